Background: an optimization exercise with open tools, aiming at small area and a short achievable clock period. Do not read the settings as production practice.
At most, simulation tests tie the RTL to the original design; equivalence was not proved.
The runs stand in the order in which they began. Some may have run side by side, so a run need not build on the results above it, and the first need not be the original design.
The series may have gaps, and a smaller design here may also do less where the tests do not look.
Only the layout flow was run in runs 1 to 7, 14, 28, 30 and 31; the RTL was not checked for function there.
Power and IR drop assume default switching activity.

## flow/design.v

```verilog
module Decoder (
input  wire [1:0] IN ,
output reg  [3:0] OUT
);
always @(*)
  begin
  OUT = 4'b0000 ;
    case (IN)
     2'b00 : OUT = 4'b0001 ;
     2'b01 : OUT = 4'b0010 ;          
     2'b10 : OUT = 4'b0100 ;     
     2'b11 : OUT = 4'b1000 ;     
   endcase
 end 
 endmodule
module ARITHMETIC_UNIT 
#( parameter IN_DATA_WIDTH = 16,
             OUT_DATA_WIDTH = 16
)
(
input  wire [IN_DATA_WIDTH-1:0]   A   ,
input  wire [IN_DATA_WIDTH-1:0]   B   ,
input  wire [1:0]                 ALU_FUNC ,
input  wire                       CLK ,
input  wire                       Arith_enable ,
output reg                        Carry_OUT,
output reg [OUT_DATA_WIDTH-1:0]   Arith_OUT,
output reg                        Arith_Flag
);
reg [OUT_DATA_WIDTH-1:0]  Arith_OUT_comb  ;
reg                       Arith_Flag_comb ;
wire                      Carry_OUT_comb  ;
always @ (posedge CLK)
 begin 
   Arith_OUT <= Arith_OUT_comb ;
   Carry_OUT <= Carry_OUT_comb ;
   Arith_Flag <= Arith_Flag_comb ;
	end
always @ (*)
 begin 
    Arith_OUT_comb = 1'b0 ;
    Arith_Flag_comb = 1'b0 ;
	if(Arith_enable)
      case (ALU_FUNC)
      2'b00 : begin
              Arith_OUT_comb = A + B ;
              Arith_Flag_comb = 1'b1 ;              
		      end
      2'b01 : begin
              Arith_OUT_comb = A - B ;
              Arith_Flag_comb = 1'b1 ;           
		      end
      2'b10 : begin
              Arith_OUT_comb = A * B ;
              Arith_Flag_comb = 1'b1 ;           
		      end
      2'b11 : begin
              Arith_OUT_comb = (B == 0) ? {IN_DATA_WIDTH{1'b1}} : A / B ;   
              Arith_Flag_comb = 1'b1 ;           
		      end
      endcase
	else
	 begin
      Arith_OUT_comb = 'b0 ;
      Arith_Flag_comb = 1'b0 ;
     end
 end
assign Carry_OUT_comb = Arith_OUT_comb [IN_DATA_WIDTH] ;
 endmodule
module LOGIC_UNIT 
#( parameter IN_DATA_WIDTH = 16 ,
             OUT_DATA_WIDTH = 16
)
(
input  wire [IN_DATA_WIDTH-1:0]  A   ,
input  wire [IN_DATA_WIDTH-1:0]  B   ,
input  wire [1:0]                ALU_FUNC ,
input  wire                      CLK ,
input  wire                      Logic_enable ,
output reg [OUT_DATA_WIDTH-1:0]  Logic_OUT,
output reg                       Logic_Flag
);
reg [OUT_DATA_WIDTH-1:0]  Logic_OUT_comb  ;
reg                       Logic_Flag_comb ;
always @ (posedge CLK)
 begin 
   Logic_OUT  <= Logic_OUT_comb ;
   Logic_Flag <= Logic_Flag_comb ;
	end
always @ (*)
 begin 
    Logic_OUT_comb = 1'b0 ;
    Logic_Flag_comb = 1'b0 ;
	if(Logic_enable)
      case (ALU_FUNC)
      2'b00 : begin
              Logic_OUT_comb = A & B ;
              Logic_Flag_comb = 1'b1 ;              
		      end
      2'b01 : begin
              Logic_OUT_comb = A | B ;
              Logic_Flag_comb = 1'b1 ;           
		      end
      2'b10 : begin
              Logic_OUT_comb = ~(A & B) ;
              Logic_Flag_comb = 1'b1 ;           
		      end
      2'b11 : begin
              Logic_OUT_comb = ~(A | B) ;
              Logic_Flag_comb = 1'b1 ;           
		      end
      endcase
	else
	 begin
      Logic_OUT_comb = 1'b0 ;
      Logic_Flag_comb = 1'b0 ;
     end
 end
 endmodule
module SHIFT_UNIT 
#( parameter IN_DATA_WIDTH = 16 ,
             OUT_DATA_WIDTH = 16
)
(
input  wire [IN_DATA_WIDTH-1:0]  A   ,
input  wire [IN_DATA_WIDTH-1:0]  B   ,
input  wire [1:0]                ALU_FUNC ,
input  wire                      CLK ,
input  wire                      Shift_enable ,
output reg  [OUT_DATA_WIDTH-1:0] Shift_OUT,
output reg                       Shift_Flag
);
reg [OUT_DATA_WIDTH-1:0]  Shift_OUT_comb  ;
reg                       Shift_Flag_comb ;
always @ (posedge CLK)
 begin 
   Shift_OUT  <= Shift_OUT_comb ;
   Shift_Flag <= Shift_Flag_comb ;
	end
always @ (*)
 begin 
    Shift_OUT_comb = 1'b0 ;
    Shift_Flag_comb = 1'b0 ;
	if(Shift_enable)
      case (ALU_FUNC)
      2'b00 : begin
              Shift_OUT_comb = A >> 1  ;
              Shift_Flag_comb = 1'b1 ;              
		      end
      2'b01 : begin
              Shift_OUT_comb = A << 1 ;
              Shift_Flag_comb = 1'b1 ;           
		      end
      2'b10 : begin
              Shift_OUT_comb = B >> 1 ;
              Shift_Flag_comb = 1'b1 ;           
		      end
      2'b11 : begin
              Shift_OUT_comb = B << 1 ;
              Shift_Flag_comb = 1'b1 ;           
		      end
      endcase
	else
	 begin
      Shift_OUT_comb = 1'b0 ;
      Shift_Flag_comb = 1'b0 ;
     end
 end
 endmodule
module CMP_UNIT 
#( parameter IN_DATA_WIDTH  = 16,
             OUT_DATA_WIDTH = 16
)
(
input  wire [IN_DATA_WIDTH-1:0]   A   ,
input  wire [IN_DATA_WIDTH-1:0]   B   ,
input  wire [1:0]                 ALU_FUNC ,
input  wire                       CLK ,
input  wire                       CMP_enable ,
output reg  [OUT_DATA_WIDTH-1:0]  CMP_OUT ,
output reg                        CMP_Flag
);
reg [OUT_DATA_WIDTH-1:0]  CMP_OUT_comb  ;
reg                       CMP_Flag_comb ;
always @ (posedge CLK)
 begin 
   CMP_OUT  <= CMP_OUT_comb ;
   CMP_Flag <= CMP_Flag_comb ;
	end
always @ (*)
 begin 
    CMP_OUT_comb = 1'b0 ;
    CMP_Flag_comb = 1'b0 ;
	if(CMP_enable)
      case (ALU_FUNC)
      2'b00 : begin
              CMP_OUT_comb = 'b0  ;
              CMP_Flag_comb = 1'b1 ;              
		      end
      2'b01 : begin
              CMP_Flag_comb = 1'b1 ;  
              if (A==B)
                CMP_OUT_comb = 'b1;
              else
                CMP_OUT_comb = 'b0;			  
		      end
      2'b10 : begin
              CMP_Flag_comb = 1'b1 ;  
              if (A>B)
                CMP_OUT_comb = 'b10;
              else
                CMP_OUT_comb = 'b0;			  
		      end
      2'b11 : begin
              CMP_Flag_comb = 1'b1 ; 
              if (A<B)
                CMP_OUT_comb = 'b11;
              else
                CMP_OUT_comb = 'b0;			  
		      end
      endcase
	else
	 begin
      CMP_OUT_comb = 'b0 ;
      CMP_Flag_comb = 1'b0 ;
     end
 end
 endmodule
module ALU_TOP 
#( parameter OP_DATA_WIDTH = 16 ,
             Arith_OUT_WIDTH = OP_DATA_WIDTH + OP_DATA_WIDTH ,            
             Logic_OUT_WIDTH = OP_DATA_WIDTH ,
             Shift_OUT_WIDTH = OP_DATA_WIDTH ,
             CMP_OUT_WIDTH = 3 
)
(
input  wire [OP_DATA_WIDTH-1:0]    A   ,
input  wire [OP_DATA_WIDTH-1:0]    B   ,
input  wire [3:0]                  ALU_FUNC ,
input  wire                        CLK ,
output wire [Arith_OUT_WIDTH-1:0]  Arith_OUT,
output wire                        Carry_OUT,
output wire                        Arith_Flag,
output wire [Logic_OUT_WIDTH-1:0]  Logic_OUT,
output wire                        Logic_Flag,
output wire [Shift_OUT_WIDTH-1:0]  Shift_OUT,
output wire                        Shift_Flag,
output wire [CMP_OUT_WIDTH-1:0]    CMP_OUT,
output wire                        CMP_Flag
);
wire                  CMP_enable ;
wire                  Shift_enable ;
wire                  Logic_enable ;
wire                  Arith_enable ;
Decoder U0 (
.IN(ALU_FUNC[3:2]),
.OUT({Shift_enable,CMP_enable,Logic_enable,Arith_enable})
);
ARITHMETIC_UNIT # ( .IN_DATA_WIDTH(OP_DATA_WIDTH), .OUT_DATA_WIDTH(Arith_OUT_WIDTH)) U0_ARITHMETIC_UNIT (
.A(A),
.B(B),
.ALU_FUNC(ALU_FUNC[1:0]),
.CLK(CLK),
.Arith_enable(Arith_enable),
.Arith_OUT(Arith_OUT),
.Carry_OUT(Carry_OUT),
.Arith_Flag(Arith_Flag)
);
LOGIC_UNIT # ( .IN_DATA_WIDTH(OP_DATA_WIDTH), .OUT_DATA_WIDTH(Logic_OUT_WIDTH)) U0_LOGIC_UNIT (
.A(A),
.B(B),
.ALU_FUNC(ALU_FUNC[1:0]),
.CLK(CLK),
.Logic_enable(Logic_enable),
.Logic_OUT(Logic_OUT),
.Logic_Flag(Logic_Flag)
);
SHIFT_UNIT # ( .IN_DATA_WIDTH(OP_DATA_WIDTH), .OUT_DATA_WIDTH(Shift_OUT_WIDTH)) U0_SHIFT_UNIT (
.A(A),
.B(B),
.ALU_FUNC(ALU_FUNC[1:0]),
.CLK(CLK),
.Shift_enable(Shift_enable),
.Shift_OUT(Shift_OUT),
.Shift_Flag(Shift_Flag)
);
CMP_UNIT # ( .IN_DATA_WIDTH(OP_DATA_WIDTH), .OUT_DATA_WIDTH(CMP_OUT_WIDTH)) U0_CMP_UNIT (
.A(A),
.B(B),
.ALU_FUNC(ALU_FUNC[1:0]),
.CLK(CLK),
.CMP_enable(CMP_enable),
.CMP_OUT(CMP_OUT),
.CMP_Flag(CMP_Flag)
);
endmodule
```

## flow/config.mk

```make
export PLATFORM = sky130hd
export DESIGN_NAME = ALU_TOP
export DESIGN_NICKNAME = ALU_TOP
export VERILOG_FILES = /design/flow/design.v
export SDC_FILE = /design/flow/constraint.sdc
export NUM_CORES = 4
export LEC_CHECK = 0
export CAP_MARGIN = 20
export CORE_MARGIN = 2
export CORE_UTILIZATION = 40
export SLEW_MARGIN = 20
```

## flow/constraint.sdc

```tcl
create_clock -name core_clock -period 105.0 [get_ports {CLK}]
set_input_delay 21.0000 -clock core_clock [delete_from_list [all_inputs] [get_ports {CLK}]]
set_output_delay 21.0000 -clock core_clock [all_outputs]
set_load 0.01 [all_outputs]
```

## flow/run.sh

```bash
#!/bin/bash
# synth_recipe.tcl (not shown) runs the flow's synth.tcl, then flattens the netlist and writes it again
# the make line also repeats each setting of config.mk as NAME=value (left out here)
make -C /OpenROAD-flow-scripts/flow DESIGN_CONFIG=/design/flow/config.mk WORK_HOME=/design/flow/orfs CLKGATE_MAP_FILE= SYNTH_SCRIPT=/design/flow/synth_recipe.tcl finish
```

==> implementation parameters, run 1 <==
Parameter                              Value

Synth
  Number of enable-type register cells in the synthesized netlist ... 0
  Share of the synthesized area in the top cell type ... 0.2014
  Cell area after synthesis ... 33910 sq um
  Warnings, synthesis ... 5
  Most used DFF post-synth ... sky130_fd_sc_hd__dfxtp_1
  Main area contributors after synthesis ... sky130_fd_sc_hd__ha_1 20%, sky130_fd_sc_hd__fa_1 12%, sky130_fd_sc_hd__nor2_1 5.8%
  Number of instances in the synthesized netlist ... 4529
  Mean instance size in the synthesized netlist ... 7.488 sq um
  Post-synthesis sequential area ratio ... 0.04132
  Flop and latch count out of synthesis ... 70
  Asr flop ratio synth ... 0
  Unique masters post-synth ... 129
  Biggest area consumer among synthesized cells ... sky130_fd_sc_hd__ha_1

STA
  Worst Max-Slew Pin Slew ... 1.129 ns
  Fmax ... 9.917 MHz
  Tcrit/Tclk final ... 0.9604
  Setup Viol. Count Final ... 0
  Post-layout min period ... 100.84 ns
  Tightest slew margin relative to the limit ... 0.2471
  Final Hold Violating Endpoints ... 0
  Final-report max-slew violation count ... 0

CTS
  TritonCTS Sinks ... 70
  Deepest level of the CTS H-tree ... 3
  Hold-fix buffer count after cts ... 0
  Buffers from clock root to sink, at most ... 2
  Clock transition at the registers of the reported paths ... 0.08 ns
  CTS tree ... built
  Number of buffers added by the clock tree synthesis step ... 9
  Cell chosen for the clock root ... sky130_fd_sc_hd__clkbuf_16

Critical path
  Endpoint arrival time on the critical path ... 101.11 ns
  Crit path depth ... 422
  Kind of cell adding the most delay to the critical path ... compound AO/OA/AOI/OAI gates
  Delay of the slowest cell on the worst path ... 0.59 ns
  Crit path from ... B[12]
  Critical Path Source Type ... input port
  Most common cell on crit path ... sky130_fd_sc_hd__o21a_1
  Critical path endpoint ... U0_ARITHMETIC_UNIT.Arith_OUT[0]$_SDFF_PP0_
  Buffers & Inverters on Critical Path ... 31
  Class of the most critical setup path ... input port to flip-flop
  CP Capture Type ... flip-flop
  Standard cell with the maximum stage delay on the critical path ... sky130_fd_sc_hd__or4_4
  WP data required ... 105.28 ns
  Peak fanout along the critical path ... 32

Cells and area
  Proportion of layout cells with a drive suffix above 1 ... 0.1588
  Core Util, Final ... 0.4762
  Most common cell after layout, fill and taps aside ... sky130_fd_sc_hd__ha_1
  Post-layout nets ... 5600
  Commonest non-fill, non-tap cells in the layout ... 522 x sky130_fd_sc_hd__ha_1, 497 x sky130_fd_sc_hd__nor2_1, 414 x sky130_fd_sc_hd__nand2_1, 339 x sky130_fd_sc_hd__inv_1, 302 x sky130_fd_sc_hd__buf_4
  Synth-to-Final Area Change ... 17.70%
  Antenna cells ... 0
  Number of fill cells in the layout ... 8359

Worst hold path
  Hold path startpoint ... ALU_FUNC[1]
  Path class of the lowest-slack min-delay path ... input port to flip-flop

Detailed routing
  Vias after detailed routing ... 34925
  Final ANT Viol Nets ... 0
  Number of vias per cell after detailed routing ... 5.861
  Number of optimization iterations in the first detailed-route pass ... 6
  Iteration-0 DRC count of the detailed router ... 3035
  Routed Wire Length ... 119.7 mm
  Post-detailed-route DRC marker count ... 0
  Detail-routed net length per standard cell ... 20.08 microns

Placed design
  HPWL after detailed placement ... 92.18 mm
  Final weighted congestion in routability-driven placement ... 0.9530
  IO buf count ... 107

Die
  Horizontal die dimension ... 295.2 microns
  Area of the die ... 87130 sq um
  Die height ... 295.2 microns
  I/O Pins ... 109
  Placement row count ... 106
  Initial core utilization ... 0.4046
  Area of the core region ... 83820 sq um

Run status
  Outcome ... no timing/DRC/antenna violations

GRT
  GRT Util Overall ... 0.2655
  Total global routing overflow ... 0
  Wire length of the first global-routing pass ... 183.3 mm
  Number of antenna violations at the first check in global routing ... 3
  Largest net degree at the start of global routing ... 54
  Number of global-route vias before repair ... 32595

Job
  Max-cap violations ... 0
[Yosys cell counts, types with 41 or more instances]
| cell | count |
|---|---|
| sky130_fd_sc_hd__nor3_1 | 235 |
| sky130_fd_sc_hd__mux2i_1 | 41 |
| sky130_fd_sc_hd__o31ai_1 | 113 |
| sky130_fd_sc_hd__o21ai_0 | 166 |
| sky130_fd_sc_hd__o21a_1 | 193 |
| sky130_fd_sc_hd__nor2_1 | 525 |
| sky130_fd_sc_hd__ha_1 | 546 |
| sky130_fd_sc_hd__inv_1 | 343 |
| sky130_fd_sc_hd__mux2_2 | 73 |
| sky130_fd_sc_hd__a211oi_1 | 43 |
| sky130_fd_sc_hd__a21oi_1 | 277 |
| sky130_fd_sc_hd__xnor2_1 | 157 |
| sky130_fd_sc_hd__and2_1 | 41 |
| sky130_fd_sc_hd__nand2_1 | 422 |
| sky130_fd_sc_hd__dfxtp_1 | 70 |
| sky130_fd_sc_hd__xor2_1 | 72 |
| sky130_fd_sc_hd__fa_1 | 196 |
| sky130_fd_sc_hd__a21o_1 | 101 |
| sky130_fd_sc_hd__nand3_1 | 64 |
| sky130_fd_sc_hd__clkbuf_1 | 97 |
| sky130_fd_sc_hd__nor2b_1 | 55 |
| sky130_fd_sc_hd__or2_2 | 50 |
[routing by layer]
metal | wire, microns | GRT usage | up-vias
met3 | 8322 | 0.03684 | 235
met5 | 0 | 0 | -
li1 | - | - | 16831
met2 | 51300 | 0.4115 | 1188
met4 | 4087 | 0.08481 | 0
met1 | 55970 | 0.3782 | 16671
[through the flow]
stage	setup TNS (ns)	worst slack (ns)	std cells	hold WS, ns	area (sq um)
after CTS	0	0.03420	5865	20.94	38030
after global routing	-0.5451	-0.5451	5959	20.97	39920
after floorplan	0	0.02913	4545	21.09	34220
after global placement	-0.07520	-0.07520	5843	21.38	37630
after detailed placement	-1.755	-1.755	5843	21.37	37630
final	0	4.161	5959	20.96	39920
[final cells by class]
type	count	area, sq um	area share
sequential	70	1401	0.03511
clock buffer	9	225.2	0.005642
multi-input combinational	3956	31910	0.7995
timing repair buffer	425	3566	0.08934
clock inverter	6	38.79	0.0009717
tap	1134	1419	0.03555
inverter	359	1351	0.03385
[worst min-delay path by stage]
stage | end | slack [ns] | cells past startpoint
6_report | U0_ARITHMETIC_UNIT.Arith_OUT[14]$_SDFF_PP0_ | 20.96 | 2
5_1_grt | U0_ARITHMETIC_UNIT.Arith_OUT[14]$_SDFF_PP0_ | 20.97 | 2
4_1_cts | U0_ARITHMETIC_UNIT.Arith_OUT[14]$_SDFF_PP0_ | 20.94 | 2
3_5_place_dp | U0_ARITHMETIC_UNIT.Arith_OUT[14]$_SDFF_PP0_ | 21.37 | 2
3_3_place_gp | U0_ARITHMETIC_UNIT.Arith_OUT[14]$_SDFF_PP0_ | 21.38 | 2
2_1_floorplan | U0_CMP_UNIT.CMP_Flag$_SDFF_PN0_ | 21.09 | 1
[cells by family after synthesis]
family                     Yosys count  share of synthesized area
buffers and inverters              520                    0.05980
and+or+nand+nor                   1613                     0.2243
muxes                              131                    0.04674
adders and majority gates          743                     0.3174
xor gates and xnor gates           231                    0.06010
DFF                                 70                    0.04132
other                                1                  0.0001106
AOI/OAI and AO/OA                 1220                     0.2502
[timing repair]
action	in CTS	in global routing
buffers inserted	7	91
endpoints found under the setup margin	1	2
gates cloned	0	3
resized for setup	23	242
pin swaps	4	92
[state kept, by name, summed over array words and instances (netlist names)]
| signal | flops |
|---|---|
| U0_ARITHMETIC_UNIT.Arith_OUT | 32 |
| U0_LOGIC_UNIT.Logic_OUT | 16 |
| U0_SHIFT_UNIT.Shift_OUT | 16 |
| U0_CMP_UNIT.CMP_OUT | 2 |
| U0_ARITHMETIC_UNIT.Arith_Flag | 1 |
| U0_CMP_UNIT.CMP_Flag | 1 |
| U0_LOGIC_UNIT.Logic_Flag | 1 |
| U0_SHIFT_UNIT.Shift_Flag | 1 |
Power of run 1 is not shown: default switching activity piles up to over one toggle a cycle in this logic, so the estimate is an artifact.
==> run 2, diff against run 1 <==
==> flow/design.v (replaced) <==
module Decoder (
input  wire [1:0] IN ,
output wire [3:0] OUT
);
assign OUT = {IN == 2'b11, IN == 2'b10, IN == 2'b01, IN == 2'b00};
endmodule
module DIV_UNIT (
input  wire [15:0] A ,
input  wire [15:0] B ,
output wire [15:0] Q
);
wire [15:0] r [0:16];
assign r[16] = A;
genvar i;
generate
  for (i = 15; i >= 0; i = i - 1) begin : row
    wire [16-i:0] d = {1'b0, r[i+1][15:i]} - {1'b0, B[15-i:0]};
    wire          fit;
    if (i == 0) begin : f0
      assign fit = 1'b1;
    end else begin : fn
      assign fit = ~|B[15:16-i];
    end
    assign Q[i] = fit & ~d[16-i];
    assign r[i][15:i] = Q[i] ? d[15-i:0] : r[i+1][15:i];
    if (i > 0) begin : low
      assign r[i][i-1:0] = r[i+1][i-1:0];
    end
  end
endgenerate
endmodule
module MUL_UNIT (
input  wire [15:0] A ,
input  wire [15:0] B ,
output wire [31:0] P
);
assign P = A * B;
endmodule
module LOGIC_UNIT (
input  wire [15:0] A ,
input  wire [15:0] B ,
input  wire [1:0]  F ,
output wire [15:0] Y
);
assign Y = (F[0] ? (A | B) : (A & B)) ^ {16{F[1]}};
endmodule
module SHIFT_UNIT (
input  wire [15:0] A ,
input  wire [15:0] B ,
input  wire [1:0]  F ,
output wire [15:0] Y
);
wire [15:0] x = F[1] ? B : A;
assign Y = F[0] ? {x[14:0], 1'b0} : {1'b0, x[15:1]};
endmodule
module CMP_UNIT (
input  wire       eq ,
input  wire       lt ,
input  wire [1:0] F ,
output wire [2:0] Y
);
assign Y = (F == 2'b01) ? {2'b00, eq} :
           (F == 2'b10) ? {1'b0, ~lt & ~eq, 1'b0} :
           (F == 2'b11) ? {1'b0, lt, lt} : 3'b000;
endmodule
module ALU_TOP (
input  wire [15:0] A ,
input  wire [15:0] B ,
input  wire [3:0]  ALU_FUNC ,
input  wire        CLK ,
output reg  [31:0] Arith_OUT ,
output reg         Carry_OUT ,
output reg         Arith_Flag ,
output reg  [15:0] Logic_OUT ,
output reg         Logic_Flag ,
output reg  [15:0] Shift_OUT ,
output reg         Shift_Flag ,
output reg  [2:0]  CMP_OUT ,
output reg         CMP_Flag
);
wire [3:0] en;
Decoder U0 (.IN(ALU_FUNC[3:2]), .OUT(en));
wire        sub = (en[0] & (ALU_FUNC[1:0] == 2'b01)) | en[2];
wire [16:0] s   = {1'b0, A} + {1'b0, B ^ {16{sub}}} + {16'b0, sub};
wire        lt  = ~s[16];
wire        eq  = (A == B);
wire [31:0] prod;
wire [15:0] quot;
MUL_UNIT U_MUL (.A(A), .B(B), .P(prod));
DIV_UNIT U_DIV (.A(A), .B(B), .Q(quot));
reg [31:0] arith;
always @(*) begin
  case (ALU_FUNC[1:0])
    2'b00: arith = {15'b0, s};
    2'b01: arith = {{16{lt}}, s[15:0]};
    2'b10: arith = prod;
    default: arith = {16'b0, quot};
  endcase
end
wire [15:0] logic_y, shift_y;
wire [2:0]  cmp_y;
LOGIC_UNIT U_LOGIC (.A(A), .B(B), .F(ALU_FUNC[1:0]), .Y(logic_y));
SHIFT_UNIT U_SHIFT (.A(A), .B(B), .F(ALU_FUNC[1:0]), .Y(shift_y));
CMP_UNIT   U_CMP   (.eq(eq), .lt(lt), .F(ALU_FUNC[1:0]), .Y(cmp_y));
always @(posedge CLK) begin
  Arith_OUT  <= en[0] ? arith : 32'b0;
  Carry_OUT  <= en[0] & arith[16];
  Arith_Flag <= en[0];
  Logic_OUT  <= en[1] ? logic_y : 16'b0;
  Logic_Flag <= en[1];
  CMP_OUT    <= en[2] ? cmp_y : 3'b0;
  CMP_Flag   <= en[2];
  Shift_OUT  <= en[3] ? shift_y : 16'b0;
  Shift_Flag <= en[3];
end
endmodule
==> implementation parameters, run 2 <==
Parameter                              Value

Detailed routing
  Iteration-0 DRC count of the detailed router ... 1400 (-54%)
  Detail-routed net length per standard cell ... 22.03 microns (+9.7%)
  Number of vias per cell after detailed routing ... 5.808 (-0.90%)
  Final ANT Viol Nets ... 0 (unchanged)
  Routed Wire Length ... 68.76 mm (-43%)
  Post-detailed-route DRC marker count ... 0 (unchanged)
  Vias after detailed routing ... 18128 (-48%)
  Number of optimization iterations in the first detailed-route pass ... 6 (unchanged)

Synth
  Flop and latch count out of synthesis ... 71 (+1.4%)
  Biggest area consumer among synthesized cells ... sky130_fd_sc_hd__fa_1
  Mean instance size in the synthesized netlist ... 8.126 sq um (+8.5%)
  Warnings, synthesis ... 2 (-3)
  Cell area after synthesis ... 19620 sq um (-42%)
  Most used DFF post-synth ... sky130_fd_sc_hd__dfxtp_1
  Post-synthesis sequential area ratio ... 0.07246 (+0.03114)
  Asr flop ratio synth ... 0 (unchanged)
  Library cell with the highest instance count after synthesis ... sky130_fd_sc_hd__inv_1
  Number of enable-type register cells in the synthesized netlist ... 0 (unchanged)
  Share of the synthesized area in the top cell type ... 0.2133 (+0.01185)
  Main area contributors after synthesis ... sky130_fd_sc_hd__fa_1 21%, sky130_fd_sc_hd__ha_1 19%, sky130_fd_sc_hd__dfxtp_1 7.2%
  Number of instances in the synthesized netlist ... 2414 (-47%)
  Unique masters post-synth ... 91 (-29%)
  Synth cell count leaders ... 303 x sky130_fd_sc_hd__inv_1, 301 x sky130_fd_sc_hd__ha_1, 277 x sky130_fd_sc_hd__nand2_1, 220 x sky130_fd_sc_hd__nor2_1, 209 x sky130_fd_sc_hd__fa_1

CTS
  Deepest level of the CTS H-tree ... 3 (unchanged)
  Clock transition at the registers of the reported paths ... 0.07 ns (about the same)
  Hold-fix buffer count after cts ... 0 (unchanged)
  Number of buffers added by the clock tree synthesis step ... 9 (unchanged)
  PostCTS Resize Cnt ... 0 (-100%)
  CTS tree ... built
  TritonCTS Sinks ... 71 (+1.4%)
  Cell chosen for the clock root ... sky130_fd_sc_hd__clkbuf_16
  Post-CTS setup buffer count ... 0 (-7)
  Buffers from clock root to sink, at most ... 2 (unchanged)

Critical path
  WP data required ... 105.29 ns (about the same)
  Kind of cell adding the most delay to the critical path ... compound AO/OA/AOI/OAI gates
  Endpoint arrival time on the critical path ... 52.06 ns (-49.05 ns)
  CP Capture Type ... flip-flop
  Peak fanout along the critical path ... 20 (-38%)
  Class of the most critical setup path ... input port to flip-flop
  Critical Path Source Type ... input port
  Standard cell with the maximum stage delay on the critical path ... sky130_fd_sc_hd__o22a_1
  Delay of the slowest cell on the worst path ... 0.75 ns (+0.16 ns)
  Buffers & Inverters on Critical Path ... 6 (-81%)

STA
  Tcrit/Tclk final ... 0.4931 (-0.4673)
  Setup Viol. Count Final ... 0 (unchanged)
  Final Hold Violating Endpoints ... 0 (unchanged)
  Post-layout min period ... 51.78 ns (-49.06 ns)
  Final-report max-slew violation count ... 0 (unchanged)
  Worst Max-Slew Pin Slew ... 1.070 ns (-0.05974 ns)
  Hold Worst Slack ... 21.25 ns (+0.2887 ns)
  Post-Route Setup TNS ... 0 ns (unchanged)
  Post-route setup slack ... 53.22 ns (+49.06 ns)
  Unrepaired setup endpoints after global routing ... no
  Fmax ... 19.31 MHz (+95%)
  Tightest slew margin relative to the limit ... 0.2869 (+0.03983)

Run status
  Outcome ... no timing/DRC/antenna violations

GRT
  Total global routing overflow ... 0 (unchanged)
  Largest net degree at the start of global routing ... 64 (+19%)
  Number of antenna violations at the first check in global routing ... 1 (-2)
  Number of global-route vias before repair ... 17687 (-46%)
  GRT Util Overall ... 0.2733 (+0.007792)
  Wire length of the first global-routing pass ... 105.0 mm (-43%)

Worst hold path
  Path class of the lowest-slack min-delay path ... input port to flip-flop
  Hold path startpoint ... ALU_FUNC[0]
  Hold Crit Endpoint ... Logic_OUT[12]$_SDFF_PN0_
  Depth of the worst hold-timing path ... 4 (+2)

Power
  Internal power ... 0.2205 mW
  Net Switching ... 0.2511 mW
  Overall power consumption ... 0.4716 mW
  Proportion of power drawn by flip-flops and latches ... 0.068
  Power per cell area ... 21.67 nW/um^2
  Clock network fraction of design power ... 0.073
  Sw Share ... 0.5324
  Part of the power in combinational logic ... 0.859
  Static leakage ... 10.27 nW
  Peak supply drop ... 0.00003383 V

Cells and area
  Number of fill cells in the layout ... 4860 (-42%)
  Post-layout nets ... 3040 (-46%)
  Post-route insts no fill ... 3121 (-48%)
  Most common cell after layout, fill and taps aside ... sky130_fd_sc_hd__inv_1
  Largest registers ranked by flip-flop count ... Arith_OUT x32, Logic_OUT x16, Shift_OUT x16
  Most flop-heavy register ... Arith_OUT
  Proportion of layout cells with a drive suffix above 1 ... 0.06245 (-0.09631)
  Synth-to-Final Area Change ... 10.96%
  Flip-flop count of the largest register after layout ... 32 (unchanged)
  Finished layout cell area ... 21770 sq um (-45%)
  Core Util, Final ... 0.4474 (-0.02878)
  Commonest non-fill, non-tap cells in the layout ... 303 x sky130_fd_sc_hd__inv_1, 301 x sky130_fd_sc_hd__ha_1, 277 x sky130_fd_sc_hd__nand2_1, 220 x sky130_fd_sc_hd__nor2_1, 209 x sky130_fd_sc_hd__fa_1

Placed design
  Final weighted congestion in routability-driven placement ... 0.9398 (-1.4%)
  IO buf count ... 107 (unchanged)
  Worst setup slack before clock tree synthesis ... 53.23 ns (+54.98 ns)
  HPWL after detailed placement ... 52.13 mm (-43%)
  Area after detailed placement ... 21450 sq um (-43%)
  Number of instances in the placed design ... 3104 (-47%)

Die
  I/O Pins ... 109 (unchanged)
  Area of the core region ... 48650 sq um (-42%)
  Placement row count ... 81 (-24%)
  Initial core utilization ... 0.4032 (-0.001360)
  Die height ... 225.5 microns (-24%)
  Area of the die ... 50830 sq um (-42%)
  Horizontal die dimension ... 225.5 microns (-24%)

Job
  Max-cap violations ... 0 (unchanged)
[run 2: cell count changes in the layout (fill, tap and decap cells not counted), sizes merged, moves of 48 or more]
cell	change
a21o	-67
a21oi	-158
buf	-270
ha	-245
mux2	-48
nand2	-145
nor2	-305
nor3	-194
o21a	-154
o21ai	-68
o31ai	-108
xnor2	-68
[run 2: cell type report]
| type | count | area, sq um | area share |
|---|---|---|---|
| Multi-Input combinational cell | 1947 | 16690 | 0.7666 |
| Sequential cell | 71 | 1421 | 0.06530 |
| Timing Repair Buffer | 153 | 1404 | 0.06450 |
| Inverter | 311 | 1167 | 0.05363 |
| Tap cell | 622 | 778.2 | 0.03576 |
| Clock buffer | 9 | 225.2 | 0.01035 |
| Clock inverter | 7 | 81.33 | 0.003736 |
| Antenna cell | 1 | 2.502 | 0.0001150 |
[run 2: cells by family after synthesis]
logic type	share of synthesized area
buffers and inverters	0.07756
DFF	0.07246
xor gates and xnor gates	0.05760
AOI/OAI and AO/OA	0.1668
adders and majority gates	0.4053
muxes	0.04682
other	0.0001912
and+or+nand+nor	0.1733
[run 2: how the worst max path moves through the flow]
stage,startpoint,to,cells past startpoint
finish,B[11],Arith_OUT[0]$_SDFF_PN0_,115
CTS,B[10],Arith_OUT[0]$_SDFF_PN0_,113
detailed placement,B[10],Arith_OUT[0]$_SDFF_PN0_,113
global placement,B[15],Arith_OUT[0]$_SDFF_PN0_,114
floorplan,B[6],Arith_OUT[0]$_SDFF_PN0_,127
global route,B[10],Arith_OUT[0]$_SDFF_PN0_,118
[run 2: power groups by stage]
stage	Clock, mW	Combinational (mW)	Sequential, mW
2_1_floorplan	0	0.294	0.0345
3_3_place_gp	0	0.396	0.0326
3_5_place_dp	0	0.398	0.0327
4_1_cts	0.0355	0.403	0.0322
5_1_grt	0.0363	0.453	0.0324
6_report	0.0344	0.405	0.0320
[run 2: per-layer routing]
layer / track usage / vias up / part of all wire
li1: - / 8307 / -
met2: 0.4180 / 804 / 0.43
met4: 0.09229 / 2 / 0.030
met1: 0.3842 / 8885 / 0.45
met3: 0.05372 / 130 / 0.089
met5: 0 / - / 0.00016
==> run 3, diff against run 2 <==
--- a/flow/config.mk
+++ b/flow/config.mk
@@ -5,6 +5,7 @@
 export SDC_FILE = /design/flow/constraint.sdc
 export NUM_CORES = 4
 export LEC_CHECK = 0
+export ABC_AREA = 1
 export CAP_MARGIN = 20
 export CORE_MARGIN = 2
 export CORE_UTILIZATION = 40
==> implementation parameters, run 3 <==
Parameter                              Value

Worst hold path
  Path class of the lowest-slack min-delay path ... input port to flip-flop
  Depth of the worst hold-timing path ... 3 (-1)
  Hold path startpoint ... ALU_FUNC[1]
  Hold Crit Endpoint ... Logic_OUT[5]$_SDFF_PN0_

Cells and area
  Most common cell after layout, fill and taps aside ... sky130_fd_sc_hd__nand2_1
  Finished layout cell area ... 21200 sq um (-2.6%)
  Most flop-heavy register ... Arith_OUT
  Flip-flop count of the largest register after layout ... 32 (unchanged)
  Proportion of layout cells with a drive suffix above 1 ... 0.06642 (+0.003972)
  Synth-to-Final Area Change ... 10.67%
  Antenna cells ... 0 (-1)
  Largest registers ranked by flip-flop count ... Arith_OUT x32, Logic_OUT x16, Shift_OUT x16
  Post-layout nets ... 3267 (+7.5%)
  Commonest non-fill, non-tap cells in the layout ... 594 x sky130_fd_sc_hd__nand2_1, 530 x sky130_fd_sc_hd__inv_1, 301 x sky130_fd_sc_hd__ha_1, 209 x sky130_fd_sc_hd__fa_1, 183 x sky130_fd_sc_hd__a21oi_1

Run status
  Outcome ... no timing/DRC/antenna violations

Power
  Overall power consumption ... 0.4529 mW (-4.0%)
  Static leakage ... 11.53 nW (+12%)
  Power per cell area ... 21.36 nW/um^2 (-1.4%)
  Peak supply drop ... 0.00002509 V (-26%)

Synth
  Synth cell count leaders ... 594 x sky130_fd_sc_hd__nand2_1, 530 x sky130_fd_sc_hd__inv_1, 301 x sky130_fd_sc_hd__ha_1, 209 x sky130_fd_sc_hd__fa_1, 183 x sky130_fd_sc_hd__a21oi_1
  Asr flop ratio synth ... 0 (unchanged)
  Share of the synthesized area in the top cell type ... 0.2184 (+0.005084)
  Flop and latch count out of synthesis ... 71 (unchanged)
  Library cell with the highest instance count after synthesis ... sky130_fd_sc_hd__nand2_1
  Number of enable-type register cells in the synthesized netlist ... 0 (unchanged)
  Post-synthesis sequential area ratio ... 0.07419 (+0.001727)
  Unique masters post-synth ... 60 (-34%)
  Warnings, synthesis ... 2 (unchanged)
  Cell area after synthesis ... 19160 sq um (-2.3%)
  Main area contributors after synthesis ... sky130_fd_sc_hd__fa_1 22%, sky130_fd_sc_hd__ha_1 20%, sky130_fd_sc_hd__nand2_1 12%
  Most used DFF post-synth ... sky130_fd_sc_hd__dfxtp_1
  Number of instances in the synthesized netlist ... 2654 (+9.9%)
  Biggest area consumer among synthesized cells ... sky130_fd_sc_hd__fa_1
  Mean instance size in the synthesized netlist ... 7.219 sq um (-11%)

GRT
  Number of global-route vias before repair ... 17104 (-3.3%)
  Largest net degree at the start of global routing ... 65 (+1.6%)
  Wire length of the first global-routing pass ... 97.00 mm (-7.6%)
  Total global routing overflow ... 0 (unchanged)
  Number of antenna violations at the first check in global routing ... 4 (+3)
  GRT Util Overall ... 0.2534 (-0.01993)

Critical path
  Class of the most critical setup path ... input port to flip-flop
  CP Capture Type ... flip-flop
  WP data required ... 105.31 ns (+0.02 ns)
  Peak fanout along the critical path ... 28 (+40%)
  Endpoint arrival time on the critical path ... 50.40 ns (-1.66 ns)
  Most common cell on crit path ... sky130_fd_sc_hd__nand2_1
  Delay of the slowest cell on the worst path ... 0.96 ns (+0.21 ns)
  Critical Path Source Type ... input port
  Standard cell with the maximum stage delay on the critical path ... sky130_fd_sc_hd__clkdlybuf4s50_1

STA
  Unrepaired setup endpoints after global routing ... no
  Tightest slew margin relative to the limit ... 0.2921 (+0.005188)
  Final-report max-slew violation count ... 0 (unchanged)
  Setup Viol. Count Final ... 0 (unchanged)
  Fmax ... 19.96 MHz (+3.4%)
  Post-Route Setup TNS ... 0 ns (unchanged)
  Final Hold Violating Endpoints ... 0 (unchanged)
  Worst Max-Slew Pin Slew ... 1.059 ns (-0.01110 ns)
  Tcrit/Tclk final ... 0.4771 (-0.01606)
  Post-layout min period ... 50.09 ns (-1.686 ns)

Placed design
  HPWL after detailed placement ... 48.53 mm (-6.9%)
  Area after detailed placement ... 20880 sq um (-2.7%)
  IO buf count ... 107 (unchanged)
  Final weighted congestion in routability-driven placement ... 0.9258 (-1.5%)

Detailed routing
  Post-detailed-route DRC marker count ... 0 (unchanged)
  Final ANT Viol Nets ... 0 (unchanged)
  Iteration-0 DRC count of the detailed router ... 1272 (-9.1%)
  Detail-routed net length per standard cell ... 18.45 microns (-16%)
  Number of optimization iterations in the first detailed-route pass ... 6 (unchanged)
  Routed Wire Length ... 61.62 mm (-10%)
  Number of vias per cell after detailed routing ... 5.202 (-10%)
  Vias after detailed routing ... 17374 (-4.2%)

Die
  Initial core utilization ... 0.4030 (about the same)
  Placement row count ... 80 (-1.2%)
  Area of the core region ... 47550 sq um (-2.3%)
  I/O Pins ... 109 (unchanged)
  Horizontal die dimension ... 222.9 microns (-1.1%)
  Area of the die ... 49670 sq um (-2.3%)
  Die height ... 222.9 microns (-1.1%)

CTS
  CTS tree ... built
  Post-CTS setup buffer count ... 0 (unchanged)
  TritonCTS Sinks ... 71 (unchanged)
  PostCTS Resize Cnt ... 0 (unchanged)
  Buffers from clock root to sink, at most ... 2 (unchanged)
  Number of buffers added by the clock tree synthesis step ... 9 (unchanged)
  Hold-fix buffer count after cts ... 0 (unchanged)
  Deepest level of the CTS H-tree ... 3 (unchanged)
  Clock transition at the registers of the reported paths ... 0.08 ns (about the same)
  Cell chosen for the clock root ... sky130_fd_sc_hd__clkbuf_16

Job
  Max-cap violations ... 0 (unchanged)
run 3: critical path, delay by kind of cell:
| family | cells | cell delay, ns |
|---|---|---|
| buf+inv | 17 | 3.26 |
| fa+ha+maj | 15 | 5.49 |
| simple gates | 72 | 9.64 |
| compound gates | 72 | 10.91 |
run 3: final cells by class:
class	instances	area (sq um)
sequential	71	1421
timing repair buffer	150	1384
inverter	543	2041
multi-input combinational	1945	15260
clock buffer	9	225.2
tap	615	769.5
clock inverter	7	100.1
fill	4811	26340
run 3: where the power goes:
group          internal (mW)  total, mW  switching (mW)  leakage (nW)
registers             0.0308     0.0321         0.00134         0.582
logic                  0.141      0.384           0.243          10.8
clock network         0.0211     0.0369          0.0159         0.161
total                  0.193      0.453           0.260          11.5
run 3: per-stage QoR:
| stage | instances | hold slack (ns) | util | worst slack (ns) |
|---|---|---|---|---|
| global route | 3340 | 21.28 | 0.4460 | 51.59 |
| finish | 3340 | 21.23 | 0.4460 | 54.91 |
| floorplan | 2654 | 21.08 | - | 60.71 |
| global placement | 3324 | 21.67 | 0.4391 | 55.80 |
| CTS | 3340 | 21.24 | 0.4460 | 55.10 |
| detailed placement | 3324 | 21.65 | 0.4391 | 54.76 |
run 3: worst max-delay path by stage:
stage	from	end	slack [ns]
2_1_floorplan	B[1]	Arith_OUT[0]$_SDFF_PN0_	60.71
3_3_place_gp	B[4]	Arith_OUT[0]$_SDFF_PN0_	55.80
3_5_place_dp	B[4]	Arith_OUT[0]$_SDFF_PN0_	54.76
4_1_cts	B[4]	Arith_OUT[0]$_SDFF_PN0_	55.10
5_1_grt	B[4]	Arith_OUT[0]$_SDFF_PN0_	51.59
6_report	B[4]	Arith_OUT[0]$_SDFF_PN0_	54.91
run 3: logic make-up after synthesis:
kind of cell / after synthesis / share of synthesized area
AND/OR/NAND/NOR: 886 / 0.2037
other: 1 / 0.0001957
flip-flops: 71 / 0.07419
adder cells (fa/ha/maj): 510 / 0.4149
buffers and inverters: 638 / 0.1292
AO/OA/AOI/OAI: 464 / 0.1393
multiplexers: 1 / 0.0005225
XOR/XNOR: 83 / 0.03794
run 3: metal layers:
metal	global-route usage	part of all wire
met4	0.08833	0.030
met5	0	0.00047
met3	0.03345	0.066
met1	0.3453	0.45
met2	0.4130	0.46
==> run 4, diff against run 3 <==
--- a/flow/design.v
+++ b/flow/design.v
@@ -9,22 +9,31 @@
 input  wire [15:0] B ,
 output wire [15:0] Q
 );
-wire [15:0] r [0:16];
-assign r[16] = A;
-genvar i;
+wire [17:0] b1 = {2'b00, B};
+wire [17:0] b2 = {1'b0, B, 1'b0};
+wire [17:0] b3 = b1 + b2;
+wire [15:0] r [0:8];
+assign r[8] = A;
+genvar k;
 generate
-  for (i = 15; i >= 0; i = i - 1) begin : row
-    wire [16-i:0] d = {1'b0, r[i+1][15:i]} - {1'b0, B[15-i:0]};
-    wire          fit;
-    if (i == 0) begin : f0
-      assign fit = 1'b1;
-    end else begin : fn
-      assign fit = ~|B[15:16-i];
-    end
-    assign Q[i] = fit & ~d[16-i];
-    assign r[i][15:i] = Q[i] ? d[15-i:0] : r[i+1][15:i];
-    if (i > 0) begin : low
-      assign r[i][i-1:0] = r[i+1][i-1:0];
+  for (k = 7; k >= 0; k = k - 1) begin : row
+    localparam integer I = 2 * k;
+    localparam integer W = 16 - I;
+    wire [W-1:0] p = r[k+1][15:I];
+    wire fit1 = (B <= ((1 << W) - 1));
+    wire fit2 = (B <= ((1 << W) - 1) / 2);
+    wire fit3 = (B <= ((1 << W) - 1) / 3);
+    wire [W:0] d1 = {1'b0, p} - {1'b0, b1[W-1:0]};
+    wire [W:0] d2 = {1'b0, p} - {1'b0, b2[W-1:0]};
+    wire [W:0] d3 = {1'b0, p} - {1'b0, b3[W-1:0]};
+    wire ge1 = fit1 & ~d1[W];
+    wire ge2 = fit2 & ~d2[W];
+    wire ge3 = fit3 & ~d3[W];
+    assign Q[I+1] = ge2;
+    assign Q[I]   = ge3 | (ge1 & ~ge2);
+    assign r[k][15:I] = ge3 ? d3[W-1:0] : ge2 ? d2[W-1:0] : ge1 ? d1[W-1:0] : p;
+    if (I > 0) begin : low
+      assign r[k][I-1:0] = r[k+1][I-1:0];
     end
   end
 endgenerate
@@ -34,7 +43,1479 @@
 input  wire [15:0] B ,
 output wire [31:0] P
 );
-assign P = A * B;
+wire pp_0_0;
+wire pp_0_1;
+wire pp_0_2;
+wire pp_0_3;
+wire pp_0_4;
+wire pp_0_5;
+wire pp_0_6;
+wire pp_0_7;
+wire pp_0_8;
+wire pp_0_9;
+wire pp_0_10;
+wire pp_0_11;
+wire pp_0_12;
+wire pp_0_13;
+wire pp_0_14;
+wire pp_0_15;
+wire pp_1_0;
+wire pp_1_1;
+wire pp_1_2;
+wire pp_1_3;
+wire pp_1_4;
+wire pp_1_5;
+wire pp_1_6;
+wire pp_1_7;
+wire pp_1_8;
+wire pp_1_9;
+wire pp_1_10;
+wire pp_1_11;
+wire pp_1_12;
+wire pp_1_13;
+wire pp_1_14;
+wire pp_1_15;
+wire pp_2_0;
+wire pp_2_1;
+wire pp_2_2;
+wire pp_2_3;
+wire pp_2_4;
+wire pp_2_5;
+wire pp_2_6;
+wire pp_2_7;
+wire pp_2_8;
+wire pp_2_9;
+wire pp_2_10;
+wire pp_2_11;
+wire pp_2_12;
+wire pp_2_13;
+wire pp_2_14;
+wire pp_2_15;
+wire pp_3_0;
+wire pp_3_1;
+wire pp_3_2;
+wire pp_3_3;
+wire pp_3_4;
+wire pp_3_5;
+wire pp_3_6;
+wire pp_3_7;
+wire pp_3_8;
+wire pp_3_9;
+wire pp_3_10;
+wire pp_3_11;
+wire pp_3_12;
+wire pp_3_13;
+wire pp_3_14;
+wire pp_3_15;
+wire pp_4_0;
+wire pp_4_1;
+wire pp_4_2;
+wire pp_4_3;
+wire pp_4_4;
+wire pp_4_5;
+wire pp_4_6;
+wire pp_4_7;
+wire pp_4_8;
+wire pp_4_9;
+wire pp_4_10;
+wire pp_4_11;
+wire pp_4_12;
+wire pp_4_13;
+wire pp_4_14;
+wire pp_4_15;
+wire pp_5_0;
+wire pp_5_1;
+wire pp_5_2;
+wire pp_5_3;
+wire pp_5_4;
+wire pp_5_5;
+wire pp_5_6;
+wire pp_5_7;
+wire pp_5_8;
+wire pp_5_9;
+wire pp_5_10;
+wire pp_5_11;
+wire pp_5_12;
+wire pp_5_13;
+wire pp_5_14;
+wire pp_5_15;
+wire pp_6_0;
+wire pp_6_1;
+wire pp_6_2;
+wire pp_6_3;
+wire pp_6_4;
+wire pp_6_5;
+wire pp_6_6;
+wire pp_6_7;
+wire pp_6_8;
+wire pp_6_9;
+wire pp_6_10;
+wire pp_6_11;
+wire pp_6_12;
+wire pp_6_13;
+wire pp_6_14;
+wire pp_6_15;
+wire pp_7_0;
+wire pp_7_1;
+wire pp_7_2;
+wire pp_7_3;
+wire pp_7_4;
+wire pp_7_5;
+wire pp_7_6;
+wire pp_7_7;
+wire pp_7_8;
+wire pp_7_9;
+wire pp_7_10;
+wire pp_7_11;
+wire pp_7_12;
+wire pp_7_13;
+wire pp_7_14;
+wire pp_7_15;
+wire pp_8_0;
+wire pp_8_1;
+wire pp_8_2;
+wire pp_8_3;
+wire pp_8_4;
+wire pp_8_5;
+wire pp_8_6;
+wire pp_8_7;
+wire pp_8_8;
+wire pp_8_9;
+wire pp_8_10;
+wire pp_8_11;
+wire pp_8_12;
+wire pp_8_13;
+wire pp_8_14;
+wire pp_8_15;
+wire pp_9_0;
+wire pp_9_1;
+wire pp_9_2;
+wire pp_9_3;
+wire pp_9_4;
+wire pp_9_5;
+wire pp_9_6;
+wire pp_9_7;
+wire pp_9_8;
+wire pp_9_9;
+wire pp_9_10;
+wire pp_9_11;
+wire pp_9_12;
+wire pp_9_13;
+wire pp_9_14;
+wire pp_9_15;
+wire pp_10_0;
+wire pp_10_1;
+wire pp_10_2;
+wire pp_10_3;
+wire pp_10_4;
+wire pp_10_5;
+wire pp_10_6;
+wire pp_10_7;
+wire pp_10_8;
+wire pp_10_9;
+wire pp_10_10;
+wire pp_10_11;
+wire pp_10_12;
+wire pp_10_13;
+wire pp_10_14;
+wire pp_10_15;
+wire pp_11_0;
+wire pp_11_1;
+wire pp_11_2;
+wire pp_11_3;
+wire pp_11_4;
+wire pp_11_5;
+wire pp_11_6;
+wire pp_11_7;
+wire pp_11_8;
+wire pp_11_9;
+wire pp_11_10;
+wire pp_11_11;
+wire pp_11_12;
+wire pp_11_13;
+wire pp_11_14;
+wire pp_11_15;
+wire pp_12_0;
+wire pp_12_1;
+wire pp_12_2;
+wire pp_12_3;
+wire pp_12_4;
+wire pp_12_5;
+wire pp_12_6;
+wire pp_12_7;
+wire pp_12_8;
+wire pp_12_9;
+wire pp_12_10;
+wire pp_12_11;
+wire pp_12_12;
+wire pp_12_13;
+wire pp_12_14;
+wire pp_12_15;
+wire pp_13_0;
+wire pp_13_1;
+wire pp_13_2;
+wire pp_13_3;
+wire pp_13_4;
+wire pp_13_5;
+wire pp_13_6;
+wire pp_13_7;
+wire pp_13_8;
+wire pp_13_9;
+wire pp_13_10;
+wire pp_13_11;
+wire pp_13_12;
+wire pp_13_13;
+wire pp_13_14;
+wire pp_13_15;
+wire pp_14_0;
+wire pp_14_1;
+wire pp_14_2;
+wire pp_14_3;
+wire pp_14_4;
+wire pp_14_5;
+wire pp_14_6;
+wire pp_14_7;
+wire pp_14_8;
+wire pp_14_9;
+wire pp_14_10;
+wire pp_14_11;
+wire pp_14_12;
+wire pp_14_13;
+wire pp_14_14;
+wire pp_14_15;
+wire pp_15_0;
+wire pp_15_1;
+wire pp_15_2;
+wire pp_15_3;
+wire pp_15_4;
+wire pp_15_5;
+wire pp_15_6;
+wire pp_15_7;
+wire pp_15_8;
+wire pp_15_9;
+wire pp_15_10;
+wire pp_15_11;
+wire pp_15_12;
+wire pp_15_13;
+wire pp_15_14;
+wire pp_15_15;
+wire s1;
+wire c2;
+wire s3;
+wire c4;
+wire s5;
+wire c6;
+wire s7;
+wire c8;
+wire s9;
+wire c10;
+wire s11;
+wire c12;
+wire s13;
+wire c14;
+wire s15;
+wire c16;
+wire s17;
+wire c18;
+wire s19;
+wire c20;
+wire s21;
+wire c22;
+wire s23;
+wire c24;
+wire s25;
+wire c26;
+wire s27;
+wire c28;
+wire s29;
+wire c30;
+wire s31;
+wire c32;
+wire s33;
+wire c34;
+wire s35;
+wire c36;
+wire s37;
+wire c38;
+wire s39;
+wire c40;
+wire s41;
+wire c42;
+wire s43;
+wire c44;
+wire s45;
+wire c46;
+wire s47;
+wire c48;
+wire s49;
+wire c50;
+wire s51;
+wire c52;
+wire s53;
+wire c54;
+wire s55;
+wire c56;
+wire s57;
+wire c58;
+wire s59;
+wire c60;
+wire s61;
+wire c62;
+wire s63;
+wire c64;
+wire s65;
+wire c66;
+wire s67;
+wire c68;
+wire s69;
+wire c70;
+wire s71;
+wire c72;
+wire s73;
+wire c74;
+wire s75;
+wire c76;
+wire s77;
+wire c78;
+wire s79;
+wire c80;
+wire s81;
+wire c82;
+wire s83;
+wire c84;
+wire s85;
+wire c86;
+wire s87;
+wire c88;
+wire s89;
+wire c90;
+wire s91;
+wire c92;
+wire s93;
+wire c94;
+wire s95;
+wire c96;
+wire s97;
+wire c98;
+wire s99;
+wire c100;
+wire s101;
+wire c102;
+wire s103;
+wire c104;
+wire s105;
+wire c106;
+wire s107;
+wire c108;
+wire s109;
+wire c110;
+wire s111;
+wire c112;
+wire s113;
+wire c114;
+wire s115;
+wire c116;
+wire s117;
+wire c118;
+wire s119;
+wire c120;
+wire s121;
+wire c122;
+wire s123;
+wire c124;
+wire s125;
+wire c126;
+wire s127;
+wire c128;
+wire s129;
+wire c130;
+wire s131;
+wire c132;
+wire s133;
+wire c134;
+wire s135;
+wire c136;
+wire s137;
+wire c138;
+wire s139;
+wire c140;
+wire s141;
+wire c142;
+wire s143;
+wire c144;
+wire s145;
+wire c146;
+wire s147;
+wire c148;
+wire s149;
+wire c150;
+wire s151;
+wire c152;
+wire s153;
+wire c154;
+wire s155;
+wire c156;
+wire s157;
+wire c158;
+wire s159;
+wire c160;
+wire s161;
+wire c162;
+wire s163;
+wire c164;
+wire s165;
+wire c166;
+wire s167;
+wire c168;
+wire s169;
+wire c170;
+wire s171;
+wire c172;
+wire s173;
+wire c174;
+wire s175;
+wire c176;
+wire s177;
+wire c178;
+wire s179;
+wire c180;
+wire s181;
+wire c182;
+wire s183;
+wire c184;
+wire s185;
+wire c186;
+wire s187;
+wire c188;
+wire s189;
+wire c190;
+wire s191;
+wire c192;
+wire s193;
+wire c194;
+wire s195;
+wire c196;
+wire s197;
+wire c198;
+wire s199;
+wire c200;
+wire s201;
+wire c202;
+wire s203;
+wire c204;
+wire s205;
+wire c206;
+wire s207;
+wire c208;
+wire s209;
+wire c210;
+wire s211;
+wire c212;
+wire s213;
+wire c214;
+wire s215;
+wire c216;
+wire s217;
+wire c218;
+wire s219;
+wire c220;
+wire s221;
+wire c222;
+wire s223;
+wire c224;
+wire s225;
+wire c226;
+wire s227;
+wire c228;
+wire s229;
+wire c230;
+wire s231;
+wire c232;
+wire s233;
+wire c234;
+wire s235;
+wire c236;
+wire s237;
+wire c238;
+wire s239;
+wire c240;
+wire s241;
+wire c242;
+wire s243;
+wire c244;
+wire s245;
+wire c246;
+wire s247;
+wire c248;
+wire s249;
+wire c250;
+wire s251;
+wire c252;
+wire s253;
+wire c254;
+wire s255;
+wire c256;
+wire s257;
+wire c258;
+wire s259;
+wire c260;
+wire s261;
+wire c262;
+wire s263;
+wire c264;
+wire s265;
+wire c266;
+wire s267;
+wire c268;
+wire s269;
+wire c270;
+wire s271;
+wire c272;
+wire s273;
+wire c274;
+wire s275;
+wire c276;
+wire s277;
+wire c278;
+wire s279;
+wire c280;
+wire s281;
+wire c282;
+wire s283;
+wire c284;
+wire s285;
+wire c286;
+wire s287;
+wire c288;
+wire s289;
+wire c290;
+wire s291;
+wire c292;
+wire s293;
+wire c294;
+wire s295;
+wire c296;
+wire s297;
+wire c298;
+wire s299;
+wire c300;
+wire s301;
+wire c302;
+wire s303;
+wire c304;
+wire s305;
+wire c306;
+wire s307;
+wire c308;
+wire s309;
+wire c310;
+wire s311;
+wire c312;
+wire s313;
+wire c314;
+wire s315;
+wire c316;
+wire s317;
+wire c318;
+wire s319;
+wire c320;
+wire s321;
+wire c322;
+wire s323;
+wire c324;
+wire s325;
+wire c326;
+wire s327;
+wire c328;
+wire s329;
+wire c330;
+wire s331;
+wire c332;
+wire s333;
+wire c334;
+wire s335;
+wire c336;
+wire s337;
+wire c338;
+wire s339;
+wire c340;
+wire s341;
+wire c342;
+wire s343;
+wire c344;
+wire s345;
+wire c346;
+wire s347;
+wire c348;
+wire s349;
+wire c350;
+wire s351;
+wire c352;
+wire s353;
+wire c354;
+wire s355;
+wire c356;
+wire s357;
+wire c358;
+wire s359;
+wire c360;
+wire s361;
+wire c362;
+wire s363;
+wire c364;
+wire s365;
+wire c366;
+wire s367;
+wire c368;
+wire s369;
+wire c370;
+wire s371;
+wire c372;
+wire s373;
+wire c374;
+wire s375;
+wire c376;
+wire s377;
+wire c378;
+wire s379;
+wire c380;
+wire s381;
+wire c382;
+wire s383;
+wire c384;
+wire s385;
+wire c386;
+wire s387;
+wire c388;
+wire s389;
+wire c390;
+wire s391;
+wire c392;
+wire s393;
+wire c394;
+wire s395;
+wire c396;
+wire s397;
+wire c398;
+wire s399;
+wire c400;
+wire s401;
+wire c402;
+wire s403;
+wire c404;
+wire s405;
+wire c406;
+wire s407;
+wire c408;
+wire s409;
+wire c410;
+wire s411;
+wire c412;
+wire s413;
+wire c414;
+wire s415;
+wire c416;
+wire s417;
+wire c418;
+wire s419;
+wire c420;
+wire s421;
+wire c422;
+wire s423;
+wire c424;
+wire s425;
+wire c426;
+wire s427;
+wire c428;
+wire s429;
+wire c430;
+wire s431;
+wire c432;
+wire s433;
+wire c434;
+wire s435;
+wire c436;
+wire s437;
+wire c438;
+wire s439;
+wire c440;
+wire s441;
+wire c442;
+wire s443;
+wire c444;
+wire s445;
+wire c446;
+wire s447;
+wire c448;
+wire s449;
+wire c450;
+wire s451;
+wire c452;
+wire s453;
+wire c454;
+wire s455;
+wire c456;
+wire s457;
+wire c458;
+wire s459;
+wire c460;
+wire s461;
+wire c462;
+wire s463;
+wire c464;
+wire s465;
+wire c466;
+wire s467;
+wire c468;
+wire s469;
+wire c470;
+wire s471;
+wire c472;
+wire s473;
+wire c474;
+wire s475;
+wire c476;
+wire s477;
+wire c478;
+wire s479;
+wire c480;
+assign pp_0_0 = A[0] & B[0];
+assign pp_0_1 = A[1] & B[0];
+assign pp_0_2 = A[2] & B[0];
+assign pp_0_3 = A[3] & B[0];
+assign pp_0_4 = A[4] & B[0];
+assign pp_0_5 = A[5] & B[0];
+assign pp_0_6 = A[6] & B[0];
+assign pp_0_7 = A[7] & B[0];
+assign pp_0_8 = A[8] & B[0];
+assign pp_0_9 = A[9] & B[0];
+assign pp_0_10 = A[10] & B[0];
+assign pp_0_11 = A[11] & B[0];
+assign pp_0_12 = A[12] & B[0];
+assign pp_0_13 = A[13] & B[0];
+assign pp_0_14 = A[14] & B[0];
+assign pp_0_15 = A[15] & B[0];
+assign pp_1_0 = A[0] & B[1];
+assign pp_1_1 = A[1] & B[1];
+assign pp_1_2 = A[2] & B[1];
+assign pp_1_3 = A[3] & B[1];
+assign pp_1_4 = A[4] & B[1];
+assign pp_1_5 = A[5] & B[1];
+assign pp_1_6 = A[6] & B[1];
+assign pp_1_7 = A[7] & B[1];
+assign pp_1_8 = A[8] & B[1];
+assign pp_1_9 = A[9] & B[1];
+assign pp_1_10 = A[10] & B[1];
+assign pp_1_11 = A[11] & B[1];
+assign pp_1_12 = A[12] & B[1];
+assign pp_1_13 = A[13] & B[1];
+assign pp_1_14 = A[14] & B[1];
+assign pp_1_15 = A[15] & B[1];
+assign pp_2_0 = A[0] & B[2];
+assign pp_2_1 = A[1] & B[2];
+assign pp_2_2 = A[2] & B[2];
+assign pp_2_3 = A[3] & B[2];
+assign pp_2_4 = A[4] & B[2];
+assign pp_2_5 = A[5] & B[2];
+assign pp_2_6 = A[6] & B[2];
+assign pp_2_7 = A[7] & B[2];
+assign pp_2_8 = A[8] & B[2];
+assign pp_2_9 = A[9] & B[2];
+assign pp_2_10 = A[10] & B[2];
+assign pp_2_11 = A[11] & B[2];
+assign pp_2_12 = A[12] & B[2];
+assign pp_2_13 = A[13] & B[2];
+assign pp_2_14 = A[14] & B[2];
+assign pp_2_15 = A[15] & B[2];
+assign pp_3_0 = A[0] & B[3];
+assign pp_3_1 = A[1] & B[3];
+assign pp_3_2 = A[2] & B[3];
+assign pp_3_3 = A[3] & B[3];
+assign pp_3_4 = A[4] & B[3];
+assign pp_3_5 = A[5] & B[3];
+assign pp_3_6 = A[6] & B[3];
+assign pp_3_7 = A[7] & B[3];
+assign pp_3_8 = A[8] & B[3];
+assign pp_3_9 = A[9] & B[3];
+assign pp_3_10 = A[10] & B[3];
+assign pp_3_11 = A[11] & B[3];
+assign pp_3_12 = A[12] & B[3];
+assign pp_3_13 = A[13] & B[3];
+assign pp_3_14 = A[14] & B[3];
+assign pp_3_15 = A[15] & B[3];
+assign pp_4_0 = A[0] & B[4];
+assign pp_4_1 = A[1] & B[4];
+assign pp_4_2 = A[2] & B[4];
+assign pp_4_3 = A[3] & B[4];
+assign pp_4_4 = A[4] & B[4];
+assign pp_4_5 = A[5] & B[4];
+assign pp_4_6 = A[6] & B[4];
+assign pp_4_7 = A[7] & B[4];
+assign pp_4_8 = A[8] & B[4];
+assign pp_4_9 = A[9] & B[4];
+assign pp_4_10 = A[10] & B[4];
+assign pp_4_11 = A[11] & B[4];
+assign pp_4_12 = A[12] & B[4];
+assign pp_4_13 = A[13] & B[4];
+assign pp_4_14 = A[14] & B[4];
+assign pp_4_15 = A[15] & B[4];
+assign pp_5_0 = A[0] & B[5];
+assign pp_5_1 = A[1] & B[5];
+assign pp_5_2 = A[2] & B[5];
+assign pp_5_3 = A[3] & B[5];
+assign pp_5_4 = A[4] & B[5];
+assign pp_5_5 = A[5] & B[5];
+assign pp_5_6 = A[6] & B[5];
+assign pp_5_7 = A[7] & B[5];
+assign pp_5_8 = A[8] & B[5];
+assign pp_5_9 = A[9] & B[5];
+assign pp_5_10 = A[10] & B[5];
+assign pp_5_11 = A[11] & B[5];
+assign pp_5_12 = A[12] & B[5];
+assign pp_5_13 = A[13] & B[5];
+assign pp_5_14 = A[14] & B[5];
+assign pp_5_15 = A[15] & B[5];
+assign pp_6_0 = A[0] & B[6];
+assign pp_6_1 = A[1] & B[6];
+assign pp_6_2 = A[2] & B[6];
+assign pp_6_3 = A[3] & B[6];
+assign pp_6_4 = A[4] & B[6];
+assign pp_6_5 = A[5] & B[6];
+assign pp_6_6 = A[6] & B[6];
+assign pp_6_7 = A[7] & B[6];
+assign pp_6_8 = A[8] & B[6];
+assign pp_6_9 = A[9] & B[6];
+assign pp_6_10 = A[10] & B[6];
+assign pp_6_11 = A[11] & B[6];
+assign pp_6_12 = A[12] & B[6];
+assign pp_6_13 = A[13] & B[6];
+assign pp_6_14 = A[14] & B[6];
+assign pp_6_15 = A[15] & B[6];
+assign pp_7_0 = A[0] & B[7];
+assign pp_7_1 = A[1] & B[7];
+assign pp_7_2 = A[2] & B[7];
+assign pp_7_3 = A[3] & B[7];
+assign pp_7_4 = A[4] & B[7];
+assign pp_7_5 = A[5] & B[7];
+assign pp_7_6 = A[6] & B[7];
+assign pp_7_7 = A[7] & B[7];
+assign pp_7_8 = A[8] & B[7];
+assign pp_7_9 = A[9] & B[7];
+assign pp_7_10 = A[10] & B[7];
+assign pp_7_11 = A[11] & B[7];
+assign pp_7_12 = A[12] & B[7];
+assign pp_7_13 = A[13] & B[7];
+assign pp_7_14 = A[14] & B[7];
+assign pp_7_15 = A[15] & B[7];
+assign pp_8_0 = A[0] & B[8];
+assign pp_8_1 = A[1] & B[8];
+assign pp_8_2 = A[2] & B[8];
+assign pp_8_3 = A[3] & B[8];
+assign pp_8_4 = A[4] & B[8];
+assign pp_8_5 = A[5] & B[8];
+assign pp_8_6 = A[6] & B[8];
+assign pp_8_7 = A[7] & B[8];
+assign pp_8_8 = A[8] & B[8];
+assign pp_8_9 = A[9] & B[8];
+assign pp_8_10 = A[10] & B[8];
+assign pp_8_11 = A[11] & B[8];
+assign pp_8_12 = A[12] & B[8];
+assign pp_8_13 = A[13] & B[8];
+assign pp_8_14 = A[14] & B[8];
+assign pp_8_15 = A[15] & B[8];
+assign pp_9_0 = A[0] & B[9];
+assign pp_9_1 = A[1] & B[9];
+assign pp_9_2 = A[2] & B[9];
+assign pp_9_3 = A[3] & B[9];
+assign pp_9_4 = A[4] & B[9];
+assign pp_9_5 = A[5] & B[9];
+assign pp_9_6 = A[6] & B[9];
+assign pp_9_7 = A[7] & B[9];
+assign pp_9_8 = A[8] & B[9];
+assign pp_9_9 = A[9] & B[9];
+assign pp_9_10 = A[10] & B[9];
+assign pp_9_11 = A[11] & B[9];
+assign pp_9_12 = A[12] & B[9];
+assign pp_9_13 = A[13] & B[9];
+assign pp_9_14 = A[14] & B[9];
+assign pp_9_15 = A[15] & B[9];
+assign pp_10_0 = A[0] & B[10];
+assign pp_10_1 = A[1] & B[10];
+assign pp_10_2 = A[2] & B[10];
+assign pp_10_3 = A[3] & B[10];
+assign pp_10_4 = A[4] & B[10];
+assign pp_10_5 = A[5] & B[10];
+assign pp_10_6 = A[6] & B[10];
+assign pp_10_7 = A[7] & B[10];
+assign pp_10_8 = A[8] & B[10];
+assign pp_10_9 = A[9] & B[10];
+assign pp_10_10 = A[10] & B[10];
+assign pp_10_11 = A[11] & B[10];
+assign pp_10_12 = A[12] & B[10];
+assign pp_10_13 = A[13] & B[10];
+assign pp_10_14 = A[14] & B[10];
+assign pp_10_15 = A[15] & B[10];
+assign pp_11_0 = A[0] & B[11];
+assign pp_11_1 = A[1] & B[11];
+assign pp_11_2 = A[2] & B[11];
+assign pp_11_3 = A[3] & B[11];
+assign pp_11_4 = A[4] & B[11];
+assign pp_11_5 = A[5] & B[11];
+assign pp_11_6 = A[6] & B[11];
+assign pp_11_7 = A[7] & B[11];
+assign pp_11_8 = A[8] & B[11];
+assign pp_11_9 = A[9] & B[11];
+assign pp_11_10 = A[10] & B[11];
+assign pp_11_11 = A[11] & B[11];
+assign pp_11_12 = A[12] & B[11];
+assign pp_11_13 = A[13] & B[11];
+assign pp_11_14 = A[14] & B[11];
+assign pp_11_15 = A[15] & B[11];
+assign pp_12_0 = A[0] & B[12];
+assign pp_12_1 = A[1] & B[12];
+assign pp_12_2 = A[2] & B[12];
+assign pp_12_3 = A[3] & B[12];
+assign pp_12_4 = A[4] & B[12];
+assign pp_12_5 = A[5] & B[12];
+assign pp_12_6 = A[6] & B[12];
+assign pp_12_7 = A[7] & B[12];
+assign pp_12_8 = A[8] & B[12];
+assign pp_12_9 = A[9] & B[12];
+assign pp_12_10 = A[10] & B[12];
+assign pp_12_11 = A[11] & B[12];
+assign pp_12_12 = A[12] & B[12];
+assign pp_12_13 = A[13] & B[12];
+assign pp_12_14 = A[14] & B[12];
+assign pp_12_15 = A[15] & B[12];
+assign pp_13_0 = A[0] & B[13];
+assign pp_13_1 = A[1] & B[13];
+assign pp_13_2 = A[2] & B[13];
+assign pp_13_3 = A[3] & B[13];
+assign pp_13_4 = A[4] & B[13];
+assign pp_13_5 = A[5] & B[13];
+assign pp_13_6 = A[6] & B[13];
+assign pp_13_7 = A[7] & B[13];
+assign pp_13_8 = A[8] & B[13];
+assign pp_13_9 = A[9] & B[13];
+assign pp_13_10 = A[10] & B[13];
+assign pp_13_11 = A[11] & B[13];
+assign pp_13_12 = A[12] & B[13];
+assign pp_13_13 = A[13] & B[13];
+assign pp_13_14 = A[14] & B[13];
+assign pp_13_15 = A[15] & B[13];
+assign pp_14_0 = A[0] & B[14];
+assign pp_14_1 = A[1] & B[14];
+assign pp_14_2 = A[2] & B[14];
+assign pp_14_3 = A[3] & B[14];
+assign pp_14_4 = A[4] & B[14];
+assign pp_14_5 = A[5] & B[14];
+assign pp_14_6 = A[6] & B[14];
+assign pp_14_7 = A[7] & B[14];
+assign pp_14_8 = A[8] & B[14];
+assign pp_14_9 = A[9] & B[14];
+assign pp_14_10 = A[10] & B[14];
+assign pp_14_11 = A[11] & B[14];
+assign pp_14_12 = A[12] & B[14];
+assign pp_14_13 = A[13] & B[14];
+assign pp_14_14 = A[14] & B[14];
+assign pp_14_15 = A[15] & B[14];
+assign pp_15_0 = A[0] & B[15];
+assign pp_15_1 = A[1] & B[15];
+assign pp_15_2 = A[2] & B[15];
+assign pp_15_3 = A[3] & B[15];
+assign pp_15_4 = A[4] & B[15];
+assign pp_15_5 = A[5] & B[15];
+assign pp_15_6 = A[6] & B[15];
+assign pp_15_7 = A[7] & B[15];
+assign pp_15_8 = A[8] & B[15];
+assign pp_15_9 = A[9] & B[15];
+assign pp_15_10 = A[10] & B[15];
+assign pp_15_11 = A[11] & B[15];
+assign pp_15_12 = A[12] & B[15];
+assign pp_15_13 = A[13] & B[15];
+assign pp_15_14 = A[14] & B[15];
+assign pp_15_15 = A[15] & B[15];
+assign s1 = pp_0_13 ^ pp_1_12;
+assign c2 = pp_0_13 & pp_1_12;
+assign s3 = pp_0_14 ^ pp_1_13 ^ pp_2_12;
+assign c4 = (pp_0_14 & pp_1_13) | (pp_0_14 & pp_2_12) | (pp_1_13 & pp_2_12);
+assign s5 = pp_3_11 ^ pp_4_10;
+assign c6 = pp_3_11 & pp_4_10;
+assign s7 = pp_0_15 ^ pp_1_14 ^ pp_2_13;
+assign c8 = (pp_0_15 & pp_1_14) | (pp_0_15 & pp_2_13) | (pp_1_14 & pp_2_13);
+assign s9 = pp_3_12 ^ pp_4_11 ^ pp_5_10;
+assign c10 = (pp_3_12 & pp_4_11) | (pp_3_12 & pp_5_10) | (pp_4_11 & pp_5_10);
+assign s11 = pp_6_9 ^ pp_7_8;
+assign c12 = pp_6_9 & pp_7_8;
+assign s13 = pp_1_15 ^ pp_2_14 ^ pp_3_13;
+assign c14 = (pp_1_15 & pp_2_14) | (pp_1_15 & pp_3_13) | (pp_2_14 & pp_3_13);
+assign s15 = pp_4_12 ^ pp_5_11 ^ pp_6_10;
+assign c16 = (pp_4_12 & pp_5_11) | (pp_4_12 & pp_6_10) | (pp_5_11 & pp_6_10);
+assign s17 = pp_7_9 ^ pp_8_8;
+assign c18 = pp_7_9 & pp_8_8;
+assign s19 = pp_2_15 ^ pp_3_14 ^ pp_4_13;
+assign c20 = (pp_2_15 & pp_3_14) | (pp_2_15 & pp_4_13) | (pp_3_14 & pp_4_13);
+assign s21 = pp_5_12 ^ pp_6_11 ^ pp_7_10;
+assign c22 = (pp_5_12 & pp_6_11) | (pp_5_12 & pp_7_10) | (pp_6_11 & pp_7_10);
+assign s23 = pp_3_15 ^ pp_4_14 ^ pp_5_13;
+assign c24 = (pp_3_15 & pp_4_14) | (pp_3_15 & pp_5_13) | (pp_4_14 & pp_5_13);
+assign s25 = pp_0_9 ^ pp_1_8;
+assign c26 = pp_0_9 & pp_1_8;
+assign s27 = pp_0_10 ^ pp_1_9 ^ pp_2_8;
+assign c28 = (pp_0_10 & pp_1_9) | (pp_0_10 & pp_2_8) | (pp_1_9 & pp_2_8);
+assign s29 = pp_3_7 ^ pp_4_6;
+assign c30 = pp_3_7 & pp_4_6;
+assign s31 = pp_0_11 ^ pp_1_10 ^ pp_2_9;
+assign c32 = (pp_0_11 & pp_1_10) | (pp_0_11 & pp_2_9) | (pp_1_10 & pp_2_9);
+assign s33 = pp_3_8 ^ pp_4_7 ^ pp_5_6;
+assign c34 = (pp_3_8 & pp_4_7) | (pp_3_8 & pp_5_6) | (pp_4_7 & pp_5_6);
+assign s35 = pp_6_5 ^ pp_7_4;
+assign c36 = pp_6_5 & pp_7_4;
+assign s37 = pp_0_12 ^ pp_1_11 ^ pp_2_10;
+assign c38 = (pp_0_12 & pp_1_11) | (pp_0_12 & pp_2_10) | (pp_1_11 & pp_2_10);
+assign s39 = pp_3_9 ^ pp_4_8 ^ pp_5_7;
+assign c40 = (pp_3_9 & pp_4_8) | (pp_3_9 & pp_5_7) | (pp_4_8 & pp_5_7);
+assign s41 = pp_6_6 ^ pp_7_5 ^ pp_8_4;
+assign c42 = (pp_6_6 & pp_7_5) | (pp_6_6 & pp_8_4) | (pp_7_5 & pp_8_4);
+assign s43 = pp_9_3 ^ pp_10_2;
+assign c44 = pp_9_3 & pp_10_2;
+assign s45 = s1 ^ pp_2_11 ^ pp_3_10;
+assign c46 = (s1 & pp_2_11) | (s1 & pp_3_10) | (pp_2_11 & pp_3_10);
+assign s47 = pp_4_9 ^ pp_5_8 ^ pp_6_7;
+assign c48 = (pp_4_9 & pp_5_8) | (pp_4_9 & pp_6_7) | (pp_5_8 & pp_6_7);
+assign s49 = pp_7_6 ^ pp_8_5 ^ pp_9_4;
+assign c50 = (pp_7_6 & pp_8_5) | (pp_7_6 & pp_9_4) | (pp_8_5 & pp_9_4);
+assign s51 = pp_10_3 ^ pp_11_2 ^ pp_12_1;
+assign c52 = (pp_10_3 & pp_11_2) | (pp_10_3 & pp_12_1) | (pp_11_2 & pp_12_1);
+assign s53 = c2 ^ s3 ^ s5;
+assign c54 = (c2 & s3) | (c2 & s5) | (s3 & s5);
+assign s55 = pp_5_9 ^ pp_6_8 ^ pp_7_7;
+assign c56 = (pp_5_9 & pp_6_8) | (pp_5_9 & pp_7_7) | (pp_6_8 & pp_7_7);
+assign s57 = pp_8_6 ^ pp_9_5 ^ pp_10_4;
+assign c58 = (pp_8_6 & pp_9_5) | (pp_8_6 & pp_10_4) | (pp_9_5 & pp_10_4);
+assign s59 = pp_11_3 ^ pp_12_2 ^ pp_13_1;
+assign c60 = (pp_11_3 & pp_12_2) | (pp_11_3 & pp_13_1) | (pp_12_2 & pp_13_1);
+assign s61 = c4 ^ c6 ^ s7;
+assign c62 = (c4 & c6) | (c4 & s7) | (c6 & s7);
+assign s63 = s9 ^ s11 ^ pp_8_7;
+assign c64 = (s9 & s11) | (s9 & pp_8_7) | (s11 & pp_8_7);
+assign s65 = pp_9_6 ^ pp_10_5 ^ pp_11_4;
+assign c66 = (pp_9_6 & pp_10_5) | (pp_9_6 & pp_11_4) | (pp_10_5 & pp_11_4);
+assign s67 = pp_12_3 ^ pp_13_2 ^ pp_14_1;
+assign c68 = (pp_12_3 & pp_13_2) | (pp_12_3 & pp_14_1) | (pp_13_2 & pp_14_1);
+assign s69 = c8 ^ c10 ^ c12;
+assign c70 = (c8 & c10) | (c8 & c12) | (c10 & c12);
+assign s71 = s13 ^ s15 ^ s17;
+assign c72 = (s13 & s15) | (s13 & s17) | (s15 & s17);
+assign s73 = pp_9_7 ^ pp_10_6 ^ pp_11_5;
+assign c74 = (pp_9_7 & pp_10_6) | (pp_9_7 & pp_11_5) | (pp_10_6 & pp_11_5);
+assign s75 = pp_12_4 ^ pp_13_3 ^ pp_14_2;
+assign c76 = (pp_12_4 & pp_13_3) | (pp_12_4 & pp_14_2) | (pp_13_3 & pp_14_2);
+assign s77 = c14 ^ c16 ^ c18;
+assign c78 = (c14 & c16) | (c14 & c18) | (c16 & c18);
+assign s79 = s19 ^ s21 ^ pp_8_9;
+assign c80 = (s19 & s21) | (s19 & pp_8_9) | (s21 & pp_8_9);
+assign s81 = pp_9_8 ^ pp_10_7 ^ pp_11_6;
+assign c82 = (pp_9_8 & pp_10_7) | (pp_9_8 & pp_11_6) | (pp_10_7 & pp_11_6);
+assign s83 = pp_12_5 ^ pp_13_4 ^ pp_14_3;
+assign c84 = (pp_12_5 & pp_13_4) | (pp_12_5 & pp_14_3) | (pp_13_4 & pp_14_3);
+assign s85 = c20 ^ c22 ^ s23;
+assign c86 = (c20 & c22) | (c20 & s23) | (c22 & s23);
+assign s87 = pp_6_12 ^ pp_7_11 ^ pp_8_10;
+assign c88 = (pp_6_12 & pp_7_11) | (pp_6_12 & pp_8_10) | (pp_7_11 & pp_8_10);
+assign s89 = pp_9_9 ^ pp_10_8 ^ pp_11_7;
+assign c90 = (pp_9_9 & pp_10_8) | (pp_9_9 & pp_11_7) | (pp_10_8 & pp_11_7);
+assign s91 = pp_12_6 ^ pp_13_5 ^ pp_14_4;
+assign c92 = (pp_12_6 & pp_13_5) | (pp_12_6 & pp_14_4) | (pp_13_5 & pp_14_4);
+assign s93 = c24 ^ pp_4_15 ^ pp_5_14;
+assign c94 = (c24 & pp_4_15) | (c24 & pp_5_14) | (pp_4_15 & pp_5_14);
+assign s95 = pp_6_13 ^ pp_7_12 ^ pp_8_11;
+assign c96 = (pp_6_13 & pp_7_12) | (pp_6_13 & pp_8_11) | (pp_7_12 & pp_8_11);
+assign s97 = pp_9_10 ^ pp_10_9 ^ pp_11_8;
+assign c98 = (pp_9_10 & pp_10_9) | (pp_9_10 & pp_11_8) | (pp_10_9 & pp_11_8);
+assign s99 = pp_12_7 ^ pp_13_6 ^ pp_14_5;
+assign c100 = (pp_12_7 & pp_13_6) | (pp_12_7 & pp_14_5) | (pp_13_6 & pp_14_5);
+assign s101 = pp_5_15 ^ pp_6_14 ^ pp_7_13;
+assign c102 = (pp_5_15 & pp_6_14) | (pp_5_15 & pp_7_13) | (pp_6_14 & pp_7_13);
+assign s103 = pp_8_12 ^ pp_9_11 ^ pp_10_10;
+assign c104 = (pp_8_12 & pp_9_11) | (pp_8_12 & pp_10_10) | (pp_9_11 & pp_10_10);
+assign s105 = pp_11_9 ^ pp_12_8 ^ pp_13_7;
+assign c106 = (pp_11_9 & pp_12_8) | (pp_11_9 & pp_13_7) | (pp_12_8 & pp_13_7);
+assign s107 = pp_6_15 ^ pp_7_14 ^ pp_8_13;
+assign c108 = (pp_6_15 & pp_7_14) | (pp_6_15 & pp_8_13) | (pp_7_14 & pp_8_13);
+assign s109 = pp_9_12 ^ pp_10_11 ^ pp_11_10;
+assign c110 = (pp_9_12 & pp_10_11) | (pp_9_12 & pp_11_10) | (pp_10_11 & pp_11_10);
+assign s111 = pp_7_15 ^ pp_8_14 ^ pp_9_13;
+assign c112 = (pp_7_15 & pp_8_14) | (pp_7_15 & pp_9_13) | (pp_8_14 & pp_9_13);
+assign s113 = pp_0_6 ^ pp_1_5;
+assign c114 = pp_0_6 & pp_1_5;
+assign s115 = pp_0_7 ^ pp_1_6 ^ pp_2_5;
+assign c116 = (pp_0_7 & pp_1_6) | (pp_0_7 & pp_2_5) | (pp_1_6 & pp_2_5);
+assign s117 = pp_3_4 ^ pp_4_3;
+assign c118 = pp_3_4 & pp_4_3;
+assign s119 = pp_0_8 ^ pp_1_7 ^ pp_2_6;
+assign c120 = (pp_0_8 & pp_1_7) | (pp_0_8 & pp_2_6) | (pp_1_7 & pp_2_6);
+assign s121 = pp_3_5 ^ pp_4_4 ^ pp_5_3;
+assign c122 = (pp_3_5 & pp_4_4) | (pp_3_5 & pp_5_3) | (pp_4_4 & pp_5_3);
+assign s123 = pp_6_2 ^ pp_7_1;
+assign c124 = pp_6_2 & pp_7_1;
+assign s125 = s25 ^ pp_2_7 ^ pp_3_6;
+assign c126 = (s25 & pp_2_7) | (s25 & pp_3_6) | (pp_2_7 & pp_3_6);
+assign s127 = pp_4_5 ^ pp_5_4 ^ pp_6_3;
+assign c128 = (pp_4_5 & pp_5_4) | (pp_4_5 & pp_6_3) | (pp_5_4 & pp_6_3);
+assign s129 = pp_7_2 ^ pp_8_1 ^ pp_9_0;
+assign c130 = (pp_7_2 & pp_8_1) | (pp_7_2 & pp_9_0) | (pp_8_1 & pp_9_0);
+assign s131 = c26 ^ s27 ^ s29;
+assign c132 = (c26 & s27) | (c26 & s29) | (s27 & s29);
+assign s133 = pp_5_5 ^ pp_6_4 ^ pp_7_3;
+assign c134 = (pp_5_5 & pp_6_4) | (pp_5_5 & pp_7_3) | (pp_6_4 & pp_7_3);
+assign s135 = pp_8_2 ^ pp_9_1 ^ pp_10_0;
+assign c136 = (pp_8_2 & pp_9_1) | (pp_8_2 & pp_10_0) | (pp_9_1 & pp_10_0);
+assign s137 = c28 ^ c30 ^ s31;
+assign c138 = (c28 & c30) | (c28 & s31) | (c30 & s31);
+assign s139 = s33 ^ s35 ^ pp_8_3;
+assign c140 = (s33 & s35) | (s33 & pp_8_3) | (s35 & pp_8_3);
+assign s141 = pp_9_2 ^ pp_10_1 ^ pp_11_0;
+assign c142 = (pp_9_2 & pp_10_1) | (pp_9_2 & pp_11_0) | (pp_10_1 & pp_11_0);
+assign s143 = c32 ^ c34 ^ c36;
+assign c144 = (c32 & c34) | (c32 & c36) | (c34 & c36);
+assign s145 = s37 ^ s39 ^ s41;
+assign c146 = (s37 & s39) | (s37 & s41) | (s39 & s41);
+assign s147 = s43 ^ pp_11_1 ^ pp_12_0;
+assign c148 = (s43 & pp_11_1) | (s43 & pp_12_0) | (pp_11_1 & pp_12_0);
+assign s149 = c38 ^ c40 ^ c42;
+assign c150 = (c38 & c40) | (c38 & c42) | (c40 & c42);
+assign s151 = c44 ^ s45 ^ s47;
+assign c152 = (c44 & s45) | (c44 & s47) | (s45 & s47);
+assign s153 = s49 ^ s51 ^ pp_13_0;
+assign c154 = (s49 & s51) | (s49 & pp_13_0) | (s51 & pp_13_0);
+assign s155 = c46 ^ c48 ^ c50;
+assign c156 = (c46 & c48) | (c46 & c50) | (c48 & c50);
+assign s157 = c52 ^ s53 ^ s55;
+assign c158 = (c52 & s53) | (c52 & s55) | (s53 & s55);
+assign s159 = s57 ^ s59 ^ pp_14_0;
+assign c160 = (s57 & s59) | (s57 & pp_14_0) | (s59 & pp_14_0);
+assign s161 = c54 ^ c56 ^ c58;
+assign c162 = (c54 & c56) | (c54 & c58) | (c56 & c58);
+assign s163 = c60 ^ s61 ^ s63;
+assign c164 = (c60 & s61) | (c60 & s63) | (s61 & s63);
+assign s165 = s65 ^ s67 ^ pp_15_0;
+assign c166 = (s65 & s67) | (s65 & pp_15_0) | (s67 & pp_15_0);
+assign s167 = c62 ^ c64 ^ c66;
+assign c168 = (c62 & c64) | (c62 & c66) | (c64 & c66);
+assign s169 = c68 ^ s69 ^ s71;
+assign c170 = (c68 & s69) | (c68 & s71) | (s69 & s71);
+assign s171 = s73 ^ s75 ^ pp_15_1;
+assign c172 = (s73 & s75) | (s73 & pp_15_1) | (s75 & pp_15_1);
+assign s173 = c70 ^ c72 ^ c74;
+assign c174 = (c70 & c72) | (c70 & c74) | (c72 & c74);
+assign s175 = c76 ^ s77 ^ s79;
+assign c176 = (c76 & s77) | (c76 & s79) | (s77 & s79);
+assign s177 = s81 ^ s83 ^ pp_15_2;
+assign c178 = (s81 & s83) | (s81 & pp_15_2) | (s83 & pp_15_2);
+assign s179 = c78 ^ c80 ^ c82;
+assign c180 = (c78 & c80) | (c78 & c82) | (c80 & c82);
+assign s181 = c84 ^ s85 ^ s87;
+assign c182 = (c84 & s85) | (c84 & s87) | (s85 & s87);
+assign s183 = s89 ^ s91 ^ pp_15_3;
+assign c184 = (s89 & s91) | (s89 & pp_15_3) | (s91 & pp_15_3);
+assign s185 = c86 ^ c88 ^ c90;
+assign c186 = (c86 & c88) | (c86 & c90) | (c88 & c90);
+assign s187 = c92 ^ s93 ^ s95;
+assign c188 = (c92 & s93) | (c92 & s95) | (s93 & s95);
+assign s189 = s97 ^ s99 ^ pp_15_4;
+assign c190 = (s97 & s99) | (s97 & pp_15_4) | (s99 & pp_15_4);
+assign s191 = c94 ^ c96 ^ c98;
+assign c192 = (c94 & c96) | (c94 & c98) | (c96 & c98);
+assign s193 = c100 ^ s101 ^ s103;
+assign c194 = (c100 & s101) | (c100 & s103) | (s101 & s103);
+assign s195 = s105 ^ pp_14_6 ^ pp_15_5;
+assign c196 = (s105 & pp_14_6) | (s105 & pp_15_5) | (pp_14_6 & pp_15_5);
+assign s197 = c102 ^ c104 ^ c106;
+assign c198 = (c102 & c104) | (c102 & c106) | (c104 & c106);
+assign s199 = s107 ^ s109 ^ pp_12_9;
+assign c200 = (s107 & s109) | (s107 & pp_12_9) | (s109 & pp_12_9);
+assign s201 = pp_13_8 ^ pp_14_7 ^ pp_15_6;
+assign c202 = (pp_13_8 & pp_14_7) | (pp_13_8 & pp_15_6) | (pp_14_7 & pp_15_6);
+assign s203 = c108 ^ c110 ^ s111;
+assign c204 = (c108 & c110) | (c108 & s111) | (c110 & s111);
+assign s205 = pp_10_12 ^ pp_11_11 ^ pp_12_10;
+assign c206 = (pp_10_12 & pp_11_11) | (pp_10_12 & pp_12_10) | (pp_11_11 & pp_12_10);
+assign s207 = pp_13_9 ^ pp_14_8 ^ pp_15_7;
+assign c208 = (pp_13_9 & pp_14_8) | (pp_13_9 & pp_15_7) | (pp_14_8 & pp_15_7);
+assign s209 = c112 ^ pp_8_15 ^ pp_9_14;
+assign c210 = (c112 & pp_8_15) | (c112 & pp_9_14) | (pp_8_15 & pp_9_14);
+assign s211 = pp_10_13 ^ pp_11_12 ^ pp_12_11;
+assign c212 = (pp_10_13 & pp_11_12) | (pp_10_13 & pp_12_11) | (pp_11_12 & pp_12_11);
+assign s213 = pp_13_10 ^ pp_14_9 ^ pp_15_8;
+assign c214 = (pp_13_10 & pp_14_9) | (pp_13_10 & pp_15_8) | (pp_14_9 & pp_15_8);
+assign s215 = pp_9_15 ^ pp_10_14 ^ pp_11_13;
+assign c216 = (pp_9_15 & pp_10_14) | (pp_9_15 & pp_11_13) | (pp_10_14 & pp_11_13);
+assign s217 = pp_12_12 ^ pp_13_11 ^ pp_14_10;
+assign c218 = (pp_12_12 & pp_13_11) | (pp_12_12 & pp_14_10) | (pp_13_11 & pp_14_10);
+assign s219 = pp_10_15 ^ pp_11_14 ^ pp_12_13;
+assign c220 = (pp_10_15 & pp_11_14) | (pp_10_15 & pp_12_13) | (pp_11_14 & pp_12_13);
+assign s221 = pp_0_4 ^ pp_1_3;
+assign c222 = pp_0_4 & pp_1_3;
+assign s223 = pp_0_5 ^ pp_1_4 ^ pp_2_3;
+assign c224 = (pp_0_5 & pp_1_4) | (pp_0_5 & pp_2_3) | (pp_1_4 & pp_2_3);
+assign s225 = pp_3_2 ^ pp_4_1;
+assign c226 = pp_3_2 & pp_4_1;
+assign s227 = s113 ^ pp_2_4 ^ pp_3_3;
+assign c228 = (s113 & pp_2_4) | (s113 & pp_3_3) | (pp_2_4 & pp_3_3);
+assign s229 = pp_4_2 ^ pp_5_1 ^ pp_6_0;
+assign c230 = (pp_4_2 & pp_5_1) | (pp_4_2 & pp_6_0) | (pp_5_1 & pp_6_0);
+assign s231 = c114 ^ s115 ^ s117;
+assign c232 = (c114 & s115) | (c114 & s117) | (s115 & s117);
+assign s233 = pp_5_2 ^ pp_6_1 ^ pp_7_0;
+assign c234 = (pp_5_2 & pp_6_1) | (pp_5_2 & pp_7_0) | (pp_6_1 & pp_7_0);
+assign s235 = c116 ^ c118 ^ s119;
+assign c236 = (c116 & c118) | (c116 & s119) | (c118 & s119);
+assign s237 = s121 ^ s123 ^ pp_8_0;
+assign c238 = (s121 & s123) | (s121 & pp_8_0) | (s123 & pp_8_0);
+assign s239 = c120 ^ c122 ^ c124;
+assign c240 = (c120 & c122) | (c120 & c124) | (c122 & c124);
+assign s241 = s125 ^ s127 ^ s129;
+assign c242 = (s125 & s127) | (s125 & s129) | (s127 & s129);
+assign s243 = c126 ^ c128 ^ c130;
+assign c244 = (c126 & c128) | (c126 & c130) | (c128 & c130);
+assign s245 = s131 ^ s133 ^ s135;
+assign c246 = (s131 & s133) | (s131 & s135) | (s133 & s135);
+assign s247 = c132 ^ c134 ^ c136;
+assign c248 = (c132 & c134) | (c132 & c136) | (c134 & c136);
+assign s249 = s137 ^ s139 ^ s141;
+assign c250 = (s137 & s139) | (s137 & s141) | (s139 & s141);
+assign s251 = c138 ^ c140 ^ c142;
+assign c252 = (c138 & c140) | (c138 & c142) | (c140 & c142);
+assign s253 = s143 ^ s145 ^ s147;
+assign c254 = (s143 & s145) | (s143 & s147) | (s145 & s147);
+assign s255 = c144 ^ c146 ^ c148;
+assign c256 = (c144 & c146) | (c144 & c148) | (c146 & c148);
+assign s257 = s149 ^ s151 ^ s153;
+assign c258 = (s149 & s151) | (s149 & s153) | (s151 & s153);
+assign s259 = c150 ^ c152 ^ c154;
+assign c260 = (c150 & c152) | (c150 & c154) | (c152 & c154);
+assign s261 = s155 ^ s157 ^ s159;
+assign c262 = (s155 & s157) | (s155 & s159) | (s157 & s159);
+assign s263 = c156 ^ c158 ^ c160;
+assign c264 = (c156 & c158) | (c156 & c160) | (c158 & c160);
+assign s265 = s161 ^ s163 ^ s165;
+assign c266 = (s161 & s163) | (s161 & s165) | (s163 & s165);
+assign s267 = c162 ^ c164 ^ c166;
+assign c268 = (c162 & c164) | (c162 & c166) | (c164 & c166);
+assign s269 = s167 ^ s169 ^ s171;
+assign c270 = (s167 & s169) | (s167 & s171) | (s169 & s171);
+assign s271 = c168 ^ c170 ^ c172;
+assign c272 = (c168 & c170) | (c168 & c172) | (c170 & c172);
+assign s273 = s173 ^ s175 ^ s177;
+assign c274 = (s173 & s175) | (s173 & s177) | (s175 & s177);
+assign s275 = c174 ^ c176 ^ c178;
+assign c276 = (c174 & c176) | (c174 & c178) | (c176 & c178);
+assign s277 = s179 ^ s181 ^ s183;
+assign c278 = (s179 & s181) | (s179 & s183) | (s181 & s183);
+assign s279 = c180 ^ c182 ^ c184;
+assign c280 = (c180 & c182) | (c180 & c184) | (c182 & c184);
+assign s281 = s185 ^ s187 ^ s189;
+assign c282 = (s185 & s187) | (s185 & s189) | (s187 & s189);
+assign s283 = c186 ^ c188 ^ c190;
+assign c284 = (c186 & c188) | (c186 & c190) | (c188 & c190);
+assign s285 = s191 ^ s193 ^ s195;
+assign c286 = (s191 & s193) | (s191 & s195) | (s193 & s195);
+assign s287 = c192 ^ c194 ^ c196;
+assign c288 = (c192 & c194) | (c192 & c196) | (c194 & c196);
+assign s289 = s197 ^ s199 ^ s201;
+assign c290 = (s197 & s199) | (s197 & s201) | (s199 & s201);
+assign s291 = c198 ^ c200 ^ c202;
+assign c292 = (c198 & c200) | (c198 & c202) | (c200 & c202);
+assign s293 = s203 ^ s205 ^ s207;
+assign c294 = (s203 & s205) | (s203 & s207) | (s205 & s207);
+assign s295 = c204 ^ c206 ^ c208;
+assign c296 = (c204 & c206) | (c204 & c208) | (c206 & c208);
+assign s297 = s209 ^ s211 ^ s213;
+assign c298 = (s209 & s211) | (s209 & s213) | (s211 & s213);
+assign s299 = c210 ^ c212 ^ c214;
+assign c300 = (c210 & c212) | (c210 & c214) | (c212 & c214);
+assign s301 = s215 ^ s217 ^ pp_15_9;
+assign c302 = (s215 & s217) | (s215 & pp_15_9) | (s217 & pp_15_9);
+assign s303 = c216 ^ c218 ^ s219;
+assign c304 = (c216 & c218) | (c216 & s219) | (c218 & s219);
+assign s305 = pp_13_12 ^ pp_14_11 ^ pp_15_10;
+assign c306 = (pp_13_12 & pp_14_11) | (pp_13_12 & pp_15_10) | (pp_14_11 & pp_15_10);
+assign s307 = c220 ^ pp_11_15 ^ pp_12_14;
+assign c308 = (c220 & pp_11_15) | (c220 & pp_12_14) | (pp_11_15 & pp_12_14);
+assign s309 = pp_13_13 ^ pp_14_12 ^ pp_15_11;
+assign c310 = (pp_13_13 & pp_14_12) | (pp_13_13 & pp_15_11) | (pp_14_12 & pp_15_11);
+assign s311 = pp_12_15 ^ pp_13_14 ^ pp_14_13;
+assign c312 = (pp_12_15 & pp_13_14) | (pp_12_15 & pp_14_13) | (pp_13_14 & pp_14_13);
+assign s313 = pp_0_3 ^ pp_1_2;
+assign c314 = pp_0_3 & pp_1_2;
+assign s315 = s221 ^ pp_2_2 ^ pp_3_1;
+assign c316 = (s221 & pp_2_2) | (s221 & pp_3_1) | (pp_2_2 & pp_3_1);
+assign s317 = c222 ^ s223 ^ s225;
+assign c318 = (c222 & s223) | (c222 & s225) | (s223 & s225);
+assign s319 = c224 ^ c226 ^ s227;
+assign c320 = (c224 & c226) | (c224 & s227) | (c226 & s227);
+assign s321 = c228 ^ c230 ^ s231;
+assign c322 = (c228 & c230) | (c228 & s231) | (c230 & s231);
+assign s323 = c232 ^ c234 ^ s235;
+assign c324 = (c232 & c234) | (c232 & s235) | (c234 & s235);
+assign s325 = c236 ^ c238 ^ s239;
+assign c326 = (c236 & c238) | (c236 & s239) | (c238 & s239);
+assign s327 = c240 ^ c242 ^ s243;
+assign c328 = (c240 & c242) | (c240 & s243) | (c242 & s243);
+assign s329 = c244 ^ c246 ^ s247;
+assign c330 = (c244 & c246) | (c244 & s247) | (c246 & s247);
+assign s331 = c248 ^ c250 ^ s251;
+assign c332 = (c248 & c250) | (c248 & s251) | (c250 & s251);
+assign s333 = c252 ^ c254 ^ s255;
+assign c334 = (c252 & c254) | (c252 & s255) | (c254 & s255);
+assign s335 = c256 ^ c258 ^ s259;
+assign c336 = (c256 & c258) | (c256 & s259) | (c258 & s259);
+assign s337 = c260 ^ c262 ^ s263;
+assign c338 = (c260 & c262) | (c260 & s263) | (c262 & s263);
+assign s339 = c264 ^ c266 ^ s267;
+assign c340 = (c264 & c266) | (c264 & s267) | (c266 & s267);
+assign s341 = c268 ^ c270 ^ s271;
+assign c342 = (c268 & c270) | (c268 & s271) | (c270 & s271);
+assign s343 = c272 ^ c274 ^ s275;
+assign c344 = (c272 & c274) | (c272 & s275) | (c274 & s275);
+assign s345 = c276 ^ c278 ^ s279;
+assign c346 = (c276 & c278) | (c276 & s279) | (c278 & s279);
+assign s347 = c280 ^ c282 ^ s283;
+assign c348 = (c280 & c282) | (c280 & s283) | (c282 & s283);
+assign s349 = c284 ^ c286 ^ s287;
+assign c350 = (c284 & c286) | (c284 & s287) | (c286 & s287);
+assign s351 = c288 ^ c290 ^ s291;
+assign c352 = (c288 & c290) | (c288 & s291) | (c290 & s291);
+assign s353 = c292 ^ c294 ^ s295;
+assign c354 = (c292 & c294) | (c292 & s295) | (c294 & s295);
+assign s355 = c296 ^ c298 ^ s299;
+assign c356 = (c296 & c298) | (c296 & s299) | (c298 & s299);
+assign s357 = c300 ^ c302 ^ s303;
+assign c358 = (c300 & c302) | (c300 & s303) | (c302 & s303);
+assign s359 = c304 ^ c306 ^ s307;
+assign c360 = (c304 & c306) | (c304 & s307) | (c306 & s307);
+assign s361 = c308 ^ c310 ^ s311;
+assign c362 = (c308 & c310) | (c308 & s311) | (c310 & s311);
+assign s363 = c312 ^ pp_13_15 ^ pp_14_14;
+assign c364 = (c312 & pp_13_15) | (c312 & pp_14_14) | (pp_13_15 & pp_14_14);
+assign s365 = pp_0_2 ^ pp_1_1;
+assign c366 = pp_0_2 & pp_1_1;
+assign s367 = s313 ^ pp_2_1 ^ pp_3_0;
+assign c368 = (s313 & pp_2_1) | (s313 & pp_3_0) | (pp_2_1 & pp_3_0);
+assign s369 = c314 ^ s315 ^ pp_4_0;
+assign c370 = (c314 & s315) | (c314 & pp_4_0) | (s315 & pp_4_0);
+assign s371 = c316 ^ s317 ^ pp_5_0;
+assign c372 = (c316 & s317) | (c316 & pp_5_0) | (s317 & pp_5_0);
+assign s373 = c318 ^ s319 ^ s229;
+assign c374 = (c318 & s319) | (c318 & s229) | (s319 & s229);
+assign s375 = c320 ^ s321 ^ s233;
+assign c376 = (c320 & s321) | (c320 & s233) | (s321 & s233);
+assign s377 = c322 ^ s323 ^ s237;
+assign c378 = (c322 & s323) | (c322 & s237) | (s323 & s237);
+assign s379 = c324 ^ s325 ^ s241;
+assign c380 = (c324 & s325) | (c324 & s241) | (s325 & s241);
+assign s381 = c326 ^ s327 ^ s245;
+assign c382 = (c326 & s327) | (c326 & s245) | (s327 & s245);
+assign s383 = c328 ^ s329 ^ s249;
+assign c384 = (c328 & s329) | (c328 & s249) | (s329 & s249);
+assign s385 = c330 ^ s331 ^ s253;
+assign c386 = (c330 & s331) | (c330 & s253) | (s331 & s253);
+assign s387 = c332 ^ s333 ^ s257;
+assign c388 = (c332 & s333) | (c332 & s257) | (s333 & s257);
+assign s389 = c334 ^ s335 ^ s261;
+assign c390 = (c334 & s335) | (c334 & s261) | (s335 & s261);
+assign s391 = c336 ^ s337 ^ s265;
+assign c392 = (c336 & s337) | (c336 & s265) | (s337 & s265);
+assign s393 = c338 ^ s339 ^ s269;
+assign c394 = (c338 & s339) | (c338 & s269) | (s339 & s269);
+assign s395 = c340 ^ s341 ^ s273;
+assign c396 = (c340 & s341) | (c340 & s273) | (s341 & s273);
+assign s397 = c342 ^ s343 ^ s277;
+assign c398 = (c342 & s343) | (c342 & s277) | (s343 & s277);
+assign s399 = c344 ^ s345 ^ s281;
+assign c400 = (c344 & s345) | (c344 & s281) | (s345 & s281);
+assign s401 = c346 ^ s347 ^ s285;
+assign c402 = (c346 & s347) | (c346 & s285) | (s347 & s285);
+assign s403 = c348 ^ s349 ^ s289;
+assign c404 = (c348 & s349) | (c348 & s289) | (s349 & s289);
+assign s405 = c350 ^ s351 ^ s293;
+assign c406 = (c350 & s351) | (c350 & s293) | (s351 & s293);
+assign s407 = c352 ^ s353 ^ s297;
+assign c408 = (c352 & s353) | (c352 & s297) | (s353 & s297);
+assign s409 = c354 ^ s355 ^ s301;
+assign c410 = (c354 & s355) | (c354 & s301) | (s355 & s301);
+assign s411 = c356 ^ s357 ^ s305;
+assign c412 = (c356 & s357) | (c356 & s305) | (s357 & s305);
+assign s413 = c358 ^ s359 ^ s309;
+assign c414 = (c358 & s359) | (c358 & s309) | (s359 & s309);
+assign s415 = c360 ^ s361 ^ pp_15_12;
+assign c416 = (c360 & s361) | (c360 & pp_15_12) | (s361 & pp_15_12);
+assign s417 = c362 ^ s363 ^ pp_15_13;
+assign c418 = (c362 & s363) | (c362 & pp_15_13) | (s363 & pp_15_13);
+assign s419 = c364 ^ pp_14_15 ^ pp_15_14;
+assign c420 = (c364 & pp_14_15) | (c364 & pp_15_14) | (pp_14_15 & pp_15_14);
+assign s421 = pp_0_1 ^ pp_1_0;
+assign c422 = pp_0_1 & pp_1_0;
+assign s423 = s365 ^ pp_2_0 ^ c422;
+assign c424 = (s365 & pp_2_0) | (s365 & c422) | (pp_2_0 & c422);
+assign s425 = c366 ^ s367 ^ c424;
+assign c426 = (c366 & s367) | (c366 & c424) | (s367 & c424);
+assign s427 = c368 ^ s369 ^ c426;
+assign c428 = (c368 & s369) | (c368 & c426) | (s369 & c426);
+assign s429 = c370 ^ s371 ^ c428;
+assign c430 = (c370 & s371) | (c370 & c428) | (s371 & c428);
+assign s431 = c372 ^ s373 ^ c430;
+assign c432 = (c372 & s373) | (c372 & c430) | (s373 & c430);
+assign s433 = c374 ^ s375 ^ c432;
+assign c434 = (c374 & s375) | (c374 & c432) | (s375 & c432);
+assign s435 = c376 ^ s377 ^ c434;
+assign c436 = (c376 & s377) | (c376 & c434) | (s377 & c434);
+assign s437 = c378 ^ s379 ^ c436;
+assign c438 = (c378 & s379) | (c378 & c436) | (s379 & c436);
+assign s439 = c380 ^ s381 ^ c438;
+assign c440 = (c380 & s381) | (c380 & c438) | (s381 & c438);
+assign s441 = c382 ^ s383 ^ c440;
+assign c442 = (c382 & s383) | (c382 & c440) | (s383 & c440);
+assign s443 = c384 ^ s385 ^ c442;
+assign c444 = (c384 & s385) | (c384 & c442) | (s385 & c442);
+assign s445 = c386 ^ s387 ^ c444;
+assign c446 = (c386 & s387) | (c386 & c444) | (s387 & c444);
+assign s447 = c388 ^ s389 ^ c446;
+assign c448 = (c388 & s389) | (c388 & c446) | (s389 & c446);
+assign s449 = c390 ^ s391 ^ c448;
+assign c450 = (c390 & s391) | (c390 & c448) | (s391 & c448);
+assign s451 = c392 ^ s393 ^ c450;
+assign c452 = (c392 & s393) | (c392 & c450) | (s393 & c450);
+assign s453 = c394 ^ s395 ^ c452;
+assign c454 = (c394 & s395) | (c394 & c452) | (s395 & c452);
+assign s455 = c396 ^ s397 ^ c454;
+assign c456 = (c396 & s397) | (c396 & c454) | (s397 & c454);
+assign s457 = c398 ^ s399 ^ c456;
+assign c458 = (c398 & s399) | (c398 & c456) | (s399 & c456);
+assign s459 = c400 ^ s401 ^ c458;
+assign c460 = (c400 & s401) | (c400 & c458) | (s401 & c458);
+assign s461 = c402 ^ s403 ^ c460;
+assign c462 = (c402 & s403) | (c402 & c460) | (s403 & c460);
+assign s463 = c404 ^ s405 ^ c462;
+assign c464 = (c404 & s405) | (c404 & c462) | (s405 & c462);
+assign s465 = c406 ^ s407 ^ c464;
+assign c466 = (c406 & s407) | (c406 & c464) | (s407 & c464);
+assign s467 = c408 ^ s409 ^ c466;
+assign c468 = (c408 & s409) | (c408 & c466) | (s409 & c466);
+assign s469 = c410 ^ s411 ^ c468;
+assign c470 = (c410 & s411) | (c410 & c468) | (s411 & c468);
+assign s471 = c412 ^ s413 ^ c470;
+assign c472 = (c412 & s413) | (c412 & c470) | (s413 & c470);
+assign s473 = c414 ^ s415 ^ c472;
+assign c474 = (c414 & s415) | (c414 & c472) | (s415 & c472);
+assign s475 = c416 ^ s417 ^ c474;
+assign c476 = (c416 & s417) | (c416 & c474) | (s417 & c474);
+assign s477 = c418 ^ s419 ^ c476;
+assign c478 = (c418 & s419) | (c418 & c476) | (s419 & c476);
+assign s479 = c420 ^ pp_15_15 ^ c478;
+assign c480 = (c420 & pp_15_15) | (c420 & c478) | (pp_15_15 & c478);
+assign P = {c480, s479, s477, s475, s473, s471, s469, s467, s465, s463, s461, s459, s457, s455, s453, s451, s449, s447, s445, s443, s441, s439, s437, s435, s433, s431, s429, s427, s425, s423, s421, pp_0_0};
 endmodule
 module LOGIC_UNIT (
 input  wire [15:0] A ,
--- a/flow/config.mk
+++ b/flow/config.mk
@@ -5,7 +5,6 @@
 export SDC_FILE = /design/flow/constraint.sdc
 export NUM_CORES = 4
 export LEC_CHECK = 0
-export ABC_AREA = 1
 export CAP_MARGIN = 20
 export CORE_MARGIN = 2
 export CORE_UTILIZATION = 40
==> implementation parameters, run 4 <==
Parameter                              Value

Run status
  Outcome ... no timing/DRC/antenna violations

Power
  Net Switching ... 0.2022 mW (-22%)
  Power per cell area ... 16.14 nW/um^2 (-24%)
  Peak supply drop ... 0.00001084 V (-57%)
  Static leakage ... 10.70 nW (-7.2%)
  Overall power consumption ... 0.3824 mW (-16%)
  Proportion of power drawn by flip-flops and latches ... 0.083 (+0.012)
  Clock network fraction of design power ... 0.083 (about the same)
  Part of the power in combinational logic ... 0.834 (-0.014)
  Internal power ... 0.1801 mW (-6.6%)
  Sw Share ... 0.5289 (-0.04544)

Cells and area
  Number of fill cells in the layout ... 5162 (+7.3%)
  Proportion of layout cells with a drive suffix above 1 ... 0.04985 (-0.01657)
  Most common cell after layout, fill and taps aside ... sky130_fd_sc_hd__inv_1
  Commonest non-fill, non-tap cells in the layout ... 332 x sky130_fd_sc_hd__inv_1, 316 x sky130_fd_sc_hd__nor2_1, 313 x sky130_fd_sc_hd__ha_1, 246 x sky130_fd_sc_hd__fa_1, 166 x sky130_fd_sc_hd__nand2_1
  Most flop-heavy register ... Arith_OUT
  Post-route insts no fill ... 3396 (+1.7%)
  Flip-flop count of the largest register after layout ... 32 (unchanged)
  Core Util, Final ... 0.4490 (+0.002992)
  Largest registers ranked by flip-flop count ... Arith_OUT x32, Logic_OUT x16, Shift_OUT x16
  Antenna cells ... 0 (unchanged)
  Post-layout nets ... 3299 (+0.98%)
  Synth-to-Final Area Change ... 10.71% (about the same)

GRT
  GRT Util Overall ... 0.2955 (+0.04213)
  Total global routing overflow ... 0 (unchanged)
  Number of global-route vias before repair ... 20431 (+19%)
  Largest net degree at the start of global routing ... 53 (-18%)
  Number of antenna violations at the first check in global routing ... 6 (+2)
  Wire length of the first global-routing pass ... 124.9 mm (+29%)

Die
  Placement row count ... 84 (+5.0%)
  Die height ... 235.3 microns (+5.6%)
  Initial core utilization ... 0.4055 (+0.002571)
  I/O Pins ... 109 (unchanged)
  Horizontal die dimension ... 235.3 microns (+5.6%)
  Area of the die ... 55360 sq um (+11%)
  Area of the core region ... 52760 sq um (+11%)

STA
  Worst Max-Slew Pin Slew ... 1.075 ns (+0.01692 ns)
  Tcrit/Tclk final ... 0.3999 (-0.07714)
  Tightest slew margin relative to the limit ... 0.2808 (-0.01132)
  Setup Viol. Count Final ... 0 (unchanged)
  Fmax ... 23.81 MHz (+19%)
  Post-layout min period ... 41.99 ns (-8.100 ns)
  Unrepaired setup endpoints after global routing ... no
  Post-Route Setup TNS ... 0 ns (unchanged)
  Final Hold Violating Endpoints ... 0 (unchanged)
  Final-report max-slew violation count ... 0 (unchanged)

Job
  Max-cap violations ... 0 (unchanged)

Worst hold path
  Path class of the lowest-slack min-delay path ... input port to flip-flop
  Depth of the worst hold-timing path ... 3 (unchanged)

Synth
  Most used DFF post-synth ... sky130_fd_sc_hd__dfxtp_1
  Share of the synthesized area in the top cell type ... 0.2302 (+0.01179)
  Unique masters post-synth ... 96 (+60%)
  Post-synthesis sequential area ratio ... 0.06643 (-0.007756)
  Library cell with the highest instance count after synthesis ... sky130_fd_sc_hd__inv_1
  Number of enable-type register cells in the synthesized netlist ... 0 (unchanged)
  Main area contributors after synthesis ... sky130_fd_sc_hd__fa_1 23%, sky130_fd_sc_hd__ha_1 18%, sky130_fd_sc_hd__dfxtp_1 6.6%
  Synth cell count leaders ... 332 x sky130_fd_sc_hd__inv_1, 316 x sky130_fd_sc_hd__nor2_1, 313 x sky130_fd_sc_hd__ha_1, 246 x sky130_fd_sc_hd__fa_1, 166 x sky130_fd_sc_hd__nand2_1
  Asr flop ratio synth ... 0 (unchanged)
  Biggest area consumer among synthesized cells ... sky130_fd_sc_hd__fa_1
  Mean instance size in the synthesized netlist ... 8.179 sq um (+13%)
  Cell area after synthesis ... 21400 sq um (+12%)
  Number of instances in the synthesized netlist ... 2616 (-1.4%)
  Flop and latch count out of synthesis ... 71 (unchanged)
  Warnings, synthesis ... 2 (unchanged)

CTS
  Cell chosen for the clock root ... sky130_fd_sc_hd__clkbuf_16
  CTS tree ... built
  Post-CTS setup buffer count ... 0 (unchanged)
  Clock transition at the registers of the reported paths ... 0.09 ns (about the same)
  Deepest level of the CTS H-tree ... 3 (unchanged)
  PostCTS Resize Cnt ... 0 (unchanged)
  Buffers from clock root to sink, at most ... 2 (unchanged)
  TritonCTS Sinks ... 71 (unchanged)
  Hold-fix buffer count after cts ... 0 (unchanged)
  Number of buffers added by the clock tree synthesis step ... 9 (unchanged)

Detailed routing
  Vias after detailed routing ... 20249 (+17%)
  Post-detailed-route DRC marker count ... 0 (unchanged)
  Routed Wire Length ... 82.32 mm (+34%)
  Final ANT Viol Nets ... 0 (unchanged)
  Iteration-0 DRC count of the detailed router ... 1713 (+35%)
  Wire length on met1 ... 34.14 mm (+24%)
  Met3 wire length ... 7.540 mm (+85%)
  Detail-routed net length per standard cell ... 24.24 microns (+31%)
  Routed met2 length ... 36.41 mm (+29%)
  Number of optimization iterations in the first detailed-route pass ... 6 (unchanged)
  Number of vias per cell after detailed routing ... 5.963 (+15%)
  Top routing layer in use ... met5

Critical path
  Most common cell on crit path ... sky130_fd_sc_hd__o21ai_0
  Class of the most critical setup path ... input port to flip-flop
  Endpoint arrival time on the critical path ... 42.31 ns (-8.09 ns)
  Delay of the slowest cell on the worst path ... 1.01 ns (+0.05 ns)
  Standard cell with the maximum stage delay on the critical path ... sky130_fd_sc_hd__clkdlybuf4s50_1
  Critical Path Source Type ... input port
  Peak fanout along the critical path ... 18 (-36%)
  WP data required ... 105.32 ns (about the same)
  CP Capture Type ... flip-flop

Placed design
  HPWL after detailed placement ... 62.37 mm (+29%)
  Final weighted congestion in routability-driven placement ... 0.9674 (+4.5%)
  IO buf count ... 107 (unchanged)
  Number of instances in the placed design ... 3380 (+1.7%)
==> run 4: changes by cell type after synthesis, moves of 37 or more <==
cell,delta
sky130_fd_sc_hd__nor2_1,+236
sky130_fd_sc_hd__nand3_1,-42
sky130_fd_sc_hd__a21oi_1,-44
sky130_fd_sc_hd__nand2_1,-428
sky130_fd_sc_hd__nor3_1,+46
sky130_fd_sc_hd__o21a_1,+46
sky130_fd_sc_hd__a21o_1,+39
sky130_fd_sc_hd__nor2b_1,+55
sky130_fd_sc_hd__fa_1,+37
sky130_fd_sc_hd__inv_1,-198
sky130_fd_sc_hd__xnor2_1,+74
==> run 4: path summary, 6_finish.rpt <==
| check | from | slack (ns) | end |
|---|---|---|---|
| worst max-delay path | B[12] | 63.01 | Arith_OUT[0]$_SDFF_PN0_ |
| worst min-delay path | ALU_FUNC[1] | 21.20 | Logic_OUT[9]$_SDFF_PN0_ |
==> run 4: through the flow <==
| stage | setup slack [ns] | cell area [sq um] | hold slack, ns |
|---|---|---|---|
| finish | 63.01 | 23690 | 21.20 |
| global route | 61.53 | 23690 | 21.23 |
| CTS | 63.35 | 23690 | 21.19 |
| detailed placement | 62.95 | 23400 | 21.58 |
| global placement | 63.64 | 23400 | 21.59 |
| floorplan | 68.42 | 21400 | 21.11 |
==> run 4: cell type report <==
class	instances	area (sq um)	share of cell area
inverters	336	1261	0.05324
well taps	688	860.8	0.03634
repair buffers	164	1484	0.06265
multi-input cells	2121	18380	0.7757
clock buffers	9	225.2	0.009508
flip-flops and latches	71	1421	0.06000
clock inverters	7	60.06	0.002535
==> run 4: routing by layer <==
layer | GRT usage | vias to the layer above
li1 | - | 9095
met1 | 0.3887 | 9891
met2 | 0.4770 | 1025
met3 | 0.05042 | 232
met4 | 0.1312 | 6
met5 | 0 | -
==> run 4: logic make-up (layout without fill, tap and decap cells) <==
kind of cell             after synthesis  in the layout  synth area share
other                                  1              1         0.0001753
flip-flops                            71             71           0.06643
AO/OA/AOI/OAI                        596            596            0.1862
multiplexers                          53             53           0.03339
buffers and inverters                424            516           0.07578
XOR/XNOR                             142            142           0.05813
adder cells (fa/ha/maj)              559            559            0.4132
AND/OR/NAND/NOR                      770            770            0.1667
==> run 4: critical path: cells and delay by family <==
| kind | cells | cell delay [ns] |
|---|---|---|
| buffers and inverters | 5 | 2.16 |
| and+or+nand+nor | 12 | 2.95 |
| muxes | 4 | 1.75 |
| AOI/OAI and AO/OA | 37 | 11.33 |
| adders and majority gates | 8 | 3.04 |
==> run 4: power groups by stage <==
| stage | logic (mW) | clock network, mW | registers (mW) |
|---|---|---|---|
| after global placement | 0.313 | 0 | 0.0324 |
| after detailed placement | 0.312 | 0 | 0.0324 |
| final | 0.319 | 0.0319 | 0.0318 |
| after floorplan | 0.217 | 0 | 0.0341 |
| after CTS | 0.315 | 0.0322 | 0.0318 |
| after global routing | 0.360 | 0.0328 | 0.0321 |
==> run 5, diff against run 4 <==
--- a/flow/config.mk
+++ b/flow/config.mk
@@ -5,6 +5,7 @@
 export SDC_FILE = /design/flow/constraint.sdc
 export NUM_CORES = 4
 export LEC_CHECK = 0
+export ABC_AREA = 1
 export CAP_MARGIN = 20
 export CORE_MARGIN = 2
 export CORE_UTILIZATION = 40
==> implementation parameters, run 5 <==
Parameter                              Value

Run status
  Outcome ... no timing/DRC/antenna violations

Synth
  Cell area after synthesis ... 21150 sq um (-1.2%)
  Post-synthesis sequential area ratio ... 0.06722 (+0.0007901)
  Unique masters post-synth ... 55 (-43%)
  Share of the synthesized area in the top cell type ... 0.2329 (+0.002737)
  Synth cell count leaders ... 682 x sky130_fd_sc_hd__inv_1, 672 x sky130_fd_sc_hd__nand2_1, 313 x sky130_fd_sc_hd__ha_1, 246 x sky130_fd_sc_hd__fa_1, 205 x sky130_fd_sc_hd__a21oi_1
  Biggest area consumer among synthesized cells ... sky130_fd_sc_hd__fa_1
  Main area contributors after synthesis ... sky130_fd_sc_hd__fa_1 23%, sky130_fd_sc_hd__ha_1 19%, sky130_fd_sc_hd__inv_1 12%
  Library cell with the highest instance count after synthesis ... sky130_fd_sc_hd__inv_1
  Number of instances in the synthesized netlist ... 2990 (+14%)
  Number of enable-type register cells in the synthesized netlist ... 0 (unchanged)
  Flop and latch count out of synthesis ... 71 (unchanged)
  Asr flop ratio synth ... 0 (unchanged)
  Warnings, synthesis ... 2 (unchanged)
  Most used DFF post-synth ... sky130_fd_sc_hd__dfxtp_1
  Mean instance size in the synthesized netlist ... 7.072 sq um (-14%)

STA
  Setup Viol. Count Final ... 0 (unchanged)
  Final-report max-slew violation count ... 0 (unchanged)
  Post-layout min period ... 38.32 ns (-3.674 ns)
  Tightest slew margin relative to the limit ... 0.3339 (+0.05307)
  Worst Max-Slew Pin Slew ... 0.9958 ns (-0.07961 ns)
  Fmax ... 26.10 MHz (+9.6%)
  Post-route setup slack ... 66.68 ns (+3.674 ns)
  Final Hold Violating Endpoints ... 0 (unchanged)
  Post-Route Setup TNS ... 0 ns (unchanged)
  Tcrit/Tclk final ... 0.3649 (-0.03499)
  Unrepaired setup endpoints after global routing ... no
  Hold Worst Slack ... 21.25 ns (+0.05430 ns)

Placed design
  Number of instances in the placed design ... 3753 (+11%)
  Final weighted congestion in routability-driven placement ... 1.003 (+3.7%)
  IO buf count ... 107 (unchanged)
  HPWL after detailed placement ... 59.14 mm (-5.2%)
  Area after detailed placement ... 23120 sq um (-1.2%)
  Worst setup slack before clock tree synthesis ... 66.70 ns (+3.750 ns)

Cells and area
  Most flop-heavy register ... Arith_OUT
  Proportion of layout cells with a drive suffix above 1 ... 0.04479 (-0.005062)
  Commonest non-fill, non-tap cells in the layout ... 682 x sky130_fd_sc_hd__inv_1, 672 x sky130_fd_sc_hd__nand2_1, 313 x sky130_fd_sc_hd__ha_1, 246 x sky130_fd_sc_hd__fa_1, 205 x sky130_fd_sc_hd__a21oi_1
  Number of fill cells in the layout ... 5309 (+2.8%)
  Most common cell after layout, fill and taps aside ... sky130_fd_sc_hd__inv_1
  Post-layout nets ... 3672 (+11%)
  Largest registers ranked by flip-flop count ... Arith_OUT x32, Logic_OUT x16, Shift_OUT x16
  Finished layout cell area ... 23430 sq um (-1.1%)
  Synth-to-Final Area Change ... 10.82%
  Flip-flop count of the largest register after layout ... 32 (unchanged)
  Antenna cells ... 0 (unchanged)
  Post-route insts no fill ... 3769 (+11%)

Critical path
  WP data required ... 105.30 ns (-0.02 ns)
  Standard cell with the maximum stage delay on the critical path ... sky130_fd_sc_hd__inv_1
  Peak fanout along the critical path ... 20 (+2)
  Critical Path Source Type ... input port
  Delay of the slowest cell on the worst path ... 0.66 ns (-0.35 ns)
  Endpoint arrival time on the critical path ... 38.62 ns (-3.69 ns)
  CP Capture Type ... flip-flop
  Most common cell on crit path ... sky130_fd_sc_hd__nand2_1
  Class of the most critical setup path ... input port to flip-flop

CTS
  Deepest level of the CTS H-tree ... 3 (unchanged)
  Post-CTS setup buffer count ... 0 (unchanged)
  TritonCTS Sinks ... 71 (unchanged)
  Number of buffers added by the clock tree synthesis step ... 9 (unchanged)
  PostCTS Resize Cnt ... 0 (unchanged)
  Clock transition at the registers of the reported paths ... 0.08 ns (about the same)
  Cell chosen for the clock root ... sky130_fd_sc_hd__clkbuf_16
  Buffers from clock root to sink, at most ... 2 (unchanged)
  Hold-fix buffer count after cts ... 0 (unchanged)
  CTS tree ... built

Die
  Placement row count ... 84 (unchanged)
  Area of the core region ... 52450 sq um (-0.60%)
  I/O Pins ... 109 (unchanged)
  Initial core utilization ... 0.4032 (-0.002357)
  Area of the die ... 54720 sq um (-1.2%)
  Horizontal die dimension ... 233.9 microns (-0.58%)
  Die height ... 233.9 microns (-0.58%)

Power
  Power per cell area ... 15.99 nW/um^2 (-0.97%)
  Peak supply drop ... 0.00001897 V (+75%)
  Static leakage ... 12.75 nW (+19%)

Detailed routing
  Routed Wire Length ... 76.71 mm (-6.8%)
  Final ANT Viol Nets ... 0 (unchanged)
  Vias after detailed routing ... 20174 (-0.37%)
  Detail-routed net length per standard cell ... 20.35 microns (-16%)
  Number of vias per cell after detailed routing ... 5.353 (-10%)
  Post-detailed-route DRC marker count ... 0 (unchanged)
  Iteration-0 DRC count of the detailed router ... 1922 (+12%)
  Number of optimization iterations in the first detailed-route pass ... 8 (+2)

Worst hold path
  Path class of the lowest-slack min-delay path ... input port to flip-flop

GRT
  Wire length of the first global-routing pass ... 117.4 mm (-6.0%)
  Total global routing overflow ... 0 (unchanged)
  Largest net degree at the start of global routing ... 60 (+13%)
  Number of global-route vias before repair ... 20152 (-1.4%)
  GRT Util Overall ... 0.2839 (-0.01160)
  Number of antenna violations at the first check in global routing ... 1 (-5)

Job
  Max-cap violations ... 0 (unchanged)
run 5: path summary, 6_finish.rpt:
path                     from                       to  cells past startpoint
setup / recovery        B[11]  Arith_OUT[0]$_SDFF_PN0_                     94
hold / removal    ALU_FUNC[1]  Logic_OUT[4]$_SDFF_PN0_                      3
run 5: layer usage:
layer	wire length (microns)	global-route usage
met5	0	0
met4	3045	0.09810
met3	5771	0.04134
met2	34340	0.4608
met1	33560	0.3859
run 5: area by class of cell:
type | count | area, sq um | share of cell area
clock buffer | 9 | 225.2 | 0.009611
clock inverter | 7 | 85.08 | 0.003631
sequential | 71 | 1421 | 0.06065
inverter | 690 | 2590 | 0.1105
tap | 688 | 860.8 | 0.03673
multi-input combinational | 2146 | 16810 | 0.7172
timing repair buffer | 158 | 1444 | 0.06162
run 5: logic make-up after synthesis:
logic type / count (synthesis) / share of synthesized area
AO/OA/AOI/OAI: 519 / 0.1428
AND/OR/NAND/NOR: 957 / 0.1881
adder cells (fa/ha/maj): 559 / 0.4181
other: 1 / 0.0001773
flip-flops: 71 / 0.06722
XOR/XNOR: 110 / 0.04556
buffers and inverters: 773 / 0.1380
run 5: critical path: cells and delay by family:
kind | cells | cell delay, ns
AO/OA/AOI/OAI | 43 | 8.23
adder cells (fa/ha/maj) | 8 | 2.74
buffers and inverters | 11 | 2.67
AND/OR/NAND/NOR | 32 | 3.96
run 5: stage by stage:
| stage | utilization | power (mW) |
|---|---|---|
| floorplan | - | 0.2437 |
| global placement | 0.4409 | 0.3368 |
| global route | 0.4468 | 0.4196 |
| CTS | 0.4468 | 0.3771 |
| detailed placement | 0.4409 | 0.3393 |
| finish | 0.4468 | 0.3746 |
run 5: power breakdown:
part	leakage [nW]	internal (mW)	switching, mW	total, mW
combinational	12.0	0.122	0.186	0.308
sequential	0.582	0.0307	0.00137	0.0321
clock	0.146	0.0189	0.0158	0.0347
total	12.7	0.172	0.203	0.375
==> run 6, diff against run 5 <==
--- a/flow/config.mk
+++ b/flow/config.mk
@@ -5,7 +5,7 @@
 export SDC_FILE = /design/flow/constraint.sdc
 export NUM_CORES = 4
 export LEC_CHECK = 0
-export ABC_AREA = 1
+export ABC_CLOCK_PERIOD_IN_PS = 12000
 export CAP_MARGIN = 20
 export CORE_MARGIN = 2
 export CORE_UTILIZATION = 40
==> implementation parameters, run 6 <==
Parameter                              Value

Run status
  Outcome ... no timing/DRC/antenna violations

Die
  Placement row count ... 84 (unchanged)
  Area of the die ... 55360 sq um (+1.2%)
  Initial core utilization ... 0.4055 (+0.002357)
  I/O Pins ... 109 (unchanged)
  Area of the core region ... 52760 sq um (+0.60%)
  Horizontal die dimension ... 235.3 microns (+0.58%)
  Die height ... 235.3 microns (+0.58%)

Detailed routing
  Final ANT Viol Nets ... 0 (unchanged)
  Number of vias per cell after detailed routing ... 5.963 (+11%)
  Iteration-0 DRC count of the detailed router ... 1713 (-11%)
  Post-detailed-route DRC marker count ... 0 (unchanged)
  Number of optimization iterations in the first detailed-route pass ... 6 (-2)
  Vias after detailed routing ... 20249 (+0.37%)
  Detail-routed net length per standard cell ... 24.24 microns (+19%)
  Routed Wire Length ... 82.32 mm (+7.3%)

Cells and area
  Post-route insts no fill ... 3396 (-9.9%)
  Finished layout cell area ... 23690 sq um (+1.1%)
  Antenna cells ... 0 (unchanged)
  Most flop-heavy register ... Arith_OUT
  Proportion of layout cells with a drive suffix above 1 ... 0.04985 (+0.005062)
  Post-layout nets ... 3299 (-10%)
  Synth-to-Final Area Change ... 10.71%
  Flip-flop count of the largest register after layout ... 32 (unchanged)
  Most common cell after layout, fill and taps aside ... sky130_fd_sc_hd__inv_1
  Largest registers ranked by flip-flop count ... Arith_OUT x32, Logic_OUT x16, Shift_OUT x16
  Core Util, Final ... 0.4490 (+0.002144)
  Commonest non-fill, non-tap cells in the layout ... 332 x sky130_fd_sc_hd__inv_1, 316 x sky130_fd_sc_hd__nor2_1, 313 x sky130_fd_sc_hd__ha_1, 246 x sky130_fd_sc_hd__fa_1, 166 x sky130_fd_sc_hd__nand2_1

Power
  Clock network fraction of design power ... 0.083 (-0.010)
  Static leakage ... 10.70 nW (-16%)
  Proportion of power drawn by flip-flops and latches ... 0.083 (-0.003)
  Net Switching ... 0.2022 mW (-0.25%)
  Part of the power in combinational logic ... 0.834 (+0.012)
  Overall power consumption ... 0.3824 mW (+2.1%)
  Peak supply drop ... 0.00001084 V (-43%)
  Power per cell area ... 16.14 nW/um^2 (+0.98%)
  Sw Share ... 0.5289 (-0.01231)
  Internal power ... 0.1801 mW (+4.8%)

CTS
  Cell chosen for the clock root ... sky130_fd_sc_hd__clkbuf_16
  CTS tree ... built
  Hold-fix buffer count after cts ... 0 (unchanged)
  TritonCTS Sinks ... 71 (unchanged)
  Clock transition at the registers of the reported paths ... 0.09 ns (about the same)
  Buffers from clock root to sink, at most ... 2 (unchanged)
  Number of buffers added by the clock tree synthesis step ... 9 (unchanged)
  Deepest level of the CTS H-tree ... 3 (unchanged)
  Post-CTS setup buffer count ... 0 (unchanged)
  PostCTS Resize Cnt ... 0 (unchanged)

Synth
  Most used DFF post-synth ... sky130_fd_sc_hd__dfxtp_1
  Biggest area consumer among synthesized cells ... sky130_fd_sc_hd__fa_1
  Asr flop ratio synth ... 0 (unchanged)
  Main area contributors after synthesis ... sky130_fd_sc_hd__fa_1 23%, sky130_fd_sc_hd__ha_1 18%, sky130_fd_sc_hd__dfxtp_1 6.6%
  Number of instances in the synthesized netlist ... 2616 (-13%)
  Share of the synthesized area in the top cell type ... 0.2302 (-0.002737)
  Flop and latch count out of synthesis ... 71 (unchanged)
  Synth cell count leaders ... 332 x sky130_fd_sc_hd__inv_1, 316 x sky130_fd_sc_hd__nor2_1, 313 x sky130_fd_sc_hd__ha_1, 246 x sky130_fd_sc_hd__fa_1, 166 x sky130_fd_sc_hd__nand2_1
  Number of enable-type register cells in the synthesized netlist ... 0 (unchanged)
  Library cell with the highest instance count after synthesis ... sky130_fd_sc_hd__inv_1
  Warnings, synthesis ... 2 (unchanged)
  Post-synthesis sequential area ratio ... 0.06643 (-0.0007901)
  Mean instance size in the synthesized netlist ... 8.179 sq um (+16%)
  Cell area after synthesis ... 21400 sq um (+1.2%)
  Unique masters post-synth ... 96 (+75%)

Critical path
  Delay of the slowest cell on the worst path ... 1.01 ns (+0.35 ns)
  Most common cell on crit path ... sky130_fd_sc_hd__o21ai_0
  Peak fanout along the critical path ... 18 (-10%)
  Standard cell with the maximum stage delay on the critical path ... sky130_fd_sc_hd__clkdlybuf4s50_1
  Critical Path Source Type ... input port
  WP data required ... 105.32 ns (+0.02 ns)
  Class of the most critical setup path ... input port to flip-flop
  Endpoint arrival time on the critical path ... 42.31 ns (+3.69 ns)
  CP Capture Type ... flip-flop

Placed design
  HPWL after detailed placement ... 62.37 mm (+5.5%)
  IO buf count ... 107 (unchanged)
  Number of instances in the placed design ... 3380 (-9.9%)
  Area after detailed placement ... 23400 sq um (+1.2%)
  Worst setup slack before clock tree synthesis ... 62.95 ns (-3.750 ns)
  Final weighted congestion in routability-driven placement ... 0.9674 (-3.6%)

GRT
  Wire length of the first global-routing pass ... 124.9 mm (+6.4%)
  Total global routing overflow ... 0 (unchanged)
  Number of antenna violations at the first check in global routing ... 6 (+5)
  Number of global-route vias before repair ... 20431 (+1.4%)
  Largest net degree at the start of global routing ... 53 (-12%)
  GRT Util Overall ... 0.2955 (+0.01160)

STA
  Post-route setup slack ... 63.01 ns (-3.674 ns)
  Final Hold Violating Endpoints ... 0 (unchanged)
  Final-report max-slew violation count ... 0 (unchanged)
  Hold Worst Slack ... 21.20 ns (-0.05430 ns)
  Worst Max-Slew Pin Slew ... 1.075 ns (+0.07961 ns)
  Unrepaired setup endpoints after global routing ... no
  Tcrit/Tclk final ... 0.3999 (+0.03499)
  Tightest slew margin relative to the limit ... 0.2808 (-0.05307)
  Fmax ... 23.81 MHz (-8.8%)
  Setup Viol. Count Final ... 0 (unchanged)
  Post-Route Setup TNS ... 0 ns (unchanged)
  Post-layout min period ... 41.99 ns (+3.674 ns)

Worst hold path
  Path class of the lowest-slack min-delay path ... input port to flip-flop

Job
  Max-cap violations ... 0 (unchanged)
-- run 6: changes by cell type after synthesis, moves of 34 or more --
cell                      delta
sky130_fd_sc_hd__nor3_1     +37
sky130_fd_sc_hd__inv_1     -350
sky130_fd_sc_hd__nand2_1   -506
sky130_fd_sc_hd__a21o_1     +34
sky130_fd_sc_hd__nor2b_1    +55
sky130_fd_sc_hd__xnor2_1    +55
sky130_fd_sc_hd__mux2i_1    +35
sky130_fd_sc_hd__o21a_1     +45
sky130_fd_sc_hd__nor2_1    +227
sky130_fd_sc_hd__nand3_1    -60
sky130_fd_sc_hd__a21oi_1    -66
-- run 6: area by class of cell --
cell class / instances / area [sq um]
Clock buffer: 9 / 225.2
Clock inverter: 7 / 60.06
Fill cell: 5162 / 29070
Inverter: 336 / 1261
Multi-Input combinational cell: 2121 / 18380
Sequential cell: 71 / 1421
Tap cell: 688 / 860.8
Timing Repair Buffer: 164 / 1484
-- run 6: kinds of logic (layout without fill, tap and decap cells) --
group / after synthesis / in the layout / share of synthesized area
other: 1 / 1 / 0.0001753
AO/OA/AOI/OAI: 596 / 596 / 0.1862
flip-flops: 71 / 71 / 0.06643
adder cells (fa/ha/maj): 559 / 559 / 0.4132
AND/OR/NAND/NOR: 770 / 770 / 0.1667
multiplexers: 53 / 53 / 0.03339
buffers and inverters: 424 / 516 / 0.07578
XOR/XNOR: 142 / 142 / 0.05813
-- run 6: worst paths after layout --
path / startpoint / end / slack (ns) / depth (start not counted)
setup / recovery: B[12] / Arith_OUT[0]$_SDFF_PN0_ / 63.01 / 66
hold / removal: ALU_FUNC[1] / Logic_OUT[9]$_SDFF_PN0_ / 21.20 / 3
-- run 6: critical path, delay by kind of cell --
family	cells	cell delay, ns
muxes	4	1.75
and+or+nand+nor	12	2.95
AOI/OAI and AO/OA	37	11.33
adders and majority gates	8	3.04
buffers and inverters	5	2.16
-- run 6: metal layers --
layer  share of wire  GRT usage  routed length [microns]  up-vias
met5         0.00039          0                       32        -
met2            0.44     0.4770                    36410     1025
met4           0.051     0.1312                     4190        6
met1            0.41     0.3887                    34140     9891
met3           0.092    0.05042                     7540      232
li1                -          -                        -     9095
-- run 6: power by group through the flow --
stage               sequential, mW  combinational, mW  clock (mW)
floorplan                   0.0341              0.217           0
global placement            0.0324              0.313           0
detailed placement          0.0324              0.312           0
CTS                         0.0318              0.315      0.0322
global route                0.0321              0.360      0.0328
finish                      0.0318              0.319      0.0319
==> run 7, diff against run 6 <==
--- a/flow/config.mk
+++ b/flow/config.mk
@@ -5,7 +5,7 @@
 export SDC_FILE = /design/flow/constraint.sdc
 export NUM_CORES = 4
 export LEC_CHECK = 0
-export ABC_CLOCK_PERIOD_IN_PS = 12000
+export ABC_CLOCK_PERIOD_IN_PS = 18000
 export CAP_MARGIN = 20
 export CORE_MARGIN = 2
 export CORE_UTILIZATION = 40
==> implementation parameters, run 7 <==
Parameter                              Value

Run status
  Outcome ... no timing/DRC/antenna violations

Synth
  Library cell with the highest instance count after synthesis ... sky130_fd_sc_hd__inv_1
  Number of instances in the synthesized netlist ... 2616 (unchanged)
  Warnings, synthesis ... 2 (unchanged)
  Flop and latch count out of synthesis ... 71 (unchanged)
  Asr flop ratio synth ... 0 (unchanged)
  Number of enable-type register cells in the synthesized netlist ... 0 (unchanged)
  Unique masters post-synth ... 96 (unchanged)
  Cell area after synthesis ... 21400 sq um (unchanged)
  Biggest area consumer among synthesized cells ... sky130_fd_sc_hd__fa_1
  Mean instance size in the synthesized netlist ... 8.179 sq um (unchanged)
  Post-synthesis sequential area ratio ... 0.06643 (unchanged)
  Main area contributors after synthesis ... sky130_fd_sc_hd__fa_1 23%, sky130_fd_sc_hd__ha_1 18%, sky130_fd_sc_hd__dfxtp_1 6.6%
  Synth cell count leaders ... 332 x sky130_fd_sc_hd__inv_1, 316 x sky130_fd_sc_hd__nor2_1, 313 x sky130_fd_sc_hd__ha_1, 246 x sky130_fd_sc_hd__fa_1, 166 x sky130_fd_sc_hd__nand2_1
  Share of the synthesized area in the top cell type ... 0.2302 (unchanged)
  Most used DFF post-synth ... sky130_fd_sc_hd__dfxtp_1

Worst hold path
  Path class of the lowest-slack min-delay path ... input port to flip-flop
  Depth of the worst hold-timing path ... 3 (unchanged)

Die
  Die height ... 235.3 microns (unchanged)
  I/O Pins ... 109 (unchanged)
  Horizontal die dimension ... 235.3 microns (unchanged)
  Area of the die ... 55360 sq um (unchanged)
  Initial core utilization ... 0.4055 (unchanged)
  Placement row count ... 84 (unchanged)
  Area of the core region ... 52760 sq um (unchanged)

Power
  Sw Share ... 0.5289 (unchanged)
  Overall power consumption ... 0.3824 mW (unchanged)
  Net Switching ... 0.2022 mW (unchanged)
  Clock network fraction of design power ... 0.083 (about the same)
  Proportion of power drawn by flip-flops and latches ... 0.083 (about the same)
  Static leakage ... 10.70 nW (unchanged)
  Power per cell area ... 16.14 nW/um^2 (unchanged)
  Part of the power in combinational logic ... 0.834 (about the same)
  Internal power ... 0.1801 mW (unchanged)
  Peak supply drop ... 0.00001084 V (unchanged)

Cells and area
  Number of fill cells in the layout ... 5162 (unchanged)
  Flip-flop count of the largest register after layout ... 32 (unchanged)
  Sequential cell area ... 1421 sq um (unchanged)
  Proportion of layout cells with a drive suffix above 1 ... 0.04985 (unchanged)
  Most flop-heavy register ... Arith_OUT
  Commonest non-fill, non-tap cells in the layout ... 332 x sky130_fd_sc_hd__inv_1, 316 x sky130_fd_sc_hd__nor2_1, 313 x sky130_fd_sc_hd__ha_1, 246 x sky130_fd_sc_hd__fa_1, 166 x sky130_fd_sc_hd__nand2_1
  Most common cell after layout, fill and taps aside ... sky130_fd_sc_hd__inv_1
  Synth-to-Final Area Change ... 10.71% (unchanged)
  Area used by multi-input combinational logic ... 18380 sq um (unchanged)
  Post-layout nets ... 3299 (unchanged)
  Largest registers ranked by flip-flop count ... Arith_OUT x32, Logic_OUT x16, Shift_OUT x16
  Antenna cells ... 0 (unchanged)

CTS
  Cell chosen for the clock root ... sky130_fd_sc_hd__clkbuf_16
  Hold-fix buffer count after cts ... 0 (unchanged)
  Number of buffers added by the clock tree synthesis step ... 9 (unchanged)
  Deepest level of the CTS H-tree ... 3 (unchanged)
  Clock transition at the registers of the reported paths ... 0.09 ns (about the same)
  Buffers from clock root to sink, at most ... 2 (unchanged)
  TritonCTS Sinks ... 71 (unchanged)
  PostCTS Resize Cnt ... 0 (unchanged)
  CTS tree ... built
  Post-CTS setup buffer count ... 0 (unchanged)

STA
  Tcrit/Tclk final ... 0.3999 (unchanged)
  Tightest slew margin relative to the limit ... 0.2808 (unchanged)
  Post-Route Setup TNS ... 0 ns (unchanged)
  Final Hold Violating Endpoints ... 0 (unchanged)
  Final-report max-slew violation count ... 0 (unchanged)
  Setup Viol. Count Final ... 0 (unchanged)
  Unrepaired setup endpoints after global routing ... no
  Post-layout min period ... 41.99 ns (unchanged)
  Worst Max-Slew Pin Slew ... 1.075 ns (unchanged)
  Fmax ... 23.81 MHz (unchanged)

Placed design
  IO buf count ... 107 (unchanged)
  Final weighted congestion in routability-driven placement ... 0.9674 (unchanged)
  HPWL after detailed placement ... 62.37 mm (unchanged)

Job
  Max-cap violations ... 0 (unchanged)

Detailed routing
  Routed Wire Length ... 82.32 mm (unchanged)
  Top routing layer in use ... met5
  Post-detailed-route DRC marker count ... 0 (unchanged)
  Routed met2 length ... 36.41 mm (unchanged)
  Met3 wire length ... 7.540 mm (unchanged)
  Number of optimization iterations in the first detailed-route pass ... 6 (unchanged)
  Number of vias per cell after detailed routing ... 5.963 (unchanged)
  Wire length on met1 ... 34.14 mm (unchanged)
  Detail-routed net length per standard cell ... 24.24 microns (unchanged)
  Iteration-0 DRC count of the detailed router ... 1713 (unchanged)
  Final ANT Viol Nets ... 0 (unchanged)
  Vias after detailed routing ... 20249 (unchanged)

GRT
  GRT Util Overall ... 0.2955 (unchanged)
  Largest net degree at the start of global routing ... 53 (unchanged)
  Number of antenna violations at the first check in global routing ... 6 (unchanged)
  Total global routing overflow ... 0 (unchanged)
  Wire length of the first global-routing pass ... 124.9 mm (unchanged)
  Number of global-route vias before repair ... 20431 (unchanged)

Critical path
  Class of the most critical setup path ... input port to flip-flop
  WP data required ... 105.32 ns (about the same)
  Critical Path Source Type ... input port
  Standard cell with the maximum stage delay on the critical path ... sky130_fd_sc_hd__clkdlybuf4s50_1
  Peak fanout along the critical path ... 18 (unchanged)
  Most common cell on crit path ... sky130_fd_sc_hd__o21ai_0
  Delay of the slowest cell on the worst path ... 1.01 ns (about the same)
  CP Capture Type ... flip-flop
  Endpoint arrival time on the critical path ... 42.31 ns (about the same)
-- run 7: cell counts in the layout (fill, tap and decap cells not counted) --
Identical to the previous run, type by type.
-- run 7: area by class of cell --
type,count,area share
clock buffers,9,0.009508
clock inverters,7,0.002535
inverters,336,0.05324
multi-input cells,2121,0.7757
flip-flops and latches,71,0.06000
well taps,688,0.03634
repair buffers,164,0.06265
-- run 7: logic make-up (layout without fill, tap and decap cells) --
logic type                 count (synthesis)  count (layout)  synth area share
AOI/OAI and AO/OA                        596             596            0.1862
xor gates and xnor gates                 142             142           0.05813
adders and majority gates                559             559            0.4132
buffers and inverters                    424             516           0.07578
DFF                                       71              71           0.06643
muxes                                     53              53           0.03339
other                                      1               1         0.0001753
and+or+nand+nor                          770             770            0.1667
-- run 7: metrics by stage --
stage                     cell area [sq um]  cells  utilization  worst slack (ns)  hold slack (ns)
after global routing                  23690   3396       0.4490             61.53            21.23
final                                 23690   3396       0.4490             63.01            21.20
after detailed placement              23400   3380       0.4436             62.95            21.58
after floorplan                       21400   2616            -             68.42            21.11
after global placement                23400   3380       0.4434             63.64            21.59
after CTS                             23690   3396       0.4490             63.35            21.19
-- run 7: layer usage --
| metal | GRT usage | up-vias |
|---|---|---|
| li1 | - | 9095 |
| met1 | 0.3887 | 9891 |
| met2 | 0.4770 | 1025 |
| met3 | 0.05042 | 232 |
| met4 | 0.1312 | 6 |
| met5 | 0 | - |
-- run 7: power by group through the flow --
stage	Clock (mW)	Combinational, mW	Sequential [mW]
final	0.0319	0.319	0.0318
after global routing	0.0328	0.360	0.0321
after CTS	0.0322	0.315	0.0318
after detailed placement	0	0.312	0.0324
after global placement	0	0.313	0.0324
after floorplan	0	0.217	0.0341
-- run 7: worst paths after layout --
check / from / end / slack, ns
min: ALU_FUNC[1] / Logic_OUT[9]$_SDFF_PN0_ / 21.20
max: B[12] / Arith_OUT[0]$_SDFF_PN0_ / 63.01
-- run 7: worst max-delay path: cells and delay by family --
| family | cells | cell delay (ns) |
|---|---|---|
| fa+ha+maj | 8 | 3.04 |
| buf+inv | 5 | 2.16 |
| compound gates | 37 | 11.33 |
| simple gates | 12 | 2.95 |
| mux | 4 | 1.75 |
==> run 8, diff against run 7 <==
==> flow/design.v (replaced) <==
module Decoder (
input  wire [1:0] IN ,
output wire [3:0] OUT
);
assign OUT = {IN == 2'b11, IN == 2'b10, IN == 2'b01, IN == 2'b00};
endmodule
module DIV_UNIT (
input  wire [15:0] A ,
input  wire [15:0] B ,
output wire [15:0] Q
);
wire [17:0] b1 = {2'b00, B};
wire [17:0] b2 = {1'b0, B, 1'b0};
wire [17:0] b3 = b1 + b2;
wire [15:0] r [0:8];
assign r[8] = A;
genvar k;
generate
  for (k = 7; k >= 0; k = k - 1) begin : row
    localparam integer I = 2 * k;
    localparam integer W = 16 - I;
    wire [W-1:0] p = r[k+1][15:I];
    wire fit1 = (B <= ((1 << W) - 1));
    wire fit2 = (B <= ((1 << W) - 1) / 2);
    wire fit3 = (B <= ((1 << W) - 1) / 3);
    wire [W:0] d1 = {1'b0, p} - {1'b0, b1[W-1:0]};
    wire [W:0] d2 = {1'b0, p} - {1'b0, b2[W-1:0]};
    wire [W:0] d3 = {1'b0, p} - {1'b0, b3[W-1:0]};
    wire ge1 = fit1 & ~d1[W];
    wire ge2 = fit2 & ~d2[W];
    wire ge3 = fit3 & ~d3[W];
    assign Q[I+1] = ge2;
    assign Q[I]   = ge3 | (ge1 & ~ge2);
    assign r[k][15:I] = ge3 ? d3[W-1:0] : ge2 ? d2[W-1:0] : ge1 ? d1[W-1:0] : p;
    if (I > 0) begin : low
      assign r[k][I-1:0] = r[k+1][I-1:0];
    end
  end
endgenerate
endmodule
module MUL_UNIT (
input  wire [15:0] A ,
input  wire [15:0] B ,
output wire [31:0] P
);
wire one0;
wire two0;
wire neg0;
wire pp0_0;
wire pp0_1;
wire pp0_2;
wire pp0_3;
wire pp0_4;
wire pp0_5;
wire pp0_6;
wire pp0_7;
wire pp0_8;
wire pp0_9;
wire pp0_10;
wire pp0_11;
wire pp0_12;
wire pp0_13;
wire pp0_14;
wire pp0_15;
wire pp0_16;
wire ns0;
wire one1;
wire two1;
wire neg1;
wire pp1_0;
wire pp1_1;
wire pp1_2;
wire pp1_3;
wire pp1_4;
wire pp1_5;
wire pp1_6;
wire pp1_7;
wire pp1_8;
wire pp1_9;
wire pp1_10;
wire pp1_11;
wire pp1_12;
wire pp1_13;
wire pp1_14;
wire pp1_15;
wire pp1_16;
wire ns1;
wire one2;
wire two2;
wire neg2;
wire pp2_0;
wire pp2_1;
wire pp2_2;
wire pp2_3;
wire pp2_4;
wire pp2_5;
wire pp2_6;
wire pp2_7;
wire pp2_8;
wire pp2_9;
wire pp2_10;
wire pp2_11;
wire pp2_12;
wire pp2_13;
wire pp2_14;
wire pp2_15;
wire pp2_16;
wire ns2;
wire one3;
wire two3;
wire neg3;
wire pp3_0;
wire pp3_1;
wire pp3_2;
wire pp3_3;
wire pp3_4;
wire pp3_5;
wire pp3_6;
wire pp3_7;
wire pp3_8;
wire pp3_9;
wire pp3_10;
wire pp3_11;
wire pp3_12;
wire pp3_13;
wire pp3_14;
wire pp3_15;
wire pp3_16;
wire ns3;
wire one4;
wire two4;
wire neg4;
wire pp4_0;
wire pp4_1;
wire pp4_2;
wire pp4_3;
wire pp4_4;
wire pp4_5;
wire pp4_6;
wire pp4_7;
wire pp4_8;
wire pp4_9;
wire pp4_10;
wire pp4_11;
wire pp4_12;
wire pp4_13;
wire pp4_14;
wire pp4_15;
wire pp4_16;
wire ns4;
wire one5;
wire two5;
wire neg5;
wire pp5_0;
wire pp5_1;
wire pp5_2;
wire pp5_3;
wire pp5_4;
wire pp5_5;
wire pp5_6;
wire pp5_7;
wire pp5_8;
wire pp5_9;
wire pp5_10;
wire pp5_11;
wire pp5_12;
wire pp5_13;
wire pp5_14;
wire pp5_15;
wire pp5_16;
wire ns5;
wire one6;
wire two6;
wire neg6;
wire pp6_0;
wire pp6_1;
wire pp6_2;
wire pp6_3;
wire pp6_4;
wire pp6_5;
wire pp6_6;
wire pp6_7;
wire pp6_8;
wire pp6_9;
wire pp6_10;
wire pp6_11;
wire pp6_12;
wire pp6_13;
wire pp6_14;
wire pp6_15;
wire pp6_16;
wire ns6;
wire one7;
wire two7;
wire neg7;
wire pp7_0;
wire pp7_1;
wire pp7_2;
wire pp7_3;
wire pp7_4;
wire pp7_5;
wire pp7_6;
wire pp7_7;
wire pp7_8;
wire pp7_9;
wire pp7_10;
wire pp7_11;
wire pp7_12;
wire pp7_13;
wire pp7_14;
wire pp7_15;
wire pp7_16;
wire ns7;
wire pl_0;
wire pl_1;
wire pl_2;
wire pl_3;
wire pl_4;
wire pl_5;
wire pl_6;
wire pl_7;
wire pl_8;
wire pl_9;
wire pl_10;
wire pl_11;
wire pl_12;
wire pl_13;
wire pl_14;
wire pl_15;
wire s1;
wire s2;
wire s3;
wire s4;
wire s5;
wire s6;
wire s7;
wire s8;
wire s9;
wire c10;
wire s11;
wire c12;
wire s13;
wire c14;
wire s15;
wire c16;
wire s17;
wire c18;
wire s19;
wire c20;
wire s21;
wire c22;
wire s23;
wire c24;
wire s25;
wire c26;
wire s27;
wire c28;
wire s29;
wire c30;
wire s31;
wire c32;
wire s33;
wire c34;
wire s35;
wire c36;
wire s37;
wire c38;
wire s39;
wire c40;
wire s41;
wire c42;
wire s43;
wire c44;
wire s45;
wire c46;
wire s47;
wire c48;
wire s49;
wire c50;
wire s51;
wire c52;
wire s53;
wire c54;
wire s55;
wire c56;
wire s57;
wire c58;
wire s59;
wire c60;
wire s61;
wire c62;
wire s63;
wire c64;
wire s65;
wire c66;
wire s67;
wire c68;
wire s69;
wire c70;
wire s71;
wire c72;
wire s73;
wire c74;
wire s75;
wire c76;
wire s77;
wire c78;
wire s79;
wire c80;
wire s81;
wire c82;
wire s83;
wire c84;
wire s85;
wire c86;
wire s87;
wire c88;
wire s89;
wire c90;
wire s91;
wire c92;
wire s93;
wire c94;
wire s95;
wire c96;
wire s97;
wire c98;
wire s99;
wire c100;
wire s101;
wire c102;
wire s103;
wire c104;
wire s105;
wire c106;
wire s107;
wire c108;
wire s109;
wire c110;
wire s111;
wire c112;
wire s113;
wire c114;
wire s115;
wire c116;
wire s117;
wire c118;
wire s119;
wire c120;
wire s121;
wire c122;
wire s123;
wire c124;
wire s125;
wire c126;
wire s127;
wire c128;
wire s129;
wire c130;
wire s131;
wire c132;
wire s133;
wire c134;
wire s135;
wire c136;
wire s137;
wire c138;
wire s139;
wire c140;
wire s141;
wire c142;
wire s143;
wire c144;
wire s145;
wire c146;
wire s147;
wire c148;
wire s149;
wire c150;
wire s151;
wire c152;
wire s153;
wire c154;
wire s155;
wire c156;
wire s157;
wire c158;
wire s159;
wire c160;
wire s161;
wire c162;
wire s163;
wire c164;
wire s165;
wire c166;
wire s167;
wire c168;
wire s169;
wire c170;
wire s171;
wire c172;
wire s173;
wire c174;
wire s175;
wire c176;
wire s177;
wire c178;
wire s179;
wire c180;
wire s181;
wire c182;
wire s183;
wire c184;
wire s185;
wire c186;
wire s187;
wire c188;
wire s189;
wire c190;
wire s191;
wire c192;
wire s193;
wire c194;
wire s195;
wire c196;
wire s197;
wire c198;
wire s199;
wire c200;
wire s201;
wire c202;
wire s203;
wire c204;
wire s205;
wire c206;
wire s207;
wire c208;
wire s209;
wire c210;
wire s211;
wire c212;
wire s213;
wire c214;
wire s215;
wire c216;
wire s217;
wire c218;
wire s219;
wire c220;
wire s221;
wire c222;
wire s223;
wire c224;
wire s225;
wire c226;
wire s227;
wire c228;
wire s229;
wire c230;
wire s231;
wire c232;
wire s233;
wire c234;
wire s235;
wire c236;
wire s237;
wire c238;
wire s239;
wire c240;
wire s241;
wire c242;
wire s243;
wire c244;
wire s245;
wire c246;
wire s247;
wire c248;
wire s249;
wire c250;
wire s251;
wire c252;
wire s253;
wire c254;
wire s255;
wire c256;
wire s257;
wire c258;
wire s259;
wire c260;
wire s261;
wire c262;
wire s263;
wire c264;
wire s265;
wire c266;
wire s267;
wire c268;
wire s269;
wire c270;
wire s271;
wire c272;
wire s273;
wire c274;
wire s275;
wire c276;
wire s277;
wire c278;
wire s279;
wire c280;
wire s281;
wire c282;
wire s283;
wire c284;
wire s285;
wire c286;
wire s287;
wire c288;
wire s289;
wire c290;
wire s291;
wire c292;
wire s293;
wire c294;
wire s295;
wire c296;
wire s297;
wire c298;
wire s299;
wire c300;
wire s301;
wire c302;
wire s303;
wire c304;
wire s305;
wire c306;
wire s307;
wire c308;
wire s309;
wire c310;
wire s311;
wire c312;
wire s313;
wire c314;
wire s315;
wire c316;
wire s317;
wire c318;
wire s319;
wire c320;
wire s321;
wire c322;
wire s323;
wire c324;
assign one0 = B[0] ^ 1'b0;
assign two0 = (B[1] & ~B[0] & ~1'b0) | (~B[1] & B[0] & 1'b0);
assign neg0 = B[1];
assign pp0_0 = ((one0 & A[0])) ^ neg0;
assign pp0_1 = ((one0 & A[1]) | (two0 & A[0])) ^ neg0;
assign pp0_2 = ((one0 & A[2]) | (two0 & A[1])) ^ neg0;
assign pp0_3 = ((one0 & A[3]) | (two0 & A[2])) ^ neg0;
assign pp0_4 = ((one0 & A[4]) | (two0 & A[3])) ^ neg0;
assign pp0_5 = ((one0 & A[5]) | (two0 & A[4])) ^ neg0;
assign pp0_6 = ((one0 & A[6]) | (two0 & A[5])) ^ neg0;
assign pp0_7 = ((one0 & A[7]) | (two0 & A[6])) ^ neg0;
assign pp0_8 = ((one0 & A[8]) | (two0 & A[7])) ^ neg0;
assign pp0_9 = ((one0 & A[9]) | (two0 & A[8])) ^ neg0;
assign pp0_10 = ((one0 & A[10]) | (two0 & A[9])) ^ neg0;
assign pp0_11 = ((one0 & A[11]) | (two0 & A[10])) ^ neg0;
assign pp0_12 = ((one0 & A[12]) | (two0 & A[11])) ^ neg0;
assign pp0_13 = ((one0 & A[13]) | (two0 & A[12])) ^ neg0;
assign pp0_14 = ((one0 & A[14]) | (two0 & A[13])) ^ neg0;
assign pp0_15 = ((one0 & A[15]) | (two0 & A[14])) ^ neg0;
assign pp0_16 = ((two0 & A[15])) ^ neg0;
assign ns0 = ~neg0;
assign one1 = B[2] ^ B[1];
assign two1 = (B[3] & ~B[2] & ~B[1]) | (~B[3] & B[2] & B[1]);
assign neg1 = B[3];
assign pp1_0 = ((one1 & A[0])) ^ neg1;
assign pp1_1 = ((one1 & A[1]) | (two1 & A[0])) ^ neg1;
assign pp1_2 = ((one1 & A[2]) | (two1 & A[1])) ^ neg1;
assign pp1_3 = ((one1 & A[3]) | (two1 & A[2])) ^ neg1;
assign pp1_4 = ((one1 & A[4]) | (two1 & A[3])) ^ neg1;
assign pp1_5 = ((one1 & A[5]) | (two1 & A[4])) ^ neg1;
assign pp1_6 = ((one1 & A[6]) | (two1 & A[5])) ^ neg1;
assign pp1_7 = ((one1 & A[7]) | (two1 & A[6])) ^ neg1;
assign pp1_8 = ((one1 & A[8]) | (two1 & A[7])) ^ neg1;
assign pp1_9 = ((one1 & A[9]) | (two1 & A[8])) ^ neg1;
assign pp1_10 = ((one1 & A[10]) | (two1 & A[9])) ^ neg1;
assign pp1_11 = ((one1 & A[11]) | (two1 & A[10])) ^ neg1;
assign pp1_12 = ((one1 & A[12]) | (two1 & A[11])) ^ neg1;
assign pp1_13 = ((one1 & A[13]) | (two1 & A[12])) ^ neg1;
assign pp1_14 = ((one1 & A[14]) | (two1 & A[13])) ^ neg1;
assign pp1_15 = ((one1 & A[15]) | (two1 & A[14])) ^ neg1;
assign pp1_16 = ((two1 & A[15])) ^ neg1;
assign ns1 = ~neg1;
assign one2 = B[4] ^ B[3];
assign two2 = (B[5] & ~B[4] & ~B[3]) | (~B[5] & B[4] & B[3]);
assign neg2 = B[5];
assign pp2_0 = ((one2 & A[0])) ^ neg2;
assign pp2_1 = ((one2 & A[1]) | (two2 & A[0])) ^ neg2;
assign pp2_2 = ((one2 & A[2]) | (two2 & A[1])) ^ neg2;
assign pp2_3 = ((one2 & A[3]) | (two2 & A[2])) ^ neg2;
assign pp2_4 = ((one2 & A[4]) | (two2 & A[3])) ^ neg2;
assign pp2_5 = ((one2 & A[5]) | (two2 & A[4])) ^ neg2;
assign pp2_6 = ((one2 & A[6]) | (two2 & A[5])) ^ neg2;
assign pp2_7 = ((one2 & A[7]) | (two2 & A[6])) ^ neg2;
assign pp2_8 = ((one2 & A[8]) | (two2 & A[7])) ^ neg2;
assign pp2_9 = ((one2 & A[9]) | (two2 & A[8])) ^ neg2;
assign pp2_10 = ((one2 & A[10]) | (two2 & A[9])) ^ neg2;
assign pp2_11 = ((one2 & A[11]) | (two2 & A[10])) ^ neg2;
assign pp2_12 = ((one2 & A[12]) | (two2 & A[11])) ^ neg2;
assign pp2_13 = ((one2 & A[13]) | (two2 & A[12])) ^ neg2;
assign pp2_14 = ((one2 & A[14]) | (two2 & A[13])) ^ neg2;
assign pp2_15 = ((one2 & A[15]) | (two2 & A[14])) ^ neg2;
assign pp2_16 = ((two2 & A[15])) ^ neg2;
assign ns2 = ~neg2;
assign one3 = B[6] ^ B[5];
assign two3 = (B[7] & ~B[6] & ~B[5]) | (~B[7] & B[6] & B[5]);
assign neg3 = B[7];
assign pp3_0 = ((one3 & A[0])) ^ neg3;
assign pp3_1 = ((one3 & A[1]) | (two3 & A[0])) ^ neg3;
assign pp3_2 = ((one3 & A[2]) | (two3 & A[1])) ^ neg3;
assign pp3_3 = ((one3 & A[3]) | (two3 & A[2])) ^ neg3;
assign pp3_4 = ((one3 & A[4]) | (two3 & A[3])) ^ neg3;
assign pp3_5 = ((one3 & A[5]) | (two3 & A[4])) ^ neg3;
assign pp3_6 = ((one3 & A[6]) | (two3 & A[5])) ^ neg3;
assign pp3_7 = ((one3 & A[7]) | (two3 & A[6])) ^ neg3;
assign pp3_8 = ((one3 & A[8]) | (two3 & A[7])) ^ neg3;
assign pp3_9 = ((one3 & A[9]) | (two3 & A[8])) ^ neg3;
assign pp3_10 = ((one3 & A[10]) | (two3 & A[9])) ^ neg3;
assign pp3_11 = ((one3 & A[11]) | (two3 & A[10])) ^ neg3;
assign pp3_12 = ((one3 & A[12]) | (two3 & A[11])) ^ neg3;
assign pp3_13 = ((one3 & A[13]) | (two3 & A[12])) ^ neg3;
assign pp3_14 = ((one3 & A[14]) | (two3 & A[13])) ^ neg3;
assign pp3_15 = ((one3 & A[15]) | (two3 & A[14])) ^ neg3;
assign pp3_16 = ((two3 & A[15])) ^ neg3;
assign ns3 = ~neg3;
assign one4 = B[8] ^ B[7];
assign two4 = (B[9] & ~B[8] & ~B[7]) | (~B[9] & B[8] & B[7]);
assign neg4 = B[9];
assign pp4_0 = ((one4 & A[0])) ^ neg4;
assign pp4_1 = ((one4 & A[1]) | (two4 & A[0])) ^ neg4;
assign pp4_2 = ((one4 & A[2]) | (two4 & A[1])) ^ neg4;
assign pp4_3 = ((one4 & A[3]) | (two4 & A[2])) ^ neg4;
assign pp4_4 = ((one4 & A[4]) | (two4 & A[3])) ^ neg4;
assign pp4_5 = ((one4 & A[5]) | (two4 & A[4])) ^ neg4;
assign pp4_6 = ((one4 & A[6]) | (two4 & A[5])) ^ neg4;
assign pp4_7 = ((one4 & A[7]) | (two4 & A[6])) ^ neg4;
assign pp4_8 = ((one4 & A[8]) | (two4 & A[7])) ^ neg4;
assign pp4_9 = ((one4 & A[9]) | (two4 & A[8])) ^ neg4;
assign pp4_10 = ((one4 & A[10]) | (two4 & A[9])) ^ neg4;
assign pp4_11 = ((one4 & A[11]) | (two4 & A[10])) ^ neg4;
assign pp4_12 = ((one4 & A[12]) | (two4 & A[11])) ^ neg4;
assign pp4_13 = ((one4 & A[13]) | (two4 & A[12])) ^ neg4;
assign pp4_14 = ((one4 & A[14]) | (two4 & A[13])) ^ neg4;
assign pp4_15 = ((one4 & A[15]) | (two4 & A[14])) ^ neg4;
assign pp4_16 = ((two4 & A[15])) ^ neg4;
assign ns4 = ~neg4;
assign one5 = B[10] ^ B[9];
assign two5 = (B[11] & ~B[10] & ~B[9]) | (~B[11] & B[10] & B[9]);
assign neg5 = B[11];
assign pp5_0 = ((one5 & A[0])) ^ neg5;
assign pp5_1 = ((one5 & A[1]) | (two5 & A[0])) ^ neg5;
assign pp5_2 = ((one5 & A[2]) | (two5 & A[1])) ^ neg5;
assign pp5_3 = ((one5 & A[3]) | (two5 & A[2])) ^ neg5;
assign pp5_4 = ((one5 & A[4]) | (two5 & A[3])) ^ neg5;
assign pp5_5 = ((one5 & A[5]) | (two5 & A[4])) ^ neg5;
assign pp5_6 = ((one5 & A[6]) | (two5 & A[5])) ^ neg5;
assign pp5_7 = ((one5 & A[7]) | (two5 & A[6])) ^ neg5;
assign pp5_8 = ((one5 & A[8]) | (two5 & A[7])) ^ neg5;
assign pp5_9 = ((one5 & A[9]) | (two5 & A[8])) ^ neg5;
assign pp5_10 = ((one5 & A[10]) | (two5 & A[9])) ^ neg5;
assign pp5_11 = ((one5 & A[11]) | (two5 & A[10])) ^ neg5;
assign pp5_12 = ((one5 & A[12]) | (two5 & A[11])) ^ neg5;
assign pp5_13 = ((one5 & A[13]) | (two5 & A[12])) ^ neg5;
assign pp5_14 = ((one5 & A[14]) | (two5 & A[13])) ^ neg5;
assign pp5_15 = ((one5 & A[15]) | (two5 & A[14])) ^ neg5;
assign pp5_16 = ((two5 & A[15])) ^ neg5;
assign ns5 = ~neg5;
assign one6 = B[12] ^ B[11];
assign two6 = (B[13] & ~B[12] & ~B[11]) | (~B[13] & B[12] & B[11]);
assign neg6 = B[13];
assign pp6_0 = ((one6 & A[0])) ^ neg6;
assign pp6_1 = ((one6 & A[1]) | (two6 & A[0])) ^ neg6;
assign pp6_2 = ((one6 & A[2]) | (two6 & A[1])) ^ neg6;
assign pp6_3 = ((one6 & A[3]) | (two6 & A[2])) ^ neg6;
assign pp6_4 = ((one6 & A[4]) | (two6 & A[3])) ^ neg6;
assign pp6_5 = ((one6 & A[5]) | (two6 & A[4])) ^ neg6;
assign pp6_6 = ((one6 & A[6]) | (two6 & A[5])) ^ neg6;
assign pp6_7 = ((one6 & A[7]) | (two6 & A[6])) ^ neg6;
assign pp6_8 = ((one6 & A[8]) | (two6 & A[7])) ^ neg6;
assign pp6_9 = ((one6 & A[9]) | (two6 & A[8])) ^ neg6;
assign pp6_10 = ((one6 & A[10]) | (two6 & A[9])) ^ neg6;
assign pp6_11 = ((one6 & A[11]) | (two6 & A[10])) ^ neg6;
assign pp6_12 = ((one6 & A[12]) | (two6 & A[11])) ^ neg6;
assign pp6_13 = ((one6 & A[13]) | (two6 & A[12])) ^ neg6;
assign pp6_14 = ((one6 & A[14]) | (two6 & A[13])) ^ neg6;
assign pp6_15 = ((one6 & A[15]) | (two6 & A[14])) ^ neg6;
assign pp6_16 = ((two6 & A[15])) ^ neg6;
assign ns6 = ~neg6;
assign one7 = B[14] ^ B[13];
assign two7 = (B[15] & ~B[14] & ~B[13]) | (~B[15] & B[14] & B[13]);
assign neg7 = B[15];
assign pp7_0 = ((one7 & A[0])) ^ neg7;
assign pp7_1 = ((one7 & A[1]) | (two7 & A[0])) ^ neg7;
assign pp7_2 = ((one7 & A[2]) | (two7 & A[1])) ^ neg7;
assign pp7_3 = ((one7 & A[3]) | (two7 & A[2])) ^ neg7;
assign pp7_4 = ((one7 & A[4]) | (two7 & A[3])) ^ neg7;
assign pp7_5 = ((one7 & A[5]) | (two7 & A[4])) ^ neg7;
assign pp7_6 = ((one7 & A[6]) | (two7 & A[5])) ^ neg7;
assign pp7_7 = ((one7 & A[7]) | (two7 & A[6])) ^ neg7;
assign pp7_8 = ((one7 & A[8]) | (two7 & A[7])) ^ neg7;
assign pp7_9 = ((one7 & A[9]) | (two7 & A[8])) ^ neg7;
assign pp7_10 = ((one7 & A[10]) | (two7 & A[9])) ^ neg7;
assign pp7_11 = ((one7 & A[11]) | (two7 & A[10])) ^ neg7;
assign pp7_12 = ((one7 & A[12]) | (two7 & A[11])) ^ neg7;
assign pp7_13 = ((one7 & A[13]) | (two7 & A[12])) ^ neg7;
assign pp7_14 = ((one7 & A[14]) | (two7 & A[13])) ^ neg7;
assign pp7_15 = ((one7 & A[15]) | (two7 & A[14])) ^ neg7;
assign pp7_16 = ((two7 & A[15])) ^ neg7;
assign ns7 = ~neg7;
assign pl_0 = A[0] & B[15];
assign pl_1 = A[1] & B[15];
assign pl_2 = A[2] & B[15];
assign pl_3 = A[3] & B[15];
assign pl_4 = A[4] & B[15];
assign pl_5 = A[5] & B[15];
assign pl_6 = A[6] & B[15];
assign pl_7 = A[7] & B[15];
assign pl_8 = A[8] & B[15];
assign pl_9 = A[9] & B[15];
assign pl_10 = A[10] & B[15];
assign pl_11 = A[11] & B[15];
assign pl_12 = A[12] & B[15];
assign pl_13 = A[13] & B[15];
assign pl_14 = A[14] & B[15];
assign pl_15 = A[15] & B[15];
assign s1 = ~ns0;
assign s2 = ~pp1_16;
assign s3 = ~pp2_16;
assign s4 = ~pp3_16;
assign s5 = ~pp4_16;
assign s6 = ~pp5_16;
assign s7 = ~pp6_16;
assign s8 = ~pp7_16;
assign s9 = pp0_10 ^ pp1_8;
assign c10 = pp0_10 & pp1_8;
assign s11 = pp0_11 ^ pp1_9;
assign c12 = pp0_11 & pp1_9;
assign s13 = pp0_12 ^ pp1_10 ^ pp2_8;
assign c14 = (pp0_12 & pp1_10) | (pp0_12 & pp2_8) | (pp1_10 & pp2_8);
assign s15 = pp3_6 ^ pp4_4;
assign c16 = pp3_6 & pp4_4;
assign s17 = pp0_13 ^ pp1_11 ^ pp2_9;
assign c18 = (pp0_13 & pp1_11) | (pp0_13 & pp2_9) | (pp1_11 & pp2_9);
assign s19 = pp3_7 ^ pp4_5;
assign c20 = pp3_7 & pp4_5;
assign s21 = pp0_14 ^ pp1_12 ^ pp2_10;
assign c22 = (pp0_14 & pp1_12) | (pp0_14 & pp2_10) | (pp1_12 & pp2_10);
assign s23 = pp3_8 ^ pp4_6 ^ pp5_4;
assign c24 = (pp3_8 & pp4_6) | (pp3_8 & pp5_4) | (pp4_6 & pp5_4);
assign s25 = pp6_2 ^ pp7_0;
assign c26 = pp6_2 & pp7_0;
assign s27 = pp0_15 ^ pp1_13 ^ pp2_11;
assign c28 = (pp0_15 & pp1_13) | (pp0_15 & pp2_11) | (pp1_13 & pp2_11);
assign s29 = pp3_9 ^ pp4_7 ^ pp5_5;
assign c30 = (pp3_9 & pp4_7) | (pp3_9 & pp5_5) | (pp4_7 & pp5_5);
assign s31 = pp6_3 ^ pp7_1;
assign c32 = pp6_3 & pp7_1;
assign s33 = pp0_16 ^ pp1_14 ^ pp2_12;
assign c34 = (pp0_16 & pp1_14) | (pp0_16 & pp2_12) | (pp1_14 & pp2_12);
assign s35 = pp3_10 ^ pp4_8 ^ pp5_6;
assign c36 = (pp3_10 & pp4_8) | (pp3_10 & pp5_6) | (pp4_8 & pp5_6);
assign s37 = pp6_4 ^ pp7_2 ^ pl_0;
assign c38 = (pp6_4 & pp7_2) | (pp6_4 & pl_0) | (pp7_2 & pl_0);
assign s39 = pp1_15 ^ pp2_13 ^ pp3_11;
assign c40 = (pp1_15 & pp2_13) | (pp1_15 & pp3_11) | (pp2_13 & pp3_11);
assign s41 = pp4_9 ^ pp5_7 ^ pp6_5;
assign c42 = (pp4_9 & pp5_7) | (pp4_9 & pp6_5) | (pp5_7 & pp6_5);
assign s43 = pp7_3 ^ pl_1 ^ s1;
assign c44 = (pp7_3 & pl_1) | (pp7_3 & s1) | (pl_1 & s1);
assign s45 = pp2_14 ^ pp3_12 ^ pp4_10;
assign c46 = (pp2_14 & pp3_12) | (pp2_14 & pp4_10) | (pp3_12 & pp4_10);
assign s47 = pp5_8 ^ pp6_6 ^ pp7_4;
assign c48 = (pp5_8 & pp6_6) | (pp5_8 & pp7_4) | (pp6_6 & pp7_4);
assign s49 = pl_2 ^ ns0 ^ s2;
assign c50 = (pl_2 & ns0) | (pl_2 & s2) | (ns0 & s2);
assign s51 = ns1 ^ pp2_15 ^ pp3_13;
assign c52 = (ns1 & pp2_15) | (ns1 & pp3_13) | (pp2_15 & pp3_13);
assign s53 = pp4_11 ^ pp5_9 ^ pp6_7;
assign c54 = (pp4_11 & pp5_9) | (pp4_11 & pp6_7) | (pp5_9 & pp6_7);
assign s55 = pp7_5 ^ pl_3 ^ pp1_16;
assign c56 = (pp7_5 & pl_3) | (pp7_5 & pp1_16) | (pl_3 & pp1_16);
assign s57 = pp3_14 ^ pp4_12 ^ pp5_10;
assign c58 = (pp3_14 & pp4_12) | (pp3_14 & pp5_10) | (pp4_12 & pp5_10);
assign s59 = pp6_8 ^ pp7_6 ^ pl_4;
assign c60 = (pp6_8 & pp7_6) | (pp6_8 & pl_4) | (pp7_6 & pl_4);
assign s61 = ns2 ^ pp3_15 ^ pp4_13;
assign c62 = (ns2 & pp3_15) | (ns2 & pp4_13) | (pp3_15 & pp4_13);
assign s63 = pp5_11 ^ pp6_9 ^ pp7_7;
assign c64 = (pp5_11 & pp6_9) | (pp5_11 & pp7_7) | (pp6_9 & pp7_7);
assign s65 = pp4_14 ^ pp5_12 ^ pp6_10;
assign c66 = (pp4_14 & pp5_12) | (pp4_14 & pp6_10) | (pp5_12 & pp6_10);
assign s67 = ns3 ^ pp4_15 ^ pp5_13;
assign c68 = (ns3 & pp4_15) | (ns3 & pp5_13) | (pp4_15 & pp5_13);
assign s69 = pp0_6 ^ pp1_4;
assign c70 = pp0_6 & pp1_4;
assign s71 = pp0_7 ^ pp1_5;
assign c72 = pp0_7 & pp1_5;
assign s73 = pp0_8 ^ pp1_6 ^ pp2_4;
assign c74 = (pp0_8 & pp1_6) | (pp0_8 & pp2_4) | (pp1_6 & pp2_4);
assign s75 = pp3_2 ^ pp4_0;
assign c76 = pp3_2 & pp4_0;
assign s77 = pp0_9 ^ pp1_7 ^ pp2_5;
assign c78 = (pp0_9 & pp1_7) | (pp0_9 & pp2_5) | (pp1_7 & pp2_5);
assign s79 = pp3_3 ^ pp4_1;
assign c80 = pp3_3 & pp4_1;
assign s81 = s9 ^ pp2_6 ^ pp3_4;
assign c82 = (s9 & pp2_6) | (s9 & pp3_4) | (pp2_6 & pp3_4);
assign s83 = pp4_2 ^ pp5_0 ^ neg5;
assign c84 = (pp4_2 & pp5_0) | (pp4_2 & neg5) | (pp5_0 & neg5);
assign s85 = c10 ^ s11 ^ pp2_7;
assign c86 = (c10 & s11) | (c10 & pp2_7) | (s11 & pp2_7);
assign s87 = pp3_5 ^ pp4_3 ^ pp5_1;
assign c88 = (pp3_5 & pp4_3) | (pp3_5 & pp5_1) | (pp4_3 & pp5_1);
assign s89 = c12 ^ s13 ^ s15;
assign c90 = (c12 & s13) | (c12 & s15) | (s13 & s15);
assign s91 = pp5_2 ^ pp6_0 ^ neg6;
assign c92 = (pp5_2 & pp6_0) | (pp5_2 & neg6) | (pp6_0 & neg6);
assign s93 = c14 ^ c16 ^ s17;
assign c94 = (c14 & c16) | (c14 & s17) | (c16 & s17);
assign s95 = s19 ^ pp5_3 ^ pp6_1;
assign c96 = (s19 & pp5_3) | (s19 & pp6_1) | (pp5_3 & pp6_1);
assign s97 = c18 ^ c20 ^ s21;
assign c98 = (c18 & c20) | (c18 & s21) | (c20 & s21);
assign s99 = s23 ^ s25 ^ neg7;
assign c100 = (s23 & s25) | (s23 & neg7) | (s25 & neg7);
assign s101 = c22 ^ c24 ^ c26;
assign c102 = (c22 & c24) | (c22 & c26) | (c24 & c26);
assign s103 = s27 ^ s29 ^ s31;
assign c104 = (s27 & s29) | (s27 & s31) | (s29 & s31);
assign s105 = c28 ^ c30 ^ c32;
assign c106 = (c28 & c30) | (c28 & c32) | (c30 & c32);
assign s107 = s33 ^ s35 ^ s37;
assign c108 = (s33 & s35) | (s33 & s37) | (s35 & s37);
assign s109 = c34 ^ c36 ^ c38;
assign c110 = (c34 & c36) | (c34 & c38) | (c36 & c38);
assign s111 = s39 ^ s41 ^ s43;
assign c112 = (s39 & s41) | (s39 & s43) | (s41 & s43);
assign s113 = c40 ^ c42 ^ c44;
assign c114 = (c40 & c42) | (c40 & c44) | (c42 & c44);
assign s115 = s45 ^ s47 ^ s49;
assign c116 = (s45 & s47) | (s45 & s49) | (s47 & s49);
assign s117 = c46 ^ c48 ^ c50;
assign c118 = (c46 & c48) | (c46 & c50) | (c48 & c50);
assign s119 = s51 ^ s53 ^ s55;
assign c120 = (s51 & s53) | (s51 & s55) | (s53 & s55);
assign s121 = c52 ^ c54 ^ c56;
assign c122 = (c52 & c54) | (c52 & c56) | (c54 & c56);
assign s123 = s57 ^ s59 ^ s3;
assign c124 = (s57 & s59) | (s57 & s3) | (s59 & s3);
assign s125 = c58 ^ c60 ^ s61;
assign c126 = (c58 & c60) | (c58 & s61) | (c60 & s61);
assign s127 = s63 ^ pl_5 ^ pp2_16;
assign c128 = (s63 & pl_5) | (s63 & pp2_16) | (pl_5 & pp2_16);
assign s129 = c62 ^ c64 ^ s65;
assign c130 = (c62 & c64) | (c62 & s65) | (c64 & s65);
assign s131 = pp7_8 ^ pl_6 ^ s4;
assign c132 = (pp7_8 & pl_6) | (pp7_8 & s4) | (pl_6 & s4);
assign s133 = c66 ^ s67 ^ pp6_11;
assign c134 = (c66 & s67) | (c66 & pp6_11) | (s67 & pp6_11);
assign s135 = pp7_9 ^ pl_7 ^ pp3_16;
assign c136 = (pp7_9 & pl_7) | (pp7_9 & pp3_16) | (pl_7 & pp3_16);
assign s137 = c68 ^ pp5_14 ^ pp6_12;
assign c138 = (c68 & pp5_14) | (c68 & pp6_12) | (pp5_14 & pp6_12);
assign s139 = pp7_10 ^ pl_8 ^ s5;
assign c140 = (pp7_10 & pl_8) | (pp7_10 & s5) | (pl_8 & s5);
assign s141 = ns4 ^ pp5_15 ^ pp6_13;
assign c142 = (ns4 & pp5_15) | (ns4 & pp6_13) | (pp5_15 & pp6_13);
assign s143 = pp7_11 ^ pl_9 ^ pp4_16;
assign c144 = (pp7_11 & pl_9) | (pp7_11 & pp4_16) | (pl_9 & pp4_16);
assign s145 = pp6_14 ^ pp7_12 ^ pl_10;
assign c146 = (pp6_14 & pp7_12) | (pp6_14 & pl_10) | (pp7_12 & pl_10);
assign s147 = ns5 ^ pp6_15 ^ pp7_13;
assign c148 = (ns5 & pp6_15) | (ns5 & pp7_13) | (pp6_15 & pp7_13);
assign s149 = pp0_4 ^ pp1_2;
assign c150 = pp0_4 & pp1_2;
assign s151 = pp0_5 ^ pp1_3;
assign c152 = pp0_5 & pp1_3;
assign s153 = s69 ^ pp2_2 ^ pp3_0;
assign c154 = (s69 & pp2_2) | (s69 & pp3_0) | (pp2_2 & pp3_0);
assign s155 = c70 ^ s71 ^ pp2_3;
assign c156 = (c70 & s71) | (c70 & pp2_3) | (s71 & pp2_3);
assign s157 = c72 ^ s73 ^ s75;
assign c158 = (c72 & s73) | (c72 & s75) | (s73 & s75);
assign s159 = c74 ^ c76 ^ s77;
assign c160 = (c74 & c76) | (c74 & s77) | (c76 & s77);
assign s161 = c78 ^ c80 ^ s81;
assign c162 = (c78 & c80) | (c78 & s81) | (c80 & s81);
assign s163 = c82 ^ c84 ^ s85;
assign c164 = (c82 & c84) | (c82 & s85) | (c84 & s85);
assign s165 = c86 ^ c88 ^ s89;
assign c166 = (c86 & c88) | (c86 & s89) | (c88 & s89);
assign s167 = c90 ^ c92 ^ s93;
assign c168 = (c90 & c92) | (c90 & s93) | (c92 & s93);
assign s169 = c94 ^ c96 ^ s97;
assign c170 = (c94 & c96) | (c94 & s97) | (c96 & s97);
assign s171 = c98 ^ c100 ^ s101;
assign c172 = (c98 & c100) | (c98 & s101) | (c100 & s101);
assign s173 = c102 ^ c104 ^ s105;
assign c174 = (c102 & c104) | (c102 & s105) | (c104 & s105);
assign s175 = c106 ^ c108 ^ s109;
assign c176 = (c106 & c108) | (c106 & s109) | (c108 & s109);
assign s177 = c110 ^ c112 ^ s113;
assign c178 = (c110 & c112) | (c110 & s113) | (c112 & s113);
assign s179 = c114 ^ c116 ^ s117;
assign c180 = (c114 & c116) | (c114 & s117) | (c116 & s117);
assign s181 = c118 ^ c120 ^ s121;
assign c182 = (c118 & c120) | (c118 & s121) | (c120 & s121);
assign s183 = c122 ^ c124 ^ s125;
assign c184 = (c122 & c124) | (c122 & s125) | (c124 & s125);
assign s185 = c126 ^ c128 ^ s129;
assign c186 = (c126 & c128) | (c126 & s129) | (c128 & s129);
assign s187 = c130 ^ c132 ^ s133;
assign c188 = (c130 & c132) | (c130 & s133) | (c132 & s133);
assign s189 = c134 ^ c136 ^ s137;
assign c190 = (c134 & c136) | (c134 & s137) | (c136 & s137);
assign s191 = c138 ^ c140 ^ s141;
assign c192 = (c138 & c140) | (c138 & s141) | (c140 & s141);
assign s193 = c142 ^ c144 ^ s145;
assign c194 = (c142 & c144) | (c142 & s145) | (c144 & s145);
assign s195 = c146 ^ s147 ^ pl_11;
assign c196 = (c146 & s147) | (c146 & pl_11) | (s147 & pl_11);
assign s197 = c148 ^ pp7_14 ^ pl_12;
assign c198 = (c148 & pp7_14) | (c148 & pl_12) | (pp7_14 & pl_12);
assign s199 = ns6 ^ pp7_15 ^ pl_13;
assign c200 = (ns6 & pp7_15) | (ns6 & pl_13) | (pp7_15 & pl_13);
assign s201 = pp0_2 ^ pp1_0;
assign c202 = pp0_2 & pp1_0;
assign s203 = pp0_3 ^ pp1_1;
assign c204 = pp0_3 & pp1_1;
assign s205 = s149 ^ pp2_0 ^ neg2;
assign c206 = (s149 & pp2_0) | (s149 & neg2) | (pp2_0 & neg2);
assign s207 = c150 ^ s151 ^ pp2_1;
assign c208 = (c150 & s151) | (c150 & pp2_1) | (s151 & pp2_1);
assign s209 = c152 ^ s153 ^ neg3;
assign c210 = (c152 & s153) | (c152 & neg3) | (s153 & neg3);
assign s211 = c154 ^ s155 ^ pp3_1;
assign c212 = (c154 & s155) | (c154 & pp3_1) | (s155 & pp3_1);
assign s213 = c156 ^ s157 ^ neg4;
assign c214 = (c156 & s157) | (c156 & neg4) | (s157 & neg4);
assign s215 = c158 ^ s159 ^ s79;
assign c216 = (c158 & s159) | (c158 & s79) | (s159 & s79);
assign s217 = c160 ^ s161 ^ s83;
assign c218 = (c160 & s161) | (c160 & s83) | (s161 & s83);
assign s219 = c162 ^ s163 ^ s87;
assign c220 = (c162 & s163) | (c162 & s87) | (s163 & s87);
assign s221 = c164 ^ s165 ^ s91;
assign c222 = (c164 & s165) | (c164 & s91) | (s165 & s91);
assign s223 = c166 ^ s167 ^ s95;
assign c224 = (c166 & s167) | (c166 & s95) | (s167 & s95);
assign s225 = c168 ^ s169 ^ s99;
assign c226 = (c168 & s169) | (c168 & s99) | (s169 & s99);
assign s227 = c170 ^ s171 ^ s103;
assign c228 = (c170 & s171) | (c170 & s103) | (s171 & s103);
assign s229 = c172 ^ s173 ^ s107;
assign c230 = (c172 & s173) | (c172 & s107) | (s173 & s107);
assign s231 = c174 ^ s175 ^ s111;
assign c232 = (c174 & s175) | (c174 & s111) | (s175 & s111);
assign s233 = c176 ^ s177 ^ s115;
assign c234 = (c176 & s177) | (c176 & s115) | (s177 & s115);
assign s235 = c178 ^ s179 ^ s119;
assign c236 = (c178 & s179) | (c178 & s119) | (s179 & s119);
assign s237 = c180 ^ s181 ^ s123;
assign c238 = (c180 & s181) | (c180 & s123) | (s181 & s123);
assign s239 = c182 ^ s183 ^ s127;
assign c240 = (c182 & s183) | (c182 & s127) | (s183 & s127);
assign s241 = c184 ^ s185 ^ s131;
assign c242 = (c184 & s185) | (c184 & s131) | (s185 & s131);
assign s243 = c186 ^ s187 ^ s135;
assign c244 = (c186 & s187) | (c186 & s135) | (s187 & s135);
assign s245 = c188 ^ s189 ^ s139;
assign c246 = (c188 & s189) | (c188 & s139) | (s189 & s139);
assign s247 = c190 ^ s191 ^ s143;
assign c248 = (c190 & s191) | (c190 & s143) | (s191 & s143);
assign s249 = c192 ^ s193 ^ s6;
assign c250 = (c192 & s193) | (c192 & s6) | (s193 & s6);
assign s251 = c194 ^ s195 ^ pp5_16;
assign c252 = (c194 & s195) | (c194 & pp5_16) | (s195 & pp5_16);
assign s253 = c196 ^ s197 ^ s7;
assign c254 = (c196 & s197) | (c196 & s7) | (s197 & s7);
assign s255 = c198 ^ s199 ^ pp6_16;
assign c256 = (c198 & s199) | (c198 & pp6_16) | (s199 & pp6_16);
assign s257 = c200 ^ pl_14 ^ s8;
assign c258 = (c200 & pl_14) | (c200 & s8) | (pl_14 & s8);
assign s259 = ns7 ^ pl_15 ^ pp7_16;
assign c260 = (ns7 & pl_15) | (ns7 & pp7_16) | (pl_15 & pp7_16);
assign s261 = pp0_0 ^ neg0;
assign c262 = pp0_0 & neg0;
assign s263 = pp0_1 ^ c262;
assign c264 = pp0_1 & c262;
assign s265 = s201 ^ neg1 ^ c264;
assign c266 = (s201 & neg1) | (s201 & c264) | (neg1 & c264);
assign s267 = c202 ^ s203 ^ c266;
assign c268 = (c202 & s203) | (c202 & c266) | (s203 & c266);
assign s269 = c204 ^ s205 ^ c268;
assign c270 = (c204 & s205) | (c204 & c268) | (s205 & c268);
assign s271 = c206 ^ s207 ^ c270;
assign c272 = (c206 & s207) | (c206 & c270) | (s207 & c270);
assign s273 = c208 ^ s209 ^ c272;
assign c274 = (c208 & s209) | (c208 & c272) | (s209 & c272);
assign s275 = c210 ^ s211 ^ c274;
assign c276 = (c210 & s211) | (c210 & c274) | (s211 & c274);
assign s277 = c212 ^ s213 ^ c276;
assign c278 = (c212 & s213) | (c212 & c276) | (s213 & c276);
assign s279 = c214 ^ s215 ^ c278;
assign c280 = (c214 & s215) | (c214 & c278) | (s215 & c278);
assign s281 = c216 ^ s217 ^ c280;
assign c282 = (c216 & s217) | (c216 & c280) | (s217 & c280);
assign s283 = c218 ^ s219 ^ c282;
assign c284 = (c218 & s219) | (c218 & c282) | (s219 & c282);
assign s285 = c220 ^ s221 ^ c284;
assign c286 = (c220 & s221) | (c220 & c284) | (s221 & c284);
assign s287 = c222 ^ s223 ^ c286;
assign c288 = (c222 & s223) | (c222 & c286) | (s223 & c286);
assign s289 = c224 ^ s225 ^ c288;
assign c290 = (c224 & s225) | (c224 & c288) | (s225 & c288);
assign s291 = c226 ^ s227 ^ c290;
assign c292 = (c226 & s227) | (c226 & c290) | (s227 & c290);
assign s293 = c228 ^ s229 ^ c292;
assign c294 = (c228 & s229) | (c228 & c292) | (s229 & c292);
assign s295 = c230 ^ s231 ^ c294;
assign c296 = (c230 & s231) | (c230 & c294) | (s231 & c294);
assign s297 = c232 ^ s233 ^ c296;
assign c298 = (c232 & s233) | (c232 & c296) | (s233 & c296);
assign s299 = c234 ^ s235 ^ c298;
assign c300 = (c234 & s235) | (c234 & c298) | (s235 & c298);
assign s301 = c236 ^ s237 ^ c300;
assign c302 = (c236 & s237) | (c236 & c300) | (s237 & c300);
assign s303 = c238 ^ s239 ^ c302;
assign c304 = (c238 & s239) | (c238 & c302) | (s239 & c302);
assign s305 = c240 ^ s241 ^ c304;
assign c306 = (c240 & s241) | (c240 & c304) | (s241 & c304);
assign s307 = c242 ^ s243 ^ c306;
assign c308 = (c242 & s243) | (c242 & c306) | (s243 & c306);
assign s309 = c244 ^ s245 ^ c308;
assign c310 = (c244 & s245) | (c244 & c308) | (s245 & c308);
assign s311 = c246 ^ s247 ^ c310;
assign c312 = (c246 & s247) | (c246 & c310) | (s247 & c310);
assign s313 = c248 ^ s249 ^ c312;
assign c314 = (c248 & s249) | (c248 & c312) | (s249 & c312);
assign s315 = c250 ^ s251 ^ c314;
assign c316 = (c250 & s251) | (c250 & c314) | (s251 & c314);
assign s317 = c252 ^ s253 ^ c316;
assign c318 = (c252 & s253) | (c252 & c316) | (s253 & c316);
assign s319 = c254 ^ s255 ^ c318;
assign c320 = (c254 & s255) | (c254 & c318) | (s255 & c318);
assign s321 = c256 ^ s257 ^ c320;
assign c322 = (c256 & s257) | (c256 & c320) | (s257 & c320);
assign s323 = c258 ^ s259 ^ c322;
assign c324 = (c258 & s259) | (c258 & c322) | (s259 & c322);
assign P = {s323, s321, s319, s317, s315, s313, s311, s309, s307, s305, s303, s301, s299, s297, s295, s293, s291, s289, s287, s285, s283, s281, s279, s277, s275, s273, s271, s269, s267, s265, s263, s261};
endmodule
module LOGIC_UNIT (
input  wire [15:0] A ,
input  wire [15:0] B ,
input  wire [1:0]  F ,
output wire [15:0] Y
);
assign Y = (F[0] ? (A | B) : (A & B)) ^ {16{F[1]}};
endmodule
module SHIFT_UNIT (
input  wire [15:0] A ,
input  wire [15:0] B ,
input  wire [1:0]  F ,
output wire [15:0] Y
);
wire [15:0] x = F[1] ? B : A;
assign Y = F[0] ? {x[14:0], 1'b0} : {1'b0, x[15:1]};
endmodule
module CMP_UNIT (
input  wire       eq ,
input  wire       lt ,
input  wire [1:0] F ,
output wire [2:0] Y
);
assign Y = (F == 2'b01) ? {2'b00, eq} :
           (F == 2'b10) ? {1'b0, ~lt & ~eq, 1'b0} :
           (F == 2'b11) ? {1'b0, lt, lt} : 3'b000;
endmodule
module ALU_TOP (
input  wire [15:0] A ,
input  wire [15:0] B ,
input  wire [3:0]  ALU_FUNC ,
input  wire        CLK ,
output reg  [31:0] Arith_OUT ,
output reg         Carry_OUT ,
output reg         Arith_Flag ,
output reg  [15:0] Logic_OUT ,
output reg         Logic_Flag ,
output reg  [15:0] Shift_OUT ,
output reg         Shift_Flag ,
output reg  [2:0]  CMP_OUT ,
output reg         CMP_Flag
);
wire [3:0] en;
Decoder U0 (.IN(ALU_FUNC[3:2]), .OUT(en));
wire        sub = (en[0] & (ALU_FUNC[1:0] == 2'b01)) | en[2];
wire [16:0] s   = {1'b0, A} + {1'b0, B ^ {16{sub}}} + {16'b0, sub};
wire        lt  = ~s[16];
wire        eq  = (A == B);
wire [31:0] prod;
wire [15:0] quot;
MUL_UNIT U_MUL (.A(A), .B(B), .P(prod));
DIV_UNIT U_DIV (.A(A), .B(B), .Q(quot));
reg [31:0] arith;
always @(*) begin
  case (ALU_FUNC[1:0])
    2'b00: arith = {15'b0, s};
    2'b01: arith = {{16{lt}}, s[15:0]};
    2'b10: arith = prod;
    default: arith = {16'b0, quot};
  endcase
end
wire [15:0] logic_y, shift_y;
wire [2:0]  cmp_y;
LOGIC_UNIT U_LOGIC (.A(A), .B(B), .F(ALU_FUNC[1:0]), .Y(logic_y));
SHIFT_UNIT U_SHIFT (.A(A), .B(B), .F(ALU_FUNC[1:0]), .Y(shift_y));
CMP_UNIT   U_CMP   (.eq(eq), .lt(lt), .F(ALU_FUNC[1:0]), .Y(cmp_y));
always @(posedge CLK) begin
  Arith_OUT  <= en[0] ? arith : 32'b0;
  Carry_OUT  <= en[0] & arith[16];
  Arith_Flag <= en[0];
  Logic_OUT  <= en[1] ? logic_y : 16'b0;
  Logic_Flag <= en[1];
  CMP_OUT    <= en[2] ? cmp_y : 3'b0;
  CMP_Flag   <= en[2];
  Shift_OUT  <= en[3] ? shift_y : 16'b0;
  Shift_Flag <= en[3];
end
endmodule
--- a/flow/config.mk
+++ b/flow/config.mk
@@ -5,7 +5,7 @@
 export SDC_FILE = /design/flow/constraint.sdc
 export NUM_CORES = 4
 export LEC_CHECK = 0
-export ABC_CLOCK_PERIOD_IN_PS = 18000
+export ABC_AREA = 1
 export CAP_MARGIN = 20
 export CORE_MARGIN = 2
 export CORE_UTILIZATION = 40
==> implementation parameters, run 8 <==
Parameter                              Value

Critical path
  Delay of the slowest cell on the worst path ... 1.16 ns (+0.15 ns)
  Critical Path Source Type ... input port
  Standard cell with the maximum stage delay on the critical path ... sky130_fd_sc_hd__clkdlybuf4s50_1
  Peak fanout along the critical path ... 20 (+2)
  CP Capture Type ... flip-flop
  Class of the most critical setup path ... input port to flip-flop
  WP data required ... 105.20 ns (-0.12 ns)
  Kind of cell adding the most delay to the critical path ... compound AO/OA/AOI/OAI gates
  Endpoint arrival time on the critical path ... 40.29 ns (-2.02 ns)
  Buffers & Inverters on Critical Path ... 9 (+4)
  Most common cell on crit path ... sky130_fd_sc_hd__nand2_1

GRT
  Largest net degree at the start of global routing ... 54 (+1.9%)
  Number of global-route vias before repair ... 18915 (-7.4%)
  GRT Util Overall ... 0.2924 (-0.003103)
  Number of antenna violations at the first check in global routing ... 0 (-6)
  Wire length of the first global-routing pass ... 112.3 mm (-10%)
  Total global routing overflow ... 0 (unchanged)

STA
  Fmax ... 24.95 MHz (+4.8%)
  Final-report max-slew violation count ... 0 (unchanged)
  Tightest slew margin relative to the limit ... 0.2676 (-0.01324)
  Post-layout min period ... 40.08 ns (-1.908 ns)
  Worst Max-Slew Pin Slew ... 1.095 ns (+0.01951 ns)
  Post-Route Setup TNS ... 0 ns (unchanged)
  Final Hold Violating Endpoints ... 0 (unchanged)
  Tcrit/Tclk final ... 0.3817 (-0.01817)
  Setup Viol. Count Final ... 0 (unchanged)
  Unrepaired setup endpoints after global routing ... no

Synth
  Unique masters post-synth ... 55 (-43%)
  Share of the synthesized area in the top cell type ... 0.2028 (-0.02735)
  Warnings, synthesis ... 2 (unchanged)
  Post-synthesis sequential area ratio ... 0.07314 (+0.006710)
  Cell area after synthesis ... 19430 sq um (-9.2%)
  Main area contributors after synthesis ... sky130_fd_sc_hd__ha_1 20%, sky130_fd_sc_hd__fa_1 16%, sky130_fd_sc_hd__xor2_1 9.6%
  Flop and latch count out of synthesis ... 71 (unchanged)
  Number of enable-type register cells in the synthesized netlist ... 0 (unchanged)
  Mean instance size in the synthesized netlist ... 7.279 sq um (-11%)
  Biggest area consumer among synthesized cells ... sky130_fd_sc_hd__ha_1
  Library cell with the highest instance count after synthesis ... sky130_fd_sc_hd__nand2_1
  Number of instances in the synthesized netlist ... 2670 (+2.1%)
  Synth cell count leaders ... 444 x sky130_fd_sc_hd__nand2_1, 405 x sky130_fd_sc_hd__inv_1, 315 x sky130_fd_sc_hd__ha_1, 223 x sky130_fd_sc_hd__a21oi_1, 214 x sky130_fd_sc_hd__xor2_1
  Asr flop ratio synth ... 0 (unchanged)
  Most used DFF post-synth ... sky130_fd_sc_hd__dfxtp_1

Cells and area
  Antenna cells ... 0 (unchanged)
  Post-layout nets ... 3282 (-0.52%)
  Flip-flop count of the largest register after layout ... 32 (unchanged)
  Core Util, Final ... 0.4546 (+0.005610)
  Largest registers ranked by flip-flop count ... Arith_OUT x32, Logic_OUT x16, Shift_OUT x16
  Number of fill cells in the layout ... 4838 (-6.3%)
  Commonest non-fill, non-tap cells in the layout ... 444 x sky130_fd_sc_hd__nand2_1, 404 x sky130_fd_sc_hd__inv_1, 315 x sky130_fd_sc_hd__ha_1, 223 x sky130_fd_sc_hd__a21oi_1, 214 x sky130_fd_sc_hd__xor2_1
  Post-route insts no fill ... 3391 (-0.15%)
  Most common cell after layout, fill and taps aside ... sky130_fd_sc_hd__nand2_1
  Most flop-heavy register ... Arith_OUT
  Proportion of layout cells with a drive suffix above 1 ... 0.05115 (+0.001300)
  Synth-to-Final Area Change ... 11.92%

Job
  Max-cap violations ... 0 (unchanged)

Die
  Area of the die ... 50360 sq um (-9.0%)
  Placement row count ... 80 (-4.8%)
  Area of the core region ... 47850 sq um (-9.3%)
  I/O Pins ... 109 (unchanged)
  Die height ... 224.4 microns (-4.6%)
  Horizontal die dimension ... 224.4 microns (-4.6%)
  Initial core utilization ... 0.4062 (+0.0006271)

Run status
  Outcome ... no timing/DRC/antenna violations

Detailed routing
  Routed Wire Length ... 73.80 mm (-10%)
  Vias after detailed routing ... 19235 (-5.0%)
  Final ANT Viol Nets ... 0 (unchanged)
  Post-detailed-route DRC marker count ... 0 (unchanged)
  Number of optimization iterations in the first detailed-route pass ... 8 (+2)
  Number of vias per cell after detailed routing ... 5.672 (-4.9%)
  Detail-routed net length per standard cell ... 21.76 microns (-10%)
  Iteration-0 DRC count of the detailed router ... 1847 (+7.8%)

CTS
  Number of buffers added by the clock tree synthesis step ... 9 (unchanged)
  Cell chosen for the clock root ... sky130_fd_sc_hd__clkbuf_16
  Deepest level of the CTS H-tree ... 3 (unchanged)
  CTS tree ... built
  PostCTS Resize Cnt ... 0 (unchanged)
  TritonCTS Sinks ... 71 (unchanged)
  Clock transition at the registers of the reported paths ... 0.06 ns (-0.03 ns)
  Post-CTS setup buffer count ... 0 (unchanged)
  Buffers from clock root to sink, at most ... 2 (unchanged)
  Hold-fix buffer count after cts ... 0 (unchanged)

Placed design
  HPWL after detailed placement ... 55.94 mm (-10%)
  Number of instances in the placed design ... 3375 (-0.15%)
  IO buf count ... 107 (unchanged)
  Final weighted congestion in routability-driven placement ... 0.9512 (-1.7%)

Power
  Overall power consumption ... 0.4357 mW (+14%)
  Power per cell area ... 20.03 nW/um^2 (+24%)
  Static leakage ... 10.76 nW (+0.55%)
  Peak supply drop ... 0.00001504 V (+39%)

Worst hold path
  Path class of the lowest-slack min-delay path ... input port to flip-flop
-- run 8: report_power, final --
group / total [mW] / switching (mW) / leakage (nW) / internal [mW]
Combinational: 0.371 / 0.221 / 10.0 / 0.150
Clock: 0.0331 / 0.0140 / 0.145 / 0.0192
Sequential: 0.0321 / 0.00109 / 0.582 / 0.0310
-- run 8: cell type report --
class / instances / area (sq um) / area share
flip-flops and latches: 71 / 1421 / 0.06535
repair buffers: 169 / 1531 / 0.07041
multi-input cells: 2098 / 16140 / 0.7419
inverters: 422 / 1584 / 0.07283
clock buffers: 10 / 239.0 / 0.01099
well taps: 615 / 769.5 / 0.03538
clock inverters: 6 / 67.56 / 0.003106
-- run 8: layer usage --
layer / vias to the layer above / part of all wire / track usage
met5: - / 0 / 0
met4: 0 / 0.043 / 0.1205
met3: 187 / 0.079 / 0.04311
met2: 890 / 0.45 / 0.4782
met1: 9115 / 0.43 / 0.3863
li1: 9043 / - / -
-- run 8: per-stage QoR --
stage | hold WS, ns | area [sq um] | setup slack (ns)
CTS | 21.28 | 21750 | 65.17
detailed placement | 21.66 | 21440 | 64.88
global route | 21.36 | 21750 | 63.18
global placement | 21.68 | 21440 | 65.45
finish | 21.30 | 21750 | 64.92
floorplan | 21.08 | 19430 | 68.89
-- run 8: path summary, 6_finish.rpt --
check	to	from	slack [ns]	depth (start not counted)
max	Arith_OUT[1]$_SDFF_PN0_	B[13]	64.92	101
min	CMP_Flag$_DFF_P_	ALU_FUNC[3]	21.30	3
-- run 8: logic make-up after synthesis --
| kind of cell | synth area share |
|---|---|
| AND/OR/NAND/NOR | 0.1577 |
| multiplexers | 0.001094 |
| XOR/XNOR | 0.1127 |
| other | 0.0001930 |
| flip-flops | 0.07314 |
| adder cells (fa/ha/maj) | 0.3666 |
| AO/OA/AOI/OAI | 0.1912 |
| buffers and inverters | 0.09748 |
==> run 9, diff against run 8 <==
--- a/flow/config.mk
+++ b/flow/config.mk
@@ -8,5 +8,5 @@
 export ABC_AREA = 1
 export CAP_MARGIN = 20
 export CORE_MARGIN = 2
-export CORE_UTILIZATION = 40
+export CORE_UTILIZATION = 65
 export SLEW_MARGIN = 20
==> implementation parameters, run 9 <==
Parameter                              Value

Synth
  Main area contributors after synthesis ... sky130_fd_sc_hd__ha_1 20%, sky130_fd_sc_hd__fa_1 16%, sky130_fd_sc_hd__xor2_1 9.6%
  Number of instances in the synthesized netlist ... 2670 (unchanged)
  Library cell with the highest instance count after synthesis ... sky130_fd_sc_hd__nand2_1
  Mean instance size in the synthesized netlist ... 7.279 sq um (unchanged)
  Unique masters post-synth ... 55 (unchanged)
  Synth cell count leaders ... 444 x sky130_fd_sc_hd__nand2_1, 405 x sky130_fd_sc_hd__inv_1, 315 x sky130_fd_sc_hd__ha_1, 223 x sky130_fd_sc_hd__a21oi_1, 214 x sky130_fd_sc_hd__xor2_1
  Post-synthesis sequential area ratio ... 0.07314 (unchanged)
  Warnings, synthesis ... 2 (unchanged)
  Share of the synthesized area in the top cell type ... 0.2028 (unchanged)
  Number of enable-type register cells in the synthesized netlist ... 0 (unchanged)
  Flop and latch count out of synthesis ... 71 (unchanged)
  Most used DFF post-synth ... sky130_fd_sc_hd__dfxtp_1
  Asr flop ratio synth ... 0 (unchanged)
  Cell area after synthesis ... 19430 sq um (unchanged)
  Biggest area consumer among synthesized cells ... sky130_fd_sc_hd__ha_1

Placed design
  HPWL after detailed placement ... 52.47 mm (-6.2%)
  Final weighted congestion in routability-driven placement ... 1.033 (+8.6%)
  IO buf count ... 107 (unchanged)
  Number of instances in the placed design ... 3132 (-7.2%)

STA
  Tightest slew margin relative to the limit ... 0.1394 (-0.1281)
  Final-report max-slew violation count ... 0 (unchanged)
  Post-layout min period ... 39.50 ns (-0.5835 ns)
  Post-Route Setup TNS ... 0 ns (unchanged)
  Final Hold Violating Endpoints ... 0 (unchanged)
  Tcrit/Tclk final ... 0.3762 (-0.005557)
  Unrepaired setup endpoints after global routing ... no
  Setup Viol. Count Final ... 0 (unchanged)
  Worst Max-Slew Pin Slew ... 1.266 ns (+0.1709 ns)
  Fmax ... 25.32 MHz (+1.5%)

Detailed routing
  Routed Wire Length ... 70.87 mm (-4.0%)
  Vias after detailed routing ... 20077 (+4.4%)
  Detail-routed net length per standard cell ... 22.51 microns (+3.4%)
  Number of optimization iterations in the first detailed-route pass ... 10 (+2)
  Post-detailed-route DRC marker count ... 0 (unchanged)
  Number of vias per cell after detailed routing ... 6.378 (+12%)
  Final ANT Viol Nets ... 0 (unchanged)
  Iteration-0 DRC count of the detailed router ... 2519 (+36%)

Critical path
  Most common cell on crit path ... sky130_fd_sc_hd__nand2_1
  Endpoint arrival time on the critical path ... 39.78 ns (-0.51 ns)
  Peak fanout along the critical path ... 25 (+25%)
  Delay of the slowest cell on the worst path ... 0.71 ns (-0.45 ns)
  Class of the most critical setup path ... input port to flip-flop
  CP Capture Type ... flip-flop
  WP data required ... 105.28 ns (+0.08 ns)
  Critical Path Source Type ... input port
  Standard cell with the maximum stage delay on the critical path ... sky130_fd_sc_hd__clkdlybuf4s50_1
  Crit path from ... B[11]

GRT
  Total global routing overflow ... 0 (unchanged)
  Number of global-route vias before repair ... 19684 (+4.1%)
  GRT Util Overall ... 0.4494 (+0.1570)
  Largest net degree at the start of global routing ... 54 (unchanged)
  Number of antenna violations at the first check in global routing ... 2 (+2)
  Wire length of the first global-routing pass ... 107.8 mm (-4.0%)

Job
  Max-cap violations ... 0 (unchanged)

Die
  Area of the die ... 31300 sq um (-38%)
  Horizontal die dimension ... 176.9 microns (-21%)
  Die height ... 176.9 microns (-21%)
  I/O Pins ... 109 (unchanged)
  Initial core utilization ... 0.6574 (+0.2513)
  Area of the core region ... 29560 sq um (-38%)
  Placement row count ... 63 (-21%)

Worst hold path
  Hold path startpoint ... ALU_FUNC[1]
  Path class of the lowest-slack min-delay path ... input port to flip-flop

CTS
  Buffers from clock root to sink, at most ... 2 (unchanged)
  Number of buffers added by the clock tree synthesis step ... 9 (unchanged)
  PostCTS Resize Cnt ... 0 (unchanged)
  Cell chosen for the clock root ... sky130_fd_sc_hd__clkbuf_16
  TritonCTS Sinks ... 71 (unchanged)
  Clock transition at the registers of the reported paths ... 0.07 ns (about the same)
  Post-CTS setup buffer count ... 0 (unchanged)
  Deepest level of the CTS H-tree ... 3 (unchanged)
  CTS tree ... built
  Hold-fix buffer count after cts ... 0 (unchanged)

Cells and area
  Proportion of layout cells with a drive suffix above 1 ... 0.04460 (-0.006555)
  Commonest non-fill, non-tap cells in the layout ... 444 x sky130_fd_sc_hd__nand2_1, 404 x sky130_fd_sc_hd__inv_1, 315 x sky130_fd_sc_hd__ha_1, 223 x sky130_fd_sc_hd__a21oi_1, 214 x sky130_fd_sc_hd__xor2_1
  Antenna cells ... 0 (unchanged)
  Number of fill cells in the layout ... 2427 (-50%)
  Most common cell after layout, fill and taps aside ... sky130_fd_sc_hd__nand2_1
  Post-layout nets ... 3264 (-0.55%)
  Largest registers ranked by flip-flop count ... Arith_OUT x32, Logic_OUT x16, Shift_OUT x16
  Most flop-heavy register ... Arith_OUT
  Flip-flop count of the largest register after layout ... 32 (unchanged)
  Synth-to-Final Area Change ... 9.703%
  Post-route insts no fill ... 3148 (-7.2%)

Power
  Static leakage ... 10.67 nW (-0.83%)
  Power per cell area ... 19.88 nW/um^2 (-0.75%)
  Peak supply drop ... 0.00001832 V (+22%)

Run status
  Outcome ... no timing/DRC/antenna violations
run 9: cell counts after synthesis:
Identical to the previous run, type by type.
run 9: where the power goes:
part	internal (mW)	switching (mW)
Clock	0.0185	0.0132
Combinational	0.146	0.214
Sequential	0.0310	0.00111
Total	0.196	0.228
run 9: through the flow:
stage / power (mW) / worst slack [ns] / hold slack, ns / cell area (sq um) / util
2_1_floorplan: 0.2810 / 68.89 / 21.08 / 19430 / -
3_3_place_gp: 0.3735 / 66.36 / 21.62 / 21020 / 0.7112
3_5_place_dp: 0.3866 / 65.66 / 21.63 / 21020 / 0.7112
4_1_cts: 0.4210 / 65.95 / 21.28 / 21320 / 0.7212
5_1_grt: 0.4712 / 63.61 / 21.35 / 21320 / 0.7212
6_report: 0.4239 / 65.50 / 21.30 / 21320 / 0.7212
run 9: path summary, 6_finish.rpt:
kind | to | cells past startpoint
setup / recovery | Arith_OUT[0]$_SDFF_PN0_ | 101
hold / removal | Logic_OUT[1]$_SDFF_PN0_ | 2
run 9: final cells by class:
cell class	count	area, sq um	area share
Tap cell	390	488.0	0.02289
Sequential cell	71	1421	0.06667
Multi-Input combinational cell	2098	16130	0.7567
Clock inverter	6	68.82	0.003228
Clock buffer	10	229.0	0.01074
Inverter	422	1584	0.07430
Timing Repair Buffer	151	1396	0.06550
run 9: logic make-up (layout without fill, tap and decap cells):
| group | after synthesis | count (layout) | synth area share |
|---|---|---|---|
| compound gates | 641 | 641 | 0.1912 |
| xor+xnor | 250 | 250 | 0.1127 |
| fa+ha+maj | 474 | 474 | 0.3666 |
| buf+inv | 501 | 589 | 0.09748 |
| flops | 71 | 71 | 0.07314 |
| mux | 2 | 2 | 0.001094 |
| other cells | 1 | 1 | 0.0001930 |
| simple gates | 730 | 730 | 0.1577 |
run 9: layer usage:
layer | up-vias | share of wire | routed length [microns] | global-route usage
met1 | 9175 | 0.36 | 25380 | 0.5331
met2 | 1441 | 0.42 | 30080 | 0.6930
met3 | 459 | 0.13 | 9245 | 0.1336
li1 | 9000 | - | - | -
met5 | - | 0.00017 | 12 | 0
met4 | 2 | 0.087 | 6150 | 0.3233
run 9: worst max-delay path, delay by kind of cell:
kind | cells | cell delay [ns]
simple gates | 39 | 5.30
fa+ha+maj | 8 | 2.82
buf+inv | 10 | 2.17
compound gates | 44 | 8.41
==> run 10, diff against run 9 <==
==> flow/flow/run.sh (new file) <==
#!/bin/bash
# Standard layout, unchanged.
set -e
bash standard.sh > standard.log 2>&1
==> flow/standard.sh (new file) <==
#!/bin/bash
# synth_recipe.tcl (not shown) runs the flow's synth.tcl, then flattens the netlist and writes it again
# the make line also repeats each setting of config.mk as NAME=value (left out here)
make -C /OpenROAD-flow-scripts/flow DESIGN_CONFIG=/design/flow/config.mk WORK_HOME=/design/flow/orfs CLKGATE_MAP_FILE= SYNTH_SCRIPT=/design/flow/synth_recipe.tcl "${@:-finish}"
--- a/flow/config.mk
+++ b/flow/config.mk
@@ -8,5 +8,5 @@
 export ABC_AREA = 1
 export CAP_MARGIN = 20
 export CORE_MARGIN = 2
-export CORE_UTILIZATION = 65
+export CORE_UTILIZATION = 40
 export SLEW_MARGIN = 20
removed: flow/run.sh
==> implementation parameters, run 10 <==
Parameter                              Value

Detailed routing
  Iteration-0 DRC count of the detailed router ... 1847 (-27%)
  Final ANT Viol Nets ... 0 (unchanged)
  Detail-routed net length per standard cell ... 21.76 microns (-3.3%)
  Routed Wire Length ... 73.80 mm (+4.1%)
  Number of vias per cell after detailed routing ... 5.672 (-11%)
  Vias after detailed routing ... 19235 (-4.2%)
  Post-detailed-route DRC marker count ... 0 (unchanged)
  Number of optimization iterations in the first detailed-route pass ... 8 (-2)

Synth
  Flop and latch count out of synthesis ... 71 (unchanged)
  Number of instances in the synthesized netlist ... 2670 (unchanged)
  Post-synthesis sequential area ratio ... 0.07314 (unchanged)
  Share of the synthesized area in the top cell type ... 0.2028 (unchanged)
  Most used DFF post-synth ... sky130_fd_sc_hd__dfxtp_1
  Mean instance size in the synthesized netlist ... 7.279 sq um (unchanged)
  Main area contributors after synthesis ... sky130_fd_sc_hd__ha_1 20%, sky130_fd_sc_hd__fa_1 16%, sky130_fd_sc_hd__xor2_1 9.6%
  Warnings, synthesis ... 2 (unchanged)
  Asr flop ratio synth ... 0 (unchanged)
  Cell area after synthesis ... 19430 sq um (unchanged)
  Unique masters post-synth ... 55 (unchanged)
  Library cell with the highest instance count after synthesis ... sky130_fd_sc_hd__nand2_1
  Synth cell count leaders ... 444 x sky130_fd_sc_hd__nand2_1, 405 x sky130_fd_sc_hd__inv_1, 315 x sky130_fd_sc_hd__ha_1, 223 x sky130_fd_sc_hd__a21oi_1, 214 x sky130_fd_sc_hd__xor2_1
  Number of enable-type register cells in the synthesized netlist ... 0 (unchanged)
  Biggest area consumer among synthesized cells ... sky130_fd_sc_hd__ha_1

GRT
  Number of antenna violations at the first check in global routing ... 0 (-2)
  Number of global-route vias before repair ... 18915 (-3.9%)
  Wire length of the first global-routing pass ... 112.3 mm (+4.2%)
  GRT Util Overall ... 0.2924 (-0.1570)
  Total global routing overflow ... 0 (unchanged)
  Largest net degree at the start of global routing ... 54 (unchanged)

Cells and area
  Synth-to-Final Area Change ... 11.92%
  Flip-flop count of the largest register after layout ... 32 (unchanged)
  Proportion of layout cells with a drive suffix above 1 ... 0.05115 (+0.006555)
  Commonest non-fill, non-tap cells in the layout ... 444 x sky130_fd_sc_hd__nand2_1, 404 x sky130_fd_sc_hd__inv_1, 315 x sky130_fd_sc_hd__ha_1, 223 x sky130_fd_sc_hd__a21oi_1, 214 x sky130_fd_sc_hd__xor2_1
  Most common cell after layout, fill and taps aside ... sky130_fd_sc_hd__nand2_1
  Number of fill cells in the layout ... 4838 (+99%)
  Antenna cells ... 0 (unchanged)
  Largest registers ranked by flip-flop count ... Arith_OUT x32, Logic_OUT x16, Shift_OUT x16
  Most flop-heavy register ... Arith_OUT
  Post-layout nets ... 3282 (+0.55%)

CTS
  Hold-fix buffer count after cts ... 0 (unchanged)
  CTS tree ... built
  PostCTS Resize Cnt ... 0 (unchanged)
  Post-CTS setup buffer count ... 0 (unchanged)
  TritonCTS Sinks ... 71 (unchanged)
  Deepest level of the CTS H-tree ... 3 (unchanged)
  Buffers from clock root to sink, at most ... 2 (unchanged)
  Clock transition at the registers of the reported paths ... 0.06 ns (about the same)
  Cell chosen for the clock root ... sky130_fd_sc_hd__clkbuf_16
  Number of buffers added by the clock tree synthesis step ... 9 (unchanged)

Power
  Power per cell area ... 20.03 nW/um^2 (+0.75%)
  Static leakage ... 10.76 nW (+0.84%)
  Peak supply drop ... 0.00001504 V (-18%)

Critical path
  Endpoint arrival time on the critical path ... 40.29 ns (+0.51 ns)
  Standard cell with the maximum stage delay on the critical path ... sky130_fd_sc_hd__clkdlybuf4s50_1
  Buffers & Inverters on Critical Path ... 9 (-1)
  Crit path from ... B[13]
  Peak fanout along the critical path ... 20 (-20%)
  Kind of cell adding the most delay to the critical path ... compound AO/OA/AOI/OAI gates
  Delay of the slowest cell on the worst path ... 1.16 ns (+0.45 ns)
  WP data required ... 105.20 ns (-0.08 ns)
  Most common cell on crit path ... sky130_fd_sc_hd__nand2_1
  Class of the most critical setup path ... input port to flip-flop
  Critical Path Source Type ... input port
  CP Capture Type ... flip-flop

Die
  I/O Pins ... 109 (unchanged)
  Area of the die ... 50360 sq um (+61%)
  Horizontal die dimension ... 224.4 microns (+27%)
  Initial core utilization ... 0.4062 (-0.2513)
  Area of the core region ... 47850 sq um (+62%)
  Placement row count ... 80 (+27%)
  Die height ... 224.4 microns (+27%)

Job
  Max-cap violations ... 0 (unchanged)

Worst hold path
  Hold path startpoint ... ALU_FUNC[3]
  Path class of the lowest-slack min-delay path ... input port to flip-flop

STA
  Unrepaired setup endpoints after global routing ... no
  Setup Viol. Count Final ... 0 (unchanged)
  Tcrit/Tclk final ... 0.3817 (+0.005557)
  Fmax ... 24.95 MHz (-1.5%)
  Final Hold Violating Endpoints ... 0 (unchanged)
  Post-route setup slack ... 64.92 ns (-0.5835 ns)
  Post-layout min period ... 40.08 ns (+0.5835 ns)
  Post-Route Setup TNS ... 0 ns (unchanged)
  Hold Worst Slack ... 21.30 ns (+0.007200 ns)
  Tightest slew margin relative to the limit ... 0.2676 (+0.1281)
  Final-report max-slew violation count ... 0 (unchanged)
  Worst Max-Slew Pin Slew ... 1.095 ns (-0.1709 ns)

Placed design
  HPWL after detailed placement ... 55.94 mm (+6.6%)
  Final weighted congestion in routability-driven placement ... 0.9512 (-7.9%)
  IO buf count ... 107 (unchanged)
  Worst setup slack before clock tree synthesis ... 64.88 ns (-0.7812 ns)

Run status
  Outcome ... no timing/DRC/antenna violations
==> run 10: area by class of cell <==
class                   instances  area, sq um  share of cell area
multi-input cells            2098        16140              0.7419
well taps                     615        769.5             0.03538
clock inverters                 6        67.56            0.003106
flip-flops and latches         71         1421             0.06535
inverters                     422         1584             0.07283
repair buffers                169         1531             0.07041
clock buffers                  10        239.0             0.01099
==> run 10: metal layers <==
metal  GRT usage  wire [microns]  share of wire
met1      0.3863           31580           0.43
met2      0.4782           33210           0.45
met3     0.04311            5827          0.079
met4      0.1205            3190          0.043
met5           0               0              0
==> run 10: worst min-delay path, cell delays in order <==
cell and delay, ns:
sky130_fd_sc_hd__clkdlybuf4s50_1 0.47, sky130_fd_sc_hd__inv_1 0.10, sky130_fd_sc_hd__nor2_1 0.05
==> run 10: where the power goes <==
part | switching (mW) | internal (mW)
clock | 0.0140 | 0.0192
sequential | 0.00109 | 0.0310
combinational | 0.221 | 0.150
==> run 10: path summary, 6_finish.rpt <==
check	endpoint	slack (ns)	depth (start not counted)
worst min-delay path	CMP_Flag$_DFF_P_	21.30	3
worst max-delay path	Arith_OUT[1]$_SDFF_PN0_	64.92	101
==> run 10: stage by stage <==
step           std cells  utilization  area (sq um)  total power, mW
2_1_floorplan       2670            -         19430           0.2810
4_1_cts             3391       0.4546         21750           0.4413
5_1_grt             3391       0.4546         21750           0.4898
6_report            3391       0.4546         21750           0.4357
3_5_place_dp        3375       0.4482         21440           0.4049
3_3_place_gp        3375       0.4482         21440           0.4006
==> run 10: logic make-up after synthesis <==
logic type	synth area share
buffers and inverters	0.09748
AO/OA/AOI/OAI	0.1912
AND/OR/NAND/NOR	0.1577
other	0.0001930
adder cells (fa/ha/maj)	0.3666
multiplexers	0.001094
XOR/XNOR	0.1127
flip-flops	0.07314
==> run 11, diff against run 10 <==
==> flow/flow/run.sh (replaced) <==
#!/bin/bash
# Layout flow: the standard synthesis, then the combinational logic is
# re-mapped (full-adder polarity chosen to save inverters, other cells
# re-mapped by ABC; flip-flops untouched), proven equivalent to the standard
# netlist, and laid out by the standard flow with small port buffers.
set -euo pipefail
F=$PWD/flow
source $F/params.sh
R=$PWD/orfs/results/sky130hd/ALU_TOP/base
export LIB=$FLOW_HOME/platforms/sky130hd/lib/sky130_fd_sc_hd__tt_025C_1v80.lib
export YOSYS=$(command -v yosys || echo /OpenROAD-flow-scripts/tools/install/yosys/bin/yosys)
export YOSYS_ABC=$(command -v yosys-abc || echo $(dirname $YOSYS)/yosys-abc)

bash standard.sh synth > synth.log 2>&1
cp $R/1_2_yosys.v std_synth.v
python3 $F/fixinv.py std_synth.v fixinv1.v > fixinv1.log 2>&1
RS_IN=$PWD/fixinv1.v RS_OUT=$PWD/resynth.v RS_LIB=$LIB RS_SCRIPT=$F/$ABC_SCRIPT \
  RS_DONT_USE="$(cat $F/dont_use.txt)" RS_CONSTR=$F/abc.constr \
  $YOSYS -c $F/resynth.tcl > resynth.log 2>&1
python3 $F/fixinv.py resynth.v fixinv2.v > fixinv2.log 2>&1
if bash $F/equiv.sh std_synth.v fixinv2.v $PWD/equiv > equiv.log 2>&1; then
  echo "re-mapped netlist proven equivalent" >> equiv.log
  cp fixinv2.v $R/1_2_yosys.v
  rm -f $R/1_synth.odb $R/1_synth.sdc
else
  echo "equivalence not proven: keeping the standard netlist" >> equiv.log
fi
bash standard.sh "${EXTRA[@]}" finish > layout.log 2>&1
==> flow/flow/abc.constr (new file) <==
set_driving_cell sky130_fd_sc_hd__buf_1
set_load 5
==> flow/flow/cutff.py (new file) <==
#!/usr/bin/env python3
"""cutff.py IN.v OUT.v: turn every dfxtp flip-flop into a pair of ports
(Q as input ffq_N, D as output ffd_N, N from the sorted instance names)."""
import re, sys
src = open(sys.argv[1]).read()
inst_re = re.compile(r"^\s*(sky130_fd_sc_hd__dfxtp_\w+)\s+(\\\S+\s|\S+)\s*\((.*?)\);", re.S | re.M)
ffs = []
def repl(m):
    pins = dict((p, n.strip()) for p, n in re.findall(r"\.(\w+)\(\s*(.*?)\s*\)\s*(?:,|$)", m.group(3), re.S))
    ffs.append((m.group(2).strip(), pins))
    return ""
body = inst_re.sub(repl, src)
ffs.sort()
esc = lambda s: s + " " if s.startswith("\\") else s
hdr_end = body.index(");") 
ports = ", ".join(f"ffq_{i}, ffd_{i}" for i in range(len(ffs)))
body = body[:hdr_end] + ", " + ports + body[hdr_end:]
decl = "".join(f"  input ffq_{i};\n  output ffd_{i};\n  assign {esc(p['Q'])} = ffq_{i};\n  assign ffd_{i} = {esc(p['D'])};\n" for i, (n, p) in enumerate(ffs))
k = body.rindex("endmodule")
body = body[:k] + decl + body[k:]
open(sys.argv[2], "w").write(body)
sys.stderr.write(f"cutff: {len(ffs)} flip-flops\n")
==> flow/flow/dont_use.txt (new file) <==
sky130_fd_sc_hd__probe_p_8 sky130_fd_sc_hd__probec_p_8 sky130_fd_sc_hd__lpflow_bleeder_1 sky130_fd_sc_hd__lpflow_clkbufkapwr_1 sky130_fd_sc_hd__lpflow_clkbufkapwr_16 sky130_fd_sc_hd__lpflow_clkbufkapwr_2 sky130_fd_sc_hd__lpflow_clkbufkapwr_4 sky130_fd_sc_hd__lpflow_clkbufkapwr_8 sky130_fd_sc_hd__lpflow_clkinvkapwr_1 sky130_fd_sc_hd__lpflow_clkinvkapwr_16 sky130_fd_sc_hd__lpflow_clkinvkapwr_2 sky130_fd_sc_hd__lpflow_clkinvkapwr_4 sky130_fd_sc_hd__lpflow_clkinvkapwr_8 sky130_fd_sc_hd__lpflow_decapkapwr_12 sky130_fd_sc_hd__lpflow_decapkapwr_3 sky130_fd_sc_hd__lpflow_decapkapwr_4 sky130_fd_sc_hd__lpflow_decapkapwr_6 sky130_fd_sc_hd__lpflow_decapkapwr_8 sky130_fd_sc_hd__lpflow_inputiso0n_1 sky130_fd_sc_hd__lpflow_inputiso0p_1 sky130_fd_sc_hd__lpflow_inputiso1n_1 sky130_fd_sc_hd__lpflow_inputiso1p_1 sky130_fd_sc_hd__lpflow_inputisolatch_1 sky130_fd_sc_hd__lpflow_isobufsrc_1 sky130_fd_sc_hd__lpflow_isobufsrc_16 sky130_fd_sc_hd__lpflow_isobufsrc_2 sky130_fd_sc_hd__lpflow_isobufsrc_4 sky130_fd_sc_hd__lpflow_isobufsrc_8 sky130_fd_sc_hd__lpflow_isobufsrckapwr_16 sky130_fd_sc_hd__lpflow_lsbuf_lh_hl_isowell_tap_1 sky130_fd_sc_hd__lpflow_lsbuf_lh_hl_isowell_tap_2 sky130_fd_sc_hd__lpflow_lsbuf_lh_hl_isowell_tap_4 sky130_fd_sc_hd__lpflow_lsbuf_lh_isowell_4 sky130_fd_sc_hd__lpflow_lsbuf_lh_isowell_tap_1 sky130_fd_sc_hd__lpflow_lsbuf_lh_isowell_tap_2 sky130_fd_sc_hd__lpflow_lsbuf_lh_isowell_tap_4
==> flow/flow/equiv.sh (new file) <==
#!/bin/bash
# equiv.sh GOLD.v GATE.v DIR: prove two sky130 netlists with the same flip-flops equivalent
set -u
T=$3; mkdir -p $T
F=$(dirname "$0")
python3 $F/cutff.py $1 $T/gold.v && python3 $F/cutff.py $2 $T/gate.v || exit 1
cat > $T/eq.ys <<EOT
read_liberty -ignore_miss_func $LIB
read_verilog -noblackbox $T/gold.v
rename ALU_TOP gold
read_verilog -noblackbox $T/gate.v
rename ALU_TOP gate
flatten gold gate
miter -equiv -flatten gold gate miter
hierarchy -top miter
flatten
techmap
aigmap
opt_clean
write_aiger -zinit $T/miter.aig
EOT
$YOSYS $T/eq.ys > $T/eq_yosys.log 2>&1 || exit 1
$YOSYS_ABC -c "read $T/miter.aig; strash; print_stats; iprove" > $T/eq_abc.log 2>&1
grep -q "^UNSATISFIABLE" $T/eq_abc.log
==> flow/flow/fixinv.py (new file) <==
#!/usr/bin/env python3
"""Re-choose the polarity of sky130 full adders in a Yosys netlist to need
fewer inverters.

A full adder is self-dual: FA(~a,~b,~c) = (~sum, ~cout).  Each fa cell may be
used in either polarity; a local search picks the polarities that need the
fewest inverters, then every inv_1 (except ones driving ports) is rebuilt:
at most one inverter per signal.  The logic function is unchanged and
flip-flops are not touched.
Usage: fixinv.py IN.v OUT.v
"""
import re, sys, random

OUTPINS = {"X", "Y", "Q", "Q_N", "SUM", "COUT", "HI", "LO"}
INV = "sky130_fd_sc_hd__inv_1"
FA = "sky130_fd_sc_hd__fa_1"

src = open(sys.argv[1]).read()
m = re.search(r"^\s*sky130_fd_sc_hd__\w+\s", src, re.M)
head = src[:m.start()]
body = src[m.start():src.rindex("endmodule")]
if re.search(r"^\s*assign\s", body, re.M):
    sys.exit("fixinv: assign statements in the cell list are not handled")
inst_re = re.compile(r"(sky130_fd_sc_hd__\w+)\s+(\\\S+\s|\S+)\s*\((.*?)\);", re.S)
pin_re = re.compile(r"\.(\w+)\(\s*(.*?)\s*\)\s*(?:,|$)", re.S)
insts = {}
for t, n, pins in inst_re.findall(body):
    insts[n.strip()] = [t, {p: net.strip() for p, net in pin_re.findall(pins)}]
ports = set()
for d, rng, names in re.findall(r"^\s*(input|output|inout)\s+(\[[^\]]+\]\s+)?([^;]+);", head, re.M):
    for nm in names.split(","):
        nm = nm.strip()
        ports.add(nm)
        if rng:
            hi, lo = map(int, re.findall(r"-?\d+", rng))
            for i in range(min(hi, lo), max(hi, lo) + 1):
                ports.add(f"{nm}[{i}]")

drv = {}
for n, (t, pins) in insts.items():
    for p, net in pins.items():
        if p in OUTPINS:
            drv[net] = (n, p)
# inverters that may be rebuilt: inv_1 not driving a port
free_inv = {n for n, (t, pins) in insts.items() if t == INV and pins["Y"] not in ports}
def base_of(net):
    par = 0
    seen = 0
    while net in drv and drv[net][0] in free_inv and seen < 100:
        net = insts[drv[net][0]][1]["A"]
        par ^= 1
        seen += 1
    return net, par
fas = [n for n, (t, _) in insts.items() if t == FA]
fa_idx = {n: i for i, n in enumerate(fas)}
# source variable of each base signal
src_var = {}
for n in fas:
    for p in ("SUM", "COUT"):
        src_var[insts[n][1][p]] = fa_idx[n]
# fas whose outputs reach ports keep their polarity
fixed = set()
# consumers: list of (base, parity, fa index or None, inst, pin)
cons = {}
for n, (t, pins) in insts.items():
    if n in free_inv:
        continue
    for p, net in pins.items():
        if p in OUTPINS:
            continue
        b, par = base_of(net)
        v = fa_idx[n] if t == FA else None
        cons.setdefault(b, []).append((par, v, n, p))
for net in ports:
    if net in drv or net in src_var:
        b, par = base_of(net)
        if b in src_var:
            fixed.add(src_var[b])
x = [0] * len(fas)
def sig_cost(b):
    sp = x[src_var[b]] if b in src_var else 0
    for par, v, _, _ in cons.get(b, ()):
        w = par ^ (x[v] if v is not None else 0)
        if w != sp:
            return 1
    return 0
# signals touched by each fa
touch = [set() for _ in fas]
for b, cl in cons.items():
    for _, v, _, _ in cl:
        if v is not None:
            touch[v].add(b)
for b, v in src_var.items():
    touch[v].add(b)
def total():
    return sum(sig_cost(b) for b in cons)
start = total()
best_x, best = list(x), start
cur = start
rng = random.Random(1)
T = 1.0
for step in range(200000):
    i = rng.randrange(len(fas))
    if i in fixed:
        continue
    before = sum(sig_cost(b) for b in touch[i])
    x[i] ^= 1
    d = sum(sig_cost(b) for b in touch[i]) - before
    if d <= 0 or rng.random() < pow(2.718, -d / T):
        cur += d
        if cur < best:
            best, best_x = cur, list(x)
    else:
        x[i] ^= 1
    T = max(0.05, T * 0.99997)
x = best_x
sys.stderr.write(f"fixinv: signals needing an inverter {start} -> {total()} "
                 f"({sum(x)} of {len(fas)} full adders flipped; {len(free_inv)} inverters before)\n")
# rebuild
for n in free_inv:
    del insts[n]
cnt = [0]
inv_net = {}
new_wires = []
for b, cl in cons.items():
    sp = x[src_var[b]] if b in src_var else 0
    for par, v, n, p in cl:
        w = par ^ (x[v] if v is not None else 0)
        if w == sp:
            insts[n][1][p] = b
        else:
            if b not in inv_net:
                cnt[0] += 1
                y = f"_fixinv_n{cnt[0]}_"
                new_wires.append(y)
                insts[f"_fixinv_i{cnt[0]}_"] = [INV, {"A": b, "Y": y}]
                inv_net[b] = y
            insts[n][1][p] = inv_net[b]
sys.stderr.write(f"fixinv: inverters now {sum(1 for t, _ in insts.values() if t == INV)}\n")
out = [head.rstrip("\n") + "\n"]
for w in new_wires:
    out.append(f"  wire {w};\n")
for n, (t, pins) in insts.items():
    esc = lambda s: s + " " if s.startswith("\\") else s
    pl = ",\n".join(f"    .{p}({esc(net)})" for p, net in pins.items())
    out.append(f"  {t} {esc(n)} (\n{pl}\n  );\n")
out.append("endmodule\n")
open(sys.argv[2], "w").write("".join(out))
==> flow/flow/params.sh (new file) <==
ABC_SCRIPT=resynth.abc
EXTRA=("BUFFER_PORTS_ARGS=-buffer_cell sky130_fd_sc_hd__buf_1")
==> flow/flow/resynth.abc (new file) <==
strash
dc2
dch
map -B 0.9
topo
stime -c
buffer -c
upsize -c
dnsize -c
==> flow/flow/resynth.tcl (new file) <==
# Re-map the combinational logic of a synthesized sky130 netlist with ABC.
# Full adders, flip-flops and tie cells stay as they are; every other cell is
# dissolved into its logic function and mapped again.
# env: RS_IN, RS_OUT, RS_LIB, RS_SCRIPT, RS_DONT_USE, RS_CONSTR
yosys -import
set lib $::env(RS_LIB)
read_liberty -ignore_miss_func $lib
read_verilog -noblackbox $::env(RS_IN)
hierarchy -top ALU_TOP
set keep {sky130_fd_sc_hd__fa_1 sky130_fd_sc_hd__dfxtp_1 sky130_fd_sc_hd__conb_1}
foreach c $keep { catch { setattr -mod -set keep_hierarchy 1 $c } }
flatten
foreach c $keep { catch { blackbox $c } }
opt_clean -purge
set dont {}
foreach c $::env(RS_DONT_USE) { lappend dont -dont_use $c }
abc -liberty $lib {*}$dont -script $::env(RS_SCRIPT) -constr $::env(RS_CONSTR)
opt_clean -purge
hilomap -singleton -hicell sky130_fd_sc_hd__conb_1 HI -locell sky130_fd_sc_hd__conb_1 LO
splitnets
opt_clean -purge
insbuf -buf sky130_fd_sc_hd__buf_2 A X
opt_clean -purge
stat -liberty $lib
write_verilog -noattr -noexpr -nohex -nodec -selected $::env(RS_OUT)
==> implementation parameters, run 11 <==
Parameter                              Value

Run status
  Outcome ... no timing/DRC/antenna violations

STA
  Final Hold Violating Endpoints ... 0 (unchanged)
  Final-report max-slew violation count ... 0 (unchanged)
  Tightest slew margin relative to the limit ... 0.2847 (+0.01717)
  Post-Route Setup TNS ... 0 ns (unchanged)
  Unrepaired setup endpoints after global routing ... no
  Fmax ... 29.34 MHz (+18%)
  Worst Max-Slew Pin Slew ... 1.072 ns (-0.02323 ns)
  Setup Viol. Count Final ... 0 (unchanged)
  Tcrit/Tclk final ... 0.3246 (-0.05714)
  Post-layout min period ... 34.08 ns (-5.999 ns)

Power
  Peak supply drop ... 0.00004706 V (+210%)
  Power per cell area ... 16.63 nW/um^2 (-17%)
  Static leakage ... 9.866 nW (-8.3%)

Cells and area
  Flip-flop count of the largest register after layout ... 32 (unchanged)
  Proportion of layout cells with a drive suffix above 1 ... 0.1093 (+0.05812)
  Most flop-heavy register ... Arith_OUT
  Commonest non-fill, non-tap cells in the layout ... 954 x sky130_fd_sc_hd__nand2_1, 267 x sky130_fd_sc_hd__inv_1, 201 x sky130_fd_sc_hd__nand3_1, 175 x sky130_fd_sc_hd__xor2_1, 169 x sky130_fd_sc_hd__nor2_1
  Post-layout nets ... 3221 (-1.9%)
  Largest registers ranked by flip-flop count ... Arith_OUT x32, Logic_OUT x16, Shift_OUT x16
  Synth-to-Final Area Change ... 6.720%
  Finished layout cell area ... 19690 sq um (-9.5%)
  Most common cell after layout, fill and taps aside ... sky130_fd_sc_hd__nand2_1
  Core Util, Final ... 0.4330 (-0.02159)
  Antenna cells ... 0 (unchanged)

GRT
  Number of antenna violations at the first check in global routing ... 2 (+2)
  Total global routing overflow ... 0 (unchanged)
  Largest net degree at the start of global routing ... 63 (+17%)
  Number of global-route vias before repair ... 20273 (+7.2%)
  GRT Util Overall ... 0.3266 (+0.03418)
  Wire length of the first global-routing pass ... 118.8 mm (+5.9%)

CTS
  Clock transition at the registers of the reported paths ... 0.07 ns (about the same)
  CTS tree ... built
  PostCTS Resize Cnt ... 0 (unchanged)
  TritonCTS Sinks ... 71 (unchanged)
  Deepest level of the CTS H-tree ... 3 (unchanged)
  Hold-fix buffer count after cts ... 0 (unchanged)
  Cell chosen for the clock root ... sky130_fd_sc_hd__clkbuf_16
  Post-CTS setup buffer count ... 0 (unchanged)
  Number of buffers added by the clock tree synthesis step ... 9 (unchanged)
  Buffers from clock root to sink, at most ... 2 (unchanged)

Critical path
  Most common cell on crit path ... sky130_fd_sc_hd__nand2_1
  Standard cell with the maximum stage delay on the critical path ... sky130_fd_sc_hd__nor2_1
  Critical Path Source Type ... input port
  Class of the most critical setup path ... input port to flip-flop
  Endpoint arrival time on the critical path ... 34.36 ns (-5.93 ns)
  Peak fanout along the critical path ... 38 (+90%)
  Delay of the slowest cell on the worst path ... 0.74 ns (-0.42 ns)
  CP Capture Type ... flip-flop
  WP data required ... 105.28 ns (+0.08 ns)

Detailed routing
  Post-detailed-route DRC marker count ... 0 (unchanged)
  Detail-routed net length per standard cell ... 21.64 microns (-0.58%)
  Routed Wire Length ... 78.52 mm (+6.4%)
  Iteration-0 DRC count of the detailed router ... 2422 (+31%)
  Number of vias per cell after detailed routing ... 5.795 (+2.2%)
  Final ANT Viol Nets ... 0 (unchanged)
  Vias after detailed routing ... 21031 (+9.3%)
  Number of optimization iterations in the first detailed-route pass ... 6 (-2)

Synth
  Mean instance size in the synthesized netlist ... 6.181 sq um (-15%)
  Warnings, synthesis ... 2 (unchanged)
  Cell area after synthesis ... 18450 sq um (-5.1%)
  Number of instances in the synthesized netlist ... 2985 (+12%)

Job
  Max-cap violations ... 0 (unchanged)

Die
  Initial core utilization ... 0.4057 (-0.0004546)
  Horizontal die dimension ... 218.8 microns (-2.5%)
  Area of the core region ... 45480 sq um (-4.9%)
  Area of the die ... 47860 sq um (-5.0%)
  I/O Pins ... 109 (unchanged)
  Placement row count ... 78 (-2.5%)
  Die height ... 218.8 microns (-2.5%)

Placed design
  Area after detailed placement ... 19420 sq um (-9.4%)
  Final weighted congestion in routability-driven placement ... 0.9710 (+2.1%)
  IO buf count ... 107 (unchanged)
  HPWL after detailed placement ... 59.22 mm (+5.9%)

Worst hold path
  Path class of the lowest-slack min-delay path ... input port to flip-flop
==> run 11: changes by cell type in the layout (fill, tap and decap cells not counted), moves of 35 or more <==
cell / previous run / this run
sky130_fd_sc_hd__nand2_1: 444 / 954
sky130_fd_sc_hd__ha_1: 315 / 0
sky130_fd_sc_hd__inv_1: 404 / 267
sky130_fd_sc_hd__a21oi_1: 223 / 101
sky130_fd_sc_hd__nand3_1: 91 / 201
sky130_fd_sc_hd__clkdlybuf4s50_1: 106 / 0
sky130_fd_sc_hd__buf_1: 0 / 102
sky130_fd_sc_hd__nand2_2: 10 / 83
sky130_fd_sc_hd__nor2_1: 108 / 169
sky130_fd_sc_hd__inv_2: 8 / 67
sky130_fd_sc_hd__o21ai_0: 156 / 115
sky130_fd_sc_hd__xor2_1: 214 / 175
sky130_fd_sc_hd__o21bai_1: 37 / 2
==> run 11: cell type report <==
cell class,count,area [sq um]
Clock inverter,6,46.29
Timing Repair Buffer,170,880.8
Inverter,355,1341
Tap cell,600,750.7
Clock buffer,9,225.2
Sequential cell,71,1421
Fill cell,4981,25790
Multi-Input combinational cell,2418,15030
==> run 11: through the flow <==
| stage | setup WS [ns] | hold slack (ns) | instances | power (mW) |
|---|---|---|---|---|
| after floorplan | 72.69 | 21.10 | 2985 | 0.2144 |
| after global placement | 71.02 | 21.31 | 3614 | 0.2979 |
| after detailed placement | 70.86 | 21.31 | 3614 | 0.2977 |
| after CTS | 71.22 | 20.94 | 3629 | 0.3296 |
| after global routing | 69.66 | 20.98 | 3629 | 0.3619 |
| final | 70.92 | 20.94 | 3629 | 0.3275 |
==> run 11: critical path, delay by kind of cell <==
kind,cells,cell delay (ns)
and+or+nand+nor,94,9.99
AOI/OAI and AO/OA,8,1.01
buffers and inverters,9,1.50
adders and majority gates,2,0.75
==> run 11: power breakdown <==
group | switching [mW] | internal [mW]
clock | 0.0136 | 0.0160
sequential | 0.00107 | 0.0306
combinational | 0.160 | 0.106
total | 0.175 | 0.153
==> run 11: path summary, 6_finish.rpt <==
check / from / to / slack, ns / cells after the start
max: B[0] / Arith_OUT[0]$_SDFF_PN0_ / 70.92 / 113
min: ALU_FUNC[2] / CMP_Flag$_DFF_P_ / 20.94 / 2
==> run 11: layer usage <==
| layer | up-vias | wire length (microns) | track usage |
|---|---|---|---|
| met3 | 226 | 8240 | 0.07082 |
| met4 | 2 | 4375 | 0.1628 |
| met1 | 9963 | 31450 | 0.4249 |
| met2 | 1141 | 34450 | 0.5109 |
| met5 | - | 13 | 0 |
| li1 | 9699 | - | - |
==> run 12, diff against run 11 <==
==> flow/flow/area.abc (new file) <==
strash
dch
map -B 0.9
topo
stime -c
buffer -c
upsize -c
dnsize -c
==> flow/flow/params.sh (replaced) <==
ABC_SCRIPT=area.abc
EXTRA=("BUFFER_PORTS_ARGS=-buffer_cell sky130_fd_sc_hd__buf_1")
==> implementation parameters, run 12 <==
Parameter                              Value

Run status
  Outcome ... no timing/DRC/antenna violations

Cells and area
  Flip-flop count of the largest register after layout ... 32 (unchanged)
  Post-layout nets ... 3317 (+3.0%)
  Proportion of layout cells with a drive suffix above 1 ... 0.1068 (-0.002431)
  Largest registers ranked by flip-flop count ... Arith_OUT x32, Logic_OUT x16, Shift_OUT x16
  Synth-to-Final Area Change ... 5.271%
  Commonest non-fill, non-tap cells in the layout ... 832 x sky130_fd_sc_hd__nand2_1, 327 x sky130_fd_sc_hd__nor2_1, 297 x sky130_fd_sc_hd__inv_1, 203 x sky130_fd_sc_hd__xor2_1, 188 x sky130_fd_sc_hd__nand3_1
  Most common cell after layout, fill and taps aside ... sky130_fd_sc_hd__nand2_1
  Finished layout cell area ... 20270 sq um (+2.9%)
  Most flop-heavy register ... Arith_OUT

CTS
  PostCTS Resize Cnt ... 0 (unchanged)
  Number of buffers added by the clock tree synthesis step ... 9 (unchanged)
  Hold-fix buffer count after cts ... 0 (unchanged)
  Deepest level of the CTS H-tree ... 3 (unchanged)
  Post-CTS setup buffer count ... 0 (unchanged)
  Cell chosen for the clock root ... sky130_fd_sc_hd__clkbuf_16
  CTS tree ... built
  Buffers from clock root to sink, at most ... 2 (unchanged)
  Clock transition at the registers of the reported paths ... 0.10 ns (+0.03 ns)
  TritonCTS Sinks ... 71 (unchanged)

Synth
  Cell area after synthesis ... 19250 sq um (+4.3%)
  Mean instance size in the synthesized netlist ... 6.220 sq um (+0.62%)
  Number of instances in the synthesized netlist ... 3095 (+3.7%)
  Warnings, synthesis ... 2 (unchanged)

Placed design
  Final weighted congestion in routability-driven placement ... 0.9641 (-0.71%)
  HPWL after detailed placement ... 57.65 mm (-2.7%)
  Worst setup slack before clock tree synthesis ... 71.61 ns (+0.7496 ns)
  IO buf count ... 107 (unchanged)
  Area after detailed placement ... 19970 sq um (+2.9%)

Die
  Initial core utilization ... 0.4040 (-0.001673)
  Area of the die ... 49900 sq um (+4.3%)
  Area of the core region ... 47650 sq um (+4.8%)
  I/O Pins ... 109 (unchanged)
  Horizontal die dimension ... 223.4 microns (+2.1%)
  Placement row count ... 80 (+2.6%)
  Die height ... 223.4 microns (+2.1%)

Detailed routing
  Vias after detailed routing ... 21406 (+1.8%)
  Final ANT Viol Nets ... 0 (unchanged)
  Detail-routed net length per standard cell ... 20.24 microns (-6.4%)
  Post-detailed-route DRC marker count ... 0 (unchanged)
  Routed Wire Length ... 75.78 mm (-3.5%)
  Iteration-0 DRC count of the detailed router ... 2309 (-4.7%)
  Number of optimization iterations in the first detailed-route pass ... 6 (unchanged)
  Number of vias per cell after detailed routing ... 5.719 (-1.3%)

Critical path
  CP Capture Type ... flip-flop
  Buffers & Inverters on Critical Path ... 7 (-2)
  Endpoint arrival time on the critical path ... 33.39 ns (-0.97 ns)
  Kind of cell adding the most delay to the critical path ... adder cells
  Class of the most critical setup path ... input port to flip-flop
  Delay of the slowest cell on the worst path ... 0.69 ns (-0.05 ns)
  WP data required ... 105.22 ns (-0.06 ns)
  Most common cell on crit path ... sky130_fd_sc_hd__fa_1
  Critical Path Source Type ... input port
  Peak fanout along the critical path ... 21 (-45%)
  Standard cell with the maximum stage delay on the critical path ... sky130_fd_sc_hd__inv_1

Power
  Internal power ... 0.1537 mW (+0.46%)
  Proportion of power drawn by flip-flops and latches ... 0.094 (-0.003)
  Power per cell area ... 16.47 nW/um^2 (-0.99%)
  Overall power consumption ... 0.3338 mW (+1.9%)
  Static leakage ... 10.00 nW (+1.4%)
  Part of the power in combinational logic ... 0.806 (-0.007)
  Sw Share ... 0.5394 (+0.006559)
  Net Switching ... 0.1800 mW (+3.1%)
  Clock network fraction of design power ... 0.100 (+0.010)
  Peak supply drop ... 0.00002489 V (-47%)

GRT
  Largest net degree at the start of global routing ... 52 (-17%)
  Wire length of the first global-routing pass ... 116.8 mm (-1.7%)
  Number of global-route vias before repair ... 20676 (+2.0%)
  Total global routing overflow ... 0 (unchanged)
  Number of antenna violations at the first check in global routing ... 2 (unchanged)
  GRT Util Overall ... 0.3003 (-0.02632)

STA
  Post-Route Setup TNS ... 0 ns (unchanged)
  Setup Viol. Count Final ... 0 (unchanged)
  Final Hold Violating Endpoints ... 0 (unchanged)
  Tightest slew margin relative to the limit ... 0.3014 (+0.01669)
  Worst Max-Slew Pin Slew ... 1.048 ns (-0.02399 ns)
  Unrepaired setup endpoints after global routing ... no
  Post-route setup slack ... 71.83 ns (+0.9129 ns)
  Fmax ... 30.15 MHz (+2.8%)
  Post-layout min period ... 33.17 ns (-0.9129 ns)
  Final-report max-slew violation count ... 0 (unchanged)
  Tcrit/Tclk final ... 0.3159 (-0.008694)

Worst hold path
  Path class of the lowest-slack min-delay path ... input port to flip-flop
  Depth of the worst hold-timing path ... 2 (unchanged)
  Hold path startpoint ... ALU_FUNC[2]
  Hold Crit Endpoint ... CMP_Flag$_DFF_P_

Job
  Max-cap violations ... 0 (unchanged)
==> run 12: cell count changes in the layout (fill, tap and decap cells not counted), sizes merged, moves of 14 or more <==
cell and change:
nand3 -20, o21ai +31, nand2 -102, inv +17
buf -14, nor2 +171, xor2 +28
==> run 12: worst max-delay path by stage <==
stage	endpoint	cells past startpoint	startpoint
after floorplan	Arith_OUT[31]$_SDFF_PN0_	44	B[1]
after global placement	Arith_OUT[31]$_SDFF_PN0_	44	B[3]
after detailed placement	Arith_OUT[31]$_SDFF_PN0_	42	B[4]
after CTS	Arith_OUT[31]$_SDFF_PN0_	42	B[4]
after global routing	Arith_OUT[0]$_SDFF_PN0_	109	B[2]
final	Arith_OUT[31]$_SDFF_PN0_	42	B[4]
==> run 12: stage by stage <==
step	cells	utilization	hold WS [ns]
2_1_floorplan	3095	-	21.11
6_report	3743	0.4253	20.95
3_3_place_gp	3724	0.4190	21.36
5_1_grt	3742	0.4253	21.01
3_5_place_dp	3725	0.4192	21.35
4_1_cts	3741	0.4252	20.95
==> run 12: power groups by stage <==
stage	sequential, mW	combinational [mW]	clock, mW
3_3_place_gp	0.0319	0.259	0
6_report	0.0313	0.269	0.0334
5_1_grt	0.0316	0.303	0.0345
3_5_place_dp	0.0320	0.265	0
2_1_floorplan	0.0337	0.184	0
4_1_cts	0.0314	0.266	0.0332
==> run 12: area by class of cell <==
type,count,area (sq um)
tap,615,769.5
inverter,374,1424
sequential,71,1421
fill,5096,27380
timing repair buffer,159,805.8
clock buffer,9,225.2
antenna,2,5.005
multi-input combinational,2506,15550
clock inverter,7,61.31
==> run 12: layer usage <==
| metal | share of wire | track usage | vias up |
|---|---|---|---|
| li1 | - | - | 9973 |
| met2 | 0.42 | 0.4663 | 1199 |
| met3 | 0.11 | 0.05650 | 209 |
| met5 | 0 | 0 | - |
| met1 | 0.43 | 0.4099 | 10025 |
| met4 | 0.044 | 0.1226 | 0 |
==> run 13, diff against run 12 <==
==> flow/flow/params.sh (replaced) <==
ABC_SCRIPT=area.abc
EXTRA=("BUFFER_PORTS_ARGS=-buffer_cell sky130_fd_sc_hd__buf_1" "SETUP_SLACK_MARGIN=75")
==> implementation parameters, run 13 <==
Parameter                              Value

Synth
  Mean instance size in the synthesized netlist ... 6.220 sq um (unchanged)
  Cell area after synthesis ... 19250 sq um (unchanged)
  Number of instances in the synthesized netlist ... 3095 (unchanged)
  Warnings, synthesis ... 2 (unchanged)

Critical path
  Standard cell with the maximum stage delay on the critical path ... sky130_fd_sc_hd__fa_1
  Class of the most critical setup path ... input port to flip-flop
  Critical Path Source Type ... input port
  Delay of the slowest cell on the worst path ... 0.54 ns (-0.15 ns)
  Most common cell on crit path ... sky130_fd_sc_hd__fa_2
  CP Capture Type ... flip-flop
  Peak fanout along the critical path ... 16 (-24%)
  WP data required ... 105.21 ns (about the same)
  Endpoint arrival time on the critical path ... 31.52 ns (-1.87 ns)

CTS
  Clock transition at the registers of the reported paths ... 0.08 ns (-0.02 ns)
  Deepest level of the CTS H-tree ... 3 (unchanged)
  Cell chosen for the clock root ... sky130_fd_sc_hd__clkbuf_16
  Buffers from clock root to sink, at most ... 2 (unchanged)
  TritonCTS Sinks ... 71 (unchanged)
  CTS tree ... built
  Number of buffers added by the clock tree synthesis step ... 9 (unchanged)

GRT
  Number of antenna violations at the first check in global routing ... 2 (unchanged)
  GRT Util Overall ... 0.3342 (+0.03386)
  Largest net degree at the start of global routing ... 52 (unchanged)
  Total global routing overflow ... 0 (unchanged)
  Wire length of the first global-routing pass ... 128.7 mm (+10%)
  Number of global-route vias before repair ... 22168 (+7.2%)

Cells and area
  Most flop-heavy register ... Arith_OUT
  Post-route insts no fill ... 4011 (+7.2%)
  Number of fill cells in the layout ... 4691 (-7.9%)
  Commonest non-fill, non-tap cells in the layout ... 676 x sky130_fd_sc_hd__nand2_1, 284 x sky130_fd_sc_hd__nor2_1, 266 x sky130_fd_sc_hd__inv_1, 259 x sky130_fd_sc_hd__buf_4, 199 x sky130_fd_sc_hd__xor2_1
  Most common cell after layout, fill and taps aside ... sky130_fd_sc_hd__nand2_1
  Sequential cell area ... 1421 sq um (unchanged)
  Area used by multi-input combinational logic ... 17460 sq um (+12%)
  Synth-to-Final Area Change ... 30.62%
  Post-layout nets ... 3587 (+8.1%)
  Antenna cells ... 0 (-2)
  Core Util, Final ... 0.5278 (+0.1024)
  Flip-flop count of the largest register after layout ... 32 (unchanged)
  Largest registers ranked by flip-flop count ... Arith_OUT x32, Logic_OUT x16, Shift_OUT x16
  Proportion of layout cells with a drive suffix above 1 ... 0.2877 (+0.1808)

Detailed routing
  Vias after detailed routing ... 23138 (+8.1%)
  Routed Wire Length ... 86.44 mm (+14%)
  Number of optimization iterations in the first detailed-route pass ... 6 (unchanged)
  Number of vias per cell after detailed routing ... 5.769 (+0.87%)
  Post-detailed-route DRC marker count ... 0 (unchanged)
  Final ANT Viol Nets ... 0 (unchanged)
  Detail-routed net length per standard cell ... 21.55 microns (+6.5%)
  Iteration-0 DRC count of the detailed router ... 2438 (+5.6%)

STA
  Tcrit/Tclk final ... 0.2982 (-0.01775)
  Final-report max-slew violation count ... 0 (unchanged)
  Worst Max-Slew Pin Slew ... 1.085 ns (+0.03706 ns)
  Fmax ... 31.94 MHz (+6.0%)
  Post-layout min period ... 31.31 ns (-1.864 ns)
  Tightest slew margin relative to the limit ... 0.2768 (-0.02461)
  Unrepaired setup endpoints after global routing ... yes
  Final Hold Violating Endpoints ... 0 (unchanged)
  Setup Viol. Count Final ... 0 (unchanged)
  Post-Route Setup TNS ... 0 ns (unchanged)

Worst hold path
  Depth of the worst hold-timing path ... 3 (+1)
  Path class of the lowest-slack min-delay path ... input port to flip-flop
  Hold Crit Endpoint ... CMP_Flag$_DFF_P_
  Hold path startpoint ... ALU_FUNC[3]

Die
  Horizontal die dimension ... 223.4 microns (unchanged)
  Area of the core region ... 47650 sq um (unchanged)
  I/O Pins ... 109 (unchanged)
  Initial core utilization ... 0.4040 (unchanged)
  Area of the die ... 49900 sq um (unchanged)
  Placement row count ... 80 (unchanged)
  Die height ... 223.4 microns (unchanged)

Power
  Static leakage ... 12.06 nW (+21%)
  Power per cell area ... 15.04 nW/um^2 (-8.7%)
  Peak supply drop ... 0.00002944 V (+18%)

Placed design
  Number of instances in the placed design ... 3722 (-0.081%)
  IO buf count ... 107 (unchanged)
  Final weighted congestion in routability-driven placement ... 0.9489 (-1.6%)
  HPWL after detailed placement ... 59.23 mm (+2.7%)

Run status
  Outcome ... no timing/DRC/antenna violations

Job
  Max-cap violations ... 0 (unchanged)
run 13: power by group:
part | switching (mW) | leakage, nW | internal (mW) | total (mW)
clock network | 0.0151 | 0.147 | 0.0187 | 0.0338
logic | 0.179 | 11.3 | 0.134 | 0.313
registers | 0.00106 | 0.582 | 0.0305 | 0.0315
total | 0.195 | 12.1 | 0.183 | 0.378
run 13: worst max-delay path by stage:
stage	endpoint	slack [ns]	cells after the start	startpoint
floorplan	Arith_OUT[31]$_SDFF_PN0_	73.82	44	B[1]
global route	Arith_OUT[0]$_SDFF_PN0_	73.06	106	B[0]
CTS	Arith_OUT[31]$_SDFF_PN0_	73.82	43	B[4]
global placement	Arith_OUT[0]$_SDFF_PN0_	71.69	96	B[2]
detailed placement	Arith_OUT[0]$_SDFF_PN0_	71.44	105	B[2]
finish	Arith_OUT[31]$_SDFF_PN0_	73.69	40	B[8]
run 13: final cells by class:
class	count	area share
repair inverters	3	0.001194
flip-flops and latches	71	0.05653
multi-input cells	2512	0.6944
inverters	374	0.06603
well taps	615	0.03060
repair buffers	420	0.1392
clock buffers	9	0.008957
clock inverters	7	0.003085
run 13: critical path: cells and delay by family:
kind	cells	cell delay [ns]
buffers and inverters	7	1.04
AO/OA/AOI/OAI	3	0.50
XOR/XNOR	3	0.59
AND/OR/NAND/NOR	4	0.68
adder cells (fa/ha/maj)	23	7.69
run 13: metal layers:
| metal | track usage | share of wire |
|---|---|---|
| met2 | 0.5249 | 0.43 |
| met3 | 0.06927 | 0.11 |
| met5 | 0 | 0.00027 |
| met4 | 0.1490 | 0.052 |
| met1 | 0.4425 | 0.41 |
run 13: stage by stage:
step                hold slack, ns  setup WS [ns]  instance area, sq um  total power, mW
floorplan                    21.11          73.82                 19420           0.2280
global placement             21.36          71.69                 20050           0.3017
detailed placement           21.36          71.44                 20050           0.3078
CTS                          21.00          73.82                 23470           0.3619
global route                 21.01          73.06                 25150           0.4152
finish                       21.00          73.69                 25150           0.3783
run 13: repair_timing:
item | CTS | global route
buffers inserted | 162 | 90
gates cloned | 17 | 4
gates resized for setup | 376 | 252
pin swaps | 123 | 179
endpoints found under the setup margin | 17 | 13
hold buffers | 0 | 0
==> run 14, diff against run 13 <==
--- a/flow/design.v
+++ b/flow/design.v
@@ -551,6 +551,56 @@
 wire c322;
 wire s323;
 wire c324;
+wire k325;
+wire s326;
+wire c327;
+wire s328;
+wire c329;
+wire s330;
+wire c331;
+wire s332;
+wire c333;
+wire s334;
+wire c335;
+wire s336;
+wire c337;
+wire s338;
+wire c339;
+wire s340;
+wire c341;
+wire s342;
+wire c343;
+wire s344;
+wire c345;
+wire s346;
+wire c347;
+wire s348;
+wire c349;
+wire s350;
+wire c351;
+wire s352;
+wire c353;
+wire s354;
+wire c355;
+wire s356;
+wire c357;
+wire m358;
+wire m359;
+wire m360;
+wire m361;
+wire m362;
+wire m363;
+wire m364;
+wire m365;
+wire m366;
+wire m367;
+wire m368;
+wire m369;
+wire m370;
+wire m371;
+wire m372;
+wire m373;
+wire cs374;
 assign one0 = B[0] ^ 1'b0;
 assign two0 = (B[1] & ~B[0] & ~1'b0) | (~B[1] & B[0] & 1'b0);
 assign neg0 = B[1];
@@ -1027,8 +1077,8 @@
 assign c290 = (c224 & s225) | (c224 & c288) | (s225 & c288);
 assign s291 = c226 ^ s227 ^ c290;
 assign c292 = (c226 & s227) | (c226 & c290) | (s227 & c290);
-assign s293 = c228 ^ s229 ^ c292;
-assign c294 = (c228 & s229) | (c228 & c292) | (s229 & c292);
+assign s293 = c228 ^ s229;
+assign c294 = c228 & s229;
 assign s295 = c230 ^ s231 ^ c294;
 assign c296 = (c230 & s231) | (c230 & c294) | (s231 & c294);
 assign s297 = c232 ^ s233 ^ c296;
@@ -1059,7 +1109,57 @@
 assign c322 = (c256 & s257) | (c256 & c320) | (s257 & c320);
 assign s323 = c258 ^ s259 ^ c322;
 assign c324 = (c258 & s259) | (c258 & c322) | (s259 & c322);
-assign P = {s323, s321, s319, s317, s315, s313, s311, s309, s307, s305, s303, s301, s299, s297, s295, s293, s291, s289, s287, s285, s283, s281, s279, s277, s275, s273, s271, s269, s267, s265, s263, s261};
+assign k325 = 1'b1;
+assign s326 = c228 ^ s229 ^ k325;
+assign c327 = (c228 & s229) | (c228 & k325) | (s229 & k325);
+assign s328 = c230 ^ s231 ^ c327;
+assign c329 = (c230 & s231) | (c230 & c327) | (s231 & c327);
+assign s330 = c232 ^ s233 ^ c329;
+assign c331 = (c232 & s233) | (c232 & c329) | (s233 & c329);
+assign s332 = c234 ^ s235 ^ c331;
+assign c333 = (c234 & s235) | (c234 & c331) | (s235 & c331);
+assign s334 = c236 ^ s237 ^ c333;
+assign c335 = (c236 & s237) | (c236 & c333) | (s237 & c333);
+assign s336 = c238 ^ s239 ^ c335;
+assign c337 = (c238 & s239) | (c238 & c335) | (s239 & c335);
+assign s338 = c240 ^ s241 ^ c337;
+assign c339 = (c240 & s241) | (c240 & c337) | (s241 & c337);
+assign s340 = c242 ^ s243 ^ c339;
+assign c341 = (c242 & s243) | (c242 & c339) | (s243 & c339);
+assign s342 = c244 ^ s245 ^ c341;
+assign c343 = (c244 & s245) | (c244 & c341) | (s245 & c341);
+assign s344 = c246 ^ s247 ^ c343;
+assign c345 = (c246 & s247) | (c246 & c343) | (s247 & c343);
+assign s346 = c248 ^ s249 ^ c345;
+assign c347 = (c248 & s249) | (c248 & c345) | (s249 & c345);
+assign s348 = c250 ^ s251 ^ c347;
+assign c349 = (c250 & s251) | (c250 & c347) | (s251 & c347);
+assign s350 = c252 ^ s253 ^ c349;
+assign c351 = (c252 & s253) | (c252 & c349) | (s253 & c349);
+assign s352 = c254 ^ s255 ^ c351;
+assign c353 = (c254 & s255) | (c254 & c351) | (s255 & c351);
+assign s354 = c256 ^ s257 ^ c353;
+assign c355 = (c256 & s257) | (c256 & c353) | (s257 & c353);
+assign s356 = c258 ^ s259 ^ c355;
+assign c357 = (c258 & s259) | (c258 & c355) | (s259 & c355);
+assign m358 = c292 ? s326 : s293;
+assign m359 = c292 ? s328 : s295;
+assign m360 = c292 ? s330 : s297;
+assign m361 = c292 ? s332 : s299;
+assign m362 = c292 ? s334 : s301;
+assign m363 = c292 ? s336 : s303;
+assign m364 = c292 ? s338 : s305;
+assign m365 = c292 ? s340 : s307;
+assign m366 = c292 ? s342 : s309;
+assign m367 = c292 ? s344 : s311;
+assign m368 = c292 ? s346 : s313;
+assign m369 = c292 ? s348 : s315;
+assign m370 = c292 ? s350 : s317;
+assign m371 = c292 ? s352 : s319;
+assign m372 = c292 ? s354 : s321;
+assign m373 = c292 ? s356 : s323;
+assign cs374 = c292 ? c357 : c324;
+assign P = {m373, m372, m371, m370, m369, m368, m367, m366, m365, m364, m363, m362, m361, m360, m359, m358, s291, s289, s287, s285, s283, s281, s279, s277, s275, s273, s271, s269, s267, s265, s263, s261};
 endmodule
 module LOGIC_UNIT (
 input  wire [15:0] A ,
==> flow/flow/params.sh (replaced) <==
ABC_SCRIPT=resynth.abc
EXTRA=("BUFFER_PORTS_ARGS=-buffer_cell sky130_fd_sc_hd__buf_1")
==> flow/flow/resynth.abc (replaced) <==
strash
dc2
dch
map -B 0.9
topo
stime -c
upsize -c
dnsize -c
removed: flow/flow/area.abc
==> implementation parameters, run 14 <==
Parameter                              Value

Run status
  Outcome ... no timing/DRC/antenna violations

Cells and area
  Most flop-heavy register ... Arith_OUT
  Post-layout nets ... 3314 (-7.6%)
  Number of fill cells in the layout ... 4945 (+5.4%)
  Synth-to-Final Area Change ... 10.16%
  Flip-flop count of the largest register after layout ... 32 (unchanged)
  Area used by multi-input combinational logic ... 14860 sq um (-15%)
  Most common cell after layout, fill and taps aside ... sky130_fd_sc_hd__nand2_1
  Sequential cell area ... 1421 sq um (unchanged)
  Antenna cells ... 0 (unchanged)
  Largest registers ranked by flip-flop count ... Arith_OUT x32, Logic_OUT x16, Shift_OUT x16
  Proportion of layout cells with a drive suffix above 1 ... 0.09528 (-0.1924)
  Commonest non-fill, non-tap cells in the layout ... 1005 x sky130_fd_sc_hd__nand2_1, 295 x sky130_fd_sc_hd__clkinv_1, 228 x sky130_fd_sc_hd__nand3_1, 185 x sky130_fd_sc_hd__nor2_1, 160 x sky130_fd_sc_hd__xor2_1

GRT
  Total global routing overflow ... 0 (unchanged)
  GRT Util Overall ... 0.3415 (+0.007343)
  Wire length of the first global-routing pass ... 122.7 mm (-4.6%)
  Largest net degree at the start of global routing ... 65 (+25%)
  Number of antenna violations at the first check in global routing ... 0 (-2)
  Number of global-route vias before repair ... 20971 (-5.4%)

Power
  Peak supply drop ... 0.00003100 V (+5.3%)
  Static leakage ... 9.161 nW (-24%)
  Power per cell area ... 17.73 nW/um^2 (+18%)

Die
  I/O Pins ... 109 (unchanged)
  Horizontal die dimension ... 215.4 microns (-3.6%)
  Placement row count ... 77 (-3.8%)
  Area of the core region ... 44120 sq um (-7.4%)
  Die height ... 215.4 microns (-3.6%)
  Initial core utilization ... 0.4051 (+0.001077)
  Area of the die ... 46400 sq um (-7.0%)

Critical path
  Peak fanout along the critical path ... 32 (+16)
  Critical Path Source Type ... input port
  Delay of the slowest cell on the worst path ... 0.65 ns (+0.11 ns)
  CP Capture Type ... flip-flop
  Most common cell on crit path ... sky130_fd_sc_hd__nand2_1
  Class of the most critical setup path ... input port to flip-flop
  WP data required ... 105.27 ns (+0.06 ns)
  Endpoint arrival time on the critical path ... 34.53 ns (+3.01 ns)
  Standard cell with the maximum stage delay on the critical path ... sky130_fd_sc_hd__clkinv_1

CTS
  Number of buffers added by the clock tree synthesis step ... 9 (unchanged)
  Clock transition at the registers of the reported paths ... 0.07 ns (about the same)
  Cell chosen for the clock root ... sky130_fd_sc_hd__clkbuf_16
  Buffers from clock root to sink, at most ... 2 (unchanged)
  TritonCTS Sinks ... 71 (unchanged)
  PostCTS Resize Cnt ... 0 (-100%)
  Deepest level of the CTS H-tree ... 3 (unchanged)
  Hold-fix buffer count after cts ... 0 (unchanged)
  CTS tree ... built
  Post-CTS setup buffer count ... 0 (-100%)

Job
  Max-cap violations ... 0 (unchanged)

STA
  Final Hold Violating Endpoints ... 0 (unchanged)
  Post-layout min period ... 34.25 ns (+2.946 ns)
  Post-route setup slack ... 70.75 ns (-2.946 ns)
  Unrepaired setup endpoints after global routing ... no
  Tightest slew margin relative to the limit ... 0.2657 (-0.01110)
  Tcrit/Tclk final ... 0.3262 (+0.02806)
  Post-Route Setup TNS ... 0 ns (unchanged)
  Fmax ... 29.20 MHz (-8.6%)
  Final-report max-slew violation count ... 0 (unchanged)
  Worst Max-Slew Pin Slew ... 1.095 ns (+0.009886 ns)
  Setup Viol. Count Final ... 0 (unchanged)

Detailed routing
  Number of optimization iterations in the first detailed-route pass ... 8 (+2)
  Vias after detailed routing ... 21599 (-6.7%)
  Detail-routed net length per standard cell ... 21.49 microns (-0.30%)
  Final ANT Viol Nets ... 0 (unchanged)
  Routed Wire Length ... 80.14 mm (-7.3%)
  Number of vias per cell after detailed routing ... 5.791 (+0.38%)
  Post-detailed-route DRC marker count ... 0 (unchanged)
  Iteration-0 DRC count of the detailed router ... 2381 (-2.3%)

Synth
  Number of instances in the synthesized netlist ... 2968 (-4.1%)
  Cell area after synthesis ... 17880 sq um (-7.1%)
  Warnings, synthesis ... 2 (unchanged)
  Mean instance size in the synthesized netlist ... 6.023 sq um (-3.2%)

Placed design
  Worst setup slack before clock tree synthesis ... 70.72 ns (-0.7228 ns)
  Final weighted congestion in routability-driven placement ... 0.9662 (+1.8%)
  IO buf count ... 107 (unchanged)
  HPWL after detailed placement ... 59.33 mm (+0.17%)

Worst hold path
  Path class of the lowest-slack min-delay path ... input port to flip-flop
## run 14: cell types whose count changed in the layout (fill, tap and decap cells not counted), moves of 90 or more
cell and change:
sky130_fd_sc_hd__nand3_1 +90, sky130_fd_sc_hd__nand2_1 +329, sky130_fd_sc_hd__buf_4 -207, sky130_fd_sc_hd__nor2_1 -99, sky130_fd_sc_hd__inv_1 -245, sky130_fd_sc_hd__clkinv_1 +290
sky130_fd_sc_hd__nand2_2 -126
## run 14: metal layers
layer  routed length [microns]  GRT usage  up-vias
met1                     32340     0.4426     9989
met2                     35270     0.5461     1239
met4                      4770     0.1791        0
met3                      7765    0.05694      271
li1                          -          -    10100
met5                         0          0        -
## run 14: critical path: cells and delay by family
kind	cells	cell delay (ns)
buffers and inverters	13	2.59
XOR/XNOR	1	0.16
adder cells (fa/ha/maj)	2	0.92
AND/OR/NAND/NOR	73	8.19
AO/OA/AOI/OAI	10	1.58
## run 14: path summary, 6_finish.rpt
path / startpoint / slack [ns] / endpoint / depth (start not counted)
hold / removal: ALU_FUNC[2] / 20.98 / Arith_Flag$_DFF_P_ / 2
setup / recovery: B[1] / 70.75 / Arith_OUT[0]$_SDFF_PN0_ / 99
## run 14: cell type report
class	instances	share of cell area
Inverter	411	0.08032
Tap cell	592	0.03762
Timing Repair Buffer	159	0.04060
Multi-Input combinational cell	2481	0.7546
Clock inverter	7	0.003241
Clock buffer	9	0.01144
Sequential cell	71	0.07218
## run 14: where the power goes
group          internal, mW  switching (mW)  total (mW)
logic                 0.105           0.180       0.285
registers            0.0309         0.00138      0.0322
clock network        0.0166          0.0151      0.0317
## run 14: through the flow
| step | instance area, sq um | total power [mW] | util | instances | hold slack, ns |
|---|---|---|---|---|---|
| 4_1_cts | 19690 | 0.3475 | 0.4462 | 3730 | 20.97 |
| 5_1_grt | 19690 | 0.3900 | 0.4463 | 3730 | 21.03 |
| 2_1_floorplan | 17880 | 0.2372 | - | 2968 | 21.09 |
| 6_report | 19690 | 0.3492 | 0.4463 | 3730 | 20.98 |
| 3_5_place_dp | 19400 | 0.3128 | 0.4397 | 3714 | 21.34 |
| 3_3_place_gp | 19400 | 0.3097 | 0.4397 | 3714 | 21.34 |
--- run 15: outline of the changes from run 14 ---
flow/design.v: 1241 -> 2494 lines; modules unchanged: 5
  DIV_UNIT: edited, 34 -> 1276 lines, shown in part
  ALU_TOP: edited, 51 -> 62 lines
==> module DIV_UNIT, changes in run 15, first 49 of 1299 lines <==
@@ -5,30 +5,1272 @@
 );
 wire [17:0] b1 = {2'b00, B};
 wire [17:0] b2 = {1'b0, B, 1'b0};
-wire [17:0] b3 = b1 + b2;
-wire [15:0] r [0:8];
-assign r[8] = A;
-genvar k;
-generate
-  for (k = 7; k >= 0; k = k - 1) begin : row
-    localparam integer I = 2 * k;
-    localparam integer W = 16 - I;
-    wire [W-1:0] p = r[k+1][15:I];
-    wire fit1 = (B <= ((1 << W) - 1));
-    wire fit2 = (B <= ((1 << W) - 1) / 2);
-    wire fit3 = (B <= ((1 << W) - 1) / 3);
-    wire [W:0] d1 = {1'b0, p} - {1'b0, b1[W-1:0]};
-    wire [W:0] d2 = {1'b0, p} - {1'b0, b2[W-1:0]};
-    wire [W:0] d3 = {1'b0, p} - {1'b0, b3[W-1:0]};
-    wire ge1 = fit1 & ~d1[W];
-    wire ge2 = fit2 & ~d2[W];
-    wire ge3 = fit3 & ~d3[W];
-    assign Q[I+1] = ge2;
-    assign Q[I]   = ge3 | (ge1 & ~ge2);
-    assign r[k][15:I] = ge3 ? d3[W-1:0] : ge2 ? d2[W-1:0] : ge1 ? d1[W-1:0] : p;
-    if (I > 0) begin : low
-      assign r[k][I-1:0] = r[k+1][I-1:0];
-    end
-  end
-endgenerate
+wire [17:0] b3;
+assign b3[0] = B[0];
+assign b3[1] = B[1] ^ B[0];
+wire t3c1 = B[1] & B[0];
+assign b3[2] = B[2] ^ B[1] ^ t3c1;
+wire t3c2 = (B[2] & B[1]) | (B[2] & t3c1) | (B[1] & t3c1);
+assign b3[3] = B[3] ^ B[2] ^ t3c2;
+wire t3c3 = (B[3] & B[2]) | (B[3] & t3c2) | (B[2] & t3c2);
+assign b3[4] = B[4] ^ B[3] ^ t3c3;
+wire t3c4 = (B[4] & B[3]) | (B[4] & t3c3) | (B[3] & t3c3);
+assign b3[5] = B[5] ^ B[4] ^ t3c4;
+wire t3c5 = (B[5] & B[4]) | (B[5] & t3c4) | (B[4] & t3c4);
+assign b3[6] = B[6] ^ B[5] ^ t3c5;
+wire t3c6 = (B[6] & B[5]) | (B[6] & t3c5) | (B[5] & t3c5);
+assign b3[7] = B[7] ^ B[6] ^ t3c6;
+wire t3c7 = (B[7] & B[6]) | (B[7] & t3c6) | (B[6] & t3c6);
+assign b3[8] = B[8] ^ B[7] ^ t3c7;
+wire t3c8 = (B[8] & B[7]) | (B[8] & t3c7) | (B[7] & t3c7);
+assign b3[9] = B[9] ^ B[8] ^ t3c8;
==> module ALU_TOP, changes in run 15 <==
@@ -16,7 +16,18 @@
 wire [3:0] en;
 Decoder U0 (.IN(ALU_FUNC[3:2]), .OUT(en));
 wire        sub = (en[0] & (ALU_FUNC[1:0] == 2'b01)) | en[2];
-wire [16:0] s   = {1'b0, A} + {1'b0, B ^ {16{sub}}} + {16'b0, sub};
+wire [15:0] y   = B ^ {16{sub}};
+wire [16:0] c;
+wire [16:0] s;
+assign c[0] = sub;
+genvar i;
+generate
+  for (i = 0; i < 16; i = i + 1) begin : add
+    assign s[i]   = A[i] ^ y[i] ^ c[i];
+    assign c[i+1] = (A[i] & y[i]) | (A[i] & c[i]) | (y[i] & c[i]);
+  end
+endgenerate
+assign s[16] = c[16];
 wire        lt  = ~s[16];
 wire        eq  = (A == B);
 wire [31:0] prod;
==> flow/flow/resynth.abc (replaced) <==
strash
dch
map -B 0.9
topo
stime -c
buffer -c
upsize -c
dnsize -c
==> implementation parameters, run 15 <==
Parameter                              Value

STA
  Final Hold Violating Endpoints ... 0 (unchanged)
  Worst Max-Slew Pin Slew ... 1.034 ns (-0.06099 ns)
  Tightest slew margin relative to the limit ... 0.3101 (+0.04441)
  Hold Worst Slack ... 20.96 ns (-0.02330 ns)
  Unrepaired setup endpoints after global routing ... no
  Post-route setup slack ... 71.79 ns (+1.040 ns)
  Setup Viol. Count Final ... 0 (unchanged)
  Post-layout min period ... 33.21 ns (-1.040 ns)
  Final-report max-slew violation count ... 0 (unchanged)
  Fmax ... 30.11 MHz (+3.1%)
  Tcrit/Tclk final ... 0.3163 (-0.009910)
  Post-Route Setup TNS ... 0 ns (unchanged)

Critical path
  Peak fanout along the critical path ... 32 (unchanged)
  Class of the most critical setup path ... input port to flip-flop
  Standard cell with the maximum stage delay on the critical path ... sky130_fd_sc_hd__nor2_1
  Endpoint arrival time on the critical path ... 33.46 ns (-1.07 ns)
  Delay of the slowest cell on the worst path ... 0.68 ns (+0.03 ns)
  WP data required ... 105.25 ns (-0.02 ns)
  Most common cell on crit path ... sky130_fd_sc_hd__nand2_1
  Critical Path Source Type ... input port
  CP Capture Type ... flip-flop

Cells and area
  Antenna cells ... 0 (unchanged)
  Flip-flop count of the largest register after layout ... 32 (unchanged)
  Proportion of layout cells with a drive suffix above 1 ... 0.1093 (+0.01405)
  Post-layout nets ... 3292 (-0.66%)
  Synth-to-Final Area Change ... 6.226%
  Most flop-heavy register ... Arith_OUT
  Core Util, Final ... 0.4296 (-0.01663)
  Commonest non-fill, non-tap cells in the layout ... 901 x sky130_fd_sc_hd__nand2_1, 277 x sky130_fd_sc_hd__nand3_1, 252 x sky130_fd_sc_hd__inv_1, 228 x sky130_fd_sc_hd__nor2_1, 205 x sky130_fd_sc_hd__fa_1
  Most common cell after layout, fill and taps aside ... sky130_fd_sc_hd__nand2_1
  Largest registers ranked by flip-flop count ... Arith_OUT x32, Logic_OUT x16, Shift_OUT x16

Placed design
  IO buf count ... 107 (unchanged)
  HPWL after detailed placement ... 59.43 mm (+0.16%)
  Final weighted congestion in routability-driven placement ... 0.9904 (+2.5%)
  Worst setup slack before clock tree synthesis ... 71.60 ns (+0.8829 ns)

Synth
  Mean instance size in the synthesized netlist ... 6.403 sq um (+6.3%)
  Cell area after synthesis ... 19310 sq um (+8.0%)
  Warnings, synthesis ... 1 (-1)
  Number of instances in the synthesized netlist ... 3016 (+1.6%)

Die
  Area of the die ... 50050 sq um (+7.9%)
  Initial core utilization ... 0.4045 (-0.0006661)
  I/O Pins ... 109 (unchanged)
  Area of the core region ... 47750 sq um (+8.2%)
  Die height ... 223.7 microns (+3.9%)
  Placement row count ... 80 (+3.9%)
  Horizontal die dimension ... 223.7 microns (+3.9%)

CTS
  Number of buffers added by the clock tree synthesis step ... 9 (unchanged)
  TritonCTS Sinks ... 71 (unchanged)
  Deepest level of the CTS H-tree ... 3 (unchanged)
  PostCTS Resize Cnt ... 0 (unchanged)
  CTS tree ... built
  Post-CTS setup buffer count ... 0 (unchanged)
  Clock transition at the registers of the reported paths ... 0.07 ns (about the same)
  Buffers from clock root to sink, at most ... 2 (unchanged)
  Hold-fix buffer count after cts ... 0 (unchanged)
  Cell chosen for the clock root ... sky130_fd_sc_hd__clkbuf_16

Detailed routing
  Number of optimization iterations in the first detailed-route pass ... 6 (-2)
  Post-detailed-route DRC marker count ... 0 (unchanged)
  Final ANT Viol Nets ... 0 (unchanged)
  Vias after detailed routing ... 20920 (-3.1%)
  Routed Wire Length ... 78.04 mm (-2.6%)
  Number of vias per cell after detailed routing ... 5.700 (-1.6%)
  Detail-routed net length per standard cell ... 21.26 microns (-1.0%)
  Iteration-0 DRC count of the detailed router ... 2075 (-13%)

GRT
  GRT Util Overall ... 0.3129 (-0.02856)
  Number of antenna violations at the first check in global routing ... 1 (+1)
  Number of global-route vias before repair ... 20782 (-0.90%)
  Wire length of the first global-routing pass ... 120.7 mm (-1.7%)
  Largest net degree at the start of global routing ... 45 (-31%)
  Total global routing overflow ... 0 (unchanged)

Run status
  Outcome ... no timing/DRC/antenna violations

Worst hold path
  Depth of the worst hold-timing path ... 2 (unchanged)
  Path class of the lowest-slack min-delay path ... input port to flip-flop

Power
  Static leakage ... 10.17 nW (+11%)
  Peak supply drop ... 0.00004668 V (+51%)
  Power per cell area ... 17.91 nW/um^2 (+1.0%)
  Overall power consumption ... 0.3675 mW (+5.2%)

Job
  Max-cap violations ... 0 (unchanged)
==> run 15: final timing paths <==
check	endpoint	start	slack, ns
worst max-delay path	Arith_OUT[0]$_SDFF_PN0_	B[0]	71.79
worst min-delay path	CMP_Flag$_DFF_P_	ALU_FUNC[2]	20.96
==> run 15: layout make-up <==
cell class	instances	area, sq um
inverters	346	1301
clock inverters	7	76.32
repair buffers	161	819.5
well taps	615	769.5
multi-input cells	2461	15900
fillers	5094	27230
flip-flops and latches	71	1421
clock buffers	9	225.2
==> run 15: metrics by stage <==
| stage | std cells | instance area [sq um] |
|---|---|---|
| 2_1_floorplan | 3016 | 19310 |
| 3_3_place_gp | 3654 | 20210 |
| 3_5_place_dp | 3654 | 20210 |
| 4_1_cts | 3670 | 20510 |
| 5_1_grt | 3670 | 20510 |
| 6_report | 3670 | 20510 |
==> run 15: per-layer routing <==
metal,GRT usage,part of all wire,up-vias
met3,0.03843,0.079,243
li1,-,-,9701
met2,0.5171,0.46,1001
met4,0.1516,0.053,2
met5,0,0.00017,-
met1,0.4060,0.41,9973
==> run 15: worst max-delay path, delay by kind of cell <==
| kind | cells | cell delay, ns |
|---|---|---|
| adders and majority gates | 4 | 1.42 |
| AOI/OAI and AO/OA | 7 | 1.32 |
| buffers and inverters | 10 | 2.05 |
| and+or+nand+nor | 51 | 7.15 |
| xor gates and xnor gates | 3 | 0.49 |
==> run 15: power breakdown <==
part           total [mW]  switching, mW  internal, mW  leakage [nW]
clock network      0.0341         0.0171        0.0170         0.149
logic               0.301          0.188         0.113          9.44
registers          0.0326        0.00148        0.0311         0.582
==> run 16, diff against run 15 <==
==> flow/flow/resynth.abc (replaced) <==
strash
dc2
dch
map -B 0.9
topo
stime -c
upsize -c
dnsize -c
==> implementation parameters, run 16 <==
Parameter                              Value

Detailed routing
  Post-detailed-route DRC marker count ... 0 (unchanged)
  Iteration-0 DRC count of the detailed router ... 1965 (-5.3%)
  Number of optimization iterations in the first detailed-route pass ... 6 (unchanged)
  Detail-routed net length per standard cell ... 21.53 microns (+1.3%)
  Number of vias per cell after detailed routing ... 5.685 (-0.26%)
  Vias after detailed routing ... 19046 (-9.0%)
  Final ANT Viol Nets ... 0 (unchanged)
  Routed Wire Length ... 72.14 mm (-7.6%)

Critical path
  Delay of the slowest cell on the worst path ... 0.52 ns (-0.16 ns)
  Critical Path Source Type ... input port
  Standard cell with the maximum stage delay on the critical path ... sky130_fd_sc_hd__fa_1
  Endpoint arrival time on the critical path ... 33.53 ns (+0.07 ns)
  Class of the most critical setup path ... input port to flip-flop
  Peak fanout along the critical path ... 39 (+22%)
  WP data required ... 105.24 ns (about the same)
  Most common cell on crit path ... sky130_fd_sc_hd__nand2_1
  CP Capture Type ... flip-flop

Die
  Die height ... 213.0 microns (-4.8%)
  Area of the core region ... 43080 sq um (-9.8%)
  Initial core utilization ... 0.4054 (+0.0009709)
  Placement row count ... 76 (-5.0%)
  Area of the die ... 45350 sq um (-9.4%)
  I/O Pins ... 109 (unchanged)
  Horizontal die dimension ... 213.0 microns (-4.8%)

Cells and area
  Largest registers ranked by flip-flop count ... Arith_OUT x32, Logic_OUT x16, Shift_OUT x16
  Synth-to-Final Area Change ... 10.26%
  Sequential cell area ... 1421 sq um (unchanged)
  Number of fill cells in the layout ... 4579 (-10%)
  Area used by multi-input combinational logic ... 14610 sq um (-8.1%)
  Flip-flop count of the largest register after layout ... 32 (unchanged)
  Most common cell after layout, fill and taps aside ... sky130_fd_sc_hd__nand2_1
  Proportion of layout cells with a drive suffix above 1 ... 0.1136 (+0.004233)
  Post-layout nets ... 3002 (-8.8%)
  Most flop-heavy register ... Arith_OUT
  Antenna cells ... 0 (unchanged)
  Commonest non-fill, non-tap cells in the layout ... 738 x sky130_fd_sc_hd__nand2_1, 251 x sky130_fd_sc_hd__clkinv_1, 208 x sky130_fd_sc_hd__nor2_1, 205 x sky130_fd_sc_hd__fa_1, 163 x sky130_fd_sc_hd__xor2_1

GRT
  Number of global-route vias before repair ... 18259 (-12%)
  Total global routing overflow ... 0 (unchanged)
  Wire length of the first global-routing pass ... 109.8 mm (-9.0%)
  Number of antenna violations at the first check in global routing ... 0 (-1)
  GRT Util Overall ... 0.3226 (+0.009667)
  Largest net degree at the start of global routing ... 62 (+38%)

CTS
  Buffers from clock root to sink, at most ... 2 (unchanged)
  CTS tree ... built
  Deepest level of the CTS H-tree ... 3 (unchanged)
  Hold-fix buffer count after cts ... 0 (unchanged)
  PostCTS Resize Cnt ... 0 (unchanged)
  Post-CTS setup buffer count ... 0 (unchanged)
  TritonCTS Sinks ... 71 (unchanged)
  Cell chosen for the clock root ... sky130_fd_sc_hd__clkbuf_16
  Number of buffers added by the clock tree synthesis step ... 9 (unchanged)
  Clock transition at the registers of the reported paths ... 0.06 ns (about the same)

Placed design
  IO buf count ... 107 (unchanged)
  HPWL after detailed placement ... 55.10 mm (-7.3%)
  Final weighted congestion in routability-driven placement ... 0.9910 (about the same)
  Worst setup slack before clock tree synthesis ... 71.52 ns (-0.08070 ns)

STA
  Post-Route Setup TNS ... 0 ns (unchanged)
  Tcrit/Tclk final ... 0.3171 (+0.0008114)
  Setup Viol. Count Final ... 0 (unchanged)
  Unrepaired setup endpoints after global routing ... no
  Fmax ... 30.03 MHz (-0.26%)
  Final Hold Violating Endpoints ... 0 (unchanged)
  Post-route setup slack ... 71.70 ns (-0.08520 ns)
  Post-layout min period ... 33.30 ns (+0.08520 ns)
  Worst Max-Slew Pin Slew ... 1.116 ns (+0.08220 ns)
  Final-report max-slew violation count ... 0 (unchanged)
  Tightest slew margin relative to the limit ... 0.2561 (-0.05404)

Synth
  Cell area after synthesis ... 17460 sq um (-9.6%)
  Number of instances in the synthesized netlist ... 2599 (-14%)
  Mean instance size in the synthesized netlist ... 6.720 sq um (+4.9%)
  Warnings, synthesis ... 1 (unchanged)

Power
  Proportion of power drawn by flip-flops and latches ... 0.092 (+0.003)
  Power per cell area ... 18.12 nW/um^2 (+1.1%)
  Clock network fraction of design power ... 0.092 (about the same)
  Net Switching ... 0.1907 mW (-7.6%)
  Sw Share ... 0.5466 (-0.01525)
  Part of the power in combinational logic ... 0.816 (-0.003)
  Internal power ... 0.1582 mW (-1.8%)
  Peak supply drop ... 0.00001990 V (-57%)
  Static leakage ... 8.400 nW (-17%)
  Overall power consumption ... 0.3489 mW (-5.1%)

Run status
  Outcome ... no timing/DRC/antenna violations

Job
  Max-cap violations ... 0 (unchanged)

Worst hold path
  Path class of the lowest-slack min-delay path ... input port to flip-flop
## run 16: cell count changes in the layout (fill, tap and decap cells not counted), moves of 21 or more
cell	change
sky130_fd_sc_hd__inv_1	-220
sky130_fd_sc_hd__nand2_1	-163
sky130_fd_sc_hd__nand3_1	-119
sky130_fd_sc_hd__clkinv_1	+225
sky130_fd_sc_hd__nand3_2	-21
sky130_fd_sc_hd__xor2_1	-25
## run 16: final timing paths
path / from / endpoint / slack (ns) / depth (start not counted)
max: B[0] / Arith_OUT[0]$_SDFF_PN0_ / 71.70 / 90
min: ALU_FUNC[2] / CMP_Flag$_DFF_P_ / 20.95 / 2
## run 16: cell type report
class,instances,share of cell area
Inverter,358,0.07316
Timing Repair Buffer,157,0.04081
Clock inverter,6,0.003574
Sequential cell,71,0.07381
Multi-Input combinational cell,2163,0.7587
Tap cell,585,0.03801
Clock buffer,10,0.01189
## run 16: power by group through the flow
stage	combinational (mW)	clock (mW)	sequential, mW
after floorplan	0.203	0	0.0350
after global placement	0.275	0	0.0326
after detailed placement	0.280	0	0.0327
after CTS	0.282	0.0330	0.0321
after global routing	0.322	0.0336	0.0325
final	0.285	0.0320	0.0321
## run 16: critical path: cells and delay by family
| kind | cells | cell delay, ns |
|---|---|---|
| and+or+nand+nor | 63 | 7.28 |
| xor gates and xnor gates | 1 | 0.19 |
| buffers and inverters | 12 | 1.84 |
| adders and majority gates | 3 | 1.40 |
| AOI/OAI and AO/OA | 11 | 1.75 |
## run 16: through the flow
stage	instances	utilization	hold WS [ns]	instance area, sq um
floorplan	2599	-	21.09	17460
global placement	3334	0.4401	21.32	18960
detailed placement	3334	0.4401	21.31	18960
CTS	3350	0.4470	20.92	19260
global route	3350	0.4470	21.01	19260
finish	3350	0.4470	20.95	19260
## run 16: metal layers
metal | wire length [microns] | vias up | global-route usage
met3 | 5719 | 177 | 0.04133
met1 | 30140 | 9108 | 0.4252
met2 | 32590 | 944 | 0.5227
li1 | - | 8817 | -
met4 | 3686 | 0 | 0.1563
met5 | 0 | - | 0
==> run 17, diff against run 16 <==
--- a/flow/design.v
+++ b/flow/design.v
@@ -2436,7 +2436,7 @@
 input  wire [3:0]  ALU_FUNC ,
 input  wire        CLK ,
 output reg  [31:0] Arith_OUT ,
-output reg         Carry_OUT ,
+output wire        Carry_OUT ,
 output reg         Arith_Flag ,
 output reg  [15:0] Logic_OUT ,
 output reg         Logic_Flag ,
@@ -2482,7 +2482,6 @@
 CMP_UNIT   U_CMP   (.eq(eq), .lt(lt), .F(ALU_FUNC[1:0]), .Y(cmp_y));
 always @(posedge CLK) begin
   Arith_OUT  <= en[0] ? arith : 32'b0;
-  Carry_OUT  <= en[0] & arith[16];
   Arith_Flag <= en[0];
   Logic_OUT  <= en[1] ? logic_y : 16'b0;
   Logic_Flag <= en[1];
@@ -2491,4 +2490,5 @@
   Shift_OUT  <= en[3] ? shift_y : 16'b0;
   Shift_Flag <= en[3];
 end
+assign Carry_OUT = Arith_OUT[16];
 endmodule
--- a/flow/config.mk
+++ b/flow/config.mk
@@ -9,4 +9,5 @@
 export CAP_MARGIN = 20
 export CORE_MARGIN = 2
 export CORE_UTILIZATION = 40
+export CTS_BUF_LIST = sky130_fd_sc_hd__clkbuf_4 sky130_fd_sc_hd__clkbuf_8
 export SLEW_MARGIN = 20
==> implementation parameters, run 17 <==
Parameter                              Value

Run status
  Outcome ... no timing/DRC/antenna violations

GRT
  Wire length of the first global-routing pass ... 110.0 mm (+0.17%)
  Total global routing overflow ... 0 (unchanged)
  Number of antenna violations at the first check in global routing ... 0 (unchanged)
  Number of global-route vias before repair ... 18098 (-0.88%)
  GRT Util Overall ... 0.3232 (+0.0006057)
  Largest net degree at the start of global routing ... 57 (-8.1%)

Power
  Peak supply drop ... 0.00001771 V (-11%)
  Power per cell area ... 17.32 nW/um^2 (-4.4%)
  Overall power consumption ... 0.3311 mW (-5.1%)
  Static leakage ... 8.213 nW (-2.2%)

CTS
  Deepest level of the CTS H-tree ... 3 (unchanged)
  Buffers from clock root to sink, at most ... 2 (unchanged)
  Cell chosen for the clock root ... sky130_fd_sc_hd__clkbuf_8
  Clock transition at the registers of the reported paths ... 0.10 ns (+0.04 ns)
  PostCTS Resize Cnt ... 0 (unchanged)
  CTS tree ... built
  Number of buffers added by the clock tree synthesis step ... 9 (unchanged)
  TritonCTS Sinks ... 70 (-1.4%)
  Hold-fix buffer count after cts ... 0 (unchanged)
  Post-CTS setup buffer count ... 0 (unchanged)

STA
  Final Hold Violating Endpoints ... 0 (unchanged)
  Post-layout min period ... 33.11 ns (-0.1890 ns)
  Tightest slew margin relative to the limit ... 0.2816 (+0.02550)
  Fmax ... 30.20 MHz (+0.57%)
  Worst Max-Slew Pin Slew ... 1.074 ns (-0.04222 ns)
  Setup Viol. Count Final ... 0 (unchanged)
  Final-report max-slew violation count ... 0 (unchanged)
  Unrepaired setup endpoints after global routing ... no
  Tcrit/Tclk final ... 0.3153 (-0.001800)
  Post-Route Setup TNS ... 0 ns (unchanged)

Critical path
  Most common cell on crit path ... sky130_fd_sc_hd__nand2_1
  Peak fanout along the critical path ... 39 (unchanged)
  Delay of the slowest cell on the worst path ... 0.49 ns (-0.03 ns)
  Critical Path Source Type ... input port
  Endpoint arrival time on the critical path ... 33.41 ns (-0.12 ns)
  WP data required ... 105.30 ns (+0.06 ns)
  CP Capture Type ... flip-flop
  Standard cell with the maximum stage delay on the critical path ... sky130_fd_sc_hd__fa_1
  Kind of cell adding the most delay to the critical path ... simple AND/OR/NAND/NOR gates
  Class of the most critical setup path ... input port to flip-flop
  Buffers & Inverters on Critical Path ... 10 (-2)

Cells and area
  Commonest non-fill, non-tap cells in the layout ... 720 x sky130_fd_sc_hd__nand2_1, 279 x sky130_fd_sc_hd__clkinv_1, 205 x sky130_fd_sc_hd__fa_1, 200 x sky130_fd_sc_hd__nor2_1, 156 x sky130_fd_sc_hd__xor2_1
  Number of fill cells in the layout ... 4561 (-0.39%)
  Post-layout nets ... 3013 (+0.37%)
  Most flop-heavy register ... Arith_OUT
  Proportion of layout cells with a drive suffix above 1 ... 0.1178 (+0.004233)
  Most common cell after layout, fill and taps aside ... sky130_fd_sc_hd__nand2_1
  Antenna cells ... 0 (unchanged)
  Largest registers ranked by flip-flop count ... Arith_OUT x32, Logic_OUT x16, Shift_OUT x16
  Flip-flop count of the largest register after layout ... 32 (unchanged)
  Synth-to-Final Area Change ... 10.04%

Placed design
  Final weighted congestion in routability-driven placement ... 0.9850 (-0.61%)
  HPWL after detailed placement ... 55.56 mm (+0.82%)
  IO buf count ... 107 (unchanged)

Worst hold path
  Path class of the lowest-slack min-delay path ... input port to flip-flop

Detailed routing
  Routed Wire Length ... 72.34 mm (+0.28%)
  Detail-routed net length per standard cell ... 21.52 microns (about the same)
  Vias after detailed routing ... 19091 (+0.24%)
  Final ANT Viol Nets ... 0 (unchanged)
  Number of optimization iterations in the first detailed-route pass ... 7 (+1)
  Iteration-0 DRC count of the detailed router ... 2156 (+9.7%)
  Number of vias per cell after detailed routing ... 5.680 (about the same)
  Post-detailed-route DRC marker count ... 0 (unchanged)

Die
  Die height ... 212.4 microns (-0.26%)
  Horizontal die dimension ... 212.4 microns (-0.26%)
  Area of the die ... 45110 sq um (-0.53%)
  Initial core utilization ... 0.4041 (-0.001286)
  Area of the core region ... 42980 sq um (-0.22%)
  I/O Pins ... 109 (unchanged)
  Placement row count ... 76 (unchanged)

Synth
  Cell area after synthesis ... 17370 sq um (-0.54%)
  Mean instance size in the synthesized netlist ... 6.676 sq um (-0.65%)
  Number of instances in the synthesized netlist ... 2602 (+0.12%)
  Warnings, synthesis ... 1 (unchanged)

Job
  Max-cap violations ... 0 (unchanged)
==> run 17: cell count changes in the layout (fill, tap and decap cells not counted), sizes merged, moves of 5 or more <==
cell    previous run  this run
clkinv           253       281
nand2            829       806
o21ai            153       173
inv              107        89
nand3            184       198
buf              150       161
xor2             163       156
nand4             18        24
a21oi             82        87
a22oi              2         7
o21a               6         1
==> run 17: worst paths after layout <==
path | slack, ns | cells after the start | startpoint | to
hold / removal | 20.90 | 3 | ALU_FUNC[3] | CMP_Flag$_DFF_P_
setup / recovery | 71.89 | 91 | B[0] | Arith_OUT[0]$_SDFF_PN0_
==> run 17: layer usage <==
layer	up-vias	track usage	share of wire
li1	8842	-	-
met1	9142	0.4408	0.42
met2	947	0.5269	0.46
met3	160	0.04018	0.084
met4	0	0.1133	0.037
met5	-	0	0
==> run 17: layout make-up <==
| class | count | area (sq um) | area share |
|---|---|---|---|
| flip-flops and latches | 70 | 1401 | 0.07331 |
| inverters | 366 | 1408 | 0.07364 |
| multi-input cells | 2157 | 14530 | 0.7601 |
| clock inverters | 7 | 61.31 | 0.003207 |
| clock buffers | 9 | 123.9 | 0.006480 |
| repair buffers | 167 | 859.6 | 0.04497 |
| well taps | 585 | 732.0 | 0.03829 |
==> run 17: power breakdown <==
| part | switching (mW) | total, mW | leakage, nW | internal [mW] |
|---|---|---|---|---|
| clock | 0.0145 | 0.0235 | 0.0888 | 0.00901 |
| combinational | 0.174 | 0.276 | 7.55 | 0.102 |
| sequential | 0.000953 | 0.0315 | 0.574 | 0.0305 |
| total | 0.189 | 0.331 | 8.21 | 0.142 |
==> run 17: through the flow <==
step	instance area, sq um	setup slack, ns	util	cells	hold WS, ns
2_1_floorplan	17370	73.75	-	2602	21.09
6_report	19110	71.89	0.4447	3361	20.90
4_1_cts	19110	72.07	0.4447	3361	20.88
5_1_grt	19110	70.61	0.4447	3361	20.91
3_5_place_dp	18930	71.62	0.4404	3345	21.33
3_3_place_gp	18930	71.86	0.4404	3345	21.33
==> run 18, diff against run 17 <==
--- a/flow/flow/run.sh
+++ b/flow/flow/run.sh
@@ -13,7 +13,7 @@
 
 bash standard.sh synth > synth.log 2>&1
 cp $R/1_2_yosys.v std_synth.v
-python3 $F/fixinv.py std_synth.v fixinv1.v > fixinv1.log 2>&1
+python3 $F/fixinv.py std_synth.v fixinv1.v $SOFTEN > fixinv1.log 2>&1
 RS_IN=$PWD/fixinv1.v RS_OUT=$PWD/resynth.v RS_LIB=$LIB RS_SCRIPT=$F/$ABC_SCRIPT \
   RS_DONT_USE="$(cat $F/dont_use.txt)" RS_CONSTR=$F/abc.constr \
   $YOSYS -c $F/resynth.tcl > resynth.log 2>&1
--- a/flow/flow/fixinv.py
+++ b/flow/flow/fixinv.py
@@ -99,7 +99,7 @@
 cur = start
 rng = random.Random(1)
 T = 1.0
-for step in range(200000):
+for step in range(200000 if fas else 0):
     i = rng.randrange(len(fas))
     if i in fixed:
         continue
@@ -137,6 +137,36 @@
                 inv_net[b] = y
             insts[n][1][p] = inv_net[b]
 sys.stderr.write(f"fixinv: inverters now {sum(1 for t, _ in insts.values() if t == INV)}\n")
+SOFT = "--soften" in sys.argv
+soft_def = ""
+if SOFT:
+    # full adders whose carry feeds logic other than full adders are handed
+    # back to ABC (as plain logic) so it can restructure those paths
+    drv2, loads2 = {}, {}
+    for n, (t, pins) in insts.items():
+        for p, net in pins.items():
+            if p in OUTPINS: drv2[net] = n
+            else: loads2.setdefault(net, []).append(n)
+    def fa_only(net):
+        for ln in loads2.get(net, []):
+            t = insts[ln][0]
+            if t == FA: continue
+            if t == INV and all(insts[l2][0] == FA for l2 in loads2.get(insts[ln][1]["Y"], [])): continue
+            return False
+        return True
+    nsoft = 0
+    for n, (t, pins) in list(insts.items()):
+        if t == FA and ("--soften-all" in sys.argv or not fa_only(pins["COUT"])):
+            insts[n][0] = "fa_soft"; nsoft += 1
+    sys.stderr.write(f"fixinv: {nsoft} full adders handed back as logic\n")
+    soft_def = """
+module fa_soft (A, B, CIN, SUM, COUT);
+  input A, B, CIN;
+  output SUM, COUT;
+  assign SUM = A ^ B ^ CIN;
+  assign COUT = (A & B) | (A & CIN) | (B & CIN);
+endmodule
+"""
 out = [head.rstrip("\n") + "\n"]
 for w in new_wires:
     out.append(f"  wire {w};\n")
@@ -145,4 +175,5 @@
     pl = ",\n".join(f"    .{p}({esc(net)})" for p, net in pins.items())
     out.append(f"  {t} {esc(n)} (\n{pl}\n  );\n")
 out.append("endmodule\n")
+out.append(soft_def)
 open(sys.argv[2], "w").write("".join(out))
==> flow/flow/params.sh (replaced) <==
ABC_SCRIPT=resynth.abc
SOFTEN="--soften --soften-all"
EXTRA=("BUFFER_PORTS_ARGS=-buffer_cell sky130_fd_sc_hd__buf_1")
==> implementation parameters, run 18 <==
Parameter                              Value

Detailed routing
  Routed Wire Length ... 70.50 mm (-2.6%)
  Number of vias per cell after detailed routing ... 5.683 (about the same)
  Final ANT Viol Nets ... 0 (unchanged)
  Number of optimization iterations in the first detailed-route pass ... 5 (-2)
  Iteration-0 DRC count of the detailed router ... 1650 (-23%)
  Post-detailed-route DRC marker count ... 0 (unchanged)
  Detail-routed net length per standard cell ... 22.18 microns (+3.0%)
  Vias after detailed routing ... 18065 (-5.4%)

Critical path
  Delay of the slowest cell on the worst path ... 0.66 ns (+0.17 ns)
  Most common cell on crit path ... sky130_fd_sc_hd__nand2_1
  Standard cell with the maximum stage delay on the critical path ... sky130_fd_sc_hd__a22oi_1
  Peak fanout along the critical path ... 28 (-28%)
  WP data required ... 105.33 ns (+0.03 ns)
  Class of the most critical setup path ... input port to flip-flop
  Endpoint arrival time on the critical path ... 38.11 ns (+4.70 ns)
  CP Capture Type ... flip-flop
  Critical Path Source Type ... input port

Job
  Max-cap violations ... 0 (unchanged)

STA
  Tightest slew margin relative to the limit ... 0.3233 (+0.04175)
  Worst Max-Slew Pin Slew ... 1.015 ns (-0.05880 ns)
  Setup Viol. Count Final ... 0 (unchanged)
  Post-layout min period ... 37.78 ns (+4.669 ns)
  Final-report max-slew violation count ... 0 (unchanged)
  Fmax ... 26.47 MHz (-12%)
  Post-Route Setup TNS ... 0 ns (unchanged)
  Unrepaired setup endpoints after global routing ... no
  Final Hold Violating Endpoints ... 0 (unchanged)
  Tcrit/Tclk final ... 0.3598 (+0.04447)

Cells and area
  Post-layout nets ... 3100 (+2.9%)
  Most common cell after layout, fill and taps aside ... sky130_fd_sc_hd__nand2_1
  Flip-flop count of the largest register after layout ... 32 (unchanged)
  Commonest non-fill, non-tap cells in the layout ... 409 x sky130_fd_sc_hd__nand2_1, 358 x sky130_fd_sc_hd__inv_1, 300 x sky130_fd_sc_hd__ha_1, 205 x sky130_fd_sc_hd__fa_1, 178 x sky130_fd_sc_hd__xor2_1
  Proportion of layout cells with a drive suffix above 1 ... 0.06048 (-0.05732)
  Most flop-heavy register ... Arith_OUT
  Largest registers ranked by flip-flop count ... Arith_OUT x32, Logic_OUT x16, Shift_OUT x16
  Synth-to-Final Area Change ... 7.517%

Synth
  Flop and latch count out of synthesis ... 70
  Number of enable-type register cells in the synthesized netlist ... 0
  Unique masters post-synth ... 63
  Mean instance size in the synthesized netlist ... 7.740 sq um (+16%)
  Biggest area consumer among synthesized cells ... sky130_fd_sc_hd__fa_1
  Asr flop ratio synth ... 0
  Synth cell count leaders ... 409 x sky130_fd_sc_hd__nand2_1, 358 x sky130_fd_sc_hd__inv_1, 300 x sky130_fd_sc_hd__ha_1, 205 x sky130_fd_sc_hd__fa_1, 178 x sky130_fd_sc_hd__xor2_1
  Cell area after synthesis ... 19130 sq um (+10%)
  Warnings, synthesis ... 1 (unchanged)
  Main area contributors after synthesis ... sky130_fd_sc_hd__fa_1 21%, sky130_fd_sc_hd__ha_1 20%, sky130_fd_sc_hd__xor2_1 8.2%
  Post-synthesis sequential area ratio ... 0.07327
  Most used DFF post-synth ... sky130_fd_sc_hd__dfxtp_1
  Library cell with the highest instance count after synthesis ... sky130_fd_sc_hd__nand2_1
  Number of instances in the synthesized netlist ... 2471 (-5.0%)
  Share of the synthesized area in the top cell type ... 0.2146

CTS
  Deepest level of the CTS H-tree ... 3 (unchanged)
  Buffers from clock root to sink, at most ... 2 (unchanged)
  Hold-fix buffer count after cts ... 0 (unchanged)
  Cell chosen for the clock root ... sky130_fd_sc_hd__clkbuf_8
  TritonCTS Sinks ... 70 (unchanged)
  Post-CTS setup buffer count ... 0 (unchanged)
  PostCTS Resize Cnt ... 0 (unchanged)
  Clock transition at the registers of the reported paths ... 0.08 ns (-0.02 ns)
  CTS tree ... built
  Number of buffers added by the clock tree synthesis step ... 9 (unchanged)

GRT
  Met1 usage ... 0.3751 (-0.06576)
  Met3 usage in global routing ... 0.03742 (-0.002753)
  Number of global-route vias before repair ... 18091 (-0.039%)
  Wire length of the first global-routing pass ... 107.7 mm (-2.1%)
  Largest net degree at the start of global routing ... 45 (-21%)
  GR Layer Usage met2 ... 0.4672 (-0.05969)
  Most congested layer reported by global routing ... met2
  Total global routing overflow ... 0 (unchanged)
  Number of antenna violations at the first check in global routing ... 1 (+1)
  GRT Util Overall ... 0.2849 (-0.03834)

Die
  I/O Pins ... 109 (unchanged)
  Horizontal die dimension ... 222.7 microns (+4.8%)
  Placement row count ... 80 (+5.3%)
  Initial core utilization ... 0.4031 (-0.001028)
  Area of the die ... 49580 sq um (+9.9%)
  Die height ... 222.7 microns (+4.8%)
  Area of the core region ... 47450 sq um (+10%)

Placed design
  IO buf count ... 107 (unchanged)
  Final weighted congestion in routability-driven placement ... 0.9607 (-2.5%)
  HPWL after detailed placement ... 53.96 mm (-2.9%)

Run status
  Outcome ... no timing/DRC/antenna violations

Worst hold path
  Hold path startpoint ... ALU_FUNC[3]
  Hold Crit Endpoint ... CMP_Flag$_DFF_P_
  Path class of the lowest-slack min-delay path ... input port to flip-flop
  Depth of the worst hold-timing path ... 3 (unchanged)
[run 18: worst max path at each step]
stage,from,endpoint,depth (start not counted)
after CTS,B[7],Arith_OUT[0]$_SDFF_PN0_,86
after floorplan,B[13],Arith_OUT[0]$_SDFF_PN0_,86
after detailed placement,B[7],Arith_OUT[0]$_SDFF_PN0_,86
final,B[7],Arith_OUT[0]$_SDFF_PN0_,86
after global routing,B[7],Arith_OUT[0]$_SDFF_PN0_,84
after global placement,B[7],Arith_OUT[0]$_SDFF_PN0_,84
[run 18: logic make-up after synthesis]
family | Yosys count | synth area share
adder cells (fa/ha/maj) | 505 | 0.4108
AO/OA/AOI/OAI | 559 | 0.1755
XOR/XNOR | 218 | 0.09983
buffers and inverters | 456 | 0.09041
other | 1 | 0.0001961
AND/OR/NAND/NOR | 659 | 0.1484
multiplexers | 3 | 0.001635
flip-flops | 70 | 0.07327
[run 18: final cells by class]
class	instances	area [sq um]
timing repair buffer	156	777.0
clock inverter	6	68.82
clock buffer	10	131.4
multi-input combinational	1945	16000
tap	615	769.5
inverter	376	1414
sequential	70	1401
fill	4892	26880
antenna	1	2.502
[run 18: critical path: cells and delay by family]
kind | cells | cell delay (ns)
AO/OA/AOI/OAI | 26 | 6.20
adder cells (fa/ha/maj) | 8 | 2.70
buffers and inverters | 17 | 3.97
AND/OR/NAND/NOR | 35 | 4.21
[run 18: metal layers]
metal | wire [microns] | share of wire
met5 | 0 | 0
met1 | 29740 | 0.42
met3 | 5293 | 0.075
met2 | 32180 | 0.46
met4 | 3283 | 0.047
[run 18: through the flow]
step	hold WS [ns]	area [sq um]	setup slack, ns	std cells	util
after floorplan	21.08	19130	70.82	2471	-
after global placement	21.36	20360	67.41	3162	0.4291
after detailed placement	21.37	20360	67.15	3162	0.4291
after CTS	20.94	20560	67.50	3178	0.4334
after global routing	20.94	20560	65.64	3178	0.4334
final	20.96	20560	67.22	3179	0.4334
Power of run 18 is not shown: the default activity estimate is doubtful for this run.
==> run 19, diff against run 18 <==
==> flow/flow/params.sh (replaced) <==
ABC_SCRIPT=resynth.abc
SOFTEN="--soften"
EXTRA=("BUFFER_PORTS_ARGS=-buffer_cell sky130_fd_sc_hd__buf_1")
--- a/flow/flow/resynth.tcl
+++ b/flow/flow/resynth.tcl
@@ -11,6 +11,8 @@
 foreach c $keep { catch { setattr -mod -set keep_hierarchy 1 $c } }
 flatten
 foreach c $keep { catch { blackbox $c } }
+techmap
+opt -fast
 opt_clean -purge
 set dont {}
 foreach c $::env(RS_DONT_USE) { lappend dont -dont_use $c }
==> implementation parameters, run 19 <==
Parameter                              Value

Run status
  Outcome ... no timing/DRC/antenna violations

Cells and area
  Flip-flop count of the largest register after layout ... 32 (unchanged)
  Synth-to-Final Area Change ... 10.16%
  Most flop-heavy register ... Arith_OUT
  Antenna cells ... 0 (-1)
  Commonest non-fill, non-tap cells in the layout ... 792 x sky130_fd_sc_hd__nand2_1, 310 x sky130_fd_sc_hd__clkinv_1, 191 x sky130_fd_sc_hd__nor2_1, 186 x sky130_fd_sc_hd__xor2_1, 164 x sky130_fd_sc_hd__nand3_1
  Largest registers ranked by flip-flop count ... Arith_OUT x32, Logic_OUT x16, Shift_OUT x16
  Most common cell after layout, fill and taps aside ... sky130_fd_sc_hd__nand2_1
  Proportion of layout cells with a drive suffix above 1 ... 0.1393 (+0.07883)
  Number of fill cells in the layout ... 4648 (-5.0%)
  Post-layout nets ... 3098 (-0.065%)

Critical path
  Standard cell with the maximum stage delay on the critical path ... sky130_fd_sc_hd__nor2_2
  Buffers & Inverters on Critical Path ... 15 (-2)
  Endpoint arrival time on the critical path ... 32.82 ns (-5.29 ns)
  Critical Path Source Type ... input port
  WP data required ... 105.32 ns (about the same)
  Class of the most critical setup path ... input port to flip-flop
  Most common cell on crit path ... sky130_fd_sc_hd__nand2_1
  CP Capture Type ... flip-flop
  Kind of cell adding the most delay to the critical path ... simple AND/OR/NAND/NOR gates
  Crit path depth ... 107 (+24%)
  Peak fanout along the critical path ... 12 (-57%)
  Delay of the slowest cell on the worst path ... 0.40 ns (-0.26 ns)

Power
  Overall power consumption ... 0.3244 mW
  Power per cell area ... 16.92 nW/um^2
  Static leakage ... 8.482 nW
  Peak supply drop ... 0.00002690 V

Synth
  Number of instances in the synthesized netlist ... 2761 (+12%)
  Cell area after synthesis ... 17410 sq um (-9.0%)
  Mean instance size in the synthesized netlist ... 6.304 sq um (-19%)
  Warnings, synthesis ... 1 (unchanged)

CTS
  Cell chosen for the clock root ... sky130_fd_sc_hd__clkbuf_8
  Clock transition at the registers of the reported paths ... 0.09 ns (about the same)
  TritonCTS Sinks ... 70 (unchanged)
  Hold-fix buffer count after cts ... 0 (unchanged)
  Post-CTS setup buffer count ... 0 (unchanged)
  Number of buffers added by the clock tree synthesis step ... 9 (unchanged)
  PostCTS Resize Cnt ... 0 (unchanged)
  Buffers from clock root to sink, at most ... 2 (unchanged)
  Deepest level of the CTS H-tree ... 3 (unchanged)
  CTS tree ... built

GRT
  Number of antenna violations at the first check in global routing ... 0 (-1)
  Number of global-route vias before repair ... 19118 (+5.7%)
  Largest net degree at the start of global routing ... 57 (+27%)
  Wire length of the first global-routing pass ... 109.1 mm (+1.3%)
  Total global routing overflow ... 0 (unchanged)
  GRT Util Overall ... 0.3165 (+0.03164)

Job
  Max-cap violations ... 0 (unchanged)

Detailed routing
  Iteration-0 DRC count of the detailed router ... 2013 (+22%)
  Detail-routed net length per standard cell ... 20.13 microns (-9.2%)
  Post-detailed-route DRC marker count ... 0 (unchanged)
  Number of optimization iterations in the first detailed-route pass ... 7 (+2)
  Final ANT Viol Nets ... 0 (unchanged)
  Number of vias per cell after detailed routing ... 5.629 (-0.94%)
  Routed Wire Length ... 70.87 mm (+0.53%)
  Vias after detailed routing ... 19821 (+9.7%)

STA
  Worst Max-Slew Pin Slew ... 1.005 ns (-0.01009 ns)
  Post-Route Setup TNS ... 0 ns (unchanged)
  Fmax ... 30.77 MHz (+16%)
  Post-layout min period ... 32.50 ns (-5.277 ns)
  Setup Viol. Count Final ... 0 (unchanged)
  Unrepaired setup endpoints after global routing ... no
  Hold Worst Slack ... 21.03 ns (+0.07470 ns)
  Final Hold Violating Endpoints ... 0 (unchanged)
  Tcrit/Tclk final ... 0.3095 (-0.05026)
  Tightest slew margin relative to the limit ... 0.3217 (-0.001683)
  Final-report max-slew violation count ... 0 (unchanged)

Die
  Horizontal die dimension ... 212.6 microns (-4.5%)
  Area of the die ... 45200 sq um (-8.8%)
  Placement row count ... 76 (-5.0%)
  Area of the core region ... 42980 sq um (-9.4%)
  Initial core utilization ... 0.4050 (+0.001872)
  Die height ... 212.6 microns (-4.5%)
  I/O Pins ... 109 (unchanged)

Worst hold path
  Hold Crit Endpoint ... CMP_Flag$_DFF_P_
  Depth of the worst hold-timing path ... 3 (unchanged)
  Path class of the lowest-slack min-delay path ... input port to flip-flop
  Hold path startpoint ... ALU_FUNC[3]

Placed design
  HPWL after detailed placement ... 53.55 mm (-0.75%)
  Final weighted congestion in routability-driven placement ... 0.9756 (+1.6%)
  IO buf count ... 107 (unchanged)
[run 19: final cells by class]
class / count / area [sq um] / area share
Multi-Input combinational cell: 2280 / 14370 / 0.7496
Inverter: 409 / 1629 / 0.08495
Sequential cell: 70 / 1401 / 0.07308
Timing Repair Buffer: 161 / 812.0 / 0.04235
Tap cell: 585 / 732.0 / 0.03817
Clock buffer: 9 / 123.9 / 0.006460
Clock inverter: 7 / 103.9 / 0.005416
[run 19: metrics by stage]
| step | utilization | setup WS [ns] | cells | cell area (sq um) |
|---|---|---|---|---|
| finish | 0.4461 | 72.50 | 3521 | 19180 |
| global route | 0.4461 | 71.32 | 3521 | 19180 |
| CTS | 0.4461 | 72.70 | 3521 | 19180 |
| detailed placement | 0.4408 | 72.29 | 3505 | 18950 |
| global placement | 0.4408 | 72.42 | 3505 | 18950 |
| floorplan | - | 74.86 | 2761 | 17410 |
[run 19: metal layers]
metal / wire length, microns / track usage
met4: 4557 / 0.1857
met1: 28750 / 0.4039
met2: 31410 / 0.5057
met3: 6144 / 0.04978
met5: 0 / 0
[run 19: worst max-delay path by stage]
stage	startpoint	endpoint	slack (ns)
3_3_place_gp	B[12]	Arith_OUT[0]$_SDFF_PN0_	72.42
4_1_cts	B[12]	Arith_OUT[0]$_SDFF_PN0_	72.70
3_5_place_dp	B[12]	Arith_OUT[0]$_SDFF_PN0_	72.29
2_1_floorplan	B[3]	Arith_OUT[31]$_SDFF_PN0_	74.86
6_report	B[12]	Arith_OUT[0]$_SDFF_PN0_	72.50
5_1_grt	B[12]	Arith_OUT[0]$_SDFF_PN0_	71.32
[run 19: worst min-delay path, stage by stage]
cell	delay, ns
sky130_fd_sc_hd__buf_1	0.20
sky130_fd_sc_hd__clkinv_1	0.08
sky130_fd_sc_hd__nor2_1	0.08
[run 19: power breakdown]
| part | switching (mW) | internal (mW) |
|---|---|---|
| clock network | 0.0137 | 0.0137 |
| logic | 0.169 | 0.0969 |
| registers | 0.00126 | 0.0302 |
==> run 20, diff against run 19 <==
--- a/flow/config.mk
+++ b/flow/config.mk
@@ -8,6 +8,6 @@
 export ABC_AREA = 1
 export CAP_MARGIN = 20
 export CORE_MARGIN = 2
-export CORE_UTILIZATION = 40
+export CORE_UTILIZATION = 55
 export CTS_BUF_LIST = sky130_fd_sc_hd__clkbuf_4 sky130_fd_sc_hd__clkbuf_8
 export SLEW_MARGIN = 20
==> implementation parameters, run 20 <==
Parameter                              Value

Critical path
  Critical Path Source Type ... input port
  CP Capture Type ... flip-flop
  Endpoint arrival time on the critical path ... 32.99 ns (+0.17 ns)
  WP data required ... 105.31 ns (about the same)
  Delay of the slowest cell on the worst path ... 0.40 ns (about the same)
  Class of the most critical setup path ... input port to flip-flop
  Peak fanout along the critical path ... 17 (+5)
  Standard cell with the maximum stage delay on the critical path ... sky130_fd_sc_hd__nor2_2
  Most common cell on crit path ... sky130_fd_sc_hd__nand2_1

Placed design
  IO buf count ... 107 (unchanged)
  Final weighted congestion in routability-driven placement ... 0.9780 (+0.25%)
  HPWL after detailed placement ... 52.24 mm (-2.5%)

Detailed routing
  Final ANT Viol Nets ... 0 (unchanged)
  Wire length on met1 ... 26.49 mm (-7.9%)
  Met3 wire length ... 7.286 mm (+19%)
  Post-detailed-route DRC marker count ... 0 (unchanged)
  Iteration-0 DRC count of the detailed router ... 2087 (+3.7%)
  Vias after detailed routing ... 20149 (+1.7%)
  Top routing layer in use ... met4
  Number of vias per cell after detailed routing ... 6.045 (+7.4%)
  Number of optimization iterations in the first detailed-route pass ... 6 (-1)
  Detail-routed net length per standard cell ... 20.66 microns (+2.7%)
  Routed Wire Length ... 68.87 mm (-2.8%)
  Routed met2 length ... 30.51 mm (-2.9%)

STA
  Post-Route Setup TNS ... 0 ns (unchanged)
  Final-report max-slew violation count ... 0 (unchanged)
  Worst Max-Slew Pin Slew ... 1.070 ns (+0.06524 ns)
  Unrepaired setup endpoints after global routing ... no
  Tightest slew margin relative to the limit ... 0.2840 (-0.03763)
  Setup Viol. Count Final ... 0 (unchanged)
  Final Hold Violating Endpoints ... 0 (unchanged)
  Fmax ... 30.60 MHz (-0.56%)
  Post-layout min period ... 32.68 ns (+0.1825 ns)
  Tcrit/Tclk final ... 0.3113 (+0.001738)

Cells and area
  Largest registers ranked by flip-flop count ... Arith_OUT x32, Logic_OUT x16, Shift_OUT x16
  Post-layout nets ... 3093 (-0.16%)
  Proportion of layout cells with a drive suffix above 1 ... 0.1378 (-0.001468)
  Flip-flop count of the largest register after layout ... 32 (unchanged)
  Synth-to-Final Area Change ... 8.482%
  Commonest non-fill, non-tap cells in the layout ... 792 x sky130_fd_sc_hd__nand2_1, 310 x sky130_fd_sc_hd__clkinv_1, 191 x sky130_fd_sc_hd__nor2_1, 186 x sky130_fd_sc_hd__xor2_1, 164 x sky130_fd_sc_hd__nand3_1
  Most common cell after layout, fill and taps aside ... sky130_fd_sc_hd__nand2_1
  Antenna cells ... 0 (unchanged)
  Most flop-heavy register ... Arith_OUT

Die
  Area of the core region ... 31390 sq um (-27%)
  I/O Pins ... 109 (unchanged)
  Placement row count ... 65 (-14%)
  Area of the die ... 33090 sq um (-27%)
  Initial core utilization ... 0.5545 (+0.1495)
  Die height ... 181.9 microns (-14%)
  Horizontal die dimension ... 181.9 microns (-14%)

Power
  Overall power consumption ... 0.3238 mW (-0.18%)
  Power per cell area ... 17.15 nW/um^2 (+1.4%)
  Peak supply drop ... 0.00003069 V (+14%)
  Static leakage ... 8.449 nW (-0.39%)

CTS
  PostCTS Resize Cnt ... 0 (unchanged)
  Number of buffers added by the clock tree synthesis step ... 9 (unchanged)
  TritonCTS Sinks ... 70 (unchanged)
  Buffers from clock root to sink, at most ... 2 (unchanged)
  Clock transition at the registers of the reported paths ... 0.09 ns (about the same)
  Cell chosen for the clock root ... sky130_fd_sc_hd__clkbuf_8
  Post-CTS setup buffer count ... 0 (unchanged)
  Deepest level of the CTS H-tree ... 3 (unchanged)
  Hold-fix buffer count after cts ... 0 (unchanged)
  CTS tree ... built

Synth
  Cell area after synthesis ... 17410 sq um (unchanged)
  Mean instance size in the synthesized netlist ... 6.304 sq um (unchanged)
  Warnings, synthesis ... 1 (unchanged)
  Number of instances in the synthesized netlist ... 2761 (unchanged)

GRT
  Number of antenna violations at the first check in global routing ... 0 (unchanged)
  Largest net degree at the start of global routing ... 55 (-3.5%)
  Wire length of the first global-routing pass ... 107.0 mm (-1.9%)
  Number of global-route vias before repair ... 19265 (+0.77%)
  Total global routing overflow ... 0 (unchanged)
  GRT Util Overall ... 0.4193 (+0.1028)

Run status
  Outcome ... no timing/DRC/antenna violations

Worst hold path
  Path class of the lowest-slack min-delay path ... input port to flip-flop

Job
  Max-cap violations ... 0 (unchanged)
-- run 20: critical path, delay by kind of cell --
family          cells  cell delay (ns)
simple gates       80             8.95
compound gates      8             1.19
buf+inv            15             1.80
-- run 20: metrics by stage --
step	hold WS [ns]	util	worst slack (ns)	std cells	instance area, sq um
finish	20.94	0.6015	72.32	3333	18880
CTS	20.92	0.6015	72.60	3333	18880
global route	20.97	0.6015	71.21	3333	18880
floorplan	21.09	-	74.86	2761	17410
detailed placement	21.33	0.5950	72.23	3317	18680
global placement	21.34	0.5950	72.17	3317	18680
-- run 20: where the power goes --
part / internal, mW / switching [mW] / total [mW]
sequential: 0.0302 / 0.00123 / 0.0315
clock: 0.0114 / 0.0133 / 0.0247
combinational: 0.0975 / 0.170 / 0.268
total: 0.139 / 0.185 / 0.324
-- run 20: cell type report --
cell class                      count  area, sq um
Tap cell                          402        503.0
Inverter                          409         1629
Multi-Input combinational cell   2280        14370
Clock buffer                        9        123.9
Fill cell                        3104        12510
Sequential cell                    70         1401
Timing Repair Buffer              156        775.7
Clock inverter                      7        80.08
-- run 20: final timing paths --
path  slack (ns)        start                       to  cells past startpoint
min        20.94  ALU_FUNC[3]         CMP_Flag$_DFF_P_                      3
max        72.32        B[12]  Arith_OUT[0]$_SDFF_PN0_                    103
-- run 20: per-layer routing --
layer / track usage / up-vias
li1: - / 9389
met1: 0.5337 / 9253
met2: 0.6725 / 1196
met3: 0.06799 / 311
met4: 0.2494 / 0
met5: 0 / -
==> run 21, diff against run 20 <==
--- a/flow/flow/fixinv.py
+++ b/flow/flow/fixinv.py
@@ -156,7 +156,8 @@
         return True
     nsoft = 0
     for n, (t, pins) in list(insts.items()):
-        if t == FA and ("--soften-all" in sys.argv or not fa_only(pins["COUT"])):
+        if t == FA and ("--soften-all" in sys.argv or not fa_only(pins["COUT"])
+                        or ("--soften-sum" in sys.argv and not fa_only(pins["SUM"]))):
             insts[n][0] = "fa_soft"; nsoft += 1
     sys.stderr.write(f"fixinv: {nsoft} full adders handed back as logic\n")
     soft_def = """
--- a/flow/config.mk
+++ b/flow/config.mk
@@ -8,6 +8,5 @@
 export ABC_AREA = 1
 export CAP_MARGIN = 20
 export CORE_MARGIN = 2
-export CORE_UTILIZATION = 55
-export CTS_BUF_LIST = sky130_fd_sc_hd__clkbuf_4 sky130_fd_sc_hd__clkbuf_8
+export CORE_UTILIZATION = 40
 export SLEW_MARGIN = 20
==> implementation parameters, run 21 <==
Parameter                              Value

Run status
  Outcome ... no timing/DRC/antenna violations

Critical path
  Most common cell on crit path ... sky130_fd_sc_hd__nand2_1
  Kind of cell adding the most delay to the critical path ... simple AND/OR/NAND/NOR gates
  Delay of the slowest cell on the worst path ... 0.41 ns (about the same)
  Class of the most critical setup path ... input port to flip-flop
  Endpoint arrival time on the critical path ... 32.86 ns (-0.13 ns)
  Peak fanout along the critical path ... 12 (-5)
  WP data required ... 105.28 ns (-0.03 ns)
  Crit path depth ... 105 (+1.9%)
  Standard cell with the maximum stage delay on the critical path ... sky130_fd_sc_hd__nor2_2
  CP Capture Type ... flip-flop
  Buffers & Inverters on Critical Path ... 13 (-2)
  Critical Path Source Type ... input port

GRT
  Total global routing overflow ... 0 (unchanged)
  GRT Util Overall ... 0.3170 (-0.1023)
  Largest net degree at the start of global routing ... 57 (+3.6%)
  Number of global-route vias before repair ... 19119 (-0.76%)
  Number of antenna violations at the first check in global routing ... 0 (unchanged)
  Wire length of the first global-routing pass ... 109.1 mm (+2.0%)

STA
  Tcrit/Tclk final ... 0.3103 (-0.001001)
  Worst Max-Slew Pin Slew ... 1.022 ns (-0.04779 ns)
  Post-Route Setup TNS ... 0 ns (unchanged)
  Final-report max-slew violation count ... 0 (unchanged)
  Unrepaired setup endpoints after global routing ... no
  Final Hold Violating Endpoints ... 0 (unchanged)
  Post-route setup slack ... 72.42 ns (+0.1051 ns)
  Fmax ... 30.70 MHz (+0.32%)
  Tightest slew margin relative to the limit ... 0.3099 (+0.02585)
  Setup Viol. Count Final ... 0 (unchanged)
  Post-layout min period ... 32.58 ns (-0.1051 ns)
  Hold Worst Slack ... 21.06 ns (+0.1197 ns)

Die
  Area of the core region ... 42980 sq um (+37%)
  I/O Pins ... 109 (unchanged)
  Placement row count ... 76 (+17%)
  Die height ... 212.6 microns (+17%)
  Horizontal die dimension ... 212.6 microns (+17%)
  Area of the die ... 45200 sq um (+37%)
  Initial core utilization ... 0.4050 (-0.1495)

Cells and area
  Sequential cell area ... 1401 sq um (unchanged)
  Core Util, Final ... 0.4485 (-0.1530)
  Synth-to-Final Area Change ... 10.75%
  Largest registers ranked by flip-flop count ... Arith_OUT x32, Logic_OUT x16, Shift_OUT x16
  Flip-flop count of the largest register after layout ... 32 (unchanged)
  Area used by multi-input combinational logic ... 14370 sq um (about the same)
  Most flop-heavy register ... Arith_OUT
  Commonest non-fill, non-tap cells in the layout ... 792 x sky130_fd_sc_hd__nand2_1, 310 x sky130_fd_sc_hd__clkinv_1, 191 x sky130_fd_sc_hd__nor2_1, 186 x sky130_fd_sc_hd__xor2_1, 164 x sky130_fd_sc_hd__nand3_1
  Post-layout nets ... 3098 (+0.16%)
  Proportion of layout cells with a drive suffix above 1 ... 0.1393 (+0.001468)
  Number of fill cells in the layout ... 4644 (+50%)
  Antenna cells ... 0 (unchanged)
  Most common cell after layout, fill and taps aside ... sky130_fd_sc_hd__nand2_1

Detailed routing
  Number of vias per cell after detailed routing ... 5.629 (-6.9%)
  Vias after detailed routing ... 19820 (-1.6%)
  Routed Wire Length ... 70.97 mm (+3.0%)
  Final ANT Viol Nets ... 0 (unchanged)
  Iteration-0 DRC count of the detailed router ... 2120 (+1.6%)
  Detail-routed net length per standard cell ... 20.16 microns (-2.5%)
  Number of optimization iterations in the first detailed-route pass ... 5 (-1)
  Post-detailed-route DRC marker count ... 0 (unchanged)

Power
  Overall power consumption ... 0.3334 mW (+3.0%)
  Sw Share ... 0.5551 (-0.01531)
  Clock network fraction of design power ... 0.108 (+0.032)
  Net Switching ... 0.1851 mW (+0.21%)
  Part of the power in combinational logic ... 0.798 (-0.029)
  Static leakage ... 8.528 nW (+0.94%)
  Peak supply drop ... 0.00002685 V (-13%)
  Proportion of power drawn by flip-flops and latches ... 0.095 (-0.002)
  Internal power ... 0.1483 mW (+6.6%)
  Power per cell area ... 17.30 nW/um^2 (+0.86%)

CTS
  Cell chosen for the clock root ... sky130_fd_sc_hd__clkbuf_16
  Buffers from clock root to sink, at most ... 2 (unchanged)
  PostCTS Resize Cnt ... 0 (unchanged)
  Post-CTS setup buffer count ... 0 (unchanged)
  Number of buffers added by the clock tree synthesis step ... 9 (unchanged)
  Deepest level of the CTS H-tree ... 3 (unchanged)
  Hold-fix buffer count after cts ... 0 (unchanged)
  Clock transition at the registers of the reported paths ... 0.06 ns (-0.03 ns)
  CTS tree ... built
  TritonCTS Sinks ... 70 (unchanged)

Placed design
  IO buf count ... 107 (unchanged)
  Worst setup slack before clock tree synthesis ... 72.29 ns (+0.06710 ns)
  HPWL after detailed placement ... 53.55 mm (+2.5%)
  Final weighted congestion in routability-driven placement ... 0.9756 (-0.25%)

Synth
  Cell area after synthesis ... 17410 sq um (unchanged)
  Warnings, synthesis ... 1 (unchanged)
  Mean instance size in the synthesized netlist ... 6.304 sq um (unchanged)
  Number of instances in the synthesized netlist ... 2761 (unchanged)

Worst hold path
  Depth of the worst hold-timing path ... 3 (unchanged)
  Path class of the lowest-slack min-delay path ... input port to flip-flop

Job
  Max-cap violations ... 0 (unchanged)
## run 21: final timing paths
| check | start | endpoint |
|---|---|---|
| max | B[12] | Arith_OUT[0]$_SDFF_PN0_ |
| min | ALU_FUNC[3] | CMP_Flag$_DFF_P_ |
## run 21: power by group through the flow
stage                     clock network, mW  registers (mW)  logic, mW
after floorplan                           0          0.0337      0.195
after detailed placement                  0          0.0321      0.263
after global placement                    0          0.0320      0.259
after CTS                            0.0365          0.0315      0.265
after global routing                 0.0371          0.0318      0.302
final                                0.0359          0.0315      0.266
## run 21: metrics by stage
step	instance area, sq um	cells
finish	19280	3521
global route	19280	3521
CTS	19280	3521
detailed placement	18950	3505
global placement	18950	3505
floorplan	17410	2761
## run 21: final cells by class
| type | count | share of cell area |
|---|---|---|
| sequential | 70 | 0.07269 |
| clock inverter | 7 | 0.005387 |
| timing repair buffer | 161 | 0.04212 |
| multi-input combinational | 2280 | 0.7456 |
| clock buffer | 9 | 0.01168 |
| inverter | 409 | 0.08451 |
| tap | 585 | 0.03797 |
## run 21: metal layers
metal	part of all wire	up-vias	wire length (microns)	GRT usage
li1	-	9398	-	-
met1	0.41	9197	28960	0.4069
met2	0.44	971	31570	0.5078
met3	0.084	254	5969	0.04653
met4	0.063	0	4481	0.1825
met5	0	-	0	0
==> run 22, diff against run 21 <==
--- a/flow/design.v
+++ b/flow/design.v
@@ -2461,7 +2461,7 @@
 endgenerate
 assign s[16] = c[16];
 wire        lt  = ~s[16];
-wire        eq  = (A == B);
+wire        eq  = ~|s[15:0];    
 wire [31:0] prod;
 wire [15:0] quot;
 MUL_UNIT U_MUL (.A(A), .B(B), .P(prod));
--- a/flow/config.mk
+++ b/flow/config.mk
@@ -6,7 +6,7 @@
 export NUM_CORES = 4
 export LEC_CHECK = 0
 export ABC_AREA = 1
-export CAP_MARGIN = 20
+export CAP_MARGIN = 5
 export CORE_MARGIN = 2
 export CORE_UTILIZATION = 40
-export SLEW_MARGIN = 20
+export SLEW_MARGIN = 5
==> implementation parameters, run 22 <==
Parameter                              Value

Run status
  Outcome ... no timing/DRC/antenna violations

Detailed routing
  Post-detailed-route DRC marker count ... 0 (unchanged)
  Number of optimization iterations in the first detailed-route pass ... 5 (unchanged)
  Routed met2 length ... 30.22 mm (-4.3%)
  Met3 wire length ... 7.152 mm (+20%)
  Final ANT Viol Nets ... 0 (unchanged)
  Routed Wire Length ... 71.88 mm (+1.3%)
  Vias after detailed routing ... 19570 (-1.3%)
  Wire length on met1 ... 30.67 mm (+5.9%)
  Top routing layer in use ... met5
  Number of vias per cell after detailed routing ... 5.819 (+3.4%)
  Detail-routed net length per standard cell ... 21.37 microns (+6.0%)
  Iteration-0 DRC count of the detailed router ... 1941 (-8.4%)

CTS
  PostCTS Resize Cnt ... 0 (unchanged)
  Hold-fix buffer count after cts ... 0 (unchanged)
  Clock transition at the registers of the reported paths ... 0.07 ns (about the same)
  Number of buffers added by the clock tree synthesis step ... 9 (unchanged)
  CTS tree ... built
  Buffers from clock root to sink, at most ... 2 (unchanged)
  Cell chosen for the clock root ... sky130_fd_sc_hd__clkbuf_16
  TritonCTS Sinks ... 70 (unchanged)
  Deepest level of the CTS H-tree ... 3 (unchanged)
  Post-CTS setup buffer count ... 0 (unchanged)

Cells and area
  Post-route insts no fill ... 3363 (-4.5%)
  Post-layout nets ... 2993 (-3.4%)
  Largest registers ranked by flip-flop count ... Arith_OUT x32, Logic_OUT x16, Shift_OUT x16
  Finished layout cell area ... 18510 sq um (-4.0%)
  Most flop-heavy register ... Arith_OUT
  Proportion of layout cells with a drive suffix above 1 ... 0.1088 (-0.03051)
  Synth-to-Final Area Change ... 10.49%
  Flip-flop count of the largest register after layout ... 32 (unchanged)
  Commonest non-fill, non-tap cells in the layout ... 796 x sky130_fd_sc_hd__nand2_1, 291 x sky130_fd_sc_hd__clkinv_1, 191 x sky130_fd_sc_hd__nor2_1, 183 x sky130_fd_sc_hd__xor2_1, 151 x sky130_fd_sc_hd__o22ai_1
  Core Util, Final ... 0.4502 (+0.001673)
  Most common cell after layout, fill and taps aside ... sky130_fd_sc_hd__nand2_1
  Antenna cells ... 0 (unchanged)

Synth
  Number of instances in the synthesized netlist ... 2662 (-3.6%)
  Warnings, synthesis ... 1 (unchanged)
  Cell area after synthesis ... 16750 sq um (-3.8%)
  Mean instance size in the synthesized netlist ... 6.292 sq um (-0.20%)

STA
  Tightest slew margin relative to the limit ... 0.2726 (-0.03729)
  Post-Route Setup TNS ... 0 ns (unchanged)
  Hold Worst Slack ... 20.97 ns (-0.08290 ns)
  Fmax ... 29.63 MHz (-3.5%)
  Post-route setup slack ... 71.25 ns (-1.176 ns)
  Worst Max-Slew Pin Slew ... 1.091 ns (+0.06890 ns)
  Setup Viol. Count Final ... 0 (unchanged)
  Final Hold Violating Endpoints ... 0 (unchanged)
  Unrepaired setup endpoints after global routing ... no
  Tcrit/Tclk final ... 0.3215 (+0.01120)
  Final-report max-slew violation count ... 0 (unchanged)
  Post-layout min period ... 33.75 ns (+1.176 ns)

Placed design
  Area after detailed placement ... 18180 sq um (-4.1%)
  Number of instances in the placed design ... 3347 (-4.5%)
  IO buf count ... 107 (unchanged)
  HPWL after detailed placement ... 53.81 mm (+0.47%)
  Worst setup slack before clock tree synthesis ... 71.23 ns (-1.063 ns)
  Final weighted congestion in routability-driven placement ... 0.9605 (-1.5%)

Critical path
  Most common cell on crit path ... sky130_fd_sc_hd__nand2_1
  Delay of the slowest cell on the worst path ... 0.44 ns (+0.03 ns)
  Buffers & Inverters on Critical Path ... 10 (-3)
  Peak fanout along the critical path ... 21 (+9)
  Endpoint arrival time on the critical path ... 34.03 ns (+1.17 ns)
  Critical Path Source Type ... input port
  CP Capture Type ... flip-flop
  WP data required ... 105.28 ns (about the same)
  Standard cell with the maximum stage delay on the critical path ... sky130_fd_sc_hd__inv_2
  Crit path depth ... 109 (+3.8%)
  Kind of cell adding the most delay to the critical path ... simple AND/OR/NAND/NOR gates
  Class of the most critical setup path ... input port to flip-flop

Power
  Peak supply drop ... 0.00001679 V (-37%)
  Power per cell area ... 18.63 nW/um^2 (+7.7%)
  Static leakage ... 8.081 nW (-5.2%)
  Overall power consumption ... 0.3447 mW (+3.4%)

Die
  Horizontal die dimension ... 208.6 microns (-1.9%)
  Area of the core region ... 41110 sq um (-4.4%)
  Placement row count ... 74 (-2.6%)
  I/O Pins ... 109 (unchanged)
  Area of the die ... 43530 sq um (-3.7%)
  Die height ... 208.6 microns (-1.9%)
  Initial core utilization ... 0.4074 (+0.002461)

GRT
  Wire length of the first global-routing pass ... 109.3 mm (+0.17%)
  Number of antenna violations at the first check in global routing ... 1 (+1)
  GRT Util Overall ... 0.3257 (+0.008702)
  Largest net degree at the start of global routing ... 67 (+18%)
  Total global routing overflow ... 0 (unchanged)
  Number of global-route vias before repair ... 18554 (-3.0%)

Job
  Max-cap violations ... 0 (unchanged)

Worst hold path
  Path class of the lowest-slack min-delay path ... input port to flip-flop
  Depth of the worst hold-timing path ... 3 (unchanged)
## run 22: final timing paths
kind	from	slack, ns	to
max	B[13]	71.25	Arith_OUT[0]$_SDFF_PN0_
min	ALU_FUNC[2]	20.97	Shift_OUT[14]$_SDFF_PN0_
## run 22: final cells by class
| type | instances | area (sq um) |
|---|---|---|
| Timing Repair Buffer | 155 | 769.5 |
| Clock inverter | 7 | 102.6 |
| Multi-Input combinational cell | 2240 | 13970 |
| Clock buffer | 9 | 225.2 |
| Inverter | 350 | 1371 |
| Fill cell | 4443 | 22600 |
| Sequential cell | 70 | 1401 |
| Tap cell | 532 | 665.6 |
## run 22: power breakdown
part	leakage, nW	internal (mW)	switching (mW)
clock	0.157	0.0211	0.0140
sequential	0.574	0.0304	0.00130
combinational	7.35	0.102	0.176
total	8.08	0.154	0.191
## run 22: per-layer routing
layer | vias up | GRT usage
met5 | - | 0
met4 | 2 | 0.1539
met3 | 215 | 0.06327
met2 | 1046 | 0.4944
met1 | 9173 | 0.4451
li1 | 9134 | -
## run 22: tightest hold or removal path: stages
cell and delay [ns]:
sky130_fd_sc_hd__buf_1 0.12, sky130_fd_sc_hd__nand2_1 0.10, sky130_fd_sc_hd__nor2_1 0.05
==> run 23, diff against run 22 <==
==> flow/flow/params.sh (replaced) <==
ABC_SCRIPT=resynth.abc
SOFTEN="--soften"
EXTRA=("BUFFER_PORTS_ARGS=-buffer_cell sky130_fd_sc_hd__buf_1" "SETUP_SLACK_MARGIN=72.5" "TNS_END_PERCENT=10")
--- a/flow/config.mk
+++ b/flow/config.mk
@@ -6,7 +6,7 @@
 export NUM_CORES = 4
 export LEC_CHECK = 0
 export ABC_AREA = 1
-export CAP_MARGIN = 5
+export CAP_MARGIN = 20
 export CORE_MARGIN = 2
 export CORE_UTILIZATION = 40
-export SLEW_MARGIN = 5
+export SLEW_MARGIN = 20
==> implementation parameters, run 23 <==
Parameter                              Value

Critical path
  Most common cell on crit path ... sky130_fd_sc_hd__nand2_1
  Delay of the slowest cell on the worst path ... 0.83 ns (+0.39 ns)
  Standard cell with the maximum stage delay on the critical path ... sky130_fd_sc_hd__fa_1
  Critical Path Source Type ... input port
  Endpoint arrival time on the critical path ... 32.21 ns (-1.82 ns)
  CP Capture Type ... flip-flop
  Class of the most critical setup path ... input port to flip-flop
  Peak fanout along the critical path ... 35 (+67%)
  WP data required ... 105.28 ns (about the same)

Detailed routing
  Number of optimization iterations in the first detailed-route pass ... 7 (+2)
  Routed Wire Length ... 74.41 mm (+3.5%)
  Iteration-0 DRC count of the detailed router ... 2069 (+6.6%)
  Final ANT Viol Nets ... 0 (unchanged)
  Vias after detailed routing ... 20223 (+3.3%)
  Detail-routed net length per standard cell ... 21.37 microns (about the same)
  Post-detailed-route DRC marker count ... 0 (unchanged)
  Number of vias per cell after detailed routing ... 5.808 (-0.19%)

Power
  Part of the power in combinational logic ... 0.812 (+0.006)
  Internal power ... 0.1591 mW (+3.6%)
  Proportion of power drawn by flip-flops and latches ... 0.089 (-0.003)
  Peak supply drop ... 0.00001674 V (-0.24%)
  Static leakage ... 8.897 nW (+10%)
  Net Switching ... 0.1965 mW (+2.8%)
  Sw Share ... 0.5526 (-0.001903)
  Clock network fraction of design power ... 0.099 (-0.003)
  Overall power consumption ... 0.3556 mW (+3.2%)
  Power per cell area ... 17.34 nW/um^2 (-6.9%)

STA
  Hold Worst Slack ... 20.97 ns (-0.004300 ns)
  Fmax ... 31.31 MHz (+5.7%)
  Final-report max-slew violation count ... 0 (unchanged)
  Worst Max-Slew Pin Slew ... 1.142 ns (+0.05069 ns)
  Tightest slew margin relative to the limit ... 0.2388 (-0.03380)
  Tcrit/Tclk final ... 0.3041 (-0.01732)
  Unrepaired setup endpoints after global routing ... no
  Post-route setup slack ... 73.07 ns (+1.819 ns)
  Post-layout min period ... 31.93 ns (-1.819 ns)
  Setup Viol. Count Final ... 0 (unchanged)
  Final Hold Violating Endpoints ... 0 (unchanged)
  Post-Route Setup TNS ... 0 ns (unchanged)

Worst hold path
  Depth of the worst hold-timing path ... 3 (unchanged)
  Path class of the lowest-slack min-delay path ... input port to flip-flop
  Hold path startpoint ... ALU_FUNC[2]
  Hold Crit Endpoint ... Shift_OUT[14]$_SDFF_PN0_

Synth
  Mean instance size in the synthesized netlist ... 6.292 sq um (unchanged)
  Warnings, synthesis ... 1 (unchanged)
  Cell area after synthesis ... 16750 sq um (unchanged)
  Number of instances in the synthesized netlist ... 2662 (unchanged)

Cells and area
  Largest registers ranked by flip-flop count ... Arith_OUT x32, Logic_OUT x16, Shift_OUT x16
  Antenna cells ... 0 (unchanged)
  Core Util, Final ... 0.4988 (+0.04857)
  Synth-to-Final Area Change ... 22.41%
  Most flop-heavy register ... Arith_OUT
  Number of fill cells in the layout ... 4332 (-2.5%)
  Commonest non-fill, non-tap cells in the layout ... 708 x sky130_fd_sc_hd__nand2_1, 271 x sky130_fd_sc_hd__clkinv_1, 183 x sky130_fd_sc_hd__xor2_1, 180 x sky130_fd_sc_hd__nor2_1, 153 x sky130_fd_sc_hd__buf_4
  Finished layout cell area ... 20500 sq um (+11%)
  Proportion of layout cells with a drive suffix above 1 ... 0.2031 (+0.09426)
  Post-layout nets ... 3112 (+4.0%)
  Post-route insts no fill ... 3482 (+3.5%)
  Flip-flop count of the largest register after layout ... 32 (unchanged)
  Most common cell after layout, fill and taps aside ... sky130_fd_sc_hd__nand2_1
  Sequential cell area ... 1401 sq um (unchanged)
  Area used by multi-input combinational logic ... 14860 sq um (+6.4%)

CTS
  Number of buffers added by the clock tree synthesis step ... 9 (unchanged)
  Deepest level of the CTS H-tree ... 3 (unchanged)
  Clock transition at the registers of the reported paths ... 0.07 ns (about the same)
  Buffers from clock root to sink, at most ... 2 (unchanged)
  Cell chosen for the clock root ... sky130_fd_sc_hd__clkbuf_16
  CTS tree ... built
  Hold-fix buffer count after cts ... 0 (unchanged)
  TritonCTS Sinks ... 70 (unchanged)

GRT
  Number of global-route vias before repair ... 18578 (+0.13%)
  Total global routing overflow ... 0 (unchanged)
  GRT Util Overall ... 0.3260 (about the same)
  Largest net degree at the start of global routing ... 67 (unchanged)
  Number of antenna violations at the first check in global routing ... 1 (unchanged)
  Wire length of the first global-routing pass ... 109.5 mm (+0.13%)

Die
  Placement row count ... 74 (unchanged)
  Die height ... 208.6 microns (unchanged)
  Area of the die ... 43530 sq um (unchanged)
  Initial core utilization ... 0.4074 (unchanged)
  Area of the core region ... 41110 sq um (unchanged)
  Horizontal die dimension ... 208.6 microns (unchanged)
  I/O Pins ... 109 (unchanged)

Placed design
  Area after detailed placement ... 18180 sq um (unchanged)
  Final weighted congestion in routability-driven placement ... 0.9605 (unchanged)
  IO buf count ... 107 (unchanged)
  HPWL after detailed placement ... 53.81 mm (unchanged)
  Worst setup slack before clock tree synthesis ... 71.23 ns (unchanged)
  Number of instances in the placed design ... 3347 (unchanged)

Run status
  Outcome ... no timing/DRC/antenna violations

Job
  Max-cap violations ... 0 (unchanged)
==> run 23: area by class of cell <==
class                      instances  share of cell area
clock buffer                       9             0.01098
clock inverter                     7            0.005004
inverter                         350             0.07201
multi-input combinational       2242              0.7249
sequential                        70             0.06835
tap                              532             0.03246
timing repair buffer             272             0.08629
==> run 23: timing repair <==
action	4_1_cts	5_1_grt
gates cloned	0	5
gates resized for setup	16	278
setup buffers	8	106
pin swaps	5	111
endpoints found under the setup margin	2	3
==> run 23: worst max-delay path by stage <==
stage,start,endpoint,slack [ns],cells after the start
floorplan,B[11],Arith_OUT[0]$_SDFF_PN0_,74.73,105
global placement,B[13],Arith_OUT[0]$_SDFF_PN0_,71.11,99
detailed placement,B[13],Arith_OUT[0]$_SDFF_PN0_,71.23,105
CTS,B[11],Arith_OUT[0]$_SDFF_PN0_,72.50,104
global route,B[15],Arith_OUT[0]$_SDFF_PN0_,72.30,103
finish,B[0],Arith_OUT[0]$_SDFF_PN0_,73.07,81
==> run 23: power groups by stage <==
stage / sequential, mW / clock (mW) / combinational (mW)
2_1_floorplan: 0.0339 / 0 / 0.206
3_3_place_gp: 0.0322 / 0 / 0.270
3_5_place_dp: 0.0322 / 0 / 0.274
4_1_cts: 0.0317 / 0.0355 / 0.277
5_1_grt: 0.0320 / 0.0367 / 0.326
6_report: 0.0317 / 0.0352 / 0.289
==> run 23: critical path, delay by kind of cell <==
kind / cells / cell delay (ns)
adder cells (fa/ha/maj): 2 / 1.23
AND/OR/NAND/NOR: 55 / 6.13
buffers and inverters: 12 / 1.72
AO/OA/AOI/OAI: 12 / 2.06
==> run 23: per-layer routing <==
layer / vias up / track usage / routed length, microns
met4: 2 / 0.1512 / 3952
met3: 228 / 0.06507 / 8042
met2: 1133 / 0.4961 / 31620
met1: 9491 / 0.4445 / 30790
li1: 9369 / - / -
met5: - / 0 / 9
==> run 24, diff against run 23 <==
==> flow/flow/params.sh (replaced) <==
ABC_SCRIPT=resynth.abc
SOFTEN="--soften"
EXTRA=("BUFFER_PORTS_ARGS=-buffer_cell sky130_fd_sc_hd__buf_1" "SETUP_SLACK_MARGIN=74" "TNS_END_PERCENT=10")
==> implementation parameters, run 24 <==
Parameter                              Value

Power
  Peak supply drop ... 0.00001678 V (+0.18%)
  Sw Share ... 0.5535 (+0.0008778)
  Part of the power in combinational logic ... 0.810 (-0.002)
  Static leakage ... 8.659 nW (-2.7%)
  Clock network fraction of design power ... 0.100 (about the same)
  Proportion of power drawn by flip-flops and latches ... 0.090 (about the same)
  Overall power consumption ... 0.3517 mW (-1.1%)
  Net Switching ... 0.1947 mW (-0.93%)
  Power per cell area ... 17.76 nW/um^2 (+2.4%)
  Internal power ... 0.1571 mW (-1.3%)

Placed design
  Final weighted congestion in routability-driven placement ... 0.9605 (unchanged)
  IO buf count ... 107 (unchanged)
  HPWL after detailed placement ... 53.81 mm (unchanged)

Die
  Die height ... 208.6 microns (unchanged)
  Horizontal die dimension ... 208.6 microns (unchanged)
  I/O Pins ... 109 (unchanged)
  Initial core utilization ... 0.4074 (unchanged)
  Area of the die ... 43530 sq um (unchanged)
  Placement row count ... 74 (unchanged)
  Area of the core region ... 41110 sq um (unchanged)

Cells and area
  Most common cell after layout, fill and taps aside ... sky130_fd_sc_hd__nand2_1
  Area used by multi-input combinational logic ... 14440 sq um (-2.9%)
  Post-layout nets ... 3078 (-1.1%)
  Number of fill cells in the layout ... 4360 (+0.65%)
  Antenna cells ... 0 (unchanged)
  Sequential cell area ... 1401 sq um (unchanged)
  Flip-flop count of the largest register after layout ... 32 (unchanged)
  Commonest non-fill, non-tap cells in the layout ... 741 x sky130_fd_sc_hd__nand2_1, 279 x sky130_fd_sc_hd__clkinv_1, 183 x sky130_fd_sc_hd__nor2_1, 183 x sky130_fd_sc_hd__xor2_1, 149 x sky130_fd_sc_hd__o22ai_1
  Synth-to-Final Area Change ... 18.25%
  Most flop-heavy register ... Arith_OUT
  Proportion of layout cells with a drive suffix above 1 ... 0.1725 (-0.03055)
  Largest registers ranked by flip-flop count ... Arith_OUT x32, Logic_OUT x16, Shift_OUT x16

STA
  Unrepaired setup endpoints after global routing ... yes
  Final Hold Violating Endpoints ... 0 (unchanged)
  Setup Viol. Count Final ... 0 (unchanged)
  Final-report max-slew violation count ... 0 (unchanged)
  Tcrit/Tclk final ... 0.3024 (-0.001702)
  Post-layout min period ... 31.76 ns (-0.1787 ns)
  Post-Route Setup TNS ... 0 ns (unchanged)
  Worst Max-Slew Pin Slew ... 1.079 ns (-0.06240 ns)
  Tightest slew margin relative to the limit ... 0.2804 (+0.04160)
  Fmax ... 31.49 MHz (+0.56%)

Detailed routing
  Final ANT Viol Nets ... 0 (unchanged)
  Detail-routed net length per standard cell ... 21.41 microns (+0.17%)
  Vias after detailed routing ... 20055 (-0.83%)
  Number of vias per cell after detailed routing ... 5.816 (+0.15%)
  Number of optimization iterations in the first detailed-route pass ... 5 (-2)
  Post-detailed-route DRC marker count ... 0 (unchanged)
  Routed Wire Length ... 73.81 mm (-0.81%)
  Iteration-0 DRC count of the detailed router ... 2089 (+0.97%)

CTS
  Deepest level of the CTS H-tree ... 3 (unchanged)
  Cell chosen for the clock root ... sky130_fd_sc_hd__clkbuf_16
  Buffers from clock root to sink, at most ... 2 (unchanged)
  Number of buffers added by the clock tree synthesis step ... 9 (unchanged)
  CTS tree ... built
  Hold-fix buffer count after cts ... 0 (unchanged)
  TritonCTS Sinks ... 70 (unchanged)
  Clock transition at the registers of the reported paths ... 0.07 ns (about the same)

GRT
  GR Layer Usage met2 ... 0.5131 (+0.01695)
  Met3 usage in global routing ... 0.05786 (-0.007214)
  Met1 usage ... 0.4613 (+0.01682)
  GRT Util Overall ... 0.3348 (+0.008733)
  Most congested layer reported by global routing ... met2
  Largest net degree at the start of global routing ... 67 (unchanged)
  Number of global-route vias before repair ... 19100 (+2.8%)
  Number of antenna violations at the first check in global routing ... 0 (-1)
  Total global routing overflow ... 0 (unchanged)
  Wire length of the first global-routing pass ... 112.6 mm (+2.9%)

Critical path
  Standard cell with the maximum stage delay on the critical path ... sky130_fd_sc_hd__nor3_4
  Most common cell on crit path ... sky130_fd_sc_hd__nand2_1
  Delay of the slowest cell on the worst path ... 0.23 ns (-0.60 ns)
  WP data required ... 105.28 ns (about the same)
  Endpoint arrival time on the critical path ... 32.03 ns (-0.18 ns)
  Peak fanout along the critical path ... 17 (-51%)
  Class of the most critical setup path ... input port to flip-flop
  Critical Path Source Type ... input port
  CP Capture Type ... flip-flop

Synth
  Number of instances in the synthesized netlist ... 2662 (unchanged)
  Warnings, synthesis ... 1 (unchanged)
  Cell area after synthesis ... 16750 sq um (unchanged)
  Mean instance size in the synthesized netlist ... 6.292 sq um (unchanged)

Run status
  Outcome ... no timing/DRC/antenna violations

Worst hold path
  Path class of the lowest-slack min-delay path ... input port to flip-flop

Job
  Max-cap violations ... 0 (unchanged)
run 24: area by class of cell:
| cell class | count | share of cell area |
|---|---|---|
| clock buffer | 9 | 0.01137 |
| clock inverter | 7 | 0.005180 |
| inverter | 350 | 0.07246 |
| multi-input combinational | 2240 | 0.7289 |
| sequential | 70 | 0.07075 |
| tap | 532 | 0.03361 |
| timing repair buffer | 240 | 0.07770 |
run 24: layer usage:
metal,routed length (microns),vias to the layer above
li1,-,9311
met1,31170,9450
met2,31650,1096
met3,7454,198
met4,3535,0
met5,0,-
run 24: power by group through the flow:
stage | Sequential, mW | Clock, mW | Combinational (mW)
after global routing | 0.0320 | 0.0367 | 0.322
after floorplan | 0.0339 | 0 | 0.206
after CTS | 0.0317 | 0.0355 | 0.282
after detailed placement | 0.0322 | 0 | 0.274
final | 0.0317 | 0.0352 | 0.285
after global placement | 0.0322 | 0 | 0.270
run 24: stage by stage:
stage	hold WS [ns]	util	cells	area [sq um]	setup slack, ns
finish	20.97	0.4818	3448	19810	73.24
global route	20.97	0.4818	3448	19810	72.38
CTS	20.96	0.4771	3440	19610	73.63
detailed placement	21.31	0.4422	3347	18180	71.23
global placement	21.32	0.4422	3347	18180	71.11
floorplan	21.09	-	2662	16750	74.73
run 24: critical path, delay by kind of cell:
kind                   cells  cell delay [ns]
AO/OA/AOI/OAI             10             1.31
buffers and inverters     23             2.78
AND/OR/NAND/NOR           74             6.88
run 24: worst paths after layout:
kind / endpoint / start / cells past startpoint / slack (ns)
setup / recovery: Arith_OUT[0]$_SDFF_PN0_ / B[11] / 107 / 73.24
hold / removal: Shift_OUT[14]$_SDFF_PN0_ / ALU_FUNC[2] / 3 / 20.97
run 24: repair_timing:
item | CTS | global route
setup endpoints to repair | 4 | 9
buffers inserted | 75 | 8
pin swaps | 50 | 25
endpoints found under the hold margin | 0 | 0
gates resized for setup | 136 | 38
gates cloned | 2 | 0
==> run 25, diff against run 24 <==
==> flow/flow/params.sh (replaced) <==
ABC_SCRIPT=resynth.abc
SOFTEN="--soften"
EXTRA=("BUFFER_PORTS_ARGS=-buffer_cell sky130_fd_sc_hd__buf_1")
--- a/flow/config.mk
+++ b/flow/config.mk
@@ -9,4 +9,6 @@
 export CAP_MARGIN = 20
 export CORE_MARGIN = 2
 export CORE_UTILIZATION = 40
+export CTS_CLUSTER_DIAMETER = 300
+export CTS_CLUSTER_SIZE = 40
 export SLEW_MARGIN = 20
==> implementation parameters, run 25 <==
Parameter                              Value

Run status
  Outcome ... no timing/DRC/antenna violations

STA
  Tightest slew margin relative to the limit ... 0.2726 (-0.007801)
  Post-Route Setup TNS ... 0 ns (unchanged)
  Fmax ... 29.63 MHz (-5.9%)
  Setup Viol. Count Final ... 0 (unchanged)
  Final-report max-slew violation count ... 0 (unchanged)
  Post-layout min period ... 33.75 ns (+1.998 ns)
  Post-route setup slack ... 71.25 ns (-1.998 ns)
  Worst Max-Slew Pin Slew ... 1.091 ns (+0.01170 ns)
  Unrepaired setup endpoints after global routing ... no
  Tcrit/Tclk final ... 0.3215 (+0.01902)
  Final Hold Violating Endpoints ... 0 (unchanged)

Cells and area
  Most flop-heavy register ... Arith_OUT
  Commonest non-fill, non-tap cells in the layout ... 796 x sky130_fd_sc_hd__nand2_1, 291 x sky130_fd_sc_hd__clkinv_1, 191 x sky130_fd_sc_hd__nor2_1, 183 x sky130_fd_sc_hd__xor2_1, 151 x sky130_fd_sc_hd__o22ai_1
  Number of fill cells in the layout ... 4443 (+1.9%)
  Largest registers ranked by flip-flop count ... Arith_OUT x32, Logic_OUT x16, Shift_OUT x16
  Antenna cells ... 0 (unchanged)
  Synth-to-Final Area Change ... 10.49%
  Area used by multi-input combinational logic ... 13970 sq um (-3.2%)
  Sequential cell area ... 1401 sq um (unchanged)
  Most common cell after layout, fill and taps aside ... sky130_fd_sc_hd__nand2_1
  Proportion of layout cells with a drive suffix above 1 ... 0.1088 (-0.06370)
  Post-layout nets ... 2993 (-2.8%)
  Flip-flop count of the largest register after layout ... 32 (unchanged)

Synth
  Cell area after synthesis ... 16750 sq um (unchanged)
  Number of instances in the synthesized netlist ... 2662 (unchanged)
  Mean instance size in the synthesized netlist ... 6.292 sq um (unchanged)
  Warnings, synthesis ... 1 (unchanged)

Detailed routing
  Number of vias per cell after detailed routing ... 5.819 (about the same)
  Detail-routed net length per standard cell ... 21.37 microns (-0.16%)
  Final ANT Viol Nets ... 0 (unchanged)
  Number of optimization iterations in the first detailed-route pass ... 5 (unchanged)
  Routed Wire Length ... 71.88 mm (-2.6%)
  Iteration-0 DRC count of the detailed router ... 1941 (-7.1%)
  Post-detailed-route DRC marker count ... 0 (unchanged)
  Vias after detailed routing ... 19570 (-2.4%)

Power
  Static leakage ... 8.081 nW (-6.7%)
  Peak supply drop ... 0.00001679 V (about the same)
  Power per cell area ... 18.63 nW/um^2 (+4.9%)

CTS
  CTS tree ... built
  Deepest level of the CTS H-tree ... 3 (unchanged)
  PostCTS Resize Cnt ... 0 (-100%)
  Clock transition at the registers of the reported paths ... 0.07 ns (about the same)
  Cell chosen for the clock root ... sky130_fd_sc_hd__clkbuf_16
  Number of buffers added by the clock tree synthesis step ... 9 (unchanged)
  Hold-fix buffer count after cts ... 0 (unchanged)
  TritonCTS Sinks ... 70 (unchanged)
  Post-CTS setup buffer count ... 0 (-100%)
  Buffers from clock root to sink, at most ... 2 (unchanged)

Critical path
  WP data required ... 105.28 ns (about the same)
  Class of the most critical setup path ... input port to flip-flop
  CP Capture Type ... flip-flop
  Endpoint arrival time on the critical path ... 34.03 ns (+2.00 ns)
  Critical Path Source Type ... input port
  Delay of the slowest cell on the worst path ... 0.44 ns (+0.21 ns)
  Standard cell with the maximum stage delay on the critical path ... sky130_fd_sc_hd__inv_2
  Most common cell on crit path ... sky130_fd_sc_hd__nand2_1
  Peak fanout along the critical path ... 21 (+4)

GRT
  Wire length of the first global-routing pass ... 109.3 mm (-2.9%)
  Number of antenna violations at the first check in global routing ... 1 (+1)
  GRT Util Overall ... 0.3257 (-0.009034)
  Number of global-route vias before repair ... 18554 (-2.9%)
  Total global routing overflow ... 0 (unchanged)
  Largest net degree at the start of global routing ... 67 (unchanged)

Job
  Max-cap violations ... 0 (unchanged)

Placed design
  HPWL after detailed placement ... 53.81 mm (unchanged)
  IO buf count ... 107 (unchanged)
  Final weighted congestion in routability-driven placement ... 0.9605 (unchanged)
  Worst setup slack before clock tree synthesis ... 71.23 ns (unchanged)

Die
  Horizontal die dimension ... 208.6 microns (unchanged)
  Placement row count ... 74 (unchanged)
  Area of the die ... 43530 sq um (unchanged)
  I/O Pins ... 109 (unchanged)
  Area of the core region ... 41110 sq um (unchanged)
  Die height ... 208.6 microns (unchanged)
  Initial core utilization ... 0.4074 (unchanged)

Worst hold path
  Path class of the lowest-slack min-delay path ... input port to flip-flop
==> run 25: where the power goes <==
group	leakage [nW]	internal, mW	switching (mW)
sequential	0.574	0.0304	0.00130
clock	0.157	0.0211	0.0140
combinational	7.35	0.102	0.176
==> run 25: layout make-up <==
type / instances / area share
clock buffer: 9 / 0.01217
timing repair buffer: 155 / 0.04158
sequential: 70 / 0.07572
inverter: 350 / 0.07410
multi-input combinational: 2240 / 0.7549
clock inverter: 7 / 0.005544
tap: 532 / 0.03597
==> run 25: critical path, delay by kind of cell <==
family / cells / cell delay (ns)
buf+inv: 10 / 1.47
compound gates: 7 / 1.10
simple gates: 92 / 10.36
==> run 25: metrics by stage <==
step,util,total power [mW],std cells,hold slack [ns],cell area [sq um]
global placement,0.4422,0.3022,3347,21.32,18180
finish,0.4502,0.3447,3363,20.97,18510
global route,0.4502,0.3840,3363,20.97,18510
floorplan,-,0.2396,2662,21.09,16750
CTS,0.4502,0.3437,3363,20.96,18510
detailed placement,0.4422,0.3066,3347,21.31,18180
==> run 25: metal layers <==
layer	part of all wire	vias to the layer above	track usage	routed length, microns
met2	0.42	1046	0.4944	30220
li1	-	9134	-	-
met5	0.00011	-	0	8
met4	0.053	2	0.1539	3830
met3	0.10	215	0.06327	7152
met1	0.43	9173	0.4451	30670
==> run 25: path summary, 6_finish.rpt <==
check	cells after the start	start	slack, ns	to
hold / removal	3	ALU_FUNC[2]	20.97	Shift_OUT[14]$_SDFF_PN0_
setup / recovery	109	B[13]	71.25	Arith_OUT[0]$_SDFF_PN0_
==> run 26, diff against run 25 <==
--- a/flow/config.mk
+++ b/flow/config.mk
@@ -9,6 +9,6 @@
 export CAP_MARGIN = 20
 export CORE_MARGIN = 2
 export CORE_UTILIZATION = 40
-export CTS_CLUSTER_DIAMETER = 300
-export CTS_CLUSTER_SIZE = 40
+export CTS_CLUSTER_DIAMETER = 500
+export CTS_CLUSTER_SIZE = 100
 export SLEW_MARGIN = 20
==> implementation parameters, run 26 <==
Parameter                              Value

Placed design
  IO buf count ... 107 (unchanged)
  Final weighted congestion in routability-driven placement ... 0.9605 (unchanged)
  Worst setup slack before clock tree synthesis ... 71.23 ns (unchanged)
  HPWL after detailed placement ... 53.81 mm (unchanged)

STA
  Setup Viol. Count Final ... 0 (unchanged)
  Fmax ... 29.63 MHz (unchanged)
  Final Hold Violating Endpoints ... 0 (unchanged)
  Post-Route Setup TNS ... 0 ns (unchanged)
  Final-report max-slew violation count ... 0 (unchanged)
  Hold Worst Slack ... 20.97 ns (unchanged)
  Worst Max-Slew Pin Slew ... 1.091 ns (unchanged)
  Tcrit/Tclk final ... 0.3215 (unchanged)
  Tightest slew margin relative to the limit ... 0.2726 (unchanged)
  Post-route setup slack ... 71.25 ns (unchanged)
  Unrepaired setup endpoints after global routing ... no
  Post-layout min period ... 33.75 ns (unchanged)

CTS
  PostCTS Resize Cnt ... 0 (unchanged)
  Hold-fix buffer count after cts ... 0 (unchanged)
  Clock transition at the registers of the reported paths ... 0.07 ns (about the same)
  Number of buffers added by the clock tree synthesis step ... 9 (unchanged)
  Post-CTS setup buffer count ... 0 (unchanged)
  Buffers from clock root to sink, at most ... 2 (unchanged)
  TritonCTS Sinks ... 70 (unchanged)
  Cell chosen for the clock root ... sky130_fd_sc_hd__clkbuf_16
  CTS tree ... built
  Deepest level of the CTS H-tree ... 3 (unchanged)

Synth
  Cell area after synthesis ... 16750 sq um (unchanged)
  Mean instance size in the synthesized netlist ... 6.292 sq um (unchanged)
  Number of instances in the synthesized netlist ... 2662 (unchanged)
  Warnings, synthesis ... 1 (unchanged)

Detailed routing
  Vias after detailed routing ... 19570 (unchanged)
  Routed met2 length ... 30.22 mm (unchanged)
  Number of optimization iterations in the first detailed-route pass ... 5 (unchanged)
  Routed Wire Length ... 71.88 mm (unchanged)
  Wire length on met1 ... 30.67 mm (unchanged)
  Top routing layer in use ... met5
  Met3 wire length ... 7.152 mm (unchanged)
  Final ANT Viol Nets ... 0 (unchanged)
  Post-detailed-route DRC marker count ... 0 (unchanged)
  Detail-routed net length per standard cell ... 21.37 microns (unchanged)
  Iteration-0 DRC count of the detailed router ... 1941 (unchanged)
  Number of vias per cell after detailed routing ... 5.819 (unchanged)

Die
  Initial core utilization ... 0.4074 (unchanged)
  Area of the core region ... 41110 sq um (unchanged)
  Placement row count ... 74 (unchanged)
  Horizontal die dimension ... 208.6 microns (unchanged)
  Die height ... 208.6 microns (unchanged)
  Area of the die ... 43530 sq um (unchanged)
  I/O Pins ... 109 (unchanged)

Worst hold path
  Path class of the lowest-slack min-delay path ... input port to flip-flop
  Depth of the worst hold-timing path ... 3 (unchanged)
  Hold path startpoint ... ALU_FUNC[2]
  Hold Crit Endpoint ... Shift_OUT[14]$_SDFF_PN0_

GRT
  Wire length of the first global-routing pass ... 109.3 mm (unchanged)
  Number of global-route vias before repair ... 18554 (unchanged)
  Largest net degree at the start of global routing ... 67 (unchanged)
  GRT Util Overall ... 0.3257 (unchanged)
  Total global routing overflow ... 0 (unchanged)
  Number of antenna violations at the first check in global routing ... 1 (unchanged)

Cells and area
  Proportion of layout cells with a drive suffix above 1 ... 0.1088 (unchanged)
  Post-layout nets ... 2993 (unchanged)
  Largest registers ranked by flip-flop count ... Arith_OUT x32, Logic_OUT x16, Shift_OUT x16
  Flip-flop count of the largest register after layout ... 32 (unchanged)
  Most common cell after layout, fill and taps aside ... sky130_fd_sc_hd__nand2_1
  Core Util, Final ... 0.4502 (unchanged)
  Most flop-heavy register ... Arith_OUT
  Synth-to-Final Area Change ... 10.49% (unchanged)
  Commonest non-fill, non-tap cells in the layout ... 796 x sky130_fd_sc_hd__nand2_1, 291 x sky130_fd_sc_hd__clkinv_1, 191 x sky130_fd_sc_hd__nor2_1, 183 x sky130_fd_sc_hd__xor2_1, 151 x sky130_fd_sc_hd__o22ai_1
  Antenna cells ... 0 (unchanged)

Critical path
  Peak fanout along the critical path ... 21 (unchanged)
  CP Capture Type ... flip-flop
  Standard cell with the maximum stage delay on the critical path ... sky130_fd_sc_hd__inv_2
  Critical Path Source Type ... input port
  WP data required ... 105.28 ns (about the same)
  Most common cell on crit path ... sky130_fd_sc_hd__nand2_1
  Endpoint arrival time on the critical path ... 34.03 ns (about the same)
  Class of the most critical setup path ... input port to flip-flop
  Delay of the slowest cell on the worst path ... 0.44 ns (about the same)

Power
  Power per cell area ... 18.63 nW/um^2 (unchanged)
  Peak supply drop ... 0.00001679 V (unchanged)
  Static leakage ... 8.081 nW (unchanged)

Job
  Max-cap violations ... 0 (unchanged)

Run status
  Outcome ... no timing/DRC/antenna violations
run 26: how the worst max path moves through the flow:
stage / depth (start not counted) / startpoint / to / slack, ns
5_1_grt: 107 / B[13] / Arith_OUT[0]$_SDFF_PN0_ / 70.16
4_1_cts: 105 / B[13] / Arith_OUT[0]$_SDFF_PN0_ / 71.59
2_1_floorplan: 105 / B[11] / Arith_OUT[0]$_SDFF_PN0_ / 74.73
3_5_place_dp: 105 / B[13] / Arith_OUT[0]$_SDFF_PN0_ / 71.23
3_3_place_gp: 99 / B[13] / Arith_OUT[0]$_SDFF_PN0_ / 71.11
6_report: 109 / B[13] / Arith_OUT[0]$_SDFF_PN0_ / 71.25
run 26: critical path, delay by kind of cell:
family | cells | cell delay [ns]
buf+inv | 10 | 1.47
compound gates | 7 | 1.10
simple gates | 92 | 10.36
run 26: power by group:
| group | switching, mW | internal, mW |
|---|---|---|
| clock network | 0.0140 | 0.0211 |
| registers | 0.00130 | 0.0304 |
| logic | 0.176 | 0.102 |
| total | 0.191 | 0.154 |
run 26: through the flow:
step | cell area (sq um) | instances | power, mW
2_1_floorplan | 16750 | 2662 | 0.2396
3_3_place_gp | 18180 | 3347 | 0.3022
3_5_place_dp | 18180 | 3347 | 0.3066
4_1_cts | 18510 | 3363 | 0.3437
5_1_grt | 18510 | 3363 | 0.3840
6_report | 18510 | 3363 | 0.3447
run 26: layout make-up:
| cell class | count | area [sq um] |
|---|---|---|
| timing repair buffer | 155 | 769.5 |
| clock inverter | 7 | 102.6 |
| tap | 532 | 665.6 |
| clock buffer | 9 | 225.2 |
| inverter | 350 | 1371 |
| multi-input combinational | 2240 | 13970 |
| fill | 4443 | 22600 |
| sequential | 70 | 1401 |
run 26: routing by layer:
layer  vias up  track usage
met5         -            0
met4         2       0.1539
met3       215      0.06327
met2      1046       0.4944
met1      9173       0.4451
li1       9134            -
==> run 27, diff against run 26 <==
--- a/flow/config.mk
+++ b/flow/config.mk
@@ -9,6 +9,4 @@
 export CAP_MARGIN = 20
 export CORE_MARGIN = 2
 export CORE_UTILIZATION = 40
-export CTS_CLUSTER_DIAMETER = 500
-export CTS_CLUSTER_SIZE = 100
 export SLEW_MARGIN = 20
==> implementation parameters, run 27 <==
Parameter                              Value

Critical path
  CP Capture Type ... flip-flop
  Buffers & Inverters on Critical Path ... 10 (unchanged)
  Most common cell on crit path ... sky130_fd_sc_hd__nand2_1
  WP data required ... 105.28 ns (about the same)
  Kind of cell adding the most delay to the critical path ... simple AND/OR/NAND/NOR gates
  Endpoint arrival time on the critical path ... 34.03 ns (about the same)
  Critical Path Source Type ... input port
  Standard cell with the maximum stage delay on the critical path ... sky130_fd_sc_hd__inv_2
  Delay of the slowest cell on the worst path ... 0.44 ns (about the same)
  Crit path from ... B[13]
  Class of the most critical setup path ... input port to flip-flop
  Peak fanout along the critical path ... 21 (unchanged)

Placed design
  IO buf count ... 107 (unchanged)
  Final weighted congestion in routability-driven placement ... 0.9605 (unchanged)
  Worst setup slack before clock tree synthesis ... 71.23 ns (unchanged)
  HPWL after detailed placement ... 53.81 mm (unchanged)

Cells and area
  Antenna cells ... 0 (unchanged)
  Commonest non-fill, non-tap cells in the layout ... 796 x sky130_fd_sc_hd__nand2_1, 291 x sky130_fd_sc_hd__clkinv_1, 191 x sky130_fd_sc_hd__nor2_1, 183 x sky130_fd_sc_hd__xor2_1, 151 x sky130_fd_sc_hd__o22ai_1
  Synth-to-Final Area Change ... 10.49% (unchanged)
  Flip-flop count of the largest register after layout ... 32 (unchanged)
  Largest registers ranked by flip-flop count ... Arith_OUT x32, Logic_OUT x16, Shift_OUT x16
  Proportion of layout cells with a drive suffix above 1 ... 0.1088 (unchanged)
  Most flop-heavy register ... Arith_OUT
  Most common cell after layout, fill and taps aside ... sky130_fd_sc_hd__nand2_1
  Post-layout nets ... 2993 (unchanged)

STA
  Final Hold Violating Endpoints ... 0 (unchanged)
  Tightest slew margin relative to the limit ... 0.2726 (unchanged)
  Unrepaired setup endpoints after global routing ... no
  Post-Route Setup TNS ... 0 ns (unchanged)
  Tcrit/Tclk final ... 0.3215 (unchanged)
  Setup Viol. Count Final ... 0 (unchanged)
  Final-report max-slew violation count ... 0 (unchanged)
  Fmax ... 29.63 MHz (unchanged)
  Worst Max-Slew Pin Slew ... 1.091 ns (unchanged)
  Hold Worst Slack ... 20.97 ns (unchanged)
  Post-route setup slack ... 71.25 ns (unchanged)
  Post-layout min period ... 33.75 ns (unchanged)

GRT
  Number of global-route vias before repair ... 18554 (unchanged)
  Wire length of the first global-routing pass ... 109.3 mm (unchanged)
  GRT Util Overall ... 0.3257 (unchanged)
  Number of antenna violations at the first check in global routing ... 1 (unchanged)
  Largest net degree at the start of global routing ... 67 (unchanged)
  Total global routing overflow ... 0 (unchanged)

Die
  I/O Pins ... 109 (unchanged)
  Horizontal die dimension ... 208.6 microns (unchanged)
  Area of the die ... 43530 sq um (unchanged)
  Die height ... 208.6 microns (unchanged)
  Placement row count ... 74 (unchanged)
  Initial core utilization ... 0.4074 (unchanged)
  Area of the core region ... 41110 sq um (unchanged)

CTS
  Hold-fix buffer count after cts ... 0 (unchanged)
  Clock transition at the registers of the reported paths ... 0.07 ns (about the same)
  Post-CTS setup buffer count ... 0 (unchanged)
  Cell chosen for the clock root ... sky130_fd_sc_hd__clkbuf_16
  Deepest level of the CTS H-tree ... 3 (unchanged)
  CTS tree ... built
  Buffers from clock root to sink, at most ... 2 (unchanged)
  PostCTS Resize Cnt ... 0 (unchanged)
  TritonCTS Sinks ... 70 (unchanged)
  Number of buffers added by the clock tree synthesis step ... 9 (unchanged)

Power
  Sw Share ... 0.5545 (unchanged)
  Net Switching ... 0.1911 mW (unchanged)
  Internal power ... 0.1536 mW (unchanged)
  Clock network fraction of design power ... 0.102 (about the same)
  Static leakage ... 8.081 nW (unchanged)
  Power per cell area ... 18.63 nW/um^2 (unchanged)
  Part of the power in combinational logic ... 0.806 (about the same)
  Peak supply drop ... 0.00001679 V (unchanged)
  Proportion of power drawn by flip-flops and latches ... 0.092 (about the same)

Synth
  Warnings, synthesis ... 1 (unchanged)
  Mean instance size in the synthesized netlist ... 6.292 sq um (unchanged)
  Cell area after synthesis ... 16750 sq um (unchanged)
  Number of instances in the synthesized netlist ... 2662 (unchanged)

Run status
  Outcome ... no timing/DRC/antenna violations

Detailed routing
  Number of vias per cell after detailed routing ... 5.819 (unchanged)
  Routed Wire Length ... 71.88 mm (unchanged)
  Number of optimization iterations in the first detailed-route pass ... 5 (unchanged)
  Final ANT Viol Nets ... 0 (unchanged)
  Vias after detailed routing ... 19570 (unchanged)
  Iteration-0 DRC count of the detailed router ... 1941 (unchanged)
  Post-detailed-route DRC marker count ... 0 (unchanged)
  Detail-routed net length per standard cell ... 21.37 microns (unchanged)

Job
  Max-cap violations ... 0 (unchanged)

Worst hold path
  Hold path startpoint ... ALU_FUNC[2]
  Path class of the lowest-slack min-delay path ... input port to flip-flop
run 27: worst paths after layout:
path,cells past startpoint,endpoint,slack (ns)
max,109,Arith_OUT[0]$_SDFF_PN0_,71.25
min,3,Shift_OUT[14]$_SDFF_PN0_,20.97
run 27: area by class of cell:
cell class | instances | area (sq um)
fill | 4443 | 22600
multi-input combinational | 2240 | 13970
sequential | 70 | 1401
inverter | 350 | 1371
timing repair buffer | 155 | 769.5
tap | 532 | 665.6
clock buffer | 9 | 225.2
clock inverter | 7 | 102.6
run 27: power by group through the flow:
stage | Combinational, mW | Sequential [mW] | Clock, mW
3_3_place_gp | 0.270 | 0.0322 | 0
2_1_floorplan | 0.206 | 0.0339 | 0
5_1_grt | 0.315 | 0.0320 | 0.0367
3_5_place_dp | 0.274 | 0.0322 | 0
6_report | 0.278 | 0.0317 | 0.0351
4_1_cts | 0.277 | 0.0317 | 0.0355
run 27: routing by layer:
layer | wire (microns) | part of all wire | vias to the layer above | global-route usage
li1 | - | - | 9134 | -
met1 | 30670 | 0.43 | 9173 | 0.4451
met2 | 30220 | 0.42 | 1046 | 0.4944
met3 | 7152 | 0.10 | 215 | 0.06327
met4 | 3830 | 0.053 | 2 | 0.1539
met5 | 8 | 0.00011 | - | 0
run 27: stage by stage:
step,util,std cells,area (sq um),power (mW)
after floorplan,-,2662,16750,0.2396
after global placement,0.4422,3347,18180,0.3022
final,0.4502,3363,18510,0.3447
after detailed placement,0.4422,3347,18180,0.3066
after global routing,0.4502,3363,18510,0.3840
after CTS,0.4502,3363,18510,0.3437
==> run 28, diff against run 27 <==
--- a/flow/design.v
+++ b/flow/design.v
@@ -58,6 +58,7 @@
 wire s7_1_g0_1 = s7_1_g1 | (s7_1_p1 & s7_1_g0);
 wire s7_1_p0_1 = s7_1_p1 & s7_1_p0;
 wire [1:0] d7_1 = {p7[1] ^ b1[1] ^ s7_1_g0, p7[0] ^ b1[0] ^ 1'b0};
+wire [1:0] c7_1 = {s7_1_g0, 1'b0};
 wire ge7_1 = fit7_1 & ~s7_1_g0_1;
 wire s7_2_g0 = ~p7[0] & b2[0];
 wire s7_2_g1 = ~p7[1] & b2[1];
@@ -66,6 +67,7 @@
 wire s7_2_g0_1 = s7_2_g1 | (s7_2_p1 & s7_2_g0);
 wire s7_2_p0_1 = s7_2_p1 & s7_2_p0;
 wire [1:0] d7_2 = {p7[1] ^ b2[1] ^ s7_2_g0, p7[0] ^ b2[0] ^ 1'b0};
+wire [1:0] c7_2 = {s7_2_g0, 1'b0};
 wire ge7_2 = fit7_2 & ~s7_2_g0_1;
 wire s7_3_g0 = ~p7[0] & b3[0];
 wire s7_3_g1 = ~p7[1] & b3[1];
@@ -74,10 +76,14 @@
 wire s7_3_g0_1 = s7_3_g1 | (s7_3_p1 & s7_3_g0);
 wire s7_3_p0_1 = s7_3_p1 & s7_3_p0;
 wire [1:0] d7_3 = {p7[1] ^ b3[1] ^ s7_3_g0, p7[0] ^ b3[0] ^ 1'b0};
+wire [1:0] c7_3 = {s7_3_g0, 1'b0};
 wire ge7_3 = fit7_3 & ~s7_3_g0_1;
 assign Q[15] = ge7_2;
 assign Q[14] = ge7_3 | (ge7_1 & ~ge7_2);
-wire [15:0] r7 = {ge7_3 ? d7_3 : ge7_2 ? d7_2 : ge7_1 ? d7_1 : p7, r8[13:0]};
+wire sel7_3 = ge7_3;
+wire sel7_2 = ge7_2 & ~ge7_3;
+wire sel7_1 = ge7_1 & ~ge7_2;
+wire [15:0] r7 = {p7[1] ^ ((sel7_1 & (b1[1] ^ c7_1[1])) | (sel7_2 & (b2[1] ^ c7_2[1])) | (sel7_3 & (b3[1] ^ c7_3[1]))), p7[0] ^ ((sel7_1 & (b1[0] ^ c7_1[0])) | (sel7_2 & (b2[0] ^ c7_2[0])) | (sel7_3 & (b3[0] ^ c7_3[0]))), r8[13:0]};
 wire [3:0] p6 = r7[15:12];
 wire fit6_1 = (B <= 16'd15);
 wire fit6_2 = (B <= 16'd7);
@@ -99,6 +105,7 @@
 wire s6_1_g1_3 = s6_1_g0_3 | (s6_1_p0_3 & s6_1_g0_1);
 wire s6_1_p1_3 = s6_1_p0_3 & s6_1_p0_1;
 wire [3:0] d6_1 = {p6[3] ^ b1[3] ^ s6_1_g1_2, p6[2] ^ b1[2] ^ s6_1_g0_1, p6[1] ^ b1[1] ^ s6_1_g0, p6[0] ^ b1[0] ^ 1'b0};
+wire [3:0] c6_1 = {s6_1_g1_2, s6_1_g0_1, s6_1_g0, 1'b0};
 wire ge6_1 = fit6_1 & ~s6_1_g1_3;
 wire s6_2_g0 = ~p6[0] & b2[0];
 wire s6_2_g1 = ~p6[1] & b2[1];
@@ -117,6 +124,7 @@
 wire s6_2_g1_3 = s6_2_g0_3 | (s6_2_p0_3 & s6_2_g0_1);
 wire s6_2_p1_3 = s6_2_p0_3 & s6_2_p0_1;
 wire [3:0] d6_2 = {p6[3] ^ b2[3] ^ s6_2_g1_2, p6[2] ^ b2[2] ^ s6_2_g0_1, p6[1] ^ b2[1] ^ s6_2_g0, p6[0] ^ b2[0] ^ 1'b0};
+wire [3:0] c6_2 = {s6_2_g1_2, s6_2_g0_1, s6_2_g0, 1'b0};
 wire ge6_2 = fit6_2 & ~s6_2_g1_3;
 wire s6_3_g0 = ~p6[0] & b3[0];
 wire s6_3_g1 = ~p6[1] & b3[1];
@@ -135,10 +143,14 @@
 wire s6_3_g1_3 = s6_3_g0_3 | (s6_3_p0_3 & s6_3_g0_1);
 wire s6_3_p1_3 = s6_3_p0_3 & s6_3_p0_1;
 wire [3:0] d6_3 = {p6[3] ^ b3[3] ^ s6_3_g1_2, p6[2] ^ b3[2] ^ s6_3_g0_1, p6[1] ^ b3[1] ^ s6_3_g0, p6[0] ^ b3[0] ^ 1'b0};
+wire [3:0] c6_3 = {s6_3_g1_2, s6_3_g0_1, s6_3_g0, 1'b0};
 wire ge6_3 = fit6_3 & ~s6_3_g1_3;
 assign Q[13] = ge6_2;
 assign Q[12] = ge6_3 | (ge6_1 & ~ge6_2);
-wire [15:0] r6 = {ge6_3 ? d6_3 : ge6_2 ? d6_2 : ge6_1 ? d6_1 : p6, r7[11:0]};
+wire sel6_3 = ge6_3;
+wire sel6_2 = ge6_2 & ~ge6_3;
+wire sel6_1 = ge6_1 & ~ge6_2;
+wire [15:0] r6 = {p6[3] ^ ((sel6_1 & (b1[3] ^ c6_1[3])) | (sel6_2 & (b2[3] ^ c6_2[3])) | (sel6_3 & (b3[3] ^ c6_3[3]))), p6[2] ^ ((sel6_1 & (b1[2] ^ c6_1[2])) | (sel6_2 & (b2[2] ^ c6_2[2])) | (sel6_3 & (b3[2] ^ c6_3[2]))), p6[1] ^ ((sel6_1 & (b1[1] ^ c6_1[1])) | (sel6_2 & (b2[1] ^ c6_2[1])) | (sel6_3 & (b3[1] ^ c6_3[1]))), p6[0] ^ ((sel6_1 & (b1[0] ^ c6_1[0])) | (sel6_2 & (b2[0] ^ c6_2[0])) | (sel6_3 & (b3[0] ^ c6_3[0]))), r7[11:0]};
 wire [5:0] p5 = r6[15:10];
 wire fit5_1 = (B <= 16'd63);
 wire fit5_2 = (B <= 16'd31);
@@ -170,6 +182,7 @@
 wire s5_1_g2_5 = s5_1_g0_5 | (s5_1_p0_5 & s5_1_g1_3);
 wire s5_1_p2_5 = s5_1_p0_5 & s5_1_p1_3;
 wire [5:0] d5_1 = {p5[5] ^ b1[5] ^ s5_1_g2_4, p5[4] ^ b1[4] ^ s5_1_g1_3, p5[3] ^ b1[3] ^ s5_1_g1_2, p5[2] ^ b1[2] ^ s5_1_g0_1, p5[1] ^ b1[1] ^ s5_1_g0, p5[0] ^ b1[0] ^ 1'b0};
+wire [5:0] c5_1 = {s5_1_g2_4, s5_1_g1_3, s5_1_g1_2, s5_1_g0_1, s5_1_g0, 1'b0};
 wire ge5_1 = fit5_1 & ~s5_1_g2_5;
 wire s5_2_g0 = ~p5[0] & b2[0];
 wire s5_2_g1 = ~p5[1] & b2[1];
@@ -198,6 +211,7 @@
 wire s5_2_g2_5 = s5_2_g0_5 | (s5_2_p0_5 & s5_2_g1_3);
 wire s5_2_p2_5 = s5_2_p0_5 & s5_2_p1_3;
 wire [5:0] d5_2 = {p5[5] ^ b2[5] ^ s5_2_g2_4, p5[4] ^ b2[4] ^ s5_2_g1_3, p5[3] ^ b2[3] ^ s5_2_g1_2, p5[2] ^ b2[2] ^ s5_2_g0_1, p5[1] ^ b2[1] ^ s5_2_g0, p5[0] ^ b2[0] ^ 1'b0};
+wire [5:0] c5_2 = {s5_2_g2_4, s5_2_g1_3, s5_2_g1_2, s5_2_g0_1, s5_2_g0, 1'b0};
 wire ge5_2 = fit5_2 & ~s5_2_g2_5;
 wire s5_3_g0 = ~p5[0] & b3[0];
 wire s5_3_g1 = ~p5[1] & b3[1];
@@ -226,10 +240,14 @@
 wire s5_3_g2_5 = s5_3_g0_5 | (s5_3_p0_5 & s5_3_g1_3);
 wire s5_3_p2_5 = s5_3_p0_5 & s5_3_p1_3;
 wire [5:0] d5_3 = {p5[5] ^ b3[5] ^ s5_3_g2_4, p5[4] ^ b3[4] ^ s5_3_g1_3, p5[3] ^ b3[3] ^ s5_3_g1_2, p5[2] ^ b3[2] ^ s5_3_g0_1, p5[1] ^ b3[1] ^ s5_3_g0, p5[0] ^ b3[0] ^ 1'b0};
+wire [5:0] c5_3 = {s5_3_g2_4, s5_3_g1_3, s5_3_g1_2, s5_3_g0_1, s5_3_g0, 1'b0};
 wire ge5_3 = fit5_3 & ~s5_3_g2_5;
 assign Q[11] = ge5_2;
 assign Q[10] = ge5_3 | (ge5_1 & ~ge5_2);
-wire [15:0] r5 = {ge5_3 ? d5_3 : ge5_2 ? d5_2 : ge5_1 ? d5_1 : p5, r6[9:0]};
+wire sel5_3 = ge5_3;
+wire sel5_2 = ge5_2 & ~ge5_3;
+wire sel5_1 = ge5_1 & ~ge5_2;
+wire [15:0] r5 = {p5[5] ^ ((sel5_1 & (b1[5] ^ c5_1[5])) | (sel5_2 & (b2[5] ^ c5_2[5])) | (sel5_3 & (b3[5] ^ c5_3[5]))), p5[4] ^ ((sel5_1 & (b1[4] ^ c5_1[4])) | (sel5_2 & (b2[4] ^ c5_2[4])) | (sel5_3 & (b3[4] ^ c5_3[4]))), p5[3] ^ ((sel5_1 & (b1[3] ^ c5_1[3])) | (sel5_2 & (b2[3] ^ c5_2[3])) | (sel5_3 & (b3[3] ^ c5_3[3]))), p5[2] ^ ((sel5_1 & (b1[2] ^ c5_1[2])) | (sel5_2 & (b2[2] ^ c5_2[2])) | (sel5_3 & (b3[2] ^ c5_3[2]))), p5[1] ^ ((sel5_1 & (b1[1] ^ c5_1[1])) | (sel5_2 & (b2[1] ^ c5_2[1])) | (sel5_3 & (b3[1] ^ c5_3[1]))), p5[0] ^ ((sel5_1 & (b1[0] ^ c5_1[0])) | (sel5_2 & (b2[0] ^ c5_2[0])) | (sel5_3 & (b3[0] ^ c5_3[0]))), r6[9:0]};
 wire [7:0] p4 = r5[15:8];
 wire fit4_1 = (B <= 16'd255);
 wire fit4_2 = (B <= 16'd127);
@@ -275,6 +293,7 @@
 wire s4_1_g2_7 = s4_1_g1_7 | (s4_1_p1_7 & s4_1_g1_3);
 wire s4_1_p2_7 = s4_1_p1_7 & s4_1_p1_3;
 wire [7:0] d4_1 = {p4[7] ^ b1[7] ^ s4_1_g2_6, p4[6] ^ b1[6] ^ s4_1_g2_5, p4[5] ^ b1[5] ^ s4_1_g2_4, p4[4] ^ b1[4] ^ s4_1_g1_3, p4[3] ^ b1[3] ^ s4_1_g1_2, p4[2] ^ b1[2] ^ s4_1_g0_1, p4[1] ^ b1[1] ^ s4_1_g0, p4[0] ^ b1[0] ^ 1'b0};
+wire [7:0] c4_1 = {s4_1_g2_6, s4_1_g2_5, s4_1_g2_4, s4_1_g1_3, s4_1_g1_2, s4_1_g0_1, s4_1_g0, 1'b0};
 wire ge4_1 = fit4_1 & ~s4_1_g2_7;
 wire s4_2_g0 = ~p4[0] & b2[0];
 wire s4_2_g1 = ~p4[1] & b2[1];
@@ -317,6 +336,7 @@
 wire s4_2_g2_7 = s4_2_g1_7 | (s4_2_p1_7 & s4_2_g1_3);
 wire s4_2_p2_7 = s4_2_p1_7 & s4_2_p1_3;
 wire [7:0] d4_2 = {p4[7] ^ b2[7] ^ s4_2_g2_6, p4[6] ^ b2[6] ^ s4_2_g2_5, p4[5] ^ b2[5] ^ s4_2_g2_4, p4[4] ^ b2[4] ^ s4_2_g1_3, p4[3] ^ b2[3] ^ s4_2_g1_2, p4[2] ^ b2[2] ^ s4_2_g0_1, p4[1] ^ b2[1] ^ s4_2_g0, p4[0] ^ b2[0] ^ 1'b0};
+wire [7:0] c4_2 = {s4_2_g2_6, s4_2_g2_5, s4_2_g2_4, s4_2_g1_3, s4_2_g1_2, s4_2_g0_1, s4_2_g0, 1'b0};
 wire ge4_2 = fit4_2 & ~s4_2_g2_7;
 wire s4_3_g0 = ~p4[0] & b3[0];
 wire s4_3_g1 = ~p4[1] & b3[1];
@@ -359,10 +379,14 @@
 wire s4_3_g2_7 = s4_3_g1_7 | (s4_3_p1_7 & s4_3_g1_3);
 wire s4_3_p2_7 = s4_3_p1_7 & s4_3_p1_3;
 wire [7:0] d4_3 = {p4[7] ^ b3[7] ^ s4_3_g2_6, p4[6] ^ b3[6] ^ s4_3_g2_5, p4[5] ^ b3[5] ^ s4_3_g2_4, p4[4] ^ b3[4] ^ s4_3_g1_3, p4[3] ^ b3[3] ^ s4_3_g1_2, p4[2] ^ b3[2] ^ s4_3_g0_1, p4[1] ^ b3[1] ^ s4_3_g0, p4[0] ^ b3[0] ^ 1'b0};
+wire [7:0] c4_3 = {s4_3_g2_6, s4_3_g2_5, s4_3_g2_4, s4_3_g1_3, s4_3_g1_2, s4_3_g0_1, s4_3_g0, 1'b0};
 wire ge4_3 = fit4_3 & ~s4_3_g2_7;
 assign Q[9] = ge4_2;
 assign Q[8] = ge4_3 | (ge4_1 & ~ge4_2);
-wire [15:0] r4 = {ge4_3 ? d4_3 : ge4_2 ? d4_2 : ge4_1 ? d4_1 : p4, r5[7:0]};
+wire sel4_3 = ge4_3;
+wire sel4_2 = ge4_2 & ~ge4_3;
+wire sel4_1 = ge4_1 & ~ge4_2;
+wire [15:0] r4 = {p4[7] ^ ((sel4_1 & (b1[7] ^ c4_1[7])) | (sel4_2 & (b2[7] ^ c4_2[7])) | (sel4_3 & (b3[7] ^ c4_3[7]))), p4[6] ^ ((sel4_1 & (b1[6] ^ c4_1[6])) | (sel4_2 & (b2[6] ^ c4_2[6])) | (sel4_3 & (b3[6] ^ c4_3[6]))), p4[5] ^ ((sel4_1 & (b1[5] ^ c4_1[5])) | (sel4_2 & (b2[5] ^ c4_2[5])) | (sel4_3 & (b3[5] ^ c4_3[5]))), p4[4] ^ ((sel4_1 & (b1[4] ^ c4_1[4])) | (sel4_2 & (b2[4] ^ c4_2[4])) | (sel4_3 & (b3[4] ^ c4_3[4]))), p4[3] ^ ((sel4_1 & (b1[3] ^ c4_1[3])) | (sel4_2 & (b2[3] ^ c4_2[3])) | (sel4_3 & (b3[3] ^ c4_3[3]))), p4[2] ^ ((sel4_1 & (b1[2] ^ c4_1[2])) | (sel4_2 & (b2[2] ^ c4_2[2])) | (sel4_3 & (b3[2] ^ c4_3[2]))), p4[1] ^ ((sel4_1 & (b1[1] ^ c4_1[1])) | (sel4_2 & (b2[1] ^ c4_2[1])) | (sel4_3 & (b3[1] ^ c4_3[1]))), p4[0] ^ ((sel4_1 & (b1[0] ^ c4_1[0])) | (sel4_2 & (b2[0] ^ c4_2[0])) | (sel4_3 & (b3[0] ^ c4_3[0]))), r5[7:0]};
 wire [9:0] p3 = r4[15:6];
 wire fit3_1 = (B <= 16'd1023);
 wire fit3_2 = (B <= 16'd511);
@@ -418,6 +442,7 @@
 wire s3_1_g3_9 = s3_1_g0_9 | (s3_1_p0_9 & s3_1_g2_7);
 wire s3_1_p3_9 = s3_1_p0_9 & s3_1_p2_7;
 wire [9:0] d3_1 = {p3[9] ^ b1[9] ^ s3_1_g3_8, p3[8] ^ b1[8] ^ s3_1_g2_7, p3[7] ^ b1[7] ^ s3_1_g2_6, p3[6] ^ b1[6] ^ s3_1_g2_5, p3[5] ^ b1[5] ^ s3_1_g2_4, p3[4] ^ b1[4] ^ s3_1_g1_3, p3[3] ^ b1[3] ^ s3_1_g1_2, p3[2] ^ b1[2] ^ s3_1_g0_1, p3[1] ^ b1[1] ^ s3_1_g0, p3[0] ^ b1[0] ^ 1'b0};
+wire [9:0] c3_1 = {s3_1_g3_8, s3_1_g2_7, s3_1_g2_6, s3_1_g2_5, s3_1_g2_4, s3_1_g1_3, s3_1_g1_2, s3_1_g0_1, s3_1_g0, 1'b0};
 wire ge3_1 = fit3_1 & ~s3_1_g3_9;
 wire s3_2_g0 = ~p3[0] & b2[0];
 wire s3_2_g1 = ~p3[1] & b2[1];
@@ -470,6 +495,7 @@
 wire s3_2_g3_9 = s3_2_g0_9 | (s3_2_p0_9 & s3_2_g2_7);
 wire s3_2_p3_9 = s3_2_p0_9 & s3_2_p2_7;
 wire [9:0] d3_2 = {p3[9] ^ b2[9] ^ s3_2_g3_8, p3[8] ^ b2[8] ^ s3_2_g2_7, p3[7] ^ b2[7] ^ s3_2_g2_6, p3[6] ^ b2[6] ^ s3_2_g2_5, p3[5] ^ b2[5] ^ s3_2_g2_4, p3[4] ^ b2[4] ^ s3_2_g1_3, p3[3] ^ b2[3] ^ s3_2_g1_2, p3[2] ^ b2[2] ^ s3_2_g0_1, p3[1] ^ b2[1] ^ s3_2_g0, p3[0] ^ b2[0] ^ 1'b0};
+wire [9:0] c3_2 = {s3_2_g3_8, s3_2_g2_7, s3_2_g2_6, s3_2_g2_5, s3_2_g2_4, s3_2_g1_3, s3_2_g1_2, s3_2_g0_1, s3_2_g0, 1'b0};
 wire ge3_2 = fit3_2 & ~s3_2_g3_9;
 wire s3_3_g0 = ~p3[0] & b3[0];
 wire s3_3_g1 = ~p3[1] & b3[1];
@@ -522,10 +548,14 @@
 wire s3_3_g3_9 = s3_3_g0_9 | (s3_3_p0_9 & s3_3_g2_7);
 wire s3_3_p3_9 = s3_3_p0_9 & s3_3_p2_7;
 wire [9:0] d3_3 = {p3[9] ^ b3[9] ^ s3_3_g3_8, p3[8] ^ b3[8] ^ s3_3_g2_7, p3[7] ^ b3[7] ^ s3_3_g2_6, p3[6] ^ b3[6] ^ s3_3_g2_5, p3[5] ^ b3[5] ^ s3_3_g2_4, p3[4] ^ b3[4] ^ s3_3_g1_3, p3[3] ^ b3[3] ^ s3_3_g1_2, p3[2] ^ b3[2] ^ s3_3_g0_1, p3[1] ^ b3[1] ^ s3_3_g0, p3[0] ^ b3[0] ^ 1'b0};
+wire [9:0] c3_3 = {s3_3_g3_8, s3_3_g2_7, s3_3_g2_6, s3_3_g2_5, s3_3_g2_4, s3_3_g1_3, s3_3_g1_2, s3_3_g0_1, s3_3_g0, 1'b0};
 wire ge3_3 = fit3_3 & ~s3_3_g3_9;
 assign Q[7] = ge3_2;
 assign Q[6] = ge3_3 | (ge3_1 & ~ge3_2);
-wire [15:0] r3 = {ge3_3 ? d3_3 : ge3_2 ? d3_2 : ge3_1 ? d3_1 : p3, r4[5:0]};
+wire sel3_3 = ge3_3;
+wire sel3_2 = ge3_2 & ~ge3_3;
+wire sel3_1 = ge3_1 & ~ge3_2;
+wire [15:0] r3 = {p3[9] ^ ((sel3_1 & (b1[9] ^ c3_1[9])) | (sel3_2 & (b2[9] ^ c3_2[9])) | (sel3_3 & (b3[9] ^ c3_3[9]))), p3[8] ^ ((sel3_1 & (b1[8] ^ c3_1[8])) | (sel3_2 & (b2[8] ^ c3_2[8])) | (sel3_3 & (b3[8] ^ c3_3[8]))), p3[7] ^ ((sel3_1 & (b1[7] ^ c3_1[7])) | (sel3_2 & (b2[7] ^ c3_2[7])) | (sel3_3 & (b3[7] ^ c3_3[7]))), p3[6] ^ ((sel3_1 & (b1[6] ^ c3_1[6])) | (sel3_2 & (b2[6] ^ c3_2[6])) | (sel3_3 & (b3[6] ^ c3_3[6]))), p3[5] ^ ((sel3_1 & (b1[5] ^ c3_1[5])) | (sel3_2 & (b2[5] ^ c3_2[5])) | (sel3_3 & (b3[5] ^ c3_3[5]))), p3[4] ^ ((sel3_1 & (b1[4] ^ c3_1[4])) | (sel3_2 & (b2[4] ^ c3_2[4])) | (sel3_3 & (b3[4] ^ c3_3[4]))), p3[3] ^ ((sel3_1 & (b1[3] ^ c3_1[3])) | (sel3_2 & (b2[3] ^ c3_2[3])) | (sel3_3 & (b3[3] ^ c3_3[3]))), p3[2] ^ ((sel3_1 & (b1[2] ^ c3_1[2])) | (sel3_2 & (b2[2] ^ c3_2[2])) | (sel3_3 & (b3[2] ^ c3_3[2]))), p3[1] ^ ((sel3_1 & (b1[1] ^ c3_1[1])) | (sel3_2 & (b2[1] ^ c3_2[1])) | (sel3_3 & (b3[1] ^ c3_3[1]))), p3[0] ^ ((sel3_1 & (b1[0] ^ c3_1[0])) | (sel3_2 & (b2[0] ^ c3_2[0])) | (sel3_3 & (b3[0] ^ c3_3[0]))), r4[5:0]};
 wire [11:0] p2 = r3[15:4];
 wire fit2_1 = (B <= 16'd4095);
 wire fit2_2 = (B <= 16'd2047);
@@ -595,6 +625,7 @@
 wire s2_1_g3_11 = s2_1_g1_11 | (s2_1_p1_11 & s2_1_g2_7);
 wire s2_1_p3_11 = s2_1_p1_11 & s2_1_p2_7;
 wire [11:0] d2_1 = {p2[11] ^ b1[11] ^ s2_1_g3_10, p2[10] ^ b1[10] ^ s2_1_g3_9, p2[9] ^ b1[9] ^ s2_1_g3_8, p2[8] ^ b1[8] ^ s2_1_g2_7, p2[7] ^ b1[7] ^ s2_1_g2_6, p2[6] ^ b1[6] ^ s2_1_g2_5, p2[5] ^ b1[5] ^ s2_1_g2_4, p2[4] ^ b1[4] ^ s2_1_g1_3, p2[3] ^ b1[3] ^ s2_1_g1_2, p2[2] ^ b1[2] ^ s2_1_g0_1, p2[1] ^ b1[1] ^ s2_1_g0, p2[0] ^ b1[0] ^ 1'b0};
+wire [11:0] c2_1 = {s2_1_g3_10, s2_1_g3_9, s2_1_g3_8, s2_1_g2_7, s2_1_g2_6, s2_1_g2_5, s2_1_g2_4, s2_1_g1_3, s2_1_g1_2, s2_1_g0_1, s2_1_g0, 1'b0};
 wire ge2_1 = fit2_1 & ~s2_1_g3_11;
 wire s2_2_g0 = ~p2[0] & b2[0];
 wire s2_2_g1 = ~p2[1] & b2[1];
@@ -661,6 +692,7 @@
 wire s2_2_g3_11 = s2_2_g1_11 | (s2_2_p1_11 & s2_2_g2_7);
 wire s2_2_p3_11 = s2_2_p1_11 & s2_2_p2_7;
 wire [11:0] d2_2 = {p2[11] ^ b2[11] ^ s2_2_g3_10, p2[10] ^ b2[10] ^ s2_2_g3_9, p2[9] ^ b2[9] ^ s2_2_g3_8, p2[8] ^ b2[8] ^ s2_2_g2_7, p2[7] ^ b2[7] ^ s2_2_g2_6, p2[6] ^ b2[6] ^ s2_2_g2_5, p2[5] ^ b2[5] ^ s2_2_g2_4, p2[4] ^ b2[4] ^ s2_2_g1_3, p2[3] ^ b2[3] ^ s2_2_g1_2, p2[2] ^ b2[2] ^ s2_2_g0_1, p2[1] ^ b2[1] ^ s2_2_g0, p2[0] ^ b2[0] ^ 1'b0};
+wire [11:0] c2_2 = {s2_2_g3_10, s2_2_g3_9, s2_2_g3_8, s2_2_g2_7, s2_2_g2_6, s2_2_g2_5, s2_2_g2_4, s2_2_g1_3, s2_2_g1_2, s2_2_g0_1, s2_2_g0, 1'b0};
 wire ge2_2 = fit2_2 & ~s2_2_g3_11;
 wire s2_3_g0 = ~p2[0] & b3[0];
 wire s2_3_g1 = ~p2[1] & b3[1];
@@ -727,10 +759,14 @@
 wire s2_3_g3_11 = s2_3_g1_11 | (s2_3_p1_11 & s2_3_g2_7);
 wire s2_3_p3_11 = s2_3_p1_11 & s2_3_p2_7;
 wire [11:0] d2_3 = {p2[11] ^ b3[11] ^ s2_3_g3_10, p2[10] ^ b3[10] ^ s2_3_g3_9, p2[9] ^ b3[9] ^ s2_3_g3_8, p2[8] ^ b3[8] ^ s2_3_g2_7, p2[7] ^ b3[7] ^ s2_3_g2_6, p2[6] ^ b3[6] ^ s2_3_g2_5, p2[5] ^ b3[5] ^ s2_3_g2_4, p2[4] ^ b3[4] ^ s2_3_g1_3, p2[3] ^ b3[3] ^ s2_3_g1_2, p2[2] ^ b3[2] ^ s2_3_g0_1, p2[1] ^ b3[1] ^ s2_3_g0, p2[0] ^ b3[0] ^ 1'b0};
+wire [11:0] c2_3 = {s2_3_g3_10, s2_3_g3_9, s2_3_g3_8, s2_3_g2_7, s2_3_g2_6, s2_3_g2_5, s2_3_g2_4, s2_3_g1_3, s2_3_g1_2, s2_3_g0_1, s2_3_g0, 1'b0};
 wire ge2_3 = fit2_3 & ~s2_3_g3_11;
 assign Q[5] = ge2_2;
 assign Q[4] = ge2_3 | (ge2_1 & ~ge2_2);
-wire [15:0] r2 = {ge2_3 ? d2_3 : ge2_2 ? d2_2 : ge2_1 ? d2_1 : p2, r3[3:0]};
+wire sel2_3 = ge2_3;
+wire sel2_2 = ge2_2 & ~ge2_3;
+wire sel2_1 = ge2_1 & ~ge2_2;
+wire [15:0] r2 = {p2[11] ^ ((sel2_1 & (b1[11] ^ c2_1[11])) | (sel2_2 & (b2[11] ^ c2_2[11])) | (sel2_3 & (b3[11] ^ c2_3[11]))), p2[10] ^ ((sel2_1 & (b1[10] ^ c2_1[10])) | (sel2_2 & (b2[10] ^ c2_2[10])) | (sel2_3 & (b3[10] ^ c2_3[10]))), p2[9] ^ ((sel2_1 & (b1[9] ^ c2_1[9])) | (sel2_2 & (b2[9] ^ c2_2[9])) | (sel2_3 & (b3[9] ^ c2_3[9]))), p2[8] ^ ((sel2_1 & (b1[8] ^ c2_1[8])) | (sel2_2 & (b2[8] ^ c2_2[8])) | (sel2_3 & (b3[8] ^ c2_3[8]))), p2[7] ^ ((sel2_1 & (b1[7] ^ c2_1[7])) | (sel2_2 & (b2[7] ^ c2_2[7])) | (sel2_3 & (b3[7] ^ c2_3[7]))), p2[6] ^ ((sel2_1 & (b1[6] ^ c2_1[6])) | (sel2_2 & (b2[6] ^ c2_2[6])) | (sel2_3 & (b3[6] ^ c2_3[6]))), p2[5] ^ ((sel2_1 & (b1[5] ^ c2_1[5])) | (sel2_2 & (b2[5] ^ c2_2[5])) | (sel2_3 & (b3[5] ^ c2_3[5]))), p2[4] ^ ((sel2_1 & (b1[4] ^ c2_1[4])) | (sel2_2 & (b2[4] ^ c2_2[4])) | (sel2_3 & (b3[4] ^ c2_3[4]))), p2[3] ^ ((sel2_1 & (b1[3] ^ c2_1[3])) | (sel2_2 & (b2[3] ^ c2_2[3])) | (sel2_3 & (b3[3] ^ c2_3[3]))), p2[2] ^ ((sel2_1 & (b1[2] ^ c2_1[2])) | (sel2_2 & (b2[2] ^ c2_2[2])) | (sel2_3 & (b3[2] ^ c2_3[2]))), p2[1] ^ ((sel2_1 & (b1[1] ^ c2_1[1])) | (sel2_2 & (b2[1] ^ c2_2[1])) | (sel2_3 & (b3[1] ^ c2_3[1]))), p2[0] ^ ((sel2_1 & (b1[0] ^ c2_1[0])) | (sel2_2 & (b2[0] ^ c2_2[0])) | (sel2_3 & (b3[0] ^ c2_3[0]))), r3[3:0]};
 wire [13:0] p1 = r2[15:2];
 wire fit1_1 = (B <= 16'd16383);
 wire fit1_2 = (B <= 16'd8191);
@@ -814,6 +850,7 @@
 wire s1_1_g3_13 = s1_1_g2_13 | (s1_1_p2_13 & s1_1_g2_7);
 wire s1_1_p3_13 = s1_1_p2_13 & s1_1_p2_7;
 wire [13:0] d1_1 = {p1[13] ^ b1[13] ^ s1_1_g3_12, p1[12] ^ b1[12] ^ s1_1_g3_11, p1[11] ^ b1[11] ^ s1_1_g3_10, p1[10] ^ b1[10] ^ s1_1_g3_9, p1[9] ^ b1[9] ^ s1_1_g3_8, p1[8] ^ b1[8] ^ s1_1_g2_7, p1[7] ^ b1[7] ^ s1_1_g2_6, p1[6] ^ b1[6] ^ s1_1_g2_5, p1[5] ^ b1[5] ^ s1_1_g2_4, p1[4] ^ b1[4] ^ s1_1_g1_3, p1[3] ^ b1[3] ^ s1_1_g1_2, p1[2] ^ b1[2] ^ s1_1_g0_1, p1[1] ^ b1[1] ^ s1_1_g0, p1[0] ^ b1[0] ^ 1'b0};
+wire [13:0] c1_1 = {s1_1_g3_12, s1_1_g3_11, s1_1_g3_10, s1_1_g3_9, s1_1_g3_8, s1_1_g2_7, s1_1_g2_6, s1_1_g2_5, s1_1_g2_4, s1_1_g1_3, s1_1_g1_2, s1_1_g0_1, s1_1_g0, 1'b0};
 wire ge1_1 = fit1_1 & ~s1_1_g3_13;
 wire s1_2_g0 = ~p1[0] & b2[0];
 wire s1_2_g1 = ~p1[1] & b2[1];
@@ -894,6 +931,7 @@
 wire s1_2_g3_13 = s1_2_g2_13 | (s1_2_p2_13 & s1_2_g2_7);
 wire s1_2_p3_13 = s1_2_p2_13 & s1_2_p2_7;
 wire [13:0] d1_2 = {p1[13] ^ b2[13] ^ s1_2_g3_12, p1[12] ^ b2[12] ^ s1_2_g3_11, p1[11] ^ b2[11] ^ s1_2_g3_10, p1[10] ^ b2[10] ^ s1_2_g3_9, p1[9] ^ b2[9] ^ s1_2_g3_8, p1[8] ^ b2[8] ^ s1_2_g2_7, p1[7] ^ b2[7] ^ s1_2_g2_6, p1[6] ^ b2[6] ^ s1_2_g2_5, p1[5] ^ b2[5] ^ s1_2_g2_4, p1[4] ^ b2[4] ^ s1_2_g1_3, p1[3] ^ b2[3] ^ s1_2_g1_2, p1[2] ^ b2[2] ^ s1_2_g0_1, p1[1] ^ b2[1] ^ s1_2_g0, p1[0] ^ b2[0] ^ 1'b0};
+wire [13:0] c1_2 = {s1_2_g3_12, s1_2_g3_11, s1_2_g3_10, s1_2_g3_9, s1_2_g3_8, s1_2_g2_7, s1_2_g2_6, s1_2_g2_5, s1_2_g2_4, s1_2_g1_3, s1_2_g1_2, s1_2_g0_1, s1_2_g0, 1'b0};
 wire ge1_2 = fit1_2 & ~s1_2_g3_13;
 wire s1_3_g0 = ~p1[0] & b3[0];
 wire s1_3_g1 = ~p1[1] & b3[1];
@@ -974,10 +1012,14 @@
 wire s1_3_g3_13 = s1_3_g2_13 | (s1_3_p2_13 & s1_3_g2_7);
 wire s1_3_p3_13 = s1_3_p2_13 & s1_3_p2_7;
 wire [13:0] d1_3 = {p1[13] ^ b3[13] ^ s1_3_g3_12, p1[12] ^ b3[12] ^ s1_3_g3_11, p1[11] ^ b3[11] ^ s1_3_g3_10, p1[10] ^ b3[10] ^ s1_3_g3_9, p1[9] ^ b3[9] ^ s1_3_g3_8, p1[8] ^ b3[8] ^ s1_3_g2_7, p1[7] ^ b3[7] ^ s1_3_g2_6, p1[6] ^ b3[6] ^ s1_3_g2_5, p1[5] ^ b3[5] ^ s1_3_g2_4, p1[4] ^ b3[4] ^ s1_3_g1_3, p1[3] ^ b3[3] ^ s1_3_g1_2, p1[2] ^ b3[2] ^ s1_3_g0_1, p1[1] ^ b3[1] ^ s1_3_g0, p1[0] ^ b3[0] ^ 1'b0};
+wire [13:0] c1_3 = {s1_3_g3_12, s1_3_g3_11, s1_3_g3_10, s1_3_g3_9, s1_3_g3_8, s1_3_g2_7, s1_3_g2_6, s1_3_g2_5, s1_3_g2_4, s1_3_g1_3, s1_3_g1_2, s1_3_g0_1, s1_3_g0, 1'b0};
 wire ge1_3 = fit1_3 & ~s1_3_g3_13;
 assign Q[3] = ge1_2;
 assign Q[2] = ge1_3 | (ge1_1 & ~ge1_2);
-wire [15:0] r1 = {ge1_3 ? d1_3 : ge1_2 ? d1_2 : ge1_1 ? d1_1 : p1, r2[1:0]};
+wire sel1_3 = ge1_3;
+wire sel1_2 = ge1_2 & ~ge1_3;
+wire sel1_1 = ge1_1 & ~ge1_2;
+wire [15:0] r1 = {p1[13] ^ ((sel1_1 & (b1[13] ^ c1_1[13])) | (sel1_2 & (b2[13] ^ c1_2[13])) | (sel1_3 & (b3[13] ^ c1_3[13]))), p1[12] ^ ((sel1_1 & (b1[12] ^ c1_1[12])) | (sel1_2 & (b2[12] ^ c1_2[12])) | (sel1_3 & (b3[12] ^ c1_3[12]))), p1[11] ^ ((sel1_1 & (b1[11] ^ c1_1[11])) | (sel1_2 & (b2[11] ^ c1_2[11])) | (sel1_3 & (b3[11] ^ c1_3[11]))), p1[10] ^ ((sel1_1 & (b1[10] ^ c1_1[10])) | (sel1_2 & (b2[10] ^ c1_2[10])) | (sel1_3 & (b3[10] ^ c1_3[10]))), p1[9] ^ ((sel1_1 & (b1[9] ^ c1_1[9])) | (sel1_2 & (b2[9] ^ c1_2[9])) | (sel1_3 & (b3[9] ^ c1_3[9]))), p1[8] ^ ((sel1_1 & (b1[8] ^ c1_1[8])) | (sel1_2 & (b2[8] ^ c1_2[8])) | (sel1_3 & (b3[8] ^ c1_3[8]))), p1[7] ^ ((sel1_1 & (b1[7] ^ c1_1[7])) | (sel1_2 & (b2[7] ^ c1_2[7])) | (sel1_3 & (b3[7] ^ c1_3[7]))), p1[6] ^ ((sel1_1 & (b1[6] ^ c1_1[6])) | (sel1_2 & (b2[6] ^ c1_2[6])) | (sel1_3 & (b3[6] ^ c1_3[6]))), p1[5] ^ ((sel1_1 & (b1[5] ^ c1_1[5])) | (sel1_2 & (b2[5] ^ c1_2[5])) | (sel1_3 & (b3[5] ^ c1_3[5]))), p1[4] ^ ((sel1_1 & (b1[4] ^ c1_1[4])) | (sel1_2 & (b2[4] ^ c1_2[4])) | (sel1_3 & (b3[4] ^ c1_3[4]))), p1[3] ^ ((sel1_1 & (b1[3] ^ c1_1[3])) | (sel1_2 & (b2[3] ^ c1_2[3])) | (sel1_3 & (b3[3] ^ c1_3[3]))), p1[2] ^ ((sel1_1 & (b1[2] ^ c1_1[2])) | (sel1_2 & (b2[2] ^ c1_2[2])) | (sel1_3 & (b3[2] ^ c1_3[2]))), p1[1] ^ ((sel1_1 & (b1[1] ^ c1_1[1])) | (sel1_2 & (b2[1] ^ c1_2[1])) | (sel1_3 & (b3[1] ^ c1_3[1]))), p1[0] ^ ((sel1_1 & (b1[0] ^ c1_1[0])) | (sel1_2 & (b2[0] ^ c1_2[0])) | (sel1_3 & (b3[0] ^ c1_3[0]))), r2[1:0]};
 wire [15:0] p0 = r1[15:0];
 wire fit0_1 = (B <= 16'd65535);
 wire fit0_2 = (B <= 16'd32767);
@@ -1079,6 +1121,7 @@
 wire s0_1_g3_15 = s0_1_g2_15 | (s0_1_p2_15 & s0_1_g2_7);
 wire s0_1_p3_15 = s0_1_p2_15 & s0_1_p2_7;
 wire [15:0] d0_1 = {p0[15] ^ b1[15] ^ s0_1_g3_14, p0[14] ^ b1[14] ^ s0_1_g3_13, p0[13] ^ b1[13] ^ s0_1_g3_12, p0[12] ^ b1[12] ^ s0_1_g3_11, p0[11] ^ b1[11] ^ s0_1_g3_10, p0[10] ^ b1[10] ^ s0_1_g3_9, p0[9] ^ b1[9] ^ s0_1_g3_8, p0[8] ^ b1[8] ^ s0_1_g2_7, p0[7] ^ b1[7] ^ s0_1_g2_6, p0[6] ^ b1[6] ^ s0_1_g2_5, p0[5] ^ b1[5] ^ s0_1_g2_4, p0[4] ^ b1[4] ^ s0_1_g1_3, p0[3] ^ b1[3] ^ s0_1_g1_2, p0[2] ^ b1[2] ^ s0_1_g0_1, p0[1] ^ b1[1] ^ s0_1_g0, p0[0] ^ b1[0] ^ 1'b0};
+wire [15:0] c0_1 = {s0_1_g3_14, s0_1_g3_13, s0_1_g3_12, s0_1_g3_11, s0_1_g3_10, s0_1_g3_9, s0_1_g3_8, s0_1_g2_7, s0_1_g2_6, s0_1_g2_5, s0_1_g2_4, s0_1_g1_3, s0_1_g1_2, s0_1_g0_1, s0_1_g0, 1'b0};
 wire ge0_1 = fit0_1 & ~s0_1_g3_15;
 wire s0_2_g0 = ~p0[0] & b2[0];
 wire s0_2_g1 = ~p0[1] & b2[1];
@@ -1177,6 +1220,7 @@
 wire s0_2_g3_15 = s0_2_g2_15 | (s0_2_p2_15 & s0_2_g2_7);
 wire s0_2_p3_15 = s0_2_p2_15 & s0_2_p2_7;
 wire [15:0] d0_2 = {p0[15] ^ b2[15] ^ s0_2_g3_14, p0[14] ^ b2[14] ^ s0_2_g3_13, p0[13] ^ b2[13] ^ s0_2_g3_12, p0[12] ^ b2[12] ^ s0_2_g3_11, p0[11] ^ b2[11] ^ s0_2_g3_10, p0[10] ^ b2[10] ^ s0_2_g3_9, p0[9] ^ b2[9] ^ s0_2_g3_8, p0[8] ^ b2[8] ^ s0_2_g2_7, p0[7] ^ b2[7] ^ s0_2_g2_6, p0[6] ^ b2[6] ^ s0_2_g2_5, p0[5] ^ b2[5] ^ s0_2_g2_4, p0[4] ^ b2[4] ^ s0_2_g1_3, p0[3] ^ b2[3] ^ s0_2_g1_2, p0[2] ^ b2[2] ^ s0_2_g0_1, p0[1] ^ b2[1] ^ s0_2_g0, p0[0] ^ b2[0] ^ 1'b0};
+wire [15:0] c0_2 = {s0_2_g3_14, s0_2_g3_13, s0_2_g3_12, s0_2_g3_11, s0_2_g3_10, s0_2_g3_9, s0_2_g3_8, s0_2_g2_7, s0_2_g2_6, s0_2_g2_5, s0_2_g2_4, s0_2_g1_3, s0_2_g1_2, s0_2_g0_1, s0_2_g0, 1'b0};
 wire ge0_2 = fit0_2 & ~s0_2_g3_15;
 wire s0_3_g0 = ~p0[0] & b3[0];
 wire s0_3_g1 = ~p0[1] & b3[1];
@@ -1275,10 +1319,14 @@
 wire s0_3_g3_15 = s0_3_g2_15 | (s0_3_p2_15 & s0_3_g2_7);
 wire s0_3_p3_15 = s0_3_p2_15 & s0_3_p2_7;
 wire [15:0] d0_3 = {p0[15] ^ b3[15] ^ s0_3_g3_14, p0[14] ^ b3[14] ^ s0_3_g3_13, p0[13] ^ b3[13] ^ s0_3_g3_12, p0[12] ^ b3[12] ^ s0_3_g3_11, p0[11] ^ b3[11] ^ s0_3_g3_10, p0[10] ^ b3[10] ^ s0_3_g3_9, p0[9] ^ b3[9] ^ s0_3_g3_8, p0[8] ^ b3[8] ^ s0_3_g2_7, p0[7] ^ b3[7] ^ s0_3_g2_6, p0[6] ^ b3[6] ^ s0_3_g2_5, p0[5] ^ b3[5] ^ s0_3_g2_4, p0[4] ^ b3[4] ^ s0_3_g1_3, p0[3] ^ b3[3] ^ s0_3_g1_2, p0[2] ^ b3[2] ^ s0_3_g0_1, p0[1] ^ b3[1] ^ s0_3_g0, p0[0] ^ b3[0] ^ 1'b0};
+wire [15:0] c0_3 = {s0_3_g3_14, s0_3_g3_13, s0_3_g3_12, s0_3_g3_11, s0_3_g3_10, s0_3_g3_9, s0_3_g3_8, s0_3_g2_7, s0_3_g2_6, s0_3_g2_5, s0_3_g2_4, s0_3_g1_3, s0_3_g1_2, s0_3_g0_1, s0_3_g0, 1'b0};
 wire ge0_3 = fit0_3 & ~s0_3_g3_15;
 assign Q[1] = ge0_2;
 assign Q[0] = ge0_3 | (ge0_1 & ~ge0_2);
-wire [15:0] r0 = {ge0_3 ? d0_3 : ge0_2 ? d0_2 : ge0_1 ? d0_1 : p0};
+wire sel0_3 = ge0_3;
+wire sel0_2 = ge0_2 & ~ge0_3;
+wire sel0_1 = ge0_1 & ~ge0_2;
+wire [15:0] r0 = {p0[15] ^ ((sel0_1 & (b1[15] ^ c0_1[15])) | (sel0_2 & (b2[15] ^ c0_2[15])) | (sel0_3 & (b3[15] ^ c0_3[15]))), p0[14] ^ ((sel0_1 & (b1[14] ^ c0_1[14])) | (sel0_2 & (b2[14] ^ c0_2[14])) | (sel0_3 & (b3[14] ^ c0_3[14]))), p0[13] ^ ((sel0_1 & (b1[13] ^ c0_1[13])) | (sel0_2 & (b2[13] ^ c0_2[13])) | (sel0_3 & (b3[13] ^ c0_3[13]))), p0[12] ^ ((sel0_1 & (b1[12] ^ c0_1[12])) | (sel0_2 & (b2[12] ^ c0_2[12])) | (sel0_3 & (b3[12] ^ c0_3[12]))), p0[11] ^ ((sel0_1 & (b1[11] ^ c0_1[11])) | (sel0_2 & (b2[11] ^ c0_2[11])) | (sel0_3 & (b3[11] ^ c0_3[11]))), p0[10] ^ ((sel0_1 & (b1[10] ^ c0_1[10])) | (sel0_2 & (b2[10] ^ c0_2[10])) | (sel0_3 & (b3[10] ^ c0_3[10]))), p0[9] ^ ((sel0_1 & (b1[9] ^ c0_1[9])) | (sel0_2 & (b2[9] ^ c0_2[9])) | (sel0_3 & (b3[9] ^ c0_3[9]))), p0[8] ^ ((sel0_1 & (b1[8] ^ c0_1[8])) | (sel0_2 & (b2[8] ^ c0_2[8])) | (sel0_3 & (b3[8] ^ c0_3[8]))), p0[7] ^ ((sel0_1 & (b1[7] ^ c0_1[7])) | (sel0_2 & (b2[7] ^ c0_2[7])) | (sel0_3 & (b3[7] ^ c0_3[7]))), p0[6] ^ ((sel0_1 & (b1[6] ^ c0_1[6])) | (sel0_2 & (b2[6] ^ c0_2[6])) | (sel0_3 & (b3[6] ^ c0_3[6]))), p0[5] ^ ((sel0_1 & (b1[5] ^ c0_1[5])) | (sel0_2 & (b2[5] ^ c0_2[5])) | (sel0_3 & (b3[5] ^ c0_3[5]))), p0[4] ^ ((sel0_1 & (b1[4] ^ c0_1[4])) | (sel0_2 & (b2[4] ^ c0_2[4])) | (sel0_3 & (b3[4] ^ c0_3[4]))), p0[3] ^ ((sel0_1 & (b1[3] ^ c0_1[3])) | (sel0_2 & (b2[3] ^ c0_2[3])) | (sel0_3 & (b3[3] ^ c0_3[3]))), p0[2] ^ ((sel0_1 & (b1[2] ^ c0_1[2])) | (sel0_2 & (b2[2] ^ c0_2[2])) | (sel0_3 & (b3[2] ^ c0_3[2]))), p0[1] ^ ((sel0_1 & (b1[1] ^ c0_1[1])) | (sel0_2 & (b2[1] ^ c0_2[1])) | (sel0_3 & (b3[1] ^ c0_3[1]))), p0[0] ^ ((sel0_1 & (b1[0] ^ c0_1[0])) | (sel0_2 & (b2[0] ^ c0_2[0])) | (sel0_3 & (b3[0] ^ c0_3[0])))};
 endmodule
 module MUL_UNIT (
 input  wire [15:0] A ,
==> implementation parameters, run 28 <==
Parameter                              Value

Die
  Initial core utilization ... 0.4046 (-0.002888)
  Die height ... 196.2 microns (-6.0%)
  Horizontal die dimension ... 196.2 microns (-6.0%)
  Placement row count ... 70 (-5.4%)
  I/O Pins ... 109 (unchanged)
  Area of the core region ... 36520 sq um (-11%)
  Area of the die ... 38490 sq um (-12%)

Detailed routing
  Number of vias per cell after detailed routing ... 5.873 (+0.92%)
  Final ANT Viol Nets ... 0 (unchanged)
  Routed Wire Length ... 66.92 mm (-6.9%)
  Routed met2 length ... 29.59 mm (-2.1%)
  Number of optimization iterations in the first detailed-route pass ... 6 (+1)
  Detail-routed net length per standard cell ... 21.94 microns (+2.7%)
  Top routing layer in use ... met4
  Wire length on met1 ... 27.74 mm (-9.6%)
  Vias after detailed routing ... 17912 (-8.5%)
  Post-detailed-route DRC marker count ... 0 (unchanged)
  Met3 wire length ... 6.503 mm (-9.1%)
  Iteration-0 DRC count of the detailed router ... 1800 (-7.3%)

STA
  Post-Route Setup TNS ... 0 ns (unchanged)
  Final-report max-slew violation count ... 0 (unchanged)
  Fmax ... 26.43 MHz (-11%)
  Unrepaired setup endpoints after global routing ... no
  Tightest slew margin relative to the limit ... 0.3242 (+0.05160)
  Setup Viol. Count Final ... 0 (unchanged)
  Worst Max-Slew Pin Slew ... 1.014 ns (-0.07754 ns)
  Post-layout min period ... 37.84 ns (+4.089 ns)
  Final Hold Violating Endpoints ... 0 (unchanged)
  Tcrit/Tclk final ... 0.3604 (+0.03895)

GRT
  Number of antenna violations at the first check in global routing ... 0 (-1)
  Total global routing overflow ... 0 (unchanged)
  Largest net degree at the start of global routing ... 41 (-39%)
  GRT Util Overall ... 0.3477 (+0.02201)
  Number of global-route vias before repair ... 17035 (-8.2%)
  Wire length of the first global-routing pass ... 101.3 mm (-7.3%)

Critical path
  Peak fanout along the critical path ... 19 (-9.5%)
  Class of the most critical setup path ... input port to flip-flop
  Endpoint arrival time on the critical path ... 38.14 ns (+4.11 ns)
  Standard cell with the maximum stage delay on the critical path ... sky130_fd_sc_hd__fa_1
  Crit path from ... B[2]
  Critical path endpoint ... Arith_OUT[0]$_SDFF_PN0_
  Most common cell on crit path ... sky130_fd_sc_hd__nand2_1
  CP Capture Type ... flip-flop
  Delay of the slowest cell on the worst path ... 1.00 ns (+0.56 ns)
  WP data required ... 105.29 ns (about the same)
  Critical Path Source Type ... input port

CTS
  Number of buffers added by the clock tree synthesis step ... 9 (unchanged)
  Buffers from clock root to sink, at most ... 2 (unchanged)
  Cell chosen for the clock root ... sky130_fd_sc_hd__clkbuf_16
  CTS tree ... built
  Post-CTS setup buffer count ... 0 (unchanged)
  PostCTS Resize Cnt ... 0 (unchanged)
  Clock transition at the registers of the reported paths ... 0.06 ns (about the same)
  TritonCTS Sinks ... 70 (unchanged)
  Hold-fix buffer count after cts ... 0 (unchanged)
  Deepest level of the CTS H-tree ... 3 (unchanged)

Cells and area
  Antenna cells ... 0 (unchanged)
  Area used by multi-input combinational logic ... 12210 sq um (-13%)
  Most flop-heavy register ... Arith_OUT
  Most common cell after layout, fill and taps aside ... sky130_fd_sc_hd__nand2_1
  Flip-flop count of the largest register after layout ... 32 (unchanged)
  Synth-to-Final Area Change ... 11.80%
  Number of fill cells in the layout ... 3926 (-12%)
  Post-route insts no fill ... 3050 (-9.3%)
  Proportion of layout cells with a drive suffix above 1 ... 0.06468 (-0.04412)
  Post-layout nets ... 2742 (-8.4%)
  Sequential cell area ... 1401 sq um (unchanged)
  Commonest non-fill, non-tap cells in the layout ... 703 x sky130_fd_sc_hd__nand2_1, 307 x sky130_fd_sc_hd__nand3_1, 255 x sky130_fd_sc_hd__clkinv_1, 176 x sky130_fd_sc_hd__nor2_1, 172 x sky130_fd_sc_hd__xor2_1
  Largest registers ranked by flip-flop count ... Arith_OUT x32, Logic_OUT x16, Shift_OUT x16

Placed design
  Number of instances in the placed design ... 3034 (-9.4%)
  Final weighted congestion in routability-driven placement ... 0.9880 (+2.9%)
  HPWL after detailed placement ... 50.58 mm (-6.0%)
  IO buf count ... 107 (unchanged)

Synth
  Warnings, synthesis ... 1 (unchanged)
  Number of instances in the synthesized netlist ... 2401 (-9.8%)
  Mean instance size in the synthesized netlist ... 6.154 sq um (-2.2%)
  Cell area after synthesis ... 14780 sq um (-12%)

Power
  Internal power ... 0.1390 mW (-9.5%)
  Clock network fraction of design power ... 0.107 (+0.005)
  Peak supply drop ... 0.00001348 V (-20%)
  Part of the power in combinational logic ... 0.793 (-0.013)
  Power per cell area ... 18.92 nW/um^2 (+1.6%)
  Net Switching ... 0.1735 mW (-9.2%)
  Sw Share ... 0.5551 (+0.0006279)
  Static leakage ... 7.190 nW (-11%)
  Proportion of power drawn by flip-flops and latches ... 0.099 (+0.007)

Job
  Max-cap violations ... 0 (unchanged)

Run status
  Outcome ... no timing/DRC/antenna violations

Worst hold path
  Path class of the lowest-slack min-delay path ... input port to flip-flop
run 28: cell type report:
type,count,share of cell area
sequential,70,0.08484
inverter,301,0.07029
tap,468,0.03545
clock inverter,6,0.004166
timing repair buffer,167,0.05181
multi-input combinational,2028,0.7390
clock buffer,10,0.01447
run 28: worst min path at each step:
stage                              end         from  cells after the start
2_1_floorplan  Logic_OUT[0]$_SDFF_PN0_  ALU_FUNC[1]                      1
3_3_place_gp          CMP_Flag$_DFF_P_  ALU_FUNC[3]                      3
3_5_place_dp          CMP_Flag$_DFF_P_  ALU_FUNC[3]                      3
4_1_cts               CMP_Flag$_DFF_P_  ALU_FUNC[3]                      3
5_1_grt               CMP_Flag$_DFF_P_  ALU_FUNC[2]                      2
6_report              CMP_Flag$_DFF_P_  ALU_FUNC[3]                      3
run 28: power groups by stage:
stage               Clock, mW  Combinational (mW)  Sequential [mW]
floorplan                   0               0.183           0.0336
global placement            0               0.241           0.0316
detailed placement          0               0.246           0.0317
CTS                    0.0343               0.248           0.0311
global route           0.0351               0.283           0.0314
finish                 0.0335               0.248           0.0311
run 28: layer usage:
| layer | track usage | vias up |
|---|---|---|
| met5 | 0 | - |
| met4 | 0.1526 | 0 |
| met3 | 0.07530 | 185 |
| met2 | 0.5610 | 985 |
| met1 | 0.4477 | 8356 |
| li1 | - | 8386 |
run 28: stage by stage:
| step | instance area (sq um) | util | hold WS, ns | power [mW] | setup slack (ns) |
|---|---|---|---|---|---|
| 2_1_floorplan | 14780 | - | 21.09 | 0.2165 | 71.87 |
| 3_3_place_gp | 16210 | 0.4439 | 21.34 | 0.2725 | 67.35 |
| 3_5_place_dp | 16210 | 0.4439 | 21.33 | 0.2777 | 67.36 |
| 4_1_cts | 16520 | 0.4523 | 20.94 | 0.3130 | 67.67 |
| 5_1_grt | 16520 | 0.4523 | 20.97 | 0.3500 | 65.49 |
| 6_report | 16520 | 0.4523 | 20.96 | 0.3126 | 67.16 |
run 28: critical path: cells and delay by family:
kind	cells	cell delay, ns
adder cells (fa/ha/maj)	1	1.00
AO/OA/AOI/OAI	3	0.55
XOR/XNOR	1	0.47
AND/OR/NAND/NOR	109	12.87
buffers and inverters	10	2.15
==> run 29, diff against run 28 <==
--- a/flow/design.v
+++ b/flow/design.v
@@ -80,10 +80,7 @@
 wire ge7_3 = fit7_3 & ~s7_3_g0_1;
 assign Q[15] = ge7_2;
 assign Q[14] = ge7_3 | (ge7_1 & ~ge7_2);
-wire sel7_3 = ge7_3;
-wire sel7_2 = ge7_2 & ~ge7_3;
-wire sel7_1 = ge7_1 & ~ge7_2;
-wire [15:0] r7 = {p7[1] ^ ((sel7_1 & (b1[1] ^ c7_1[1])) | (sel7_2 & (b2[1] ^ c7_2[1])) | (sel7_3 & (b3[1] ^ c7_3[1]))), p7[0] ^ ((sel7_1 & (b1[0] ^ c7_1[0])) | (sel7_2 & (b2[0] ^ c7_2[0])) | (sel7_3 & (b3[0] ^ c7_3[0]))), r8[13:0]};
+wire [15:0] r7 = {ge7_3 ? d7_3 : ge7_2 ? d7_2 : ge7_1 ? d7_1 : p7, r8[13:0]};
 wire [3:0] p6 = r7[15:12];
 wire fit6_1 = (B <= 16'd15);
 wire fit6_2 = (B <= 16'd7);
@@ -147,10 +144,7 @@
 wire ge6_3 = fit6_3 & ~s6_3_g1_3;
 assign Q[13] = ge6_2;
 assign Q[12] = ge6_3 | (ge6_1 & ~ge6_2);
-wire sel6_3 = ge6_3;
-wire sel6_2 = ge6_2 & ~ge6_3;
-wire sel6_1 = ge6_1 & ~ge6_2;
-wire [15:0] r6 = {p6[3] ^ ((sel6_1 & (b1[3] ^ c6_1[3])) | (sel6_2 & (b2[3] ^ c6_2[3])) | (sel6_3 & (b3[3] ^ c6_3[3]))), p6[2] ^ ((sel6_1 & (b1[2] ^ c6_1[2])) | (sel6_2 & (b2[2] ^ c6_2[2])) | (sel6_3 & (b3[2] ^ c6_3[2]))), p6[1] ^ ((sel6_1 & (b1[1] ^ c6_1[1])) | (sel6_2 & (b2[1] ^ c6_2[1])) | (sel6_3 & (b3[1] ^ c6_3[1]))), p6[0] ^ ((sel6_1 & (b1[0] ^ c6_1[0])) | (sel6_2 & (b2[0] ^ c6_2[0])) | (sel6_3 & (b3[0] ^ c6_3[0]))), r7[11:0]};
+wire [15:0] r6 = {ge6_3 ? d6_3 : ge6_2 ? d6_2 : ge6_1 ? d6_1 : p6, r7[11:0]};
 wire [5:0] p5 = r6[15:10];
 wire fit5_1 = (B <= 16'd63);
 wire fit5_2 = (B <= 16'd31);
@@ -244,10 +238,7 @@
 wire ge5_3 = fit5_3 & ~s5_3_g2_5;
 assign Q[11] = ge5_2;
 assign Q[10] = ge5_3 | (ge5_1 & ~ge5_2);
-wire sel5_3 = ge5_3;
-wire sel5_2 = ge5_2 & ~ge5_3;
-wire sel5_1 = ge5_1 & ~ge5_2;
-wire [15:0] r5 = {p5[5] ^ ((sel5_1 & (b1[5] ^ c5_1[5])) | (sel5_2 & (b2[5] ^ c5_2[5])) | (sel5_3 & (b3[5] ^ c5_3[5]))), p5[4] ^ ((sel5_1 & (b1[4] ^ c5_1[4])) | (sel5_2 & (b2[4] ^ c5_2[4])) | (sel5_3 & (b3[4] ^ c5_3[4]))), p5[3] ^ ((sel5_1 & (b1[3] ^ c5_1[3])) | (sel5_2 & (b2[3] ^ c5_2[3])) | (sel5_3 & (b3[3] ^ c5_3[3]))), p5[2] ^ ((sel5_1 & (b1[2] ^ c5_1[2])) | (sel5_2 & (b2[2] ^ c5_2[2])) | (sel5_3 & (b3[2] ^ c5_3[2]))), p5[1] ^ ((sel5_1 & (b1[1] ^ c5_1[1])) | (sel5_2 & (b2[1] ^ c5_2[1])) | (sel5_3 & (b3[1] ^ c5_3[1]))), p5[0] ^ ((sel5_1 & (b1[0] ^ c5_1[0])) | (sel5_2 & (b2[0] ^ c5_2[0])) | (sel5_3 & (b3[0] ^ c5_3[0]))), r6[9:0]};
+wire [15:0] r5 = {ge5_3 ? d5_3 : ge5_2 ? d5_2 : ge5_1 ? d5_1 : p5, r6[9:0]};
 wire [7:0] p4 = r5[15:8];
 wire fit4_1 = (B <= 16'd255);
 wire fit4_2 = (B <= 16'd127);
@@ -383,10 +374,7 @@
 wire ge4_3 = fit4_3 & ~s4_3_g2_7;
 assign Q[9] = ge4_2;
 assign Q[8] = ge4_3 | (ge4_1 & ~ge4_2);
-wire sel4_3 = ge4_3;
-wire sel4_2 = ge4_2 & ~ge4_3;
-wire sel4_1 = ge4_1 & ~ge4_2;
-wire [15:0] r4 = {p4[7] ^ ((sel4_1 & (b1[7] ^ c4_1[7])) | (sel4_2 & (b2[7] ^ c4_2[7])) | (sel4_3 & (b3[7] ^ c4_3[7]))), p4[6] ^ ((sel4_1 & (b1[6] ^ c4_1[6])) | (sel4_2 & (b2[6] ^ c4_2[6])) | (sel4_3 & (b3[6] ^ c4_3[6]))), p4[5] ^ ((sel4_1 & (b1[5] ^ c4_1[5])) | (sel4_2 & (b2[5] ^ c4_2[5])) | (sel4_3 & (b3[5] ^ c4_3[5]))), p4[4] ^ ((sel4_1 & (b1[4] ^ c4_1[4])) | (sel4_2 & (b2[4] ^ c4_2[4])) | (sel4_3 & (b3[4] ^ c4_3[4]))), p4[3] ^ ((sel4_1 & (b1[3] ^ c4_1[3])) | (sel4_2 & (b2[3] ^ c4_2[3])) | (sel4_3 & (b3[3] ^ c4_3[3]))), p4[2] ^ ((sel4_1 & (b1[2] ^ c4_1[2])) | (sel4_2 & (b2[2] ^ c4_2[2])) | (sel4_3 & (b3[2] ^ c4_3[2]))), p4[1] ^ ((sel4_1 & (b1[1] ^ c4_1[1])) | (sel4_2 & (b2[1] ^ c4_2[1])) | (sel4_3 & (b3[1] ^ c4_3[1]))), p4[0] ^ ((sel4_1 & (b1[0] ^ c4_1[0])) | (sel4_2 & (b2[0] ^ c4_2[0])) | (sel4_3 & (b3[0] ^ c4_3[0]))), r5[7:0]};
+wire [15:0] r4 = {ge4_3 ? d4_3 : ge4_2 ? d4_2 : ge4_1 ? d4_1 : p4, r5[7:0]};
 wire [9:0] p3 = r4[15:6];
 wire fit3_1 = (B <= 16'd1023);
 wire fit3_2 = (B <= 16'd511);
==> implementation parameters, run 29 <==
Parameter                              Value

Run status
  Outcome ... no timing/DRC/antenna violations

CTS
  PostCTS Resize Cnt ... 0 (unchanged)
  Buffers from clock root to sink, at most ... 2 (unchanged)
  Post-CTS setup buffer count ... 0 (unchanged)
  Clock transition at the registers of the reported paths ... 0.07 ns (about the same)
  Cell chosen for the clock root ... sky130_fd_sc_hd__clkbuf_16
  Hold-fix buffer count after cts ... 0 (unchanged)
  CTS tree ... built
  TritonCTS Sinks ... 70 (unchanged)
  Number of buffers added by the clock tree synthesis step ... 9 (unchanged)
  Deepest level of the CTS H-tree ... 3 (unchanged)

Placed design
  Final weighted congestion in routability-driven placement ... 0.9940 (+0.61%)
  Number of instances in the placed design ... 3172 (+4.5%)
  IO buf count ... 107 (unchanged)
  HPWL after detailed placement ... 50.49 mm (-0.18%)
  Area after detailed placement ... 17020 sq um (+5.0%)

Cells and area
  Synth-to-Final Area Change ... 10.91%
  Largest registers ranked by flip-flop count ... Arith_OUT x32, Logic_OUT x16, Shift_OUT x16
  Post-route insts no fill ... 3188 (+4.5%)
  Most flop-heavy register ... Arith_OUT
  Proportion of layout cells with a drive suffix above 1 ... 0.08652 (+0.02184)
  Commonest non-fill, non-tap cells in the layout ... 736 x sky130_fd_sc_hd__nand2_1, 264 x sky130_fd_sc_hd__clkinv_1, 240 x sky130_fd_sc_hd__nand3_1, 187 x sky130_fd_sc_hd__xor2_1, 186 x sky130_fd_sc_hd__nor2_1
  Finished layout cell area ... 17320 sq um (+4.8%)
  Antenna cells ... 0 (unchanged)
  Most common cell after layout, fill and taps aside ... sky130_fd_sc_hd__nand2_1
  Core Util, Final ... 0.4491 (-0.003161)
  Post-layout nets ... 2831 (+3.2%)
  Flip-flop count of the largest register after layout ... 32 (unchanged)

Power
  Internal power ... 0.1468 mW (+5.6%)
  Power per cell area ... 19.11 nW/um^2 (+1.0%)
  Proportion of power drawn by flip-flops and latches ... 0.095 (-0.004)
  Peak supply drop ... 0.00001632 V (+21%)
  Static leakage ... 7.535 nW (+4.8%)
  Sw Share ... 0.5564 (+0.001234)
  Net Switching ... 0.1841 mW (+6.1%)
  Clock network fraction of design power ... 0.097 (-0.010)
  Part of the power in combinational logic ... 0.808 (+0.015)

Critical path
  WP data required ... 105.24 ns (-0.05 ns)
  CP Capture Type ... flip-flop
  Buffers & Inverters on Critical Path ... 14 (+4)
  Endpoint arrival time on the critical path ... 35.78 ns (-2.36 ns)
  Standard cell with the maximum stage delay on the critical path ... sky130_fd_sc_hd__xor2_1
  Delay of the slowest cell on the worst path ... 0.47 ns (-0.53 ns)
  Critical Path Source Type ... input port
  Crit path from ... B[9]
  Kind of cell adding the most delay to the critical path ... simple AND/OR/NAND/NOR gates
  Most common cell on crit path ... sky130_fd_sc_hd__nand2_1
  Class of the most critical setup path ... input port to flip-flop
  Peak fanout along the critical path ... 28 (+9)

GRT
  Number of global-route vias before repair ... 17735 (+4.1%)
  Wire length of the first global-routing pass ... 104.2 mm (+2.8%)
  Total global routing overflow ... 0 (unchanged)
  Largest net degree at the start of global routing ... 64 (+56%)
  GRT Util Overall ... 0.3318 (-0.01593)
  Number of antenna violations at the first check in global routing ... 1 (+1)

Worst hold path
  Path class of the lowest-slack min-delay path ... input port to flip-flop
  Depth of the worst hold-timing path ... 2 (-1)
  Hold path startpoint ... ALU_FUNC[2]
  Hold Crit Endpoint ... CMP_Flag$_DFF_P_

Detailed routing
  Routed Wire Length ... 67.77 mm (+1.3%)
  Vias after detailed routing ... 18601 (+3.8%)
  Final ANT Viol Nets ... 0 (unchanged)
  Detail-routed net length per standard cell ... 21.26 microns (-3.1%)
  Post-detailed-route DRC marker count ... 0 (unchanged)
  Iteration-0 DRC count of the detailed router ... 2204 (+22%)
  Number of optimization iterations in the first detailed-route pass ... 5 (-1)
  Number of vias per cell after detailed routing ... 5.835 (-0.65%)

Synth
  Warnings, synthesis ... 1 (unchanged)
  Mean instance size in the synthesized netlist ... 6.240 sq um (+1.4%)
  Number of instances in the synthesized netlist ... 2502 (+4.2%)
  Cell area after synthesis ... 15610 sq um (+5.7%)

STA
  Setup Viol. Count Final ... 0 (unchanged)
  Tcrit/Tclk final ... 0.3385 (-0.02194)
  Unrepaired setup endpoints after global routing ... no
  Fmax ... 28.14 MHz (+6.5%)
  Tightest slew margin relative to the limit ... 0.2818 (-0.04239)
  Post-Route Setup TNS ... 0 ns (unchanged)
  Final-report max-slew violation count ... 0 (unchanged)
  Post-layout min period ... 35.54 ns (-2.304 ns)
  Final Hold Violating Endpoints ... 0 (unchanged)
  Worst Max-Slew Pin Slew ... 1.077 ns (+0.06372 ns)

Job
  Max-cap violations ... 0 (unchanged)

Die
  Area of the core region ... 38560 sq um (+5.6%)
  Die height ... 201.6 microns (+2.7%)
  Horizontal die dimension ... 201.6 microns (+2.7%)
  I/O Pins ... 109 (unchanged)
  Area of the die ... 40630 sq um (+5.6%)
  Initial core utilization ... 0.4050 (about the same)
  Placement row count ... 72 (+2.9%)
run 29: worst max path at each step:
stage                              endpoint  slack, ns  cells after the start
finish              Arith_OUT[0]$_SDFF_PN0_      69.46                    116
global route        Arith_OUT[0]$_SDFF_PN0_      68.14                    118
CTS                 Arith_OUT[0]$_SDFF_PN0_      69.98                    116
detailed placement  Arith_OUT[0]$_SDFF_PN0_      69.63                    116
global placement    Arith_OUT[0]$_SDFF_PN0_      69.63                    123
floorplan           Arith_OUT[0]$_SDFF_PN0_      73.18                    111
run 29: layout make-up:
cell class	count	area [sq um]
Timing Repair Buffer	154	759.5
Multi-Input combinational cell	2110	12980
Clock buffer	9	225.2
Sequential cell	70	1401
Inverter	320	1235
Fill cell	4189	21240
Tap cell	518	648.1
Clock inverter	7	71.32
run 29: per-layer routing:
layer  share of wire  global-route usage
met1            0.42              0.4553
met2            0.43              0.5172
met3           0.098             0.04519
met4           0.046              0.1520
met5               0                   0
run 29: stage by stage:
stage	worst slack [ns]	total power, mW	hold slack, ns
after floorplan	73.18	0.2309	21.09
after global placement	69.63	0.2936	21.30
after detailed placement	69.63	0.2969	21.28
after CTS	69.98	0.3314	20.91
after global routing	68.14	0.3689	20.93
final	69.46	0.3310	20.93
run 29: power groups by stage:
stage | combinational, mW | clock, mW | sequential, mW
after floorplan | 0.197 | 0 | 0.0338
after global placement | 0.262 | 0 | 0.0319
after detailed placement | 0.265 | 0 | 0.0319
after CTS | 0.267 | 0.0330 | 0.0314
after global routing | 0.303 | 0.0341 | 0.0316
final | 0.267 | 0.0322 | 0.0314
==> run 30, diff against run 29 <==
--- a/flow/design.v
+++ b/flow/design.v
@@ -374,7 +374,10 @@
 wire ge4_3 = fit4_3 & ~s4_3_g2_7;
 assign Q[9] = ge4_2;
 assign Q[8] = ge4_3 | (ge4_1 & ~ge4_2);
-wire [15:0] r4 = {ge4_3 ? d4_3 : ge4_2 ? d4_2 : ge4_1 ? d4_1 : p4, r5[7:0]};
+wire sel4_3 = ge4_3;
+wire sel4_2 = ge4_2 & ~ge4_3;
+wire sel4_1 = ge4_1 & ~ge4_2;
+wire [15:0] r4 = {p4[7] ^ ((sel4_1 & (b1[7] ^ c4_1[7])) | (sel4_2 & (b2[7] ^ c4_2[7])) | (sel4_3 & (b3[7] ^ c4_3[7]))), p4[6] ^ ((sel4_1 & (b1[6] ^ c4_1[6])) | (sel4_2 & (b2[6] ^ c4_2[6])) | (sel4_3 & (b3[6] ^ c4_3[6]))), p4[5] ^ ((sel4_1 & (b1[5] ^ c4_1[5])) | (sel4_2 & (b2[5] ^ c4_2[5])) | (sel4_3 & (b3[5] ^ c4_3[5]))), p4[4] ^ ((sel4_1 & (b1[4] ^ c4_1[4])) | (sel4_2 & (b2[4] ^ c4_2[4])) | (sel4_3 & (b3[4] ^ c4_3[4]))), p4[3] ^ ((sel4_1 & (b1[3] ^ c4_1[3])) | (sel4_2 & (b2[3] ^ c4_2[3])) | (sel4_3 & (b3[3] ^ c4_3[3]))), p4[2] ^ ((sel4_1 & (b1[2] ^ c4_1[2])) | (sel4_2 & (b2[2] ^ c4_2[2])) | (sel4_3 & (b3[2] ^ c4_3[2]))), p4[1] ^ ((sel4_1 & (b1[1] ^ c4_1[1])) | (sel4_2 & (b2[1] ^ c4_2[1])) | (sel4_3 & (b3[1] ^ c4_3[1]))), p4[0] ^ ((sel4_1 & (b1[0] ^ c4_1[0])) | (sel4_2 & (b2[0] ^ c4_2[0])) | (sel4_3 & (b3[0] ^ c4_3[0]))), r5[7:0]};
 wire [9:0] p3 = r4[15:6];
 wire fit3_1 = (B <= 16'd1023);
 wire fit3_2 = (B <= 16'd511);
==> implementation parameters, run 30 <==
Parameter                              Value

Run status
  Outcome ... no timing/DRC/antenna violations

Detailed routing
  Number of vias per cell after detailed routing ... 5.841 (+0.11%)
  Post-detailed-route DRC marker count ... 0 (unchanged)
  Vias after detailed routing ... 18464 (-0.74%)
  Detail-routed net length per standard cell ... 21.81 microns (+2.6%)
  Number of optimization iterations in the first detailed-route pass ... 6 (+1)
  Iteration-0 DRC count of the detailed router ... 2251 (+2.1%)
  Final ANT Viol Nets ... 0 (unchanged)
  Routed Wire Length ... 68.94 mm (+1.7%)

CTS
  PostCTS Resize Cnt ... 0 (unchanged)
  Post-CTS setup buffer count ... 0 (unchanged)
  Number of buffers added by the clock tree synthesis step ... 9 (unchanged)
  Hold-fix buffer count after cts ... 0 (unchanged)
  Cell chosen for the clock root ... sky130_fd_sc_hd__clkbuf_16
  Clock transition at the registers of the reported paths ... 0.07 ns (about the same)
  Buffers from clock root to sink, at most ... 2 (unchanged)
  TritonCTS Sinks ... 70 (unchanged)
  CTS tree ... built
  Deepest level of the CTS H-tree ... 3 (unchanged)

Critical path
  Most common cell on crit path ... sky130_fd_sc_hd__nand2_1
  WP data required ... 105.29 ns (+0.05 ns)
  Critical Path Source Type ... input port
  Delay of the slowest cell on the worst path ... 0.63 ns (+0.16 ns)
  Standard cell with the maximum stage delay on the critical path ... sky130_fd_sc_hd__inv_2
  Peak fanout along the critical path ... 27 (-3.6%)
  Buffers & Inverters on Critical Path ... 11 (-3)
  Kind of cell adding the most delay to the critical path ... simple AND/OR/NAND/NOR gates
  Class of the most critical setup path ... input port to flip-flop
  Endpoint arrival time on the critical path ... 37.08 ns (+1.30 ns)
  CP Capture Type ... flip-flop

Worst hold path
  Path class of the lowest-slack min-delay path ... input port to flip-flop

Cells and area
  Most flop-heavy register ... Arith_OUT
  Post-layout nets ... 2809 (-0.78%)
  Commonest non-fill, non-tap cells in the layout ... 673 x sky130_fd_sc_hd__nand2_1, 279 x sky130_fd_sc_hd__nand3_1, 266 x sky130_fd_sc_hd__clkinv_1, 188 x sky130_fd_sc_hd__xor2_1, 176 x sky130_fd_sc_hd__nor2_1
  Largest registers ranked by flip-flop count ... Arith_OUT x32, Logic_OUT x16, Shift_OUT x16
  Synth-to-Final Area Change ... 11.63%
  Flip-flop count of the largest register after layout ... 32 (unchanged)
  Proportion of layout cells with a drive suffix above 1 ... 0.08642 (-0.0001018)
  Antenna cells ... 0 (unchanged)
  Most common cell after layout, fill and taps aside ... sky130_fd_sc_hd__nand2_1

STA
  Worst Max-Slew Pin Slew ... 1.093 ns (+0.01528 ns)
  Final Hold Violating Endpoints ... 0 (unchanged)
  Hold Worst Slack ... 20.93 ns (+0.003400 ns)
  Tcrit/Tclk final ... 0.3503 (+0.01185)
  Fmax ... 27.19 MHz (-3.4%)
  Post-Route Setup TNS ... 0 ns (unchanged)
  Final-report max-slew violation count ... 0 (unchanged)
  Setup Viol. Count Final ... 0 (unchanged)
  Unrepaired setup endpoints after global routing ... no
  Post-layout min period ... 36.78 ns (+1.244 ns)
  Tightest slew margin relative to the limit ... 0.2689 (-0.01288)

GRT
  GRT Util Overall ... 0.3391 (+0.007343)
  Largest net degree at the start of global routing ... 67 (+4.7%)
  Number of global-route vias before repair ... 17352 (-2.2%)
  Number of antenna violations at the first check in global routing ... 1 (unchanged)
  Wire length of the first global-routing pass ... 104.8 mm (+0.64%)
  Total global routing overflow ... 0 (unchanged)

Placed design
  Final weighted congestion in routability-driven placement ... 1.002 (+0.79%)
  HPWL after detailed placement ... 51.10 mm (+1.2%)
  IO buf count ... 107 (unchanged)

Synth
  Cell area after synthesis ... 15400 sq um (-1.4%)
  Warnings, synthesis ... 1 (unchanged)
  Number of instances in the synthesized netlist ... 2469 (-1.3%)
  Mean instance size in the synthesized netlist ... 6.237 sq um (about the same)

Die
  I/O Pins ... 109 (unchanged)
  Placement row count ... 71 (-1.4%)
  Area of the core region ... 37760 sq um (-2.1%)
  Initial core utilization ... 0.4079 (+0.002902)
  Die height ... 200.2 microns (-0.68%)
  Horizontal die dimension ... 200.2 microns (-0.68%)
  Area of the die ... 40080 sq um (-1.3%)

Job
  Max-cap violations ... 0 (unchanged)

Power
  Peak supply drop ... 0.00001472 V (-9.8%)
  Power per cell area ... 18.58 nW/um^2 (-2.8%)
  Static leakage ... 7.443 nW (-1.2%)
-- run 30: area by class of cell --
| cell class | count | area, sq um |
|---|---|---|
| Fill cell | 4146 | 20570 |
| Multi-Input combinational cell | 2068 | 12720 |
| Sequential cell | 70 | 1401 |
| Inverter | 329 | 1269 |
| Timing Repair Buffer | 167 | 858.3 |
| Tap cell | 511 | 639.4 |
| Clock buffer | 10 | 229.0 |
| Clock inverter | 6 | 70.07 |
-- run 30: report_power, final --
group	leakage (nW)	switching, mW	internal, mW	total [mW]
clock network	0.136	0.0148	0.0186	0.0334
registers	0.574	0.00105	0.0303	0.0313
logic	6.73	0.162	0.0927	0.255
-- run 30: worst paths after layout --
check,slack (ns),start,end,cells past startpoint
min,20.93,ALU_FUNC[2],CMP_Flag$_DFF_P_,2
max,68.22,B[11],Arith_OUT[0]$_SDFF_PN0_,119
-- run 30: per-layer routing --
layer | GRT usage | part of all wire | up-vias
met3 | 0.04507 | 0.094 | 170
met4 | 0.1495 | 0.045 | 2
met2 | 0.5314 | 0.43 | 1039
met1 | 0.4658 | 0.43 | 8678
met5 | 0 | 0.00019 | -
li1 | - | - | 8575
-- run 30: per-stage QoR --
| stage | total power [mW] | util | cell area [sq um] | worst slack [ns] | cells |
|---|---|---|---|---|---|
| floorplan | 0.2242 | - | 15400 | 72.92 | 2469 |
| global placement | 0.2782 | 0.4474 | 16890 | 68.33 | 3145 |
| detailed placement | 0.2836 | 0.4474 | 16890 | 68.32 | 3145 |
| CTS | 0.3182 | 0.4553 | 17190 | 68.65 | 3161 |
| global route | 0.3583 | 0.4553 | 17190 | 66.79 | 3161 |
| finish | 0.3193 | 0.4553 | 17190 | 68.22 | 3161 |
==> run 31, diff against run 30 <==
--- a/flow/design.v
+++ b/flow/design.v
@@ -374,10 +374,7 @@
 wire ge4_3 = fit4_3 & ~s4_3_g2_7;
 assign Q[9] = ge4_2;
 assign Q[8] = ge4_3 | (ge4_1 & ~ge4_2);
-wire sel4_3 = ge4_3;
-wire sel4_2 = ge4_2 & ~ge4_3;
-wire sel4_1 = ge4_1 & ~ge4_2;
-wire [15:0] r4 = {p4[7] ^ ((sel4_1 & (b1[7] ^ c4_1[7])) | (sel4_2 & (b2[7] ^ c4_2[7])) | (sel4_3 & (b3[7] ^ c4_3[7]))), p4[6] ^ ((sel4_1 & (b1[6] ^ c4_1[6])) | (sel4_2 & (b2[6] ^ c4_2[6])) | (sel4_3 & (b3[6] ^ c4_3[6]))), p4[5] ^ ((sel4_1 & (b1[5] ^ c4_1[5])) | (sel4_2 & (b2[5] ^ c4_2[5])) | (sel4_3 & (b3[5] ^ c4_3[5]))), p4[4] ^ ((sel4_1 & (b1[4] ^ c4_1[4])) | (sel4_2 & (b2[4] ^ c4_2[4])) | (sel4_3 & (b3[4] ^ c4_3[4]))), p4[3] ^ ((sel4_1 & (b1[3] ^ c4_1[3])) | (sel4_2 & (b2[3] ^ c4_2[3])) | (sel4_3 & (b3[3] ^ c4_3[3]))), p4[2] ^ ((sel4_1 & (b1[2] ^ c4_1[2])) | (sel4_2 & (b2[2] ^ c4_2[2])) | (sel4_3 & (b3[2] ^ c4_3[2]))), p4[1] ^ ((sel4_1 & (b1[1] ^ c4_1[1])) | (sel4_2 & (b2[1] ^ c4_2[1])) | (sel4_3 & (b3[1] ^ c4_3[1]))), p4[0] ^ ((sel4_1 & (b1[0] ^ c4_1[0])) | (sel4_2 & (b2[0] ^ c4_2[0])) | (sel4_3 & (b3[0] ^ c4_3[0]))), r5[7:0]};
+wire [15:0] r4 = {ge4_3 ? d4_3 : ge4_2 ? d4_2 : ge4_1 ? d4_1 : p4, r5[7:0]};
 wire [9:0] p3 = r4[15:6];
 wire fit3_1 = (B <= 16'd1023);
 wire fit3_2 = (B <= 16'd511);
@@ -543,10 +540,7 @@
 wire ge3_3 = fit3_3 & ~s3_3_g3_9;
 assign Q[7] = ge3_2;
 assign Q[6] = ge3_3 | (ge3_1 & ~ge3_2);
-wire sel3_3 = ge3_3;
-wire sel3_2 = ge3_2 & ~ge3_3;
-wire sel3_1 = ge3_1 & ~ge3_2;
-wire [15:0] r3 = {p3[9] ^ ((sel3_1 & (b1[9] ^ c3_1[9])) | (sel3_2 & (b2[9] ^ c3_2[9])) | (sel3_3 & (b3[9] ^ c3_3[9]))), p3[8] ^ ((sel3_1 & (b1[8] ^ c3_1[8])) | (sel3_2 & (b2[8] ^ c3_2[8])) | (sel3_3 & (b3[8] ^ c3_3[8]))), p3[7] ^ ((sel3_1 & (b1[7] ^ c3_1[7])) | (sel3_2 & (b2[7] ^ c3_2[7])) | (sel3_3 & (b3[7] ^ c3_3[7]))), p3[6] ^ ((sel3_1 & (b1[6] ^ c3_1[6])) | (sel3_2 & (b2[6] ^ c3_2[6])) | (sel3_3 & (b3[6] ^ c3_3[6]))), p3[5] ^ ((sel3_1 & (b1[5] ^ c3_1[5])) | (sel3_2 & (b2[5] ^ c3_2[5])) | (sel3_3 & (b3[5] ^ c3_3[5]))), p3[4] ^ ((sel3_1 & (b1[4] ^ c3_1[4])) | (sel3_2 & (b2[4] ^ c3_2[4])) | (sel3_3 & (b3[4] ^ c3_3[4]))), p3[3] ^ ((sel3_1 & (b1[3] ^ c3_1[3])) | (sel3_2 & (b2[3] ^ c3_2[3])) | (sel3_3 & (b3[3] ^ c3_3[3]))), p3[2] ^ ((sel3_1 & (b1[2] ^ c3_1[2])) | (sel3_2 & (b2[2] ^ c3_2[2])) | (sel3_3 & (b3[2] ^ c3_3[2]))), p3[1] ^ ((sel3_1 & (b1[1] ^ c3_1[1])) | (sel3_2 & (b2[1] ^ c3_2[1])) | (sel3_3 & (b3[1] ^ c3_3[1]))), p3[0] ^ ((sel3_1 & (b1[0] ^ c3_1[0])) | (sel3_2 & (b2[0] ^ c3_2[0])) | (sel3_3 & (b3[0] ^ c3_3[0]))), r4[5:0]};
+wire [15:0] r3 = {ge3_3 ? d3_3 : ge3_2 ? d3_2 : ge3_1 ? d3_1 : p3, r4[5:0]};
 wire [11:0] p2 = r3[15:4];
 wire fit2_1 = (B <= 16'd4095);
 wire fit2_2 = (B <= 16'd2047);
==> implementation parameters, run 31 <==
Parameter                              Value

Run status
  Outcome ... no timing/DRC/antenna violations

CTS
  TritonCTS Sinks ... 70 (unchanged)
  Hold-fix buffer count after cts ... 0 (unchanged)
  PostCTS Resize Cnt ... 0 (unchanged)
  Buffers from clock root to sink, at most ... 2 (unchanged)
  Number of buffers added by the clock tree synthesis step ... 9 (unchanged)
  Clock transition at the registers of the reported paths ... 0.07 ns (about the same)
  Post-CTS setup buffer count ... 0 (unchanged)
  Cell chosen for the clock root ... sky130_fd_sc_hd__clkbuf_16
  Deepest level of the CTS H-tree ... 3 (unchanged)
  CTS tree ... built

Power
  Peak supply drop ... 0.00001534 V (+4.2%)
  Power per cell area ... 18.55 nW/um^2 (-0.14%)
  Static leakage ... 7.749 nW (+4.1%)

Placed design
  IO buf count ... 107 (unchanged)
  HPWL after detailed placement ... 52.55 mm (+2.8%)
  Number of instances in the placed design ... 3260 (+3.7%)
  Area after detailed placement ... 17400 sq um (+3.0%)
  Final weighted congestion in routability-driven placement ... 0.9857 (-1.6%)

Cells and area
  Flip-flop count of the largest register after layout ... 32 (unchanged)
  Number of fill cells in the layout ... 4270 (+3.0%)
  Antenna cells ... 0 (unchanged)
  Sequential cell area ... 1401 sq um (unchanged)
  Finished layout cell area ... 17680 sq um (+2.9%)
  Synth-to-Final Area Change ... 11.10%
  Most common cell after layout, fill and taps aside ... sky130_fd_sc_hd__nand2_1
  Most flop-heavy register ... Arith_OUT
  Largest registers ranked by flip-flop count ... Arith_OUT x32, Logic_OUT x16, Shift_OUT x16
  Proportion of layout cells with a drive suffix above 1 ... 0.08433 (-0.002082)
  Post-route insts no fill ... 3276 (+3.6%)
  Area used by multi-input combinational logic ... 13180 sq um (+3.6%)
  Commonest non-fill, non-tap cells in the layout ... 775 x sky130_fd_sc_hd__nand2_1, 296 x sky130_fd_sc_hd__clkinv_1, 228 x sky130_fd_sc_hd__nand3_1, 195 x sky130_fd_sc_hd__xor2_1, 178 x sky130_fd_sc_hd__nor2_1
  Post-layout nets ... 2912 (+3.7%)

Detailed routing
  Post-detailed-route DRC marker count ... 0 (unchanged)
  Vias after detailed routing ... 18878 (+2.2%)
  Number of optimization iterations in the first detailed-route pass ... 8 (+2)
  Iteration-0 DRC count of the detailed router ... 1707 (-24%)
  Detail-routed net length per standard cell ... 21.31 microns (-2.3%)
  Number of vias per cell after detailed routing ... 5.763 (-1.3%)
  Final ANT Viol Nets ... 0 (unchanged)
  Routed Wire Length ... 69.81 mm (+1.3%)

Critical path
  Peak fanout along the critical path ... 13 (-52%)
  Most common cell on crit path ... sky130_fd_sc_hd__nand2_1
  Standard cell with the maximum stage delay on the critical path ... sky130_fd_sc_hd__o21ai_0
  Delay of the slowest cell on the worst path ... 0.62 ns (about the same)
  Critical Path Source Type ... input port
  WP data required ... 105.28 ns (about the same)
  Class of the most critical setup path ... input port to flip-flop
  Endpoint arrival time on the critical path ... 35.20 ns (-1.88 ns)
  CP Capture Type ... flip-flop

Worst hold path
  Hold path startpoint ... ALU_FUNC[2]
  Hold Crit Endpoint ... CMP_Flag$_DFF_P_
  Path class of the lowest-slack min-delay path ... input port to flip-flop
  Depth of the worst hold-timing path ... 2 (unchanged)

Die
  Horizontal die dimension ... 203.5 microns (+1.6%)
  Die height ... 203.5 microns (+1.6%)
  I/O Pins ... 109 (unchanged)
  Placement row count ... 73 (+2.8%)
  Area of the core region ... 39550 sq um (+4.8%)
  Area of the die ... 41410 sq um (+3.3%)
  Initial core utilization ... 0.4025 (-0.005374)

Synth
  Number of instances in the synthesized netlist ... 2574 (+4.3%)
  Mean instance size in the synthesized netlist ... 6.184 sq um (-0.84%)
  Cell area after synthesis ... 15920 sq um (+3.4%)
  Warnings, synthesis ... 1 (unchanged)

STA
  Post-Route Setup TNS ... 0 ns (unchanged)
  Final Hold Violating Endpoints ... 0 (unchanged)
  Unrepaired setup endpoints after global routing ... no
  Tightest slew margin relative to the limit ... 0.2992 (+0.03027)
  Post-layout min period ... 34.92 ns (-1.864 ns)
  Worst Max-Slew Pin Slew ... 1.047 ns (-0.04523 ns)
  Setup Viol. Count Final ... 0 (unchanged)
  Fmax ... 28.64 MHz (+5.3%)
  Tcrit/Tclk final ... 0.3326 (-0.01775)
  Final-report max-slew violation count ... 0 (unchanged)

GRT
  Number of antenna violations at the first check in global routing ... 0 (-1)
  Number of global-route vias before repair ... 17751 (+2.3%)
  Wire length of the first global-routing pass ... 105.4 mm (+0.59%)
  Total global routing overflow ... 0 (unchanged)
  GRT Util Overall ... 0.3338 (-0.005293)
  Largest net degree at the start of global routing ... 65 (-3.0%)

Job
  Max-cap violations ... 0 (unchanged)
-- run 31: cell count changes in the layout (fill, tap and decap cells not counted), moves of 11 or more --
cell / change
sky130_fd_sc_hd__clkinv_1: +30
sky130_fd_sc_hd__inv_1: -11
sky130_fd_sc_hd__nand2_1: +102
sky130_fd_sc_hd__nand2_2: +13
sky130_fd_sc_hd__nand3_1: -51
sky130_fd_sc_hd__nand3_2: +12
sky130_fd_sc_hd__o21ai_0: +13
sky130_fd_sc_hd__xnor2_1: +11
-- run 31: metal layers --
metal	global-route usage	wire length [microns]	share of wire	vias to the layer above
met3	0.06088	7158	0.10	177
li1	-	-	-	8846
met4	0.1429	3221	0.046	0
met5	0	0	0	-
met1	0.4656	30320	0.43	8857
met2	0.5043	29110	0.42	998
-- run 31: critical path: cells and delay by family --
family	cells	cell delay [ns]
AND/OR/NAND/NOR	84	10.15
buffers and inverters	9	1.62
AO/OA/AOI/OAI	10	2.00
XOR/XNOR	1	0.39
-- run 31: worst max path at each step --
stage	depth (start not counted)	slack, ns	to	from
final	104	70.08	Arith_OUT[0]$_SDFF_PN0_	B[12]
after global routing	105	68.72	Arith_OUT[0]$_SDFF_PN0_	B[12]
after CTS	105	70.58	Arith_OUT[0]$_SDFF_PN0_	B[12]
after detailed placement	109	70.24	Arith_OUT[0]$_SDFF_PN0_	B[12]
after global placement	105	70.26	Arith_OUT[0]$_SDFF_PN0_	B[12]
after floorplan	103	73.67	Arith_OUT[0]$_SDFF_PN0_	B[11]
-- run 31: layout make-up --
| class | instances | share of cell area |
|---|---|---|
| multi-input cells | 2159 | 0.7450 |
| clock inverters | 7 | 0.003538 |
| inverters | 343 | 0.07549 |
| clock buffers | 9 | 0.01274 |
| well taps | 525 | 0.03714 |
| repair buffers | 163 | 0.04684 |
| flip-flops and latches | 70 | 0.07924 |
-- run 31: stage by stage --
stage	total power [mW]	utilization	hold WS [ns]	worst slack, ns
floorplan	0.2281	-	21.09	73.67
global placement	0.2902	0.4399	21.33	70.26
detailed placement	0.2947	0.4399	21.33	70.24
CTS	0.3273	0.4472	20.96	70.58
global route	0.3643	0.4472	20.99	68.72
finish	0.3280	0.4472	20.97	70.08
-- run 31: power by group --
part           internal (mW)  switching [mW]
registers             0.0304         0.00121
logic                 0.0967           0.169
clock network         0.0165          0.0146

-- separate check: timing with driven ports --
Ports are ideal in the flow. The routed layouts listed here were re-timed in OpenROAD. Step 1: set_driving_cell puts a clkbuf_16 on CLK and a buf_2 on each other input, an assumption about the parent block. Step 2 times the ports against the registers' clock, not the clock port: input delays grow and output delays shrink by t, the midpoint of the rising clock arrivals with the driver on. Slacks: ideal ports / drivers / drivers and shift; pairs: ideal ports / drivers.
run	t, ns	setup slack, ns	hold WS [ns]	worst setup path after step 2	cell pins on the clock port's net
run 1	0.449	4.161 / 4.196 / 3.747	20.962 / 21.019 / 21.467	input to register	1
run 2	0.438	53.223 / 53.250 / 52.812	21.251 / 21.224 / 21.662	input to register	1
run 3	0.440	54.909 / 54.937 / 54.497	21.231 / 21.200 / 21.640	input to register	1
run 4	0.404	63.009 / 63.027 / 62.623	21.197 / 21.179 / 21.583	input to register	1
run 5	0.414	66.684 / 66.698 / 66.284	21.251 / 21.230 / 21.644	input to register	1
run 6	0.404	63.009 / 63.027 / 62.623	21.197 / 21.179 / 21.583	input to register	1
run 7	0.404	63.009 / 63.027 / 62.623	21.197 / 21.179 / 21.583	input to register	1
run 8	0.419	64.918 / 64.948 / 64.529	21.305 / 21.280 / 21.699	input to register	1
run 9	0.399	65.501 / 65.528 / 65.128	21.297 / 21.273 / 21.672	input to register	1
run 10	0.419	64.918 / 64.948 / 64.529	21.305 / 21.280 / 21.699	input to register	1
run 11	0.403	70.917 / 70.941 / 70.538	20.941 / 20.921 / 21.324	input to register	1
run 12	0.412	71.830 / 71.852 / 71.440	20.950 / 20.933 / 21.345	input to register	1
run 13	0.398	73.694 / 73.718 / 73.320	20.999 / 20.973 / 21.371	input to register	1
run 14	0.399	70.748 / 70.772 / 70.373	20.982 / 20.959 / 21.358	input to register	1
run 15	0.421	71.789 / 71.814 / 71.392	20.959 / 20.931 / 21.352	input to register	1
run 16	0.407	71.703 / 71.725 / 71.318	20.946 / 20.927 / 21.335	input to register	1
run 17	0.466	71.892 / 71.920 / 71.454	20.902 / 20.875 / 21.341	input to register	1
run 18	0.442	67.223 / 67.241 / 66.800	20.958 / 20.938 / 21.380	input to register	1
run 19	0.455	72.500 / 72.526 / 72.071	21.033 / 21.006 / 21.400	input to register	1
run 20	0.440	72.318 / 72.341 / 71.901	20.937 / 20.918 / 21.357	input to register	1
run 21	0.421	72.423 / 72.453 / 72.032	21.056 / 21.026 / 21.399	input to register	1
run 22	0.398	71.247 / 71.275 / 70.877	20.974 / 20.952 / 21.350	input to register	1
run 23	0.400	73.066 / 73.093 / 72.693	20.969 / 20.947 / 21.347	input to register	1
run 24	0.399	73.244 / 73.272 / 72.873	20.975 / 20.953 / 21.352	input to register	1
run 25	0.398	71.247 / 71.275 / 70.877	20.974 / 20.952 / 21.350	input to register	1
run 26	0.398	71.247 / 71.275 / 70.877	20.974 / 20.952 / 21.350	input to register	1
run 27	0.398	71.247 / 71.275 / 70.877	20.974 / 20.952 / 21.350	input to register	1
run 28	0.434	67.157 / 67.192 / 66.758	20.963 / 20.932 / 21.366	input to register	1
run 29	0.415	69.461 / 69.492 / 69.076	20.925 / 20.905 / 21.320	input to register	1
run 30	0.426	68.217 / 68.251 / 67.824	20.929 / 20.905 / 21.331	input to register	1
run 31	0.411	70.081 / 70.095 / 69.684	20.968 / 20.946 / 21.358	input to register	1
After both steps setup and hold are still met in every run listed. The setup slack of run 17, which loses most, moves by +0.028 ns with the drivers and by -0.438 ns with both steps.
